Background: an optimization exercise with open tools, aiming at small area, a short achievable clock period and few clock cycles per item. Do not read the settings as production practice.
RTL that was checked went through simulation tests only; none was proved equivalent to the original.
Runs are listed by start time; runs that overlapped did not see each other's results, and the first one shown may already differ from the original design.
Not every run is shown, and edits may drop behaviour that the tests do not exercise.
Only the layout flow was run in runs 5, 6, 8, 10 to 21, 23 to 26, 28, 29, 35, 36, 39 and 41; the RTL was not checked for function there.
Power is estimated from default activity; no workload was simulated.

===== design.v =====
`timescale 1ns / 1ps
module COMP_Control(
    input clock,
    input rst,
    input start_trigger,
    input reset_act,
    input reset_data,
    input signed [15:0] K0,
    input signed [15:0] K1,
    input signed [15:0] K2,
    input signed [17:0] setPoint,
    input signed [17:0] data,
    output reg busy,
    output wire signed [15:0] COMP_output
    );
    reg [2:0] state;
    wire signed [16:0] K0_sign;
    wire signed [16:0] K1_sign;
    wire signed [16:0] K2_sign;
    assign K0_sign[16:0] = {1'b0,K0[15:0]};
    assign K1_sign[16:0] = {1'b0,K1[15:0]};
    assign K2_sign[16:0] = {1'b0,K2[15:0]};
    reg signed [20:0] difference;
    reg signed [20:0] difference_buf;
    reg signed [20:0] difference_buf2;
    reg signed [47:0] COMP_output_buf;
    assign COMP_output[15:0] = {COMP_output_buf[47],COMP_output_buf[29:15]};
    parameter STANDBY=0,
               CAL1=1,
               CAL2=2,
               RST=3,
               END_OF_CYCLE=4;
    always@ (posedge clock) begin
        if(rst==1'b1)begin
            state <= STANDBY;
            busy <= 1'b0;
            difference<=0;
            difference_buf<=0;
            difference_buf2<=0;
            COMP_output_buf<=0;
        end
        else if(reset_act==1'b1)begin
            if(reset_data==1'b1)begin
                difference<=0;
                difference_buf<=0;
                difference_buf2<=0;
                COMP_output_buf<=0;
            end
            else begin
                difference<=0;
                COMP_output_buf<=COMP_output_buf;
            end
            busy <= 1'b0;
        end
        else begin
            case(state)
                STANDBY: begin
                    if (start_trigger == 1'b1) begin
                        state <= CAL1;
                        busy <= 1'b1;
                    end
                    else begin
                        busy <= 1'b0;
                    end
                end
                CAL1: begin
                    state <= CAL2;
                    difference <= setPoint-data;
                    difference_buf <=difference;
                    difference_buf2 <= difference_buf;
                end
                CAL2: begin
                    state <= END_OF_CYCLE;
                    COMP_output_buf <= COMP_output_buf + difference * K0_sign- difference_buf * K1_sign+ difference_buf2 * K2_sign;
                end
                END_OF_CYCLE: begin
                    state <= STANDBY;
                end
                default:
                    state <= STANDBY;
            endcase
        end
    end
endmodule

===== config.mk =====
export PLATFORM = sky130hd
export DESIGN_NAME = COMP_Control
export DESIGN_NICKNAME = COMP_Control
export VERILOG_FILES = /design/flow/design.v
export SDC_FILE = /design/flow/constraint.sdc
export NUM_CORES = 4
export LEC_CHECK = 0
export CAP_MARGIN = 20
export CORE_MARGIN = 2
export CORE_UTILIZATION = 40
export SLEW_MARGIN = 20

===== constraint.sdc =====
create_clock -name core_clock -period 12.0 [get_ports {clock}]
set_input_delay 2.4000 -clock core_clock [delete_from_list [all_inputs] [get_ports {clock}]]
set_output_delay 2.4000 -clock core_clock [all_outputs]
set_load 0.01 [all_outputs]

===== run.sh =====
#!/bin/bash
# synth_recipe.tcl (not shown) runs the flow's synth.tcl, then flattens the netlist and writes it again
# the make line also repeats each setting of config.mk as NAME=value (left out here)
make -C /OpenROAD-flow-scripts/flow DESIGN_CONFIG=/design/flow/config.mk WORK_HOME=/design/flow/orfs CLKGATE_MAP_FILE= SYNTH_SCRIPT=/design/flow/synth_recipe.tcl finish

==> results of run 1 <==
## routing by layer
metal	GRT usage, %	vias up	routed length [um]
met5	0	-	7
met2	38.2	736	60300
met4	8.27	2	4810
li1	-	13299	-
met1	26.1	15615	43000
met3	2.55	194	5040
## report_power, final
group / internal (uW) / switching, uW
clock: 145 / 198
sequential: 383 / 29.1
combinational: 3460 / 5390
## flip-flops by register name, indices dropped and copies added, names as in the netlist
register / cells
COMP_output_buf: 48
difference_buf: 19
state: 3
difference_buf2: 19
busy: 1
difference: 19
## cell usage after synthesis, types with 6 or more instances
library cell / count
a211oi_1: 10
o211ai_1: 12
ha_1: 269
dfxtp_1: 109
o21ai_0: 53
a21oi_1: 73
inv_1: 1366
a22oi_1: 64
xor2_1: 21
fa_1: 1219
nand2_1: 535
buf_4: 16
and3_1: 10
nor3_1: 9
nor2_1: 94
o21a_1: 12
a21o_1: 23
and2_1: 461
nor2b_1: 8
o21bai_1: 7
nand4_1: 7
clkbuf_1: 168
a31oi_1: 11
buf_1: 10
nand3_1: 14
xnor2_1: 47
or3_1: 6
nand2b_1: 9
## metrics by stage
| step | hold slack (ns) | cells | setup slack [ns] | instance area, um^2 |
|---|---|---|---|---|
| after floorplan | 0.425 | 4696 | 1.83 | 44200 |
| after global placement | 0.438 | 6134 | 0.701 | 46700 |
| after detailed placement | 0.449 | 6134 | 0.665 | 46700 |
| after CTS | 0.469 | 6149 | 1.07 | 47000 |
| after global routing | 0.486 | 6151 | 0.486 | 47100 |
| final | 0.465 | 6151 | 0.951 | 47100 |
## cell type report
cell class              instances  area, um^2
diodes                          1        2.50
fillers                     10803       62200
clock buffers                   9         225
repair buffers                157        1460
flip-flops and latches        109        2180
multi-input cells            3027       36200
well taps                    1476        1850
inverters                    1366        5130
clock inverters                 6        61.3
## tightest hold or removal path, cell delays in order (launching register included)
cell     delay [ns]
dfxtp_1        0.33
nand2_1        0.05
o21ai_0        0.06
## logic make-up (layout without fill, tap and decap cells)
| kind of cell | count (synthesis) | after routing | share of synthesized area, % |
|---|---|---|---|
| buffers and inverters | 1560 | 1538 | 13.4 |
| flip-flops | 109 | 109 | 4.94 |
| AO/OA/AOI/OAI | 293 | 293 | 4.38 |
| other | 0 | 1 | 0 |
| adder cells (fa/ha/maj) | 1488 | 1488 | 62.8 |
| multiplexers | 4 | 4 | 0.0906 |
| AND/OR/NAND/NOR | 1174 | 1174 | 13.1 |
| XOR/XNOR | 68 | 68 | 1.35 |
## how the worst max path moves through the flow
stage,cells past startpoint,start,to
4_1_cts,26,K1[5],COMP_output_buf[47]
2_1_floorplan,32,K0[0],COMP_output_buf[44]
6_report,27,K1[5],COMP_output_buf[45]
3_5_place_dp,26,K1[5],COMP_output_buf[39]
5_1_grt,26,K1[5],COMP_output_buf[39]
3_3_place_gp,26,K1[5],COMP_output_buf[39]
==> notes.md, run 1 <==
Lkg Pwr=0.0221 uW; number of global-route vias before repair=32566; Critical R2R Launch=difference_buf[19]; Worst setup SP type=input port; via count=29846; gr usage total=21.3%; die height=336 um; Slew @ Worst Pin=1.02 ns; min Tclk post-route=11.05 ns; Sink Count=109; register area share after synthesis=4.94%; Num CTS Buffers=9; Top-Level Pins=106; clk buf depth=2; Top delay family on crit path=adder cells; num rows=121; initial antenna violation count=3; final WL=113000 um; hold buffers post-CTS=0; critical path type=in2reg; ratio of cells with drive above 1 in the final layout=1.97%; total gr overflow=0; Synth Area per Inst=9.41 um^2; Max Clk Rate=0.0905 GHz; final core utilization=43.1%; pin count of the biggest net entering global routing=43; Nets=6247; max-slew violation count=0; post-DP HPWL=98100 um; Remaining DRCs=0; reg2reg end=COMP_output_buf[45]; most frequent cells in the layout=1366 x inv_1, 1219 x fa_1, 534 x nand2_1; number of I/O port buffers=105; Setup Skew=0.0372 ns; Worst Hold Launch=COMP_output_buf[33]; Post-synth EDFFs=0; Core Box Area=109000 um^2; # Max-Cap Violations=0; register bit total from synthesis=109; CP most frequent cell=fa_1; Max-slew headroom=31.6%; DRT Pass-1 Iters=5; total chip power=9600 uW; crit path max fanout=19; commonest non-fill, non-tap cell in the layout=inv_1; Post-Route Setup TNS=0 ns; share of synthesized registers carrying an async set or reset=0%; antenna viol nets, final=0; CTS tree=done; PwrDens=204 nW/um^2; Vias/cell=4.85; post-synth top area share=55.2%; Worst Setup End Kind=flop; Hold Path Sink=COMP_output_buf[33]; Synth cell types=56; CP required=12.32 ns; placer congestion estimate=0.910; CTS HTree Levels=3; WP data arrival=11.37 ns; Crit-path slowest cell=clkdlybuf4s50_1; worst-skew pair later-pin latency=0.44 ns; Worst R2R Setup Slack=2.99 ns; post-synth top area cell=fa_1; largest cells by area after synthesis=fa_1 55%, inv_1 12%, ha_1 7.6%, and2_1 6.5%, dfxtp_1 4.9%; Worst Path Buf+Inv=7; endpoints failing hold=0; HP Class=reg2reg; Cells after Synth=4696; DR iter-0 viols=1543; Worst Hold Depth=2; root buffer cell=clkbuf_16; effective utilization at floorplan=40.4%; Syn Std Cell Area=44200 um^2; CP max stage delay=0.84 ns; first-pass GRT wire length=183000 um; ys flop type=dfxtp_1; Setup Buffers After CTS=0; drt wl/cell=18.4 um; ratio of final minimum period to clock period=92.1%; CTS clock-pin slew for the worst setup and hold paths=0.09 ns; post-cts sizing count=0; area grow syn2layout=6.46%; Peak VDD IR=0.527 mV; outcome=no timing/DRC/antenna violations; unrepaired setup endpoints after global routing=false; die width=336 um; die area=113000 um^2; Synthesis Warnings=1; count of final setup violators=0; cells on worst reg2reg path=26
Testbench counts, summed over its fixed seeds: cycles 120,000, items 24,000.
## Run 2: large edit since run 1, in outline
design.v: 84 -> 1932 lines; modules unchanged: 0
  COMP_Control: edited, 83 -> 1928 lines, shown in part
  FA: new, 4 lines
  code outside the modules changed too, not shown
==> module COMP_Control, changes in run 2, first 42 of 1981 lines <==
@@ -13,70 +13,1915 @@
     output wire signed [15:0] COMP_output
     );
-    reg [2:0] state;
-    wire signed [16:0] K0_sign;
-    wire signed [16:0] K1_sign;
-    wire signed [16:0] K2_sign;
-    assign K0_sign[16:0] = {1'b0,K0[15:0]};
-    assign K1_sign[16:0] = {1'b0,K1[15:0]};
-    assign K2_sign[16:0] = {1'b0,K2[15:0]};
-    reg signed [20:0] difference;
-    reg signed [20:0] difference_buf;
-    reg signed [20:0] difference_buf2;
-    reg signed [47:0] COMP_output_buf;
-    assign COMP_output[15:0] = {COMP_output_buf[47],COMP_output_buf[29:15]};
-    parameter STANDBY=0,
-               CAL1=1,
-               CAL2=2,
-               RST=3,
-               END_OF_CYCLE=4;
-    always@ (posedge clock) begin
-        if(rst==1'b1)begin
-            state <= STANDBY;
-            busy <= 1'b0;
-            difference<=0;
-            difference_buf<=0;
-            difference_buf2<=0;
-            COMP_output_buf<=0;
-        end
-        else if(reset_act==1'b1)begin
-            if(reset_data==1'b1)begin
-                difference<=0;
-                difference_buf<=0;
-                difference_buf2<=0;
-                COMP_output_buf<=0;
-            end
-            else begin
-                difference<=0;
-                COMP_output_buf<=COMP_output_buf;
+    reg [18:0] e0, e1, e2;
+    reg [47:0] S, C;
+    reg [15:0] K0r, K1r, K2r;
==> module FA as of run 2 <==
module FA(input a, input b, input c, output s, output co);
    assign s = a ^ b ^ c;
    assign co = (a & b) | (a & c) | (b & c);
endmodule
--- a/config.mk
+++ b/config.mk
@@ -10,2 +10,4 @@
 export CORE_UTILIZATION = 40
 export SLEW_MARGIN = 20
+export SYNTH_HIERARCHICAL = 1
+export SYNTH_MINIMUM_KEEP_SIZE = 0
==> run 2 against run 1 <==
Against the previous run:
- still clean on timing, DRC and antenna
- worst setup slack better by 4.2 ns
- sequential share of layout area is 7.6 points higher
- clock power increased by 140%
- wire length fell by 0.27%
- flip-flop and latch count is 93 higher
- clock-buffer cell count up 26
- synthesized cell count shrank 37%
- combinational power decreased by 76%
- die area decreased by 32%
- critical path depth decreased by 17
- largest cell class unchanged
- highest routed layer is now met4
==> notes.md, run 2 <==
outcome=no timing/DRC/antenna violations; pin count of the biggest net entering global routing=96 (+120%); critical path type=reg2out; fillers=7006 (-35%); crit path max fanout=5 (-14); Sink Count=202 (+85%); CTS HTree Levels=1 (-2); ys flop type=dfxtp_1; post-synth top area share=38.6% (-17 points); Vias/cell=5.97 (+23%); Placed Area=32100 um^2 (-31%); final WL=113000 um (-0.27%); number of global-route vias before repair=24452 (-25%); Syn Std Cell Area=30100 um^2 (-32%); share of synthesized registers carrying an async set or reset=0% (unchanged); ant diodes=0 (-1); number of I/O port buffers=105 (unchanged); clk buf depth=3 (+1); CTS clock-pin slew for the worst setup and hold paths=0.06 ns (-0.03 ns); CP most frequent cell=o21ai_0; Crit-path slowest cell=o21ai_0; Largest regs=C: 48 flops, S: 48 flops; via count=23283 (-22%); antenna viol nets, final=0 (unchanged); unrepaired setup endpoints after global routing=false; worst-skew pair later-pin latency=0.63 ns (+0.19 ns); register area share after synthesis=13.4% (+8.5 points); endpoints failing hold=0 (unchanged); commonest non-fill, non-tap cell in the layout=fa_1; Critical R2R Launch=e1[1]; total gr overflow=0 (unchanged); PwrDens=116 nW/um^2 (-43%); Post-synth EDFFs=0 (unchanged); Worst Hold Launch=e2[18]; Final WS setup=5.16 ns (+4.21 ns); Num CTS Buffers=27 (+18); crit-path cells=ha_1, and3_1, nand4_1, nor2_1, a221oi_4, o21ai_0, a21oi_1, o21ai_0, xnor2_1, clkdlybuf4s50_1; hold buffers post-CTS=0 (unchanged); min Tclk post-route=6.84 ns (-4.21 ns); Setup Skew=0.0460 ns (+0.00884 ns); placer congestion estimate=0.980 (+7.7%); most frequent cells in the layout=581 x fa_1, 484 x xnor2_1, 362 x a22oi_1; register bit total from synthesis=202 (+85%); Top delay family on crit path=compound AO/OA/AOI/OAI gates; effective utilization at floorplan=40.5% (about the same); Max Clk Rate=0.146 GHz (+62%); Worst R2R Setup Slack=5.69 ns (+2.70 ns); DP Worst Slack=5.76 ns (+5.10 ns); cell area after layout=33000 um^2 (-30%); initial antenna violation count=0 (-3); max-slew violation count=0 (unchanged); Synth Area per Inst=10.2 um^2 (+8.1%); CP max stage delay=0.88 ns (+0.04 ns); Peak VDD IR=0.121 mV (-77%); CP required=9.60 ns (-2.72 ns); Worst Hold Depth=2 (unchanged); count of final setup violators=0 (unchanged); Post-Route Setup TNS=0 ns (unchanged); post-cts sizing count=0 (unchanged); Worst setup SP type=flop; DRT Pass-1 Iters=6 (+1); post-synth top area cell=fa_1; ratio of final minimum period to clock period=57.0% (-35 points); Worst Setup End Kind=primary output; die width=278 um (-17%); Finished Layout Cells=3903 (-37%); Setup Buffers After CTS=0 (unchanged); # Max-Cap Violations=0 (unchanged); num rows=100 (-17%); drt wl/cell=28.9 um (+57%); Lkg Pwr=0.0135 uW (-39%); die area=77500 um^2 (-32%); most common cell in the netlist=fa_1; Slew @ Worst Pin=1.09 ns (+0.0674 ns); Hold Path Sink=e2[18]; cells on worst reg2reg path=13 (-50%); gr usage total=29.4% (+8.1 points); Cells after Synth=2959 (-37%); die height=278 um (-17%); Synth top cells by count=581 x fa_1, 484 x xnor2_1, 362 x a22oi_1; Core Box Area=74400 um^2 (-32%); Synthesis Warnings=7 (+6); Worst Path Buf+Inv=1 (-6); area grow syn2layout=9.42%; CTS tree=done; HP Class=reg2reg; Placed Cells=3855 (-37%); largest cells by area after synthesis=fa_1 39%, xnor2_1 14%, dfxtp_1 13%, a22oi_1 9.0%, ha_1 4.2%; post-DP HPWL=88600 um (-9.7%); Max-slew headroom=26.4% (-5.2 points); ratio of cells with drive above 1 in the final layout=6.03% (+4.1 points); WP data arrival=4.44 ns (-6.93 ns); DR iter-0 viols=2859 (+85%); Top-Level Pins=106 (unchanged); Synth cell types=59 (+5.4%); Remaining DRCs=0 (unchanged); reg2reg end=C[19]; root buffer cell=clkbuf_16; first-pass GRT wire length=167000 um (-8.8%); Nets=3687 (-41%)
-- run 2: kinds of logic (layout without fill, tap and decap cells) --
kind of cell,Yosys count,count (layout),share of synthesized area (%)
xor+xnor,526,526,15.3
compound gates,631,631,14.7
simple gates,549,549,9.05
other cells,1,12,0.0125
buf+inv,364,328,4.59
mux,3,3,0.0997
fa+ha+maj,683,683,42.9
flops,202,202,13.4
-- run 2: how the worst max path moves through the flow --
stage | start | slack [ns] | depth (start not counted) | endpoint
finish | S[14] | 5.16 | 10 | COMP_output[15]
global route | S[14] | 5.10 | 10 | COMP_output[15]
CTS | C[1] | 5.19 | 10 | COMP_output[15]
detailed placement | e1[1] | 5.76 | 13 | C[19]
global placement | C[1] | 5.84 | 10 | COMP_output[15]
floorplan | e1[13] | 6.38 | 15 | C[18]
-- run 2: layout make-up --
cell class                      count  area [um^2]  area share [%]
Tap cell                          969         1210            3.68
Inverter                           97          364            1.10
Multi-Input combinational cell   2404        24800            75.3
Clock inverter                     13          146           0.444
Timing Repair Buffer              183         1640            4.97
Clock buffer                       35          726            2.20
Sequential cell                   202         4040            12.3
-- run 2: routing by layer --
metal | GRT usage (%) | vias to the layer above | share of wire [%]
met2 | 46.9 | 1270 | 47
met1 | 36.5 | 11924 | 37
li1 | - | 9773 | -
met4 | 20.3 | 0 | 8.5
met5 | 0 | - | 0
met3 | 4.91 | 316 | 8.3
-- run 2: power by group --
part | switching (uW) | internal [uW] | leakage (uW)
Combinational | 1160 | 988 | 0.0115
Clock | 354 | 471 | 0.000425
Sequential | 86.7 | 769 | 0.00165
-- run 2: stage by stage --
stage	hold WS, ns	util (%)	power, uW
3_5_place_dp	0.455	43.1	3010
2_1_floorplan	0.440	-	2280
5_1_grt	0.487	44.3	4140
4_1_cts	0.463	44.3	3860
3_3_place_gp	0.452	43.1	2980
6_report	0.457	44.3	3820
-- run 2: worst reg2reg max path, stage by stage (launching register included) --
cell and delay, ns:
dfxtp_1 1.03, inv_1 0.22, ha_1 0.72, a22oi_1 0.22
xnor2_1 0.18, fa_1 0.46, fa_1 0.54, fa_1 0.47
fa_1 0.46, fa_1 0.42, fa_1 0.40, fa_1 0.52
fa_1 0.41, and2_1 0.14
-- run 2: per-module statistics from Yosys, one instance, submodules excluded --
| module | area [um^2] | copies in the design |
|---|---|---|
| FA | 20.0 | 580 |
| COMP_Control | 18500 | 1 |
Testbench counts for the RTL of run 2, summed over its fixed seeds: cycles 48,000, items 24,000.
--- run 3: outline of the changes from run 2 ---
design.v: 1932 -> 831 lines; modules unchanged: 1
  COMP_Control: edited, 1928 -> 827 lines, shown in part
==> module COMP_Control as of run 3, first 40 of 827 lines <==
module COMP_Control(
    input clock,
    input rst,
    input start_trigger,
    input reset_act,
    input reset_data,
    input signed [15:0] K0,
    input signed [15:0] K1,
    input signed [15:0] K2,
    input signed [17:0] setPoint,
    input signed [17:0] data,
    output reg busy,
    output wire signed [15:0] COMP_output
    );
    reg [18:0] e0, e1, e2;
    reg [47:0] S, C;
    reg [15:0] Kr;
    reg sB, sC, sD;    
    wire load = start_trigger & ~busy & ~reset_act & ~rst;
    wire clr_all = rst | (reset_act & reset_data);
    wire [18:0] diff = {setPoint[17], setPoint} - {data[17], data};
    wire [47:0] acc = S + C;
    assign COMP_output = {acc[47], acc[29:15]};
    wire d0_one = e2[0] ^ 1'b0;
    wire d0_two = (e2[1] & ~e2[0] & ~1'b0) | (~e2[1] & e2[0] & 1'b0);
    wire d0_neg = (e2[1] & ~(e2[0] & 1'b0)) ^ sC;
    wire d0_pp0 = ((d0_one & Kr[0])) ^ d0_neg;
    wire d0_pp1 = ((d0_one & Kr[1]) | (d0_two & Kr[0])) ^ d0_neg;
    wire d0_pp2 = ((d0_one & Kr[2]) | (d0_two & Kr[1])) ^ d0_neg;
    wire d0_pp3 = ((d0_one & Kr[3]) | (d0_two & Kr[2])) ^ d0_neg;
    wire d0_pp4 = ((d0_one & Kr[4]) | (d0_two & Kr[3])) ^ d0_neg;
    wire d0_pp5 = ((d0_one & Kr[5]) | (d0_two & Kr[4])) ^ d0_neg;
    wire d0_pp6 = ((d0_one & Kr[6]) | (d0_two & Kr[5])) ^ d0_neg;
    wire d0_pp7 = ((d0_one & Kr[7]) | (d0_two & Kr[6])) ^ d0_neg;
    wire d0_pp8 = ((d0_one & Kr[8]) | (d0_two & Kr[7])) ^ d0_neg;
    wire d0_pp9 = ((d0_one & Kr[9]) | (d0_two & Kr[8])) ^ d0_neg;
    wire d0_pp10 = ((d0_one & Kr[10]) | (d0_two & Kr[9])) ^ d0_neg;
    wire d0_pp11 = ((d0_one & Kr[11]) | (d0_two & Kr[10])) ^ d0_neg;
    wire d0_pp12 = ((d0_one & Kr[12]) | (d0_two & Kr[11])) ^ d0_neg;
    wire d0_pp13 = ((d0_one & Kr[13]) | (d0_two & Kr[12])) ^ d0_neg;
==> run 3 against run 2 <==
Against the previous run:
- still clean on timing, DRC and antenna
- sequential power fell by 16%
- wire length fell by 63%
- total power is 41% lower
- sequential share of layout area rose by 6.7 points
==> notes.md, run 3 <==
count of final setup violators=0 (unchanged); most common cell in the netlist=fa_1; die area=41900 um^2 (-46%); CTS tree=done; area grow syn2layout=12.9%; pin count of the biggest net entering global routing=95 (-1.0%); final WL=41700 um (-63%); Worst Hold Depth=2 (unchanged); Worst setup SP type=flop; total chip power=2270 uW (-41%); DR iter-0 viols=867 (-70%); share of synthesized registers carrying an async set or reset=0% (unchanged); root buffer cell=clkbuf_16; Synth cell types=70 (+19%); Lkg Pwr=0.00745 uW (-45%); Peak VDD IR=0.0587 mV (-51%); outcome=no timing/DRC/antenna violations; number of global-route vias before repair=12282 (-50%); Top-Level Pins=106 (unchanged); HP Class=reg2reg; ys flop type=dfxtp_1; largest cells by area after synthesis=fa_1 26%, dfxtp_1 21%, xnor2_1 10%, ha_1 7.3%, a22oi_1 6.3%; CTS clock-pin slew for the worst setup and hold paths=0.08 ns (+0.02 ns); Post-synth EDFFs=0 (unchanged); die width=205 um (-26%); Cells after Synth=1665 (-44%); total gr overflow=0 (unchanged); CP startpoint=C[2]; Worst Hold Launch=e1[12]; Max-slew headroom=29.7% (+3.3 points); reg2reg end=C[21]; Worst Setup End Kind=primary output; fillers=3806 (-46%); worst-skew pair later-pin latency=0.45 ns (-0.18 ns); placer congestion estimate=0.868 (-11%); post-DP HPWL=30900 um (-65%); Slew @ Worst Pin=1.05 ns (-0.0430 ns); CTS HTree Levels=4 (+3); ant diodes=0 (unchanged); CP required=9.60 ns (about the same); ratio of cells with drive above 1 in the final layout=4.81% (-1.2 points); hold buffers post-CTS=0 (unchanged); crit path max fanout=3 (-2); crit-path cells=ha_1, a21oi_1, a21oi_1, o21ai_0, nand3_1, a41oi_1, o21ai_0, xnor2_1, clkdlybuf4s50_1; Critical R2R Launch=e2[3]; Sink Count=172 (-15%); Core Box Area=39700 um^2 (-47%); Post-Synth Simple-Gate Area=12.8% (+3.7 points); Synth Area per Inst=9.68 um^2 (-4.9%); post-cts sizing count=0 (unchanged); initial antenna violation count=0 (unchanged); Largest regs=C: 48 flops, S: 48 flops; max-slew violation count=0 (unchanged); Setup Skew=0.0160 ns (-0.0300 ns); number of I/O port buffers=105 (unchanged); post-synth top area cell=fa_1; CP max stage delay=0.63 ns (-0.25 ns); antenna viol nets, final=0 (unchanged); register bit total from synthesis=172 (-15%); Worst R2R Setup Slack=6.93 ns (+1.24 ns); Nets=2107 (-43%); gr usage total=20.4% (-9.0 points); clk buf depth=2 (-1); most frequent cells in the layout=211 x fa_1, 185 x xnor2_1, 171 x dfxtp_1; Max Clk Rate=0.165 GHz (+13%); critical path type=reg2out; drt wl/cell=18.5 um (-36%); Num CTS Buffers=17 (-37%); register area share after synthesis=21.4% (+7.9 points); via count=12144 (-48%); proportion of synthesized area in mux cells=0.443% (+0.34 points); unrepaired setup endpoints after global routing=false; largest family of logic cells by synthesized area=adder cells; Worst Path Buf+Inv=1 (unchanged); num rows=73 (-27%); Remaining DRCs=0 (unchanged); Syn Std Cell Area=16100 um^2 (-47%); Setup Buffers After CTS=0 (unchanged); Crit-path slowest cell=a41oi_1; ratio of final minimum period to clock period=50.4% (-6.6 points); Hold Path Sink=e2[12]; Top delay family on crit path=compound AO/OA/AOI/OAI gates; commonest non-fill, non-tap cell in the layout=fa_1; Vias/cell=5.39 (-9.6%); first-pass GRT wire length=67400 um (-60%); PwrDens=125 nW/um^2 (+7.5%); cells on worst reg2reg path=12 (-1); Post-Synth Adder-Cell Area=33.5% (-9.3 points); Synthesis Warnings=7 (unchanged); Synth Area in Compound Gates=15.7% (+1.1 points); post-synth top area share=26.2% (-12 points); DRT Pass-1 Iters=6 (unchanged); min Tclk post-route=6.05 ns (-0.790 ns); effective utilization at floorplan=40.5% (+0.096 points); WP data arrival=3.65 ns (-0.79 ns); die height=205 um (-26%); WP depth=9 (-1); XOR/XNOR Fraction of Synth Area=12.0% (-3.3 points); # Max-Cap Violations=0 (unchanged); Post-Route Setup TNS=0 ns (unchanged); Synth top cells by count=211 x fa_1, 185 x xnor2_1, 172 x dfxtp_1; endpoints failing hold=0 (unchanged)
==> run 3: changes by cell type in the layout (fill, tap and decap cells not counted), sizes merged, moves of 30 or more <==
cell | previous run | this run
inv | 98 | 49
xnor2 | 484 | 186
a22oi | 362 | 136
nand2 | 213 | 161
buf | 78 | 21
and3 | 60 | 6
fa | 581 | 211
dfxtp | 202 | 172
==> run 3: per-stage QoR <==
stage | cells | setup WS [ns] | util [%] | area [um^2] | hold slack [ns]
6_report | 2251 | 5.95 | 45.8 | 18200 | 0.445
5_1_grt | 2251 | 5.71 | 45.8 | 18200 | 0.461
4_1_cts | 2251 | 5.88 | 45.8 | 18200 | 0.453
3_5_place_dp | 2219 | 6.17 | 44.2 | 17600 | 0.444
3_3_place_gp | 2219 | 6.18 | 44.2 | 17600 | 0.439
2_1_floorplan | 1686 | 7.62 | - | 16200 | 0.427
==> run 3: Yosys stat by module (local to each module, per instance) <==
module / cells / flip-flops and latches
COMP_Control: 1455 / 172
FA: 1 / 0
==> run 3: logic make-up after synthesis <==
family,count (synthesis)
adder cells (fa/ha/maj),305
AO/OA/AOI/OAI,393
multiplexers,7
flip-flops,172
buffers and inverters,161
other,1
XOR/XNOR,219
AND/OR/NAND/NOR,407
==> run 3: how the worst max path moves through the flow <==
stage | end | slack, ns
after CTS | COMP_output[15] | 5.88
final | COMP_output[15] | 5.95
after global placement | e1[0] | 6.18
after detailed placement | e1[13] | 6.17
after global routing | COMP_output[15] | 5.71
after floorplan | COMP_output[15] | 7.62
==> run 3: final cells by class <==
type / instances / area, um^2 / area share, %
inverter: 43 / 161 / 0.887
timing repair buffer: 126 / 1210 / 6.64
tap: 525 / 657 / 3.61
clock inverter: 14 / 198 / 1.09
multi-input combinational: 1353 / 12100 / 66.4
clock buffer: 18 / 439 / 2.41
sequential: 172 / 3440 / 18.9
==> run 3: metal layers <==
| layer | wire [um] | GRT usage [%] | part of all wire, % |
|---|---|---|---|
| met3 | 2530 | 2.62 | 6.1 |
| met1 | 18800 | 28.8 | 45 |
| met5 | 0 | 0 | 0 |
| met4 | 933 | 6.63 | 2.2 |
| met2 | 19500 | 32.3 | 47 |
==> run 3: tightest hold or removal path, delay by kind of cell, from the launching register on <==
| family | cells | cell delay, ns |
|---|---|---|
| simple gates | 1 | 0.05 |
| compound gates | 1 | 0.05 |
| flops | 1 | 0.31 |
==> run 3: power breakdown <==
group          switching, uW  internal (uW)  total [uW]  leakage [uW]
Clock                    277            325         603      0.000308
Combinational            482            469         950       0.00574
Sequential              70.8            645         716       0.00140
Total                    830           1440        2270       0.00745
Testbench counts for the RTL of run 3, summed over its fixed seeds: cycles 96,000, items 24,000.
==> run 4, diff against run 3 <==
==> flow/run.sh (new file) <==
#!/bin/bash
# The standard layout (standard.sh: the standard flow's synthesis, floorplan, placement,
# CTS, routing) at the design's clock period and constraints, with two
# changes to how hard the resizer works:
#  - repair_timing aims for a setup slack of SETUP_MARGIN ns instead of 0,
#    so the critical paths get sized and buffered although the 12 ns clock
#    would already be met;
#  - the port buffers are buf_4 cells rather than the resizer's pick.
set -euo pipefail
cd "$(dirname "$0")/.."
SETUP_MARGIN=$(cat flow/setup_margin.txt)
bash standard.sh "SETUP_SLACK_MARGIN=$SETUP_MARGIN" \
  "BUFFER_PORTS_ARGS=-buffer_cell sky130_fd_sc_hd__buf_4" finish > standard_make.log 2>&1
==> flow/setup_margin.txt (new file) <==
7.5
==> standard.sh (new file) <==
#!/bin/bash
# synth_recipe.tcl (not shown) runs the flow's synth.tcl, then flattens the netlist and writes it again
# the make line also repeats each setting of config.mk as NAME=value (left out here)
make -C /OpenROAD-flow-scripts/flow DESIGN_CONFIG=/design/flow/config.mk WORK_HOME=/design/flow/orfs CLKGATE_MAP_FILE= SYNTH_SCRIPT=/design/flow/synth_recipe.tcl "${@:-finish}"
removed: run.sh
==> run 4 against run 3 <==
Against the previous run:
- critical endpoint is now COMP_output[7]
- clock-buffer cell count fell by 1
- via count rose by 1.1%
- synthesized area did not move
- worst setup slack improved by 1.2 ns
- clock skew rose by 0.0015 ns
- combinational power rose by 6%
- highest routed layer unchanged
- still clean on timing, DRC and antenna
- largest cell class unchanged
==> notes.md, run 4 <==
outcome=no timing/DRC/antenna violations; Crit-path slowest cell=dfxtp_2; crit path max fanout=5 (+2); Sink Count=172 (unchanged); CP required=9.60 ns (about the same); final WL=42200 um (+1.2%); number of global-route vias before repair=12283 (+0.0081%); Max Clk Rate=0.207 GHz (+25%); drt wl/cell=18.5 um (about the same); crit-path cells=ha_4, a21oi_2, o21ai_2, nor3b_2, a31oi_2, buf_6, a21o_4, a21oi_2, xnor2_1, buf_4; hold buffers post-CTS=0 (unchanged); Post-synth EDFFs=0 (unchanged); proportion of synthesized area in mux cells=0.443% (unchanged); Synth Area in Compound Gates=15.7% (unchanged); Placed Cells=2217 (-0.090%); total gr overflow=0 (unchanged); Num CTS Buffers=17 (unchanged); Vias/cell=5.39 (about the same); largest family of logic cells by synthesized area=adder cells; DR iter-0 viols=809 (-6.7%); Slew @ Worst Pin=0.961 ns (-0.0879 ns); Finished Layout Cells=2278 (+1.2%); Worst setup SP type=flop; root buffer cell=clkbuf_16; ratio of final minimum period to clock period=40.3% (-10 points); Synth cell types=70 (unchanged); ant diodes=0 (unchanged); Top-Level Pins=106 (unchanged); Cells after Synth=1665 (unchanged); PwrDens=123 nW/um^2 (-1.6%); first-pass GRT wire length=67400 um (+0.11%); Core Box Area=39700 um^2 (unchanged); largest cells by area after synthesis=fa_1 26%, dfxtp_1 21%, xnor2_1 10%, ha_1 7.3%, a22oi_1 6.3%; register area=3510 um^2 (+1.9%); CP max stage delay=0.35 ns (-0.28 ns); Remaining DRCs=0 (unchanged); area grow syn2layout=17.2%; Post-Synth Simple-Gate Area=12.8% (unchanged); pin count of the biggest net entering global routing=95 (unchanged); CP most frequent cell=a21oi_2; cells on worst reg2reg path=10 (-2); max-slew violation count=0 (unchanged); CTS HTree Levels=4 (unchanged); num rows=73 (unchanged); die height=205 um (unchanged); most frequent cells in the layout=211 x fa_1, 175 x xnor2_1, 157 x nand2_1; worst-skew pair later-pin latency=0.46 ns (about the same); Nets=2134 (+1.3%); via count=12281 (+1.1%); clk buf depth=2 (unchanged); Synth top cells by count=211 x fa_1, 185 x xnor2_1, 172 x dfxtp_1; fillers=3709 (-2.5%); endpoints failing hold=0 (unchanged); ys flop type=dfxtp_1; CTS clock-pin slew for the worst setup and hold paths=0.07 ns (about the same); number of I/O port buffers=105 (unchanged); gr usage total=20.4% (about the same); antenna viol nets, final=0 (unchanged); initial antenna violation count=0 (unchanged); count of final setup violators=0 (unchanged); DRT Pass-1 Iters=5 (-1); post-DP HPWL=31000 um (+0.20%); Peak VDD IR=0.0841 mV (+43%); Setup Skew=0.0175 ns (+0.00147 ns); CTS tree=done; WP data arrival=2.44 ns (-1.21 ns); share of synthesized registers carrying an async set or reset=0% (unchanged); Syn Std Cell Area=16100 um^2 (unchanged); XOR/XNOR Fraction of Synth Area=12.0% (unchanged); post-synth top area share=26.2% (unchanged); Synth Area per Inst=9.68 um^2 (unchanged); critical path type=reg2out; Worst Setup End Kind=primary output; register area share after synthesis=21.4% (unchanged); area of the multi-input gates=12700 um^2 (+5.4%); # Max-Cap Violations=0 (unchanged); Post-Synth Adder-Cell Area=33.5% (unchanged); die width=205 um (unchanged); HP Class=reg2reg; Largest regs=C: 48 flops, S: 48 flops; post-synth top area cell=fa_1; Max-slew headroom=35.6% (+5.9 points); die area=41900 um^2 (unchanged); unrepaired setup endpoints after global routing=true; Lkg Pwr=0.00773 uW (+3.7%); Worst Hold Depth=2 (unchanged); effective utilization at floorplan=40.5% (unchanged); Synthesis Warnings=7 (unchanged); placer congestion estimate=0.862 (-0.70%); Post-Route Setup TNS=0 ns (unchanged); ratio of cells with drive above 1 in the final layout=19.7% (+15 points); most common cell in the netlist=fa_1; min Tclk post-route=4.84 ns (-1.21 ns); commonest non-fill, non-tap cell in the layout=fa_1; register bit total from synthesis=172 (unchanged)
==> run 4: cell counts after synthesis <==
No cell type changed its count.
==> run 4: per-layer routing <==
metal	vias up	part of all wire (%)	track usage (%)
met2	381	47	32.5
li1	5781	-	-
met1	6068	45	28.7
met3	51	5.7	2.77
met5	-	0	0
met4	0	2.2	6.50
==> run 4: logic make-up after synthesis <==
logic type / after synthesis
muxes: 7
AOI/OAI and AO/OA: 393
DFF: 172
adders and majority gates: 305
xor gates and xnor gates: 219
buffers and inverters: 161
and+or+nand+nor: 407
other: 1
==> run 4: per-module statistics from Yosys (local to each module, per instance) <==
module        cell area [um^2]  cells inside
COMP_Control             11900          1455
FA                        20.0             1
==> run 4: final timing paths <==
| kind | from | end | slack [ns] |
|---|---|---|---|
| hold / removal | e1[11] | e2[11] | 0.45 |
| hold reg to reg | e1[11] | e2[11] | 0.45 |
| setup / recovery | C[13] | COMP_output[7] | 7.16 |
| setup reg to reg | e2[14] | C[21] | 7.70 |
==> run 4: worst max-delay path: cells and delay by family (launching register included) <==
family | cells | cell delay, ns
fa+ha+maj | 1 | 0.27
xor+xnor | 1 | 0.13
simple gates | 1 | 0.20
buf+inv | 2 | 0.30
flops | 1 | 0.35
compound gates | 5 | 0.74
==> run 4: cell type report <==
class | instances | area share, %
Clock inverter | 15 | 1.04
Multi-Input combinational cell | 1353 | 67.4
Tap cell | 525 | 3.48
Sequential cell | 172 | 18.6
Inverter | 43 | 1.00
Timing Repair Buffer | 153 | 6.20
Clock buffer | 17 | 2.25
==> run 4: repair_timing <==
item,CTS,global route
setup buffers,11,18
resized for setup,133,56
setup endpoints to repair,75,58
pin swaps,42,29
endpoints found under the hold margin,0,0
==> run 4: power by group <==
part,switching (uW),internal [uW]
Sequential,80.9,650
Clock,289,285
Combinational,514,499
Total,884,1430
==> run 4: per-stage QoR <==
stage / utilization, % / hold WS [ns] / total power [uW] / setup WS (ns) / cell area, um^2
global placement: 43.5 / 0.435 / 1650 / 6.72 / 17300
global route: 47.5 / 0.470 / 2530 / 6.98 / 18900
detailed placement: 43.5 / 0.442 / 1670 / 6.79 / 17300
CTS: 46.7 / 0.453 / 2330 / 7.11 / 18600
floorplan: - / 0.427 / 1390 / 7.62 / 16200
finish: 47.5 / 0.452 / 2320 / 7.16 / 18900
--- run 5: outline of the changes from run 4 ---
design.v: 831 -> 865 lines; modules unchanged: 1
  COMP_Control: edited, 827 -> 861 lines, not shown
--- a/flow/run.sh
+++ b/flow/run.sh
@@ -6,8 +6,8 @@
 #    so the critical paths get sized and buffered although the 12 ns clock
 #    would already be met;
-#  - the port buffers are buf_4 cells rather than the resizer's pick.
+#  - the port buffers are buf_2 cells rather than the resizer's pick.
 set -euo pipefail
 cd "$(dirname "$0")/.."
 SETUP_MARGIN=$(cat flow/setup_margin.txt)
 bash standard.sh "SETUP_SLACK_MARGIN=$SETUP_MARGIN" \
-  "BUFFER_PORTS_ARGS=-buffer_cell sky130_fd_sc_hd__buf_4" finish > standard_make.log 2>&1
+  "BUFFER_PORTS_ARGS=-buffer_cell sky130_fd_sc_hd__buf_2" finish > standard_make.log 2>&1
==> run 5 against run 4 <==
Against the previous run:
- register-to-register slack lost 0.10 ns
- maximum frequency shrank 9.3%
- clock power shrank 0.9%
- die area shrank 0.50%
- core utilization shrank 1.8 points
- critical endpoint unchanged
==> notes.md, run 5 <==
outcome=no timing/DRC/antenna violations; Synthesis Warnings=7 (unchanged); WP data arrival=2.94 ns (+0.50 ns); Vias/cell=5.41 (+0.31%); number of I/O port buffers=105 (unchanged); Synth Area per Inst=9.61 um^2 (-0.69%); ratio of cells with drive above 1 in the final layout=14.9% (-4.7 points); cell area after layout=18100 um^2 (-4.1%); post-synth top area cell=fa_1; Slew @ Worst Pin=0.968 ns (+0.00672 ns); ys flop type=dfxtp_1; combinational share of power=43.1% (-0.6 points); Setup Skew=0.0143 ns (-0.00314 ns); Crit-path slowest cell=dfxtp_2; Core Box Area=39600 um^2 (-0.23%); Top-Level Pins=106 (unchanged); Finished Layout Cells=2252 (-1.1%); gr usage total=21.2% (+0.83 points); DRT Pass-1 Iters=6 (+1); clk buf depth=2 (unchanged); commonest non-fill, non-tap cell in the layout=fa_1; CP max stage delay=0.33 ns (-0.02 ns); total chip power=2310 uW (-0.48%); cells on worst reg2reg path=9 (-1); Lkg Pwr=0.00743 uW (-3.9%); Post-Synth Adder-Cell Area=33.4% (-0.14 points); pin count of the biggest net entering global routing=96 (+1.1%); Worst setup SP type=flop; number of global-route vias before repair=12837 (+4.5%); Post-Route Setup TNS=0 ns (unchanged); Synth top cells by count=211 x fa_1, 185 x xnor2_1, 172 x dfxtp_1; die area=41700 um^2 (-0.50%); count of final setup violators=0 (unchanged); register area=3460 um^2 (-1.4%); DR iter-0 viols=987 (+22%); fillers=3747 (+1.0%); Final WS setup=6.66 ns (-0.499 ns); Reg power frac=32.3% (+0.8 points); first-pass GRT wire length=69600 um (+3.2%); Post-synth EDFFs=0 (unchanged); Worst R2R Setup Slack=7.60 ns (-0.10 ns); cell internal pwr=1400 uW (-2.5%); max-slew violation count=0 (unchanged); via count=12179 (-0.83%); die width=204 um (-0.25%); register bit total from synthesis=172 (unchanged); ant diodes=0 (unchanged); root buffer cell=clkbuf_16; XOR/XNOR Fraction of Synth Area=12.2% (+0.28 points); endpoints failing hold=0 (unchanged); crit path max fanout=3 (-2); initial antenna violation count=0 (unchanged); Syn Std Cell Area=16000 um^2 (-0.51%); placer congestion estimate=0.850 (-1.3%); Hold Path Sink=e1[12]; area of the multi-input gates=12400 um^2 (-3.0%); DP Worst Slack=6.54 ns (-0.250 ns); Synth Area in Compound Gates=15.9% (+0.17 points); Max Clk Rate=0.187 GHz (-9.3%); Placed Area=16900 um^2 (-1.9%); unrepaired setup endpoints after global routing=true; drt wl/cell=18.6 um (+0.34%); Sw Share=39.4% (+1.2 points); die height=204 um (-0.25%); largest family of logic cells by synthesized area=adder cells; CTS tree=done; num rows=73 (unchanged); crit-path cells=ha_4, a211oi_4, o21ai_2, a31o_1, a211o_1, a221oi_4, buf_6, nor3_2, a221oi_2, o31a_1, buf_2; hold buffers post-CTS=0 (unchanged); largest cells by area after synthesis=fa_1 26%, dfxtp_1 21%, xnor2_1 10%, ha_1 7.0%, a22oi_1 6.4%; most common cell in the netlist=fa_1; Max-slew headroom=35.4% (-0.26 points); post-synth top area share=26.4% (+0.14 points); CTS clock-pin slew for the worst setup and hold paths=0.08 ns (about the same); Worst Hold Launch=e0[12]; proportion of synthesized area in mux cells=0.312% (-0.13 points); ratio of final minimum period to clock period=44.5% (+4.2 points); # Max-Cap Violations=0 (unchanged); register area share after synthesis=21.5% (+0.11 points); Cells after Synth=1668 (+0.18%); antenna viol nets, final=0 (unchanged); Remaining DRCs=0 (unchanged); Post-Synth Simple-Gate Area=12.3% (-0.41 points); Synth cell types=64 (-8.6%); final WL=41800 um (-0.81%); critical path type=reg2out; post-DP HPWL=31100 um (+0.52%); Clk pwr share=24.6% (about the same); PwrDens=127 nW/um^2 (+3.7%); worst-skew pair later-pin latency=0.45 ns (about the same); reg2reg end=C[19]; CP required=9.60 ns (about the same); Sink Count=172 (unchanged); Worst Hold Depth=2 (unchanged); Nets=2104 (-1.4%); most frequent cells in the layout=211 x fa_1, 176 x xnor2_1, 161 x dfxtp_1; Switch Pwr=908 uW (+2.7%); Worst Setup End Kind=primary output; Peak VDD IR=0.0952 mV (+13%); area grow syn2layout=13.0%; Largest regs=C: 48 flops, S: 48 flops; min Tclk post-route=5.34 ns (+0.499 ns); total gr overflow=0 (unchanged); Critical R2R Launch=sC; Num CTS Buffers=17 (unchanged); HP Class=reg2reg; share of synthesized registers carrying an async set or reset=0% (unchanged); CTS HTree Levels=4 (unchanged); effective utilization at floorplan=40.4% (-0.11 points); Placed Cells=2208 (-0.41%)
run 5: changes by cell type after synthesis, sizes merged, moves of 5 or more:
cell | before | now
inv | 43 | 57
nor2 | 47 | 60
clkbuf | 83 | 93
nor3 | 15 | 5
a21o | 21 | 12
buf | 35 | 26
nand2 | 161 | 155
a211oi | 9 | 14
and3 | 6 | 1
run 5: cell type report:
class	instances	share of cell area, %
multi-input combinational	1325	68.2
inverter	58	1.30
tap	525	3.63
clock inverter	15	0.946
sequential	172	19.1
clock buffer	17	2.35
timing repair buffer	140	4.48
run 5: worst max path at each step:
stage | to | start | depth (start not counted)
finish | COMP_output[7] | S[1] | 11
CTS | COMP_output[15] | C[24] | 10
global route | COMP_output[15] | C[16] | 10
floorplan | COMP_output[7] | S[1] | 9
detailed placement | COMP_output[15] | C[15] | 9
global placement | COMP_output[15] | C[15] | 9
run 5: what timing repair did:
action	4_1_cts	5_1_grt
resized for setup	46	46
setup buffers	4	8
endpoints found under the setup margin	83	66
pin swaps	17	24
run 5: cells by family (layout without fill, tap and decap cells):
kind of cell	after synthesis	in the layout
simple gates	398	398
compound gates	391	391
fa+ha+maj	301	301
xor+xnor	223	223
buf+inv	177	230
flops	172	172
mux	5	5
other cells	1	7
run 5: critical path: cells and delay by family (launching register included):
kind	cells	cell delay, ns
fa+ha+maj	1	0.24
buf+inv	2	0.30
flops	1	0.33
compound gates	7	1.56
simple gates	1	0.05
run 5: power by group through the flow:
stage	clock network, uW	logic (uW)	registers (uW)
global placement	0	949	753
CTS	581	988	745
detailed placement	0	963	757
finish	568	994	745
global route	606	1150	762
floorplan	0	705	727
run 5: routing by layer:
layer  global-route usage [%]  share of wire [%]  up-vias
met4                     7.43                2.7        0
met3                     3.28                5.5       85
met5                        0                  0        -
li1                         -                  -     5703
met2                     34.6                 47      396
met1                     28.7                 45     5995
run 5: Yosys stat by module, one instance, submodules excluded:
| module | cells | cell area [um^2] | flops+latches | times used |
|---|---|---|---|---|
| COMP_Control | 1458 | 11800 | 172 | 1 |
| FA | 1 | 20.0 | 0 | 210 |
run 5: stage by stage:
| stage | hold WS (ns) | utilization, % |
|---|---|---|
| floorplan | 0.427 | - |
| global placement | 0.433 | 42.7 |
| detailed placement | 0.437 | 42.7 |
| CTS | 0.450 | 45.0 |
| global route | 0.463 | 45.7 |
| finish | 0.451 | 45.7 |
--- run 6: outline of the changes from run 5 ---
design.v: 865 -> 861 lines; modules unchanged: 1
  COMP_Control: edited, 861 -> 857 lines, not shown
==> flow/setup_margin.txt (replaced) <==
7.0
==> run 6 against run 5 <==
Against the previous run:
- clock power grew 2%
- flip-flop and latch count shrank 20
- non-clock buffer count increased by 82
- via count shrank 0.47%
- global-route usage is 2.1 points higher
- clock skew is 0.0088 ns higher
- wire length grew 6.8%
- first-iteration DRC count shrank 24%
- register-to-register slack worse by 0.82 ns
- sequential share of layout area fell by 3.3 points
- final area increased by 6.9%
- critical path depth rose by 5
==> notes.md, run 6 <==
number of I/O port buffers=105 (unchanged); ant diodes=0 (unchanged); Slew @ Worst Pin=0.982 ns (+0.0134 ns); Synth top cells by count=211 x fa_1, 209 x xnor2_1, 152 x dfxtp_1; crit path max fanout=6 (+3); Post-Route Setup TNS=0 ns (unchanged); combinational share of power=52.2% (+9.1 points); most common cell in the netlist=fa_1; Nets=2099 (-0.24%); Vias/cell=5.43 (+0.38%); outcome=no timing/DRC/antenna violations; effective utilization at floorplan=40.5% (+0.10 points); Post-Synth Adder-Cell Area=35.1% (+1.7 points); Finished Layout Cells=2233 (-0.84%); clk buf depth=2 (unchanged); placer congestion estimate=0.892 (+4.8%); PwrDens=137 nW/um^2 (+7.9%); max-slew violation count=0 (unchanged); CTS clock-pin slew for the worst setup and hold paths=0.07 ns (about the same); first-pass GRT wire length=70700 um (+1.5%); HP Class=reg2reg; ratio of final minimum period to clock period=49.8% (+5.3 points); endpoints failing hold=0 (unchanged); XOR/XNOR Fraction of Synth Area=12.7% (+0.47 points); Syn Std Cell Area=15200 um^2 (-5.0%); Num CTS Buffers=17 (unchanged); Setup Skew=0.0231 ns (+0.00876 ns); area grow syn2layout=27.1%; antenna viol nets, final=0 (unchanged); largest cells by area after synthesis=fa_1 28%, dfxtp_1 20%, xnor2_1 12%, ha_1 7.4%, a22oi_1 6.7%; die width=199 um (-2.5%); commonest non-fill, non-tap cell in the layout=xnor2_1; min Tclk post-route=5.97 ns (+0.630 ns); proportion of synthesized area in mux cells=0.131% (-0.18 points); Placed Area=16500 um^2 (-2.6%); via count=12122 (-0.47%); unrepaired setup endpoints after global routing=true; num rows=71 (-2.7%); cell internal pwr=1620 uW (+16%); Top-Level Pins=106 (unchanged); CP required=12.34 ns (+2.74 ns); Placed Cells=2099 (-4.9%); Cells after Synth=1555 (-6.8%); Core Box Area=37600 um^2 (-5.2%); cell area after layout=19400 um^2 (+6.9%); Lkg Pwr=0.00788 uW (+6.0%); Synth cell types=59 (-7.8%); die height=199 um (-2.5%); Worst setup SP type=input port; largest family of logic cells by synthesized area=adder cells; Sink Count=152 (-12%); critical path type=in2reg; Post-Synth Simple-Gate Area=11.0% (-1.3 points); register bit total from synthesis=152 (-12%); # Max-Cap Violations=0 (unchanged); ratio of cells with drive above 1 in the final layout=31.9% (+17 points); ys flop type=dfxtp_1; hold buffers post-CTS=0 (unchanged); Reg power frac=26.0% (-6.3 points); total gr overflow=0 (unchanged); share of synthesized registers carrying an async set or reset=0% (unchanged); Sw Share=39.1% (-0.24 points); number of global-route vias before repair=12500 (-2.6%); initial antenna violation count=0 (unchanged); Largest regs=C: 48 flops, S: 48 flops; Peak VDD IR=0.104 mV (+9.3%); final WL=44700 um (+6.8%); worst-skew pair later-pin latency=0.46 ns (about the same); Remaining DRCs=0 (unchanged); post-DP HPWL=32600 um (+4.8%); most frequent cells in the layout=170 x xnor2_1, 144 x dfxtp_1, 128 x nand2_1; Post-synth EDFFs=0 (unchanged); DRT Pass-1 Iters=5 (-1); drt wl/cell=20.0 um (+7.7%); Synth Area per Inst=9.80 um^2 (+1.9%); Worst Setup End Kind=flop; die area=39700 um^2 (-4.9%); Synth Area in Compound Gates=17.1% (+1.2 points); Clk pwr share=21.7% (-2.9 points); post-synth top area share=27.7% (+1.4 points); root buffer cell=clkbuf_16; count of final setup violators=0 (unchanged); DR iter-0 viols=754 (-24%); Max-slew headroom=34.5% (-0.90 points); register area share after synthesis=20.0% (-1.5 points); CTS tree=done; Switch Pwr=1040 uW (+15%); CTS HTree Levels=4 (unchanged); gr usage total=23.3% (+2.1 points); Max Clk Rate=0.167 GHz (-11%); WP data arrival=6.31 ns (+3.37 ns); pin count of the biggest net entering global routing=96 (unchanged); Synthesis Warnings=7 (unchanged); post-synth top area cell=fa_1
==> run 6: changes by cell type in the layout (fill, tap and decap cells not counted), moves of 12 or more <==
cell / previous run / this run
a22oi_1: 136 / 87
fa_1: 211 / 101
xor2_1: 35 / 11
a21o_1: 12 / 24
nand2_1: 154 / 128
xnor2_2: 6 / 38
buf_4: 31 / 72
dfxtp_1: 161 / 144
fa_2: 0 / 110
a21oi_1: 116 / 74
buf_6: 4 / 32
nor3b_1: 19 / 2
a22oi_2: 0 / 50
a21o_4: 0 / 16
==> run 6: critical path, stage by stage <==
cell and delay, ns:
buf_8 0.10, or2_4 0.26, nor3_4 0.12, buf_6 0.15, buf_6 0.12, buf_16 0.12
a21o_4 0.18, buf_12 0.12, a22oi_2 0.07, xnor2_1 0.18, fa_1 0.57, fa_2 0.46
fa_2 0.35, fa_2 0.54, fa_2 0.42, and2_4 0.14
==> run 6: repair_timing <==
action                                 CTS  global route
setup buffers                           81            14
pin swaps                              150           102
gates resized for setup                200            75
cloned                                   7             0
setup endpoints to repair               85            73
endpoints found under the hold margin    0             0
==> run 6: path summary, 6_finish.rpt <==
kind	depth (start not counted)	slack [ns]	startpoint	endpoint
worst min register to register	2	0.45	e0[5]	e1[5]
worst max-delay path	16	6.03	rst	C[20]
worst max register to register	10	6.78	sB	C[19]
worst min-delay path	2	0.45	e0[5]	e1[5]
==> run 6: cell families after synthesis <==
family          Yosys count
other cells               1
mux                       2
buf+inv                 148
compound gates          388
simple gates            342
fa+ha+maj               301
flops                   152
xor+xnor                221
==> run 6: modules after synthesis, one instance, submodules excluded <==
module,cells,flip-flops and latches
COMP_Control,1345,152
FA,1,0
==> run 6: metal layers <==
layer	up-vias	share of wire [%]	global-route usage (%)
li1	5611	-	-
met1	6046	45	31.9
met2	392	47	37.3
met3	73	5.1	3.46
met4	0	3.1	8.90
met5	-	0	0
==> run 6: stage by stage <==
step | hold WS [ns] | setup slack (ns) | utilization [%] | power [uW]
4_1_cts | 0.452 | 6.10 | 50.2 | 2660
3_3_place_gp | 0.429 | 4.60 | 43.9 | 1920
6_report | 0.451 | 6.03 | 51.5 | 2660
2_1_floorplan | 0.427 | 5.78 | - | 1600
3_5_place_dp | 0.442 | 4.50 | 43.9 | 1960
5_1_grt | 0.465 | 5.93 | 51.5 | 2910
==> run 6: power by group through the flow <==
| stage | sequential [uW] | clock [uW] | combinational (uW) |
|---|---|---|---|
| after floorplan | 675 | 0 | 928 |
| after global placement | 697 | 0 | 1230 |
| after detailed placement | 699 | 0 | 1270 |
| after CTS | 693 | 590 | 1370 |
| after global routing | 709 | 609 | 1590 |
| final | 693 | 578 | 1390 |
==> run 6: layout make-up <==
cell class | instances | area (um^2)
Fill cell | 3338 | 18200
Multi-Input combinational cell | 1263 | 13100
Timing Repair Buffer | 222 | 1780
Tap cell | 511 | 639
Sequential cell | 152 | 3060
Clock buffer | 19 | 443
Clock inverter | 13 | 180
Inverter | 53 | 203
==> run 7, diff against run 6 <==
--- a/design.v
+++ b/design.v
@@ -20,5 +20,6 @@
     wire clr_all = rst | (reset_act & reset_data);
     wire [18:0] diff = {setPoint[17], setPoint} - {data[17], data};
-    wire [15:0] Km = Kr | (K2 & {16{load}});
+    wire [15:0] Km = busy ? Kr : K2;
+    wire acc_en = load | busy;
     wire [47:0] acc = S + C;
     assign COMP_output = {acc[47], acc[29:15]};
@@ -819,10 +820,5 @@
     assign C_n[47] = f249_s;
     always @(posedge clock) begin
-        if (load)
-            Kr <= K1;
-        else if (sB & ~rst)
-            Kr <= K0;
-        else
-            Kr <= 16'd0;
+        Kr <= sB ? K0 : K1;
         if (rst) begin
             busy <= 1'b0;
@@ -841,6 +837,8 @@
             e2 <= 19'd0;
         end else begin
-            S <= S_n;
-            C <= C_n;
+            if (acc_en) begin
+                S <= S_n;
+                C <= C_n;
+            end
             if (reset_act) begin
                 e0 <= 19'd0;
==> flow/setup_margin.txt (replaced) <==
7.5
==> run 7 against run 6 <==
Against the previous run:
- still clean
- register-to-register slack improved by 0.18 ns
- sequential power fell by 12%
- critical endpoint is now C[15]
- wire length rose by 2.5%
- sequential share of layout area rose by 0.28 points
- clock power fell by 3%
- worst setup slack improved by 0.53 ns
- total power fell by 14%
- via count rose by 8.5%
- final area fell by 0.37%
- highest routed layer unchanged
- core utilization fell by 3.0 points
- critical path depth fell by 4
- first-iteration DRC count rose by 29%
==> notes.md, run 7 <==
outcome=no timing/DRC/antenna violations; commonest non-fill, non-tap cell in the layout=nand2_1; ys flop type=dfxtp_1; post-DP HPWL=32700 um (+0.18%); hold buffers post-CTS=0 (unchanged); area of the multi-input gates=13500 um^2 (+3.4%); Core Box Area=39700 um^2 (+5.7%); Finished Layout Cells=2393 (+7.2%); CTS HTree Levels=4 (unchanged); post-synth top area cell=fa_1; CP required=12.31 ns (-0.03 ns); Worst Setup End Kind=flop; register area share after synthesis=18.9% (-1.0 points); Synthesis Warnings=7 (unchanged); total gr overflow=0 (unchanged); combinational share of power=48.9% (-3.3 points); fillers=3692 (+11%); num rows=73 (+2.8%); Nets=2244 (+6.9%); number of I/O port buffers=105 (unchanged); initial antenna violation count=1 (+1); most common cell in the netlist=nand2_1; Max-slew headroom=27.4% (-7.1 points); ratio of final minimum period to clock period=45.3% (-4.4 points); die width=204 um (+2.7%); Sink Count=152 (unchanged); Slew @ Worst Pin=1.09 ns (+0.106 ns); Switch Pwr=912 uW (-12%); HP Class=reg2reg; Lkg Pwr=0.00751 uW (-4.7%); Post-synth EDFFs=0 (unchanged); root buffer cell=clkbuf_16; Clk pwr share=24.5% (+2.8 points); most frequent cells in the layout=305 x nand2_1, 173 x xnor2_1, 173 x a21oi_1; Worst setup SP type=input port; critical path type=in2reg; DRT Pass-1 Iters=5 (unchanged); die area=41800 um^2 (+5.4%); final WL=45800 um (+2.5%); Syn Std Cell Area=16100 um^2 (+5.5%); Vias/cell=5.50 (+1.3%); register bit total from synthesis=152 (unchanged); crit path max fanout=6 (unchanged); worst-skew pair later-pin latency=0.47 ns (about the same); CTS tree=done; Placed Cells=2303 (+9.7%); Synth top cells by count=307 x nand2_1, 211 x fa_1, 189 x xnor2_1; Sw Share=39.9% (+0.72 points); Top-Level Pins=106 (unchanged); endpoints failing hold=0 (unchanged); DR iter-0 viols=975 (+29%); clk buf depth=2 (unchanged); largest cells by area after synthesis=fa_1 26%, dfxtp_1 19%, xnor2_1 10%, nand2_1 7.2%, ha_1 7.0%; Num CTS Buffers=17 (unchanged); effective utilization at floorplan=40.5% (-0.082 points); share of synthesized registers carrying an async set or reset=0% (unchanged); Max Clk Rate=0.184 GHz (+9.7%); Reg power frac=26.6% (+0.6 points); ratio of cells with drive above 1 in the final layout=26.2% (-5.6 points); max-slew violation count=0 (unchanged); # Max-Cap Violations=0 (unchanged); area grow syn2layout=20.0%; Largest regs=C: 48 flops, S: 48 flops; pin count of the biggest net entering global routing=99 (+3.1%); via count=13155 (+8.5%); Post-Route Setup TNS=0 ns (unchanged); Synth Area per Inst=9.12 um^2 (-6.9%); PwrDens=119 nW/um^2 (-14%); Peak VDD IR=0.0755 mV (-27%); cell internal pwr=1380 uW (-15%); drt wl/cell=19.1 um (-4.4%); min Tclk post-route=5.44 ns (-0.528 ns); number of global-route vias before repair=13527 (+8.2%); count of final setup violators=0 (unchanged); Remaining DRCs=0 (unchanged); die height=204 um (+2.7%); Synth cell types=61 (+3.4%); register area=3100 um^2 (+1.4%); post-synth top area share=26.3% (-1.5 points); gr usage total=22.8% (-0.50 points); WP data arrival=5.76 ns (-0.55 ns); Setup Skew=0.00973 ns (-0.0134 ns); placer congestion estimate=0.873 (-2.1%); antenna viol nets, final=0 (unchanged); first-pass GRT wire length=74800 um (+5.9%); Cells after Synth=1763 (+13%); unrepaired setup endpoints after global routing=true; CTS clock-pin slew for the worst setup and hold paths=0.07 ns (about the same); total chip power=2290 uW (-14%); Worst R2R Setup Slack=6.96 ns (+0.18 ns)
[run 7: changes by cell type after synthesis, moves of 19 or more]
cell	change
nand2_1	+178
and2_1	-94
a21oi_1	+91
mux2_2	+32
a21o_1	-28
xnor2_1	-20
xor2_1	+20
clkbuf_1	+19
[run 7: per-layer routing]
layer,track usage [%],wire [um]
met1,29.8,19600
met4,9.52,1690
met2,37.9,22100
met3,3.22,2380
met5,0,0
[run 7: worst max-delay path, stage by stage]
cell and delay [ns]:
buf_6 0.09, mux2_4 0.32, xor2_1 0.16, a2bb2oi_2 0.20, xnor2_2 0.11, fa_1 0.55
fa_2 0.44, fa_2 0.36, fa_2 0.54, fa_2 0.43, nand2_1 0.08, a21oi_1 0.06
[run 7: final timing paths]
path                from      to  cells after the start
setup / recovery  K2[14]   C[15]                     12
hold / removal    e0[17]  e1[17]                      2
hold reg to reg   e0[17]  e1[17]                      2
setup reg to reg   e1[1]   C[19]                     13
[run 7: cell families after synthesis]
logic type	Yosys count	share of synthesized area, %
compound gates	444	17.6
simple gates	430	11.2
fa+ha+maj	301	33.3
xor+xnor	222	12.1
buf+inv	175	4.27
flops	152	18.9
mux	38	2.62
other cells	1	0.0233
[run 7: timing repair]
item                       in CTS  in global routing
buffers inserted               42                 12
pin swaps                      63                 43
resized for setup             162                 67
gates cloned                    3                  0
setup endpoints to repair      88                 93
[run 7: layout make-up]
class | count | share of cell area, %
clock buffer | 18 | 2.28
antenna | 1 | 0.0130
clock inverter | 14 | 0.817
multi-input combinational | 1445 | 70.0
timing repair buffer | 176 | 6.21
tap | 525 | 3.40
sequential | 152 | 16.1
inverter | 62 | 1.21
[run 7: per-module statistics from Yosys (local to each module, per instance)]
module / flip-flops and latches / cell area (um^2)
COMP_Control: 152 / 11900
FA: 0 / 20.0
[run 7: power groups by stage]
stage / logic [uW] / registers [uW] / clock network [uW]
finish: 1120 / 609 / 560
floorplan: 785 / 599 / 0
detailed placement: 1040 / 613 / 0
global route: 1280 / 617 / 588
global placement: 1020 / 612 / 0
CTS: 1100 / 609 / 570
[run 7: metrics by stage]
stage | instance area (um^2) | utilization, % | hold slack [ns] | setup WS (ns)
2_1_floorplan | 16500 | - | 0.427 | 6.34
3_3_place_gp | 17300 | 43.4 | 0.438 | 6.02
3_5_place_dp | 17300 | 43.4 | 0.445 | 5.94
4_1_cts | 18900 | 47.6 | 0.456 | 6.59
5_1_grt | 19300 | 48.6 | 0.467 | 6.49
6_report | 19300 | 48.6 | 0.458 | 6.56
Testbench counts for the RTL of run 7, summed over its fixed seeds: cycles 72,000, items 24,000.
==> run 8: too many edits to list; what changed since run 7 <==
design.v: 859 -> 869 lines; modules unchanged: 1
  COMP_Control: edited, 855 -> 855 lines, not shown
  FAX: new, 4 lines
  XOR3: new, 3 lines
  MAJ3: new, 3 lines
==> module FAX as of run 8 <==
module FAX(input a, input b, input c, output s, output co);
    XOR3 ux (.a(a), .b(b), .c(c), .y(s));
    MAJ3 um (.a(a), .b(b), .c(c), .y(co));
endmodule
==> module XOR3 as of run 8 <==
module XOR3(input a, input b, input c, output y);
    assign y = a ^ b ^ c;
endmodule
==> module MAJ3 as of run 8 <==
module MAJ3(input a, input b, input c, output y);
    assign y = (a & b) | (a & c) | (b & c);
endmodule
==> run 8 against run 7 <==
Against the previous run:
- wire length grew 11%
- synthesized area grew 4.6%
- final area grew 9.7%
- clock power shrank 3%
- clock-buffer cell count is the same
- non-clock buffer count grew 70
- die area grew 4.6%
- flip-flop and latch count is the same
- global-route usage grew 0.51 points
- synthesized cell count grew 0.79%
- highest routed layer unchanged
==> notes.md, run 8 <==
PwrDens=126 nW/um^2 (+6.1%); Largest regs=C: 48 flops, S: 48 flops; num rows=75 (+2.7%); CTS clock-pin slew for the worst setup and hold paths=0.07 ns (about the same); antenna viol nets, final=0 (unchanged); Synthesis Warnings=7 (unchanged); Worst Hold Launch=e0[5]; most frequent cells in the layout=275 x nand2_1, 145 x xnor2_1, 145 x a21oi_1; Synth cell types=62 (+1.6%); Synth Area in Compound Gates=15.5% (-2.0 points); max-slew violation count=0 (unchanged); Final WS setup=6.54 ns (-0.0173 ns); gr usage total=23.3% (+0.51 points); die width=209 um (+2.3%); Worst setup SP type=flop; unrepaired setup endpoints after global routing=true; register area share after synthesis=18.1% (-0.84 points); Hold Path Sink=e1[5]; root buffer cell=clkbuf_16; Post-synth EDFFs=0 (unchanged); number of global-route vias before repair=13988 (+3.4%); ratio of final minimum period to clock period=45.5% (+0.14 points); Worst R2R Setup Slack=7.29 ns (+0.33 ns); Core Box Area=41800 um^2 (+5.1%); CTS HTree Levels=4 (unchanged); ys flop type=dfxtp_1; combinational share of power=56.9% (+8.0 points); Switch Pwr=969 uW (+6.2%); Post-Synth Simple-Gate Area=10.5% (-0.66 points); DR iter-0 viols=1090 (+12%); HP Class=reg2reg; count of final setup violators=0 (unchanged); initial antenna violation count=0 (-1); endpoints failing hold=0 (unchanged); Top-Level Pins=106 (unchanged); reg2reg end=C[21]; pin count of the biggest net entering global routing=98 (-1.0%); Setup Skew=0.0110 ns (+0.00131 ns); most common cell in the netlist=nand2_1; Worst Hold Depth=2 (unchanged); outcome=no timing/DRC/antenna violations; Post-Route Setup TNS=0 ns (unchanged); register bit total from synthesis=152 (unchanged); total gr overflow=0 (unchanged); largest family of logic cells by synthesized area=adder cells; ratio of cells with drive above 1 in the final layout=34.3% (+8.0 points); die height=209 um (+2.3%); largest cells by area after synthesis=dfxtp_1 18%, fa_1 17%, xnor2_1 9.7%, xor3_1 9.2%, ha_1 6.7%; cell internal pwr=1690 uW (+23%); worst-skew pair later-pin latency=0.46 ns (about the same); cells on worst reg2reg path=11 (-2); Cells after Synth=1777 (+0.79%); final WL=50900 um (+11%); Worst Setup End Kind=primary output; Nets=2270 (+1.2%); Synth Area per Inst=9.47 um^2 (+3.8%); Max Clk Rate=0.183 GHz (-0.32%); Lkg Pwr=0.00870 uW (+16%); post-synth top area cell=dfxtp_1; clk buf depth=2 (unchanged); CP required=9.60 ns (-2.71 ns); via count=14149 (+7.6%); die area=43700 um^2 (+4.6%); post-synth top area share=18.1% (-8.2 points); XOR/XNOR Fraction of Synth Area=20.6% (+8.5 points); critical path type=reg2out; Vias/cell=5.67 (+3.2%); effective utilization at floorplan=40.3% (-0.17 points); post-DP HPWL=32900 um (+0.60%); proportion of synthesized area in mux cells=2.98% (+0.36 points); share of synthesized registers carrying an async set or reset=0% (unchanged); Peak VDD IR=0.124 mV (+64%); drt wl/cell=20.4 um (+6.7%); first-pass GRT wire length=79600 um (+6.4%); Sw Share=36.4% (-3.5 points); # Max-Cap Violations=0 (unchanged); placer congestion estimate=0.851 (-2.5%); Remaining DRCs=0 (unchanged); CTS tree=done; Reg power frac=22.8% (-3.8 points); hold buffers post-CTS=0 (unchanged); Slew @ Worst Pin=1.12 ns (+0.0326 ns); area grow syn2layout=25.8%; commonest non-fill, non-tap cell in the layout=nand2_1; min Tclk post-route=5.46 ns (+0.0173 ns); Synth top cells by count=290 x nand2_1, 187 x xnor2_1, 165 x a21oi_1; Post-Synth Adder-Cell Area=28.4% (-4.9 points); Num CTS Buffers=17 (unchanged); Max-slew headroom=25.3% (-2.0 points); ant diodes=0 (-1); DP Worst Slack=6.36 ns (+0.417 ns); number of I/O port buffers=105 (unchanged); crit path max fanout=5 (-1); Sink Count=152 (unchanged); DRT Pass-1 Iters=5 (unchanged); Clk pwr share=20.4% (-4.1 points); Critical R2R Launch=sB; Syn Std Cell Area=16800 um^2 (+4.6%); WP data arrival=3.06 ns (-2.70 ns)
==> run 8: worst max-delay path by stage <==
stage                 from              end  slack (ns)
detailed placement  K2[14]            S[20]        6.36
global placement    K2[13]            C[14]        6.36
global route          S[1]  COMP_output[13]        6.47
floorplan           K2[10]            C[22]        6.70
CTS                   S[1]  COMP_output[13]        6.51
finish                S[1]  COMP_output[15]        6.54
==> run 8: layer usage <==
layer	global-route usage, %	vias to the layer above	share of wire, %
met2	37.0	544	45
met1	31.8	6995	44
met3	4.16	141	7.0
met4	9.09	0	3.8
li1	-	6469	-
met5	0	-	0
==> run 8: critical path, stage by stage, from the launching register on <==
cell      delay [ns]
dfxtp_2         0.34
ha_4            0.25
a211oi_4        0.23
o21ai_2         0.10
a221oi_4        0.39
buf_4           0.19
o21ai_4         0.08
a21oi_4         0.23
o31ai_4         0.11
or4_1           0.42
nand4_1         0.11
buf_2           0.15
==> run 8: through the flow <==
stage                     hold slack [ns]  util, %  instances  area [um^2]  power (uW)
after CTS                           0.453     48.6       2455        20300        2620
after global routing                0.476     50.7       2494        21200        2830
after global placement              0.434     43.5       2335        18200        1940
after detailed placement            0.446     43.5       2335        18200        1960
final                               0.452     50.7       2494        21200        2660
after floorplan                     0.427        -       1783        17400        1700
==> run 8: timing repair <==
item / CTS / global route
pin swaps: 181 / 114
buffers inserted: 84 / 38
gates resized for setup: 177 / 109
setup endpoints to repair: 70 / 78
gates cloned: 7 / 0
==> run 8: logic make-up (layout without fill, tap and decap cells) <==
group / count (synthesis) / in the layout
AO/OA/AOI/OAI: 407 / 407
other: 1 / 7
adder cells (fa/ha/maj): 301 / 301
multiplexers: 46 / 53
buffers and inverters: 166 / 331
XOR/XNOR: 284 / 284
flip-flops: 152 / 152
AND/OR/NAND/NOR: 420 / 420
==> run 8: power by group through the flow <==
stage | clock network, uW | logic (uW) | registers [uW]
after floorplan | 0 | 1100 | 599
after global placement | 0 | 1330 | 613
after detailed placement | 0 | 1340 | 615
after CTS | 555 | 1460 | 607
after global routing | 573 | 1650 | 615
final | 542 | 1510 | 607
==> run 8: layout make-up <==
type | count | area [um^2]
Clock buffer | 18 | 439
Clock inverter | 11 | 126
Fill cell | 3680 | 20600
Inverter | 56 | 210
Multi-Input combinational cell | 1472 | 14700
Sequential cell | 152 | 3060
Tap cell | 539 | 674
Timing Repair Buffer | 246 | 1970
==> run 8: modules after synthesis (local to each module, per instance), excerpt <==
module / times used / area (um^2) / flops+latches
COMP_Control: 1 / 11600 / 152
FA: 145 / 20.0 / 0
MAJ3: 65 / 11.3 / 0
XOR3: 65 / 23.8 / 0
==> run 9, diff against run 8 <==
==> design.v: back to that of run 7 <==
==> flow/setup_margin.txt (replaced) <==
7.0
==> run 9 against run 8 <==
Against the previous run:
- via count fell by 6.3%
- synthesized cell count decreased by 0.79%
- register-to-register slack got worse by 0.43 ns
- clock skew is 0.0037 ns lower
- maximum frequency is essentially flat
- combinational power down 25%
- first-iteration DRC count decreased by 17%
- global-route usage is 0.31 points lower
- final cell count decreased by 4.0%
- clock-buffer cell count did not move
- worst hold slack got worse by 0.0010 ns
- critical path type is now in2reg
- highest routed layer unchanged
==> notes.md, run 9 <==
final WL=45900 um (-10%); ratio of cells with drive above 1 in the final layout=25.7% (-8.6 points); antenna viol nets, final=0 (unchanged); register bit total from synthesis=152 (unchanged); XOR/XNOR Fraction of Synth Area=12.1% (-8.5 points); commonest non-fill, non-tap cell in the layout=nand2_1; most frequent cells in the layout=304 x nand2_1, 173 x a21oi_1, 171 x xnor2_1; crit path max fanout=5 (unchanged); Synth top cells by count=307 x nand2_1, 211 x fa_1, 189 x xnor2_1; CP max stage delay=0.55 ns (+0.13 ns); die width=204 um (-2.2%); Top-Level Pins=106 (unchanged); Synth cell types=61 (-1.6%); num rows=73 (-2.7%); DR iter-0 viols=902 (-17%); # Max-Cap Violations=0 (unchanged); fillers=3667 (-0.35%); ratio of final minimum period to clock period=45.5% (about the same); Worst Setup End Kind=flop; Post-Synth Simple-Gate Area=11.2% (+0.66 points); clk buf depth=2 (unchanged); WP data arrival=5.78 ns (+2.72 ns); Synthesis Warnings=7 (unchanged); max-slew violation count=0 (unchanged); Lkg Pwr=0.00751 uW (-14%); unrepaired setup endpoints after global routing=true; DRT Pass-1 Iters=5 (unchanged); Max-slew headroom=26.4% (+1.1 points); Nets=2245 (-1.1%); register area share after synthesis=18.9% (+0.84 points); drt wl/cell=19.2 um (-6.2%); die area=41800 um^2 (-4.4%); total gr overflow=0 (unchanged); Num CTS Buffers=17 (unchanged); Synth Area in Compound Gates=17.6% (+2.0 points); die height=204 um (-2.2%); Largest regs=C: 48 flops, S: 48 flops; gr usage total=23.0% (-0.31 points); Post-Synth Adder-Cell Area=33.3% (+4.9 points); ys flop type=dfxtp_1; Worst setup SP type=input port; CTS clock-pin slew for the worst setup and hold paths=0.07 ns (about the same); root buffer cell=clkbuf_16; Max Clk Rate=0.183 GHz (about the same); CTS HTree Levels=4 (unchanged); initial antenna violation count=1 (+1); proportion of synthesized area in mux cells=2.62% (-0.36 points); number of I/O port buffers=105 (unchanged); pin count of the biggest net entering global routing=97 (-1.0%); largest cells by area after synthesis=fa_1 26%, dfxtp_1 19%, xnor2_1 10%, nand2_1 7.2%, ha_1 7.0%; CP required=12.32 ns (+2.72 ns); post-synth top area share=26.3% (+8.2 points); HP Class=reg2reg; share of synthesized registers carrying an async set or reset=0% (unchanged); Remaining DRCs=0 (unchanged); Post-Route Setup TNS=0 ns (unchanged); Peak VDD IR=0.0831 mV (-33%); critical path type=in2reg; CP most frequent cell=fa_2; Slew @ Worst Pin=1.10 ns (-0.0158 ns); GRT met1 Usage=30.4% (-1.4 points); post-synth top area cell=fa_1; Top delay family on crit path=adder cells; grt met3 use=3.06% (-1.1 points); Synth Area per Inst=9.12 um^2 (-3.7%); endpoints failing hold=0 (unchanged); Crit-path slowest cell=fa_2; CTS tree=done; Vias/cell=5.54 (-2.4%); Core Box Area=39700 um^2 (-4.9%); Worst Path Buf+Inv=1 (-1); number of global-route vias before repair=13678 (-2.2%); Cells after Synth=1763 (-0.79%); largest family of logic cells by synthesized area=adder cells; via count=13262 (-6.3%); most common cell in the netlist=nand2_1; worst-skew pair later-pin latency=0.46 ns (about the same); first-pass GRT wire length=75200 um (-5.5%); area grow syn2layout=19.7%; min Tclk post-route=5.46 ns (-0.000590 ns); Setup Skew=0.00732 ns (-0.00372 ns); Placed Area=17200 um^2 (-5.2%); effective utilization at floorplan=40.5% (+0.17 points); gr busiest metal=met2; Post-synth EDFFs=0 (unchanged); post-DP HPWL=32400 um (-1.3%); outcome=no timing/DRC/antenna violations; cell area after layout=19200 um^2 (-9.1%); Sink Count=152 (unchanged); placer congestion estimate=0.917 (+7.7%); PwrDens=119 nW/um^2 (-5.5%); met2 global-route usage=38.0% (+1.1 points); Syn Std Cell Area=16100 um^2 (-4.4%); count of final setup violators=0 (unchanged); crit-path cells=buf_8, mux2_4, xor2_2, a2bb2oi_2, xnor2_2, fa_1, fa_1, fa_2, fa_2, fa_2, nand2_1, a21oi_1
==> run 9: modules after synthesis (local to each module, per instance) <==
module	times used	flops+latches	cell area, um^2
FA	210	0	20.0
COMP_Control	1	152	11900
==> run 9: worst paths after layout <==
kind	slack [ns]	cells after the start	to	startpoint
setup / recovery	6.54	12	C[15]	K2[14]
hold / removal	0.45	2	e1[5]	e0[5]
setup reg to reg	6.86	13	C[19]	e1[1]
hold reg to reg	0.45	2	e1[5]	e0[5]
==> run 9: metrics by stage <==
step	utilization (%)	cells	hold slack, ns	worst slack, ns	total power (uW)
floorplan	-	1769	0.427	6.34	1380
global placement	43.4	2303	0.438	6.04	1630
detailed placement	43.4	2303	0.441	5.96	1650
CTS	47.5	2383	0.449	6.59	2280
global route	48.4	2394	0.461	6.47	2490
finish	48.4	2394	0.451	6.54	2290
==> run 9: cells by family after synthesis <==
kind of cell | count (synthesis)
AOI/OAI and AO/OA | 444
and+or+nand+nor | 430
adders and majority gates | 301
xor gates and xnor gates | 222
buffers and inverters | 175
DFF | 152
muxes | 38
other | 1
==> run 9: what timing repair did <==
item,CTS,global route
hold buffers,0,0
pin swaps,49,44
buffers inserted,44,10
gates cloned,4,0
setup endpoints to repair,45,57
gates resized for setup,149,59
==> run 9: layout make-up <==
class | instances | area, um^2 | share of cell area, %
Antenna cell | 1 | 2.50 | 0.0130
Inverter | 62 | 233 | 1.21
Multi-Input combinational cell | 1446 | 13500 | 70.3
Clock inverter | 14 | 154 | 0.800
Tap cell | 525 | 657 | 3.42
Sequential cell | 152 | 3090 | 16.1
Timing Repair Buffer | 176 | 1140 | 5.91
Clock buffer | 18 | 439 | 2.28
==> run 9: where the power goes <==
part           internal (uW)  switching (uW)  total [uW]
Combinational            522             605        1130
Sequential               554            52.8         607
Clock                    300             254         553
==> run 9: per-layer routing <==
metal | routed length [um] | share of wire, %
met3 | 2270 | 4.9
met2 | 22100 | 48
met4 | 1850 | 4.0
met1 | 19600 | 43
met5 | 0 | 0
==> run 9: worst reg2reg max path: cells and delay by family, from the launching register on <==
kind / cells / cell delay, ns
buffers and inverters: 2 / 0.84
AND/OR/NAND/NOR: 2 / 0.10
adder cells (fa/ha/maj): 6 / 2.65
flip-flops: 1 / 0.31
AO/OA/AOI/OAI: 1 / 0.16
XOR/XNOR: 2 / 1.00
Testbench counts for the RTL of run 9, summed over its fixed seeds: cycles 72,000, items 24,000.
--- run 10: outline of the changes from run 9 ---
design.v: 859 -> 1219 lines; modules unchanged: 1
  COMP_Control: edited, 855 -> 1187 lines, not shown
  FAX: new, 4 lines, not shown
  XOR3: new, 3 lines
  MAJ3: new, 3 lines
  AOI21: new, 3 lines
  OAI21: new, 3 lines
  NAND2: new, 3 lines
  NOR2: new, 3 lines
  XOR2: new, 3 lines
  XNOR2: new, 3 lines
==> module XOR3 as of run 10 <==
module XOR3(input a, input b, input c, output y);
    assign y = a ^ b ^ c;
endmodule
==> module MAJ3 as of run 10 <==
module MAJ3(input a, input b, input c, output y);
    assign y = (a & b) | (a & c) | (b & c);
endmodule
==> module AOI21 as of run 10 <==
module AOI21(input a, input b, input c, output y);    
    assign y = ~(a | (b & c));
endmodule
==> module OAI21 as of run 10 <==
module OAI21(input a, input b, input c, output y);    
    assign y = ~(a & (b | c));
endmodule
==> module NAND2 as of run 10 <==
module NAND2(input a, input b, output y);
    assign y = ~(a & b);
endmodule
==> module NOR2 as of run 10 <==
module NOR2(input a, input b, output y);
    assign y = ~(a | b);
endmodule
==> module XOR2 as of run 10 <==
module XOR2(input a, input b, output y);
    assign y = a ^ b;
endmodule
==> module XNOR2 as of run 10 <==
module XNOR2(input a, input b, output y);
    assign y = ~(a ^ b);
endmodule
==> run 10 against run 9 <==
Against the previous run:
- still clean on timing, DRC and antenna
- total power shrank 1.4%
- die area increased by 3.0%
- worst hold slack got worse by 0.0013 ns
- final area fell by 0.48%
- clock skew rose by 0.0039 ns
- sequential share of layout area down 0.11 points
- wire length up 7.8%
- core utilization shrank 1.5 points
- clock-buffer cell count is 2 higher
- final cell count is 5.6% higher
==> notes.md, run 10 <==
Worst R2R Setup Slack=6.57 ns (-0.29 ns); Remaining DRCs=0 (unchanged); CTS HTree Levels=4 (unchanged); CTS tree=done; unrepaired setup endpoints after global routing=true; via count=13953 (+5.2%); effective utilization at floorplan=40.6% (+0.12 points); most frequent cells in the layout=375 x nand2_1, 189 x xnor2_1, 141 x a21oi_1; Synth Area per Inst=8.67 um^2 (-4.9%); Top-Level Pins=106 (unchanged); pin count of the biggest net entering global routing=99 (+2.1%); largest cells by area after synthesis=fa_1 25%, dfxtp_1 18%, xnor2_1 11%, nand2_1 8.5%, a22oi_1 5.4%; antenna viol nets, final=0 (unchanged); ratio of cells with drive above 1 in the final layout=24.4% (-1.3 points); min Tclk post-route=5.44 ns (-0.0204 ns); Setup Skew=0.0112 ns (+0.00392 ns); Synth Area in Compound Gates=18.7% (+1.1 points); DR iter-0 viols=1255 (+39%); area of the multi-input gates=13600 um^2 (+0.49%); Nets=2336 (+4.1%); Top delay family on crit path=adder cells; final core utilization=46.9% (-1.5 points); area grow syn2layout=15.5%; die area=43100 um^2 (+3.0%); crit path max fanout=6 (+1); DRT Pass-1 Iters=5 (unchanged); most common cell in the netlist=nand2_1; HP Class=reg2reg; Post-Synth Adder-Cell Area=29.3% (-3.9 points); hold buffers post-CTS=0 (unchanged); crit-path cells=buf_6, mux2_4, a22oi_2, xnor2_2, fa_1, fa_1, fa_2, fa_2, fa_2, nand2_1, a21oi_1; total gr overflow=0 (unchanged); Placed Cells=2456 (+6.6%); Largest regs=C: 48 flops, S: 48 flops; ratio of final minimum period to clock period=45.3% (-0.17 points); ant diodes=0 (-1); Sink Count=152 (unchanged); register area=3060 um^2 (-1.1%); root buffer cell=clkbuf_16; worst-skew pair later-pin latency=0.45 ns (about the same); Placed Area=17700 um^2 (+2.6%); Syn Std Cell Area=16600 um^2 (+3.1%); Max Clk Rate=0.184 GHz (+0.38%); die width=208 um (+1.5%); post-synth top area share=25.5% (-0.79 points); final WL=49400 um (+7.8%); Slew @ Worst Pin=1.15 ns (+0.0433 ns); Worst Path Buf+Inv=1 (unchanged); Post-synth EDFFs=0 (unchanged); number of I/O port buffers=105 (unchanged); # Max-Cap Violations=0 (unchanged); CTS clock-pin slew for the worst setup and hold paths=0.07 ns (about the same); Post-Synth Simple-Gate Area=14.0% (+2.8 points); register area share after synthesis=18.4% (-0.57 points); post-synth top area cell=fa_1; critical path type=in2reg; number of global-route vias before repair=14079 (+2.9%); Synthesis Warnings=7 (unchanged); WP data arrival=5.74 ns (-0.04 ns); Peak VDD IR=0.0926 mV (+11%); num rows=74 (+1.4%); endpoints failing hold=0 (unchanged); CP required=12.30 ns (-0.02 ns); Post-Route Setup TNS=0 ns (unchanged); drt wl/cell=19.5 um (+2.0%); commonest non-fill, non-tap cell in the layout=nand2_1; outcome=no timing/DRC/antenna violations; initial antenna violation count=0 (-1); Finished Layout Cells=2529 (+5.6%); Lkg Pwr=0.00694 uW (-7.6%); placer congestion estimate=0.994 (+8.4%); cell area after layout=19100 um^2 (-0.48%); Worst setup SP type=input port; ys flop type=dfxtp_1; PwrDens=118 nW/um^2 (-0.90%); largest family of logic cells by synthesized area=adder cells; share of synthesized registers carrying an async set or reset=0% (unchanged); Vias/cell=5.52 (-0.41%); Crit-path slowest cell=fa_1; register bit total from synthesis=152 (unchanged); Cells after Synth=1911 (+8.4%); fillers=3895 (+6.2%); proportion of synthesized area in mux cells=2.73% (+0.12 points); first-pass GRT wire length=79400 um (+5.5%); CP max stage delay=0.61 ns (+0.06 ns); gr usage total=23.4% (+0.36 points); post-DP HPWL=35200 um (+8.4%); die height=208 um (+1.5%); CP most frequent cell=fa_2; final hold slack=0.450 ns (-0.00127 ns); count of final setup violators=0 (unchanged); Core Box Area=40800 um^2 (+2.8%); clk buf depth=2 (unchanged); max-slew violation count=0 (unchanged); Max-slew headroom=23.0% (-3.4 points); Synth top cells by count=375 x nand2_1, 211 x fa_1, 203 x xnor2_1; Num CTS Buffers=17 (unchanged); Synth cell types=61 (unchanged); Worst Setup End Kind=flop; XOR/XNOR Fraction of Synth Area=12.5% (+0.38 points)
## run 10: cell types whose count changed in the layout (fill, tap and decap cells not counted), moves of 16 or more
cell / before / now
a21oi_1: 173 / 141
a21oi_2: 5 / 56
buf_4: 63 / 39
dfxtp_1: 123 / 139
ha_1: 70 / 51
ha_4: 17 / 0
nand2_1: 304 / 375
nor2_1: 39 / 124
nor2_2: 1 / 17
o21ai_0: 35 / 18
o21ai_1: 10 / 79
xnor2_1: 171 / 189
## run 10: final timing paths
check	start	to	depth (start not counted)
worst max-delay path	K2[15]	C[20]	11
worst min register to register	e0[13]	e1[13]	2
worst min-delay path	e0[13]	e1[13]	2
worst max register to register	sB	C[20]	11
## run 10: worst register-to-register path, stage by stage (launching register included)
cell and delay (ns):
dfxtp_2 0.47, buf_4 0.36, xnor2_1 0.97, inv_2 0.60, xnor2_1 0.39, fa_1 0.50, fa_1 0.48, fa_2 0.40
fa_2 0.55, fa_2 0.42, nand2_1 0.07, a21oi_1 0.06
## run 10: cells by family after synthesis
kind of cell,after synthesis
simple gates,574
compound gates,477
xor+xnor,236
fa+ha+maj,262
buf+inv,171
flops,152
mux,38
other cells,1
## run 10: cell type report
cell class / instances / share of cell area (%)
multi-input cells: 1599 / 71.0
flip-flops and latches: 152 / 16.0
repair buffers: 155 / 5.25
well taps: 532 / 3.48
clock buffers: 20 / 2.44
inverters: 60 / 1.18
clock inverters: 11 / 0.713
## run 10: repair_timing
item,CTS,global route
gates resized for setup,91,47
pin swaps,65,25
buffers inserted,35,1
gates cloned,5,0
endpoints found under the hold margin,0,0
endpoints found under the setup margin,33,57
## run 10: Yosys stat by module (local to each module, per instance)
module	cell area, um^2	copies in the design
OAI21	5.00	79
COMP_Control	10700	1
NAND2	3.75	92
NOR2	3.75	107
FA	20.0	210
AOI21	8.76	55
## run 10: power breakdown
group          internal [uW]  switching (uW)  total, uW  leakage (uW)
registers                554            81.7        636       0.00124
clock network            326             244        569      0.000284
logic                    482             569       1050       0.00542
total                   1360             895       2260       0.00694
## run 10: routing by layer
layer  routed length [um]  global-route usage, %  part of all wire, %
met1                21600                   31.8                   44
met2                22700                   36.8                   46
met3                 3160                   4.24                  6.4
met4                 1980                   9.63                  4.0
met5                    0                      0                    0
## run 10: stage by stage
step                worst slack [ns]  power [uW]
finish                          6.56        2260
global route                    6.53        2450
CTS                             6.58        2250
detailed placement              6.03        1620
global placement                6.00        1610
floorplan                       6.37        1370
==> run 11, diff against run 10 <==
--- a/design.v
+++ b/design.v
@@ -15,10 +15,9 @@
     reg [18:0] e0, e1, e2;
     reg [47:0] S, C;
-    reg [15:0] Kr;
     reg sB, sC;    
     wire load = start_trigger & ~busy & ~reset_act & ~rst;
     wire clr_all = rst | (reset_act & reset_data);
     wire [18:0] diff = {setPoint[17], setPoint} - {data[17], data};
-    wire [15:0] Km = busy ? Kr : K2;
+    wire [15:0] Km = (K2 & {16{~busy}}) | (K1 & {16{sB}}) | (K0 & {16{sC}});
     wire acc_en = load | busy;
     wire d0_one = e1[0] ^ 1'b0;
@@ -319,5 +318,5 @@
     FA uf48 (.a(d5_pp4), .b(d6_pp2), .c(d7_pp0), .s(f48_s), .co(f48_c));
     wire f49_s, f49_c;
-    FA uf49 (.a(d7_neg), .b(h4_s), .c(f3_s), .s(f49_s), .co(f49_c));
+    FAX uf49 (.a(d7_neg), .b(h4_s), .c(f3_s), .s(f49_s), .co(f49_c));
     wire f50_s, f50_c;
     FA uf50 (.a(d3_pp9), .b(d4_pp7), .c(d5_pp5), .s(f50_s), .co(f50_c));
@@ -325,5 +324,5 @@
     FA uf51 (.a(d6_pp3), .b(d7_pp1), .c(h4_c), .s(f51_s), .co(f51_c));
     wire f52_s, f52_c;
-    FA uf52 (.a(h6_s), .b(f3_c), .c(f5_s), .s(f52_s), .co(f52_c));
+    FAX uf52 (.a(h6_s), .b(f3_c), .c(f5_s), .s(f52_s), .co(f52_c));
     wire f53_s, f53_c;
     FA uf53 (.a(d6_pp4), .b(d7_pp2), .c(d8_pp0), .s(f53_s), .co(f53_c));
@@ -331,5 +330,5 @@
     FA uf54 (.a(d8_neg), .b(h6_c), .c(h9_s), .s(f54_s), .co(f54_c));
     wire f55_s, f55_c;
-    FA uf55 (.a(f5_c), .b(f7_s), .c(f8_s), .s(f55_s), .co(f55_c));
+    FAX uf55 (.a(f5_c), .b(f7_s), .c(f8_s), .s(f55_s), .co(f55_c));
     wire f56_s, f56_c;
     FA uf56 (.a(f10_s), .b(d6_pp5), .c(d7_pp3), .s(f56_s), .co(f56_c));
@@ -337,5 +336,5 @@
     FA uf57 (.a(d8_pp1), .b(h9_c), .c(f7_c), .s(f57_s), .co(f57_c));
     wire f58_s, f58_c;
-    FA uf58 (.a(f8_c), .b(f11_s), .c(f12_s), .s(f58_s), .co(f58_c));
+    FAX uf58 (.a(f8_c), .b(f11_s), .c(f12_s), .s(f58_s), .co(f58_c));
     wire f59_s, f59_c;
     FA uf59 (.a(f10_c), .b(f13_s), .c(d9_pp0), .s(f59_s), .co(f59_c));
@@ -343,11 +342,11 @@
     FA uf60 (.a(d9_neg), .b(h16_s), .c(f11_c), .s(f60_s), .co(f60_c));
     wire f61_s, f61_c;
-    FA uf61 (.a(f12_c), .b(f14_s), .c(f15_s), .s(f61_s), .co(f61_c));
+    FAX uf61 (.a(f12_c), .b(f14_s), .c(f15_s), .s(f61_s), .co(f61_c));
     wire f62_s, f62_c;
     FA uf62 (.a(f13_c), .b(d8_pp3), .c(d9_pp1), .s(f62_s), .co(f62_c));
     wire f63_s, f63_c;
-    FA uf63 (.a(h16_c), .b(f14_c), .c(f15_c), .s(f63_s), .co(f63_c));
+    FAX uf63 (.a(h16_c), .b(f14_c), .c(f15_c), .s(f63_s), .co(f63_c));
     wire f64_s, f64_c;
-    FA uf64 (.a(f17_s), .b(f18_s), .c(f19_s), .s(f64_s), .co(f64_c));
+    FAX uf64 (.a(f17_s), .b(f18_s), .c(f19_s), .s(f64_s), .co(f64_c));
     wire f65_s, f65_c;
     FA uf65 (.a(f20_s), .b(d7_pp6), .c(d8_pp4), .s(f65_s), .co(f65_c));
@@ -355,5 +354,5 @@
     FA uf66 (.a(d9_pp2), .b(h22_s), .c(f17_c), .s(f66_s), .co(f66_c));
     wire f67_s, f67_c;
-    FA uf67 (.a(f18_c), .b(f19_c), .c(f21_s), .s(f67_s), .co(f67_c));
+    FAX uf67 (.a(f18_c), .b(f19_c), .c(f21_s), .s(f67_s), .co(f67_c));
     wire f68_s, f68_c;
     FA uf68 (.a(f20_c), .b(d6_pp9), .c(d7_pp7), .s(f68_s), .co(f68_c));
@@ -361,5 +360,5 @@
     FA uf69 (.a(d8_pp5), .b(d9_pp3), .c(h22_c), .s(f69_s), .co(f69_c));
     wire f70_s, f70_c;
-    FA uf70 (.a(f21_c), .b(f23_s), .c(f24_s), .s(f70_s), .co(f70_c));
+    FAX uf70 (.a(f21_c), .b(f23_s), .c(f24_s), .s(f70_s), .co(f70_c));
     wire f71_s, f71_c;
     FA uf71 (.a(f25_s), .b(d5_pp12), .c(d6_pp10), .s(f71_s), .co(f71_c));
@@ -373,5 +372,5 @@
     FA uf75 (.a(d6_pp11), .b(d7_pp9), .c(d8_pp7), .s(f75_s), .co(f75_c));
     wire f76_s, f76_c;
-    FA uf76 (.a(d9_pp5), .b(h26_c), .c(f27_s), .s(f76_s), .co(f76_c));
+    FAX uf76 (.a(d9_pp5), .b(h26_c), .c(f27_s), .s(f76_s), .co(f76_c));
     wire f77_s, f77_c;
     FA uf77 (.a(C[24]), .b(h28_s), .c(d4_pp16), .s(f77_s), .co(f77_c));
@@ -451,41 +450,41 @@
     FA uf114 (.a(f44_c), .b(f45_c), .c(f46_c), .s(f114_s), .co(f114_c));
     wire f115_s, f115_c;
-    FA uf115 (.a(f47_s), .b(f48_s), .c(f49_s), .s(f115_s), .co(f115_c));
+    FAX uf115 (.a(f47_s), .b(f48_s), .c(f49_s), .s(f115_s), .co(f115_c));
     wire f116_s, f116_c;
     FA uf116 (.a(f47_c), .b(f48_c), .c(f50_s), .s(f116_s), .co(f116_c));
     wire f117_s, f117_c;
-    FA uf117 (.a(f51_s), .b(f49_c), .c(f52_s), .s(f117_s), .co(f117_c));
+    FAX uf117 (.a(f51_s), .b(f52_s), .c(f49_c), .s(f117_s), .co(f117_c));
     wire f118_s, f118_c;
     FA uf118 (.a(f50_c), .b(f53_s), .c(f51_c), .s(f118_s), .co(f118_c));
     wire f119_s, f119_c;
-    FA uf119 (.a(f54_s), .b(f52_c), .c(f55_s), .s(f119_s), .co(f119_c));
+    FAX uf119 (.a(f54_s), .b(f52_c), .c(f55_s), .s(f119_s), .co(f119_c));
     wire f120_s, f120_c;
     FA uf120 (.a(f53_c), .b(f56_s), .c(f54_c), .s(f120_s), .co(f120_c));
     wire f121_s, f121_c;
-    FA uf121 (.a(f57_s), .b(f55_c), .c(f58_s), .s(f121_s), .co(f121_c));
+    FAX uf121 (.a(f57_s), .b(f55_c), .c(f58_s), .s(f121_s), .co(f121_c));
     wire f122_s, f122_c;
     FA uf122 (.a(f56_c), .b(f59_s), .c(f57_c), .s(f122_s), .co(f122_c));
     wire f123_s, f123_c;
-    FA uf123 (.a(f60_s), .b(f58_c), .c(f61_s), .s(f123_s), .co(f123_c));
+    FAX uf123 (.a(f58_c), .b(f61_s), .c(f60_s), .s(f123_s), .co(f123_c));
     wire f124_s, f124_c;
-    FA uf124 (.a(f59_c), .b(f62_s), .c(f60_c), .s(f124_s), .co(f124_c));
+    FAX uf124 (.a(f59_c), .b(f62_s), .c(f60_c), .s(f124_s), .co(f124_c));
     wire f125_s, f125_c;
-    FA uf125 (.a(f61_c), .b(f63_s), .c(f64_s), .s(f125_s), .co(f125_c));
+    FAX uf125 (.a(f63_s), .b(f61_c), .c(f64_s), .s(f125_s), .co(f125_c));
     wire f126_s, f126_c;
-    FA uf126 (.a(f62_c), .b(f65_s), .c(f66_s), .s(f126_s), .co(f126_c));
+    FAX uf126 (.a(f62_c), .b(f65_s), .c(f66_s), .s(f126_s), .co(f126_c));
     wire f127_s, f127_c;
-    FA uf127 (.a(f63_c), .b(f64_c), .c(f67_s), .s(f127_s), .co(f127_c));
+    FAX uf127 (.a(f63_c), .b(f67_s), .c(f64_c), .s(f127_s), .co(f127_c));
     wire f128_s, f128_c;
     FA uf128 (.a(f65_c), .b(f68_s), .c(f69_s), .s(f128_s), .co(f128_c));
     wire f129_s, f129_c;
-    FA uf129 (.a(f66_c), .b(f67_c), .c(f70_s), .s(f129_s), .co(f129_c));
+    FAX uf129 (.a(f66_c), .b(f70_s), .c(f67_c), .s(f129_s), .co(f129_c));
     wire f130_s, f130_c;
     FA uf130 (.a(f68_c), .b(f71_s), .c(f72_s), .s(f130_s), .co(f130_c));
     wire f131_s, f131_c;
-    FA uf131 (.a(f69_c), .b(f70_c), .c(f73_s), .s(f131_s), .co(f131_c));
+    FAX uf131 (.a(f69_c), .b(f70_c), .c(f73_s), .s(f131_s), .co(f131_c));
     wire f132_s, f132_c;
     FA uf132 (.a(f71_c), .b(f72_c), .c(f74_s), .s(f132_s), .co(f132_c));
     wire f133_s, f133_c;
-    FA uf133 (.a(f75_s), .b(f73_c), .c(f76_s), .s(f133_s), .co(f133_c));
+    FAX uf133 (.a(f75_s), .b(f76_s), .c(f73_c), .s(f133_s), .co(f133_c));
     wire f134_s, f134_c;
     FA uf134 (.a(f74_c), .b(f75_c), .c(f77_s), .s(f134_s), .co(f134_c));
@@ -559,25 +558,25 @@
     FA uf168 (.a(f112_c), .b(f113_c), .c(f114_s), .s(f168_s), .co(f168_c));
     wire f169_s, f169_c;
-    FA uf169 (.a(f114_c), .b(f116_s), .c(f115_c), .s(f169_s), .co(f169_c));
+    FAX uf169 (.a(f114_c), .b(f116_s), .c(f115_c), .s(f169_s), .co(f169_c));
     wire f170_s, f170_c;
-    FA uf170 (.a(f116_c), .b(f118_s), .c(f117_c), .s(f170_s), .co(f170_c));
+    FAX uf170 (.a(f116_c), .b(f118_s), .c(f117_c), .s(f170_s), .co(f170_c));
     wire f171_s, f171_c;
-    FA uf171 (.a(f118_c), .b(f120_s), .c(f119_c), .s(f171_s), .co(f171_c));
+    FAX uf171 (.a(f118_c), .b(f120_s), .c(f119_c), .s(f171_s), .co(f171_c));
     wire f172_s, f172_c;
-    FA uf172 (.a(f120_c), .b(f122_s), .c(f121_c), .s(f172_s), .co(f172_c));
+    FAX uf172 (.a(f120_c), .b(f122_s), .c(f121_c), .s(f172_s), .co(f172_c));
     wire f173_s, f173_c;
-    FA uf173 (.a(f122_c), .b(f124_s), .c(f123_c), .s(f173_s), .co(f173_c));
+    FAX uf173 (.a(f124_s), .b(f122_c), .c(f123_c), .s(f173_s), .co(f173_c));
     wire f174_s, f174_c;
-    FA uf174 (.a(f124_c), .b(f126_s), .c(f125_c), .s(f174_s), .co(f174_c));
+    FAX uf174 (.a(f126_s), .b(f124_c), .c(f125_c), .s(f174_s), .co(f174_c));
     wire f175_s, f175_c;
-    FA uf175 (.a(f128_s), .b(f126_c), .c(f127_c), .s(f175_s), .co(f175_c));
+    FAX uf175 (.a(f128_s), .b(f126_c), .c(f127_c), .s(f175_s), .co(f175_c));
     wire f176_s, f176_c;
-    FA uf176 (.a(f130_s), .b(f128_c), .c(f129_c), .s(f176_s), .co(f176_c));
+    FAX uf176 (.a(f130_s), .b(f128_c), .c(f129_c), .s(f176_s), .co(f176_c));
     wire f177_s, f177_c;
-    FA uf177 (.a(f130_c), .b(f132_s), .c(f131_c), .s(f177_s), .co(f177_c));
+    FAX uf177 (.a(f130_c), .b(f132_s), .c(f131_c), .s(f177_s), .co(f177_c));
     wire f178_s, f178_c;
-    FA uf178 (.a(f132_c), .b(f134_s), .c(f133_c), .s(f178_s), .co(f178_c));
+    FAX uf178 (.a(f132_c), .b(f134_s), .c(f133_c), .s(f178_s), .co(f178_c));
     wire f179_s, f179_c;
-    FA uf179 (.a(f134_c), .b(f136_s), .c(f137_s), .s(f179_s), .co(f179_c));
+    FAX uf179 (.a(f134_c), .b(f136_s), .c(f137_s), .s(f179_s), .co(f179_c));
     wire f180_s, f180_c;
     FA uf180 (.a(f138_s), .b(f136_c), .c(f139_s), .s(f180_s), .co(f180_c));
@@ -653,29 +652,29 @@
     FA uf215 (.a(f113_s), .b(f166_c), .c(f167_s), .s(f215_s), .co(f215_c));
     wire f216_s, f216_c;
-    FA uf216 (.a(f167_c), .b(f115_s), .c(f168_s), .s(f216_s), .co(f216_c));
+    FA uf216 (.a(f115_s), .b(f167_c), .c(f168_s), .s(f216_s), .co(f216_c));
     wire f217_s, f217_c;
-    FA uf217 (.a(f168_c), .b(f117_s), .c(f169_s), .s(f217_s), .co(f217_c));
+    FAX uf217 (.a(f117_s), .b(f168_c), .c(f169_s), .s(f217_s), .co(f217_c));
     wire f218_s, f218_c;
-    FA uf218 (.a(f119_s), .b(f169_c), .c(f170_s), .s(f218_s), .co(f218_c));
+    FAX uf218 (.a(f119_s), .b(f169_c), .c(f170_s), .s(f218_s), .co(f218_c));
     wire f219_s, f219_c;
-    FA uf219 (.a(f121_s), .b(f170_c), .c(f171_s), .s(f219_s), .co(f219_c));
+    FAX uf219 (.a(f121_s), .b(f171_s), .c(f170_c), .s(f219_s), .co(f219_c));
     wire f220_s, f220_c;
-    FA uf220 (.a(f123_s), .b(f171_c), .c(f172_s), .s(f220_s), .co(f220_c));
+    FAX uf220 (.a(f123_s), .b(f171_c), .c(f172_s), .s(f220_s), .co(f220_c));
     wire f221_s, f221_c;
-    FA uf221 (.a(f125_s), .b(f172_c), .c(f173_s), .s(f221_s), .co(f221_c));
+    FAX uf221 (.a(f125_s), .b(f173_s), .c(f172_c), .s(f221_s), .co(f221_c));
     wire f222_s, f222_c;
-    FA uf222 (.a(f127_s), .b(f173_c), .c(f174_s), .s(f222_s), .co(f222_c));
+    FAX uf222 (.a(f127_s), .b(f174_s), .c(f173_c), .s(f222_s), .co(f222_c));
     wire f223_s, f223_c;
-    FA uf223 (.a(f129_s), .b(f174_c), .c(f175_s), .s(f223_s), .co(f223_c));
+    FAX uf223 (.a(f129_s), .b(f175_s), .c(f174_c), .s(f223_s), .co(f223_c));
     wire f224_s, f224_c;
-    FA uf224 (.a(f131_s), .b(f175_c), .c(f176_s), .s(f224_s), .co(f224_c));
+    FAX uf224 (.a(f131_s), .b(f176_s), .c(f175_c), .s(f224_s), .co(f224_c));
     wire f225_s, f225_c;
-    FA uf225 (.a(f133_s), .b(f176_c), .c(f177_s), .s(f225_s), .co(f225_c));
+    FAX uf225 (.a(f133_s), .b(f177_s), .c(f176_c), .s(f225_s), .co(f225_c));
     wire f226_s, f226_c;
-    FA uf226 (.a(f135_s), .b(f177_c), .c(f178_s), .s(f226_s), .co(f226_c));
+    FAX uf226 (.a(f135_s), .b(f178_s), .c(f177_c), .s(f226_s), .co(f226_c));
     wire f227_s, f227_c;
-    FA uf227 (.a(f135_c), .b(f178_c), .c(f179_s), .s(f227_s), .co(f227_c));
+    FAX uf227 (.a(f135_c), .b(f179_s), .c(f178_c), .s(f227_s), .co(f227_c));
     wire f228_s, f228_c;
-    FA uf228 (.a(f137_c), .b(f180_s), .c(f179_c), .s(f228_s), .co(f228_c));
+    FAX uf228 (.a(f137_c), .b(f180_s), .c(f179_c), .s(f228_s), .co(f228_c));
     wire f229_s, f229_c;
     FA uf229 (.a(f141_s), .b(f180_c), .c(f181_s), .s(f229_s), .co(f229_c));
@@ -1085,6 +1084,6 @@
     assign S_n[14] = f215_c;
     assign C_n[14] = f216_s;
-    assign S_n[15] = f216_c;
-    assign C_n[15] = f217_s;
+    assign S_n[15] = f217_s;
+    assign C_n[15] = f216_c;
     assign S_n[16] = f217_c;
     assign C_n[16] = f218_s;
@@ -1093,18 +1092,18 @@
     assign S_n[18] = f219_c;
     assign C_n[18] = f220_s;
-    assign S_n[19] = f220_c;
-    assign C_n[19] = f221_s;
-    assign S_n[20] = f221_c;
-    assign C_n[20] = f222_s;
-    assign S_n[21] = f222_c;
-    assign C_n[21] = f223_s;
-    assign S_n[22] = f223_c;
-    assign C_n[22] = f224_s;
-    assign S_n[23] = f224_c;
-    assign C_n[23] = f225_s;
-    assign S_n[24] = f225_c;
-    assign C_n[24] = f226_s;
-    assign S_n[25] = f226_c;
-    assign C_n[25] = f227_s;
+    assign S_n[19] = f221_s;
+    assign C_n[19] = f220_c;
+    assign S_n[20] = f222_s;
+    assign C_n[20] = f221_c;
+    assign S_n[21] = f223_s;
+    assign C_n[21] = f222_c;
+    assign S_n[22] = f224_s;
+    assign C_n[22] = f223_c;
+    assign S_n[23] = f225_s;
+    assign C_n[23] = f224_c;
+    assign S_n[24] = f226_s;
+    assign C_n[24] = f225_c;
+    assign S_n[25] = f227_s;
+    assign C_n[25] = f226_c;
     assign S_n[26] = f228_s;
     assign C_n[26] = f227_c;
@@ -1152,5 +1151,4 @@
     assign C_n[47] = f249_s;
     always @(posedge clock) begin
-        Kr <= sB ? K0 : K1;
         if (rst) begin
             busy <= 1'b0;
==> run 11 against run 10 <==
Against the previous run:
- clock skew rose by 0.012 ns
- clock power fell by 5.1%
- register-to-register slack improved by 0.93 ns
- flip-flop and latch count fell by 15
- first-iteration DRC count fell by 3.7%
- core utilization rose by 0.98 points
- total power rose by 12%
- worst setup slack improved by 0.23 ns
- sequential share of layout area fell by 2.1 points
==> notes.md, run 11 <==
outcome=no timing/DRC/antenna violations; die area=43900 um^2 (+2.0%); Core Box Area=41900 um^2 (+2.5%); ant diodes=0 (unchanged); clk buf depth=2 (unchanged); max-slew violation count=0 (unchanged); endpoints failing hold=0 (unchanged); Max Clk Rate=0.192 GHz (+4.4%); Syn Std Cell Area=16900 um^2 (+2.0%); HP Class=reg2reg; min Tclk post-route=5.21 ns (-0.230 ns); die height=210 um (+0.98%); Post-Route Setup TNS=0 ns (unchanged); Synth cell types=61 (unchanged); post-synth top area share=19.7% (-5.8 points); DP Worst Slack=6.05 ns (+0.0271 ns); Worst Setup End Kind=flop; Setup Skew=0.0232 ns (+0.0119 ns); # Max-Cap Violations=0 (unchanged); commonest non-fill, non-tap cell in the layout=nand2_1; Synth Area per Inst=8.51 um^2 (-1.9%); routed length on met3=2820 um (-11%); Top-Level Pins=106 (unchanged); crit path max fanout=11 (+5); register area share after synthesis=16.2% (-2.1 points); antenna viol nets, final=0 (unchanged); total gr overflow=0 (unchanged); Largest regs=C: 48 flops, S: 48 flops; number of I/O port buffers=105 (unchanged); Max-slew headroom=22.1% (-0.83 points); Num CTS Buffers=17 (unchanged); highest routed layer=met4; Metal-1 WL=21700 um (+0.33%); WP data arrival=5.51 ns (-0.23 ns); final WL=52900 um (+7.0%); CTS clock-pin slew for the worst setup and hold paths=0.07 ns (about the same); Placed Cells=2538 (+3.3%); root buffer cell=clkbuf_16; Synth top cells by count=415 x nand2_1, 213 x xnor2_1, 166 x fa_1; gr usage total=24.4% (+0.99 points); PwrDens=126 nW/um^2 (+6.7%); Nets=2394 (+2.5%); Remaining DRCs=0 (unchanged); effective utilization at floorplan=40.4% (-0.20 points); initial antenna violation count=0 (unchanged); CTS HTree Levels=4 (unchanged); first-pass GRT wire length=83600 um (+5.3%); number of global-route vias before repair=15066 (+7.0%); unrepaired setup endpoints after global routing=true; via count=14753 (+5.7%); Cells after Synth=1986 (+3.9%); metal2 WL=25800 um (+14%); num rows=75 (+1.4%); Finished Layout Cells=2640 (+4.4%); largest cells by area after synthesis=fa_1 20%, dfxtp_1 16%, xnor2_1 11%, nand2_1 9.2%, xor3_1 6.3%; ratio of final minimum period to clock period=43.4% (-1.9 points); most common cell in the netlist=nand2_1; critical path type=in2reg; Sink Count=137 (-9.9%); Synthesis Warnings=7 (unchanged); Worst setup SP type=input port; count of final setup violators=0 (unchanged); Peak VDD IR=0.0953 mV (+2.9%); Final WS setup=6.79 ns (+0.230 ns); ratio of cells with drive above 1 in the final layout=26.7% (+2.3 points); register bit total from synthesis=137 (-9.9%); Lkg Pwr=0.00752 uW (+8.3%); die width=210 um (+0.98%); placer congestion estimate=0.913 (-8.2%); Slew @ Worst Pin=1.17 ns (+0.0206 ns); ys flop type=dfxtp_1; pin count of the biggest net entering global routing=98 (-1.0%); DR iter-0 viols=1208 (-3.7%); Post-synth EDFFs=0 (unchanged); post-DP HPWL=37700 um (+7.1%); worst-skew pair later-pin latency=0.46 ns (about the same); DRT Pass-1 Iters=6 (+1); most frequent cells in the layout=379 x nand2_1, 204 x xnor2_1, 149 x a21oi_1; area grow syn2layout=18.5%; drt wl/cell=20.0 um (+2.5%); CP required=12.30 ns (about the same); CTS tree=done; share of synthesized registers carrying an async set or reset=0% (unchanged); Vias/cell=5.59 (+1.3%); post-synth top area cell=fa_1
-- run 11: cell count changes after synthesis, sizes merged, moves of 15 or more --
cell and change:
fa -45, dfxtp -15, xor3 +45, mux2 -32
maj3 +45, nand2 +40
-- run 11: logic make-up (layout without fill, tap and decap cells) --
| family | count (synthesis) | in the layout | share of synthesized area (%) |
|---|---|---|---|
| AOI/OAI and AO/OA | 502 | 502 | 18.9 |
| xor gates and xnor gates | 282 | 282 | 18.7 |
| adders and majority gates | 262 | 262 | 26.4 |
| muxes | 6 | 6 | 0.370 |
| other | 1 | 7 | 0.0222 |
| and+or+nand+nor | 624 | 627 | 15.1 |
| buffers and inverters | 172 | 278 | 4.28 |
| DFF | 137 | 137 | 16.2 |
-- run 11: layout make-up --
class / instances / area (um^2)
fill: 4026 / 21800
multi-input combinational: 1686 / 14400
sequential: 137 / 2770
timing repair buffer: 185 / 1350
tap: 539 / 674
clock buffer: 17 / 425
inverter: 61 / 234
clock inverter: 15 / 170
-- run 11: layer usage --
layer | vias to the layer above | global-route usage, %
met5 | - | 0
met4 | 0 | 11.1
met3 | 135 | 3.20
met2 | 512 | 42.4
met1 | 7178 | 30.2
li1 | 6928 | -
-- run 11: path summary, 6_finish.rpt --
path | cells after the start | slack, ns | start | to
max | 12 | 6.79 | K2[15] | S[23]
min | 2 | 0.45 | e0[13] | e1[13]
max reg2reg | 11 | 7.50 | sB | C[18]
min reg2reg | 2 | 0.45 | e0[13] | e1[13]
-- run 11: Yosys stat by module, one instance, submodules excluded, a selection --
| module | area [um^2] | cells inside |
|---|---|---|
| AOI21 | 8.76 | 1 |
| COMP_Control | 10400 | 1398 |
| FA | 20.0 | 1 |
| MAJ3 | 11.3 | 1 |
| NAND2 | 3.75 | 1 |
| NOR2 | 3.75 | 1 |
| OAI21 | 5.00 | 1 |
| XOR3 | 23.8 | 1 |
-- run 11: what timing repair did --
action,CTS,global route
hold buffers,0,0
setup endpoints to repair,45,58
setup buffers,55,11
gates cloned,2,1
resized for setup,50,107
pin swaps,67,35
-- run 11: where the power goes --
part	switching [uW]	internal, uW	total, uW
Sequential	76.8	500	577
Clock	243	297	540
Combinational	646	758	1400
Total	966	1550	2520
-- run 11: worst max-delay path, cell delays in order --
cell	delay (ns)
buf_2	0.11
inv_6	0.03
o21ai_4	0.28
buf_4	0.27
a22oi_1	0.11
xnor2_1	0.29
fa_2	0.49
fa_1	0.55
xor3_1	0.45
xor3_1	0.38
nand2_1	0.07
a21oi_1	0.06
-- run 11: metrics by stage --
| stage | util, % | hold WS, ns | power, uW | instance area [um^2] |
|---|---|---|---|---|
| 5_1_grt | 47.9 | 0.465 | 2680 | 20000 |
| 3_5_place_dp | 43.5 | 0.441 | 1900 | 18200 |
| 4_1_cts | 46.7 | 0.451 | 2500 | 19500 |
| 2_1_floorplan | - | 0.427 | 1610 | 17500 |
| 3_3_place_gp | 43.5 | 0.432 | 1880 | 18200 |
| 6_report | 47.9 | 0.454 | 2520 | 20000 |
==> run 12, diff against run 11 <==
--- a/design.v
+++ b/design.v
@@ -318,5 +318,5 @@
     FA uf48 (.a(d5_pp4), .b(d6_pp2), .c(d7_pp0), .s(f48_s), .co(f48_c));
     wire f49_s, f49_c;
-    FAX uf49 (.a(d7_neg), .b(h4_s), .c(f3_s), .s(f49_s), .co(f49_c));
+    FA uf49 (.a(d7_neg), .b(h4_s), .c(f3_s), .s(f49_s), .co(f49_c));
     wire f50_s, f50_c;
     FA uf50 (.a(d3_pp9), .b(d4_pp7), .c(d5_pp5), .s(f50_s), .co(f50_c));
@@ -324,5 +324,5 @@
     FA uf51 (.a(d6_pp3), .b(d7_pp1), .c(h4_c), .s(f51_s), .co(f51_c));
     wire f52_s, f52_c;
-    FAX uf52 (.a(h6_s), .b(f3_c), .c(f5_s), .s(f52_s), .co(f52_c));
+    FA uf52 (.a(h6_s), .b(f3_c), .c(f5_s), .s(f52_s), .co(f52_c));
     wire f53_s, f53_c;
     FA uf53 (.a(d6_pp4), .b(d7_pp2), .c(d8_pp0), .s(f53_s), .co(f53_c));
@@ -330,5 +330,5 @@
     FA uf54 (.a(d8_neg), .b(h6_c), .c(h9_s), .s(f54_s), .co(f54_c));
     wire f55_s, f55_c;
-    FAX uf55 (.a(f5_c), .b(f7_s), .c(f8_s), .s(f55_s), .co(f55_c));
+    FA uf55 (.a(f5_c), .b(f7_s), .c(f8_s), .s(f55_s), .co(f55_c));
     wire f56_s, f56_c;
     FA uf56 (.a(f10_s), .b(d6_pp5), .c(d7_pp3), .s(f56_s), .co(f56_c));
@@ -336,5 +336,5 @@
     FA uf57 (.a(d8_pp1), .b(h9_c), .c(f7_c), .s(f57_s), .co(f57_c));
     wire f58_s, f58_c;
-    FAX uf58 (.a(f8_c), .b(f11_s), .c(f12_s), .s(f58_s), .co(f58_c));
+    FA uf58 (.a(f8_c), .b(f11_s), .c(f12_s), .s(f58_s), .co(f58_c));
     wire f59_s, f59_c;
     FA uf59 (.a(f10_c), .b(f13_s), .c(d9_pp0), .s(f59_s), .co(f59_c));
@@ -342,11 +342,11 @@
     FA uf60 (.a(d9_neg), .b(h16_s), .c(f11_c), .s(f60_s), .co(f60_c));
     wire f61_s, f61_c;
-    FAX uf61 (.a(f12_c), .b(f14_s), .c(f15_s), .s(f61_s), .co(f61_c));
+    FA uf61 (.a(f12_c), .b(f14_s), .c(f15_s), .s(f61_s), .co(f61_c));
     wire f62_s, f62_c;
     FA uf62 (.a(f13_c), .b(d8_pp3), .c(d9_pp1), .s(f62_s), .co(f62_c));
     wire f63_s, f63_c;
-    FAX uf63 (.a(h16_c), .b(f14_c), .c(f15_c), .s(f63_s), .co(f63_c));
+    FA uf63 (.a(h16_c), .b(f14_c), .c(f15_c), .s(f63_s), .co(f63_c));
     wire f64_s, f64_c;
-    FAX uf64 (.a(f17_s), .b(f18_s), .c(f19_s), .s(f64_s), .co(f64_c));
+    FA uf64 (.a(f17_s), .b(f18_s), .c(f19_s), .s(f64_s), .co(f64_c));
     wire f65_s, f65_c;
     FA uf65 (.a(f20_s), .b(d7_pp6), .c(d8_pp4), .s(f65_s), .co(f65_c));
@@ -354,5 +354,5 @@
     FA uf66 (.a(d9_pp2), .b(h22_s), .c(f17_c), .s(f66_s), .co(f66_c));
     wire f67_s, f67_c;
-    FAX uf67 (.a(f18_c), .b(f19_c), .c(f21_s), .s(f67_s), .co(f67_c));
+    FA uf67 (.a(f18_c), .b(f19_c), .c(f21_s), .s(f67_s), .co(f67_c));
     wire f68_s, f68_c;
     FA uf68 (.a(f20_c), .b(d6_pp9), .c(d7_pp7), .s(f68_s), .co(f68_c));
@@ -360,5 +360,5 @@
     FA uf69 (.a(d8_pp5), .b(d9_pp3), .c(h22_c), .s(f69_s), .co(f69_c));
     wire f70_s, f70_c;
-    FAX uf70 (.a(f21_c), .b(f23_s), .c(f24_s), .s(f70_s), .co(f70_c));
+    FA uf70 (.a(f21_c), .b(f23_s), .c(f24_s), .s(f70_s), .co(f70_c));
     wire f71_s, f71_c;
     FA uf71 (.a(f25_s), .b(d5_pp12), .c(d6_pp10), .s(f71_s), .co(f71_c));
@@ -372,5 +372,5 @@
     FA uf75 (.a(d6_pp11), .b(d7_pp9), .c(d8_pp7), .s(f75_s), .co(f75_c));
     wire f76_s, f76_c;
-    FAX uf76 (.a(d9_pp5), .b(h26_c), .c(f27_s), .s(f76_s), .co(f76_c));
+    FA uf76 (.a(d9_pp5), .b(h26_c), .c(f27_s), .s(f76_s), .co(f76_c));
     wire f77_s, f77_c;
     FA uf77 (.a(C[24]), .b(h28_s), .c(d4_pp16), .s(f77_s), .co(f77_c));
@@ -450,41 +450,41 @@
     FA uf114 (.a(f44_c), .b(f45_c), .c(f46_c), .s(f114_s), .co(f114_c));
     wire f115_s, f115_c;
-    FAX uf115 (.a(f47_s), .b(f48_s), .c(f49_s), .s(f115_s), .co(f115_c));
+    FA uf115 (.a(f47_s), .b(f48_s), .c(f49_s), .s(f115_s), .co(f115_c));
     wire f116_s, f116_c;
     FA uf116 (.a(f47_c), .b(f48_c), .c(f50_s), .s(f116_s), .co(f116_c));
     wire f117_s, f117_c;
-    FAX uf117 (.a(f51_s), .b(f52_s), .c(f49_c), .s(f117_s), .co(f117_c));
+    FA uf117 (.a(f51_s), .b(f49_c), .c(f52_s), .s(f117_s), .co(f117_c));
     wire f118_s, f118_c;
     FA uf118 (.a(f50_c), .b(f53_s), .c(f51_c), .s(f118_s), .co(f118_c));
     wire f119_s, f119_c;
-    FAX uf119 (.a(f54_s), .b(f52_c), .c(f55_s), .s(f119_s), .co(f119_c));
+    FA uf119 (.a(f54_s), .b(f52_c), .c(f55_s), .s(f119_s), .co(f119_c));
     wire f120_s, f120_c;
     FA uf120 (.a(f53_c), .b(f56_s), .c(f54_c), .s(f120_s), .co(f120_c));
     wire f121_s, f121_c;
-    FAX uf121 (.a(f57_s), .b(f55_c), .c(f58_s), .s(f121_s), .co(f121_c));
+    FA uf121 (.a(f57_s), .b(f55_c), .c(f58_s), .s(f121_s), .co(f121_c));
     wire f122_s, f122_c;
     FA uf122 (.a(f56_c), .b(f59_s), .c(f57_c), .s(f122_s), .co(f122_c));
     wire f123_s, f123_c;
-    FAX uf123 (.a(f58_c), .b(f61_s), .c(f60_s), .s(f123_s), .co(f123_c));
+    FA uf123 (.a(f60_s), .b(f58_c), .c(f61_s), .s(f123_s), .co(f123_c));
     wire f124_s, f124_c;
-    FAX uf124 (.a(f59_c), .b(f62_s), .c(f60_c), .s(f124_s), .co(f124_c));
+    FA uf124 (.a(f59_c), .b(f62_s), .c(f60_c), .s(f124_s), .co(f124_c));
     wire f125_s, f125_c;
-    FAX uf125 (.a(f63_s), .b(f61_c), .c(f64_s), .s(f125_s), .co(f125_c));
+    FA uf125 (.a(f61_c), .b(f63_s), .c(f64_s), .s(f125_s), .co(f125_c));
     wire f126_s, f126_c;
-    FAX uf126 (.a(f62_c), .b(f65_s), .c(f66_s), .s(f126_s), .co(f126_c));
+    FA uf126 (.a(f62_c), .b(f65_s), .c(f66_s), .s(f126_s), .co(f126_c));
     wire f127_s, f127_c;
-    FAX uf127 (.a(f63_c), .b(f67_s), .c(f64_c), .s(f127_s), .co(f127_c));
+    FA uf127 (.a(f63_c), .b(f64_c), .c(f67_s), .s(f127_s), .co(f127_c));
     wire f128_s, f128_c;
     FA uf128 (.a(f65_c), .b(f68_s), .c(f69_s), .s(f128_s), .co(f128_c));
     wire f129_s, f129_c;
-    FAX uf129 (.a(f66_c), .b(f70_s), .c(f67_c), .s(f129_s), .co(f129_c));
+    FA uf129 (.a(f66_c), .b(f67_c), .c(f70_s), .s(f129_s), .co(f129_c));
     wire f130_s, f130_c;
     FA uf130 (.a(f68_c), .b(f71_s), .c(f72_s), .s(f130_s), .co(f130_c));
     wire f131_s, f131_c;
-    FAX uf131 (.a(f69_c), .b(f70_c), .c(f73_s), .s(f131_s), .co(f131_c));
+    FA uf131 (.a(f69_c), .b(f70_c), .c(f73_s), .s(f131_s), .co(f131_c));
     wire f132_s, f132_c;
     FA uf132 (.a(f71_c), .b(f72_c), .c(f74_s), .s(f132_s), .co(f132_c));
     wire f133_s, f133_c;
-    FAX uf133 (.a(f75_s), .b(f76_s), .c(f73_c), .s(f133_s), .co(f133_c));
+    FA uf133 (.a(f75_s), .b(f73_c), .c(f76_s), .s(f133_s), .co(f133_c));
     wire f134_s, f134_c;
     FA uf134 (.a(f74_c), .b(f75_c), .c(f77_s), .s(f134_s), .co(f134_c));
@@ -558,25 +558,25 @@
     FA uf168 (.a(f112_c), .b(f113_c), .c(f114_s), .s(f168_s), .co(f168_c));
     wire f169_s, f169_c;
-    FAX uf169 (.a(f114_c), .b(f116_s), .c(f115_c), .s(f169_s), .co(f169_c));
+    FA uf169 (.a(f114_c), .b(f116_s), .c(f115_c), .s(f169_s), .co(f169_c));
     wire f170_s, f170_c;
-    FAX uf170 (.a(f116_c), .b(f118_s), .c(f117_c), .s(f170_s), .co(f170_c));
+    FA uf170 (.a(f116_c), .b(f118_s), .c(f117_c), .s(f170_s), .co(f170_c));
     wire f171_s, f171_c;
-    FAX uf171 (.a(f118_c), .b(f120_s), .c(f119_c), .s(f171_s), .co(f171_c));
+    FA uf171 (.a(f118_c), .b(f120_s), .c(f119_c), .s(f171_s), .co(f171_c));
     wire f172_s, f172_c;
-    FAX uf172 (.a(f120_c), .b(f122_s), .c(f121_c), .s(f172_s), .co(f172_c));
+    FA uf172 (.a(f120_c), .b(f122_s), .c(f121_c), .s(f172_s), .co(f172_c));
     wire f173_s, f173_c;
-    FAX uf173 (.a(f124_s), .b(f122_c), .c(f123_c), .s(f173_s), .co(f173_c));
+    FA uf173 (.a(f122_c), .b(f124_s), .c(f123_c), .s(f173_s), .co(f173_c));
     wire f174_s, f174_c;
-    FAX uf174 (.a(f126_s), .b(f124_c), .c(f125_c), .s(f174_s), .co(f174_c));
+    FA uf174 (.a(f124_c), .b(f126_s), .c(f125_c), .s(f174_s), .co(f174_c));
     wire f175_s, f175_c;
-    FAX uf175 (.a(f128_s), .b(f126_c), .c(f127_c), .s(f175_s), .co(f175_c));
+    FA uf175 (.a(f128_s), .b(f126_c), .c(f127_c), .s(f175_s), .co(f175_c));
     wire f176_s, f176_c;
-    FAX uf176 (.a(f130_s), .b(f128_c), .c(f129_c), .s(f176_s), .co(f176_c));
+    FA uf176 (.a(f130_s), .b(f128_c), .c(f129_c), .s(f176_s), .co(f176_c));
     wire f177_s, f177_c;
-    FAX uf177 (.a(f130_c), .b(f132_s), .c(f131_c), .s(f177_s), .co(f177_c));
+    FA uf177 (.a(f130_c), .b(f132_s), .c(f131_c), .s(f177_s), .co(f177_c));
     wire f178_s, f178_c;
-    FAX uf178 (.a(f132_c), .b(f134_s), .c(f133_c), .s(f178_s), .co(f178_c));
+    FA uf178 (.a(f132_c), .b(f134_s), .c(f133_c), .s(f178_s), .co(f178_c));
     wire f179_s, f179_c;
-    FAX uf179 (.a(f134_c), .b(f136_s), .c(f137_s), .s(f179_s), .co(f179_c));
+    FA uf179 (.a(f134_c), .b(f136_s), .c(f137_s), .s(f179_s), .co(f179_c));
     wire f180_s, f180_c;
     FA uf180 (.a(f138_s), .b(f136_c), .c(f139_s), .s(f180_s), .co(f180_c));
@@ -652,29 +652,29 @@
     FA uf215 (.a(f113_s), .b(f166_c), .c(f167_s), .s(f215_s), .co(f215_c));
     wire f216_s, f216_c;
-    FA uf216 (.a(f115_s), .b(f167_c), .c(f168_s), .s(f216_s), .co(f216_c));
+    FA uf216 (.a(f167_c), .b(f115_s), .c(f168_s), .s(f216_s), .co(f216_c));
     wire f217_s, f217_c;
-    FAX uf217 (.a(f117_s), .b(f168_c), .c(f169_s), .s(f217_s), .co(f217_c));
+    FA uf217 (.a(f168_c), .b(f117_s), .c(f169_s), .s(f217_s), .co(f217_c));
     wire f218_s, f218_c;
-    FAX uf218 (.a(f119_s), .b(f169_c), .c(f170_s), .s(f218_s), .co(f218_c));
+    FA uf218 (.a(f119_s), .b(f169_c), .c(f170_s), .s(f218_s), .co(f218_c));
     wire f219_s, f219_c;
-    FAX uf219 (.a(f121_s), .b(f171_s), .c(f170_c), .s(f219_s), .co(f219_c));
+    FA uf219 (.a(f121_s), .b(f170_c), .c(f171_s), .s(f219_s), .co(f219_c));
     wire f220_s, f220_c;
-    FAX uf220 (.a(f123_s), .b(f171_c), .c(f172_s), .s(f220_s), .co(f220_c));
+    FA uf220 (.a(f123_s), .b(f171_c), .c(f172_s), .s(f220_s), .co(f220_c));
     wire f221_s, f221_c;
-    FAX uf221 (.a(f125_s), .b(f173_s), .c(f172_c), .s(f221_s), .co(f221_c));
+    FA uf221 (.a(f125_s), .b(f172_c), .c(f173_s), .s(f221_s), .co(f221_c));
     wire f222_s, f222_c;
-    FAX uf222 (.a(f127_s), .b(f174_s), .c(f173_c), .s(f222_s), .co(f222_c));
+    FA uf222 (.a(f127_s), .b(f173_c), .c(f174_s), .s(f222_s), .co(f222_c));
     wire f223_s, f223_c;
-    FAX uf223 (.a(f129_s), .b(f175_s), .c(f174_c), .s(f223_s), .co(f223_c));
+    FA uf223 (.a(f129_s), .b(f174_c), .c(f175_s), .s(f223_s), .co(f223_c));
     wire f224_s, f224_c;
-    FAX uf224 (.a(f131_s), .b(f176_s), .c(f175_c), .s(f224_s), .co(f224_c));
+    FA uf224 (.a(f131_s), .b(f175_c), .c(f176_s), .s(f224_s), .co(f224_c));
     wire f225_s, f225_c;
-    FAX uf225 (.a(f133_s), .b(f177_s), .c(f176_c), .s(f225_s), .co(f225_c));
+    FA uf225 (.a(f133_s), .b(f176_c), .c(f177_s), .s(f225_s), .co(f225_c));
     wire f226_s, f226_c;
-    FAX uf226 (.a(f135_s), .b(f178_s), .c(f177_c), .s(f226_s), .co(f226_c));
+    FA uf226 (.a(f135_s), .b(f177_c), .c(f178_s), .s(f226_s), .co(f226_c));
     wire f227_s, f227_c;
-    FAX uf227 (.a(f135_c), .b(f179_s), .c(f178_c), .s(f227_s), .co(f227_c));
+    FA uf227 (.a(f135_c), .b(f178_c), .c(f179_s), .s(f227_s), .co(f227_c));
     wire f228_s, f228_c;
-    FAX uf228 (.a(f137_c), .b(f180_s), .c(f179_c), .s(f228_s), .co(f228_c));
+    FA uf228 (.a(f137_c), .b(f180_s), .c(f179_c), .s(f228_s), .co(f228_c));
     wire f229_s, f229_c;
     FA uf229 (.a(f141_s), .b(f180_c), .c(f181_s), .s(f229_s), .co(f229_c));
@@ -1084,6 +1084,6 @@
     assign S_n[14] = f215_c;
     assign C_n[14] = f216_s;
-    assign S_n[15] = f217_s;
-    assign C_n[15] = f216_c;
+    assign S_n[15] = f216_c;
+    assign C_n[15] = f217_s;
     assign S_n[16] = f217_c;
     assign C_n[16] = f218_s;
@@ -1092,18 +1092,18 @@
     assign S_n[18] = f219_c;
     assign C_n[18] = f220_s;
-    assign S_n[19] = f221_s;
-    assign C_n[19] = f220_c;
-    assign S_n[20] = f222_s;
-    assign C_n[20] = f221_c;
-    assign S_n[21] = f223_s;
-    assign C_n[21] = f222_c;
-    assign S_n[22] = f224_s;
-    assign C_n[22] = f223_c;
-    assign S_n[23] = f225_s;
-    assign C_n[23] = f224_c;
-    assign S_n[24] = f226_s;
-    assign C_n[24] = f225_c;
-    assign S_n[25] = f227_s;
-    assign C_n[25] = f226_c;
+    assign S_n[19] = f220_c;
+    assign C_n[19] = f221_s;
+    assign S_n[20] = f221_c;
+    assign C_n[20] = f222_s;
+    assign S_n[21] = f222_c;
+    assign C_n[21] = f223_s;
+    assign S_n[22] = f223_c;
+    assign C_n[22] = f224_s;
+    assign S_n[23] = f224_c;
+    assign C_n[23] = f225_s;
+    assign S_n[24] = f225_c;
+    assign C_n[24] = f226_s;
+    assign S_n[25] = f226_c;
+    assign C_n[25] = f227_s;
     assign S_n[26] = f228_s;
     assign C_n[26] = f227_c;
==> run 12 against run 11 <==
Against the previous run:
- still clean on timing, DRC and antenna
- core utilization shrank 0.64 points
- final cell count decreased by 3.1%
- register-to-register slack worse by 0.41 ns
- largest cell class unchanged
==> notes.md, run 12 <==
GRT met1 Usage=31.6% (+1.3 points); Clk pwr share=26.4% (+5.0 points); WP data arrival=5.85 ns (+0.34 ns); Post-Route Setup TNS=0 ns (unchanged); PwrDens=117 nW/um^2 (-7.3%); Top-Level Pins=106 (unchanged); Worst setup SP type=input port; first-pass GRT wire length=80800 um (-3.3%); Worst Setup End Kind=flop; outcome=no timing/DRC/antenna violations; endpoints failing hold=0 (unchanged); Post-synth EDFFs=0 (unchanged); Placed Cells=2478 (-2.4%); cell internal pwr=1290 uW (-17%); Lkg Pwr=0.00686 uW (-8.8%); post-synth top area share=26.0% (+6.3 points); final WL=50700 um (-4.1%); register bit total from synthesis=137 (unchanged); CP required=12.29 ns (about the same); Sink Count=137 (unchanged); clk buf depth=2 (unchanged); ys flop type=dfxtp_1; die height=206 um (-1.9%); effective utilization at floorplan=40.7% (+0.35 points); post-DP HPWL=36500 um (-3.0%); most frequent cells in the layout=388 x nand2_1, 204 x xnor2_1, 153 x a21oi_1; CP max stage delay=0.57 ns (+0.02 ns); Switch Pwr=910 uW (-5.7%); Finished Layout Cells=2557 (-3.1%); pin count of the biggest net entering global routing=96 (-2.0%); critical path type=in2reg; crit path max fanout=10 (-1); count of final setup violators=0 (unchanged); die area=42300 um^2 (-3.7%); gr busiest metal=met2; unrepaired setup endpoints after global routing=true; Worst Path Buf+Inv=2 (-1); Synth top cells by count=414 x nand2_1, 215 x xnor2_1, 211 x fa_1; register area share after synthesis=16.9% (+0.64 points); Largest regs=C: 48 flops, S: 48 flops; Synthesis Warnings=7 (unchanged); die width=206 um (-1.9%); hold buffers post-CTS=0 (unchanged); DP Worst Slack=5.82 ns (-0.235 ns); CTS tree=done; Max Clk Rate=0.180 GHz (-6.2%); Peak VDD IR=0.118 mV (+24%); ratio of cells with drive above 1 in the final layout=22.1% (-4.6 points); worst-skew pair later-pin latency=0.47 ns (about the same); gr usage total=24.9% (+0.52 points); DR iter-0 viols=1197 (-0.91%); # Max-Cap Violations=0 (unchanged); Remaining DRCs=0 (unchanged); ant diodes=0 (unchanged); commonest non-fill, non-tap cell in the layout=nand2_1; post-synth top area cell=fa_1; max-slew violation count=0 (unchanged); Vias/cell=5.57 (-0.25%); crit-path cells=buf_2, a22oi_2, o21ai_4, buf_12, a22oi_2, xnor2_2, fa_1, fa_2, fa_2, fa_2, fa_2, nand2_1, a21oi_1; via count=14254 (-3.4%); largest cells by area after synthesis=fa_1 26%, dfxtp_1 17%, xnor2_1 12%, nand2_1 9.6%, a22oi_1 5.7%; Cells after Synth=1941 (-2.3%); Worst R2R Setup Slack=7.09 ns (-0.41 ns); min Tclk post-route=5.55 ns (+0.345 ns); share of synthesized registers carrying an async set or reset=0% (unchanged); CTS HTree Levels=4 (unchanged); Final WS setup=6.45 ns (-0.345 ns); area grow syn2layout=15.9%; Top delay family on crit path=adder cells; num rows=73 (-2.7%); CTS clock-pin slew for the worst setup and hold paths=0.08 ns (about the same); Max-slew headroom=21.2% (-0.95 points); CP most frequent cell=fa_2; Reg power frac=25.9% (+3.0 points); Synth Area per Inst=8.38 um^2 (-1.6%); antenna viol nets, final=0 (unchanged); Sw Share=41.4% (+3.1 points); cell area after layout=18800 um^2 (-5.9%); total chip power=2200 uW (-13%); placer congestion estimate=0.876 (-4.0%); Synth cell types=58 (-4.9%); Core Box Area=39900 um^2 (-4.6%); most common cell in the netlist=nand2_1; total gr overflow=0 (unchanged); DRT Pass-1 Iters=8 (+2); number of global-route vias before repair=14790 (-1.8%); number of I/O port buffers=105 (unchanged); combinational share of power=47.6% (-8.1 points); Syn Std Cell Area=16300 um^2 (-3.8%); Crit-path slowest cell=fa_1; grt met3 use=5.31% (+2.1 points); Setup Skew=0.0157 ns (-0.00750 ns); Slew @ Worst Pin=1.18 ns (+0.0143 ns); initial antenna violation count=0 (unchanged); Placed Area=17400 um^2 (-4.4%); met2 global-route usage=40.2% (-2.2 points); root buffer cell=clkbuf_16; Num CTS Buffers=17 (unchanged); HP Class=reg2reg; Nets=2370 (-1.0%); drt wl/cell=19.8 um (-0.97%); ratio of final minimum period to clock period=46.3% (+2.9 points)
-- run 12: changes by cell type in the layout (fill, tap and decap cells not counted), sizes merged, moves of 3 or more --
cell    before  now
buf        185  164
fa         166  211
nor2b       27   30
o21a         4    1
a21o         9    6
xor3        45    0
maj3        45    0
nor3b        0    4
o211ai       2    5
-- run 12: stage by stage --
stage | util (%) | hold slack, ns
2_1_floorplan | - | 0.427
3_5_place_dp | 43.6 | 0.445
5_1_grt | 47.2 | 0.470
3_3_place_gp | 43.6 | 0.432
6_report | 47.2 | 0.452
4_1_cts | 46.6 | 0.450
-- run 12: modules after synthesis (local to each module, per instance) --
module	times used	area (um^2)	flip-flops and latches	cells inside
OAI21	79	5.00	0	1
NAND2	92	3.75	0	1
NOR2	107	3.75	0	1
FA	210	20.0	0	1
AOI21	55	8.76	0	1
COMP_Control	1	10400	137	1398
-- run 12: worst paths after layout --
check	startpoint	end	cells after the start
worst max register to register	busy	C[22]	14
worst max-delay path	K1[12]	C[22]	13
worst min register to register	e0[6]	e1[6]	2
worst min-delay path	e0[6]	e1[6]	2
-- run 12: tightest hold or removal path: cells and delay by family (launching register included) --
family | cells | cell delay, ns
AO/OA/AOI/OAI | 1 | 0.05
flip-flops | 1 | 0.31
AND/OR/NAND/NOR | 1 | 0.06
-- run 12: repair_timing --
item                                    in CTS  in global routing
cloned                                       1                  0
buffers inserted                            36                 10
pin swaps                                   57                 30
resized for setup                           66                 41
endpoints found under the setup margin      44                 63
-- run 12: cell type report --
cell class	count	area, um^2
multi-input combinational	1639	13500
clock inverter	14	175
fill	3803	21100
sequential	137	2750
inverter	60	225
timing repair buffer	164	1060
tap	525	657
clock buffer	18	439
-- run 12: logic make-up after synthesis --
kind of cell / Yosys count / synth area share [%]
flip-flops: 137 / 16.9
AND/OR/NAND/NOR: 629 / 16.0
buffers and inverters: 172 / 4.63
XOR/XNOR: 237 / 12.8
multiplexers: 4 / 0.246
other: 1 / 0.0231
adder cells (fa/ha/maj): 262 / 29.9
AO/OA/AOI/OAI: 499 / 19.5
-- run 12: power groups by stage --
stage / registers, uW / clock network, uW / logic, uW
floorplan: 555 / 0 / 737
global route: 579 / 605 / 1190
finish: 570 / 581 / 1050
detailed placement: 581 / 0 / 982
CTS: 571 / 591 / 1040
global placement: 579 / 0 / 961
-- run 12: per-layer routing --
| metal | wire, um | part of all wire (%) |
|---|---|---|
| met1 | 21400 | 42 |
| met2 | 23400 | 46 |
| met3 | 3420 | 6.7 |
| met4 | 2420 | 4.8 |
| met5 | 0 | 0 |
==> run 13, diff against run 12 <==
--- a/design.v
+++ b/design.v
@@ -15,9 +15,10 @@
     reg [18:0] e0, e1, e2;
     reg [47:0] S, C;
+    reg [15:0] Kr;
     reg sB, sC;    
     wire load = start_trigger & ~busy & ~reset_act & ~rst;
     wire clr_all = rst | (reset_act & reset_data);
     wire [18:0] diff = {setPoint[17], setPoint} - {data[17], data};
-    wire [15:0] Km = (K2 & {16{~busy}}) | (K1 & {16{sB}}) | (K0 & {16{sC}});
+    wire [15:0] Km = busy ? Kr : K2;
     wire acc_en = load | busy;
     wire d0_one = e1[0] ^ 1'b0;
@@ -1151,4 +1152,5 @@
     assign C_n[47] = f249_s;
     always @(posedge clock) begin
+        Kr <= sB ? K0 : K1;
         if (rst) begin
             busy <= 1'b0;
==> flow/setup_margin.txt (replaced) <==
6.6
==> run 13 against run 12 <==
Against the previous run:
- total power shrank 0.54%
- sequential power grew 11%
- global-route usage shrank 2.5 points
- worst setup slack gained 0.050 ns
- still clean
- non-clock buffer count shrank 10
- worst hold slack lost 0.010 ns
- highest routed layer unchanged
- wire length shrank 6.1%
- final area shrank 1.2%
- largest power group unchanged
- register-to-register slack lost 0.24 ns
- synthesized cell count shrank 1.5%
- maximum frequency grew 0.92%
==> notes.md, run 13 <==
outcome=no timing/DRC/antenna violations; ratio of cells with drive above 1 in the final layout=19.0% (-3.2 points); proportion of synthesized area in mux cells=2.73% (+2.5 points); largest family of logic cells by synthesized area=adder cells; register area share after synthesis=18.4% (+1.5 points); Top-Level Pins=106 (unchanged); Largest regs=C: 48 flops, S: 48 flops; Post-Synth Simple-Gate Area=14.0% (-2.0 points); fillers=3916 (+3.0%); die area=43100 um^2 (+1.9%); most frequent cells in the layout=375 x nand2_1, 200 x xnor2_1, 173 x fa_1; CP required=12.30 ns (about the same); gr usage total=22.5% (-2.5 points); Synth cell types=61 (+5.2%); count of final setup violators=0 (unchanged); DR iter-0 viols=1255 (+4.8%); ratio of final minimum period to clock period=45.9% (-0.42 points); largest cells by area after synthesis=fa_1 25%, dfxtp_1 18%, xnor2_1 11%, nand2_1 8.5%, a22oi_1 5.4%; critical path type=in2reg; Synth Area in Compound Gates=18.7% (-0.85 points); root buffer cell=clkbuf_16; # Max-Cap Violations=0 (unchanged); commonest non-fill, non-tap cell in the layout=nand2_1; XOR/XNOR Fraction of Synth Area=12.5% (-0.29 points); crit path max fanout=7 (-3); Post-synth EDFFs=0 (unchanged); Post-Synth Adder-Cell Area=29.3% (-0.56 points); gr busiest metal=met2; final core utilization=45.6% (-1.6 points); Remaining DRCs=0 (unchanged); num rows=74 (+1.4%); placer congestion estimate=0.969 (+11%); Sink Count=152 (+11%); Crit-path slowest cell=fa_2; die width=208 um (+0.93%); effective utilization at floorplan=40.6% (-0.15 points); CTS clock-pin slew for the worst setup and hold paths=0.07 ns (about the same); Core Box Area=40800 um^2 (+2.3%); drt wl/cell=18.8 um (-5.0%); number of global-route vias before repair=14049 (-5.0%); Vias/cell=5.47 (-1.9%); post-synth top area cell=fa_1; GRT met1 Usage=30.8% (-0.76 points); CP most frequent cell=fa_2; Setup Skew=0.0191 ns (+0.00347 ns); antenna viol nets, final=0 (unchanged); DRT Pass-1 Iters=7 (-1); Synth top cells by count=375 x nand2_1, 211 x fa_1, 203 x xnor2_1; number of I/O port buffers=105 (unchanged); Peak VDD IR=0.0670 mV (-43%); Max-slew headroom=27.4% (+6.2 points); Top delay family on crit path=adder cells; via count=13808 (-3.1%); pin count of the biggest net entering global routing=99 (+3.1%); post-synth top area share=25.5% (-0.49 points); Worst setup SP type=input port; Max Clk Rate=0.182 GHz (+0.92%); HP Class=reg2reg; crit-path cells=buf_6, mux2_4, buf_12, a22oi_2, xnor2_2, fa_2, fa_2, fa_2, fa_2, fa_1, nand2_1, a21oi_1; Synth Area per Inst=8.67 um^2 (+3.5%); met2 global-route usage=35.6% (-4.6 points); most common cell in the netlist=nand2_1; Slew @ Worst Pin=1.09 ns (-0.0931 ns); total gr overflow=0 (unchanged); initial antenna violation count=1 (+1); Num CTS Buffers=17 (unchanged); Cells after Synth=1911 (-1.5%); min Tclk post-route=5.50 ns (-0.0504 ns); ys flop type=dfxtp_1; final hold slack=0.441 ns (-0.0104 ns); die height=208 um (+0.93%); worst-skew pair later-pin latency=0.46 ns (about the same); CTS tree=done; first-pass GRT wire length=76900 um (-4.8%); Synthesis Warnings=7 (unchanged); max-slew violation count=0 (unchanged); hold buffers post-CTS=0 (unchanged); Lkg Pwr=0.00685 uW (-0.17%); Nets=2331 (-1.6%); area grow syn2layout=12.4%; Worst Setup End Kind=flop; Syn Std Cell Area=16600 um^2 (+1.9%); CTS HTree Levels=4 (unchanged); final WL=47600 um (-6.1%); Worst Path Buf+Inv=2 (unchanged); PwrDens=117 nW/um^2 (+0.62%); grt met3 use=4.07% (-1.2 points); Post-Route Setup TNS=0 ns (unchanged); endpoints failing hold=0 (unchanged); DP Worst Slack=5.98 ns (+0.163 ns); WP data arrival=5.80 ns (-0.05 ns); Final WS setup=6.50 ns (+0.0504 ns); share of synthesized registers carrying an async set or reset=0% (unchanged); clk buf depth=2 (unchanged); unrepaired setup endpoints after global routing=true; CP max stage delay=0.55 ns (-0.02 ns); register bit total from synthesis=152 (+11%); post-DP HPWL=34700 um (-4.9%)
[run 13: path summary, 6_finish.rpt]
check / startpoint / to / slack [ns] / cells past startpoint
max: K2[14] / C[22] / 6.50 / 12
min: e0[9] / e1[9] / 0.44 / 2
max reg2reg: sB / C[22] / 6.85 / 11
min reg2reg: e0[9] / e1[9] / 0.44 / 2
[run 13: area by class of cell]
type	instances	area, um^2	area share (%)
clock buffer	20	467	2.51
sequential	152	3050	16.3
clock inverter	12	116	0.625
tap	532	666	3.57
timing repair buffer	154	932	5.00
inverter	60	225	1.21
multi-input combinational	1595	13200	70.7
antenna	1	2.50	0.0134
[run 13: stage by stage]
stage	std cells	power [uW]	instance area [um^2]
6_report	2526	2190	18600
2_1_floorplan	1917	1360	16800
5_1_grt	2525	2380	18600
3_3_place_gp	2460	1600	17600
4_1_cts	2515	2180	18400
3_5_place_dp	2460	1610	17600
[run 13: kinds of logic after synthesis]
kind of cell | after synthesis
xor gates and xnor gates | 236
and+or+nand+nor | 574
buffers and inverters | 171
adders and majority gates | 262
muxes | 38
AOI/OAI and AO/OA | 477
other | 1
DFF | 152
[run 13: per-layer routing]
metal,routed length (um),up-vias
met5,0,-
met3,2990,80
li1,-,6523
met1,21500,6700
met4,1330,0
met2,21800,505
[run 13: Yosys stat by module (local to each module, per instance)]
| module | times used | flops+latches | cells inside |
|---|---|---|---|
| FA | 210 | 0 | 1 |
| COMP_Control | 1 | 152 | 1368 |
| NAND2 | 92 | 0 | 1 |
| AOI21 | 55 | 0 | 1 |
| OAI21 | 79 | 0 | 1 |
| NOR2 | 107 | 0 | 1 |
[run 13: power by group]
| part | internal (uW) | total, uW | switching, uW |
|---|---|---|---|
| combinational | 461 | 1020 | 557 |
| sequential | 552 | 630 | 77.4 |
| clock | 304 | 540 | 235 |
| total | 1320 | 2190 | 869 |
[run 13: worst reg2reg max path: cells and delay by family, from the launching register on]
kind	cells	cell delay, ns
and+or+nand+nor	1	0.07
buffers and inverters	2	0.89
xor gates and xnor gates	2	1.27
DFF	1	0.31
adders and majority gates	5	2.40
AOI/OAI and AO/OA	1	0.06
[run 13: repair_timing]
item	4_1_cts	5_1_grt
pin swaps	2	31
cloned	0	1
setup buffers	23	8
setup endpoints to repair	10	22
gates resized for setup	8	37
==> run 14, diff against run 13 <==
==> flow/setup_margin.txt (replaced) <==
6.2
==> run 14 against run 13 <==
Against the previous run:
- still clean
- sequential share of layout area up 0.56 points
- register-to-register slack better by 0.03 ns
- core utilization down 1.5 points
- critical path depth down 1
- die area unchanged
- via count down 1.9%
- worst hold slack better by 0.0074 ns
- synthesized area unchanged
- wire length down 2.6%
- first-iteration DRC count down 20%
- clock-buffer cell count down 3
- largest cell class unchanged
==> notes.md, run 14 <==
Synth Area per Inst=8.67 um^2 (unchanged); Setup Skew=0.0142 ns (-0.00491 ns); initial antenna violation count=1 (unchanged); Crit-path slowest cell=fa_1; via count=13542 (-1.9%); CTS clock-pin slew for the worst setup and hold paths=0.07 ns (about the same); metal2 WL=21400 um (-1.9%); Nets=2298 (-1.4%); # Max-Cap Violations=0 (unchanged); post-synth top area cell=fa_1; ratio of cells with drive above 1 in the final layout=13.8% (-5.2 points); Finished Layout Cells=2493 (-1.3%); total gr overflow=0 (unchanged); pin count of the biggest net entering global routing=99 (unchanged); post-synth top area share=25.5% (unchanged); share of synthesized registers carrying an async set or reset=0% (unchanged); drt wl/cell=18.6 um (-1.3%); Synth top cells by count=375 x nand2_1, 211 x fa_1, 203 x xnor2_1; register area share after synthesis=18.4% (unchanged); area grow syn2layout=8.71%; crit-path cells=buf_2, mux2_2, a22oi_1, xnor2_1, fa_1, fa_1, fa_1, fa_1, fa_1, nand2_1, a21oi_1; post-DP HPWL=34600 um (-0.25%); Remaining DRCs=0 (unchanged); count of final setup violators=0 (unchanged); CP max stage delay=0.51 ns (-0.04 ns); Worst setup SP type=input port; highest routed layer=met4; Sink Count=152 (unchanged); register area=3050 um^2 (unchanged); max-slew violation count=0 (unchanged); Vias/cell=5.43 (-0.63%); Worst Hold Launch=e0[12]; fillers=4009 (+2.4%); Top-Level Pins=106 (unchanged); Post-synth EDFFs=0 (unchanged); unrepaired setup endpoints after global routing=false; antenna viol nets, final=0 (unchanged); ratio of final minimum period to clock period=47.0% (+1.1 points); area of the multi-input gates=12800 um^2 (-2.6%); die area=43100 um^2 (unchanged); HP Class=reg2reg; WP data arrival=6.01 ns (+0.21 ns); clk buf depth=2 (unchanged); Cells after Synth=1911 (unchanged); Synth cell types=61 (unchanged); PwrDens=119 nW/um^2 (+1.1%); reg2reg end=C[20]; CP required=12.38 ns (+0.08 ns); Worst R2R Setup Slack=6.88 ns (+0.03 ns); commonest non-fill, non-tap cell in the layout=nand2_1; die height=208 um (unchanged); outcome=no timing/DRC/antenna violations; total chip power=2140 uW (-2.2%); Syn Std Cell Area=16600 um^2 (unchanged); Placed Cells=2460 (unchanged); effective utilization at floorplan=40.6% (unchanged); num rows=74 (unchanged); CP startpoint=K2[10]; CTS HTree Levels=4 (unchanged); min Tclk post-route=5.64 ns (+0.134 ns); Worst Hold Depth=2 (unchanged); CP most frequent cell=fa_1; routed length on met3=2830 um (-5.4%); Lkg Pwr=0.00667 uW (-2.5%); CTS tree=done; Synthesis Warnings=7 (unchanged); Metal-1 WL=20700 um (-3.7%); Post-Route Setup TNS=0 ns (unchanged); critical path type=in2reg; gr usage total=22.1% (-0.35 points); crit path max fanout=19 (+12); Core Box Area=40800 um^2 (unchanged); register bit total from synthesis=152 (unchanged); endpoints failing hold=0 (unchanged); Largest regs=C: 48 flops, S: 48 flops; cells on worst reg2reg path=12 (+1); most frequent cells in the layout=375 x nand2_1, 211 x fa_1, 203 x xnor2_1; Peak VDD IR=0.121 mV (+81%); final WL=46400 um (-2.6%); number of global-route vias before repair=14008 (-0.29%); Hold Path Sink=e1[12]; worst-skew pair later-pin latency=0.45 ns (about the same); Slew @ Worst Pin=1.09 ns (-0.00105 ns); Setup Buffers After CTS=0 (-100%); hold buffers post-CTS=0 (unchanged); first-pass GRT wire length=76000 um (-1.2%); Critical R2R Launch=e1[5]; ys flop type=dfxtp_1; Max-slew headroom=27.5% (+0.070 points); Num CTS Buffers=17 (unchanged); Worst Setup End Kind=flop; post-cts sizing count=0 (-8); number of I/O port buffers=105 (unchanged); root buffer cell=clkbuf_16; DRT Pass-1 Iters=6 (-1); largest cells by area after synthesis=fa_1 25%, dfxtp_1 18%, xnor2_1 11%, nand2_1 8.5%, a22oi_1 5.4%; die width=208 um (unchanged); most common cell in the netlist=nand2_1; DR iter-0 viols=1000 (-20%); placer congestion estimate=0.990 (+2.2%); Max Clk Rate=0.177 GHz (-2.4%)
[run 14: how the worst max path moves through the flow]
stage / endpoint / cells past startpoint
global route: C[15] / 12
global placement: C[15] / 12
finish: C[20] / 11
detailed placement: C[15] / 12
floorplan: C[18] / 11
CTS: C[15] / 12
[run 14: through the flow]
stage          utilization [%]  area (um^2)  hold WS, ns  setup slack, ns
2_1_floorplan                -        16600        0.427             6.25
3_3_place_gp              42.7        17400        0.434             5.91
3_5_place_dp              42.7        17400        0.439             5.91
4_1_cts                   44.1        18000        0.450             6.38
5_1_grt                   44.1        18000        0.472             6.23
6_report                  44.1        18000        0.449             6.36
[run 14: logic make-up after synthesis]
family	count (synthesis)	synth area share (%)
buf+inv	171	4.39
simple gates	574	14.0
fa+ha+maj	262	29.3
mux	38	2.73
other cells	1	0.0226
xor+xnor	236	12.5
flops	152	18.4
compound gates	477	18.7
[run 14: Yosys stat by module, one instance, submodules excluded]
module	times used	area [um^2]	cells inside	flip-flops and latches
COMP_Control	1	10700	1368	152
FA	210	20.0	1	0
AOI21	55	8.76	1	0
OAI21	79	5.00	1	0
NAND2	92	3.75	1	0
NOR2	107	3.75	1	0
[run 14: critical path, delay by kind of cell]
| family | cells | cell delay, ns |
|---|---|---|
| AND/OR/NAND/NOR | 1 | 0.05 |
| AO/OA/AOI/OAI | 2 | 0.45 |
| XOR/XNOR | 1 | 0.13 |
| buffers and inverters | 1 | 0.09 |
| adder cells (fa/ha/maj) | 5 | 2.43 |
| multiplexers | 1 | 0.45 |
[run 14: final cells by class]
cell class	instances	area share [%]
multi-input cells	1594	71.3
well taps	532	3.70
diodes	1	0.0139
clock buffers	17	2.36
repair buffers	122	3.65
inverters	60	1.25
clock inverters	15	0.861
flip-flops and latches	152	16.9
[run 14: metal layers]
layer / global-route usage, % / vias up
li1: - / 6463
met2: 35.4 / 422
met4: 9.01 / 0
met3: 4.08 / 86
met1: 29.5 / 6571
met5: 0 / -
[run 14: where the power goes]
group          leakage [uW]  switching (uW)  internal [uW]
registers           0.00124            76.8            552
clock network      0.000285             251            294
logic               0.00515             538            426
total               0.00667             866           1270
--- run 15: outline of the changes from run 14 ---
design.v: 1219 -> 1173 lines; modules unchanged: 10
  COMP_Control: edited, 1187 -> 1141 lines, not shown
==> flow/setup_margin.txt (replaced) <==
6.6
==> run 15 against run 14 <==
Against the previous run:
- flip-flop and latch count decreased by 15
- first-iteration DRC count is 13% lower
- clock-buffer cell count unchanged
- die area rose by 0.38%
- worst setup slack got worse by 0.031 ns
- sequential power down 4.1%
- synthesized cell count decreased by 4.1%
- largest cell class unchanged
==> notes.md, run 15 <==
effective utilization at floorplan=40.6% (+0.064 points); Largest regs=C: 48 flops, S: 48 flops; register area share after synthesis=16.5% (-1.9 points); Lkg Pwr=0.00705 uW (+5.6%); number of global-route vias before repair=13964 (-0.31%); unrepaired setup endpoints after global routing=true; final core utilization=46.8% (+2.7 points); die area=43200 um^2 (+0.38%); Crit-path slowest cell=fa_1; num rows=74 (unchanged); CTS tree=done; pin count of the biggest net entering global routing=70 (-29%); Worst Setup End Kind=flop; Max-slew headroom=23.2% (-4.3 points); Worst Hold Launch=C[0]; Hold Path Sink=C[0]; Nets=2278 (-0.87%); Peak VDD IR=0.115 mV (-5.0%); Post-Route Setup TNS=0 ns (unchanged); fillers=3902 (-2.7%); DP Worst Slack=5.44 ns (-0.474 ns); total gr overflow=0 (unchanged); Synthesis Warnings=7 (unchanged); ratio of final minimum period to clock period=47.2% (+0.26 points); area grow syn2layout=15.2%; CP required=12.38 ns (about the same); critical path type=in2reg; worst-skew pair later-pin latency=0.46 ns (about the same); drt wl/cell=20.2 um (+8.8%); outcome=no timing/DRC/antenna violations; Vias/cell=5.59 (+2.9%); most common cell in the netlist=nand2_1; count of final setup violators=0 (unchanged); ratio of cells with drive above 1 in the final layout=27.3% (+14 points); Worst Path Buf+Inv=3 (+2); WP depth=14 (+3); HP Class=reg2reg; post-synth top area share=27.3% (+1.8 points); Max Clk Rate=0.176 GHz (-0.54%); register bit total from synthesis=137 (-9.9%); DRT Pass-1 Iters=7 (+1); Critical R2R Launch=e1[3]; WP data arrival=6.05 ns (+0.04 ns); largest cells by area after synthesis=fa_1 27%, dfxtp_1 16%, xnor2_1 12%, nand2_1 7.2%, a22oi_2 6.4%; final WL=49700 um (+7.2%); Worst R2R Setup Slack=7.31 ns (+0.43 ns); CTS clock-pin slew for the worst setup and hold paths=0.07 ns (about the same); ys flop type=dfxtp_1; max-slew violation count=0 (unchanged); Post-synth EDFFs=0 (unchanged); post-DP HPWL=34400 um (-0.77%); Synth top cells by count=318 x nand2_1, 227 x fa_1, 225 x xnor2_1; post-synth top area cell=fa_1; Setup Skew=0.0167 ns (+0.00250 ns); CTS HTree Levels=4 (unchanged); die height=208 um (+0.19%); Worst setup SP type=input port; reg2reg end=C[17]; share of synthesized registers carrying an async set or reset=0% (unchanged); first-pass GRT wire length=78800 um (+3.7%); placer congestion estimate=0.873 (-12%); Top-Level Pins=106 (unchanged); Top delay family on crit path=adder cells; via count=13731 (+1.4%); # Max-Cap Violations=0 (unchanged); Sink Count=137 (-9.9%); clk buf depth=2 (unchanged); Syn Std Cell Area=16600 um^2 (+0.39%); Cells after Synth=1832 (-4.1%); Num CTS Buffers=17 (unchanged); Final WS setup=6.33 ns (-0.0308 ns); Synth cell types=59 (-3.3%); crit path max fanout=6 (-13); Slew @ Worst Pin=1.15 ns (+0.0640 ns); Remaining DRCs=0 (unchanged); crit-path cells=buf_6, and2_4, a221o_2, buf_12, buf_6, a22oi_2, xnor2_1, ha_1, fa_1, fa_1, fa_2, fa_2, nand2_1, a21oi_1; Synth Area per Inst=9.08 um^2 (+4.7%); initial antenna violation count=0 (-1); cells on worst reg2reg path=11 (-1); number of I/O port buffers=105 (unchanged); CP max stage delay=0.53 ns (+0.02 ns); die width=208 um (+0.19%); endpoints failing hold=0 (unchanged); ant diodes=0 (-1); PwrDens=141 nW/um^2 (+19%); antenna viol nets, final=0 (unchanged); Worst Hold Depth=2 (unchanged); most frequent cells in the layout=316 x nand2_1, 198 x xnor2_1, 156 x fa_1; min Tclk post-route=5.67 ns (+0.0308 ns); root buffer cell=clkbuf_16; Core Box Area=40900 um^2 (+0.23%); gr usage total=23.1% (+1.0 points); commonest non-fill, non-tap cell in the layout=nand2_1; DR iter-0 viols=869 (-13%)
==> run 15: cell types whose count changed in the layout (fill, tap and decap cells not counted), sizes merged, moves of 19 or more <==
cell	previous run	this run
a21oi	199	153
a221o	0	19
buf	122	180
mux2	34	0
nand2	375	318
o21ai	108	76
o22ai	2	24
xnor2	204	225
xor2	32	8
==> run 15: layout make-up <==
type / count / area, um^2 / area share [%]
Multi-Input combinational cell: 1508 / 13600 / 70.9
Inverter: 65 / 244 / 1.27
Clock buffer: 17 / 425 / 2.22
Sequential cell: 137 / 2750 / 14.3
Timing Repair Buffer: 182 / 1350 / 7.06
Clock inverter: 15 / 136 / 0.712
Tap cell: 532 / 666 / 3.47
==> run 15: worst max path at each step <==
stage                 from  endpoint  slack, ns
floorplan            K1[4]     C[20]       6.15
global placement    K1[11]     C[17]       5.46
detailed placement  K1[13]     C[16]       5.44
CTS                  K1[8]     C[17]       6.41
global route         K1[9]     C[19]       6.29
finish               K1[9]     C[20]       6.33
==> run 15: cell families after synthesis <==
logic type | count (synthesis) | share of synthesized area (%)
flops | 137 | 16.5
buf+inv | 196 | 6.03
compound gates | 449 | 20.7
simple gates | 537 | 13.3
mux | 1 | 0.0602
other cells | 1 | 0.0225
xor+xnor | 233 | 12.3
fa+ha+maj | 278 | 31.2
==> run 15: report_power, final <==
part	internal, uW	switching (uW)	total [uW]
logic	732	840	1570
clock network	272	251	523
registers	512	90.7	603
==> run 15: what timing repair did <==
action                     4_1_cts  5_1_grt
pin swaps                       44       51
hold endpoints to repair         0        0
setup buffers                   37       16
hold buffers                     0        0
setup endpoints to repair       40       47
resized for setup               74       78
cloned                           2        3
==> run 15: stage by stage <==
stage / area [um^2] / instances / power [uW] / hold WS (ns)
after floorplan: 16900 / 1838 / 1720 / 0.449
after global placement: 17400 / 2365 / 2070 / 0.465
after detailed placement: 17400 / 2366 / 2080 / 0.474
after CTS: 18600 / 2437 / 2670 / 0.484
after global routing: 19200 / 2456 / 2960 / 0.508
final: 19200 / 2456 / 2700 / 0.484
==> run 15: modules after synthesis (local to each module, per instance) <==
module / copies in the design / cells inside / flops+latches / cell area (um^2)
COMP_Control: 1 / 1367 / 137 / 11000
FA: 226 / 1 / 0 / 20.0
AOI21: 31 / 1 / 0 / 8.76
OAI21: 54 / 1 / 0 / 5.00
NAND2: 72 / 1 / 0 / 3.75
NOR2: 82 / 1 / 0 / 3.75
==> run 15: layer usage <==
layer	share of wire (%)	GRT usage (%)
met1	41	29.8
met2	48	38.0
met3	7.2	4.95
met4	3.8	8.71
met5	0	0
==> run 15: worst register-to-register path, stage by stage, from the launching register on <==
cell     delay [ns]
dfxtp_1        0.55
nand2_1        0.11
o21ai_2        0.89
a22oi_1        0.28
xnor2_1        0.23
fa_2           0.59
fa_2           0.45
fa_2           0.35
fa_2           0.54
fa_2           0.42
nand2_1        0.07
a21oi_1        0.06
==> run 16, diff against run 15 <==
==> design.v: back to that of run 10 <==
==> flow/setup_margin.txt (replaced) <==
5.4
==> run 16 against run 15 <==
Against the previous run:
- register-to-register slack got worse by 0.43 ns
- sequential power increased by 4.3%
- first-iteration DRC count increased by 15%
- final cell count increased by 1.5%
- wire length decreased by 6.7%
- non-clock buffer count decreased by 60
- synthesized area decreased by 0.38%
- worst setup slack improved by 0.031 ns
- critical endpoint is now C[20]
==> notes.md, run 16 <==
crit path max fanout=19 (+13); Cells after Synth=1911 (+4.3%); Sink Count=152 (+11%); Max-slew headroom=27.5% (+4.3 points); HP Class=reg2reg; Finished Layout Cells=2493 (+1.5%); ys flop type=dfxtp_1; most common cell in the netlist=nand2_1; Worst setup SP type=input port; pin count of the biggest net entering global routing=99 (+41%); number of global-route vias before repair=14008 (+0.32%); Setup Buffers After CTS=0 (-100%); DR iter-0 viols=1000 (+15%); CP required=12.38 ns (about the same); unrepaired setup endpoints after global routing=false; ratio of cells with drive above 1 in the final layout=13.8% (-14 points); PwrDens=119 nW/um^2 (-16%); final WL=46400 um (-6.7%); register bit total from synthesis=152 (+11%); Num CTS Buffers=17 (unchanged); Top-Level Pins=106 (unchanged); Nets=2298 (+0.88%); post-DP HPWL=34600 um (+0.78%); Post-synth EDFFs=0 (unchanged); final core utilization=44.1% (-2.7 points); num rows=74 (unchanged); min Tclk post-route=5.64 ns (-0.0308 ns); critical path type=in2reg; count of final setup violators=0 (unchanged); Placed Cells=2460 (+4.0%); area grow syn2layout=8.71%; root buffer cell=clkbuf_16; Slew @ Worst Pin=1.09 ns (-0.0640 ns); die width=208 um (-0.19%); hold buffers post-CTS=0 (unchanged); gr usage total=22.1% (-1.0 points); share of synthesized registers carrying an async set or reset=0% (unchanged); post-cts sizing count=0 (-100%); CTS HTree Levels=4 (unchanged); Largest regs=C: 48 flops, S: 48 flops; via count=13542 (-1.4%); worst-skew pair later-pin latency=0.45 ns (about the same); Lkg Pwr=0.00667 uW (-5.3%); Synth Area per Inst=8.67 um^2 (-4.5%); antenna viol nets, final=0 (unchanged); Vias/cell=5.43 (-2.8%); clk buf depth=2 (unchanged); Remaining DRCs=0 (unchanged); Synth cell types=61 (+3.4%); Core Box Area=40800 um^2 (-0.23%); Setup Skew=0.0142 ns (-0.00250 ns); Syn Std Cell Area=16600 um^2 (-0.38%); register area share after synthesis=18.4% (+1.9 points); fillers=4009 (+2.7%); CTS tree=done; Post-Route Setup TNS=0 ns (unchanged); effective utilization at floorplan=40.6% (-0.064 points); largest cells by area after synthesis=fa_1 25%, dfxtp_1 18%, xnor2_1 11%, nand2_1 8.5%, a22oi_1 5.4%; post-synth top area cell=fa_1; Synth top cells by count=375 x nand2_1, 211 x fa_1, 203 x xnor2_1; drt wl/cell=18.6 um (-8.1%); Peak VDD IR=0.121 mV (+5.3%); outcome=no timing/DRC/antenna violations; total gr overflow=0 (unchanged); die height=208 um (-0.19%); placer congestion estimate=0.990 (+13%); most frequent cells in the layout=375 x nand2_1, 211 x fa_1, 203 x xnor2_1; first-pass GRT wire length=76000 um (-3.6%); ratio of final minimum period to clock period=47.0% (-0.26 points); commonest non-fill, non-tap cell in the layout=nand2_1; initial antenna violation count=1 (+1); number of I/O port buffers=105 (unchanged); Synthesis Warnings=7 (unchanged); Worst Setup End Kind=flop; die area=43100 um^2 (-0.37%); CTS clock-pin slew for the worst setup and hold paths=0.07 ns (about the same); # Max-Cap Violations=0 (unchanged); max-slew violation count=0 (unchanged); WP data arrival=6.01 ns (-0.04 ns); Max Clk Rate=0.177 GHz (+0.55%); DRT Pass-1 Iters=6 (-1); endpoints failing hold=0 (unchanged); post-synth top area share=25.5% (-1.8 points)
[run 16: cell count changes in the layout (fill, tap and decap cells not counted), sizes merged, moves of 21 or more]
cell	before	now
buf	180	122
xor2	8	32
xnor2	225	204
a21oi	153	199
o22ai	24	2
mux2	0	34
nand2	318	375
o21ai	76	108
[run 16: path summary, 6_finish.rpt]
kind         slack, ns  cells after the start  startpoint      to
max               6.36                     11      K2[10]   C[20]
min               0.45                      2      e0[12]  e1[12]
max reg2reg       6.88                     12       e1[5]   C[20]
min reg2reg       0.45                      2      e0[12]  e1[12]
[run 16: power by group]
group	leakage (uW)	internal, uW	switching [uW]
clock network	0.000285	294	251
registers	0.00124	552	76.8
logic	0.00515	426	538
[run 16: routing by layer]
| layer | GRT usage, % | part of all wire [%] | wire length, um | vias up |
|---|---|---|---|---|
| li1 | - | - | - | 6463 |
| met1 | 29.5 | 45 | 20700 | 6571 |
| met2 | 35.4 | 46 | 21400 | 422 |
| met3 | 4.08 | 6.1 | 2830 | 86 |
| met4 | 9.01 | 3.2 | 1480 | 0 |
| met5 | 0 | 0 | 0 | - |
[run 16: layout make-up]
class                           count  area [um^2]  share of cell area [%]
Sequential cell                   152         3050                    16.9
Antenna cell                        1         2.50                  0.0139
Inverter                           60          225                    1.25
Tap cell                          532          666                    3.70
Multi-Input combinational cell   1594        12800                    71.3
Timing Repair Buffer              122          657                    3.65
Clock inverter                     15          155                   0.861
Clock buffer                       17          425                    2.36
[run 16: logic make-up (layout without fill, tap and decap cells)]
logic type	count (synthesis)	count (layout)	share of synthesized area, %
AO/OA/AOI/OAI	477	477	18.7
XOR/XNOR	236	236	12.5
adder cells (fa/ha/maj)	262	262	29.3
buffers and inverters	171	214	4.39
flip-flops	152	152	18.4
multiplexers	38	38	2.73
other	1	8	0.0226
AND/OR/NAND/NOR	574	574	14.0
[run 16: through the flow]
step / hold WS (ns) / worst slack (ns) / total power, uW / area (um^2)
after floorplan: 0.427 / 6.25 / 1340 / 16600
after global placement: 0.434 / 5.91 / 1580 / 17400
after detailed placement: 0.439 / 5.91 / 1590 / 17400
after CTS: 0.450 / 6.38 / 2160 / 18000
after global routing: 0.472 / 6.23 / 2330 / 18000
final: 0.449 / 6.36 / 2140 / 18000
[run 16: critical path: stages]
cell and delay (ns):
buf_2 0.09, mux2_2 0.45, a22oi_1 0.30, xnor2_1 0.13, fa_1 0.48, fa_1 0.51
fa_1 0.49, fa_1 0.46, fa_1 0.49, nand2_1 0.05, a21oi_1 0.15
[run 16: per-module statistics from Yosys, one instance, submodules excluded]
module | flops+latches | cells inside | times used | area, um^2
NAND2 | 0 | 1 | 92 | 3.75
NOR2 | 0 | 1 | 107 | 3.75
OAI21 | 0 | 1 | 79 | 5.00
FA | 0 | 1 | 210 | 20.0
COMP_Control | 152 | 1368 | 1 | 10700
AOI21 | 0 | 1 | 55 | 8.76
==> run 17, diff against run 16 <==
==> flow/setup_margin.txt (replaced) <==
5.8
==> run 17 against run 16 <==
Against the previous run:
- non-clock buffer count unchanged
- sequential power is essentially flat
- critical path depth stayed put
- clock power about the same
- worst setup slack stayed put
- total power stayed put
- combinational power is essentially flat
- clock skew unchanged
- critical endpoint unchanged
- final cell count did not move
- global-route usage stayed put
- worst hold slack stayed put
==> notes.md, run 17 <==
outcome=no timing/DRC/antenna violations; antenna viol nets, final=0 (unchanged); post-synth top area share=25.5% (unchanged); die height=208 um (unchanged); first-pass GRT wire length=76000 um (unchanged); CTS HTree Levels=4 (unchanged); crit path max fanout=19 (unchanged); max-slew violation count=0 (unchanged); number of global-route vias before repair=14008 (unchanged); Post-synth EDFFs=0 (unchanged); DRT Pass-1 Iters=6 (unchanged); area grow syn2layout=8.71% (unchanged); Synth cell types=61 (unchanged); most frequent cells in the layout=375 x nand2_1, 211 x fa_1, 203 x xnor2_1; Synth Area in Compound Gates=18.7% (unchanged); die area=43100 um^2 (unchanged); ratio of final minimum period to clock period=47.0% (unchanged); via count=13542 (unchanged); Synth top cells by count=375 x nand2_1, 211 x fa_1, 203 x xnor2_1; XOR/XNOR Fraction of Synth Area=12.5% (unchanged); unrepaired setup endpoints after global routing=false; register area=3050 um^2 (unchanged); Largest regs=C: 48 flops, S: 48 flops; total gr overflow=0 (unchanged); worst-skew pair later-pin latency=0.45 ns (about the same); Max-slew headroom=27.5% (unchanged); post-DP HPWL=34600 um (unchanged); drt wl/cell=18.6 um (unchanged); largest family of logic cells by synthesized area=adder cells; CTS tree=done; num rows=74 (unchanged); Max Clk Rate=0.177 GHz (unchanged); Post-Synth Simple-Gate Area=14.0% (unchanged); share of synthesized registers carrying an async set or reset=0% (unchanged); ys flop type=dfxtp_1; critical path type=in2reg; Post-Synth Adder-Cell Area=29.3% (unchanged); register bit total from synthesis=152 (unchanged); most common cell in the netlist=nand2_1; Vias/cell=5.43 (unchanged); WP data arrival=6.01 ns (about the same); pin count of the biggest net entering global routing=99 (unchanged); final WL=46400 um (unchanged); endpoints failing hold=0 (unchanged); gr usage total=22.1% (unchanged); Remaining DRCs=0 (unchanged); initial antenna violation count=1 (unchanged); number of I/O port buffers=105 (unchanged); Peak VDD IR=0.121 mV (unchanged); proportion of synthesized area in mux cells=2.73% (unchanged); Finished Layout Cells=2493 (unchanged); DR iter-0 viols=1000 (unchanged); Synthesis Warnings=7 (unchanged); Setup Buffers After CTS=0 (unchanged); die width=208 um (unchanged); Placed Area=17400 um^2 (unchanged); effective utilization at floorplan=40.6% (unchanged); HP Class=reg2reg; Nets=2298 (unchanged); commonest non-fill, non-tap cell in the layout=nand2_1; fillers=4009 (unchanged); Cells after Synth=1911 (unchanged); CTS clock-pin slew for the worst setup and hold paths=0.07 ns (about the same); min Tclk post-route=5.64 ns (unchanged); Lkg Pwr=0.00667 uW (unchanged); area of the multi-input gates=12800 um^2 (unchanged); Worst Setup End Kind=flop; Syn Std Cell Area=16600 um^2 (unchanged); CP required=12.38 ns (about the same); Setup Skew=0.0142 ns (unchanged); PwrDens=119 nW/um^2 (unchanged); register area share after synthesis=18.4% (unchanged); Slew @ Worst Pin=1.09 ns (unchanged); placer congestion estimate=0.990 (unchanged); Placed Cells=2460 (unchanged); Worst R2R Setup Slack=6.88 ns (about the same); count of final setup violators=0 (unchanged); Post-Route Setup TNS=0 ns (unchanged); clk buf depth=2 (unchanged); cell area after layout=18000 um^2 (unchanged); Top-Level Pins=106 (unchanged); Synth Area per Inst=8.67 um^2 (unchanged); largest cells by area after synthesis=fa_1 25%, dfxtp_1 18%, xnor2_1 11%, nand2_1 8.5%, a22oi_1 5.4%; post-synth top area cell=fa_1; root buffer cell=clkbuf_16; post-cts sizing count=0 (unchanged); Sink Count=152 (unchanged); Core Box Area=40800 um^2 (unchanged); Worst setup SP type=input port; ratio of cells with drive above 1 in the final layout=13.8% (unchanged); Num CTS Buffers=17 (unchanged); hold buffers post-CTS=0 (unchanged); # Max-Cap Violations=0 (unchanged); final hold slack=0.449 ns (unchanged)
[run 17: modules after synthesis (local to each module, per instance)]
module,flip-flops and latches,copies in the design,cells inside
COMP_Control,152,1,1368
FA,0,210,1
AOI21,0,55,1
OAI21,0,79,1
NAND2,0,92,1
NOR2,0,107,1
[run 17: layout make-up]
class / instances / area share [%]
multi-input combinational: 1594 / 71.3
inverter: 60 / 1.25
clock buffer: 17 / 2.36
sequential: 152 / 16.9
antenna: 1 / 0.0139
timing repair buffer: 122 / 3.65
tap: 532 / 3.70
clock inverter: 15 / 0.861
[run 17: layer usage]
layer | track usage, % | vias up | wire [um]
met5 | 0 | - | 0
met4 | 9.01 | 0 | 1480
met3 | 4.08 | 86 | 2830
met2 | 35.4 | 422 | 21400
met1 | 29.5 | 6571 | 20700
li1 | - | 6463 | -
[run 17: per-stage QoR]
stage / util [%] / power, uW / worst slack [ns]
2_1_floorplan: - / 1340 / 6.25
3_3_place_gp: 42.7 / 1580 / 5.91
3_5_place_dp: 42.7 / 1590 / 5.91
4_1_cts: 44.1 / 2160 / 6.38
5_1_grt: 44.1 / 2330 / 6.23
6_report: 44.1 / 2140 / 6.36
[run 17: worst max-delay path: stages]
cell and delay, ns:
buf_2 0.09, mux2_2 0.45, a22oi_1 0.30, xnor2_1 0.13
fa_1 0.48, fa_1 0.51, fa_1 0.49, fa_1 0.46
fa_1 0.49, nand2_1 0.05, a21oi_1 0.15
[run 17: kinds of logic (layout without fill, tap and decap cells)]
family	Yosys count	in the layout
buffers and inverters	171	214
muxes	38	38
xor gates and xnor gates	236	236
adders and majority gates	262	262
DFF	152	152
AOI/OAI and AO/OA	477	477
and+or+nand+nor	574	574
other	1	8
[run 17: worst paths after layout]
kind | from | to | depth (start not counted)
max | K2[10] | C[20] | 11
min | e0[12] | e1[12] | 2
max reg2reg | e1[5] | C[20] | 12
min reg2reg | e0[12] | e1[12] | 2
[run 17: where the power goes]
group          leakage, uW  internal [uW]  switching [uW]
clock             0.000285            294             251
combinational      0.00515            426             538
sequential         0.00124            552            76.8
--- run 18: outline of the changes from run 17 ---
design.v: 1219 -> 1227 lines; modules unchanged: 10
  COMP_Control: edited, 1187 -> 1189 lines, not shown
  BOOTH: new, 3 lines
  KMUX: new, 3 lines
==> module BOOTH as of run 18 <==
module BOOTH(input one, input two, input neg, input k1, input k0, output y);
    assign y = ((one & k1) | (two & k0)) ^ neg;
endmodule
==> module KMUX as of run 18 <==
module KMUX(input busy, input [15:0] kr, input [15:0] k2, output [15:0] y);
    assign y = busy ? kr : k2;
endmodule
==> flow/setup_margin.txt (replaced) <==
6.8
==> run 18 against run 17 <==
Against the previous run:
- still clean
- final cell count rose by 1.5%
- wire length grew 6.7%
- flip-flop and latch count stayed put
- die area grew 3.5%
- total power is 14% higher
- clock-buffer cell count is the same
- clock power up 2%
- largest power group unchanged
- highest routed layer unchanged
==> notes.md, run 18 <==
Sw Share=42.6% (+2.2 points); fillers=4018 (+0.22%); Post-Synth Adder-Cell Area=28.3% (-1.0 points); worst-skew pair later-pin latency=0.47 ns (+0.02 ns); number of I/O port buffers=105 (unchanged); min Tclk post-route=5.41 ns (-0.226 ns); critical path type=in2reg; first-pass GRT wire length=79800 um (+5.0%); commonest non-fill, non-tap cell in the layout=nand2_1; Nets=2330 (+1.4%); DRT Pass-1 Iters=5 (-1); number of global-route vias before repair=14630 (+4.4%); HP Class=reg2reg; ant diodes=0 (-1); placer congestion estimate=0.907 (-8.5%); outcome=no timing/DRC/antenna violations; Sink Count=152 (unchanged); num rows=75 (+1.4%); Synthesis Warnings=7 (unchanged); cell internal pwr=1390 uW (+9.5%); Reg power frac=26.8% (-2.6 points); CTS tree=done; Peak VDD IR=0.0798 mV (-34%); Worst R2R Setup Slack=7.01 ns (+0.13 ns); post-synth top area cell=fa_1; most common cell in the netlist=nand2_1; CP required=12.32 ns (-0.06 ns); ratio of cells with drive above 1 in the final layout=26.4% (+13 points); Largest regs=C: 48 flops, S: 48 flops; CTS clock-pin slew for the worst setup and hold paths=0.09 ns (+0.02 ns); count of final setup violators=0 (unchanged); ys flop type=dfxtp_1; CTS HTree Levels=4 (unchanged); Syn Std Cell Area=17200 um^2 (+3.6%); die width=211 um (+1.7%); Synth Area per Inst=9.34 um^2 (+7.8%); drt wl/cell=19.5 um (+5.1%); final hold slack=0.449 ns (+0.000600 ns); register bit total from synthesis=152 (unchanged); proportion of synthesized area in mux cells=3.94% (+1.2 points); Lkg Pwr=0.00700 uW (+4.9%); Top-Level Pins=106 (unchanged); Post-synth EDFFs=0 (unchanged); endpoints failing hold=0 (unchanged); clk buf depth=2 (unchanged); pin count of the biggest net entering global routing=98 (-1.0%); Post-Route Setup TNS=0 ns (unchanged); Synth Area in Compound Gates=22.7% (+4.1 points); Max-slew headroom=22.8% (-4.6 points); Placed Cells=2468 (+0.33%); XOR/XNOR Fraction of Synth Area=11.5% (-0.99 points); die area=44600 um^2 (+3.5%); initial antenna violation count=0 (-1); combinational share of power=50.3% (+5.2 points); hold buffers post-CTS=0 (unchanged); final WL=49500 um (+6.7%); PwrDens=125 nW/um^2 (+5.1%); Synth top cells by count=369 x nand2_1, 211 x fa_1, 209 x xnor2_1; Finished Layout Cells=2531 (+1.5%); root buffer cell=clkbuf_16; most frequent cells in the layout=365 x nand2_1, 197 x xnor2_1, 177 x fa_1; Vias/cell=5.52 (+1.6%); max-slew violation count=0 (unchanged); Remaining DRCs=0 (unchanged); Worst Setup End Kind=flop; Slew @ Worst Pin=1.16 ns (+0.0693 ns); unrepaired setup endpoints after global routing=true; area grow syn2layout=13.5%; Synth cell types=55 (-9.8%); ratio of final minimum period to clock period=45.1% (-1.9 points); effective utilization at floorplan=40.7% (+0.16 points); Worst setup SP type=input port; antenna viol nets, final=0 (unchanged); Clk pwr share=22.9% (-2.6 points); via count=13966 (+3.1%); register area share after synthesis=17.7% (-0.64 points); Setup Skew=0.0318 ns (+0.0176 ns); Core Box Area=42100 um^2 (+3.2%); Num CTS Buffers=17 (unchanged); total gr overflow=0 (unchanged); post-DP HPWL=37100 um (+7.0%); share of synthesized registers carrying an async set or reset=0% (unchanged); die height=211 um (+1.7%); largest family of logic cells by synthesized area=adder cells; gr usage total=23.0% (+0.86 points); post-synth top area share=24.6% (-0.88 points); crit path max fanout=5 (-14); Cells after Synth=1837 (-3.9%); Switch Pwr=1040 uW (+20%); # Max-Cap Violations=0 (unchanged); Max Clk Rate=0.185 GHz (+4.2%); WP data arrival=5.73 ns (-0.28 ns); largest cells by area after synthesis=fa_1 25%, dfxtp_1 18%, a22oi_2 11%, xnor2_1 11%, nand2_1 8.1%; Post-Synth Simple-Gate Area=12.4% (-1.6 points); DR iter-0 viols=828 (-17%)
run 18: stage by stage:
step | worst slack, ns | total power (uW) | area (um^2) | utilization (%)
2_1_floorplan | 6.44 | 1490 | 17300 | -
3_3_place_gp | 6.15 | 1800 | 18300 | 43.5
3_5_place_dp | 6.11 | 1830 | 18300 | 43.5
4_1_cts | 6.67 | 2420 | 19300 | 45.7
5_1_grt | 6.52 | 2630 | 19500 | 46.2
6_report | 6.59 | 2430 | 19500 | 46.2
run 18: timing repair:
| action | in CTS | in global routing |
|---|---|---|
| endpoints found under the setup margin | 19 | 33 |
| pin swaps | 18 | 10 |
| buffers inserted | 22 | 5 |
| hold endpoints to repair | 0 | 0 |
| gates resized for setup | 23 | 37 |
| cloned | 3 | 0 |
run 18: cell type report:
cell class              instances  area [um^2]  area share, %
multi-input cells            1593        13900           71.5
flip-flops and latches        152         3050           15.7
repair buffers                154          976           5.01
well taps                     539          674           3.46
clock buffers                  17          425           2.18
inverters                      61          236           1.21
clock inverters                15          181          0.931
run 18: per-module statistics from Yosys (local to each module, per instance):
module,copies in the design,flops+latches,cells inside
OAI21,79,0,1
KMUX,2,0,18
FA,210,0,1
AOI21,55,0,1
BOOTH,150,0,2
COMP_Control,1,152,958
NAND2,92,0,1
NOR2,107,0,1
run 18: power by group through the flow:
stage	registers (uW)	clock network [uW]	logic, uW
floorplan	627	0	867
global placement	657	0	1150
detailed placement	660	0	1170
CTS	649	569	1200
global route	664	588	1380
finish	651	555	1220
run 18: routing by layer:
| layer | vias to the layer above | part of all wire (%) | track usage (%) |
|---|---|---|---|
| met5 | - | 0 | 0 |
| li1 | 6511 | - | - |
| met3 | 91 | 4.5 | 2.63 |
| met4 | 0 | 3.3 | 8.84 |
| met2 | 395 | 48 | 39.0 |
| met1 | 6969 | 44 | 30.0 |
run 18: logic make-up (layout without fill, tap and decap cells):
| kind of cell | count (synthesis) | after routing |
|---|---|---|
| other | 2 | 22 |
| AND/OR/NAND/NOR | 538 | 538 |
| XOR/XNOR | 226 | 226 |
| flip-flops | 152 | 152 |
| multiplexers | 54 | 57 |
| AO/OA/AOI/OAI | 488 | 488 |
| buffers and inverters | 115 | 247 |
| adder cells (fa/ha/maj) | 262 | 262 |
run 18: path summary, 6_finish.rpt:
check,from,end,cells past startpoint
setup / recovery,K2[10],C[20],12
hold / removal,e0[2],e1[2],2
hold reg to reg,e0[2],e1[2],2
setup reg to reg,e1[11],C[19],12
run 18: critical path: stages:
cell and delay (ns):
buf_2 0.11, mux2_4 0.31, buf_6 0.13, a22oi_2 0.17, xnor2_2 0.10, fa_2 0.57, fa_2 0.46, fa_2 0.36
fa_2 0.54, fa_2 0.42, nand2_1 0.08, a21oi_1 0.09
==> run 19, diff against run 18 <==
==> flow/setup_margin.txt (replaced) <==
6.0
==> run 19 against run 18 <==
Against the previous run:
- still clean
- combinational power down 6%
- sequential power down 0.9%
- synthesized cell count unchanged
- critical path depth down 1
- critical path type is now reg2reg
==> notes.md, run 19 <==
area of the multi-input gates=13700 um^2 (-1.9%); Worst Setup End Kind=flop; CTS tree=done; hold buffers post-CTS=0 (unchanged); worst-skew pair later-pin latency=0.45 ns (-0.02 ns); ratio of final minimum period to clock period=45.9% (+0.85 points); CP most frequent cell=fa_1; crit path max fanout=21 (+16); register bit total from synthesis=152 (unchanged); CTS HTree Levels=4 (unchanged); Crit-path slowest cell=xnor2_1; PwrDens=124 nW/um^2 (-0.74%); most common cell in the netlist=nand2_1; unrepaired setup endpoints after global routing=false; cell internal pwr=1390 uW (-0.34%); fillers=4070 (+1.3%); number of I/O port buffers=105 (unchanged); Largest regs=C: 48 flops, S: 48 flops; min Tclk post-route=5.51 ns (+0.102 ns); Vias/cell=5.41 (-2.0%); commonest non-fill, non-tap cell in the layout=nand2_1; DRT Pass-1 Iters=5 (unchanged); WP depth=11 (-1); Slew @ Worst Pin=1.09 ns (-0.0711 ns); critical path type=reg2reg; die area=44600 um^2 (unchanged); Clk pwr share=23.4% (+0.5 points); Switch Pwr=953 uW (-8.0%); cell area after layout=18900 um^2 (-2.9%); register area share after synthesis=17.7% (unchanged); antenna viol nets, final=0 (unchanged); Synth Area per Inst=9.34 um^2 (unchanged); Synth cell types=55 (unchanged); Cells after Synth=1837 (unchanged); die height=211 um (unchanged); Sw Share=40.7% (-1.9 points); Placed Area=18300 um^2 (-0.32%); CTS clock-pin slew for the worst setup and hold paths=0.06 ns (-0.03 ns); placer congestion estimate=0.930 (+2.5%); first-pass GRT wire length=77200 um (-3.2%); Max Clk Rate=0.181 GHz (-1.8%); outcome=no timing/DRC/antenna violations; Top-Level Pins=106 (unchanged); via count=13515 (-3.2%); DR iter-0 viols=752 (-9.2%); Num CTS Buffers=17 (unchanged); ant diodes=0 (unchanged); final WL=47900 um (-3.2%); most frequent cells in the layout=368 x nand2_1, 211 x fa_1, 209 x xnor2_1; share of synthesized registers carrying an async set or reset=0% (unchanged); Max-slew headroom=27.5% (+4.7 points); Peak VDD IR=0.102 mV (+28%); # Max-Cap Violations=0 (unchanged); WP data arrival=5.88 ns (+0.15 ns); post-cts sizing count=0 (-100%); area grow syn2layout=10.3%; Setup Skew=0.0146 ns (-0.0172 ns); drt wl/cell=19.2 um (-2.0%); Worst Hold Depth=2 (unchanged); endpoints failing hold=0 (unchanged); gr usage total=22.3% (-0.63 points); root buffer cell=clkbuf_16; initial antenna violation count=0 (unchanged); post-synth top area cell=fa_1; Syn Std Cell Area=17200 um^2 (unchanged); Worst setup SP type=flop; effective utilization at floorplan=40.7% (unchanged); CP max stage delay=0.83 ns (+0.26 ns); register area=3040 um^2 (-0.29%); Synthesis Warnings=7 (unchanged); Remaining DRCs=0 (unchanged); CP required=12.37 ns (+0.05 ns); cells on worst reg2reg path=11 (-1); Sink Count=152 (unchanged); pin count of the biggest net entering global routing=101 (+3.1%); Reg power frac=27.5% (+0.7 points); Worst Path Buf+Inv=2 (unchanged); total gr overflow=0 (unchanged); clk buf depth=2 (unchanged); Nets=2300 (-1.3%); Synth top cells by count=369 x nand2_1, 211 x fa_1, 209 x xnor2_1; ys flop type=dfxtp_1; Lkg Pwr=0.00677 uW (-3.3%); largest cells by area after synthesis=fa_1 25%, dfxtp_1 18%, a22oi_2 11%, xnor2_1 11%, nand2_1 8.1%; Setup Buffers After CTS=0 (-100%); Post-synth EDFFs=0 (unchanged); count of final setup violators=0 (unchanged); num rows=75 (unchanged); combinational share of power=49.1% (-1.2 points); number of global-route vias before repair=14046 (-4.0%); max-slew violation count=0 (unchanged); HP Class=reg2reg; Post-Route Setup TNS=0 ns (unchanged); post-synth top area share=24.6% (unchanged); Top delay family on crit path=adder cells; crit-path cells=buf_4, xnor2_1, inv_1, xnor2_1, fa_1, fa_1, fa_1, fa_1, fa_1, nand2_1, a21oi_1; die width=211 um (unchanged); Core Box Area=42100 um^2 (unchanged); ratio of cells with drive above 1 in the final layout=22.0% (-4.4 points); post-DP HPWL=36800 um (-0.86%)
## run 19: cells by family after synthesis
group / share of synthesized area (%)
buffers and inverters: 3.32
XOR/XNOR: 11.5
multiplexers: 3.94
AND/OR/NAND/NOR: 12.4
other: 0.0438
AO/OA/AOI/OAI: 22.7
flip-flops: 17.7
adder cells (fa/ha/maj): 28.3
## run 19: layer usage
layer / up-vias / share of wire [%] / GRT usage [%]
li1: 6441 / - / -
met1: 6657 / 44 / 29.0
met2: 354 / 48 / 38.2
met3: 63 / 4.6 / 3.17
met4: 0 / 2.7 / 7.29
met5: - / 0 / 0
## run 19: worst paths after layout
check | slack [ns] | endpoint | start
worst min-delay path | 0.45 | e1[6] | e0[6]
worst max register to register | 6.49 | C[19] | sB
worst max-delay path | 6.49 | C[19] | sB
worst min register to register | 0.45 | e1[6] | e0[6]
## run 19: metrics by stage
stage | utilization [%] | worst slack (ns) | power, uW | hold slack, ns | cells
2_1_floorplan | - | 6.40 | 1480 | 0.427 | 1857
3_5_place_dp | 43.4 | 6.06 | 1800 | 0.438 | 2467
5_1_grt | 44.9 | 6.41 | 2550 | 0.466 | 2499
3_3_place_gp | 43.4 | 6.10 | 1780 | 0.432 | 2467
6_report | 44.9 | 6.49 | 2340 | 0.450 | 2499
4_1_cts | 44.8 | 6.51 | 2360 | 0.450 | 2497
## run 19: Yosys stat by module, one instance, submodules excluded
module | cell area, um^2 | flops+latches
OAI21 | 5.00 | 0
FA | 20.0 | 0
NOR2 | 3.75 | 0
KMUX | 249 | 0
BOOTH | 21.3 | 0
COMP_Control | 7650 | 152
AOI21 | 8.76 | 0
NAND2 | 3.75 | 0
## run 19: cell type report
class                      count  area share [%]
clock inverter                 8           0.509
inverter                      61            1.21
tap                          539            3.56
clock buffer                  22            2.56
multi-input combinational   1590            72.2
timing repair buffer         127            3.84
sequential                   152            16.1
## run 19: worst register-to-register path, cell delays in order (launching register included)
cell and delay, ns:
dfxtp_1 0.47, buf_4 0.32, xnor2_1 0.83, inv_1 0.80, xnor2_1 0.45, fa_1 0.48
fa_1 0.50, fa_1 0.42, fa_1 0.48, fa_1 0.49, nand2_1 0.05, a21oi_1 0.15
## run 19: power groups by stage
stage	combinational, uW	clock (uW)	sequential (uW)
2_1_floorplan	854	0	627
3_3_place_gp	1130	0	655
3_5_place_dp	1150	0	657
4_1_cts	1160	561	646
5_1_grt	1310	580	655
6_report	1150	548	645
--- run 20: outline of the changes from run 19 ---
design.v: 1227 -> 1276 lines; modules unchanged: 12
  COMP_Control: edited, 1189 -> 1238 lines, not shown
==> run 20 against run 19 <==
Against the previous run:
- critical path depth is 1 lower
- largest power group unchanged
- worst hold slack improved by 0.031 ns
- wire length up 8.3%
- highest routed layer unchanged
- critical path type is now reg2out
- final cell count up 4.6%
- non-clock buffer count is 8 higher
- synthesized area grew 3.4%
- total power is 23% higher
- global-route usage up 0.95 points
- maximum frequency fell by 0.72%
- flip-flop and latch count grew 1
==> notes.md, run 20 <==
outcome=no timing/DRC/antenna violations; number of I/O port buffers=105 (unchanged); pin count of the biggest net entering global routing=97 (-4.0%); largest cells by area after synthesis=fa_1 26%, dfxtp_1 17%, xnor2_1 11%, a22oi_2 11%, nand2_1 7.1%; HP Class=reg2reg; num rows=77 (+2.7%); Num CTS Buffers=17 (unchanged); Top delay family on crit path=compound AO/OA/AOI/OAI gates; Worst setup SP type=flop; root buffer cell=clkbuf_16; area grow syn2layout=11.0%; ys flop type=dfxtp_1; CP max stage delay=0.55 ns (-0.28 ns); Lkg Pwr=0.00702 uW (+3.7%); count of final setup violators=0 (unchanged); Core Box Area=44000 um^2 (+4.5%); commonest non-fill, non-tap cell in the layout=nand2_1; drt wl/cell=19.8 um (+3.5%); total chip power=2890 uW (+23%); DRT Pass-1 Iters=5 (unchanged); Sink Count=153 (+0.66%); CP required=9.60 ns (-2.77 ns); DP Worst Slack=6.08 ns (+0.0203 ns); Post-synth EDFFs=0 (unchanged); die width=215 um (+1.6%); unrepaired setup endpoints after global routing=false; most frequent cells in the layout=334 x nand2_1, 227 x fa_1, 223 x xnor2_1; crit-path cells=nor2_1, o21ai_1, a21oi_2, o21ai_1, a21oi_2, inv_1, a21oi_2, xor2_1, xnor2_1, buf_2; cell area after layout=19700 um^2 (+4.0%); min Tclk post-route=5.55 ns (+0.0400 ns); grt met3 use=3.28% (+0.11 points); ratio of final minimum period to clock period=46.3% (+0.33 points); Worst R2R Setup Slack=7.48 ns (+0.99 ns); register bit total from synthesis=153 (+0.66%); Crit-path slowest cell=nor2_1; post-cts sizing count=0 (unchanged); Setup Buffers After CTS=0 (unchanged); GRT met1 Usage=31.5% (+2.5 points); Cells after Synth=1899 (+3.4%); Final WS setup=6.45 ns (-0.0400 ns); placer congestion estimate=0.936 (+0.68%); Switch Pwr=1260 uW (+32%); ratio of cells with drive above 1 in the final layout=22.0% (about the same); met2 global-route usage=37.8% (-0.40 points); register area share after synthesis=17.3% (-0.46 points); Slew @ Worst Pin=1.02 ns (-0.0697 ns); DR iter-0 viols=994 (+32%); post-synth top area cell=fa_1; die height=215 um (+1.6%); Vias/cell=5.42 (+0.30%); total gr overflow=0 (unchanged); Synth top cells by count=334 x nand2_1, 227 x fa_1, 223 x xnor2_1; hold buffers post-CTS=0 (unchanged); CTS tree=done; Peak VDD IR=0.102 mV (-0.56%); worst-skew pair later-pin latency=0.47 ns (+0.02 ns); max-slew violation count=0 (unchanged); Synth cell types=51 (-7.3%); post-synth top area share=25.6% (+1.0 points); ant diodes=0 (unchanged); final WL=51900 um (+8.3%); initial antenna violation count=0 (unchanged); combinational share of power=56.7% (+7.6 points); Reg power frac=23.8% (-3.7 points); Placed Cells=2584 (+4.7%); cell internal pwr=1630 uW (+17%); most common cell in the netlist=nand2_1; first-pass GRT wire length=83300 um (+8.0%); WP data arrival=3.15 ns (-2.73 ns); crit path max fanout=4 (-81%); Max-slew headroom=32.2% (+4.7 points); effective utilization at floorplan=40.3% (-0.44 points); Top-Level Pins=106 (unchanged); post-DP HPWL=40600 um (+11%); gr busiest metal=met2; die area=46000 um^2 (+3.3%); Synthesis Warnings=7 (unchanged); Syn Std Cell Area=17700 um^2 (+3.4%); share of synthesized registers carrying an async set or reset=0% (unchanged); Worst Path Buf+Inv=2 (unchanged); clk buf depth=2 (unchanged); CP most frequent cell=a21oi_2; Clk pwr share=19.5% (-3.9 points); CTS clock-pin slew for the worst setup and hold paths=0.07 ns (about the same); Max Clk Rate=0.180 GHz (-0.72%); Sw Share=43.5% (+2.8 points); # Max-Cap Violations=0 (unchanged); Finished Layout Cells=2615 (+4.6%); Remaining DRCs=0 (unchanged); Nets=2379 (+3.4%); endpoints failing hold=0 (unchanged); Largest regs=C: 48 flops, S: 48 flops; CTS HTree Levels=4 (unchanged); gr usage total=23.3% (+0.95 points); number of global-route vias before repair=14569 (+3.7%); Setup Skew=0.0234 ns (+0.00882 ns); PwrDens=147 nW/um^2 (+18%); Synth Area per Inst=9.34 um^2 (about the same); antenna viol nets, final=0 (unchanged); Post-Route Setup TNS=0 ns (unchanged); Worst Setup End Kind=primary output; via count=14185 (+5.0%); critical path type=reg2out; Placed Area=19100 um^2 (+4.3%)
## run 20: worst register-to-register path: stages, from the launching register on
cell and delay (ns):
dfxtp_2 0.38, buf_4 0.52, mux2_2 0.58, a22oi_2 0.27, xnor2_1 0.13, fa_1 0.56
fa_1 0.44, fa_1 0.41, fa_1 0.47, fa_1 0.49, nand2_1 0.05, a21oi_1 0.16
## run 20: area by class of cell
| cell class | instances | area, um^2 |
|---|---|---|
| timing repair buffer | 135 | 771 |
| clock buffer | 19 | 453 |
| tap | 592 | 741 |
| fill | 4276 | 24300 |
| sequential | 153 | 3070 |
| multi-input combinational | 1645 | 14300 |
| clock inverter | 11 | 136 |
| inverter | 60 | 225 |
## run 20: path summary, 6_finish.rpt
check                           start              end  cells after the start
worst min-delay path             S[0]             S[0]                      2
worst max register to register   busy            C[22]                     11
worst max-delay path             C[8]  COMP_output[15]                     10
worst min register to register   S[0]             S[0]                      2
## run 20: Yosys stat by module, one instance, submodules excluded
module        area (um^2)  flops+latches  copies in the design  cells inside
COMP_Control         7900            153                     1          1004
NAND2                3.75              0                    92             1
BOOTH                21.3              0                   150             2
AOI21                8.76              0                    55             1
NOR2                 3.75              0                   107             1
OAI21                5.00              0                    79             1
FA                   20.0              0                   226             1
KMUX                  249              0                     2            18
## run 20: power by group through the flow
stage	Clock [uW]	Combinational [uW]	Sequential, uW
floorplan	0	1240	660
global placement	0	1630	697
detailed placement	0	1660	701
CTS	576	1670	690
global route	596	1890	704
finish	562	1640	688
## run 20: kinds of logic after synthesis
| logic type | share of synthesized area (%) |
|---|---|
| AND/OR/NAND/NOR | 12.5 |
| AO/OA/AOI/OAI | 23.0 |
| adder cells (fa/ha/maj) | 29.2 |
| XOR/XNOR | 11.5 |
| flip-flops | 17.3 |
| buffers and inverters | 3.03 |
| multiplexers | 3.47 |
| other | 0.0423 |
## run 20: metal layers
| metal | vias to the layer above | part of all wire [%] |
|---|---|---|
| met5 | - | 0 |
| met4 | 0 | 3.5 |
| met3 | 66 | 4.6 |
| met2 | 404 | 47 |
| met1 | 7019 | 45 |
| li1 | 6696 | - |
## run 20: per-stage QoR
step                hold WS, ns  util, %
finish                    0.481     44.7
global route              0.507     44.7
CTS                       0.481     44.6
detailed placement        0.471     43.3
global placement          0.463     43.3
floorplan                 0.449        -
## Run 21: large edit since run 20, in outline
design.v: 1276 -> 1183 lines; modules unchanged: 12
  COMP_Control: edited, 1238 -> 1145 lines, not shown
==> run 21 against run 20 <==
Against the previous run:
- register-to-register slack lost 0.16 ns
- critical path depth is 1 higher
- combinational power about the same
- critical path type is now in2reg
- largest power group unchanged
- non-clock buffer count down 6
- clock power decreased by 2%
- clock skew fell by 0.011 ns
- first-iteration DRC count fell by 20%
- worst setup slack improved by 0.021 ns
- via count shrank 6.6%
- synthesized cell count shrank 6.1%
==> notes.md, run 21 <==
outcome=no timing/DRC/antenna violations; PwrDens=151 nW/um^2 (+2.7%); total gr overflow=0 (unchanged); drt wl/cell=18.9 um (-4.5%); post-synth top area cell=fa_1; effective utilization at floorplan=40.7% (+0.42 points); DR iter-0 viols=795 (-20%); crit-path cells=buf_2, mux2_2, a22oi_2, xnor2_1, fa_1, fa_1, fa_1, fa_1, fa_1, nand2_1, a21oi_1; endpoints failing hold=0 (unchanged); final core utilization=45.0% (+0.34 points); min Tclk post-route=5.53 ns (-0.0210 ns); ys flop type=dfxtp_1; max-slew violation count=0 (unchanged); Synth Area in Compound Gates=21.6% (-1.3 points); Worst Setup End Kind=flop; CP max stage delay=0.50 ns (-0.05 ns); Synth cell types=52 (+2.0%); register bit total from synthesis=153 (unchanged); cell area after layout=19000 um^2 (-3.6%); number of global-route vias before repair=13577 (-6.8%); Slew @ Worst Pin=1.13 ns (+0.111 ns); num rows=75 (-2.6%); pin count of the biggest net entering global routing=102 (+5.2%); post-DP HPWL=35000 um (-14%); register area share after synthesis=17.9% (+0.59 points); root buffer cell=clkbuf_16; Vias/cell=5.42 (about the same); ant diodes=0 (unchanged); hold buffers post-CTS=0 (unchanged); Peak VDD IR=0.129 mV (+27%); count of final setup violators=0 (unchanged); proportion of synthesized area in mux cells=3.59% (+0.12 points); CTS clock-pin slew for the worst setup and hold paths=0.06 ns (about the same); most frequent cells in the layout=304 x nand2_1, 227 x fa_1, 221 x xnor2_1; CP required=12.38 ns (+2.78 ns); Nets=2258 (-5.1%); HP Class=reg2reg; antenna viol nets, final=0 (unchanged); post-cts sizing count=0 (unchanged); WP data arrival=5.91 ns (+2.76 ns); critical path type=in2reg; Placed Cells=2410 (-6.7%); Cells after Synth=1784 (-6.1%); DRT Pass-1 Iters=5 (unchanged); Synth top cells by count=304 x nand2_1, 227 x fa_1, 221 x xnor2_1; XOR/XNOR Fraction of Synth Area=11.9% (+0.45 points); clk buf depth=2 (unchanged); Max Clk Rate=0.181 GHz (+0.38%); # Max-Cap Violations=0 (unchanged); Setup Skew=0.0126 ns (-0.0108 ns); die area=44600 um^2 (-3.3%); Max-slew headroom=24.8% (-7.4 points); Core Box Area=42100 um^2 (-4.3%); unrepaired setup endpoints after global routing=false; die height=211 um (-1.6%); most common cell in the netlist=nand2_1; initial antenna violation count=1 (+1); CTS HTree Levels=4 (unchanged); Top delay family on crit path=adder cells; share of synthesized registers carrying an async set or reset=0% (unchanged); ratio of final minimum period to clock period=46.1% (-0.18 points); Finished Layout Cells=2443 (-6.6%); final WL=46300 um (-11%); Worst setup SP type=input port; area grow syn2layout=10.7%; Remaining DRCs=0 (unchanged); Post-synth EDFFs=0 (unchanged); ratio of cells with drive above 1 in the final layout=22.0% (-0.043 points); Syn Std Cell Area=17200 um^2 (-3.3%); worst-skew pair later-pin latency=0.47 ns (about the same); Post-Route Setup TNS=0 ns (unchanged); Crit-path slowest cell=fa_1; largest family of logic cells by synthesized area=adder cells; Num CTS Buffers=17 (unchanged); Synthesis Warnings=7 (unchanged); Post-Synth Adder-Cell Area=30.2% (+1.0 points); Setup Buffers After CTS=0 (unchanged); commonest non-fill, non-tap cell in the layout=nand2_1; Top-Level Pins=106 (unchanged); die width=211 um (-1.6%); via count=13245 (-6.6%); crit path max fanout=10 (+6); Lkg Pwr=0.00690 uW (-1.7%); number of I/O port buffers=105 (unchanged); largest cells by area after synthesis=fa_1 26%, dfxtp_1 18%, xnor2_1 11%, a22oi_2 11%, nand2_1 6.7%; Sink Count=153 (unchanged); CTS tree=done; Post-Synth Simple-Gate Area=11.5% (-1.0 points); Placed Area=18400 um^2 (-3.7%); post-synth top area share=26.5% (+0.88 points); placer congestion estimate=0.856 (-8.6%); first-pass GRT wire length=75300 um (-9.6%); gr usage total=21.7% (-1.6 points); Largest regs=C: 48 flops, S: 48 flops; Synth Area per Inst=9.61 um^2 (+2.9%); Worst Path Buf+Inv=1 (-1); CP most frequent cell=fa_1
run 21: per-layer routing:
layer  up-vias  track usage, %  share of wire [%]
li1       6268               -                  -
met1      6502            28.5                 44
met5         -               0              0.026
met2       385            36.1                 48
met4         2            8.04                3.0
met3        88            3.58                5.3
run 21: final timing paths:
kind / start / to / slack (ns) / cells past startpoint
setup / recovery: K2[13] / C[17] / 6.47 / 11
hold reg to reg: C[0] / C[0] / 0.48 / 2
setup reg to reg: e1[1] / C[17] / 7.32 / 11
hold / removal: C[0] / C[0] / 0.48 / 2
run 21: metrics by stage:
| step | power, uW | setup WS, ns | hold WS [ns] |
|---|---|---|---|
| final | 2860 | 6.47 | 0.481 |
| after detailed placement | 2320 | 6.01 | 0.474 |
| after global placement | 2280 | 6.08 | 0.464 |
| after global routing | 3140 | 6.37 | 0.510 |
| after floorplan | 1880 | 6.36 | 0.449 |
| after CTS | 2890 | 6.50 | 0.482 |
run 21: logic make-up (layout without fill, tap and decap cells):
| family | Yosys count | count (layout) |
|---|---|---|
| xor+xnor | 234 | 234 |
| simple gates | 497 | 497 |
| fa+ha+maj | 278 | 278 |
| other cells | 2 | 22 |
| flops | 153 | 153 |
| mux | 48 | 48 |
| buf+inv | 126 | 226 |
| compound gates | 446 | 446 |
run 21: area by class of cell:
class	count	area [um^2]
Timing Repair Buffer	129	713
Clock buffer	19	433
Clock inverter	13	146
Multi-Input combinational cell	1525	13700
Sequential cell	153	3060
Tap cell	539	674
Fill cell	3965	23200
Inverter	65	244
run 21: per-module statistics from Yosys, one instance, submodules excluded, excerpt:
module | area, um^2 | cells | flops+latches
COMP_Control | 7820 | 983 | 153
FA | 20.0 | 1 | 0
OAI21 | 5.00 | 1 | 0
KMUX | 249 | 18 | 0
NOR2 | 3.75 | 1 | 0
BOOTH | 21.3 | 2 | 0
run 21: tightest hold or removal path: cells and delay by family, from the launching register on:
family / cells / cell delay [ns]
flops: 1 / 0.32
simple gates: 1 / 0.06
compound gates: 1 / 0.05
run 21: where the power goes:
part	leakage, uW	internal, uW	switching [uW]
registers	0.00125	574	112
logic	0.00539	739	883
clock network	0.000266	307	245
total	0.00690	1620	1240
==> run 22: too many edits to list; what changed since run 21 <==
design.v: 1183 -> 1124 lines; modules unchanged: 10
  COMP_Control: edited, 1145 -> 1092 lines, shown in part
  removed: BOOTH, KMUX
==> module COMP_Control as of run 22, first 37 of 1092 lines <==
module COMP_Control(
    input clock,
    input rst,
    input start_trigger,
    input reset_act,
    input reset_data,
    input signed [15:0] K0,
    input signed [15:0] K1,
    input signed [15:0] K2,
    input signed [17:0] setPoint,
    input signed [17:0] data,
    output reg busy,
    output wire signed [15:0] COMP_output
    );
    reg [18:0] e0, e1;
    reg [47:0] S, C;
    reg [15:0] Kr;
    reg sB, sC;    
    wire load = start_trigger & ~busy & ~reset_act & ~rst;
    wire clr_all = rst | (reset_act & reset_data);
    wire [18:0] diff = {setPoint[17], setPoint} - {data[17], data};
    wire [15:0] Km = busy ? Kr : K2;
    wire acc_en = load | busy;
    wire d0_one = e1[0] ^ 1'b0;
    wire d0_two = (e1[1] & ~e1[0] & ~1'b0) | (~e1[1] & e1[0] & 1'b0);
    wire d0_neg = (e1[1] & ~(e1[0] & 1'b0)) ^ sB;
    wire d0_pp0 = ((d0_one & Km[0])) ^ d0_neg;
    wire d0_pp1 = ((d0_one & Km[1]) | (d0_two & Km[0])) ^ d0_neg;
    wire d0_pp2 = ((d0_one & Km[2]) | (d0_two & Km[1])) ^ d0_neg;
    wire d0_pp3 = ((d0_one & Km[3]) | (d0_two & Km[2])) ^ d0_neg;
    wire d0_pp4 = ((d0_one & Km[4]) | (d0_two & Km[3])) ^ d0_neg;
    wire d0_pp5 = ((d0_one & Km[5]) | (d0_two & Km[4])) ^ d0_neg;
    wire d0_pp6 = ((d0_one & Km[6]) | (d0_two & Km[5])) ^ d0_neg;
    wire d0_pp7 = ((d0_one & Km[7]) | (d0_two & Km[6])) ^ d0_neg;
    wire d0_pp8 = ((d0_one & Km[8]) | (d0_two & Km[7])) ^ d0_neg;
    wire d0_pp9 = ((d0_one & Km[9]) | (d0_two & Km[8])) ^ d0_neg;
    wire d0_pp10 = ((d0_one & Km[10]) | (d0_two & Km[9])) ^ d0_neg;
--- a/config.mk
+++ b/config.mk
@@ -9,4 +9,5 @@
 export CORE_MARGIN = 2
 export CORE_UTILIZATION = 40
+export CTS_BUF_LIST = sky130_fd_sc_hd__clkbuf_8
 export SLEW_MARGIN = 20
 export SYNTH_HIERARCHICAL = 1
==> run 22 against run 21 <==
Against the previous run:
- clock-buffer cell count shrank 1
- largest power group unchanged
- still clean
- sequential power shrank 9.2%
- maximum frequency shrank 2.0%
- global-route usage grew 0.093 points
- critical path type unchanged
- critical endpoint is now C[15]
- total power shrank 31%
==> notes.md, run 22 <==
die height=204 um (-3.1%); Synthesis Warnings=7 (unchanged); Worst R2R Setup Slack=7.13 ns (-0.19 ns); Core Box Area=39700 um^2 (-5.7%); total gr overflow=0 (unchanged); most common cell in the netlist=nand2_1; Post-Route Setup TNS=0 ns (unchanged); crit path max fanout=19 (+9); drt wl/cell=18.2 um (-4.1%); Setup Buffers After CTS=0 (unchanged); effective utilization at floorplan=40.4% (-0.26 points); placer congestion estimate=0.892 (+4.2%); Setup Skew=0.0139 ns (+0.00126 ns); antenna viol nets, final=0 (unchanged); Largest regs=C: 48 flops, S: 48 flops; CTS clock-pin slew for the worst setup and hold paths=0.10 ns (+0.04 ns); PwrDens=114 nW/um^2 (-24%); Nets=2205 (-2.3%); Worst setup SP type=input port; Cells after Synth=1819 (+2.0%); Slew @ Worst Pin=1.09 ns (-0.0335 ns); register bit total from synthesis=152 (-0.65%); WP data arrival=6.08 ns (+0.17 ns); Vias/cell=5.34 (-1.5%); root buffer cell=clkbuf_8; num rows=73 (-2.7%); most frequent cells in the layout=355 x nand2_1, 211 x fa_1, 205 x xnor2_1; ratio of cells with drive above 1 in the final layout=13.1% (-8.8 points); clk buf depth=2 (unchanged); endpoints failing hold=0 (unchanged); via count=12785 (-3.5%); Post-synth EDFFs=0 (unchanged); Sink Count=152 (-0.65%); outcome=no timing/DRC/antenna violations; post-synth top area cell=fa_1; initial antenna violation count=1 (unchanged); CTS tree=done; Worst Setup End Kind=flop; final core utilization=43.6% (-1.5 points); CTS HTree Levels=4 (unchanged); # Max-Cap Violations=0 (unchanged); worst-skew pair later-pin latency=0.51 ns (+0.04 ns); max-slew violation count=0 (unchanged); fillers=3912 (-1.3%); Max-slew headroom=27.0% (+2.2 points); Remaining DRCs=0 (unchanged); hold buffers post-CTS=0 (unchanged); HP Class=reg2reg; share of synthesized registers carrying an async set or reset=0% (unchanged); count of final setup violators=0 (unchanged); area grow syn2layout=7.75%; Synth Area per Inst=8.83 um^2 (-8.1%); Top-Level Pins=106 (unchanged); Peak VDD IR=0.0617 mV (-52%); Num CTS Buffers=17 (unchanged); first-pass GRT wire length=71400 um (-5.2%); number of global-route vias before repair=13061 (-3.8%); Synth cell types=61 (+17%); die area=41800 um^2 (-6.2%); unrepaired setup endpoints after global routing=false; Syn Std Cell Area=16100 um^2 (-6.3%); gr usage total=21.8% (+0.093 points); number of I/O port buffers=105 (unchanged); CP required=12.44 ns (+0.06 ns); critical path type=in2reg; pin count of the biggest net entering global routing=98 (-3.9%); Lkg Pwr=0.00649 uW (-5.9%); post-synth top area share=26.3% (-0.21 points); Synth top cells by count=355 x nand2_1, 211 x fa_1, 205 x xnor2_1; final WL=43500 um (-6.1%); min Tclk post-route=5.65 ns (+0.115 ns); die width=204 um (-3.1%); Max Clk Rate=0.177 GHz (-2.0%); post-DP HPWL=32200 um (-8.0%); DRT Pass-1 Iters=5 (unchanged); largest cells by area after synthesis=fa_1 26%, dfxtp_1 19%, xnor2_1 11%, nand2_1 8.3%, a22oi_1 5.6%; ratio of final minimum period to clock period=47.0% (+0.96 points); DR iter-0 viols=831 (+4.5%); commonest non-fill, non-tap cell in the layout=nand2_1; register area share after synthesis=18.9% (+1.1 points); post-cts sizing count=0 (unchanged); ys flop type=dfxtp_1
-- run 22: changes by cell type in the layout (fill, tap and decap cells not counted), moves of 16 or more --
| cell | delta |
|---|---|
| xnor2_1 | -16 |
| a221oi_1 | -16 |
| and2_1 | -18 |
| a21oi_1 | +26 |
| clkbuf_8 | +18 |
| clkbuf_16 | -17 |
| a211oi_1 | -16 |
| a22oi_1 | +118 |
| nand2_1 | +51 |
| nor2_1 | -35 |
| xor2_1 | +17 |
| a22oi_2 | -150 |
| nor2b_1 | +20 |
| fa_1 | -16 |
-- run 22: worst max-delay path: stages --
cell       delay (ns)
buf_2            0.10
mux2_2           0.44
xor2_1           0.21
a2bb2oi_1        0.20
xnor2_1          0.22
fa_1             0.50
fa_1             0.46
fa_1             0.39
fa_1             0.46
fa_1             0.49
nand2_1          0.05
a21oi_1          0.17
-- run 22: logic make-up after synthesis --
group / after synthesis / synth area share [%]
XOR/XNOR: 236 / 12.9
AO/OA/AOI/OAI: 428 / 17.2
multiplexers: 38 / 2.82
adder cells (fa/ha/maj): 262 / 30.3
flip-flops: 152 / 18.9
other: 1 / 0.0233
AND/OR/NAND/NOR: 529 / 13.3
buffers and inverters: 173 / 4.56
-- run 22: power breakdown --
part / switching, uW / internal (uW)
sequential: 71.2 / 552
clock: 237 / 178
combinational: 517 / 420
-- run 22: layout make-up --
class | count | area (um^2) | area share [%]
inverter | 62 | 233 | 1.34
clock buffer | 18 | 248 | 1.43
multi-input combinational | 1500 | 12300 | 71.2
tap | 525 | 657 | 3.79
antenna | 1 | 2.50 | 0.0145
timing repair buffer | 121 | 646 | 3.73
sequential | 152 | 3050 | 17.6
clock inverter | 14 | 153 | 0.882
-- run 22: modules after synthesis (local to each module, per instance) --
module / times used / cells inside / flops+latches
AOI21: 31 / 1 / 0
COMP_Control: 1 / 1370 / 152
FA: 210 / 1 / 0
NAND2: 72 / 1 / 0
NOR2: 82 / 1 / 0
OAI21: 54 / 1 / 0
-- run 22: per-layer routing --
layer / wire length (um) / track usage, % / vias to the layer above
li1: - / - / 6125
met1: 19500 / 29.9 / 6212
met2: 20200 / 34.6 / 390
met3: 2640 / 3.94 / 58
met4: 1100 / 7.58 / 0
met5: 0 / 0 / -
-- run 22: path summary, 6_finish.rpt --
kind                             start      to  depth (start not counted)
worst max-delay path            K2[14]   C[15]                         12
worst min-delay path            e0[12]  e1[12]                          2
worst max register to register   e1[5]   C[20]                         12
worst min register to register  e0[12]  e1[12]                          2
-- run 22: through the flow --
step | hold WS [ns] | setup slack, ns | area (um^2) | power (uW) | cells
after floorplan | 0.427 | 6.25 | 16100 | 1330 | 1825
after global placement | 0.436 | 5.90 | 16900 | 1560 | 2360
after detailed placement | 0.443 | 5.87 | 16900 | 1580 | 2360
after CTS | 0.443 | 6.41 | 17300 | 2000 | 2392
after global routing | 0.469 | 6.21 | 17300 | 2170 | 2393
final | 0.438 | 6.35 | 17300 | 1970 | 2393
Testbench counts for the RTL of run 22, summed over its fixed seeds: cycles 72,000, items 24,000.
## Run 23: large edit since run 22, in outline
design.v: 1124 -> 1096 lines; modules unchanged: 10
  COMP_Control: edited, 1092 -> 1061 lines, not shown
  KMUX: new, 3 lines
==> module KMUX as of run 23 <==
module KMUX(input busy, input [15:0] kr, input [15:0] k2, output [15:0] y);
    assign y = busy ? kr : k2;
endmodule
==> run 23 against run 22 <==
Against the previous run:
- worst hold slack improved by 0.0063 ns
- synthesized area rose by 2.4%
- first-iteration DRC count grew 16%
- via count grew 3.5%
- largest cell class unchanged
- largest power group unchanged
==> notes.md, run 23 <==
Setup Buffers After CTS=0 (unchanged); area grow syn2layout=7.60%; die area=42800 um^2 (+2.4%); WP data arrival=5.98 ns (-0.10 ns); CTS clock-pin slew for the worst setup and hold paths=0.11 ns (about the same); largest cells by area after synthesis=fa_1 26%, dfxtp_1 18%, xnor2_1 11%, nand2_1 7.8%, a22oi_1 5.5%; post-synth top area share=25.7% (-0.62 points); most common cell in the netlist=nand2_1; final hold slack=0.444 ns (+0.00628 ns); crit path max fanout=17 (-2); effective utilization at floorplan=40.4% (-0.045 points); commonest non-fill, non-tap cell in the layout=nand2_1; unrepaired setup endpoints after global routing=false; Synthesis Warnings=7 (unchanged); Sink Count=152 (unchanged); HP Class=reg2reg; num rows=74 (+1.4%); Worst Hold Depth=2 (unchanged); first-pass GRT wire length=74000 um (+3.7%); DR iter-0 viols=960 (+16%); ys flop type=dfxtp_1; placer congestion estimate=0.892 (about the same); Largest regs=C: 48 flops, S: 48 flops; CP required=12.43 ns (about the same); ratio of cells with drive above 1 in the final layout=14.0% (+0.92 points); number of global-route vias before repair=13620 (+4.3%); share of synthesized registers carrying an async set or reset=0% (unchanged); via count=13235 (+3.5%); Cells after Synth=1861 (+2.3%); Post-Route Setup TNS=0 ns (unchanged); Peak VDD IR=0.0633 mV (+2.5%); total gr overflow=0 (unchanged); endpoints failing hold=0 (unchanged); Vias/cell=5.44 (+1.8%); CTS tree=done; PwrDens=127 nW/um^2 (+11%); initial antenna violation count=0 (-1); Max Clk Rate=0.180 GHz (+1.6%); post-cts sizing count=0 (unchanged); worst-skew pair later-pin latency=0.51 ns (about the same); Remaining DRCs=0 (unchanged); Post-synth EDFFs=0 (unchanged); # Max-Cap Violations=0 (unchanged); Critical R2R Launch=e1[15]; ratio of final minimum period to clock period=46.3% (-0.76 points); die height=207 um (+1.2%); DRT Pass-1 Iters=6 (+1); Worst Setup End Kind=flop; Synth Area per Inst=8.84 um^2 (+0.11%); Placed Area=17300 um^2 (+2.1%); min Tclk post-route=5.56 ns (-0.0908 ns); root buffer cell=clkbuf_8; register bit total from synthesis=152 (unchanged); ant diodes=0 (-1); Syn Std Cell Area=16500 um^2 (+2.4%); final core utilization=43.5% (-0.11 points); drt wl/cell=18.6 um (+2.4%); clk buf depth=2 (unchanged); cells on worst reg2reg path=13 (+1); post-DP HPWL=33800 um (+5.0%); gr usage total=22.3% (+0.46 points); cell area after layout=17700 um^2 (+2.3%); Core Box Area=40700 um^2 (+2.5%); most frequent cells in the layout=344 x nand2_1, 211 x fa_1, 203 x xnor2_1; count of final setup violators=0 (unchanged); pin count of the biggest net entering global routing=96 (-2.0%); Worst Hold Launch=e0[8]; antenna viol nets, final=0 (unchanged); Num CTS Buffers=17 (unchanged); register area share after synthesis=18.5% (-0.45 points); Nets=2237 (+1.5%); CTS HTree Levels=4 (unchanged); outcome=no timing/DRC/antenna violations; Setup Skew=0.0208 ns (+0.00698 ns); number of I/O port buffers=105 (unchanged); Lkg Pwr=0.00666 uW (+2.5%); critical path type=reg2reg; CP startpoint=e1[15]; total chip power=2250 uW (+14%); Synth top cells by count=344 x nand2_1, 211 x fa_1, 203 x xnor2_1; hold buffers post-CTS=0 (unchanged); die width=207 um (+1.2%); Top-Level Pins=106 (unchanged); max-slew violation count=0 (unchanged); Max-slew headroom=25.1% (-1.9 points); Synth cell types=69 (+13%); Slew @ Worst Pin=1.12 ns (+0.0288 ns); post-synth top area cell=fa_1; Worst setup SP type=flop; final WL=45200 um (+4.1%)
[run 23: cell types whose count changed after synthesis, moves of 11 or more]
cell	before	now
mux2_4	8	20
nand2_1	355	344
a2bb2oi_1	14	0
inv_1	54	38
a21oi_1	143	156
clkbuf_1	60	73
buf_1	6	21
nor3b_1	0	15
[run 23: worst paths after layout]
check	slack, ns	end
hold reg to reg	0.44	e1[8]
setup / recovery	6.44	C[19]
setup reg to reg	6.44	C[19]
hold / removal	0.44	e1[8]
[run 23: layout make-up]
class | count | area (um^2)
Timing Repair Buffer | 122 | 653
Clock inverter | 15 | 204
Tap cell | 532 | 666
Fill cell | 4070 | 23000
Inverter | 47 | 176
Multi-Input combinational cell | 1549 | 12700
Clock buffer | 17 | 234
Sequential cell | 152 | 3050
[run 23: logic make-up after synthesis]
group | count (synthesis) | synth area share [%]
compound gates | 444 | 17.2
xor+xnor | 234 | 12.5
fa+ha+maj | 259 | 29.3
buf+inv | 181 | 4.80
flops | 152 | 18.5
mux | 52 | 3.98
other cells | 1 | 0.0228
simple gates | 538 | 13.7
[run 23: metrics by stage]
stage,worst slack (ns),std cells
2_1_floorplan,6.27,1882
3_3_place_gp,6.12,2402
3_5_place_dp,6.06,2402
4_1_cts,6.45,2434
5_1_grt,6.14,2434
6_report,6.44,2434
[run 23: worst max-delay path: stages (launching register included)]
cell	delay, ns
dfxtp_1	0.47
ha_1	0.19
nor2_1	0.04
xnor2_1	0.64
inv_2	0.45
fa_1	0.52
fa_1	0.55
fa_1	0.55
fa_1	0.46
fa_1	0.49
fa_1	0.40
fa_1	0.51
nand2_1	0.05
a21oi_1	0.16
[run 23: where the power goes]
part / switching (uW) / internal, uW / total [uW]
registers: 66.8 / 552 / 619
clock network: 242 / 215 / 457
logic: 649 / 521 / 1170
total: 958 / 1290 / 2250
[run 23: per-module statistics from Yosys, one instance, submodules excluded]
module | cells inside | flops+latches
COMP_Control | 1376 | 152
NAND2 | 1 | 0
AOI21 | 1 | 0
NOR2 | 1 | 0
OAI21 | 1 | 0
FA | 1 | 0
KMUX | 18 | 0
[run 23: layer usage]
metal	part of all wire [%]	GRT usage (%)	wire, um	vias to the layer above
li1	-	-	-	6255
met1	41	28.0	18700	6562
met2	51	39.4	23200	359
met3	4.8	3.20	2180	59
met4	2.6	7.07	1160	0
met5	0	0	0	-
==> run 24, diff against run 23 <==
--- a/design.v
+++ b/design.v
@@ -20,9 +20,9 @@
     wire clr_all = rst | (reset_act & reset_data);
     wire [18:0] diff = {setPoint[17], setPoint} - {data[17], data};
+    wire go = start_trigger & ~reset_act;
     wire [15:0] Km;
-    KMUX umA (.busy(busy), .kr(Kr), .k2(K2), .y(Km));
-    wire acc_en = load | busy;
+    KMUX umA (.busy(busy), .go(go), .kr(Kr), .k2(K2), .y(Km));
     wire [15:0] KmB;    
-    KMUX umB (.busy(busy), .kr(Kr), .k2(K2), .y(KmB));
+    KMUX umB (.busy(busy), .go(go), .kr(Kr), .k2(K2), .y(KmB));
     wire d0_one = e1[0] ^ 1'b0;
     wire d0_two = (e1[1] & ~e1[0] & ~1'b0) | (~e1[1] & e1[0] & 1'b0);
@@ -1044,8 +1044,6 @@
             e1 <= 19'd0;
         end else begin
-            if (acc_en) begin
-                S <= S_n;
-                C <= C_n;
-            end
+            S <= S_n;
+            C <= C_n;
             if (reset_act) begin
                 e0 <= 19'd0;
@@ -1074,6 +1072,6 @@
     assign y = (a & b) | (a & c) | (b & c);
 endmodule
-module KMUX(input busy, input [15:0] kr, input [15:0] k2, output [15:0] y);
-    assign y = busy ? kr : k2;
+module KMUX(input busy, input go, input [15:0] kr, input [15:0] k2, output [15:0] y);
+    assign y = busy ? kr : (k2 & {16{go}});
 endmodule
 module AOI21(input a, input b, input c, output y);    
==> run 24 against run 23 <==
Against the previous run:
- still clean
- clock power down 5.3%
- sequential power rose by 13%
- final cell count decreased by 7.8%
- largest power group unchanged
==> notes.md, run 24 <==
outcome=no timing/DRC/antenna violations; die height=201 um (-2.6%); commonest non-fill, non-tap cell in the layout=xnor2_1; via count=11900 (-10%); worst-skew pair later-pin latency=0.51 ns (about the same); Peak VDD IR=0.0986 mV (+56%); min Tclk post-route=5.85 ns (+0.291 ns); ys flop type=dfxtp_1; pin count of the biggest net entering global routing=93 (-3.1%); critical path type=in2reg; Num CTS Buffers=17 (unchanged); DP Worst Slack=5.12 ns (-0.942 ns); HP Class=reg2reg; area grow syn2layout=10.2%; cell area after layout=17200 um^2 (-2.9%); hold buffers post-CTS=0 (unchanged); Cells after Synth=1656 (-11%); Worst Setup End Kind=flop; ratio of cells with drive above 1 in the final layout=17.1% (+3.1 points); die width=201 um (-2.6%); Sink Count=152 (unchanged); gr usage total=22.0% (-0.32 points); placer congestion estimate=0.918 (+2.8%); Post-Route Setup TNS=0 ns (unchanged); unrepaired setup endpoints after global routing=false; Slew @ Worst Pin=1.07 ns (-0.0505 ns); Synth cell types=60 (-13%); Worst R2R Setup Slack=6.63 ns (+0.19 ns); first-pass GRT wire length=69200 um (-6.5%); post-DP HPWL=32900 um (-2.8%); post-synth top area cell=fa_1; CTS tree=done; Synth top cells by count=211 x fa_1, 210 x xnor2_1, 170 x nand2_1; Finished Layout Cells=2244 (-7.8%); Syn Std Cell Area=15600 um^2 (-5.3%); Nets=2060 (-7.9%); Synth Area per Inst=9.42 um^2 (+6.5%); reg2reg end=C[23]; Largest regs=C: 48 flops, S: 48 flops; crit path max fanout=19 (+2); drt wl/cell=19.1 um (+3.0%); Remaining DRCs=0 (unchanged); num rows=72 (-2.7%); Vias/cell=5.30 (-2.5%); post-synth top area share=27.1% (+1.4 points); cells on worst reg2reg path=13 (unchanged); PwrDens=149 nW/um^2 (+17%); Setup Skew=0.0193 ns (-0.00154 ns); CTS clock-pin slew for the worst setup and hold paths=0.09 ns (-0.02 ns); Critical R2R Launch=sB; count of final setup violators=0 (unchanged); final WL=42900 um (-5.1%); ratio of final minimum period to clock period=48.7% (+2.4 points); most common cell in the netlist=fa_1; endpoints failing hold=0 (unchanged); WP data arrival=6.26 ns (+0.28 ns); Critical Path End=C[19]; Placed Area=16600 um^2 (-3.7%); Core Box Area=38600 um^2 (-5.4%); Lkg Pwr=0.00670 uW (+0.67%); clk buf depth=2 (unchanged); DR iter-0 viols=941 (-2.0%); number of I/O port buffers=105 (unchanged); register area share after synthesis=19.5% (+1.0 points); total gr overflow=0 (unchanged); Max-slew headroom=28.0% (+2.9 points); die area=40600 um^2 (-5.2%); root buffer cell=clkbuf_8; max-slew violation count=0 (unchanged); number of global-route vias before repair=12361 (-9.2%); register bit total from synthesis=152 (unchanged); Post-synth EDFFs=0 (unchanged); share of synthesized registers carrying an async set or reset=0% (unchanged); DRT Pass-1 Iters=5 (-1); Synthesis Warnings=7 (unchanged); Top-Level Pins=106 (unchanged); CP startpoint=start_trigger; CP required=12.41 ns (-0.02 ns); CTS HTree Levels=4 (unchanged); most frequent cells in the layout=210 x xnor2_1, 192 x fa_1, 170 x nand2_1; Worst setup SP type=input port; Final WS setup=6.15 ns (-0.291 ns); # Max-Cap Violations=0 (unchanged); initial antenna violation count=2 (+2); Max Clk Rate=0.171 GHz (-5.0%); total chip power=2560 uW (+14%); effective utilization at floorplan=40.4% (+0.044 points); antenna viol nets, final=0 (unchanged); Placed Cells=2203 (-8.3%); largest cells by area after synthesis=fa_1 27%, dfxtp_1 20%, xnor2_1 12%, a22oi_1 5.8%, nand2_1 4.1%
==> run 24: critical path, cell delays in order <==
cell and delay (ns):
buf_6 0.18, inv_4 0.11, nor2_4 0.16, nor2b_4 0.29
buf_4 0.16, a22o_4 0.20, a22oi_1 0.12, xnor2_1 0.20
fa_1 0.48, fa_1 0.43, fa_1 0.42, fa_1 0.55
fa_1 0.42, and2_1 0.14
==> run 24: metrics by stage <==
step,util [%],hold slack [ns]
after floorplan,-,0.427
after global placement,43.1,0.436
after detailed placement,43.1,0.440
after CTS,44.3,0.452
after global routing,44.6,0.466
final,44.6,0.456
==> run 24: area by class of cell <==
type                       count  area [um^2]
antenna                        1         2.50
clock buffer                  19          262
clock inverter                13          166
fill                        3776        21400
inverter                      50          190
multi-input combinational   1361        12100
sequential                   152         3050
tap                          518          648
timing repair buffer         130          732
==> run 24: metal layers <==
layer | track usage (%) | part of all wire, % | vias to the layer above
met5 | 0 | 0.030 | -
met4 | 7.96 | 2.7 | 2
met3 | 4.73 | 7.1 | 66
met2 | 35.0 | 46 | 403
met1 | 29.4 | 44 | 5812
li1 | - | - | 5617
==> run 24: repair_timing <==
item,4_1_cts,5_1_grt
setup endpoints to repair,21,19
endpoints found under the hold margin,0,0
buffers inserted,1,7
pin swaps,0,1
resized for setup,2,11
==> run 24: worst min-delay path by stage <==
stage	start	cells after the start	endpoint	slack (ns)
floorplan	e0[16]	2	e1[16]	0.43
global route	e0[8]	2	e1[8]	0.47
finish	e0[7]	2	e1[7]	0.46
global placement	e0[12]	2	e1[12]	0.44
detailed placement	e0[7]	2	e1[7]	0.44
CTS	e0[7]	2	e1[7]	0.45
==> run 24: kinds of logic after synthesis <==
logic type | Yosys count | synth area share [%]
AND/OR/NAND/NOR | 454 | 14.0
AO/OA/AOI/OAI | 369 | 16.3
adder cells (fa/ha/maj) | 259 | 30.9
XOR/XNOR | 236 | 13.3
buffers and inverters | 164 | 4.49
flip-flops | 152 | 19.5
multiplexers | 21 | 1.48
other | 1 | 0.0240
==> run 24: power by group <==
| group | total, uW | internal (uW) | switching [uW] |
|---|---|---|---|
| Sequential | 700 | 598 | 102 |
| Clock | 433 | 218 | 215 |
| Combinational | 1430 | 677 | 751 |
| Total | 2560 | 1490 | 1070 |
==> run 24: per-module statistics from Yosys (local to each module, per instance) <==
module | flip-flops and latches | times used | area, um^2
OAI21 | 0 | 54 | 5.00
NAND2 | 0 | 72 | 3.75
NOR2 | 0 | 82 | 3.75
COMP_Control | 152 | 1 | 9870
FA | 0 | 210 | 20.0
KMUX | 0 | 2 | 201
AOI21 | 0 | 31 | 8.76
==> run 25: too many edits to list; what changed since run 24 <==
design.v: 1094 -> 1128 lines; modules unchanged: 11
  COMP_Control: edited, 1059 -> 1093 lines, not shown
==> run 25 against run 24 <==
Against the previous run:
- still clean on timing, DRC and antenna
- non-clock buffer count down 4
- synthesized cell count down 0.60%
- clock-buffer cell count down 2
- critical endpoint unchanged
- largest cell class unchanged
==> notes.md, run 25 <==
outcome=no timing/DRC/antenna violations; clk buf depth=2 (unchanged); Num CTS Buffers=17 (unchanged); Sink Count=152 (unchanged); Lkg Pwr=0.00666 uW (-0.70%); number of I/O port buffers=105 (unchanged); hold buffers post-CTS=0 (unchanged); Syn Std Cell Area=15600 um^2 (unchanged); Placed Area=16400 um^2 (-1.2%); CTS HTree Levels=4 (unchanged); Top-Level Pins=106 (unchanged); final core utilization=44.1% (-0.54 points); register area share after synthesis=19.5% (unchanged); register bit total from synthesis=152 (unchanged); Synth top cells by count=211 x fa_1, 207 x xnor2_1, 163 x nand2_1; CTS clock-pin slew for the worst setup and hold paths=0.10 ns (about the same); Worst Hold Launch=e0[8]; total gr overflow=0 (unchanged); final WL=41200 um (-4.1%); unrepaired setup endpoints after global routing=false; ratio of cells with drive above 1 in the final layout=15.2% (-1.9 points); count of final setup violators=0 (unchanged); placer congestion estimate=0.862 (-6.0%); Largest regs=C: 48 flops, S: 48 flops; number of global-route vias before repair=12091 (-2.2%); register area=3050 um^2 (unchanged); antenna viol nets, final=0 (unchanged); gr usage total=20.9% (-1.0 points); Worst setup SP type=input port; fillers=3805 (+0.77%); share of synthesized registers carrying an async set or reset=0% (unchanged); CP startpoint=reset_act; Switch Pwr=975 uW (-8.7%); area of the multi-input gates=12000 um^2 (-1.5%); min Tclk post-route=5.92 ns (+0.0709 ns); Setup Skew=0.0212 ns (+0.00187 ns); # Max-Cap Violations=0 (unchanged); cell internal pwr=1350 uW (-9.6%); worst-skew pair later-pin latency=0.50 ns (about the same); CTS tree=done; die area=40600 um^2 (unchanged); post-synth top area cell=fa_1; Peak VDD IR=0.0676 mV (-31%); ys flop type=dfxtp_1; Synth cell types=58 (-3.3%); effective utilization at floorplan=40.4% (unchanged); Final WS setup=6.08 ns (-0.0709 ns); pin count of the biggest net entering global routing=64 (-31%); DP Worst Slack=5.34 ns (+0.220 ns); Core Box Area=38600 um^2 (unchanged); Cells after Synth=1646 (-0.60%); Worst Setup End Kind=flop; ratio of final minimum period to clock period=49.3% (+0.59 points); first-pass GRT wire length=66400 um (-4.0%); post-DP HPWL=32200 um (-2.0%); Remaining DRCs=0 (unchanged); die width=201 um (unchanged); drt wl/cell=18.6 um (-3.0%); initial antenna violation count=0 (-2); Reg power frac=31.2% (+3.9 points); largest cells by area after synthesis=fa_1 27%, dfxtp_1 20%, xnor2_1 12%, a22oi_1 5.8%, ha_1 4.1%; Synth Area per Inst=9.47 um^2 (+0.61%); DR iter-0 viols=686 (-27%); Clk pwr share=17.8% (+0.9 points); CP required=12.39 ns (-0.02 ns); Critical R2R Launch=sB; max-slew violation count=0 (unchanged); die height=201 um (unchanged); HP Class=reg2reg; ant diodes=0 (-1); critical path type=in2reg; combinational share of power=50.9% (-4.9 points); Post-synth EDFFs=0 (unchanged); WP data arrival=6.31 ns (+0.05 ns); via count=11676 (-1.9%); area grow syn2layout=8.92%; num rows=72 (unchanged); post-synth top area share=27.1% (unchanged); most frequent cells in the layout=211 x fa_1, 207 x xnor2_1, 163 x nand2_1; most common cell in the netlist=fa_1; Sw Share=41.9% (+0.24 points); Worst R2R Setup Slack=7.01 ns (+0.38 ns); Post-Route Setup TNS=0 ns (unchanged); Synthesis Warnings=7 (unchanged); Slew @ Worst Pin=0.921 ns (-0.152 ns); root buffer cell=clkbuf_8; commonest non-fill, non-tap cell in the layout=fa_1; cell area after layout=17000 um^2 (-1.2%); DRT Pass-1 Iters=7 (+2); PwrDens=137 nW/um^2 (-8.1%); Vias/cell=5.26 (-0.73%); crit path max fanout=14 (-5); endpoints failing hold=0 (unchanged); Max-slew headroom=38.1% (+10 points); Max Clk Rate=0.169 GHz (-1.2%); Nets=2038 (-1.1%)
run 25: cell count changes after synthesis, moves of 3 or more:
cell      change
mux2_2        +7
xor2_1        +5
ha_1          +3
nand3_1       +7
nor2_1       -15
xnor2_1       -3
o22ai_1       -3
inv_1        +12
o221ai_1      +4
and4_1        -4
nand2_1       -7
a31oi_1       -5
run 25: worst paths after layout:
path | end | cells after the start
worst max-delay path | C[19] | 13
worst min-delay path | e1[8] | 2
worst max register to register | C[20] | 10
worst min register to register | e1[8] | 2
run 25: cells by family after synthesis:
logic type	Yosys count	synth area share (%)
xor+xnor	238	13.4
mux	27	1.92
flops	152	19.5
fa+ha+maj	262	31.2
other cells	1	0.0240
simple gates	440	13.6
compound gates	356	15.8
buf+inv	170	4.60
run 25: repair_timing:
item,in CTS,in global routing
gates resized for setup,1,12
setup endpoints to repair,10,22
buffers inserted,0,7
run 25: final cells by class:
type	count	share of cell area, %
Sequential cell	152	17.9
Clock inverter	15	0.972
Tap cell	518	3.82
Timing Repair Buffer	126	4.17
Multi-Input combinational cell	1330	70.4
Clock buffer	17	1.38
Inverter	60	1.33
run 25: critical path, stage by stage:
cell and delay, ns:
buf_2 0.17, nor2b_4 0.20, nor2b_4 0.20, buf_12 0.15, a22o_1 0.45, a22oi_1 0.19
xnor2_1 0.17, ha_1 0.36, fa_1 0.50, fa_1 0.46, fa_1 0.51, fa_1 0.40
and2_1 0.14
run 25: per-stage QoR:
step           hold slack (ns)  cells  total power, uW
6_report                 0.446   2218             2330
5_1_grt                  0.465   2218             2580
4_1_cts                  0.449   2211             2360
3_5_place_dp             0.443   2179             1940
3_3_place_gp             0.432   2179             1900
2_1_floorplan            0.429   1652             1600
run 25: per-module statistics from Yosys (local to each module, per instance):
module / cells / area [um^2]
KMUX: 24 / 201
COMP_Control: 1149 / 9870
OAI21: 1 / 5.00
NOR2: 1 / 3.75
FA: 1 / 20.0
AOI21: 1 / 8.76
NAND2: 1 / 3.75
run 25: metal layers:
layer	GRT usage [%]	up-vias	part of all wire, %
met5	0.357	-	0
met4	6.51	0	2.2
met3	4.24	43	5.5
met2	35.1	308	48
met1	27.2	5767	44
li1	-	5558	-
run 25: power by group through the flow:
| stage | Sequential, uW | Combinational (uW) | Clock (uW) |
|---|---|---|---|
| finish | 726 | 1180 | 415 |
| global route | 748 | 1380 | 444 |
| CTS | 728 | 1210 | 427 |
| detailed placement | 740 | 1200 | 0 |
| global placement | 736 | 1160 | 0 |
| floorplan | 709 | 890 | 0 |
==> run 26, diff against run 25 <==
--- a/design.v
+++ b/design.v
@@ -23,6 +23,4 @@
     wire [15:0] Km;
     KMUX umA (.busy(busy), .go(go), .kr(Kr), .k2(K2), .y(Km));
-    wire [15:0] KmB;    
-    KMUX umB (.busy(busy), .go(go), .kr(Kr), .k2(K2), .y(KmB));
     wire d0_one = e1[0] ^ 1'b0;
     wire d0_two = (e1[1] & ~e1[0] & ~1'b0) | (~e1[1] & e1[0] & 1'b0);
@@ -128,101 +126,101 @@
     wire d5_two = (e1[11] & ~e1[10] & ~e1[9]) | (~e1[11] & e1[10] & e1[9]);
     wire d5_neg = (e1[11] & ~(e1[10] & e1[9])) ^ sB;
-    wire d5_pp0 = ((d5_one & KmB[0])) ^ d5_neg;
-    wire d5_pp1 = ((d5_one & KmB[1]) | (d5_two & KmB[0])) ^ d5_neg;
-    wire d5_pp2 = ((d5_one & KmB[2]) | (d5_two & KmB[1])) ^ d5_neg;
-    wire d5_pp3 = ((d5_one & KmB[3]) | (d5_two & KmB[2])) ^ d5_neg;
-    wire d5_pp4 = ((d5_one & KmB[4]) | (d5_two & KmB[3])) ^ d5_neg;
-    wire d5_pp5 = ((d5_one & KmB[5]) | (d5_two & KmB[4])) ^ d5_neg;
-    wire d5_pp6 = ((d5_one & KmB[6]) | (d5_two & KmB[5])) ^ d5_neg;
-    wire d5_pp7 = ((d5_one & KmB[7]) | (d5_two & KmB[6])) ^ d5_neg;
-    wire d5_pp8 = ((d5_one & KmB[8]) | (d5_two & KmB[7])) ^ d5_neg;
-    wire d5_pp9 = ((d5_one & KmB[9]) | (d5_two & KmB[8])) ^ d5_neg;
-    wire d5_pp10 = ((d5_one & KmB[10]) | (d5_two & KmB[9])) ^ d5_neg;
-    wire d5_pp11 = ((d5_one & KmB[11]) | (d5_two & KmB[10])) ^ d5_neg;
-    wire d5_pp12 = ((d5_one & KmB[12]) | (d5_two & KmB[11])) ^ d5_neg;
-    wire d5_pp13 = ((d5_one & KmB[13]) | (d5_two & KmB[12])) ^ d5_neg;
-    wire d5_pp14 = ((d5_one & KmB[14]) | (d5_two & KmB[13])) ^ d5_neg;
-    wire d5_pp15 = ((d5_one & KmB[15]) | (d5_two & KmB[14])) ^ d5_neg;
-    wire d5_pp16 = ((d5_two & KmB[15])) ^ d5_neg;
+    wire d5_pp0 = ((d5_one & Km[0])) ^ d5_neg;
+    wire d5_pp1 = ((d5_one & Km[1]) | (d5_two & Km[0])) ^ d5_neg;
+    wire d5_pp2 = ((d5_one & Km[2]) | (d5_two & Km[1])) ^ d5_neg;
+    wire d5_pp3 = ((d5_one & Km[3]) | (d5_two & Km[2])) ^ d5_neg;
+    wire d5_pp4 = ((d5_one & Km[4]) | (d5_two & Km[3])) ^ d5_neg;
+    wire d5_pp5 = ((d5_one & Km[5]) | (d5_two & Km[4])) ^ d5_neg;
+    wire d5_pp6 = ((d5_one & Km[6]) | (d5_two & Km[5])) ^ d5_neg;
+    wire d5_pp7 = ((d5_one & Km[7]) | (d5_two & Km[6])) ^ d5_neg;
+    wire d5_pp8 = ((d5_one & Km[8]) | (d5_two & Km[7])) ^ d5_neg;
+    wire d5_pp9 = ((d5_one & Km[9]) | (d5_two & Km[8])) ^ d5_neg;
+    wire d5_pp10 = ((d5_one & Km[10]) | (d5_two & Km[9])) ^ d5_neg;
+    wire d5_pp11 = ((d5_one & Km[11]) | (d5_two & Km[10])) ^ d5_neg;
+    wire d5_pp12 = ((d5_one & Km[12]) | (d5_two & Km[11])) ^ d5_neg;
+    wire d5_pp13 = ((d5_one & Km[13]) | (d5_two & Km[12])) ^ d5_neg;
+    wire d5_pp14 = ((d5_one & Km[14]) | (d5_two & Km[13])) ^ d5_neg;
+    wire d5_pp15 = ((d5_one & Km[15]) | (d5_two & Km[14])) ^ d5_neg;
+    wire d5_pp16 = ((d5_two & Km[15])) ^ d5_neg;
     wire d6_one = e1[12] ^ e1[11];
     wire d6_two = (e1[13] & ~e1[12] & ~e1[11]) | (~e1[13] & e1[12] & e1[11]);
     wire d6_neg = (e1[13] & ~(e1[12] & e1[11])) ^ sB;
-    wire d6_pp0 = ((d6_one & KmB[0])) ^ d6_neg;
-    wire d6_pp1 = ((d6_one & KmB[1]) | (d6_two & KmB[0])) ^ d6_neg;
-    wire d6_pp2 = ((d6_one & KmB[2]) | (d6_two & KmB[1])) ^ d6_neg;
-    wire d6_pp3 = ((d6_one & KmB[3]) | (d6_two & KmB[2])) ^ d6_neg;
-    wire d6_pp4 = ((d6_one & KmB[4]) | (d6_two & KmB[3])) ^ d6_neg;
-    wire d6_pp5 = ((d6_one & KmB[5]) | (d6_two & KmB[4])) ^ d6_neg;
-    wire d6_pp6 = ((d6_one & KmB[6]) | (d6_two & KmB[5])) ^ d6_neg;
-    wire d6_pp7 = ((d6_one & KmB[7]) | (d6_two & KmB[6])) ^ d6_neg;
-    wire d6_pp8 = ((d6_one & KmB[8]) | (d6_two & KmB[7])) ^ d6_neg;
-    wire d6_pp9 = ((d6_one & KmB[9]) | (d6_two & KmB[8])) ^ d6_neg;
-    wire d6_pp10 = ((d6_one & KmB[10]) | (d6_two & KmB[9])) ^ d6_neg;
-    wire d6_pp11 = ((d6_one & KmB[11]) | (d6_two & KmB[10])) ^ d6_neg;
-    wire d6_pp12 = ((d6_one & KmB[12]) | (d6_two & KmB[11])) ^ d6_neg;
-    wire d6_pp13 = ((d6_one & KmB[13]) | (d6_two & KmB[12])) ^ d6_neg;
-    wire d6_pp14 = ((d6_one & KmB[14]) | (d6_two & KmB[13])) ^ d6_neg;
-    wire d6_pp15 = ((d6_one & KmB[15]) | (d6_two & KmB[14])) ^ d6_neg;
-    wire d6_pp16 = ((d6_two & KmB[15])) ^ d6_neg;
+    wire d6_pp0 = ((d6_one & Km[0])) ^ d6_neg;
+    wire d6_pp1 = ((d6_one & Km[1]) | (d6_two & Km[0])) ^ d6_neg;
+    wire d6_pp2 = ((d6_one & Km[2]) | (d6_two & Km[1])) ^ d6_neg;
+    wire d6_pp3 = ((d6_one & Km[3]) | (d6_two & Km[2])) ^ d6_neg;
+    wire d6_pp4 = ((d6_one & Km[4]) | (d6_two & Km[3])) ^ d6_neg;
+    wire d6_pp5 = ((d6_one & Km[5]) | (d6_two & Km[4])) ^ d6_neg;
+    wire d6_pp6 = ((d6_one & Km[6]) | (d6_two & Km[5])) ^ d6_neg;
+    wire d6_pp7 = ((d6_one & Km[7]) | (d6_two & Km[6])) ^ d6_neg;
+    wire d6_pp8 = ((d6_one & Km[8]) | (d6_two & Km[7])) ^ d6_neg;
+    wire d6_pp9 = ((d6_one & Km[9]) | (d6_two & Km[8])) ^ d6_neg;
+    wire d6_pp10 = ((d6_one & Km[10]) | (d6_two & Km[9])) ^ d6_neg;
+    wire d6_pp11 = ((d6_one & Km[11]) | (d6_two & Km[10])) ^ d6_neg;
+    wire d6_pp12 = ((d6_one & Km[12]) | (d6_two & Km[11])) ^ d6_neg;
+    wire d6_pp13 = ((d6_one & Km[13]) | (d6_two & Km[12])) ^ d6_neg;
+    wire d6_pp14 = ((d6_one & Km[14]) | (d6_two & Km[13])) ^ d6_neg;
+    wire d6_pp15 = ((d6_one & Km[15]) | (d6_two & Km[14])) ^ d6_neg;
+    wire d6_pp16 = ((d6_two & Km[15])) ^ d6_neg;
     wire d7_one = e1[14] ^ e1[13];
     wire d7_two = (e1[15] & ~e1[14] & ~e1[13]) | (~e1[15] & e1[14] & e1[13]);
     wire d7_neg = (e1[15] & ~(e1[14] & e1[13])) ^ sB;
-    wire d7_pp0 = ((d7_one & KmB[0])) ^ d7_neg;
-    wire d7_pp1 = ((d7_one & KmB[1]) | (d7_two & KmB[0])) ^ d7_neg;
-    wire d7_pp2 = ((d7_one & KmB[2]) | (d7_two & KmB[1])) ^ d7_neg;
-    wire d7_pp3 = ((d7_one & KmB[3]) | (d7_two & KmB[2])) ^ d7_neg;
-    wire d7_pp4 = ((d7_one & KmB[4]) | (d7_two & KmB[3])) ^ d7_neg;
-    wire d7_pp5 = ((d7_one & KmB[5]) | (d7_two & KmB[4])) ^ d7_neg;
-    wire d7_pp6 = ((d7_one & KmB[6]) | (d7_two & KmB[5])) ^ d7_neg;
-    wire d7_pp7 = ((d7_one & KmB[7]) | (d7_two & KmB[6])) ^ d7_neg;
-    wire d7_pp8 = ((d7_one & KmB[8]) | (d7_two & KmB[7])) ^ d7_neg;
-    wire d7_pp9 = ((d7_one & KmB[9]) | (d7_two & KmB[8])) ^ d7_neg;
-    wire d7_pp10 = ((d7_one & KmB[10]) | (d7_two & KmB[9])) ^ d7_neg;
-    wire d7_pp11 = ((d7_one & KmB[11]) | (d7_two & KmB[10])) ^ d7_neg;
-    wire d7_pp12 = ((d7_one & KmB[12]) | (d7_two & KmB[11])) ^ d7_neg;
-    wire d7_pp13 = ((d7_one & KmB[13]) | (d7_two & KmB[12])) ^ d7_neg;
-    wire d7_pp14 = ((d7_one & KmB[14]) | (d7_two & KmB[13])) ^ d7_neg;
-    wire d7_pp15 = ((d7_one & KmB[15]) | (d7_two & KmB[14])) ^ d7_neg;
-    wire d7_pp16 = ((d7_two & KmB[15])) ^ d7_neg;
+    wire d7_pp0 = ((d7_one & Km[0])) ^ d7_neg;
+    wire d7_pp1 = ((d7_one & Km[1]) | (d7_two & Km[0])) ^ d7_neg;
+    wire d7_pp2 = ((d7_one & Km[2]) | (d7_two & Km[1])) ^ d7_neg;
+    wire d7_pp3 = ((d7_one & Km[3]) | (d7_two & Km[2])) ^ d7_neg;
+    wire d7_pp4 = ((d7_one & Km[4]) | (d7_two & Km[3])) ^ d7_neg;
+    wire d7_pp5 = ((d7_one & Km[5]) | (d7_two & Km[4])) ^ d7_neg;
+    wire d7_pp6 = ((d7_one & Km[6]) | (d7_two & Km[5])) ^ d7_neg;
+    wire d7_pp7 = ((d7_one & Km[7]) | (d7_two & Km[6])) ^ d7_neg;
+    wire d7_pp8 = ((d7_one & Km[8]) | (d7_two & Km[7])) ^ d7_neg;
+    wire d7_pp9 = ((d7_one & Km[9]) | (d7_two & Km[8])) ^ d7_neg;
+    wire d7_pp10 = ((d7_one & Km[10]) | (d7_two & Km[9])) ^ d7_neg;
+    wire d7_pp11 = ((d7_one & Km[11]) | (d7_two & Km[10])) ^ d7_neg;
+    wire d7_pp12 = ((d7_one & Km[12]) | (d7_two & Km[11])) ^ d7_neg;
+    wire d7_pp13 = ((d7_one & Km[13]) | (d7_two & Km[12])) ^ d7_neg;
+    wire d7_pp14 = ((d7_one & Km[14]) | (d7_two & Km[13])) ^ d7_neg;
+    wire d7_pp15 = ((d7_one & Km[15]) | (d7_two & Km[14])) ^ d7_neg;
+    wire d7_pp16 = ((d7_two & Km[15])) ^ d7_neg;
     wire d8_one = e1[16] ^ e1[15];
     wire d8_two = (e1[17] & ~e1[16] & ~e1[15]) | (~e1[17] & e1[16] & e1[15]);
     wire d8_neg = (e1[17] & ~(e1[16] & e1[15])) ^ sB;
-    wire d8_pp0 = ((d8_one & KmB[0])) ^ d8_neg;
-    wire d8_pp1 = ((d8_one & KmB[1]) | (d8_two & KmB[0])) ^ d8_neg;
-    wire d8_pp2 = ((d8_one & KmB[2]) | (d8_two & KmB[1])) ^ d8_neg;
-    wire d8_pp3 = ((d8_one & KmB[3]) | (d8_two & KmB[2])) ^ d8_neg;
-    wire d8_pp4 = ((d8_one & KmB[4]) | (d8_two & KmB[3])) ^ d8_neg;
-    wire d8_pp5 = ((d8_one & KmB[5]) | (d8_two & KmB[4])) ^ d8_neg;
-    wire d8_pp6 = ((d8_one & KmB[6]) | (d8_two & KmB[5])) ^ d8_neg;
-    wire d8_pp7 = ((d8_one & KmB[7]) | (d8_two & KmB[6])) ^ d8_neg;
-    wire d8_pp8 = ((d8_one & KmB[8]) | (d8_two & KmB[7])) ^ d8_neg;
-    wire d8_pp9 = ((d8_one & KmB[9]) | (d8_two & KmB[8])) ^ d8_neg;
-    wire d8_pp10 = ((d8_one & KmB[10]) | (d8_two & KmB[9])) ^ d8_neg;
-    wire d8_pp11 = ((d8_one & KmB[11]) | (d8_two & KmB[10])) ^ d8_neg;
-    wire d8_pp12 = ((d8_one & KmB[12]) | (d8_two & KmB[11])) ^ d8_neg;
-    wire d8_pp13 = ((d8_one & KmB[13]) | (d8_two & KmB[12])) ^ d8_neg;
-    wire d8_pp14 = ((d8_one & KmB[14]) | (d8_two & KmB[13])) ^ d8_neg;
-    wire d8_pp15 = ((d8_one & KmB[15]) | (d8_two & KmB[14])) ^ d8_neg;
-    wire d8_pp16 = ((d8_two & KmB[15])) ^ d8_neg;
+    wire d8_pp0 = ((d8_one & Km[0])) ^ d8_neg;
+    wire d8_pp1 = ((d8_one & Km[1]) | (d8_two & Km[0])) ^ d8_neg;
+    wire d8_pp2 = ((d8_one & Km[2]) | (d8_two & Km[1])) ^ d8_neg;
+    wire d8_pp3 = ((d8_one & Km[3]) | (d8_two & Km[2])) ^ d8_neg;
+    wire d8_pp4 = ((d8_one & Km[4]) | (d8_two & Km[3])) ^ d8_neg;
+    wire d8_pp5 = ((d8_one & Km[5]) | (d8_two & Km[4])) ^ d8_neg;
+    wire d8_pp6 = ((d8_one & Km[6]) | (d8_two & Km[5])) ^ d8_neg;
+    wire d8_pp7 = ((d8_one & Km[7]) | (d8_two & Km[6])) ^ d8_neg;
+    wire d8_pp8 = ((d8_one & Km[8]) | (d8_two & Km[7])) ^ d8_neg;
+    wire d8_pp9 = ((d8_one & Km[9]) | (d8_two & Km[8])) ^ d8_neg;
+    wire d8_pp10 = ((d8_one & Km[10]) | (d8_two & Km[9])) ^ d8_neg;
+    wire d8_pp11 = ((d8_one & Km[11]) | (d8_two & Km[10])) ^ d8_neg;
+    wire d8_pp12 = ((d8_one & Km[12]) | (d8_two & Km[11])) ^ d8_neg;
+    wire d8_pp13 = ((d8_one & Km[13]) | (d8_two & Km[12])) ^ d8_neg;
+    wire d8_pp14 = ((d8_one & Km[14]) | (d8_two & Km[13])) ^ d8_neg;
+    wire d8_pp15 = ((d8_one & Km[15]) | (d8_two & Km[14])) ^ d8_neg;
+    wire d8_pp16 = ((d8_two & Km[15])) ^ d8_neg;
     wire d9_one = e1[18] ^ e1[17];
     wire d9_two = (e1[18] & ~e1[18] & ~e1[17]) | (~e1[18] & e1[18] & e1[17]);
     wire d9_neg = (e1[18] & ~(e1[18] & e1[17])) ^ sB;
-    wire d9_pp0 = ((d9_one & KmB[0])) ^ d9_neg;
-    wire d9_pp1 = ((d9_one & KmB[1]) | (d9_two & KmB[0])) ^ d9_neg;
-    wire d9_pp2 = ((d9_one & KmB[2]) | (d9_two & KmB[1])) ^ d9_neg;
-    wire d9_pp3 = ((d9_one & KmB[3]) | (d9_two & KmB[2])) ^ d9_neg;
-    wire d9_pp4 = ((d9_one & KmB[4]) | (d9_two & KmB[3])) ^ d9_neg;
-    wire d9_pp5 = ((d9_one & KmB[5]) | (d9_two & KmB[4])) ^ d9_neg;
-    wire d9_pp6 = ((d9_one & KmB[6]) | (d9_two & KmB[5])) ^ d9_neg;
-    wire d9_pp7 = ((d9_one & KmB[7]) | (d9_two & KmB[6])) ^ d9_neg;
-    wire d9_pp8 = ((d9_one & KmB[8]) | (d9_two & KmB[7])) ^ d9_neg;
-    wire d9_pp9 = ((d9_one & KmB[9]) | (d9_two & KmB[8])) ^ d9_neg;
-    wire d9_pp10 = ((d9_one & KmB[10]) | (d9_two & KmB[9])) ^ d9_neg;
-    wire d9_pp11 = ((d9_one & KmB[11]) | (d9_two & KmB[10])) ^ d9_neg;
-    wire d9_pp12 = ((d9_one & KmB[12]) | (d9_two & KmB[11])) ^ d9_neg;
-    wire d9_pp13 = ((d9_one & KmB[13]) | (d9_two & KmB[12])) ^ d9_neg;
-    wire d9_pp14 = ((d9_one & KmB[14]) | (d9_two & KmB[13])) ^ d9_neg;
-    wire d9_pp15 = ((d9_one & KmB[15]) | (d9_two & KmB[14])) ^ d9_neg;
-    wire d9_pp16 = ((d9_two & KmB[15])) ^ d9_neg;
+    wire d9_pp0 = ((d9_one & Km[0])) ^ d9_neg;
+    wire d9_pp1 = ((d9_one & Km[1]) | (d9_two & Km[0])) ^ d9_neg;
+    wire d9_pp2 = ((d9_one & Km[2]) | (d9_two & Km[1])) ^ d9_neg;
+    wire d9_pp3 = ((d9_one & Km[3]) | (d9_two & Km[2])) ^ d9_neg;
+    wire d9_pp4 = ((d9_one & Km[4]) | (d9_two & Km[3])) ^ d9_neg;
+    wire d9_pp5 = ((d9_one & Km[5]) | (d9_two & Km[4])) ^ d9_neg;
+    wire d9_pp6 = ((d9_one & Km[6]) | (d9_two & Km[5])) ^ d9_neg;
+    wire d9_pp7 = ((d9_one & Km[7]) | (d9_two & Km[6])) ^ d9_neg;
+    wire d9_pp8 = ((d9_one & Km[8]) | (d9_two & Km[7])) ^ d9_neg;
+    wire d9_pp9 = ((d9_one & Km[9]) | (d9_two & Km[8])) ^ d9_neg;
+    wire d9_pp10 = ((d9_one & Km[10]) | (d9_two & Km[9])) ^ d9_neg;
+    wire d9_pp11 = ((d9_one & Km[11]) | (d9_two & Km[10])) ^ d9_neg;
+    wire d9_pp12 = ((d9_one & Km[12]) | (d9_two & Km[11])) ^ d9_neg;
+    wire d9_pp13 = ((d9_one & Km[13]) | (d9_two & Km[12])) ^ d9_neg;
+    wire d9_pp14 = ((d9_one & Km[14]) | (d9_two & Km[13])) ^ d9_neg;
+    wire d9_pp15 = ((d9_one & Km[15]) | (d9_two & Km[14])) ^ d9_neg;
+    wire d9_pp16 = ((d9_two & Km[15])) ^ d9_neg;
     wire h1_s = S[12] ^ C[12];
     wire h1_c = S[12] & C[12];
==> run 26 against run 25 <==
Against the previous run:
- still clean on timing, DRC and antenna
- first-iteration DRC count increased by 12%
- core utilization grew 1.2 points
- global-route usage decreased by 0.71 points
- die area down 0.92%
- combinational power is essentially flat
- synthesized area down 0.94%
- wire length decreased by 3.4%
- final cell count grew 0.14%
- sequential power increased by 1%
- critical path depth grew 1
- final area up 0.80%
- critical endpoint unchanged
- highest routed layer unchanged
==> notes.md, run 26 <==
CTS HTree Levels=4 (unchanged); ratio of cells with drive above 1 in the final layout=17.4% (+2.2 points); share of synthesized registers carrying an async set or reset=0% (unchanged); final core utilization=45.2% (+1.2 points); Nets=2048 (+0.49%); Worst Setup End Kind=flop; die height=201 um (-0.46%); largest cells by area after synthesis=fa_1 27%, dfxtp_1 20%, xnor2_1 12%, a22oi_1 5.8%, ha_1 4.1%; Switch Pwr=963 uW (-1.2%); clk buf depth=2 (unchanged); Synthesis Warnings=7 (unchanged); Sink Count=152 (unchanged); Peak VDD IR=0.0658 mV (-2.6%); PwrDens=138 nW/um^2 (+0.81%); first-pass GRT wire length=64400 um (-3.1%); combinational share of power=51.0% (about the same); Synth cell types=52 (-10%); Core Box Area=37800 um^2 (-1.8%); num rows=71 (-1.4%); commonest non-fill, non-tap cell in the layout=xnor2_1; WP data arrival=6.26 ns (-0.05 ns); unrepaired setup endpoints after global routing=false; Clk pwr share=17.8% (about the same); crit path max fanout=14 (unchanged); Largest regs=C: 48 flops, S: 48 flops; Synth Area per Inst=9.42 um^2 (-0.58%); Lkg Pwr=0.00668 uW (+0.34%); die width=201 um (-0.46%); Synth top cells by count=211 x fa_1, 209 x xnor2_1, 164 x nand2_1; CP required=12.37 ns (-0.02 ns); number of global-route vias before repair=11674 (-3.4%); CP startpoint=reset_act; placer congestion estimate=0.856 (-0.79%); outcome=no timing/DRC/antenna violations; cell internal pwr=1400 uW (+3.7%); # Max-Cap Violations=0 (unchanged); Cells after Synth=1640 (-0.36%); HP Class=reg2reg; CTS tree=done; drt wl/cell=17.9 um (-3.6%); Num CTS Buffers=17 (unchanged); number of I/O port buffers=105 (unchanged); endpoints failing hold=0 (unchanged); Worst setup SP type=input port; critical path type=in2reg; worst-skew pair later-pin latency=0.47 ns (-0.03 ns); Worst Hold Launch=e0[14]; DR iter-0 viols=771 (+12%); most common cell in the netlist=fa_1; Slew @ Worst Pin=1.03 ns (+0.105 ns); effective utilization at floorplan=40.8% (+0.38 points); min Tclk post-route=5.89 ns (-0.0303 ns); Critical R2R Launch=e1[1]; Remaining DRCs=0 (unchanged); Post-Route Setup TNS=0 ns (unchanged); max-slew violation count=0 (unchanged); Top-Level Pins=106 (unchanged); via count=11525 (-1.3%); Sw Share=40.7% (-1.2 points); Syn Std Cell Area=15400 um^2 (-0.94%); root buffer cell=clkbuf_8; Vias/cell=5.19 (-1.4%); initial antenna violation count=0 (unchanged); post-synth top area cell=fa_1; final WL=39700 um (-3.4%); Reg power frac=31.1% (about the same); DRT Pass-1 Iters=5 (-2); count of final setup violators=0 (unchanged); gr usage total=20.2% (-0.71 points); area grow syn2layout=10.8%; Post-synth EDFFs=0 (unchanged); most frequent cells in the layout=209 x xnor2_1, 190 x fa_1, 164 x nand2_1; CTS clock-pin slew for the worst setup and hold paths=0.09 ns (about the same); hold buffers post-CTS=0 (unchanged); post-DP HPWL=29900 um (-7.3%); ys flop type=dfxtp_1; pin count of the biggest net entering global routing=96 (+50%); ratio of final minimum period to clock period=49.1% (-0.25 points); Max Clk Rate=0.170 GHz (+0.51%); register area share after synthesis=19.7% (+0.18 points); total gr overflow=0 (unchanged); Max-slew headroom=31.6% (-6.6 points); Setup Skew=0.0162 ns (-0.00501 ns); post-synth top area share=27.3% (+0.26 points); register bit total from synthesis=152 (unchanged); die area=40200 um^2 (-0.92%); antenna viol nets, final=0 (unchanged)
==> run 26: cell count changes after synthesis, sizes merged, moves of 4 or more <==
cell,before,now
mux2,23,17
nor2,104,115
a211oi,3,10
a22o,28,14
nand3,12,7
nor3,5,11
o221ai,4,0
mux2i,4,10
inv,60,65
==> run 26: what timing repair did <==
action / in CTS / in global routing
setup buffers: 4 / 19
endpoints found under the setup margin: 36 / 14
gates resized for setup: 14 / 6
pin swaps: 1 / 6
==> run 26: path summary, 6_finish.rpt <==
kind / end / slack [ns] / cells past startpoint
worst min-delay path: e1[14] / 0.45 / 2
worst min register to register: e1[14] / 0.45 / 2
worst max-delay path: C[19] / 6.11 / 14
worst max register to register: C[19] / 6.98 / 12
==> run 26: cell families (layout without fill, tap and decap cells) <==
family | count (synthesis) | after routing | synth area share (%)
other | 1 | 8 | 0.0243
AND/OR/NAND/NOR | 446 | 446 | 13.8
flip-flops | 152 | 152 | 19.7
adder cells (fa/ha/maj) | 262 | 262 | 31.5
multiplexers | 27 | 27 | 1.89
XOR/XNOR | 237 | 237 | 13.5
AO/OA/AOI/OAI | 342 | 342 | 14.8
buffers and inverters | 173 | 236 | 4.82
==> run 26: per-module statistics from Yosys, one instance, submodules excluded, a selection <==
module | cells | area (um^2) | copies in the design
NAND2 | 1 | 3.75 | 72
NOR2 | 1 | 3.75 | 82
KMUX | 24 | 201 | 1
FA | 1 | 20.0 | 210
COMP_Control | 1167 | 9920 | 1
AOI21 | 1 | 8.76 | 31
==> run 26: cell type report <==
class	count	area, um^2
flip-flops and latches	152	3050
inverters	65	244
clock inverters	12	150
multi-input cells	1321	12000
diodes	1	2.50
well taps	511	639
clock buffers	19	262
repair buffers	140	816
fillers	3657	20700
==> run 26: stage by stage <==
stage          setup WS, ns  power (uW)  area (um^2)  cells  hold slack, ns
2_1_floorplan          5.70        1640        15800   1646           0.427
3_3_place_gp           4.90        1920        16400   2166           0.432
3_5_place_dp           4.81        1950        16400   2166           0.440
4_1_cts                6.03        2400        16900   2201           0.449
5_1_grt                6.01        2630        17100   2220           0.465
6_report               6.11        2360        17100   2221           0.447
==> run 26: metal layers <==
| layer | wire (um) | global-route usage, % | part of all wire (%) | vias up |
|---|---|---|---|---|
| li1 | - | - | - | 5526 |
| met1 | 18400 | 28.1 | 46 | 5647 |
| met2 | 18600 | 32.5 | 47 | 309 |
| met3 | 1900 | 2.97 | 4.8 | 43 |
| met4 | 836 | 6.51 | 2.1 | 0 |
| met5 | 0 | 0 | 0 | - |
==> run 26: critical path, stage by stage <==
cell and delay (ns):
buf_2 0.23, nor2b_4 0.08, nor2b_4 0.14, buf_12 0.17
buf_4 0.13, a22o_4 0.30, a22oi_1 0.24, xnor2_1 0.13
fa_1 0.56, fa_2 0.46, fa_2 0.37, fa_1 0.50
fa_1 0.40, and2_1 0.14
==> run 26: power groups by stage <==
| stage | logic [uW] | clock network, uW | registers (uW) |
|---|---|---|---|
| after floorplan | 927 | 0 | 711 |
| after CTS | 1220 | 436 | 737 |
| after global placement | 1170 | 0 | 745 |
| after global routing | 1420 | 456 | 757 |
| final | 1210 | 422 | 736 |
| after detailed placement | 1200 | 0 | 748 |
==> run 27, diff against run 26 <==
--- a/design.v
+++ b/design.v
@@ -20,7 +20,6 @@
     wire clr_all = rst | (reset_act & reset_data);
     wire [18:0] diff = {setPoint[17], setPoint} - {data[17], data};
-    wire go = start_trigger & ~reset_act;
-    wire [15:0] Km;
-    KMUX umA (.busy(busy), .go(go), .kr(Kr), .k2(K2), .y(Km));
+    wire [15:0] Km = busy ? Kr : K2;
+    wire acc_en = load | busy;
     wire d0_one = e1[0] ^ 1'b0;
     wire d0_two = (e1[1] & ~e1[0] & ~1'b0) | (~e1[1] & e1[0] & 1'b0);
@@ -1076,6 +1075,8 @@
             e1 <= 19'd0;
         end else begin
-            S <= S_n;
-            C <= C_n;
+            if (acc_en) begin
+                S <= S_n;
+                C <= C_n;
+            end
             if (reset_act) begin
                 e0 <= 19'd0;
@@ -1104,7 +1105,4 @@
     assign y = (a & b) | (a & c) | (b & c);
 endmodule
-module KMUX(input busy, input go, input [15:0] kr, input [15:0] k2, output [15:0] y);
-    assign y = busy ? kr : (k2 & {16{go}});
-endmodule
 module AOI21(input a, input b, input c, output y);    
     assign y = ~(a | (b & c));
--- a/flow/run.sh
+++ b/flow/run.sh
@@ -6,8 +6,8 @@
 #    so the critical paths get sized and buffered although the 12 ns clock
 #    would already be met;
-#  - the port buffers are buf_2 cells rather than the resizer's pick.
+#  - the port buffers are buf_1 cells rather than the resizer's pick.
 set -euo pipefail
 cd "$(dirname "$0")/.."
 SETUP_MARGIN=$(cat flow/setup_margin.txt)
 bash standard.sh "SETUP_SLACK_MARGIN=$SETUP_MARGIN" \
-  "BUFFER_PORTS_ARGS=-buffer_cell sky130_fd_sc_hd__buf_2" finish > standard_make.log 2>&1
+  "BUFFER_PORTS_ARGS=-buffer_cell sky130_fd_sc_hd__buf_1" finish > standard_make.log 2>&1
==> run 27 against run 26 <==
Against the previous run:
- core utilization fell by 1.9 points
- total power fell by 17%
- maximum frequency rose by 4.5%
- critical endpoint is now C[16]
- register-to-register slack improved by 0.05 ns
- non-clock buffer count fell by 17
- critical path depth fell by 2
- sequential power fell by 15%
- largest power group unchanged
==> notes.md, run 27 <==
Placed Cells=2361 (+9.0%); post-cts sizing count=0 (-14); gr busiest metal=met2; CP most frequent cell=fa_1; CP required=12.44 ns (+0.07 ns); Reg power frac=31.6% (+0.5 points); initial antenna violation count=1 (+1); Top-Level Pins=106 (unchanged); number of global-route vias before repair=13215 (+13%); first-pass GRT wire length=71900 um (+12%); via count=12923 (+12%); ys flop type=dfxtp_1; max-slew violation count=0 (unchanged); Post-synth EDFFs=0 (unchanged); crit path max fanout=19 (+5); Worst Hold Launch=e0[7]; drt wl/cell=18.3 um (+2.1%); hold buffers post-CTS=0 (unchanged); Hold Path Sink=e1[7]; post-DP HPWL=32300 um (+8.3%); worst-skew pair later-pin latency=0.52 ns (+0.05 ns); reg2reg end=C[20]; root buffer cell=clkbuf_8; Max-slew headroom=26.6% (-5.0 points); Max Clk Rate=0.178 GHz (+4.5%); DP Worst Slack=5.82 ns (+1.01 ns); Worst Hold Depth=2 (unchanged); # Max-Cap Violations=0 (unchanged); die height=204 um (+2.0%); post-synth top area share=26.3% (-1.1 points); register bit total from synthesis=152 (unchanged); final WL=43800 um (+10%); HP Class=reg2reg; Nets=2207 (+7.8%); area grow syn2layout=7.23%; Final WS setup=6.37 ns (+0.254 ns); cell area after layout=17200 um^2 (+0.65%); final core utilization=43.4% (-1.9 points); Finished Layout Cells=2395 (+7.8%); Synth cell types=61 (+17%); gr usage total=22.0% (+1.7 points); Peak VDD IR=0.0645 mV (-2.0%); effective utilization at floorplan=40.4% (-0.37 points); Placed Area=16800 um^2 (+2.3%); WP data arrival=6.08 ns (-0.18 ns); placer congestion estimate=0.881 (+3.0%); DR iter-0 viols=940 (+22%); Synth Area per Inst=8.83 um^2 (-6.2%); min Tclk post-route=5.63 ns (-0.254 ns); crit-path cells=buf_1, mux2_2, xor2_1, a2bb2oi_1, xnor2_1, fa_1, fa_1, fa_1, fa_1, fa_1, nand2_1, a21oi_1; Worst setup SP type=input port; combinational share of power=47.5% (-3.5 points); DRT Pass-1 Iters=8 (+3); Sw Share=43.0% (+2.2 points); Slew @ Worst Pin=1.10 ns (+0.0748 ns); post-synth top area cell=fa_1; antenna viol nets, final=0 (unchanged); share of synthesized registers carrying an async set or reset=0% (unchanged); largest cells by area after synthesis=fa_1 26%, dfxtp_1 19%, xnor2_1 11%, nand2_1 8.3%, a22oi_1 5.6%; Cells after Synth=1819 (+11%); pin count of the biggest net entering global routing=98 (+2.1%); clk buf depth=2 (unchanged); CTS tree=done; register area share after synthesis=18.9% (-0.76 points); endpoints failing hold=0 (unchanged); Num CTS Buffers=17 (unchanged); Setup Skew=0.0237 ns (+0.00751 ns); Clk pwr share=20.9% (+3.1 points); CTS HTree Levels=4 (unchanged); Lkg Pwr=0.00620 uW (-7.1%); critical path type=in2reg; Crit-path slowest cell=fa_1; outcome=no timing/DRC/antenna violations; Setup Buffers After CTS=0 (-4); Remaining DRCs=0 (unchanged); Worst Setup End Kind=flop; Worst R2R Setup Slack=7.03 ns (+0.05 ns); Synthesis Warnings=7 (unchanged); Critical R2R Launch=e1[1]; count of final setup violators=0 (unchanged); die width=204 um (+2.0%); GRT met1 Usage=29.8% (+1.6 points); cell internal pwr=1120 uW (-20%); CP max stage delay=0.51 ns (-0.05 ns); Syn Std Cell Area=16100 um^2 (+4.0%); unrepaired setup endpoints after global routing=false; Sink Count=152 (unchanged); Post-Route Setup TNS=0 ns (unchanged); Vias/cell=5.40 (+4.0%); PwrDens=114 nW/um^2 (-17%); Core Box Area=39700 um^2 (+5.0%); Switch Pwr=846 uW (-12%); number of I/O port buffers=105 (unchanged); ratio of cells with drive above 1 in the final layout=7.60% (-9.8 points); total gr overflow=0 (unchanged); CTS clock-pin slew for the worst setup and hold paths=0.11 ns (+0.02 ns); grt met3 use=4.07% (+1.1 points); commonest non-fill, non-tap cell in the layout=nand2_1; most common cell in the netlist=nand2_1; die area=41800 um^2 (+3.9%); Largest regs=C: 48 flops, S: 48 flops; Synth top cells by count=355 x nand2_1, 211 x fa_1, 205 x xnor2_1; most frequent cells in the layout=355 x nand2_1, 211 x fa_1, 205 x xnor2_1; met2 global-route usage=34.6% (+2.1 points); ratio of final minimum period to clock period=46.9% (-2.1 points); num rows=73 (+2.8%); cells on worst reg2reg path=13 (+1)
## run 27: metal layers
layer	share of wire, %	vias to the layer above	wire length (um)
li1	-	6128	-
met1	45	6316	19700
met2	46	405	20100
met3	5.9	74	2590
met4	3.2	0	1390
met5	0	-	0
## run 27: critical path, delay by kind of cell
family	cells	cell delay (ns)
adder cells (fa/ha/maj)	5	2.32
buffers and inverters	1	0.07
AO/OA/AOI/OAI	2	0.36
AND/OR/NAND/NOR	1	0.05
XOR/XNOR	2	0.43
multiplexers	1	0.44
## run 27: through the flow
step                hold slack [ns]  power, uW
CTS                           0.460       1990
global placement              0.434       1550
floorplan                     0.427       1330
detailed placement            0.441       1580
finish                        0.456       1970
global route                  0.480       2170
## run 27: power by group through the flow
| stage | Sequential, uW | Combinational, uW | Clock (uW) |
|---|---|---|---|
| after floorplan | 613 | 721 | 0 |
| after global placement | 632 | 922 | 0 |
| after detailed placement | 635 | 942 | 0 |
| after CTS | 624 | 946 | 423 |
| after global routing | 634 | 1090 | 441 |
| final | 622 | 936 | 411 |
## run 27: how the worst max path moves through the flow
stage | slack (ns) | to | startpoint | cells after the start
floorplan | 6.25 | C[18] | K2[8] | 11
detailed placement | 5.82 | C[16] | K2[14] | 12
CTS | 6.38 | C[16] | K2[14] | 12
global route | 6.18 | COMP_output[14] | C[4] | 11
finish | 6.37 | C[16] | K2[14] | 12
global placement | 5.91 | C[15] | K2[14] | 12
## run 27: cell families after synthesis
group / Yosys count / share of synthesized area [%]
AOI/OAI and AO/OA: 428 / 17.2
xor gates and xnor gates: 236 / 12.9
adders and majority gates: 262 / 30.3
buffers and inverters: 173 / 4.56
DFF: 152 / 18.9
muxes: 38 / 2.82
other: 1 / 0.0233
and+or+nand+nor: 529 / 13.3
## run 27: cell type report
class	instances	area, um^2
antenna	1	2.50
clock buffer	17	234
clock inverter	15	180
fill	3919	22500
inverter	62	233
multi-input combinational	1500	12300
sequential	152	3050
tap	525	657
timing repair buffer	123	549
## run 27: Yosys stat by module (local to each module, per instance)
module        cell area (um^2)  flip-flops and latches
NAND2                     3.75                       0
NOR2                      3.75                       0
COMP_Control             10700                     152
AOI21                     8.76                       0
OAI21                     5.00                       0
FA                        20.0                       0
Testbench counts for the RTL of run 27, summed over its fixed seeds: cycles 72,000, items 24,000.
==> run 28, diff against run 27 <==
--- a/design.v
+++ b/design.v
@@ -19,7 +19,89 @@
     wire load = start_trigger & ~busy & ~reset_act & ~rst;
     wire clr_all = rst | (reset_act & reset_data);
-    wire [18:0] diff = {setPoint[17], setPoint} - {data[17], data};
-    wire [15:0] Km = busy ? Kr : K2;
+    wire [18:0] diff;    
+    wire [15:0] Km;
+    KMUX umA (.busy(busy), .kr(Kr), .k2(K2), .y(Km));
     wire acc_en = load | busy;
+    wire [15:0] KmB;    
+    KMUX umB (.busy(busy), .kr(Kr), .k2(K2), .y(KmB));
+    wire sb_1; AOI21 usb_1 (.a((setPoint[1] & ~data[1])), .b((setPoint[1] | ~data[1])), .c((setPoint[0] | ~data[0])), .y(sb_1));
+    wire sb_2; NAND2 usb_2 (.a((setPoint[1] | ~data[1])), .b((setPoint[0] | ~data[0])), .y(sb_2));
+    wire sb_3; AOI21 usb_3 (.a((setPoint[3] & ~data[3])), .b((setPoint[3] | ~data[3])), .c((setPoint[2] & ~data[2])), .y(sb_3));
+    wire sb_4; NAND2 usb_4 (.a((setPoint[3] | ~data[3])), .b((setPoint[2] | ~data[2])), .y(sb_4));
+    wire sb_5; AOI21 usb_5 (.a((setPoint[5] & ~data[5])), .b((setPoint[5] | ~data[5])), .c((setPoint[4] & ~data[4])), .y(sb_5));
+    wire sb_6; NAND2 usb_6 (.a((setPoint[5] | ~data[5])), .b((setPoint[4] | ~data[4])), .y(sb_6));
+    wire sb_7; AOI21 usb_7 (.a((setPoint[7] & ~data[7])), .b((setPoint[7] | ~data[7])), .c((setPoint[6] & ~data[6])), .y(sb_7));
+    wire sb_8; NAND2 usb_8 (.a((setPoint[7] | ~data[7])), .b((setPoint[6] | ~data[6])), .y(sb_8));
+    wire sb_9; AOI21 usb_9 (.a((setPoint[9] & ~data[9])), .b((setPoint[9] | ~data[9])), .c((setPoint[8] & ~data[8])), .y(sb_9));
+    wire sb_10; NAND2 usb_10 (.a((setPoint[9] | ~data[9])), .b((setPoint[8] | ~data[8])), .y(sb_10));
+    wire sb_11; AOI21 usb_11 (.a((setPoint[11] & ~data[11])), .b((setPoint[11] | ~data[11])), .c((setPoint[10] & ~data[10])), .y(sb_11));
+    wire sb_12; NAND2 usb_12 (.a((setPoint[11] | ~data[11])), .b((setPoint[10] | ~data[10])), .y(sb_12));
+    wire sb_13; AOI21 usb_13 (.a((setPoint[13] & ~data[13])), .b((setPoint[13] | ~data[13])), .c((setPoint[12] & ~data[12])), .y(sb_13));
+    wire sb_14; NAND2 usb_14 (.a((setPoint[13] | ~data[13])), .b((setPoint[12] | ~data[12])), .y(sb_14));
+    wire sb_15; AOI21 usb_15 (.a((setPoint[15] & ~data[15])), .b((setPoint[15] | ~data[15])), .c((setPoint[14] & ~data[14])), .y(sb_15));
+    wire sb_16; NAND2 usb_16 (.a((setPoint[15] | ~data[15])), .b((setPoint[14] | ~data[14])), .y(sb_16));
+    wire sb_17; AOI21 usb_17 (.a((setPoint[17] & ~data[17])), .b((setPoint[17] | ~data[17])), .c((setPoint[16] & ~data[16])), .y(sb_17));
+    wire sb_18; NAND2 usb_18 (.a((setPoint[17] | ~data[17])), .b((setPoint[16] | ~data[16])), .y(sb_18));
+    wire sb_19; OAI21 usb_19 (.a(sb_3), .b(sb_4), .c(sb_1), .y(sb_19));
+    wire sb_20; NOR2 usb_20 (.a(sb_4), .b(sb_2), .y(sb_20));
+    wire sb_21; OAI21 usb_21 (.a(sb_7), .b(sb_8), .c(sb_5), .y(sb_21));
+    wire sb_22; NOR2 usb_22 (.a(sb_8), .b(sb_6), .y(sb_22));
+    wire sb_23; OAI21 usb_23 (.a(sb_11), .b(sb_12), .c(sb_9), .y(sb_23));
+    wire sb_24; NOR2 usb_24 (.a(sb_12), .b(sb_10), .y(sb_24));
+    wire sb_25; OAI21 usb_25 (.a(sb_15), .b(sb_16), .c(sb_13), .y(sb_25));
+    wire sb_26; NOR2 usb_26 (.a(sb_16), .b(sb_14), .y(sb_26));
+    wire sb_27; AOI21 usb_27 (.a(sb_21), .b(sb_22), .c(sb_19), .y(sb_27));
+    wire sb_28; NAND2 usb_28 (.a(sb_22), .b(sb_20), .y(sb_28));
+    wire sb_29; AOI21 usb_29 (.a(sb_25), .b(sb_26), .c(sb_23), .y(sb_29));
+    wire sb_30; NAND2 usb_30 (.a(sb_26), .b(sb_24), .y(sb_30));
+    wire sb_31; OAI21 usb_31 (.a(sb_29), .b(sb_30), .c(sb_27), .y(sb_31));
+    wire sb_32; NOR2 usb_32 (.a(sb_30), .b(sb_28), .y(sb_32));
+    wire sb_33; AOI21 usb_33 (.a(sb_23), .b(sb_24), .c(~sb_27), .y(sb_33));
+    wire sb_34; NAND2 usb_34 (.a(sb_24), .b(~sb_28), .y(sb_34));
+    wire sb_35; OAI21 usb_35 (.a(sb_5), .b(sb_6), .c(~sb_19), .y(sb_35));
+    wire sb_36; NOR2 usb_36 (.a(sb_6), .b(~sb_20), .y(sb_36));
+    wire sb_37; OAI21 usb_37 (.a(sb_9), .b(sb_10), .c(sb_27), .y(sb_37));
+    wire sb_38; NOR2 usb_38 (.a(sb_10), .b(sb_28), .y(sb_38));
+    wire sb_39; OAI21 usb_39 (.a(sb_13), .b(sb_14), .c(sb_33), .y(sb_39));
+    wire sb_40; NOR2 usb_40 (.a(sb_14), .b(sb_34), .y(sb_40));
+    wire sb_41; OAI21 usb_41 (.a(sb_17), .b(sb_18), .c(~sb_31), .y(sb_41));
+    wire sb_42; NOR2 usb_42 (.a(sb_18), .b(~sb_32), .y(sb_42));
+    wire sb_43; AOI21 usb_43 (.a((setPoint[2] & ~data[2])), .b((setPoint[2] | ~data[2])), .c(~sb_1), .y(sb_43));
+    wire sb_44; NAND2 usb_44 (.a((setPoint[2] | ~data[2])), .b(~sb_2), .y(sb_44));
+    wire sb_45; AOI21 usb_45 (.a((setPoint[4] & ~data[4])), .b((setPoint[4] | ~data[4])), .c(sb_19), .y(sb_45));
+    wire sb_46; NAND2 usb_46 (.a((setPoint[4] | ~data[4])), .b(sb_20), .y(sb_46));
+    wire sb_47; AOI21 usb_47 (.a((setPoint[6] & ~data[6])), .b((setPoint[6] | ~data[6])), .c(sb_35), .y(sb_47));
+    wire sb_48; NAND2 usb_48 (.a((setPoint[6] | ~data[6])), .b(sb_36), .y(sb_48));
+    wire sb_49; AOI21 usb_49 (.a((setPoint[8] & ~data[8])), .b((setPoint[8] | ~data[8])), .c(~sb_27), .y(sb_49));
+    wire sb_50; NAND2 usb_50 (.a((setPoint[8] | ~data[8])), .b(~sb_28), .y(sb_50));
+    wire sb_51; AOI21 usb_51 (.a((setPoint[10] & ~data[10])), .b((setPoint[10] | ~data[10])), .c(sb_37), .y(sb_51));
+    wire sb_52; NAND2 usb_52 (.a((setPoint[10] | ~data[10])), .b(sb_38), .y(sb_52));
+    wire sb_53; AOI21 usb_53 (.a((setPoint[12] & ~data[12])), .b((setPoint[12] | ~data[12])), .c(~sb_33), .y(sb_53));
+    wire sb_54; NAND2 usb_54 (.a((setPoint[12] | ~data[12])), .b(~sb_34), .y(sb_54));
+    wire sb_55; AOI21 usb_55 (.a((setPoint[14] & ~data[14])), .b((setPoint[14] | ~data[14])), .c(sb_39), .y(sb_55));
+    wire sb_56; NAND2 usb_56 (.a((setPoint[14] | ~data[14])), .b(sb_40), .y(sb_56));
+    wire sb_57; AOI21 usb_57 (.a((setPoint[16] & ~data[16])), .b((setPoint[16] | ~data[16])), .c(sb_31), .y(sb_57));
+    wire sb_58; NAND2 usb_58 (.a((setPoint[16] | ~data[16])), .b(sb_32), .y(sb_58));
+    wire sb_59; AOI21 usb_59 (.a((setPoint[17] & ~data[17])), .b((setPoint[17] | ~data[17])), .c(sb_41), .y(sb_59));
+    wire sb_60; NAND2 usb_60 (.a((setPoint[17] | ~data[17])), .b(sb_42), .y(sb_60));
+    assign diff[0] = ~(setPoint[0] ^ ~data[0]);
+    assign diff[1] = (setPoint[1] ^ ~data[1]) ^ (setPoint[0] | ~data[0]);
+    assign diff[2] = (setPoint[2] ^ ~data[2]) ^ ~sb_1;
+    assign diff[3] = (setPoint[3] ^ ~data[3]) ^ ~sb_43;
+    assign diff[4] = (setPoint[4] ^ ~data[4]) ^ sb_19;
+    assign diff[5] = (setPoint[5] ^ ~data[5]) ^ ~sb_45;
+    assign diff[6] = (setPoint[6] ^ ~data[6]) ^ sb_35;
+    assign diff[7] = (setPoint[7] ^ ~data[7]) ^ ~sb_47;
+    assign diff[8] = (setPoint[8] ^ ~data[8]) ^ ~sb_27;
+    assign diff[9] = (setPoint[9] ^ ~data[9]) ^ ~sb_49;
+    assign diff[10] = (setPoint[10] ^ ~data[10]) ^ sb_37;
+    assign diff[11] = (setPoint[11] ^ ~data[11]) ^ ~sb_51;
+    assign diff[12] = (setPoint[12] ^ ~data[12]) ^ ~sb_33;
+    assign diff[13] = (setPoint[13] ^ ~data[13]) ^ ~sb_53;
+    assign diff[14] = (setPoint[14] ^ ~data[14]) ^ sb_39;
+    assign diff[15] = (setPoint[15] ^ ~data[15]) ^ ~sb_55;
+    assign diff[16] = (setPoint[16] ^ ~data[16]) ^ sb_31;
+    assign diff[17] = (setPoint[17] ^ ~data[17]) ^ ~sb_57;
+    assign diff[18] = (setPoint[17] ^ ~data[17]) ^ sb_41;
     wire d0_one = e1[0] ^ 1'b0;
     wire d0_two = (e1[1] & ~e1[0] & ~1'b0) | (~e1[1] & e1[0] & 1'b0);
@@ -125,101 +207,101 @@
     wire d5_two = (e1[11] & ~e1[10] & ~e1[9]) | (~e1[11] & e1[10] & e1[9]);
     wire d5_neg = (e1[11] & ~(e1[10] & e1[9])) ^ sB;
-    wire d5_pp0 = ((d5_one & Km[0])) ^ d5_neg;
-    wire d5_pp1 = ((d5_one & Km[1]) | (d5_two & Km[0])) ^ d5_neg;
-    wire d5_pp2 = ((d5_one & Km[2]) | (d5_two & Km[1])) ^ d5_neg;
-    wire d5_pp3 = ((d5_one & Km[3]) | (d5_two & Km[2])) ^ d5_neg;
-    wire d5_pp4 = ((d5_one & Km[4]) | (d5_two & Km[3])) ^ d5_neg;
-    wire d5_pp5 = ((d5_one & Km[5]) | (d5_two & Km[4])) ^ d5_neg;
-    wire d5_pp6 = ((d5_one & Km[6]) | (d5_two & Km[5])) ^ d5_neg;
-    wire d5_pp7 = ((d5_one & Km[7]) | (d5_two & Km[6])) ^ d5_neg;
-    wire d5_pp8 = ((d5_one & Km[8]) | (d5_two & Km[7])) ^ d5_neg;
-    wire d5_pp9 = ((d5_one & Km[9]) | (d5_two & Km[8])) ^ d5_neg;
-    wire d5_pp10 = ((d5_one & Km[10]) | (d5_two & Km[9])) ^ d5_neg;
-    wire d5_pp11 = ((d5_one & Km[11]) | (d5_two & Km[10])) ^ d5_neg;
-    wire d5_pp12 = ((d5_one & Km[12]) | (d5_two & Km[11])) ^ d5_neg;
-    wire d5_pp13 = ((d5_one & Km[13]) | (d5_two & Km[12])) ^ d5_neg;
-    wire d5_pp14 = ((d5_one & Km[14]) | (d5_two & Km[13])) ^ d5_neg;
-    wire d5_pp15 = ((d5_one & Km[15]) | (d5_two & Km[14])) ^ d5_neg;
-    wire d5_pp16 = ((d5_two & Km[15])) ^ d5_neg;
+    wire d5_pp0 = ((d5_one & KmB[0])) ^ d5_neg;
+    wire d5_pp1 = ((d5_one & KmB[1]) | (d5_two & KmB[0])) ^ d5_neg;
+    wire d5_pp2 = ((d5_one & KmB[2]) | (d5_two & KmB[1])) ^ d5_neg;
+    wire d5_pp3 = ((d5_one & KmB[3]) | (d5_two & KmB[2])) ^ d5_neg;
+    wire d5_pp4 = ((d5_one & KmB[4]) | (d5_two & KmB[3])) ^ d5_neg;
+    wire d5_pp5 = ((d5_one & KmB[5]) | (d5_two & KmB[4])) ^ d5_neg;
+    wire d5_pp6 = ((d5_one & KmB[6]) | (d5_two & KmB[5])) ^ d5_neg;
+    wire d5_pp7 = ((d5_one & KmB[7]) | (d5_two & KmB[6])) ^ d5_neg;
+    wire d5_pp8 = ((d5_one & KmB[8]) | (d5_two & KmB[7])) ^ d5_neg;
+    wire d5_pp9 = ((d5_one & KmB[9]) | (d5_two & KmB[8])) ^ d5_neg;
+    wire d5_pp10 = ((d5_one & KmB[10]) | (d5_two & KmB[9])) ^ d5_neg;
+    wire d5_pp11 = ((d5_one & KmB[11]) | (d5_two & KmB[10])) ^ d5_neg;
+    wire d5_pp12 = ((d5_one & KmB[12]) | (d5_two & KmB[11])) ^ d5_neg;
+    wire d5_pp13 = ((d5_one & KmB[13]) | (d5_two & KmB[12])) ^ d5_neg;
+    wire d5_pp14 = ((d5_one & KmB[14]) | (d5_two & KmB[13])) ^ d5_neg;
+    wire d5_pp15 = ((d5_one & KmB[15]) | (d5_two & KmB[14])) ^ d5_neg;
+    wire d5_pp16 = ((d5_two & KmB[15])) ^ d5_neg;
     wire d6_one = e1[12] ^ e1[11];
     wire d6_two = (e1[13] & ~e1[12] & ~e1[11]) | (~e1[13] & e1[12] & e1[11]);
     wire d6_neg = (e1[13] & ~(e1[12] & e1[11])) ^ sB;
-    wire d6_pp0 = ((d6_one & Km[0])) ^ d6_neg;
-    wire d6_pp1 = ((d6_one & Km[1]) | (d6_two & Km[0])) ^ d6_neg;
-    wire d6_pp2 = ((d6_one & Km[2]) | (d6_two & Km[1])) ^ d6_neg;
-    wire d6_pp3 = ((d6_one & Km[3]) | (d6_two & Km[2])) ^ d6_neg;
-    wire d6_pp4 = ((d6_one & Km[4]) | (d6_two & Km[3])) ^ d6_neg;
-    wire d6_pp5 = ((d6_one & Km[5]) | (d6_two & Km[4])) ^ d6_neg;
-    wire d6_pp6 = ((d6_one & Km[6]) | (d6_two & Km[5])) ^ d6_neg;
-    wire d6_pp7 = ((d6_one & Km[7]) | (d6_two & Km[6])) ^ d6_neg;
-    wire d6_pp8 = ((d6_one & Km[8]) | (d6_two & Km[7])) ^ d6_neg;
-    wire d6_pp9 = ((d6_one & Km[9]) | (d6_two & Km[8])) ^ d6_neg;
-    wire d6_pp10 = ((d6_one & Km[10]) | (d6_two & Km[9])) ^ d6_neg;
-    wire d6_pp11 = ((d6_one & Km[11]) | (d6_two & Km[10])) ^ d6_neg;
-    wire d6_pp12 = ((d6_one & Km[12]) | (d6_two & Km[11])) ^ d6_neg;
-    wire d6_pp13 = ((d6_one & Km[13]) | (d6_two & Km[12])) ^ d6_neg;
-    wire d6_pp14 = ((d6_one & Km[14]) | (d6_two & Km[13])) ^ d6_neg;
-    wire d6_pp15 = ((d6_one & Km[15]) | (d6_two & Km[14])) ^ d6_neg;
-    wire d6_pp16 = ((d6_two & Km[15])) ^ d6_neg;
+    wire d6_pp0 = ((d6_one & KmB[0])) ^ d6_neg;
+    wire d6_pp1 = ((d6_one & KmB[1]) | (d6_two & KmB[0])) ^ d6_neg;
+    wire d6_pp2 = ((d6_one & KmB[2]) | (d6_two & KmB[1])) ^ d6_neg;
+    wire d6_pp3 = ((d6_one & KmB[3]) | (d6_two & KmB[2])) ^ d6_neg;
+    wire d6_pp4 = ((d6_one & KmB[4]) | (d6_two & KmB[3])) ^ d6_neg;
+    wire d6_pp5 = ((d6_one & KmB[5]) | (d6_two & KmB[4])) ^ d6_neg;
+    wire d6_pp6 = ((d6_one & KmB[6]) | (d6_two & KmB[5])) ^ d6_neg;
+    wire d6_pp7 = ((d6_one & KmB[7]) | (d6_two & KmB[6])) ^ d6_neg;
+    wire d6_pp8 = ((d6_one & KmB[8]) | (d6_two & KmB[7])) ^ d6_neg;
+    wire d6_pp9 = ((d6_one & KmB[9]) | (d6_two & KmB[8])) ^ d6_neg;
+    wire d6_pp10 = ((d6_one & KmB[10]) | (d6_two & KmB[9])) ^ d6_neg;
+    wire d6_pp11 = ((d6_one & KmB[11]) | (d6_two & KmB[10])) ^ d6_neg;
+    wire d6_pp12 = ((d6_one & KmB[12]) | (d6_two & KmB[11])) ^ d6_neg;
+    wire d6_pp13 = ((d6_one & KmB[13]) | (d6_two & KmB[12])) ^ d6_neg;
+    wire d6_pp14 = ((d6_one & KmB[14]) | (d6_two & KmB[13])) ^ d6_neg;
+    wire d6_pp15 = ((d6_one & KmB[15]) | (d6_two & KmB[14])) ^ d6_neg;
+    wire d6_pp16 = ((d6_two & KmB[15])) ^ d6_neg;
     wire d7_one = e1[14] ^ e1[13];
     wire d7_two = (e1[15] & ~e1[14] & ~e1[13]) | (~e1[15] & e1[14] & e1[13]);
     wire d7_neg = (e1[15] & ~(e1[14] & e1[13])) ^ sB;
-    wire d7_pp0 = ((d7_one & Km[0])) ^ d7_neg;
-    wire d7_pp1 = ((d7_one & Km[1]) | (d7_two & Km[0])) ^ d7_neg;
-    wire d7_pp2 = ((d7_one & Km[2]) | (d7_two & Km[1])) ^ d7_neg;
-    wire d7_pp3 = ((d7_one & Km[3]) | (d7_two & Km[2])) ^ d7_neg;
-    wire d7_pp4 = ((d7_one & Km[4]) | (d7_two & Km[3])) ^ d7_neg;
-    wire d7_pp5 = ((d7_one & Km[5]) | (d7_two & Km[4])) ^ d7_neg;
-    wire d7_pp6 = ((d7_one & Km[6]) | (d7_two & Km[5])) ^ d7_neg;
-    wire d7_pp7 = ((d7_one & Km[7]) | (d7_two & Km[6])) ^ d7_neg;
-    wire d7_pp8 = ((d7_one & Km[8]) | (d7_two & Km[7])) ^ d7_neg;
-    wire d7_pp9 = ((d7_one & Km[9]) | (d7_two & Km[8])) ^ d7_neg;
-    wire d7_pp10 = ((d7_one & Km[10]) | (d7_two & Km[9])) ^ d7_neg;
-    wire d7_pp11 = ((d7_one & Km[11]) | (d7_two & Km[10])) ^ d7_neg;
-    wire d7_pp12 = ((d7_one & Km[12]) | (d7_two & Km[11])) ^ d7_neg;
-    wire d7_pp13 = ((d7_one & Km[13]) | (d7_two & Km[12])) ^ d7_neg;
-    wire d7_pp14 = ((d7_one & Km[14]) | (d7_two & Km[13])) ^ d7_neg;
-    wire d7_pp15 = ((d7_one & Km[15]) | (d7_two & Km[14])) ^ d7_neg;
-    wire d7_pp16 = ((d7_two & Km[15])) ^ d7_neg;
+    wire d7_pp0 = ((d7_one & KmB[0])) ^ d7_neg;
+    wire d7_pp1 = ((d7_one & KmB[1]) | (d7_two & KmB[0])) ^ d7_neg;
+    wire d7_pp2 = ((d7_one & KmB[2]) | (d7_two & KmB[1])) ^ d7_neg;
+    wire d7_pp3 = ((d7_one & KmB[3]) | (d7_two & KmB[2])) ^ d7_neg;
+    wire d7_pp4 = ((d7_one & KmB[4]) | (d7_two & KmB[3])) ^ d7_neg;
+    wire d7_pp5 = ((d7_one & KmB[5]) | (d7_two & KmB[4])) ^ d7_neg;
+    wire d7_pp6 = ((d7_one & KmB[6]) | (d7_two & KmB[5])) ^ d7_neg;
+    wire d7_pp7 = ((d7_one & KmB[7]) | (d7_two & KmB[6])) ^ d7_neg;
+    wire d7_pp8 = ((d7_one & KmB[8]) | (d7_two & KmB[7])) ^ d7_neg;
+    wire d7_pp9 = ((d7_one & KmB[9]) | (d7_two & KmB[8])) ^ d7_neg;
+    wire d7_pp10 = ((d7_one & KmB[10]) | (d7_two & KmB[9])) ^ d7_neg;
+    wire d7_pp11 = ((d7_one & KmB[11]) | (d7_two & KmB[10])) ^ d7_neg;
+    wire d7_pp12 = ((d7_one & KmB[12]) | (d7_two & KmB[11])) ^ d7_neg;
+    wire d7_pp13 = ((d7_one & KmB[13]) | (d7_two & KmB[12])) ^ d7_neg;
+    wire d7_pp14 = ((d7_one & KmB[14]) | (d7_two & KmB[13])) ^ d7_neg;
+    wire d7_pp15 = ((d7_one & KmB[15]) | (d7_two & KmB[14])) ^ d7_neg;
+    wire d7_pp16 = ((d7_two & KmB[15])) ^ d7_neg;
     wire d8_one = e1[16] ^ e1[15];
     wire d8_two = (e1[17] & ~e1[16] & ~e1[15]) | (~e1[17] & e1[16] & e1[15]);
     wire d8_neg = (e1[17] & ~(e1[16] & e1[15])) ^ sB;
-    wire d8_pp0 = ((d8_one & Km[0])) ^ d8_neg;
-    wire d8_pp1 = ((d8_one & Km[1]) | (d8_two & Km[0])) ^ d8_neg;
-    wire d8_pp2 = ((d8_one & Km[2]) | (d8_two & Km[1])) ^ d8_neg;
-    wire d8_pp3 = ((d8_one & Km[3]) | (d8_two & Km[2])) ^ d8_neg;
-    wire d8_pp4 = ((d8_one & Km[4]) | (d8_two & Km[3])) ^ d8_neg;
-    wire d8_pp5 = ((d8_one & Km[5]) | (d8_two & Km[4])) ^ d8_neg;
-    wire d8_pp6 = ((d8_one & Km[6]) | (d8_two & Km[5])) ^ d8_neg;
-    wire d8_pp7 = ((d8_one & Km[7]) | (d8_two & Km[6])) ^ d8_neg;
-    wire d8_pp8 = ((d8_one & Km[8]) | (d8_two & Km[7])) ^ d8_neg;
-    wire d8_pp9 = ((d8_one & Km[9]) | (d8_two & Km[8])) ^ d8_neg;
-    wire d8_pp10 = ((d8_one & Km[10]) | (d8_two & Km[9])) ^ d8_neg;
-    wire d8_pp11 = ((d8_one & Km[11]) | (d8_two & Km[10])) ^ d8_neg;
-    wire d8_pp12 = ((d8_one & Km[12]) | (d8_two & Km[11])) ^ d8_neg;
-    wire d8_pp13 = ((d8_one & Km[13]) | (d8_two & Km[12])) ^ d8_neg;
-    wire d8_pp14 = ((d8_one & Km[14]) | (d8_two & Km[13])) ^ d8_neg;
-    wire d8_pp15 = ((d8_one & Km[15]) | (d8_two & Km[14])) ^ d8_neg;
-    wire d8_pp16 = ((d8_two & Km[15])) ^ d8_neg;
+    wire d8_pp0 = ((d8_one & KmB[0])) ^ d8_neg;
+    wire d8_pp1 = ((d8_one & KmB[1]) | (d8_two & KmB[0])) ^ d8_neg;
+    wire d8_pp2 = ((d8_one & KmB[2]) | (d8_two & KmB[1])) ^ d8_neg;
+    wire d8_pp3 = ((d8_one & KmB[3]) | (d8_two & KmB[2])) ^ d8_neg;
+    wire d8_pp4 = ((d8_one & KmB[4]) | (d8_two & KmB[3])) ^ d8_neg;
+    wire d8_pp5 = ((d8_one & KmB[5]) | (d8_two & KmB[4])) ^ d8_neg;
+    wire d8_pp6 = ((d8_one & KmB[6]) | (d8_two & KmB[5])) ^ d8_neg;
+    wire d8_pp7 = ((d8_one & KmB[7]) | (d8_two & KmB[6])) ^ d8_neg;
+    wire d8_pp8 = ((d8_one & KmB[8]) | (d8_two & KmB[7])) ^ d8_neg;
+    wire d8_pp9 = ((d8_one & KmB[9]) | (d8_two & KmB[8])) ^ d8_neg;
+    wire d8_pp10 = ((d8_one & KmB[10]) | (d8_two & KmB[9])) ^ d8_neg;
+    wire d8_pp11 = ((d8_one & KmB[11]) | (d8_two & KmB[10])) ^ d8_neg;
+    wire d8_pp12 = ((d8_one & KmB[12]) | (d8_two & KmB[11])) ^ d8_neg;
+    wire d8_pp13 = ((d8_one & KmB[13]) | (d8_two & KmB[12])) ^ d8_neg;
+    wire d8_pp14 = ((d8_one & KmB[14]) | (d8_two & KmB[13])) ^ d8_neg;
+    wire d8_pp15 = ((d8_one & KmB[15]) | (d8_two & KmB[14])) ^ d8_neg;
+    wire d8_pp16 = ((d8_two & KmB[15])) ^ d8_neg;
     wire d9_one = e1[18] ^ e1[17];
     wire d9_two = (e1[18] & ~e1[18] & ~e1[17]) | (~e1[18] & e1[18] & e1[17]);
     wire d9_neg = (e1[18] & ~(e1[18] & e1[17])) ^ sB;
-    wire d9_pp0 = ((d9_one & Km[0])) ^ d9_neg;
-    wire d9_pp1 = ((d9_one & Km[1]) | (d9_two & Km[0])) ^ d9_neg;
-    wire d9_pp2 = ((d9_one & Km[2]) | (d9_two & Km[1])) ^ d9_neg;
-    wire d9_pp3 = ((d9_one & Km[3]) | (d9_two & Km[2])) ^ d9_neg;
-    wire d9_pp4 = ((d9_one & Km[4]) | (d9_two & Km[3])) ^ d9_neg;
-    wire d9_pp5 = ((d9_one & Km[5]) | (d9_two & Km[4])) ^ d9_neg;
-    wire d9_pp6 = ((d9_one & Km[6]) | (d9_two & Km[5])) ^ d9_neg;
-    wire d9_pp7 = ((d9_one & Km[7]) | (d9_two & Km[6])) ^ d9_neg;
-    wire d9_pp8 = ((d9_one & Km[8]) | (d9_two & Km[7])) ^ d9_neg;
-    wire d9_pp9 = ((d9_one & Km[9]) | (d9_two & Km[8])) ^ d9_neg;
-    wire d9_pp10 = ((d9_one & Km[10]) | (d9_two & Km[9])) ^ d9_neg;
-    wire d9_pp11 = ((d9_one & Km[11]) | (d9_two & Km[10])) ^ d9_neg;
-    wire d9_pp12 = ((d9_one & Km[12]) | (d9_two & Km[11])) ^ d9_neg;
-    wire d9_pp13 = ((d9_one & Km[13]) | (d9_two & Km[12])) ^ d9_neg;
-    wire d9_pp14 = ((d9_one & Km[14]) | (d9_two & Km[13])) ^ d9_neg;
-    wire d9_pp15 = ((d9_one & Km[15]) | (d9_two & Km[14])) ^ d9_neg;
-    wire d9_pp16 = ((d9_two & Km[15])) ^ d9_neg;
+    wire d9_pp0 = ((d9_one & KmB[0])) ^ d9_neg;
+    wire d9_pp1 = ((d9_one & KmB[1]) | (d9_two & KmB[0])) ^ d9_neg;
+    wire d9_pp2 = ((d9_one & KmB[2]) | (d9_two & KmB[1])) ^ d9_neg;
+    wire d9_pp3 = ((d9_one & KmB[3]) | (d9_two & KmB[2])) ^ d9_neg;
+    wire d9_pp4 = ((d9_one & KmB[4]) | (d9_two & KmB[3])) ^ d9_neg;
+    wire d9_pp5 = ((d9_one & KmB[5]) | (d9_two & KmB[4])) ^ d9_neg;
+    wire d9_pp6 = ((d9_one & KmB[6]) | (d9_two & KmB[5])) ^ d9_neg;
+    wire d9_pp7 = ((d9_one & KmB[7]) | (d9_two & KmB[6])) ^ d9_neg;
+    wire d9_pp8 = ((d9_one & KmB[8]) | (d9_two & KmB[7])) ^ d9_neg;
+    wire d9_pp9 = ((d9_one & KmB[9]) | (d9_two & KmB[8])) ^ d9_neg;
+    wire d9_pp10 = ((d9_one & KmB[10]) | (d9_two & KmB[9])) ^ d9_neg;
+    wire d9_pp11 = ((d9_one & KmB[11]) | (d9_two & KmB[10])) ^ d9_neg;
+    wire d9_pp12 = ((d9_one & KmB[12]) | (d9_two & KmB[11])) ^ d9_neg;
+    wire d9_pp13 = ((d9_one & KmB[13]) | (d9_two & KmB[12])) ^ d9_neg;
+    wire d9_pp14 = ((d9_one & KmB[14]) | (d9_two & KmB[13])) ^ d9_neg;
+    wire d9_pp15 = ((d9_one & KmB[15]) | (d9_two & KmB[14])) ^ d9_neg;
+    wire d9_pp16 = ((d9_two & KmB[15])) ^ d9_neg;
     wire h1_s = S[12] ^ C[12];
     wire h1_c = S[12] & C[12];
@@ -1105,4 +1187,7 @@
     assign y = (a & b) | (a & c) | (b & c);
 endmodule
+module KMUX(input busy, input [15:0] kr, input [15:0] k2, output [15:0] y);
+    assign y = busy ? kr : k2;
+endmodule
 module AOI21(input a, input b, input c, output y);    
     assign y = ~(a | (b & c));
==> run 28 against run 27 <==
Against the previous run:
- combinational power increased by 8%
- register-to-register slack improved by 0.13 ns
- synthesized cell count increased by 1.4%
- core utilization decreased by 0.84 points
- non-clock buffer count decreased by 10
- flip-flop and latch count unchanged
- global-route usage decreased by 1.1 points
- critical path depth decreased by 1
- first-iteration DRC count increased by 5.3%
- sequential share of layout area decreased by 0.56 points
- worst setup slack improved by 0.014 ns
- highest routed layer unchanged
==> notes.md, run 28 <==
outcome=no timing/DRC/antenna violations; share of synthesized registers carrying an async set or reset=0% (unchanged); max-slew violation count=0 (unchanged); post-synth top area cell=fa_1; ratio of final minimum period to clock period=46.8% (-0.11 points); Reg power frac=29.5% (-2.1 points); antenna viol nets, final=0 (unchanged); Synth cell types=41 (-33%); combinational share of power=47.8% (+0.3 points); Worst setup SP type=flop; cell internal pwr=1230 uW (+9.9%); most frequent cells in the layout=296 x nand2_1, 210 x xnor2_1, 210 x fa_1; die area=44000 um^2 (+5.3%); die height=210 um (+2.6%); Lkg Pwr=0.00666 uW (+7.4%); count of final setup violators=0 (unchanged); Peak VDD IR=0.0919 mV (+42%); HP Class=reg2reg; root buffer cell=clkbuf_8; largest cells by area after synthesis=fa_1 25%, dfxtp_1 18%, xnor2_1 11%, nand2_1 6.6%, ha_1 5.0%; WP data arrival=3.22 ns (-2.86 ns); PwrDens=119 nW/um^2 (+3.9%); pin count of the biggest net entering global routing=98 (unchanged); first-pass GRT wire length=72300 um (+0.56%); Switch Pwr=879 uW (+3.9%); # Max-Cap Violations=0 (unchanged); Sw Share=41.6% (-1.4 points); gr usage total=20.9% (-1.1 points); placer congestion estimate=0.894 (+1.4%); register area share after synthesis=18.0% (-0.98 points); Max-slew headroom=27.8% (+1.2 points); final WL=44200 um (+0.86%); crit path max fanout=4 (-15); register bit total from synthesis=152 (unchanged); Num CTS Buffers=17 (unchanged); most common cell in the netlist=nand2_1; Max Clk Rate=0.178 GHz (+0.24%); area grow syn2layout=5.05%; endpoints failing hold=0 (unchanged); Cells after Synth=1844 (+1.4%); Vias/cell=5.33 (-1.3%); drt wl/cell=18.4 um (+0.40%); Synth Area per Inst=9.19 um^2 (+4.0%); Sink Count=152 (unchanged); hold buffers post-CTS=0 (unchanged); num rows=75 (+2.7%); via count=12817 (-0.82%); Remaining DRCs=0 (unchanged); min Tclk post-route=5.62 ns (-0.0137 ns); Syn Std Cell Area=16900 um^2 (+5.4%); post-synth top area share=24.8% (-1.5 points); CP required=9.60 ns (-2.84 ns); post-cts sizing count=0 (unchanged); effective utilization at floorplan=40.5% (about the same); fillers=4160 (+6.1%); DP Worst Slack=5.98 ns (+0.163 ns); ys flop type=dfxtp_1; Post-Route Setup TNS=0 ns (unchanged); Placed Cells=2373 (+0.51%); ant diodes=0 (-1); CP startpoint=C[9]; post-DP HPWL=33300 um (+2.8%); Largest regs=C: 48 flops, S: 48 flops; commonest non-fill, non-tap cell in the layout=nand2_1; Nets=2221 (+0.63%); Setup Skew=0.0129 ns (-0.0108 ns); ratio of cells with drive above 1 in the final layout=9.64% (+2.0 points); DRT Pass-1 Iters=7 (-1); Final WS setup=6.38 ns (+0.0137 ns); number of global-route vias before repair=13444 (+1.7%); Top-Level Pins=106 (unchanged); Post-synth EDFFs=0 (unchanged); Synth top cells by count=296 x nand2_1, 210 x fa_1, 210 x xnor2_1; worst-skew pair later-pin latency=0.50 ns (-0.02 ns); unrepaired setup endpoints after global routing=false; CTS clock-pin slew for the worst setup and hold paths=0.09 ns (-0.02 ns); Finished Layout Cells=2406 (+0.46%); Worst Hold Launch=C[0]; critical path type=reg2out; Slew @ Worst Pin=1.08 ns (-0.0181 ns); Critical R2R Launch=busy; die width=210 um (+2.6%); DR iter-0 viols=990 (+5.3%); initial antenna violation count=0 (-1); Core Box Area=41900 um^2 (+5.3%); Setup Buffers After CTS=0 (unchanged); Synthesis Warnings=7 (unchanged); CTS tree=done; CTS HTree Levels=4 (unchanged); clk buf depth=2 (unchanged); total gr overflow=0 (unchanged); number of I/O port buffers=105 (unchanged); Worst Setup End Kind=primary output; Clk pwr share=22.7% (+1.8 points)
## run 28: cell types whose count changed in the layout (fill, tap and decap cells not counted), moves of 10 or more
| cell | previous run | this run |
|---|---|---|
| nor3b_1 | 0 | 15 |
| ha_1 | 51 | 68 |
| mux2_4 | 8 | 20 |
| buf_4 | 17 | 7 |
| a2bb2oi_1 | 14 | 0 |
| a21oi_1 | 143 | 129 |
| mux2i_1 | 4 | 31 |
| nand2_1 | 355 | 296 |
| inv_1 | 54 | 88 |
| a21oi_2 | 31 | 51 |
## run 28: per-module statistics from Yosys (local to each module, per instance)
module        cells  times used  flops+latches  area, um^2
AOI21             1          51              0        8.76
COMP_Control   1318           1            152       10900
FA                1         210              0        20.0
KMUX             18           2              0         249
NAND2             1          81              0        3.75
NOR2              1          85              0        3.75
OAI21             1          63              0        5.00
## run 28: final cells by class
| class | instances | area [um^2] | share of cell area, % |
|---|---|---|---|
| clock inverter | 15 | 229 | 1.29 |
| inverter | 96 | 365 | 2.05 |
| multi-input combinational | 1474 | 12800 | 71.8 |
| timing repair buffer | 113 | 475 | 2.67 |
| sequential | 152 | 3050 | 17.1 |
| clock buffer | 17 | 234 | 1.31 |
| tap | 539 | 674 | 3.79 |
## run 28: through the flow
stage / power [uW] / utilization [%] / cell area (um^2) / hold WS, ns
finish: 2110 / 42.5 / 17800 / 0.491
global route: 2300 / 42.5 / 17800 / 0.516
CTS: 2140 / 42.5 / 17800 / 0.492
detailed placement: 1650 / 41.4 / 17300 / 0.478
global placement: 1620 / 41.4 / 17300 / 0.459
floorplan: 1380 / - / 17000 / 0.449
## run 28: critical path: stages, from the launching register on
cell     delay, ns
dfxtp_1       0.42
nor2_1        0.09
nor2_1        0.41
nand2_1       0.19
o21ai_1       0.30
a21oi_2       0.06
o21ai_1       0.42
inv_1         0.08
o21ai_1       0.19
xnor2_1       0.10
xnor2_1       0.29
buf_1         0.19
## run 28: power groups by stage
stage / sequential, uW / clock [uW] / combinational [uW]
after floorplan: 614 / 0 / 761
after global placement: 634 / 0 / 989
after detailed placement: 637 / 0 / 1010
after CTS: 625 / 493 / 1020
after global routing: 635 / 512 / 1150
final: 623 / 481 / 1010
## run 28: worst paths after layout
path                          end  slack [ns]  cells after the start
setup / recovery  COMP_output[14]        6.38                     11
hold / removal               C[0]        0.49                      2
setup reg to reg            C[15]        7.16                     12
hold reg to reg              C[0]        0.49                      2
## run 28: routing by layer
metal,global-route usage [%],wire (um),vias up
li1,-,-,6053
met1,26.4,18700,6334
met2,36.1,21900,362
met3,3.65,2180,68
met4,7.24,1410,0
met5,0,0,-
## run 28: cells by family (layout without fill, tap and decap cells)
family / Yosys count / in the layout / share of synthesized area [%]
flops: 152 / 152 / 18.0
compound gates: 396 / 396 / 15.2
other cells: 1 / 7 / 0.0221
fa+ha+maj: 278 / 278 / 29.8
xor+xnor: 244 / 244 / 13.2
simple gates: 470 / 470 / 11.5
mux: 79 / 79 / 5.46
buf+inv: 224 / 241 / 6.87
==> run 29, diff against run 28 <==
--- a/design.v
+++ b/design.v
@@ -15,5 +15,4 @@
     reg [18:0] e0, e1;
     reg [47:0] S, C;
-    reg [15:0] Kr;
     reg sB, sC;    
     wire load = start_trigger & ~busy & ~reset_act & ~rst;
@@ -21,8 +20,8 @@
     wire [18:0] diff;    
     wire [15:0] Km;
-    KMUX umA (.busy(busy), .kr(Kr), .k2(K2), .y(Km));
+    KMUX umA (.sA(~busy), .sB(sB), .sC(sC), .k2(K2), .k1(K1), .k0(K0), .y(Km));
     wire acc_en = load | busy;
     wire [15:0] KmB;    
-    KMUX umB (.busy(busy), .kr(Kr), .k2(K2), .y(KmB));
+    KMUX umB (.sA(~busy), .sB(sB), .sC(sC), .k2(K2), .k1(K1), .k0(K0), .y(KmB));
     wire sb_1; AOI21 usb_1 (.a((setPoint[1] & ~data[1])), .b((setPoint[1] | ~data[1])), .c((setPoint[0] | ~data[0])), .y(sb_1));
     wire sb_2; NAND2 usb_2 (.a((setPoint[1] | ~data[1])), .b((setPoint[0] | ~data[0])), .y(sb_2));
@@ -1141,5 +1140,4 @@
     assign C_n[47] = f249_s;
     always @(posedge clock) begin
-        Kr <= sB ? K0 : K1;
         if (rst) begin
             busy <= 1'b0;
@@ -1187,6 +1185,6 @@
     assign y = (a & b) | (a & c) | (b & c);
 endmodule
-module KMUX(input busy, input [15:0] kr, input [15:0] k2, output [15:0] y);
-    assign y = busy ? kr : k2;
+module KMUX(input sA, input sB, input sC, input [15:0] k2, input [15:0] k1, input [15:0] k0, output [15:0] y);
+    assign y = (k2 & {16{sA}}) | (k1 & {16{sB}}) | (k0 & {16{sC}});
 endmodule
 module AOI21(input a, input b, input c, output y);    
==> run 29 against run 28 <==
Against the previous run:
- critical endpoint is now C[17]
- flip-flop and latch count fell by 15
- clock power shrank 16%
- worst hold slack worse by 0.036 ns
- first-iteration DRC count up 3.9%
- sequential share of layout area fell by 1.2 points
- clock skew about the same
==> notes.md, run 29 <==
fillers=4014 (-3.5%); die area=42600 um^2 (-3.3%); cell internal pwr=1150 uW (-6.7%); Max-slew headroom=27.0% (-0.77 points); share of synthesized registers carrying an async set or reset=0% (unchanged); Sw Share=41.9% (+0.30 points); largest cells by area after synthesis=fa_1 26%, dfxtp_1 17%, xnor2_1 11%, nand2_1 7.6%, a22oi_1 5.2%; ratio of final minimum period to clock period=49.2% (+2.4 points); number of I/O port buffers=105 (unchanged); Switch Pwr=830 uW (-5.6%); Peak VDD IR=0.0797 mV (-13%); Worst Hold Launch=e0[3]; Synth cell types=41 (unchanged); Critical Path End=C[17]; crit-path cells=buf_1, a222oi_1, inv_1, a22oi_1, xnor2_1, ha_1, fa_1, fa_1, fa_1, fa_1, nand2_1, a21oi_1; min Tclk post-route=5.90 ns (+0.285 ns); Num CTS Buffers=17 (unchanged); HP Class=reg2reg; number of global-route vias before repair=13387 (-0.42%); Worst setup SP type=input port; Critical R2R Launch=sB; Sink Count=137 (-9.9%); # Max-Cap Violations=0 (unchanged); total gr overflow=0 (unchanged); CTS clock-pin slew for the worst setup and hold paths=0.08 ns (about the same); Worst Setup End Kind=flop; die width=206 um (-1.6%); post-synth top area cell=fa_1; ratio of cells with drive above 1 in the final layout=7.61% (-2.0 points); Slew @ Worst Pin=1.09 ns (+0.0115 ns); antenna viol nets, final=0 (unchanged); via count=13078 (+2.0%); outcome=no timing/DRC/antenna violations; register bit total from synthesis=137 (-9.9%); final WL=44800 um (+1.5%); CP startpoint=K2[7]; unrepaired setup endpoints after global routing=true; Worst Hold Depth=2 (unchanged); placer congestion estimate=0.870 (-2.7%); Setup Skew=0.0132 ns (+0.000254 ns); reg2reg end=C[19]; CP max stage delay=0.59 ns (+0.17 ns); CP required=12.41 ns (+2.81 ns); post-DP HPWL=33800 um (+1.6%); Placed Area=16800 um^2 (-3.0%); Largest regs=C: 48 flops, S: 48 flops; most common cell in the netlist=nand2_1; Nets=2250 (+1.3%); max-slew violation count=0 (unchanged); critical path type=in2reg; Core Box Area=40600 um^2 (-2.9%); Worst R2R Setup Slack=7.08 ns (-0.08 ns); cell area after layout=17300 um^2 (-3.0%); Post-synth EDFFs=0 (unchanged); ys flop type=dfxtp_1; drt wl/cell=18.5 um (+0.69%); CTS HTree Levels=4 (unchanged); die height=206 um (-1.6%); initial antenna violation count=0 (unchanged); Clk pwr share=20.5% (-2.2 points); Reg power frac=28.7% (-0.8 points); CTS tree=done; first-pass GRT wire length=72400 um (about the same); register area share after synthesis=16.7% (-1.2 points); WP data arrival=6.32 ns (+3.10 ns); endpoints failing hold=0 (unchanged); CP most frequent cell=fa_1; Crit-path slowest cell=a222oi_1; Synthesis Warnings=7 (unchanged); clk buf depth=2 (unchanged); Cells after Synth=1864 (+1.1%); Post-Route Setup TNS=0 ns (unchanged); cells on worst reg2reg path=11 (-1); pin count of the biggest net entering global routing=98 (unchanged); num rows=74 (-1.3%); Max Clk Rate=0.169 GHz (-4.8%); combinational share of power=50.8% (+3.0 points); area grow syn2layout=5.39%; crit path max fanout=10 (+6); DRT Pass-1 Iters=6 (-1); Top-Level Pins=106 (unchanged); effective utilization at floorplan=40.3% (-0.19 points); commonest non-fill, non-tap cell in the layout=nand2_1; final hold slack=0.455 ns (-0.0357 ns); Lkg Pwr=0.00637 uW (-4.3%); PwrDens=115 nW/um^2 (-3.3%); Vias/cell=5.39 (+1.2%); root buffer cell=clkbuf_8; DR iter-0 viols=1029 (+3.9%); count of final setup violators=0 (unchanged); most frequent cells in the layout=333 x nand2_1, 210 x xnor2_1, 210 x fa_1; Syn Std Cell Area=16400 um^2 (-3.3%); worst-skew pair later-pin latency=0.48 ns (-0.02 ns); Synth top cells by count=333 x nand2_1, 210 x fa_1, 210 x xnor2_1; Synth Area per Inst=8.79 um^2 (-4.4%); post-synth top area share=25.7% (+0.85 points); Remaining DRCs=0 (unchanged); gr usage total=22.0% (+1.1 points)
[run 29: logic make-up (layout without fill, tap and decap cells)]
family                   Yosys count  in the layout  synth area share [%]
adder cells (fa/ha/maj)          278            278                  30.9
AND/OR/NAND/NOR                  487            487                  12.3
multiplexers                      12             12                 0.733
other                              1              8                0.0229
XOR/XNOR                         244            244                  13.5
buffers and inverters            257            280                  7.58
flip-flops                       137            137                  16.7
AO/OA/AOI/OAI                    448            448                  18.3
[run 29: worst min path at each step]
stage          endpoint  slack [ns]
2_1_floorplan    e1[12]        0.43
3_3_place_gp      e1[6]        0.44
3_5_place_dp     e1[15]        0.45
4_1_cts          e1[15]        0.46
5_1_grt           e1[8]        0.47
6_report          e1[3]        0.46
[run 29: Yosys stat by module, one instance, submodules excluded]
module        cell area [um^2]  flip-flops and latches  times used
AOI21                     8.76                       0          51
COMP_Control             10300                     137           1
FA                        20.0                       0         210
KMUX                       248                       0           2
NAND2                     3.75                       0          81
NOR2                      3.75                       0          85
OAI21                     5.00                       0          63
[run 29: layout make-up]
| type | instances | area, um^2 | share of cell area [%] |
|---|---|---|---|
| antenna | 1 | 2.50 | 0.0145 |
| clock buffer | 20 | 275 | 1.59 |
| clock inverter | 9 | 126 | 0.732 |
| inverter | 128 | 480 | 2.78 |
| multi-input combinational | 1476 | 12400 | 72.1 |
| sequential | 137 | 2740 | 15.9 |
| tap | 532 | 666 | 3.86 |
| timing repair buffer | 121 | 515 | 2.99 |
| timing repair inverter | 2 | 10.0 | 0.0580 |
[run 29: power by group through the flow]
| stage | logic [uW] | registers [uW] | clock network [uW] |
|---|---|---|---|
| 6_report | 1010 | 570 | 406 |
| 5_1_grt | 1170 | 580 | 439 |
| 4_1_cts | 1020 | 570 | 419 |
| 3_5_place_dp | 1010 | 581 | 0 |
| 3_3_place_gp | 992 | 577 | 0 |
| 2_1_floorplan | 762 | 561 | 0 |
[run 29: through the flow]
stage                     cells  setup WS [ns]  total power (uW)  utilization [%]
after floorplan            1870           6.11              1320                -
after global placement     2387           5.54              1570             41.3
after detailed placement   2387           5.56              1590             41.3
after CTS                  2416           6.08              2010             42.3
after global routing       2425           6.00              2180             42.5
final                      2426           6.10              1980             42.5
[run 29: worst max-delay path: cells and delay by family]
kind	cells	cell delay (ns)
AO/OA/AOI/OAI	3	1.05
adder cells (fa/ha/maj)	5	2.15
AND/OR/NAND/NOR	1	0.05
buffers and inverters	2	0.49
XOR/XNOR	1	0.18
[run 29: repair_timing]
action,in CTS,in global routing
setup buffers,0,7
hold endpoints to repair,0,0
hold buffers,0,0
setup endpoints to repair,0,14
resized for setup,0,7
[run 29: layer usage]
metal | track usage, % | wire, um
met5 | 0 | 0
met1 | 29.1 | 19900
met3 | 3.19 | 2290
met2 | 37.0 | 21700
met4 | 6.61 | 973
==> run 30, diff against run 29 <==
--- a/design.v
+++ b/design.v
@@ -15,92 +15,14 @@
     reg [18:0] e0, e1;
     reg [47:0] S, C;
+    reg [15:0] Kr;
     reg sB, sC;    
     wire load = start_trigger & ~busy & ~reset_act & ~rst;
     wire clr_all = rst | (reset_act & reset_data);
-    wire [18:0] diff;    
+    wire [18:0] diff = {setPoint[17], setPoint} - {data[17], data};
     wire [15:0] Km;
-    KMUX umA (.sA(~busy), .sB(sB), .sC(sC), .k2(K2), .k1(K1), .k0(K0), .y(Km));
+    KMUX umA (.busy(busy), .kr(Kr), .k2(K2), .y(Km));
     wire acc_en = load | busy;
     wire [15:0] KmB;    
-    KMUX umB (.sA(~busy), .sB(sB), .sC(sC), .k2(K2), .k1(K1), .k0(K0), .y(KmB));
-    wire sb_1; AOI21 usb_1 (.a((setPoint[1] & ~data[1])), .b((setPoint[1] | ~data[1])), .c((setPoint[0] | ~data[0])), .y(sb_1));
-    wire sb_2; NAND2 usb_2 (.a((setPoint[1] | ~data[1])), .b((setPoint[0] | ~data[0])), .y(sb_2));
-    wire sb_3; AOI21 usb_3 (.a((setPoint[3] & ~data[3])), .b((setPoint[3] | ~data[3])), .c((setPoint[2] & ~data[2])), .y(sb_3));
-    wire sb_4; NAND2 usb_4 (.a((setPoint[3] | ~data[3])), .b((setPoint[2] | ~data[2])), .y(sb_4));
-    wire sb_5; AOI21 usb_5 (.a((setPoint[5] & ~data[5])), .b((setPoint[5] | ~data[5])), .c((setPoint[4] & ~data[4])), .y(sb_5));
-    wire sb_6; NAND2 usb_6 (.a((setPoint[5] | ~data[5])), .b((setPoint[4] | ~data[4])), .y(sb_6));
-    wire sb_7; AOI21 usb_7 (.a((setPoint[7] & ~data[7])), .b((setPoint[7] | ~data[7])), .c((setPoint[6] & ~data[6])), .y(sb_7));
-    wire sb_8; NAND2 usb_8 (.a((setPoint[7] | ~data[7])), .b((setPoint[6] | ~data[6])), .y(sb_8));
-    wire sb_9; AOI21 usb_9 (.a((setPoint[9] & ~data[9])), .b((setPoint[9] | ~data[9])), .c((setPoint[8] & ~data[8])), .y(sb_9));
-    wire sb_10; NAND2 usb_10 (.a((setPoint[9] | ~data[9])), .b((setPoint[8] | ~data[8])), .y(sb_10));
-    wire sb_11; AOI21 usb_11 (.a((setPoint[11] & ~data[11])), .b((setPoint[11] | ~data[11])), .c((setPoint[10] & ~data[10])), .y(sb_11));
-    wire sb_12; NAND2 usb_12 (.a((setPoint[11] | ~data[11])), .b((setPoint[10] | ~data[10])), .y(sb_12));
-    wire sb_13; AOI21 usb_13 (.a((setPoint[13] & ~data[13])), .b((setPoint[13] | ~data[13])), .c((setPoint[12] & ~data[12])), .y(sb_13));
-    wire sb_14; NAND2 usb_14 (.a((setPoint[13] | ~data[13])), .b((setPoint[12] | ~data[12])), .y(sb_14));
-    wire sb_15; AOI21 usb_15 (.a((setPoint[15] & ~data[15])), .b((setPoint[15] | ~data[15])), .c((setPoint[14] & ~data[14])), .y(sb_15));
-    wire sb_16; NAND2 usb_16 (.a((setPoint[15] | ~data[15])), .b((setPoint[14] | ~data[14])), .y(sb_16));
-    wire sb_17; AOI21 usb_17 (.a((setPoint[17] & ~data[17])), .b((setPoint[17] | ~data[17])), .c((setPoint[16] & ~data[16])), .y(sb_17));
-    wire sb_18; NAND2 usb_18 (.a((setPoint[17] | ~data[17])), .b((setPoint[16] | ~data[16])), .y(sb_18));
-    wire sb_19; OAI21 usb_19 (.a(sb_3), .b(sb_4), .c(sb_1), .y(sb_19));
-    wire sb_20; NOR2 usb_20 (.a(sb_4), .b(sb_2), .y(sb_20));
-    wire sb_21; OAI21 usb_21 (.a(sb_7), .b(sb_8), .c(sb_5), .y(sb_21));
-    wire sb_22; NOR2 usb_22 (.a(sb_8), .b(sb_6), .y(sb_22));
-    wire sb_23; OAI21 usb_23 (.a(sb_11), .b(sb_12), .c(sb_9), .y(sb_23));
-    wire sb_24; NOR2 usb_24 (.a(sb_12), .b(sb_10), .y(sb_24));
-    wire sb_25; OAI21 usb_25 (.a(sb_15), .b(sb_16), .c(sb_13), .y(sb_25));
-    wire sb_26; NOR2 usb_26 (.a(sb_16), .b(sb_14), .y(sb_26));
-    wire sb_27; AOI21 usb_27 (.a(sb_21), .b(sb_22), .c(sb_19), .y(sb_27));
-    wire sb_28; NAND2 usb_28 (.a(sb_22), .b(sb_20), .y(sb_28));
-    wire sb_29; AOI21 usb_29 (.a(sb_25), .b(sb_26), .c(sb_23), .y(sb_29));
-    wire sb_30; NAND2 usb_30 (.a(sb_26), .b(sb_24), .y(sb_30));
-    wire sb_31; OAI21 usb_31 (.a(sb_29), .b(sb_30), .c(sb_27), .y(sb_31));
-    wire sb_32; NOR2 usb_32 (.a(sb_30), .b(sb_28), .y(sb_32));
-    wire sb_33; AOI21 usb_33 (.a(sb_23), .b(sb_24), .c(~sb_27), .y(sb_33));
-    wire sb_34; NAND2 usb_34 (.a(sb_24), .b(~sb_28), .y(sb_34));
-    wire sb_35; OAI21 usb_35 (.a(sb_5), .b(sb_6), .c(~sb_19), .y(sb_35));
-    wire sb_36; NOR2 usb_36 (.a(sb_6), .b(~sb_20), .y(sb_36));
-    wire sb_37; OAI21 usb_37 (.a(sb_9), .b(sb_10), .c(sb_27), .y(sb_37));
-    wire sb_38; NOR2 usb_38 (.a(sb_10), .b(sb_28), .y(sb_38));
-    wire sb_39; OAI21 usb_39 (.a(sb_13), .b(sb_14), .c(sb_33), .y(sb_39));
-    wire sb_40; NOR2 usb_40 (.a(sb_14), .b(sb_34), .y(sb_40));
-    wire sb_41; OAI21 usb_41 (.a(sb_17), .b(sb_18), .c(~sb_31), .y(sb_41));
-    wire sb_42; NOR2 usb_42 (.a(sb_18), .b(~sb_32), .y(sb_42));
-    wire sb_43; AOI21 usb_43 (.a((setPoint[2] & ~data[2])), .b((setPoint[2] | ~data[2])), .c(~sb_1), .y(sb_43));
-    wire sb_44; NAND2 usb_44 (.a((setPoint[2] | ~data[2])), .b(~sb_2), .y(sb_44));
-    wire sb_45; AOI21 usb_45 (.a((setPoint[4] & ~data[4])), .b((setPoint[4] | ~data[4])), .c(sb_19), .y(sb_45));
-    wire sb_46; NAND2 usb_46 (.a((setPoint[4] | ~data[4])), .b(sb_20), .y(sb_46));
-    wire sb_47; AOI21 usb_47 (.a((setPoint[6] & ~data[6])), .b((setPoint[6] | ~data[6])), .c(sb_35), .y(sb_47));
-    wire sb_48; NAND2 usb_48 (.a((setPoint[6] | ~data[6])), .b(sb_36), .y(sb_48));
-    wire sb_49; AOI21 usb_49 (.a((setPoint[8] & ~data[8])), .b((setPoint[8] | ~data[8])), .c(~sb_27), .y(sb_49));
-    wire sb_50; NAND2 usb_50 (.a((setPoint[8] | ~data[8])), .b(~sb_28), .y(sb_50));
-    wire sb_51; AOI21 usb_51 (.a((setPoint[10] & ~data[10])), .b((setPoint[10] | ~data[10])), .c(sb_37), .y(sb_51));
-    wire sb_52; NAND2 usb_52 (.a((setPoint[10] | ~data[10])), .b(sb_38), .y(sb_52));
-    wire sb_53; AOI21 usb_53 (.a((setPoint[12] & ~data[12])), .b((setPoint[12] | ~data[12])), .c(~sb_33), .y(sb_53));
-    wire sb_54; NAND2 usb_54 (.a((setPoint[12] | ~data[12])), .b(~sb_34), .y(sb_54));
-    wire sb_55; AOI21 usb_55 (.a((setPoint[14] & ~data[14])), .b((setPoint[14] | ~data[14])), .c(sb_39), .y(sb_55));
-    wire sb_56; NAND2 usb_56 (.a((setPoint[14] | ~data[14])), .b(sb_40), .y(sb_56));
-    wire sb_57; AOI21 usb_57 (.a((setPoint[16] & ~data[16])), .b((setPoint[16] | ~data[16])), .c(sb_31), .y(sb_57));
-    wire sb_58; NAND2 usb_58 (.a((setPoint[16] | ~data[16])), .b(sb_32), .y(sb_58));
-    wire sb_59; AOI21 usb_59 (.a((setPoint[17] & ~data[17])), .b((setPoint[17] | ~data[17])), .c(sb_41), .y(sb_59));
-    wire sb_60; NAND2 usb_60 (.a((setPoint[17] | ~data[17])), .b(sb_42), .y(sb_60));
-    assign diff[0] = ~(setPoint[0] ^ ~data[0]);
-    assign diff[1] = (setPoint[1] ^ ~data[1]) ^ (setPoint[0] | ~data[0]);
-    assign diff[2] = (setPoint[2] ^ ~data[2]) ^ ~sb_1;
-    assign diff[3] = (setPoint[3] ^ ~data[3]) ^ ~sb_43;
-    assign diff[4] = (setPoint[4] ^ ~data[4]) ^ sb_19;
-    assign diff[5] = (setPoint[5] ^ ~data[5]) ^ ~sb_45;
-    assign diff[6] = (setPoint[6] ^ ~data[6]) ^ sb_35;
-    assign diff[7] = (setPoint[7] ^ ~data[7]) ^ ~sb_47;
-    assign diff[8] = (setPoint[8] ^ ~data[8]) ^ ~sb_27;
-    assign diff[9] = (setPoint[9] ^ ~data[9]) ^ ~sb_49;
-    assign diff[10] = (setPoint[10] ^ ~data[10]) ^ sb_37;
-    assign diff[11] = (setPoint[11] ^ ~data[11]) ^ ~sb_51;
-    assign diff[12] = (setPoint[12] ^ ~data[12]) ^ ~sb_33;
-    assign diff[13] = (setPoint[13] ^ ~data[13]) ^ ~sb_53;
-    assign diff[14] = (setPoint[14] ^ ~data[14]) ^ sb_39;
-    assign diff[15] = (setPoint[15] ^ ~data[15]) ^ ~sb_55;
-    assign diff[16] = (setPoint[16] ^ ~data[16]) ^ sb_31;
-    assign diff[17] = (setPoint[17] ^ ~data[17]) ^ ~sb_57;
-    assign diff[18] = (setPoint[17] ^ ~data[17]) ^ sb_41;
+    KMUX umB (.busy(busy), .kr(Kr), .k2(K2), .y(KmB));
     wire d0_one = e1[0] ^ 1'b0;
     wire d0_two = (e1[1] & ~e1[0] & ~1'b0) | (~e1[1] & e1[0] & 1'b0);
@@ -1140,4 +1062,5 @@
     assign C_n[47] = f249_s;
     always @(posedge clock) begin
+        Kr <= sB ? K0 : K1;
         if (rst) begin
             busy <= 1'b0;
@@ -1185,6 +1108,6 @@
     assign y = (a & b) | (a & c) | (b & c);
 endmodule
-module KMUX(input sA, input sB, input sC, input [15:0] k2, input [15:0] k1, input [15:0] k0, output [15:0] y);
-    assign y = (k2 & {16{sA}}) | (k1 & {16{sB}}) | (k0 & {16{sC}});
+module KMUX(input busy, input [15:0] kr, input [15:0] k2, output [15:0] y);
+    assign y = busy ? kr : k2;
 endmodule
 module AOI21(input a, input b, input c, output y);    
--- a/flow/run.sh
+++ b/flow/run.sh
@@ -6,8 +6,8 @@
 #    so the critical paths get sized and buffered although the 12 ns clock
 #    would already be met;
-#  - the port buffers are buf_1 cells rather than the resizer's pick.
+#  - the port buffers are buf_2 cells rather than the resizer's pick.
 set -euo pipefail
 cd "$(dirname "$0")/.."
 SETUP_MARGIN=$(cat flow/setup_margin.txt)
 bash standard.sh "SETUP_SLACK_MARGIN=$SETUP_MARGIN" \
-  "BUFFER_PORTS_ARGS=-buffer_cell sky130_fd_sc_hd__buf_1" finish > standard_make.log 2>&1
+  "BUFFER_PORTS_ARGS=-buffer_cell sky130_fd_sc_hd__buf_2" finish > standard_make.log 2>&1
==> run 30 against run 29 <==
Against the previous run:
- clock power grew 2%
- clock-buffer cell count shrank 3
- final cell count shrank 0.87%
- flip-flop and latch count grew 15
- core utilization grew 1.5 points
- register-to-register slack lost 0.18 ns
- global-route usage shrank 0.27 points
- maximum frequency grew 7.3%
- sequential power grew 8.9%
- clock skew grew 0.0065 ns
- combinational power shrank 4%
- still clean
==> notes.md, run 30 <==
post-synth top area share=25.9% (+0.28 points); min Tclk post-route=5.50 ns (-0.401 ns); ant diodes=0 (-1); area grow syn2layout=7.69%; CP most frequent cell=o21ai_1; ratio of final minimum period to clock period=45.9% (-3.3 points); first-pass GRT wire length=71400 um (-1.4%); DRT Pass-1 Iters=5 (-1); Setup Skew=0.0196 ns (+0.00647 ns); Syn Std Cell Area=16300 um^2 (-0.60%); hold buffers post-CTS=0 (unchanged); initial antenna violation count=0 (unchanged); CTS clock-pin slew for the worst setup and hold paths=0.11 ns (+0.03 ns); Post-synth EDFFs=0 (unchanged); count of final setup violators=0 (unchanged); # Max-Cap Violations=0 (unchanged); critical path type=reg2out; Crit-path slowest cell=dfxtp_1; Peak VDD IR=0.0643 mV (-19%); Post-Route Setup TNS=0 ns (unchanged); CTS tree=done; cells on worst reg2reg path=13 (+2); die width=206 um (-0.30%); worst-skew pair later-pin latency=0.51 ns (+0.03 ns); Top delay family on crit path=compound AO/OA/AOI/OAI gates; HP Class=reg2reg; effective utilization at floorplan=40.8% (+0.49 points); Synth cell types=54 (+32%); Max Clk Rate=0.182 GHz (+7.3%); root buffer cell=clkbuf_8; Slew @ Worst Pin=0.831 ns (-0.263 ns); CTS HTree Levels=4 (unchanged); most frequent cells in the layout=344 x nand2_1, 211 x fa_1, 207 x xnor2_1; Synth Area per Inst=8.81 um^2 (+0.20%); Setup Buffers After CTS=0 (unchanged); Sink Count=152 (+11%); share of synthesized registers carrying an async set or reset=0% (unchanged); max-slew violation count=0 (unchanged); largest cells by area after synthesis=fa_1 26%, dfxtp_1 19%, xnor2_1 11%, nand2_1 8.0%, a22oi_1 5.5%; register bit total from synthesis=152 (+11%); CP required=9.60 ns (-2.81 ns); Core Box Area=39900 um^2 (-1.8%); met2 global-route usage=36.9% (-0.14 points); register area=3050 um^2 (+11%); post-synth top area cell=fa_1; fillers=3947 (-1.7%); endpoints failing hold=0 (unchanged); die height=206 um (-0.30%); post-cts sizing count=0 (unchanged); Nets=2218 (-1.4%); num rows=73 (-1.4%); GRT met1 Usage=28.7% (-0.43 points); Largest regs=C: 48 flops, S: 48 flops; most common cell in the netlist=nand2_1; Worst Path Buf+Inv=2 (unchanged); Synth top cells by count=345 x nand2_1, 211 x fa_1, 207 x xnor2_1; via count=12951 (-0.97%); WP data arrival=3.10 ns (-3.22 ns); Lkg Pwr=0.00659 uW (+3.4%); Synthesis Warnings=7 (unchanged); unrepaired setup endpoints after global routing=false; Remaining DRCs=0 (unchanged); Vias/cell=5.39 (-0.11%); final core utilization=43.9% (+1.5 points); area of the multi-input gates=12500 um^2 (+0.48%); WP depth=11 (-1); drt wl/cell=18.4 um (-0.54%); Worst setup SP type=flop; final WL=44200 um (-1.4%); gr busiest metal=met2; Cells after Synth=1849 (-0.80%); Top-Level Pins=106 (unchanged); crit path max fanout=4 (-6); DR iter-0 viols=1040 (+1.1%); crit-path cells=nor2_1, nor2_1, nand2_1, o21ai_1, a21oi_2, o21ai_1, inv_1, o21ai_1, xnor2_1, xnor2_1, buf_2; Worst Setup End Kind=primary output; Worst Hold Depth=2 (unchanged); ys flop type=dfxtp_1; number of I/O port buffers=105 (unchanged); register area share after synthesis=18.7% (+1.9 points); commonest non-fill, non-tap cell in the layout=nand2_1; post-DP HPWL=33000 um (-2.2%); grt met3 use=2.72% (-0.46 points); pin count of the biggest net entering global routing=97 (-1.0%); CP max stage delay=0.43 ns (-0.16 ns); Num CTS Buffers=17 (unchanged); outcome=no timing/DRC/antenna violations; Max-slew headroom=44.2% (+17 points); gr usage total=21.7% (-0.27 points); placer congestion estimate=0.872 (+0.24%); number of global-route vias before repair=12979 (-3.0%); PwrDens=114 nW/um^2 (-0.28%); die area=42300 um^2 (-0.59%); total gr overflow=0 (unchanged); ratio of cells with drive above 1 in the final layout=13.5% (+5.9 points); antenna viol nets, final=0 (unchanged); clk buf depth=2 (unchanged)
[run 30: modules after synthesis (local to each module, per instance)]
module,times used,area [um^2],cells inside,flip-flops and latches
AOI21,31,8.76,1,0
COMP_Control,1,10500,1364,152
FA,210,20.0,1,0
KMUX,2,249,18,0
NAND2,72,3.75,1,0
NOR2,82,3.75,1,0
OAI21,54,5.00,1,0
[run 30: stage by stage]
step | worst slack [ns] | total power [uW] | hold slack, ns | std cells | instance area [um^2]
after floorplan | 6.24 | 1350 | 0.427 | 1855 | 16300
after global placement | 6.04 | 1590 | 0.429 | 2372 | 17100
after global routing | 6.18 | 2190 | 0.477 | 2405 | 17500
after CTS | 6.36 | 2030 | 0.460 | 2404 | 17500
after detailed placement | 6.04 | 1610 | 0.444 | 2372 | 17100
final | 6.50 | 2010 | 0.458 | 2405 | 17500
[run 30: final cells by class]
| type | count | share of cell area [%] |
|---|---|---|
| repair buffers | 123 | 3.88 |
| clock buffers | 17 | 1.33 |
| well taps | 525 | 3.75 |
| multi-input cells | 1510 | 71.3 |
| inverters | 63 | 1.35 |
| flip-flops and latches | 152 | 17.4 |
| clock inverters | 15 | 1.01 |
[run 30: cells by family after synthesis]
kind of cell / after synthesis / synth area share [%]
buf+inv: 193 / 4.83
xor+xnor: 241 / 13.0
simple gates: 519 / 13.0
other cells: 1 / 0.0230
mux: 56 / 4.27
fa+ha+maj: 262 / 29.9
compound gates: 425 / 16.3
flops: 152 / 18.7
[run 30: final timing paths]
check                            start               to  slack [ns]
worst min-delay path            e0[17]           e1[17]        0.46
worst max register to register   e1[1]            C[20]        6.90
worst min register to register  e0[17]           e1[17]        0.46
worst max-delay path              C[9]  COMP_output[14]        6.50
[run 30: worst reg2reg max path, delay by kind of cell, from the launching register on]
kind	cells	cell delay, ns
and+or+nand+nor	2	0.10
AOI/OAI and AO/OA	1	0.15
buffers and inverters	2	0.89
xor gates and xnor gates	2	1.00
adders and majority gates	6	2.56
DFF	1	0.32
[run 30: power breakdown]
group | switching, uW | leakage, uW | internal [uW]
clock | 256 | 0.000208 | 160
combinational | 537 | 0.00515 | 433
sequential | 69.0 | 0.00124 | 552
total | 862 | 0.00659 | 1150
[run 30: metal layers]
layer  vias to the layer above  part of all wire (%)
met5                         -                     0
met4                         0                   2.5
met3                        60                   4.3
met2                       352                    49
met1                      6392                    44
li1                       6147                     -
Testbench counts for the RTL of run 30, summed over its fixed seeds: cycles 72,000, items 24,000.
==> run 31, diff against run 30 <==
==> flow/setup_margin.txt (replaced) <==
6.6
==> run 31 against run 30 <==
Against the previous run:
- die area unchanged
- critical path depth increased by 1
- clock power about the same
- final cell count increased by 0.21%
- core utilization increased by 0.67 points
- critical endpoint is now C[15]
- largest power group unchanged
==> notes.md, run 31 <==
outcome=no timing/DRC/antenna violations; Peak VDD IR=0.0727 mV (+13%); crit path max fanout=5 (+1); HP Class=reg2reg; cells on worst reg2reg path=13 (unchanged); Synth top cells by count=345 x nand2_1, 211 x fa_1, 207 x xnor2_1; Worst Setup End Kind=flop; # Max-Cap Violations=0 (unchanged); Post-Synth Adder-Cell Area=29.9% (unchanged); register area=3070 um^2 (+0.66%); Clk pwr share=20.3% (-0.4 points); CTS HTree Levels=4 (unchanged); critical path type=in2reg; Worst Hold Launch=e0[0]; total chip power=2060 uW (+2.6%); Synthesis Warnings=7 (unchanged); XOR/XNOR Fraction of Synth Area=13.0% (unchanged); initial antenna violation count=0 (unchanged); DR iter-0 viols=958 (-7.9%); min Tclk post-route=5.40 ns (-0.106 ns); Hold Path Sink=e1[0]; largest cells by area after synthesis=fa_1 26%, dfxtp_1 19%, xnor2_1 11%, nand2_1 8.0%, a22oi_1 5.5%; ratio of cells with drive above 1 in the final layout=17.3% (+3.8 points); Largest regs=C: 48 flops, S: 48 flops; Post-synth EDFFs=0 (unchanged); placer congestion estimate=0.891 (+2.1%); clk buf depth=2 (unchanged); effective utilization at floorplan=40.8% (unchanged); Post-Route Setup TNS=0 ns (unchanged); max-slew violation count=0 (unchanged); Post-Synth Simple-Gate Area=13.0% (unchanged); area grow syn2layout=9.34%; Lkg Pwr=0.00664 uW (+0.70%); Placed Area=17100 um^2 (+0.30%); area of the multi-input gates=12800 um^2 (+2.0%); Synth cell types=54 (unchanged); number of I/O port buffers=105 (unchanged); ant diodes=0 (unchanged); Max-slew headroom=41.6% (-2.6 points); DRT Pass-1 Iters=5 (unchanged); register bit total from synthesis=152 (unchanged); Switch Pwr=863 uW (+0.11%); cell area after layout=17800 um^2 (+1.5%); post-DP HPWL=33500 um (+1.4%); Cells after Synth=1849 (unchanged); fillers=3893 (-1.4%); total gr overflow=0 (unchanged); Synth Area per Inst=8.81 um^2 (unchanged); cell internal pwr=1200 uW (+4.4%); die height=206 um (unchanged); Top-Level Pins=106 (unchanged); Num CTS Buffers=17 (unchanged); root buffer cell=clkbuf_8; Crit-path slowest cell=fa_2; crit-path cells=buf_2, mux2_4, xor2_1, a21oi_2, xnor2_2, fa_1, fa_2, fa_2, fa_2, fa_1, nand2_1, a21oi_2; Slew @ Worst Pin=0.869 ns (+0.0380 ns); Remaining DRCs=0 (unchanged); endpoints failing hold=0 (unchanged); Worst setup SP type=input port; reg2reg end=C[19]; CP most frequent cell=fa_2; Worst R2R Setup Slack=6.82 ns (-0.08 ns); Sw Share=41.9% (-1.0 points); die area=42300 um^2 (unchanged); die width=206 um (unchanged); post-synth top area cell=fa_1; CP required=12.34 ns (+2.74 ns); proportion of synthesized area in mux cells=4.27% (unchanged); worst-skew pair later-pin latency=0.50 ns (about the same); ys flop type=dfxtp_1; Sink Count=152 (unchanged); pin count of the biggest net entering global routing=99 (+2.1%); Synth Area in Compound Gates=16.3% (unchanged); antenna viol nets, final=0 (unchanged); Max Clk Rate=0.185 GHz (+2.0%); commonest non-fill, non-tap cell in the layout=nand2_1; largest family of logic cells by synthesized area=adder cells; final WL=45400 um (+2.8%); gr usage total=22.2% (+0.47 points); drt wl/cell=18.9 um (+2.6%); count of final setup violators=0 (unchanged); Reg power frac=30.5% (-0.4 points); Worst Hold Depth=2 (unchanged); unrepaired setup endpoints after global routing=true; via count=13094 (+1.1%); Nets=2223 (+0.23%); CTS clock-pin slew for the worst setup and hold paths=0.09 ns (-0.02 ns); ratio of final minimum period to clock period=45.0% (-0.89 points); Setup Skew=0.0209 ns (+0.00127 ns); num rows=73 (unchanged); CTS tree=done; PwrDens=116 nW/um^2 (+1.0%); most common cell in the netlist=nand2_1; Core Box Area=39900 um^2 (unchanged); combinational share of power=49.2% (+0.9 points); final core utilization=44.6% (+0.67 points); CP max stage delay=0.53 ns (+0.10 ns); first-pass GRT wire length=72900 um (+2.1%); WP data arrival=5.74 ns (+2.64 ns); number of global-route vias before repair=13396 (+3.2%); register area share after synthesis=18.7% (unchanged); hold buffers post-CTS=0 (unchanged); Critical R2R Launch=e1[1]; post-synth top area share=25.9% (unchanged); final hold slack=0.459 ns (+0.0000950 ns); Syn Std Cell Area=16300 um^2 (unchanged); Vias/cell=5.43 (+0.89%); share of synthesized registers carrying an async set or reset=0% (unchanged); most frequent cells in the layout=344 x nand2_1, 203 x xnor2_1, 194 x fa_1
==> run 31: how the worst max path moves through the flow <==
stage	start	endpoint	slack, ns	depth (start not counted)
5_1_grt	K2[14]	C[17]	6.53	12
3_5_place_dp	K2[15]	C[22]	6.02	11
2_1_floorplan	K2[14]	C[15]	6.32	12
6_report	K2[14]	C[15]	6.60	12
4_1_cts	C[6]	COMP_output[14]	6.60	11
3_3_place_gp	K2[15]	C[22]	6.04	11
==> run 31: layout make-up <==
cell class	instances	share of cell area (%)
timing repair buffer	126	3.86
inverter	63	1.33
clock inverter	15	0.914
sequential	152	17.2
clock buffer	17	1.31
tap	525	3.69
multi-input combinational	1512	71.7
==> run 31: power by group through the flow <==
stage               combinational, uW  sequential, uW  clock [uW]
finish                           1010             628         418
floorplan                         743             614           0
detailed placement                993             636           0
CTS                              1000             624         431
global route                     1140             639         449
global placement                  984             633           0
==> run 31: stage by stage <==
stage | setup WS (ns) | cells
5_1_grt | 6.53 | 2410
4_1_cts | 6.60 | 2405
2_1_floorplan | 6.32 | 1855
6_report | 6.60 | 2410
3_5_place_dp | 6.02 | 2373
3_3_place_gp | 6.04 | 2373
==> run 31: kinds of logic (layout without fill, tap and decap cells) <==
family	Yosys count	count (layout)
AO/OA/AOI/OAI	425	425
XOR/XNOR	241	241
adder cells (fa/ha/maj)	262	262
buffers and inverters	193	221
flip-flops	152	152
multiplexers	56	58
other	1	7
AND/OR/NAND/NOR	519	519
==> run 31: critical path: cells and delay by family <==
| kind | cells | cell delay (ns) |
|---|---|---|
| AO/OA/AOI/OAI | 2 | 0.27 |
| XOR/XNOR | 2 | 0.26 |
| adder cells (fa/ha/maj) | 5 | 2.24 |
| buffers and inverters | 1 | 0.13 |
| multiplexers | 1 | 0.33 |
| AND/OR/NAND/NOR | 1 | 0.08 |
==> run 31: timing repair <==
item,4_1_cts,5_1_grt
setup endpoints to repair,6,22
gates resized for setup,6,53
pin swaps,0,6
gates cloned,0,2
buffers inserted,0,3
==> run 31: modules after synthesis, one instance, submodules excluded <==
module        cells  flops+latches  area, um^2  copies in the design
AOI21             1              0        8.76                    31
COMP_Control   1364            152       10500                     1
FA                1              0        20.0                   210
KMUX             18              0         249                     2
NAND2             1              0        3.75                    72
NOR2              1              0        3.75                    82
OAI21             1              0        5.00                    54
==> run 31: metal layers <==
layer	vias to the layer above	wire length, um	GRT usage, %	part of all wire (%)
li1	6171	-	-	-
met1	6441	19500	28.7	43
met2	404	21800	36.9	48
met3	78	2610	3.94	5.7
met4	0	1480	8.27	3.3
met5	-	0	0	0
==> run 32, diff against run 31 <==
==> flow/setup_margin.txt (replaced) <==
6.8
==> run 32 against run 31 <==
Against the previous run:
- still clean
- sequential share of layout area down 0.20 points
- wire length rose by 1.1%
- worst hold slack got worse by 0.014 ns
- flip-flop and latch count is the same
- largest cell class unchanged
- highest routed layer unchanged
==> notes.md, run 32 <==
Max Clk Rate=0.185 GHz (-0.36%); Post-Route Setup TNS=0 ns (unchanged); Vias/cell=5.43 (about the same); final WL=45900 um (+1.1%); Post-synth EDFFs=0 (unchanged); Placed Cells=2373 (unchanged); Worst setup SP type=input port; unrepaired setup endpoints after global routing=true; die width=206 um (unchanged); crit path max fanout=8 (+3); Setup Skew=0.0103 ns (-0.0106 ns); number of global-route vias before repair=13501 (+0.78%); total gr overflow=0 (unchanged); cells on worst reg2reg path=13 (unchanged); area of the multi-input gates=13000 um^2 (+2.0%); Worst Hold Depth=2 (unchanged); area grow syn2layout=11.6%; Top-Level Pins=106 (unchanged); min Tclk post-route=5.42 ns (+0.0197 ns); antenna viol nets, final=0 (unchanged); count of final setup violators=0 (unchanged); largest cells by area after synthesis=fa_1 26%, dfxtp_1 19%, xnor2_1 11%, nand2_1 8.0%, a22oi_1 5.5%; Slew @ Worst Pin=1.09 ns (+0.220 ns); gr usage total=22.6% (+0.43 points); Synth cell types=54 (unchanged); endpoints failing hold=0 (unchanged); Synthesis Warnings=7 (unchanged); Nets=2236 (+0.58%); Synth Area per Inst=8.81 um^2 (unchanged); drt wl/cell=19.0 um (+0.59%); ratio of cells with drive above 1 in the final layout=22.7% (+5.3 points); die height=206 um (unchanged); critical path type=in2reg; worst-skew pair later-pin latency=0.50 ns (about the same); via count=13152 (+0.44%); pin count of the biggest net entering global routing=99 (unchanged); register area=3090 um^2 (+0.94%); max-slew violation count=0 (unchanged); ys flop type=dfxtp_1; Finished Layout Cells=2423 (+0.54%); number of I/O port buffers=105 (unchanged); most common cell in the netlist=nand2_1; post-synth top area cell=fa_1; post-synth top area share=25.9% (unchanged); Lkg Pwr=0.00673 uW (+1.4%); most frequent cells in the layout=342 x nand2_1, 201 x xnor2_1, 173 x fa_1; effective utilization at floorplan=40.8% (unchanged); Synth top cells by count=345 x nand2_1, 211 x fa_1, 207 x xnor2_1; Sink Count=152 (unchanged); num rows=73 (unchanged); DR iter-0 viols=1049 (+9.5%); root buffer cell=clkbuf_8; register area share after synthesis=18.7% (unchanged); first-pass GRT wire length=73800 um (+1.3%); CP max stage delay=0.61 ns (+0.08 ns); CP most frequent cell=fa_2; Cells after Synth=1849 (unchanged); crit-path cells=buf_6, mux2_4, a22oi_2, xnor2_2, fa_2, fa_2, fa_2, fa_2, fa_2, nand2_1, a21oi_1; share of synthesized registers carrying an async set or reset=0% (unchanged); Worst Setup End Kind=flop; CTS tree=done; die area=42300 um^2 (unchanged); CP required=12.42 ns (+0.08 ns); Syn Std Cell Area=16300 um^2 (unchanged); ant diodes=0 (unchanged); Num CTS Buffers=17 (unchanged); HP Class=reg2reg; register bit total from synthesis=152 (unchanged); WP data arrival=5.84 ns (+0.10 ns); CTS clock-pin slew for the worst setup and hold paths=0.10 ns (about the same); ratio of final minimum period to clock period=45.1% (+0.16 points); placer congestion estimate=0.876 (-1.6%); CTS HTree Levels=4 (unchanged); Remaining DRCs=0 (unchanged); commonest non-fill, non-tap cell in the layout=nand2_1; clk buf depth=2 (unchanged); DRT Pass-1 Iters=5 (unchanged); Crit-path slowest cell=fa_2; PwrDens=114 nW/um^2 (-1.4%); post-DP HPWL=33400 um (-0.38%); # Max-Cap Violations=0 (unchanged); fillers=3827 (-1.7%); Peak VDD IR=0.0719 mV (-1.2%); Max-slew headroom=27.4% (-14 points); Core Box Area=39900 um^2 (unchanged); Largest regs=C: 48 flops, S: 48 flops; outcome=no timing/DRC/antenna violations; initial antenna violation count=0 (unchanged)
[run 32: cell counts after synthesis]
No cell type changed its count.
[run 32: final timing paths]
check        startpoint  endpoint  slack (ns)
max              K2[15]     C[20]        6.58
min              e0[13]    e1[13]        0.44
min reg2reg      e0[13]    e1[13]        0.44
max reg2reg       e1[1]     C[18]        6.84
[run 32: final cells by class]
cell class              count  area share, %
multi-input cells        1512           71.6
well taps                 525           3.61
repair buffers            139           4.40
clock buffers              17           1.29
inverters                  63           1.30
clock inverters            15          0.778
flip-flops and latches    152           17.0
[run 32: power breakdown]
group / switching (uW) / internal [uW] / total, uW
sequential: 70.3 / 558 / 628
clock: 235 / 168 / 403
combinational: 575 / 466 / 1040
total: 879 / 1190 / 2070
[run 32: per-layer routing]
layer  vias to the layer above  part of all wire [%]  track usage [%]
li1                       6186                     -                -
met1                      6453                    43             28.8
met2                       433                    48             37.9
met3                        80                   5.9             4.50
met4                         0                   3.1             8.17
met5                         -                     0                0
[run 32: cell families (layout without fill, tap and decap cells)]
family	after synthesis	count (layout)	synth area share, %
muxes	56	58	4.27
other	1	7	0.0230
and+or+nand+nor	519	519	13.0
AOI/OAI and AO/OA	425	425	16.3
adders and majority gates	262	262	29.9
DFF	152	152	18.7
xor gates and xnor gates	241	241	13.0
buffers and inverters	193	234	4.83
[run 32: Yosys stat by module (local to each module, per instance)]
module,copies in the design,cells,flops+latches
AOI21,31,1,0
COMP_Control,1,1364,152
FA,210,1,0
OAI21,54,1,0
KMUX,2,18,0
NAND2,72,1,0
NOR2,82,1,0
[run 32: metrics by stage]
step	instance area, um^2	worst slack [ns]	total power [uW]	utilization [%]	hold WS, ns
final	18200	6.58	2070	45.5	0.445
after global routing	18200	6.52	2270	45.5	0.468
after CTS	17900	6.65	2070	44.8	0.454
after detailed placement	17200	6.03	1640	43.2	0.442
after global placement	17200	6.06	1620	43.2	0.432
after floorplan	16600	6.32	1370	-	0.427
[run 32: timing repair]
item,in CTS,in global routing
gates resized for setup,47,85
pin swaps,17,18
setup endpoints to repair,28,38
setup buffers,11,5
hold buffers,0,0
cloned,1,1
[run 32: critical path: cells and delay by family]
| kind | cells | cell delay, ns |
|---|---|---|
| AOI/OAI and AO/OA | 2 | 0.39 |
| xor gates and xnor gates | 1 | 0.12 |
| adders and majority gates | 5 | 2.44 |
| buffers and inverters | 1 | 0.10 |
| muxes | 1 | 0.33 |
| and+or+nand+nor | 1 | 0.05 |
==> run 33, diff against run 32 <==
==> flow/setup_margin.txt (replaced) <==
6.0
--- a/config.mk
+++ b/config.mk
@@ -8,5 +8,5 @@
 export CAP_MARGIN = 20
 export CORE_MARGIN = 2
-export CORE_UTILIZATION = 40
+export CORE_UTILIZATION = 55
 export CTS_BUF_LIST = sky130_fd_sc_hd__clkbuf_8
 export SLEW_MARGIN = 20
==> run 33 against run 32 <==
Against the previous run:
- worst hold slack better by 0.0074 ns
- synthesized area unchanged
- die area down 27%
- flip-flop and latch count unchanged
- core utilization up 14 points
- critical path depth unchanged
- clock skew up 0.0090 ns
- register-to-register slack worse by 0.05 ns
- largest cell class unchanged
- still clean on timing, DRC and antenna
- clock-buffer cell count up 1
- synthesized cell count unchanged
- clock power up 9.7%
==> notes.md, run 33 <==
outcome=no timing/DRC/antenna violations; register bit total from synthesis=152 (unchanged); Cells after Synth=1849 (unchanged); ys flop type=dfxtp_1; DR iter-0 viols=1082 (+3.1%); gr usage total=30.2% (+7.6 points); final core utilization=60.0% (+14 points); initial antenna violation count=0 (unchanged); cell area after layout=17300 um^2 (-4.6%); Post-Synth Adder-Cell Area=29.9% (unchanged); Crit-path slowest cell=o21ai_1; ratio of final minimum period to clock period=46.4% (+1.3 points); Nets=2218 (-0.81%); Post-Route Setup TNS=0 ns (unchanged); total chip power=2030 uW (-2.0%); die height=176 um (-14%); worst-skew pair later-pin latency=0.52 ns (+0.02 ns); # Max-Cap Violations=0 (unchanged); XOR/XNOR Fraction of Synth Area=13.0% (unchanged); Sink Count=152 (unchanged); most common cell in the netlist=nand2_1; Sw Share=40.1% (-2.4 points); root buffer cell=clkbuf_8; pin count of the biggest net entering global routing=72 (-27%); WP data arrival=3.17 ns (-2.67 ns); min Tclk post-route=5.57 ns (+0.151 ns); cell internal pwr=1220 uW (+2.0%); Synth Area in Compound Gates=16.3% (unchanged); effective utilization at floorplan=56.3% (+15 points); Reg power frac=30.5% (+0.2 points); CP most frequent cell=o21ai_1; combinational share of power=47.7% (-2.5 points); clk buf depth=2 (unchanged); Setup Buffers After CTS=0 (-11); first-pass GRT wire length=72500 um (-1.8%); die width=176 um (-14%); critical path type=reg2out; die area=31000 um^2 (-27%); Critical R2R Launch=sB; antenna viol nets, final=0 (unchanged); Setup Skew=0.0193 ns (+0.00896 ns); num rows=62 (-15%); Worst Hold Launch=e0[10]; Syn Std Cell Area=16300 um^2 (unchanged); CP required=9.60 ns (-2.82 ns); largest family of logic cells by synthesized area=adder cells; max-slew violation count=0 (unchanged); Switch Pwr=813 uW (-7.5%); Slew @ Worst Pin=0.996 ns (-0.0928 ns); commonest non-fill, non-tap cell in the layout=nand2_1; Largest regs=C: 48 flops, S: 48 flops; most frequent cells in the layout=344 x nand2_1, 211 x fa_1, 207 x xnor2_1; Synthesis Warnings=7 (unchanged); post-cts sizing count=0 (-100%); HP Class=reg2reg; CTS HTree Levels=4 (unchanged); ratio of cells with drive above 1 in the final layout=13.4% (-9.3 points); Num CTS Buffers=17 (unchanged); Post-synth EDFFs=0 (unchanged); Worst Setup End Kind=primary output; CP max stage delay=0.48 ns (-0.13 ns); proportion of synthesized area in mux cells=4.27% (unchanged); hold buffers post-CTS=0 (unchanged); Clk pwr share=21.8% (+2.4 points); CTS clock-pin slew for the worst setup and hold paths=0.09 ns (about the same); crit path max fanout=4 (-4); CTS tree=done; Placed Area=16900 um^2 (-1.8%); post-DP HPWL=32800 um (-1.6%); share of synthesized registers carrying an async set or reset=0% (unchanged); DRT Pass-1 Iters=6 (+1); post-synth top area cell=fa_1; area grow syn2layout=6.55%; number of I/O port buffers=105 (unchanged); CP startpoint=C[9]; endpoints failing hold=0 (unchanged); final WL=43800 um (-4.7%); PwrDens=117 nW/um^2 (+2.6%); Max-slew headroom=33.4% (+6.1 points); register area share after synthesis=18.7% (unchanged); ant diodes=0 (unchanged); total gr overflow=0 (unchanged); Max Clk Rate=0.180 GHz (-2.7%); Core Box Area=28900 um^2 (-28%); count of final setup violators=0 (unchanged); crit-path cells=nor2_1, nor2_1, nand2_1, o21ai_1, a21oi_2, o21ai_1, inv_1, o21ai_1, xnor2_1, xnor2_1, buf_2; Peak VDD IR=0.0952 mV (+32%); Synth cell types=54 (unchanged); Synth top cells by count=345 x nand2_1, 211 x fa_1, 207 x xnor2_1; Post-Synth Simple-Gate Area=13.0% (unchanged); placer congestion estimate=0.891 (+1.7%); Top-Level Pins=106 (unchanged); Synth Area per Inst=8.81 um^2 (unchanged); Worst setup SP type=flop; largest cells by area after synthesis=fa_1 26%, dfxtp_1 19%, xnor2_1 11%, nand2_1 8.0%, a22oi_1 5.5%; Lkg Pwr=0.00659 uW (-2.0%); number of global-route vias before repair=13170 (-2.5%); Remaining DRCs=0 (unchanged); unrepaired setup endpoints after global routing=false; drt wl/cell=19.3 um (+2.0%); Vias/cell=5.69 (+4.8%); post-synth top area share=25.9% (unchanged); via count=12869 (-2.2%)
-- run 33: cell counts after synthesis --
No cell type changed its count.
-- run 33: power groups by stage --
stage | sequential, uW | combinational [uW] | clock, uW
CTS | 621 | 975 | 455
detailed placement | 633 | 969 | 0
finish | 620 | 967 | 442
global route | 631 | 1120 | 475
floorplan | 614 | 732 | 0
global placement | 630 | 950 | 0
-- run 33: cells by family (layout without fill, tap and decap cells) --
family          Yosys count  count (layout)
mux                      56              56
xor+xnor                241             241
simple gates            519             519
flops                   152             152
compound gates          425             425
fa+ha+maj               262             262
buf+inv                 193             217
other cells               1               7
-- run 33: final timing paths --
kind	end	slack [ns]	depth (start not counted)
min	e1[10]	0.45	2
min reg2reg	e1[10]	0.45	2
max reg2reg	C[20]	6.79	11
max	COMP_output[14]	6.43	11
-- run 33: final cells by class --
type,instances,area [um^2]
Sequential cell,152,3050
Fill cell,2593,11600
Clock buffer,18,248
Multi-Input combinational cell,1510,12500
Tap cell,384,480
Inverter,63,236
Timing Repair Buffer,123,661
Clock inverter,13,178
-- run 33: metrics by stage --
step                      cells  hold WS (ns)  setup slack, ns
after detailed placement   2232         0.437             6.04
final                      2263         0.452             6.43
after global placement     2232         0.432             6.11
after global routing       2263         0.482             6.23
after CTS                  2263         0.450             6.42
after floorplan            1855         0.427             6.24
-- run 33: modules after synthesis (local to each module, per instance) --
| module | area, um^2 | cells inside | flip-flops and latches | times used |
|---|---|---|---|---|
| COMP_Control | 10500 | 1364 | 152 | 1 |
| KMUX | 249 | 18 | 0 | 2 |
| FA | 20.0 | 1 | 0 | 210 |
| AOI21 | 8.76 | 1 | 0 | 31 |
| OAI21 | 5.00 | 1 | 0 | 54 |
| NAND2 | 3.75 | 1 | 0 | 72 |
| NOR2 | 3.75 | 1 | 0 | 82 |
-- run 33: worst max-delay path: cells and delay by family, from the launching register on --
kind / cells / cell delay [ns]
AO/OA/AOI/OAI: 4 / 1.02
XOR/XNOR: 2 / 0.28
buffers and inverters: 2 / 0.23
AND/OR/NAND/NOR: 3 / 0.70
flip-flops: 1 / 0.42
-- run 33: per-layer routing --
metal / GRT usage [%] / part of all wire (%) / vias to the layer above
li1: - / - / 6157
met1: 40.2 / 43 / 6244
met2: 49.9 / 47 / 406
met3: 5.84 / 6.6 / 62
met4: 9.50 / 2.8 / 0
met5: 0 / 0 / -
==> run 34, diff against run 33 <==
--- a/config.mk
+++ b/config.mk
@@ -8,5 +8,5 @@
 export CAP_MARGIN = 20
 export CORE_MARGIN = 2
-export CORE_UTILIZATION = 55
+export CORE_UTILIZATION = 70
 export CTS_BUF_LIST = sky130_fd_sc_hd__clkbuf_8
 export SLEW_MARGIN = 20
==> run 34 against run 33 <==
Against the previous run:
- still clean
- critical path depth is the same
- via count grew 4.0%
- flip-flop and latch count is the same
- sequential share of layout area grew 0.19 points
- core utilization grew 16 points
- register-to-register slack is essentially flat
- critical endpoint is now COMP_output[12]
- largest cell class unchanged
==> notes.md, run 34 <==
Top delay family on crit path=compound AO/OA/AOI/OAI gates; worst-skew pair later-pin latency=0.48 ns (-0.04 ns); placer congestion estimate=0.963 (+8.0%); post-DP HPWL=31800 um (-3.3%); Worst Hold Depth=2 (unchanged); register area share after synthesis=18.7% (unchanged); DR iter-0 viols=1297 (+20%); unrepaired setup endpoints after global routing=false; cell internal pwr=1150 uW (-5.6%); CP startpoint=S[8]; antenna viol nets, final=0 (unchanged); initial antenna violation count=0 (unchanged); most frequent cells in the layout=344 x nand2_1, 211 x fa_1, 207 x xnor2_1; min Tclk post-route=5.66 ns (+0.0887 ns); Worst Path Buf+Inv=2 (unchanged); die height=157 um (-11%); critical path type=reg2out; die area=24500 um^2 (-21%); Post-synth EDFFs=0 (unchanged); HP Class=reg2reg; total gr overflow=0 (unchanged); Synthesis Warnings=7 (unchanged); ratio of cells with drive above 1 in the final layout=13.4% (+0.053 points); Synth top cells by count=345 x nand2_1, 211 x fa_1, 207 x xnor2_1; Crit-path slowest cell=nor2_1; num rows=55 (-11%); first-pass GRT wire length=69600 um (-4.0%); outcome=no timing/DRC/antenna violations; Top-Level Pins=106 (unchanged); CTS clock-pin slew for the worst setup and hold paths=0.10 ns (about the same); WP depth=11 (unchanged); max-slew violation count=0 (unchanged); # Max-Cap Violations=0 (unchanged); Hold Path Sink=e1[13]; total chip power=1990 uW (-2.0%); cells on worst reg2reg path=13 (+2); register bit total from synthesis=152 (unchanged); Synth cell types=54 (unchanged); pin count of the biggest net entering global routing=98 (+36%); CTS HTree Levels=4 (unchanged); combinational share of power=48.8% (+1.1 points); root buffer cell=clkbuf_8; Max-slew headroom=24.9% (-8.5 points); Largest regs=C: 48 flops, S: 48 flops; cell area after layout=17200 um^2 (-1.1%); die width=157 um (-11%); Worst setup SP type=flop; Setup Buffers After CTS=0 (unchanged); number of global-route vias before repair=13418 (+1.9%); DRT Pass-1 Iters=6 (unchanged); CTS tree=done; Nets=2217 (-0.045%); Worst Setup End Kind=primary output; CP required=9.60 ns (about the same); Sink Count=152 (unchanged); share of synthesized registers carrying an async set or reset=0% (unchanged); post-synth top area share=25.9% (unchanged); number of I/O port buffers=105 (unchanged); clk buf depth=2 (unchanged); ant diodes=0 (unchanged); CP most frequent cell=o21ai_1; final WL=42700 um (-2.5%); Vias/cell=6.18 (+8.8%); PwrDens=116 nW/um^2 (-0.96%); Clk pwr share=19.9% (-1.9 points); Worst R2R Setup Slack=6.79 ns (about the same); via count=13383 (+4.0%); Final WS setup=6.34 ns (-0.0887 ns); reg2reg end=C[20]; crit path max fanout=4 (unchanged); Cells after Synth=1849 (unchanged); hold buffers post-CTS=0 (unchanged); post-synth top area cell=fa_1; effective utilization at floorplan=71.7% (+15 points); count of final setup violators=0 (unchanged); Max Clk Rate=0.177 GHz (-1.6%); Num CTS Buffers=17 (unchanged); Syn Std Cell Area=16300 um^2 (unchanged); Sw Share=42.3% (+2.2 points); Peak VDD IR=0.0637 mV (-33%); Slew @ Worst Pin=1.13 ns (+0.130 ns); endpoints failing hold=0 (unchanged); ys flop type=dfxtp_1; Lkg Pwr=0.00656 uW (-0.54%); Placed Area=16800 um^2 (-0.78%); Post-Route Setup TNS=0 ns (unchanged); most common cell in the netlist=nand2_1; gr usage total=36.4% (+6.2 points); Critical R2R Launch=e1[1]; Setup Skew=0.0156 ns (-0.00367 ns); area grow syn2layout=5.43%; ratio of final minimum period to clock period=47.1% (+0.74 points); crit-path cells=nor2_1, nor2_1, nand2_1, o21ai_1, a21oi_2, o21ai_1, inv_1, o21ai_1, xnor2_1, xnor2_1, buf_2; DP Worst Slack=5.99 ns (-0.0474 ns); Remaining DRCs=0 (unchanged); drt wl/cell=19.7 um (+2.0%); CP max stage delay=0.51 ns (+0.03 ns); WP data arrival=3.26 ns (+0.09 ns); Synth Area per Inst=8.81 um^2 (unchanged); Reg power frac=31.2% (+0.7 points); Worst Hold Launch=e0[13]; Core Box Area=22700 um^2 (-22%); post-cts sizing count=0 (unchanged); largest cells by area after synthesis=fa_1 26%, dfxtp_1 19%, xnor2_1 11%, nand2_1 8.0%, a22oi_1 5.5%; commonest non-fill, non-tap cell in the layout=nand2_1; Switch Pwr=840 uW (+3.3%)
-- run 34: per-stage QoR --
step                utilization [%]  cells  hold WS, ns
floorplan                         -   1855        0.427
global placement               73.9   2131        0.435
detailed placement             73.9   2132        0.441
CTS                            75.6   2164        0.446
global route                   75.6   2164        0.467
finish                         75.6   2164        0.446
-- run 34: Yosys stat by module (local to each module, per instance), excerpt --
| module | area (um^2) | times used | cells | flops+latches |
|---|---|---|---|---|
| COMP_Control | 10500 | 1 | 1364 | 152 |
| NAND2 | 3.75 | 72 | 1 | 0 |
| NOR2 | 3.75 | 82 | 1 | 0 |
| FA | 20.0 | 210 | 1 | 0 |
| KMUX | 249 | 2 | 18 | 0 |
| AOI21 | 8.76 | 31 | 1 | 0 |
-- run 34: layout make-up --
cell class / instances / area [um^2]
timing repair buffer: 122 / 653
fill: 1751 / 5540
tap: 285 / 357
clock buffer: 19 / 262
sequential: 152 / 3050
multi-input combinational: 1510 / 12500
clock inverter: 13 / 111
inverter: 63 / 236
-- run 34: worst max path at each step --
| stage | end | slack [ns] |
|---|---|---|
| after detailed placement | C[20] | 5.99 |
| after CTS | C[20] | 6.49 |
| after floorplan | C[15] | 6.24 |
| after global placement | C[20] | 6.10 |
| after global routing | COMP_output[14] | 6.25 |
| final | COMP_output[12] | 6.34 |
-- run 34: metal layers --
metal	GRT usage (%)	up-vias	part of all wire, %
li1	-	6149	-
met1	46.2	6482	39
met2	61.2	620	48
met3	7.01	132	8.1
met4	15.6	0	4.5
met5	0	-	0
-- run 34: kinds of logic after synthesis --
logic type               after synthesis  synth area share, %
flip-flops                           152                 18.7
other                                  1               0.0230
buffers and inverters                193                 4.83
adder cells (fa/ha/maj)              262                 29.9
multiplexers                          56                 4.27
XOR/XNOR                             241                 13.0
AND/OR/NAND/NOR                      519                 13.0
AO/OA/AOI/OAI                        425                 16.3
-- run 34: worst reg2reg max path: cells and delay by family, from the launching register on --
family	cells	cell delay, ns
compound gates	1	0.16
fa+ha+maj	6	2.61
buf+inv	2	0.89
flops	1	0.32
simple gates	2	0.10
xor+xnor	2	1.07
-- run 34: power groups by stage --
stage,logic [uW],clock network (uW),registers (uW)
3_5_place_dp,967,0,633
3_3_place_gp,929,0,629
4_1_cts,974,402,621
5_1_grt,1110,420,631
6_report,971,396,621
2_1_floorplan,732,0,614
--- run 35: outline of the changes from run 34 ---
design.v: 1130 -> 1226 lines; modules unchanged: 11
  COMP_Control: edited, 1095 -> 1188 lines, not shown
  BOOTH: new, 3 lines
==> module BOOTH as of run 35 <==
module BOOTH(input one, input two, input neg, input k1, input k0, output y);
    assign y = ((one & k1) | (two & k0)) ^ neg;
endmodule
--- a/config.mk
+++ b/config.mk
@@ -8,5 +8,5 @@
 export CAP_MARGIN = 20
 export CORE_MARGIN = 2
-export CORE_UTILIZATION = 70
+export CORE_UTILIZATION = 40
 export CTS_BUF_LIST = sky130_fd_sc_hd__clkbuf_8
 export SLEW_MARGIN = 20
==> run 35 against run 34 <==
Against the previous run:
- clock-buffer cell count shrank 1
- maximum frequency grew 3.8%
- non-clock buffer count is 6 higher
- critical endpoint is now C[22]
- largest power group unchanged
==> notes.md, run 35 <==
outcome=no timing/DRC/antenna violations; most frequent cells in the layout=368 x nand2_1, 211 x fa_1, 209 x xnor2_1; die height=211 um (+35%); total gr overflow=0 (unchanged); final WL=47300 um (+11%); Setup Skew=0.0258 ns (+0.0102 ns); Peak VDD IR=0.0797 mV (+25%); count of final setup violators=0 (unchanged); crit-path cells=buf_2, mux2_2, a22oi_2, xnor2_1, fa_1, fa_1, fa_1, fa_1, fa_1, nand2_1, a21oi_1; first-pass GRT wire length=77500 um (+11%); reg2reg end=C[20]; Worst Setup End Kind=flop; Critical R2R Launch=sB; Post-Synth Simple-Gate Area=12.4% (-0.62 points); post-synth top area share=24.6% (-1.3 points); Synth Area per Inst=9.34 um^2 (+6.1%); Final WS setup=6.55 ns (+0.208 ns); Synth Area in Compound Gates=22.7% (+6.4 points); critical path type=in2reg; Cells after Synth=1837 (-0.65%); area grow syn2layout=9.00%; Synthesis Warnings=7 (unchanged); Top-Level Pins=106 (unchanged); pin count of the biggest net entering global routing=98 (unchanged); CP required=12.44 ns (+2.84 ns); Syn Std Cell Area=17200 um^2 (+5.4%); gr usage total=22.3% (-14 points); share of synthesized registers carrying an async set or reset=0% (unchanged); number of I/O port buffers=105 (unchanged); die area=44600 um^2 (+82%); commonest non-fill, non-tap cell in the layout=nand2_1; Core Box Area=42100 um^2 (+86%); register area share after synthesis=17.7% (-0.96 points); drt wl/cell=18.9 um (-4.2%); max-slew violation count=0 (unchanged); largest family of logic cells by synthesized area=adder cells; register bit total from synthesis=152 (unchanged); clk buf depth=2 (unchanged); Max Clk Rate=0.184 GHz (+3.8%); HP Class=reg2reg; Setup Buffers After CTS=0 (unchanged); most common cell in the netlist=nand2_1; CTS clock-pin slew for the worst setup and hold paths=0.11 ns (about the same); hold buffers post-CTS=0 (unchanged); cells on worst reg2reg path=11 (-2); Remaining DRCs=0 (unchanged); DP Worst Slack=6.07 ns (+0.0763 ns); proportion of synthesized area in mux cells=3.94% (-0.34 points); WP data arrival=5.88 ns (+2.62 ns); Synth top cells by count=369 x nand2_1, 211 x fa_1, 209 x xnor2_1; Post-Route Setup TNS=0 ns (unchanged); CTS tree=done; ant diodes=0 (unchanged); XOR/XNOR Fraction of Synth Area=11.5% (-1.5 points); fillers=4073 (+130%); effective utilization at floorplan=40.7% (-31 points); Worst setup SP type=input port; die width=211 um (+35%); Worst R2R Setup Slack=6.56 ns (-0.23 ns); Slew @ Worst Pin=1.10 ns (-0.0303 ns); ratio of final minimum period to clock period=45.4% (-1.7 points); Crit-path slowest cell=fa_1; Sink Count=152 (unchanged); via count=13602 (+1.6%); worst-skew pair later-pin latency=0.50 ns (+0.02 ns); post-cts sizing count=0 (unchanged); Lkg Pwr=0.00669 uW (+1.9%); largest cells by area after synthesis=fa_1 25%, dfxtp_1 18%, a22oi_2 11%, xnor2_1 11%, nand2_1 8.1%; Synth cell types=55 (+1.9%); DR iter-0 viols=783 (-40%); unrepaired setup endpoints after global routing=false; PwrDens=118 nW/um^2 (+2.2%); Worst Hold Launch=e0[14]; CTS HTree Levels=4 (unchanged); placer congestion estimate=0.944 (-2.0%); Post-synth EDFFs=0 (unchanged); Worst Hold Depth=2 (unchanged); ratio of cells with drive above 1 in the final layout=22.1% (+8.6 points); root buffer cell=clkbuf_8; number of global-route vias before repair=14295 (+6.5%); # Max-Cap Violations=0 (unchanged); DRT Pass-1 Iters=5 (-1); antenna viol nets, final=0 (unchanged); Hold Path Sink=e1[14]; Post-Synth Adder-Cell Area=28.3% (-1.5 points); min Tclk post-route=5.45 ns (-0.208 ns); post-synth top area cell=fa_1; Vias/cell=5.44 (-12%); Max-slew headroom=26.9% (+1.9 points); Nets=2301 (+3.8%); num rows=75 (+36%); endpoints failing hold=0 (unchanged); initial antenna violation count=0 (unchanged); crit path max fanout=10 (+6); post-DP HPWL=37000 um (+17%); CP most frequent cell=fa_1; Largest regs=C: 48 flops, S: 48 flops; CP max stage delay=0.59 ns (+0.08 ns); ys flop type=dfxtp_1; Num CTS Buffers=17 (unchanged)
-- run 35: changes by cell type after synthesis, sizes merged, moves of 17 or more --
| cell | delta |
|---|---|
| clkbuf | -69 |
| a22oi | +30 |
| o21ai | +28 |
| nand2 | +24 |
| nor2 | +23 |
| nor2b | -17 |
-- run 35: power by group --
group / internal (uW) / switching, uW / leakage (uW) / total (uW)
clock: 192 / 224 / 0.000211 / 416
combinational: 507 / 647 / 0.00524 / 1150
sequential: 557 / 87.7 / 0.00124 / 645
total: 1260 / 959 / 0.00669 / 2220
-- run 35: worst max-delay path by stage --
| stage | from | to | cells past startpoint |
|---|---|---|---|
| after global placement | K2[13] | C[20] | 11 |
| final | K2[15] | C[22] | 11 |
| after detailed placement | K2[15] | C[22] | 11 |
| after floorplan | K2[13] | C[20] | 10 |
| after global routing | sB | C[19] | 11 |
| after CTS | sB | C[20] | 11 |
-- run 35: layout make-up --
class,instances,area [um^2],area share (%)
flip-flops and latches,152,3040,16.3
well taps,539,674,3.60
clock inverters,14,148,0.789
repair buffers,128,698,3.73
multi-input cells,1590,13700,73.1
clock buffers,18,248,1.32
inverters,61,229,1.22
-- run 35: cells by family (layout without fill, tap and decap cells) --
family / Yosys count / in the layout
DFF: 152 / 152
buffers and inverters: 115 / 221
other: 2 / 22
and+or+nand+nor: 538 / 538
xor gates and xnor gates: 226 / 226
muxes: 54 / 54
adders and majority gates: 262 / 262
AOI/OAI and AO/OA: 488 / 488
-- run 35: critical path: cells and delay by family --
kind | cells | cell delay, ns
compound gates | 2 | 0.39
xor+xnor | 1 | 0.12
fa+ha+maj | 5 | 2.42
buf+inv | 1 | 0.11
mux | 1 | 0.38
simple gates | 1 | 0.05
-- run 35: routing by layer --
layer  track usage, %  vias to the layer above  share of wire, %
li1                 -                     6436                 -
met1             28.7                     6717                44
met2             37.1                      366                48
met3             4.62                       83               5.5
met4             8.04                        0               3.0
met5                0                        -                 0
-- run 35: through the flow --
stage	area (um^2)	power [uW]	hold slack [ns]	utilization, %	std cells
floorplan	17200	1480	0.427	-	1857
detailed placement	18300	1810	0.442	43.4	2470
global route	18700	2420	0.476	44.4	2502
CTS	18700	2230	0.451	44.4	2502
global placement	18300	1790	0.429	43.4	2470
finish	18700	2220	0.452	44.4	2502
-- run 35: modules after synthesis, one instance, submodules excluded --
module / area [um^2] / flops+latches / copies in the design / cells inside
NOR2: 3.75 / 0 / 107 / 1
BOOTH: 21.3 / 0 / 150 / 2
NAND2: 3.75 / 0 / 92 / 1
AOI21: 8.76 / 0 / 55 / 1
FA: 20.0 / 0 / 210 / 1
COMP_Control: 7650 / 152 / 1 / 958
KMUX: 249 / 0 / 2 / 18
OAI21: 5.00 / 0 / 79 / 1
==> run 36: too many edits to list; what changed since run 35 <==
design.v: 1226 -> 1130 lines; modules unchanged: 11
  COMP_Control: edited, 1188 -> 1095 lines, shown in part
  removed: BOOTH
==> module COMP_Control as of run 36, first 41 of 1095 lines <==
module COMP_Control(
    input clock,
    input rst,
    input start_trigger,
    input reset_act,
    input reset_data,
    input signed [15:0] K0,
    input signed [15:0] K1,
    input signed [15:0] K2,
    input signed [17:0] setPoint,
    input signed [17:0] data,
    output reg busy,
    output wire signed [15:0] COMP_output
    );
    reg [18:0] e0, e1;
    reg [47:0] S, C;
    reg [15:0] Kr;
    reg sB, sC;    
    wire load = start_trigger & ~busy & ~reset_act & ~rst;
    wire clr_all = rst | (reset_act & reset_data);
    wire [18:0] diff = {setPoint[17], setPoint} - {data[17], data};
    wire [15:0] Km;
    KMUX umA (.busy(busy), .kr(Kr), .k2(K2), .y(Km));
    wire acc_en = load | busy;
    wire [15:0] KmB;    
    KMUX umB (.busy(busy), .kr(Kr), .k2(K2), .y(KmB));
    wire d0_one = e1[0] ^ 1'b0;
    wire d0_two = (e1[1] & ~e1[0] & ~1'b0) | (~e1[1] & e1[0] & 1'b0);
    wire d0_neg = (e1[1] & ~(e1[0] & 1'b0)) ^ sB;
    wire d0_pp0 = ((d0_one & Km[0])) ^ d0_neg;
    wire d0_pp1 = ((d0_one & Km[1]) | (d0_two & Km[0])) ^ d0_neg;
    wire d0_pp2 = ((d0_one & Km[2]) | (d0_two & Km[1])) ^ d0_neg;
    wire d0_pp3 = ((d0_one & Km[3]) | (d0_two & Km[2])) ^ d0_neg;
    wire d0_pp4 = ((d0_one & Km[4]) | (d0_two & Km[3])) ^ d0_neg;
    wire d0_pp5 = ((d0_one & Km[5]) | (d0_two & Km[4])) ^ d0_neg;
    wire d0_pp6 = ((d0_one & Km[6]) | (d0_two & Km[5])) ^ d0_neg;
    wire d0_pp7 = ((d0_one & Km[7]) | (d0_two & Km[6])) ^ d0_neg;
    wire d0_pp8 = ((d0_one & Km[8]) | (d0_two & Km[7])) ^ d0_neg;
    wire d0_pp9 = ((d0_one & Km[9]) | (d0_two & Km[8])) ^ d0_neg;
    wire d0_pp10 = ((d0_one & Km[10]) | (d0_two & Km[9])) ^ d0_neg;
    wire d0_pp11 = ((d0_one & Km[11]) | (d0_two & Km[10])) ^ d0_neg;
==> run 36 against run 35 <==
Against the previous run:
- combinational power up 6%
- non-clock buffer count fell by 4
- synthesized area decreased by 3.0%
- first-iteration DRC count grew 47%
- largest power group unchanged
- die area shrank 3.0%
- worst setup slack got worse by 0.094 ns
- highest routed layer unchanged
- register-to-register slack better by 0.63 ns
- clock-buffer cell count up 1
- core utilization fell by 0.58 points
- total power increased by 3.5%
==> notes.md, run 36 <==
GRT met1 Usage=30.4% (+1.7 points); die height=208 um (-1.5%); crit path max fanout=4 (-6); via count=13217 (-2.8%); register area share after synthesis=18.3% (+0.55 points); fillers=4079 (+0.15%); final WL=45300 um (-4.2%); Clk pwr share=19.3% (+0.5 points); effective utilization at floorplan=40.7% (-0.068 points); pin count of the biggest net entering global routing=98 (unchanged); combinational share of power=53.4% (+1.3 points); gr usage total=21.6% (-0.72 points); Vias/cell=5.43 (-0.20%); cell internal pwr=1440 uW (+15%); die area=43300 um^2 (-3.0%); cell area after layout=17900 um^2 (-4.1%); critical path type=reg2out; total chip power=2290 uW (+3.5%); Num CTS Buffers=17 (unchanged); number of I/O port buffers=105 (unchanged); drt wl/cell=18.6 um (-1.6%); die width=208 um (-1.5%); HP Class=reg2reg; # Max-Cap Violations=0 (unchanged); Placed Area=17500 um^2 (-4.6%); area grow syn2layout=7.76%; max-slew violation count=0 (unchanged); Worst Path Buf+Inv=2 (+1); worst-skew pair later-pin latency=0.52 ns (+0.02 ns); Worst R2R Setup Slack=7.19 ns (+0.63 ns); CTS HTree Levels=4 (unchanged); Post-synth EDFFs=0 (unchanged); ant diodes=0 (unchanged); commonest non-fill, non-tap cell in the layout=nand2_1; Peak VDD IR=0.0789 mV (-1.1%); Hold Path Sink=e1[18]; Setup Skew=0.0126 ns (-0.0132 ns); Nets=2219 (-3.6%); Max-slew headroom=24.3% (-2.6 points); WP data arrival=3.14 ns (-2.74 ns); root buffer cell=clkbuf_8; grt met3 use=3.22% (-1.4 points); Synth Area per Inst=8.89 um^2 (-4.9%); DR iter-0 viols=1148 (+47%); share of synthesized registers carrying an async set or reset=0% (unchanged); Worst Hold Launch=e0[18]; min Tclk post-route=5.54 ns (+0.0940 ns); placer congestion estimate=0.904 (-4.2%); Synth top cells by count=345 x nand2_1, 207 x xnor2_1, 187 x fa_1; Max Clk Rate=0.180 GHz (-1.7%); post-cts sizing count=0 (unchanged); Remaining DRCs=0 (unchanged); PwrDens=128 nW/um^2 (+8.0%); Synth cell types=56 (+1.8%); Top-Level Pins=106 (unchanged); num rows=74 (-1.3%); Sink Count=152 (unchanged); Top delay family on crit path=compound AO/OA/AOI/OAI gates; number of global-route vias before repair=13272 (-7.2%); Cells after Synth=1873 (+2.0%); CP required=9.60 ns (-2.84 ns); endpoints failing hold=0 (unchanged); Lkg Pwr=0.00679 uW (+1.5%); Crit-path slowest cell=o21ai_1; antenna viol nets, final=0 (unchanged); initial antenna violation count=0 (unchanged); Setup Buffers After CTS=0 (unchanged); Core Box Area=40900 um^2 (-2.9%); Largest regs=C: 48 flops, S: 48 flops; Slew @ Worst Pin=1.14 ns (+0.0397 ns); reg2reg end=S[21]; cells on worst reg2reg path=11 (unchanged); ratio of cells with drive above 1 in the final layout=14.5% (-7.5 points); gr busiest metal=met2; Sw Share=37.1% (-6.1 points); final hold slack=0.454 ns (+0.00256 ns); Worst Hold Depth=2 (unchanged); count of final setup violators=0 (unchanged); largest cells by area after synthesis=fa_1 22%, dfxtp_1 18%, xnor2_1 11%, nand2_1 7.8%, a22oi_1 5.4%; post-synth top area cell=fa_1; met2 global-route usage=34.0% (-3.1 points); crit-path cells=nor2_1, nor2_1, nand2_1, o21ai_1, a21oi_2, o21ai_1, inv_1, o21ai_1, xnor2_1, xnor2_1, buf_2; CP max stage delay=0.46 ns (-0.13 ns); CP most frequent cell=o21ai_1; Synthesis Warnings=7 (unchanged); DRT Pass-1 Iters=5 (unchanged); CTS clock-pin slew for the worst setup and hold paths=0.09 ns (-0.02 ns); total gr overflow=0 (unchanged); Post-Route Setup TNS=0 ns (unchanged); Worst Setup End Kind=primary output; unrepaired setup endpoints after global routing=false; Critical R2R Launch=sB; DP Worst Slack=6.21 ns (+0.136 ns); first-pass GRT wire length=73900 um (-4.6%); hold buffers post-CTS=0 (unchanged); register bit total from synthesis=152 (unchanged); Reg power frac=27.3% (-1.8 points); Worst setup SP type=flop; ratio of final minimum period to clock period=46.2% (+0.78 points); Syn Std Cell Area=16600 um^2 (-3.0%); post-synth top area share=22.5% (-2.1 points); post-DP HPWL=34200 um (-7.5%); Switch Pwr=852 uW (-11%); ys flop type=dfxtp_1; Final WS setup=6.46 ns (-0.0940 ns); outcome=no timing/DRC/antenna violations; most common cell in the netlist=nand2_1; clk buf depth=2 (unchanged); CTS tree=done; most frequent cells in the layout=344 x nand2_1, 207 x xnor2_1, 187 x fa_1
-- run 36: changes by cell type in the layout (fill, tap and decap cells not counted), moves of 24 or more --
cell     previous run  this run
a22oi_2           150         0
a22oi_1             0       120
a21oi_2            56        31
o21ai_1            87        62
fa_1              211       187
maj3_2              0        24
nand2_1           368       344
xor3_1              0        24
-- run 36: cells by family after synthesis --
group	share of synthesized area [%]
DFF	18.3
muxes	4.18
and+or+nand+nor	12.7
adders and majority gates	28.0
buffers and inverters	4.73
other	0.0225
AOI/OAI and AO/OA	15.9
xor gates and xnor gates	16.2
-- run 36: through the flow --
step | cells | util, %
3_5_place_dp | 2404 | 42.7
3_3_place_gp | 2404 | 42.7
6_report | 2436 | 43.8
4_1_cts | 2435 | 43.8
5_1_grt | 2436 | 43.8
2_1_floorplan | 1879 | -
-- run 36: worst min-delay path, delay by kind of cell, from the launching register on --
kind / cells / cell delay (ns)
compound gates: 1 / 0.05
flops: 1 / 0.31
simple gates: 1 / 0.05
-- run 36: power by group through the flow --
stage | Clock, uW | Combinational (uW) | Sequential (uW)
3_5_place_dp | 0 | 1220 | 639
3_3_place_gp | 0 | 1210 | 635
6_report | 442 | 1220 | 626
4_1_cts | 456 | 1230 | 627
2_1_floorplan | 0 | 978 | 615
5_1_grt | 475 | 1360 | 638
-- run 36: modules after synthesis (local to each module, per instance), excerpt --
module | cells | copies in the design | area [um^2] | flip-flops and latches
FA | 1 | 186 | 20.0 | 0
NAND2 | 1 | 72 | 3.75 | 0
MAJ3 | 1 | 24 | 11.3 | 0
XOR3 | 1 | 24 | 23.8 | 0
NOR2 | 1 | 82 | 3.75 | 0
COMP_Control | 1364 | 1 | 10500 | 152
KMUX | 18 | 2 | 249 | 0
AOI21 | 1 | 31 | 8.76 | 0
-- run 36: worst max-delay path by stage --
stage,start,to,slack [ns],cells after the start
3_3_place_gp,K2[15],S[19],6.27,11
3_5_place_dp,K2[15],S[19],6.21,11
6_report,C[8],COMP_output[14],6.46,11
5_1_grt,S[9],COMP_output[14],6.26,11
4_1_cts,S[9],COMP_output[14],6.41,11
2_1_floorplan,K2[15],S[19],6.51,11
-- run 36: cell type report --
class                           instances  area (um^2)  area share, %
Multi-Input combinational cell       1534        12900           71.7
Timing Repair Buffer                  124          688           3.84
Sequential cell                       152         3050           17.0
Inverter                               63          236           1.32
Clock buffer                           19          262           1.46
Tap cell                              532          666           3.71
Clock inverter                         12          175          0.977
-- run 36: layer usage --
layer / wire [um] / vias up
met5: 0 / -
met4: 1160 / 0
met3: 2620 / 64
met2: 20600 / 396
met1: 20900 / 6492
li1: - / 6265
==> run 37, diff against run 36 <==
==> design.v: back to that of run 30 <==
--- a/config.mk
+++ b/config.mk
@@ -10,4 +10,6 @@
 export CORE_UTILIZATION = 40
 export CTS_BUF_LIST = sky130_fd_sc_hd__clkbuf_8
+export CTS_CLUSTER_DIAMETER = 80
+export CTS_CLUSTER_SIZE = 40
 export SLEW_MARGIN = 20
 export SYNTH_HIERARCHICAL = 1
==> run 37 against run 36 <==
Against the previous run:
- still clean on timing, DRC and antenna
- final cell count down 1.3%
- register-to-register slack worse by 0.29 ns
- via count down 2.0%
- largest cell class unchanged
- largest power group unchanged
- highest routed layer unchanged
==> notes.md, run 37 <==
largest family of logic cells by synthesized area=adder cells; post-DP HPWL=33000 um (-3.5%); crit-path cells=nor2_1, nor2_1, nand2_1, o21ai_1, a21oi_2, o21ai_1, inv_1, o21ai_1, xnor2_1, xnor2_1, buf_2; num rows=73 (-1.4%); Post-synth EDFFs=0 (unchanged); die area=42300 um^2 (-2.1%); DR iter-0 viols=1040 (-9.4%); # Max-Cap Violations=0 (unchanged); Nets=2218 (-0.045%); antenna viol nets, final=0 (unchanged); placer congestion estimate=0.872 (-3.5%); largest cells by area after synthesis=fa_1 26%, dfxtp_1 19%, xnor2_1 11%, nand2_1 8.0%, a22oi_1 5.5%; number of I/O port buffers=105 (unchanged); die width=206 um (-1.1%); CTS tree=done; Worst Path Buf+Inv=2 (unchanged); Num CTS Buffers=17 (unchanged); Post-Route Setup TNS=0 ns (unchanged); crit path max fanout=4 (unchanged); gr usage total=21.7% (+0.098 points); most frequent cells in the layout=344 x nand2_1, 211 x fa_1, 207 x xnor2_1; Synth Area per Inst=8.81 um^2 (-0.90%); WP data arrival=3.10 ns (-0.04 ns); via count=12951 (-2.0%); Peak VDD IR=0.0643 mV (-18%); Cells after Synth=1849 (-1.3%); Max Clk Rate=0.182 GHz (+0.71%); Largest regs=C: 48 flops, S: 48 flops; CP max stage delay=0.43 ns (-0.03 ns); unrepaired setup endpoints after global routing=false; final hold slack=0.458 ns (+0.00400 ns); Post-Synth Adder-Cell Area=29.9% (+1.9 points); commonest non-fill, non-tap cell in the layout=nand2_1; critical path type=reg2out; ys flop type=dfxtp_1; drt wl/cell=18.4 um (-1.2%); initial antenna violation count=0 (unchanged); highest routed layer=met4; hold buffers post-CTS=0 (unchanged); Top delay family on crit path=compound AO/OA/AOI/OAI gates; Syn Std Cell Area=16300 um^2 (-2.2%); final WL=44200 um (-2.4%); XOR/XNOR Fraction of Synth Area=13.0% (-3.1 points); Max-slew headroom=44.2% (+20 points); min Tclk post-route=5.50 ns (-0.0393 ns); endpoints failing hold=0 (unchanged); Vias/cell=5.39 (-0.75%); die height=206 um (-1.1%); ant diodes=0 (unchanged); root buffer cell=clkbuf_8; post-synth top area cell=fa_1; post-synth top area share=25.9% (+3.4 points); most common cell in the netlist=nand2_1; post-cts sizing count=0 (unchanged); total chip power=2010 uW (-12%); Synthesis Warnings=7 (unchanged); metal2 WL=21700 um (+5.3%); Slew @ Worst Pin=0.831 ns (-0.304 ns); count of final setup violators=0 (unchanged); worst-skew pair later-pin latency=0.51 ns (about the same); register area=3050 um^2 (unchanged); routed length on met3=1890 um (-28%); Metal-1 WL=19500 um (-6.8%); Setup Buffers After CTS=0 (unchanged); Remaining DRCs=0 (unchanged); Synth top cells by count=345 x nand2_1, 211 x fa_1, 207 x xnor2_1; ratio of final minimum period to clock period=45.9% (-0.33 points); CTS HTree Levels=4 (unchanged); register bit total from synthesis=152 (unchanged); Setup Skew=0.0196 ns (+0.00700 ns); Crit-path slowest cell=dfxtp_1; CP required=9.60 ns (about the same); effective utilization at floorplan=40.8% (+0.13 points); area grow syn2layout=7.69% (about the same); CTS clock-pin slew for the worst setup and hold paths=0.11 ns (+0.02 ns); fillers=3947 (-3.2%); Top-Level Pins=106 (unchanged); Post-Synth Simple-Gate Area=13.0% (+0.28 points); outcome=no timing/DRC/antenna violations; Synth Area in Compound Gates=16.3% (+0.35 points); first-pass GRT wire length=71400 um (-3.4%); proportion of synthesized area in mux cells=4.27% (+0.093 points); max-slew violation count=0 (unchanged); PwrDens=114 nW/um^2 (-10%); number of global-route vias before repair=12979 (-2.2%); ratio of cells with drive above 1 in the final layout=13.5% (-1.0 points); register area share after synthesis=18.7% (+0.40 points); HP Class=reg2reg; Sink Count=152 (unchanged); pin count of the biggest net entering global routing=97 (-1.0%); area of the multi-input gates=12500 um^2 (-2.8%); Core Box Area=39900 um^2 (-2.5%); DRT Pass-1 Iters=5 (unchanged); clk buf depth=2 (unchanged); Synth cell types=54 (-3.6%); Worst setup SP type=flop; Lkg Pwr=0.00659 uW (-2.8%); share of synthesized registers carrying an async set or reset=0% (unchanged); Worst Setup End Kind=primary output; Placed Area=17100 um^2 (-2.1%); CP most frequent cell=o21ai_1; total gr overflow=0 (unchanged); cell area after layout=17500 um^2 (-2.2%)
run 37: cell count changes after synthesis, sizes merged:
cell / previous run / this run
buf: 35 / 33
clkbuf: 95 / 97
fa: 187 / 211
maj3: 24 / 0
xor3: 24 / 0
run 37: metal layers:
layer  up-vias  GRT usage (%)
li1       6147              -
met4         0           6.71
met2       352           36.9
met1      6392           28.7
met3        60           2.72
met5         -              0
run 37: Yosys stat by module (local to each module, per instance):
| module | area [um^2] | flip-flops and latches | copies in the design | cells |
|---|---|---|---|---|
| NOR2 | 3.75 | 0 | 82 | 1 |
| COMP_Control | 10500 | 152 | 1 | 1364 |
| FA | 20.0 | 0 | 210 | 1 |
| KMUX | 249 | 0 | 2 | 18 |
| NAND2 | 3.75 | 0 | 72 | 1 |
| OAI21 | 5.00 | 0 | 54 | 1 |
| AOI21 | 8.76 | 0 | 31 | 1 |
run 37: report_power, final:
| part | internal, uW | total (uW) | switching (uW) |
|---|---|---|---|
| registers | 552 | 621 | 69.0 |
| logic | 433 | 970 | 537 |
| clock network | 160 | 416 | 256 |
| total | 1150 | 2010 | 862 |
run 37: path summary, 6_finish.rpt:
kind	from	to	slack, ns	cells after the start
max reg2reg	e1[1]	C[20]	6.90	13
max	C[9]	COMP_output[14]	6.50	11
min reg2reg	e0[17]	e1[17]	0.46	2
min	e0[17]	e1[17]	0.46	2
run 37: cells by family (layout without fill, tap and decap cells):
| logic type | after synthesis | after routing |
|---|---|---|
| buffers and inverters | 193 | 218 |
| xor gates and xnor gates | 241 | 241 |
| DFF | 152 | 152 |
| AOI/OAI and AO/OA | 425 | 425 |
| and+or+nand+nor | 519 | 519 |
| other | 1 | 7 |
| adders and majority gates | 262 | 262 |
| muxes | 56 | 56 |
run 37: tightest hold or removal path, cell delays in order (launching register included):
cell	delay (ns)
dfxtp_1	0.32
nand2_1	0.05
a21oi_1	0.05
run 37: final cells by class:
class	instances	share of cell area, %
clock buffers	17	1.33
clock inverters	15	1.01
inverters	63	1.35
multi-input cells	1510	71.3
flip-flops and latches	152	17.4
well taps	525	3.75
repair buffers	123	3.88
run 37: stage by stage:
step / std cells / setup WS [ns] / utilization (%)
after floorplan: 1855 / 6.24 / -
after global placement: 2372 / 6.04 / 42.8
after detailed placement: 2372 / 6.04 / 42.8
after CTS: 2404 / 6.36 / 43.9
after global routing: 2405 / 6.18 / 43.9
final: 2405 / 6.50 / 43.9
Testbench counts for the RTL of run 37, summed over its fixed seeds: cycles 72,000, items 24,000.
==> run 38, diff against run 37 <==
--- a/config.mk
+++ b/config.mk
@@ -6,10 +6,9 @@
 export NUM_CORES = 4
 export LEC_CHECK = 0
+export ABC_AREA = 1
 export CAP_MARGIN = 20
 export CORE_MARGIN = 2
 export CORE_UTILIZATION = 40
 export CTS_BUF_LIST = sky130_fd_sc_hd__clkbuf_8
-export CTS_CLUSTER_DIAMETER = 80
-export CTS_CLUSTER_SIZE = 40
 export SLEW_MARGIN = 20
 export SYNTH_HIERARCHICAL = 1
==> run 38 against run 37 <==
Against the previous run:
- sequential power increased by 5.8%
- critical path type is now reg2reg
- critical path depth up 1
- wire length rose by 1.3%
- sequential share of layout area rose by 0.068 points
- synthesized area decreased by 0.43%
- clock skew is 0.0059 ns lower
- total power up 29%
- clock-buffer cell count up 1
- critical endpoint is now C[19]
- clock power decreased by 4%
- flip-flop and latch count is the same
- largest cell class unchanged
- first-iteration DRC count rose by 26%
==> notes.md, run 38 <==
Num CTS Buffers=17 (unchanged); Peak VDD IR=0.0777 mV (+21%); cell area after layout=17500 um^2 (-0.47%); worst-skew pair later-pin latency=0.51 ns (about the same); Final WS setup=6.40 ns (-0.0978 ns); root buffer cell=clkbuf_8; number of global-route vias before repair=13730 (+5.8%); DP Worst Slack=5.98 ns (-0.0586 ns); Remaining DRCs=0 (unchanged); total gr overflow=0 (unchanged); most common cell in the netlist=nand2_1; WP data arrival=6.02 ns (+2.92 ns); Nets=2432 (+9.6%); post-DP HPWL=34900 um (+5.7%); Synth Area per Inst=8.02 um^2 (-8.9%); fillers=3996 (+1.2%); first-pass GRT wire length=73100 um (+2.4%); Lkg Pwr=0.00794 uW (+20%); Worst setup SP type=flop; Synth cell types=38 (-30%); register bit total from synthesis=152 (unchanged); Setup Skew=0.0137 ns (-0.00593 ns); critical path type=reg2reg; Sink Count=152 (unchanged); clk buf depth=2 (unchanged); DR iter-0 viols=1312 (+26%); reg2reg end=C[19]; Worst R2R Setup Slack=6.40 ns (-0.50 ns); post-synth top area cell=fa_1; endpoints failing hold=0 (unchanged); Crit-path slowest cell=dfxtp_1; outcome=no timing/DRC/antenna violations; XOR/XNOR Fraction of Synth Area=11.2% (-1.8 points); area grow syn2layout=7.65% (about the same); share of synthesized registers carrying an async set or reset=0% (unchanged); ratio of cells with drive above 1 in the final layout=10.8% (-2.7 points); Setup Buffers After CTS=0 (unchanged); min Tclk post-route=5.60 ns (+0.0978 ns); Synthesis Warnings=7 (unchanged); commonest non-fill, non-tap cell in the layout=nand2_1; final WL=44800 um (+1.3%); Worst Setup End Kind=flop; Top-Level Pins=106 (unchanged); effective utilization at floorplan=40.6% (-0.18 points); placer congestion estimate=0.999 (+15%); PwrDens=149 nW/um^2 (+30%); Max Clk Rate=0.179 GHz (-1.7%); Post-Route Setup TNS=0 ns (unchanged); cells on worst reg2reg path=12 (-1); die width=205 um (-0.21%); die area=42200 um^2 (-0.42%); hold buffers post-CTS=0 (unchanged); Vias/cell=5.25 (-2.5%); ys flop type=dfxtp_1; Synth top cells by count=513 x nand2_1, 211 x fa_1, 167 x nor2_1; CP required=12.42 ns (+2.82 ns); crit-path cells=inv_1, o21ai_0, nand2_1, inv_2, xor2_1, fa_1, fa_1, fa_1, fa_1, fa_1, nand2_1, a21oi_1; ratio of final minimum period to clock period=46.7% (+0.82 points); CP max stage delay=1.02 ns (+0.59 ns); Synth Area in Compound Gates=15.6% (-0.74 points); number of I/O port buffers=105 (unchanged); final core utilization=43.7% (-0.21 points); Critical R2R Launch=sB; max-slew violation count=0 (unchanged); CTS HTree Levels=4 (unchanged); via count=13759 (+6.2%); Worst Hold Depth=2 (unchanged); most frequent cells in the layout=512 x nand2_1, 211 x fa_1, 167 x nor2_1; Worst Hold Launch=e0[12]; pin count of the biggest net entering global routing=86 (-11%); largest cells by area after synthesis=fa_1 26%, dfxtp_1 19%, nand2_1 12%, xor2_1 8.8%, o22ai_1 5.3%; die height=205 um (-0.21%); gr usage total=22.1% (+0.45 points); CP most frequent cell=fa_1; crit path max fanout=28 (+24); antenna viol nets, final=0 (unchanged); count of final setup violators=0 (unchanged); unrepaired setup endpoints after global routing=false; CTS tree=done; Syn Std Cell Area=16200 um^2 (-0.43%); Post-Synth Simple-Gate Area=18.0% (+5.0 points); Placed Area=17100 um^2 (-0.19%); largest family of logic cells by synthesized area=adder cells; register area share after synthesis=18.8% (+0.081 points); Cells after Synth=2022 (+9.4%); drt wl/cell=17.1 um (-7.0%); initial antenna violation count=1 (+1); DRT Pass-1 Iters=7 (+2); Core Box Area=39900 um^2 (unchanged); post-cts sizing count=0 (unchanged); Post-synth EDFFs=0 (unchanged); Max-slew headroom=30.0% (-14 points); CTS clock-pin slew for the worst setup and hold paths=0.10 ns (about the same); total chip power=2600 uW (+29%); Largest regs=C: 48 flops, S: 48 flops; num rows=73 (unchanged); Slew @ Worst Pin=1.05 ns (+0.217 ns); HP Class=reg2reg; # Max-Cap Violations=0 (unchanged); Post-Synth Adder-Cell Area=30.0% (+0.13 points); post-synth top area share=26.1% (+0.11 points); Hold Path Sink=e1[12]; proportion of synthesized area in mux cells=0% (-4.3 points)
==> run 38: cell types whose count changed after synthesis, moves of 22 or more <==
| cell | before | now |
|---|---|---|
| clkinv_1 | 0 | 31 |
| nand2_1 | 345 | 513 |
| nand3_1 | 5 | 31 |
| clkbuf_1 | 97 | 35 |
| xnor2_1 | 207 | 44 |
| mux2_2 | 28 | 0 |
| o22ai_1 | 3 | 137 |
| inv_1 | 55 | 111 |
| nor2_1 | 110 | 167 |
| a21oi_1 | 160 | 108 |
| xor2_1 | 33 | 163 |
| nor2b_1 | 27 | 0 |
| a22oi_1 | 120 | 0 |
| o21ai_0 | 18 | 40 |
==> run 38: worst max-delay path by stage <==
stage / start / end / slack [ns] / cells past startpoint
after detailed placement: K2[15] / C[22] / 5.98 / 13
after global placement: K2[15] / C[22] / 6.01 / 13
after floorplan: K2[15] / C[18] / 6.44 / 12
after global routing: sB / C[19] / 6.06 / 12
after CTS: sB / C[22] / 6.41 / 12
final: sB / C[19] / 6.40 / 12
==> run 38: cells by family (layout without fill, tap and decap cells) <==
family,count (synthesis),after routing
AO/OA/AOI/OAI,418,418
XOR/XNOR,207,207
adder cells (fa/ha/maj),262,262
buffers and inverters,243,309
flip-flops,152,152
other,1,8
AND/OR/NAND/NOR,739,739
==> run 38: cell type report <==
| class | instances | area, um^2 | share of cell area (%) |
|---|---|---|---|
| Inverter | 160 | 611 | 3.50 |
| Clock inverter | 14 | 126 | 0.724 |
| Sequential cell | 152 | 3040 | 17.4 |
| Multi-Input combinational cell | 1633 | 12100 | 69.6 |
| Clock buffer | 18 | 248 | 1.42 |
| Antenna cell | 1 | 2.50 | 0.0143 |
| Timing Repair Buffer | 117 | 616 | 3.53 |
| Tap cell | 525 | 657 | 3.76 |
==> run 38: per-module statistics from Yosys, one instance, submodules excluded <==
module	cell area, um^2	flip-flops and latches	copies in the design
OAI21	5.00	0	54
AOI21	8.76	0	31
KMUX	244	0	2
NAND2	3.75	0	72
FA	20.0	0	210
NOR2	3.75	0	82
COMP_Control	10400	152	1
==> run 38: metal layers <==
| layer | share of wire, % | global-route usage (%) | routed length (um) |
|---|---|---|---|
| met1 | 45 | 29.8 | 20000 |
| met2 | 47 | 36.2 | 20800 |
| met4 | 3.3 | 7.86 | 1490 |
| met3 | 5.4 | 3.37 | 2410 |
| met5 | 0 | 0 | 0 |
==> run 38: power by group <==
part	internal, uW	total, uW	switching [uW]
registers	566	657	90.7
clock network	158	398	241
logic	683	1540	859
==> run 38: through the flow <==
stage | cells | hold WS [ns]
detailed placement | 2586 | 0.451
finish | 2620 | 0.471
global route | 2620 | 0.493
global placement | 2586 | 0.447
floorplan | 2028 | 0.439
CTS | 2618 | 0.469
==> run 38: critical path: cells and delay by family, from the launching register on <==
kind	cells	cell delay, ns
buf+inv	2	1.16
xor+xnor	1	0.17
flops	1	1.02
fa+ha+maj	5	2.43
compound gates	2	0.39
simple gates	2	0.33
==> run 39, diff against run 38 <==
--- a/design.v
+++ b/design.v
@@ -21,8 +21,7 @@
     wire [18:0] diff = {setPoint[17], setPoint} - {data[17], data};
     wire [15:0] Km;
-    KMUX umA (.busy(busy), .kr(Kr), .k2(K2), .y(Km));
-    wire acc_en = load | busy;
+    KMUX umA (.busy(busy), .start(start_trigger), .ract(reset_act), .kr(Kr), .k2(K2), .y(Km));
     wire [15:0] KmB;    
-    KMUX umB (.busy(busy), .kr(Kr), .k2(K2), .y(KmB));
+    KMUX umB (.busy(busy), .start(start_trigger), .ract(reset_act), .kr(Kr), .k2(K2), .y(KmB));
     wire d0_one = e1[0] ^ 1'b0;
     wire d0_two = (e1[1] & ~e1[0] & ~1'b0) | (~e1[1] & e1[0] & 1'b0);
@@ -1078,8 +1077,6 @@
             e1 <= 19'd0;
         end else begin
-            if (acc_en) begin
-                S <= S_n;
-                C <= C_n;
-            end
+            S <= S_n;
+            C <= C_n;
             if (reset_act) begin
                 e0 <= 19'd0;
@@ -1108,6 +1105,7 @@
     assign y = (a & b) | (a & c) | (b & c);
 endmodule
-module KMUX(input busy, input [15:0] kr, input [15:0] k2, output [15:0] y);
-    assign y = busy ? kr : k2;
+module KMUX(input busy, input start, input ract, input [15:0] kr, input [15:0] k2, output [15:0] y);
+    wire go = start & ~ract;
+    assign y = busy ? kr : (k2 & {16{go}});
 endmodule
 module AOI21(input a, input b, input c, output y);    
--- a/config.mk
+++ b/config.mk
@@ -6,5 +6,4 @@
 export NUM_CORES = 4
 export LEC_CHECK = 0
-export ABC_AREA = 1
 export CAP_MARGIN = 20
 export CORE_MARGIN = 2
==> run 39 against run 38 <==
Against the previous run:
- worst setup slack lost 0.31 ns
- critical path depth decreased by 1
- critical path type is now in2reg
- global-route usage down 1.2 points
- synthesized area decreased by 2.8%
- via count decreased by 13%
- combinational power down 19%
- register-to-register slack better by 0.67 ns
==> notes.md, run 39 <==
outcome=no timing/DRC/antenna violations; effective utilization at floorplan=40.7% (+0.046 points); first-pass GRT wire length=67000 um (-8.3%); num rows=72 (-1.4%); fillers=3793 (-5.1%); Sw Share=42.1% (-3.7 points); initial antenna violation count=0 (-1); area grow syn2layout=9.90%; Lkg Pwr=0.00674 uW (-15%); Synth Area per Inst=9.28 um^2 (+16%); die height=202 um (-1.4%); most common cell in the netlist=fa_1; combinational share of power=52.1% (-7.3 points); CTS tree=done; min Tclk post-route=5.91 ns (+0.310 ns); Syn Std Cell Area=15800 um^2 (-2.8%); number of global-route vias before repair=12366 (-9.9%); reg2reg end=C[22]; unrepaired setup endpoints after global routing=false; Sink Count=152 (unchanged); clk buf depth=2 (unchanged); final core utilization=44.7% (+0.96 points); WP data arrival=6.30 ns (+0.28 ns); largest cells by area after synthesis=fa_1 27%, dfxtp_1 19%, xnor2_1 12%, a22oi_1 5.7%, nand2_1 4.4%; Slew @ Worst Pin=0.938 ns (-0.111 ns); gr usage total=21.0% (-1.2 points); Nets=2097 (-14%); total gr overflow=0 (unchanged); Largest regs=C: 48 flops, S: 48 flops; DR iter-0 viols=761 (-42%); Worst Setup End Kind=flop; Critical R2R Launch=sB; Peak VDD IR=0.0598 mV (-23%); share of synthesized registers carrying an async set or reset=0% (unchanged); Setup Skew=0.0158 ns (+0.00205 ns); die area=41000 um^2 (-2.8%); HP Class=reg2reg; CTS clock-pin slew for the worst setup and hold paths=0.09 ns (about the same); endpoints failing hold=0 (unchanged); register bit total from synthesis=152 (unchanged); CTS HTree Levels=4 (unchanged); Num CTS Buffers=17 (unchanged); post-DP HPWL=32200 um (-7.8%); Placed Cells=2237 (-13%); critical path type=in2reg; Synthesis Warnings=7 (unchanged); register area share after synthesis=19.3% (+0.55 points); via count=11959 (-13%); DRT Pass-1 Iters=5 (-2); cells on worst reg2reg path=10 (-2); Max-slew headroom=37.0% (+7.1 points); cell internal pwr=1380 uW (-1.8%); CP startpoint=start_trigger; Worst R2R Setup Slack=7.07 ns (+0.67 ns); CP required=12.39 ns (-0.03 ns); Max Clk Rate=0.169 GHz (-5.3%); ratio of final minimum period to clock period=49.3% (+2.6 points); Clk pwr share=17.3% (+2.0 points); count of final setup violators=0 (unchanged); Post-Route Setup TNS=0 ns (unchanged); Switch Pwr=1010 uW (-15%); Synth cell types=60 (+58%); Synth top cells by count=211 x fa_1, 210 x xnor2_1, 185 x nand2_1; Worst Hold Depth=2 (unchanged); final hold slack=0.449 ns (-0.0219 ns); Core Box Area=38700 um^2 (-2.9%); number of I/O port buffers=105 (unchanged); commonest non-fill, non-tap cell in the layout=fa_1; area of the multi-input gates=12200 um^2 (+0.56%); ant diodes=0 (-1); ys flop type=dfxtp_1; total chip power=2390 uW (-8.0%); die width=202 um (-1.4%); Worst setup SP type=input port; ratio of cells with drive above 1 in the final layout=15.1% (+4.3 points); drt wl/cell=18.1 um (+6.1%); final WL=41300 um (-7.8%); most frequent cells in the layout=211 x fa_1, 210 x xnor2_1, 185 x nand2_1; Worst Hold Launch=e0[12]; pin count of the biggest net entering global routing=96 (+12%); # Max-Cap Violations=0 (unchanged); placer congestion estimate=0.888 (-11%); worst-skew pair later-pin latency=0.50 ns (about the same); Top-Level Pins=106 (unchanged); Vias/cell=5.25 (about the same); Remaining DRCs=0 (unchanged); crit path max fanout=26 (-7.1%); Reg power frac=30.6% (+5.3 points); post-synth top area cell=fa_1; Cells after Synth=1698 (-16%); max-slew violation count=0 (unchanged); Critical Path End=C[17]; post-synth top area share=26.8% (+0.76 points); Post-synth EDFFs=0 (unchanged); root buffer cell=clkbuf_8; PwrDens=138 nW/um^2 (-7.3%); register area=3050 um^2 (about the same); antenna viol nets, final=0 (unchanged); Finished Layout Cells=2277 (-13%)
-- run 39: through the flow --
step                setup slack [ns]  instance area [um^2]
floorplan                       6.05                 15800
detailed placement              4.96                 16600
global route                    6.02                 17300
global placement                4.78                 16600
finish                          6.09                 17300
CTS                             6.04                 17100
-- run 39: kinds of logic (layout without fill, tap and decap cells) --
| family | count (synthesis) | after routing | synth area share (%) |
|---|---|---|---|
| simple gates | 492 | 492 | 15.0 |
| compound gates | 354 | 354 | 15.1 |
| fa+ha+maj | 262 | 262 | 30.9 |
| xor+xnor | 241 | 241 | 13.4 |
| buf+inv | 171 | 226 | 4.53 |
| flops | 152 | 152 | 19.3 |
| mux | 25 | 25 | 1.72 |
| other cells | 1 | 7 | 0.0238 |
-- run 39: worst min-delay path by stage --
stage	slack, ns	to
final	0.45	e1[12]
after global routing	0.48	e1[10]
after CTS	0.45	e1[14]
after detailed placement	0.44	e1[12]
after global placement	0.43	e1[13]
after floorplan	0.43	e1[10]
-- run 39: modules after synthesis, one instance, submodules excluded --
module / times used / flops+latches
KMUX: 2 / 0
AOI21: 31 / 0
OAI21: 54 / 0
COMP_Control: 1 / 152
NAND2: 72 / 0
NOR2: 82 / 0
FA: 210 / 0
-- run 39: power by group through the flow --
stage | clock, uW | combinational (uW) | sequential [uW]
finish | 413 | 1240 | 731
global route | 448 | 1460 | 753
CTS | 426 | 1260 | 734
detailed placement | 0 | 1250 | 745
global placement | 0 | 1200 | 741
floorplan | 0 | 928 | 715
-- run 39: critical path: stages --
cell	delay (ns)
buf_4	0.32
nand2b_4	0.27
o21ai_2	0.59
a22oi_1	0.17
xnor2_1	0.24
ha_1	0.29
fa_1	0.48
fa_1	0.46
fa_1	0.51
fa_1	0.40
and2_1	0.14
-- run 39: layout make-up --
class | count | area share, %
Timing Repair Buffer | 132 | 4.44
Clock inverter | 15 | 0.954
Multi-Input combinational cell | 1381 | 70.6
Inverter | 62 | 1.34
Sequential cell | 152 | 17.6
Clock buffer | 17 | 1.35
Tap cell | 518 | 3.74
-- run 39: per-layer routing --
metal	part of all wire, %	GRT usage, %	vias to the layer above
met5	0	0	-
met4	2.6	7.25	0
met3	5.6	3.32	56
met2	47	34.6	384
met1	45	27.9	5841
li1	-	-	5678
-- run 39: timing repair --
action | in CTS | in global routing
hold buffers | 0 | 0
endpoints found under the setup margin | 28 | 23
setup buffers | 0 | 8
resized for setup | 20 | 15
pin swaps | 0 | 7
endpoints found under the hold margin | 0 | 0
==> run 40, diff against run 39 <==
--- a/design.v
+++ b/design.v
@@ -21,7 +21,8 @@
     wire [18:0] diff = {setPoint[17], setPoint} - {data[17], data};
     wire [15:0] Km;
-    KMUX umA (.busy(busy), .start(start_trigger), .ract(reset_act), .kr(Kr), .k2(K2), .y(Km));
+    KMUX umA (.busy(busy), .kr(Kr), .k2(K2), .y(Km));
+    wire acc_en = load | busy;
     wire [15:0] KmB;    
-    KMUX umB (.busy(busy), .start(start_trigger), .ract(reset_act), .kr(Kr), .k2(K2), .y(KmB));
+    KMUX umB (.busy(busy), .kr(Kr), .k2(K2), .y(KmB));
     wire d0_one = e1[0] ^ 1'b0;
     wire d0_two = (e1[1] & ~e1[0] & ~1'b0) | (~e1[1] & e1[0] & 1'b0);
@@ -1077,6 +1078,8 @@
             e1 <= 19'd0;
         end else begin
-            S <= S_n;
-            C <= C_n;
+            if (acc_en) begin
+                S <= S_n;
+                C <= C_n;
+            end
             if (reset_act) begin
                 e0 <= 19'd0;
@@ -1105,7 +1108,6 @@
     assign y = (a & b) | (a & c) | (b & c);
 endmodule
-module KMUX(input busy, input start, input ract, input [15:0] kr, input [15:0] k2, output [15:0] y);
-    wire go = start & ~ract;
-    assign y = busy ? kr : (k2 & {16{go}});
+module KMUX(input busy, input [15:0] kr, input [15:0] k2, output [15:0] y);
+    assign y = busy ? kr : k2;
 endmodule
 module AOI21(input a, input b, input c, output y);    
==> flow/setup_margin.txt (replaced) <==
6.4
==> run 40 against run 39 <==
Against the previous run:
- clock power about the same
- worst setup slack better by 0.45 ns
- die area grew 3.3%
- first-iteration DRC count grew 16%
- final cell count increased by 5.7%
- combinational power shrank 22%
- critical path type unchanged
- sequential share of layout area shrank 0.22 points
- largest cell class unchanged
- maximum frequency increased by 8.3%
- global-route usage up 0.99 points
- wire length up 7.2%
- via count rose by 8.3%
- non-clock buffer count down 8
==> notes.md, run 40 <==
outcome=no timing/DRC/antenna violations; min Tclk post-route=5.46 ns (-0.451 ns); critical path type=in2reg; Sink Count=152 (unchanged); WP data arrival=5.89 ns (-0.41 ns); most common cell in the netlist=nand2_1; Synth top cells by count=345 x nand2_1, 211 x fa_1, 207 x xnor2_1; number of global-route vias before repair=13298 (+7.5%); via count=12951 (+8.3%); reg2reg end=C[20]; Worst Path Buf+Inv=1 (unchanged); commonest non-fill, non-tap cell in the layout=nand2_1; Nets=2219 (+5.8%); # Max-Cap Violations=0 (unchanged); worst-skew pair later-pin latency=0.52 ns (+0.02 ns); number of I/O port buffers=105 (unchanged); final core utilization=43.9% (-0.76 points); grt met3 use=3.67% (+0.35 points); Max-slew headroom=38.6% (+1.6 points); Syn Std Cell Area=16300 um^2 (+3.4%); CTS tree=done; gr usage total=21.9% (+0.99 points); Worst Hold Launch=e0[10]; post-DP HPWL=33300 um (+3.5%); Num CTS Buffers=17 (unchanged); Post-synth EDFFs=0 (unchanged); Synth Area per Inst=8.81 um^2 (-5.1%); share of synthesized registers carrying an async set or reset=0% (unchanged); post-synth top area share=25.9% (-0.87 points); ratio of final minimum period to clock period=45.5% (-3.8 points); GRT met1 Usage=28.0% (about the same); ys flop type=dfxtp_1; fillers=3933 (+3.7%); met2 global-route usage=37.4% (+2.7 points); antenna viol nets, final=0 (unchanged); die width=206 um (+1.6%); Final WS setup=6.54 ns (+0.451 ns); final WL=44300 um (+7.2%); Slew @ Worst Pin=0.921 ns (-0.0174 ns); Synth cell types=54 (-10%); Finished Layout Cells=2406 (+5.7%); Remaining DRCs=0 (unchanged); CP startpoint=K2[15]; register area=3050 um^2 (unchanged); Worst Setup End Kind=flop; hold buffers post-CTS=0 (unchanged); Setup Buffers After CTS=0 (unchanged); register bit total from synthesis=152 (unchanged); Top-Level Pins=106 (unchanged); Synthesis Warnings=7 (unchanged); root buffer cell=clkbuf_8; Top delay family on crit path=adder cells; Setup Skew=0.0182 ns (+0.00240 ns); Placed Cells=2374 (+6.1%); clk buf depth=2 (unchanged); PwrDens=114 nW/um^2 (-17%); Post-Route Setup TNS=0 ns (unchanged); effective utilization at floorplan=40.8% (+0.13 points); CTS clock-pin slew for the worst setup and hold paths=0.09 ns (about the same); Worst Hold Depth=2 (unchanged); die height=206 um (+1.6%); ratio of cells with drive above 1 in the final layout=14.0% (-1.1 points); Vias/cell=5.38 (+2.5%); post-synth top area cell=fa_1; count of final setup violators=0 (unchanged); pin count of the biggest net entering global routing=81 (-16%); DP Worst Slack=6.06 ns (+1.10 ns); area grow syn2layout=7.69%; CP max stage delay=0.64 ns (+0.05 ns); area of the multi-input gates=12500 um^2 (+2.6%); crit-path cells=buf_2, mux2_2, a22oi_1, xnor2_1, fa_1, fa_1, fa_1, fa_1, fa_1, nand2_1, a21oi_1; DR iter-0 viols=881 (+16%); DRT Pass-1 Iters=6 (+1); Max Clk Rate=0.183 GHz (+8.3%); die area=42300 um^2 (+3.3%); Critical R2R Launch=e1[1]; register area share after synthesis=18.7% (-0.63 points); CP required=12.43 ns (+0.04 ns); gr busiest metal=met2; Hold Path Sink=e1[10]; Core Box Area=39900 um^2 (+3.0%); Lkg Pwr=0.00658 uW (-2.4%); Worst R2R Setup Slack=6.88 ns (-0.19 ns); Peak VDD IR=0.0638 mV (+6.6%); ant diodes=0 (unchanged); Largest regs=C: 48 flops, S: 48 flops; total gr overflow=0 (unchanged); first-pass GRT wire length=72000 um (+7.5%); initial antenna violation count=0 (unchanged); CP most frequent cell=fa_1; endpoints failing hold=0 (unchanged); Worst setup SP type=input port; Cells after Synth=1849 (+8.9%); num rows=73 (+1.4%); max-slew violation count=0 (unchanged); drt wl/cell=18.4 um (+1.5%); most frequent cells in the layout=344 x nand2_1, 208 x fa_1, 207 x xnor2_1; final hold slack=0.453 ns (+0.00404 ns); Crit-path slowest cell=fa_1; CTS HTree Levels=4 (unchanged); crit path max fanout=10 (-62%); cells on worst reg2reg path=13 (+3); HP Class=reg2reg; unrepaired setup endpoints after global routing=true; placer congestion estimate=0.900 (+1.3%); largest cells by area after synthesis=fa_1 26%, dfxtp_1 19%, xnor2_1 11%, nand2_1 8.0%, a22oi_1 5.5%
## run 40: changes by cell type after synthesis, sizes merged, moves of 25 or more
cell | before | now
a21oi | 93 | 191
mux2 | 17 | 48
nand2b | 34 | 2
clkbuf | 72 | 97
nand2 | 186 | 345
and2 | 97 | 1
o21ai | 107 | 81
## run 40: what timing repair did
item,CTS,global route
setup endpoints to repair,0,4
endpoints found under the hold margin,0,0
resized for setup,0,4
## run 40: worst register-to-register path: cells and delay by family, from the launching register on
family | cells | cell delay [ns]
fa+ha+maj | 6 | 2.58
xor+xnor | 2 | 1.01
buf+inv | 2 | 0.87
flops | 1 | 0.33
compound gates | 1 | 0.15
simple gates | 2 | 0.11
## run 40: cell type report
type	count	share of cell area, %
Multi-Input combinational cell	1510	71.5
Sequential cell	152	17.4
Timing Repair Buffer	124	3.81
Tap cell	525	3.75
Inverter	63	1.35
Clock buffer	17	1.33
Clock inverter	15	0.899
## run 40: routing by layer
layer / wire length [um] / share of wire, %
met1: 18800 / 43
met2: 21500 / 49
met3: 2540 / 5.7
met4: 1340 / 3.0
met5: 0 / 0
## run 40: cells by family (layout without fill, tap and decap cells)
group | count (synthesis) | in the layout | share of synthesized area (%)
simple gates | 519 | 519 | 13.0
compound gates | 425 | 425 | 16.3
fa+ha+maj | 262 | 262 | 29.9
xor+xnor | 241 | 241 | 13.0
buf+inv | 193 | 219 | 4.83
flops | 152 | 152 | 18.7
mux | 56 | 56 | 4.27
other cells | 1 | 7 | 0.0230
## run 40: where the power goes
part           switching [uW]  internal, uW
Clock                     239           172
Combinational             537           433
Sequential               68.1           552
Total                     843          1160
## run 40: worst max-delay path by stage
stage	cells after the start	slack, ns	endpoint
detailed placement	11	6.06	C[22]
CTS	11	6.43	COMP_output[14]
finish	11	6.54	C[22]
global route	11	6.40	C[20]
global placement	12	6.07	C[17]
floorplan	12	6.32	C[15]
## run 40: per-stage QoR
stage | instance area [um^2] | power (uW)
after detailed placement | 17100 | 1610
final | 17500 | 2000
after global placement | 17100 | 1600
after global routing | 17500 | 2190
after floorplan | 16400 | 1350
after CTS | 17500 | 2030
## run 40: Yosys stat by module, one instance, submodules excluded
| module | flops+latches | times used |
|---|---|---|
| KMUX | 0 | 2 |
| AOI21 | 0 | 31 |
| NOR2 | 0 | 82 |
| FA | 0 | 210 |
| COMP_Control | 152 | 1 |
| NAND2 | 0 | 72 |
| OAI21 | 0 | 54 |
Testbench counts for the RTL of run 40, summed over its fixed seeds: cycles 72,000, items 24,000.
==> run 41: too many edits to list; what changed since run 40 <==
design.v: 1130 -> 1223 lines; modules unchanged: 11
  COMP_Control: edited, 1095 -> 1188 lines, not shown
==> flow/setup_margin.txt (replaced) <==
6.6
==> run 41 against run 40 <==
Against the previous run:
- die area rose by 3.0%
- sequential power up 1%
- final cell count up 4.7%
- critical path depth stayed put
- worst setup slack improved by 0.013 ns
- synthesized area up 3.1%
- worst hold slack lost 0.00076 ns
- highest routed layer unchanged
- total power increased by 2.3%
- largest power group unchanged
- clock skew decreased by 0.0016 ns
- clock-buffer cell count unchanged
- still clean
- first-iteration DRC count fell by 2.5%
- register-to-register slack improved by 0.03 ns
==> notes.md, run 41 <==
outcome=no timing/DRC/antenna violations; Worst R2R Setup Slack=6.91 ns (+0.03 ns); Final WS setup=6.55 ns (+0.0126 ns); pin count of the biggest net entering global routing=101 (+25%); Post-synth EDFFs=0 (unchanged); Cells after Synth=1941 (+5.0%); root buffer cell=clkbuf_8; register area share after synthesis=18.1% (-0.55 points); Setup Skew=0.0165 ns (-0.00163 ns); Remaining DRCs=0 (unchanged); Syn Std Cell Area=16800 um^2 (+3.1%); DR iter-0 viols=859 (-2.5%); Synth Area per Inst=8.64 um^2 (-1.8%); die width=209 um (+1.5%); commonest non-fill, non-tap cell in the layout=nand2_1; min Tclk post-route=5.45 ns (-0.0126 ns); hold buffers post-CTS=0 (unchanged); drt wl/cell=18.8 um (+2.0%); Num CTS Buffers=17 (unchanged); # Max-Cap Violations=0 (unchanged); endpoints failing hold=0 (unchanged); PwrDens=112 nW/um^2 (-1.8%); die area=43600 um^2 (+3.0%); ratio of cells with drive above 1 in the final layout=16.3% (+2.2 points); unrepaired setup endpoints after global routing=true; initial antenna violation count=0 (unchanged); Critical R2R Launch=sB; Largest regs=C: 48 flops, S: 48 flops; Worst setup SP type=input port; reg2reg end=C[19]; antenna viol nets, final=0 (unchanged); Hold Path Sink=e1[15]; CP required=12.33 ns (-0.10 ns); Sink Count=152 (unchanged); WP data arrival=5.78 ns (-0.11 ns); Synth cell types=54 (unchanged); post-DP HPWL=36100 um (+8.3%); Worst Setup End Kind=flop; die height=209 um (+1.5%); number of I/O port buffers=105 (unchanged); most frequent cells in the layout=364 x nand2_1, 203 x xnor2_1, 195 x fa_1; Post-Route Setup TNS=0 ns (unchanged); post-synth top area share=25.2% (-0.77 points); critical path type=in2reg; total gr overflow=0 (unchanged); clk buf depth=2 (unchanged); ant diodes=0 (unchanged); num rows=75 (+2.7%); Finished Layout Cells=2519 (+4.7%); crit path max fanout=9 (-1); Top-Level Pins=106 (unchanged); placer congestion estimate=0.896 (-0.47%); Worst Hold Launch=e0[15]; register bit total from synthesis=152 (unchanged); cells on worst reg2reg path=11 (-2); gr usage total=22.3% (+0.36 points); Synth top cells by count=365 x nand2_1, 211 x fa_1, 205 x xnor2_1; Worst Hold Depth=2 (unchanged); most common cell in the netlist=nand2_1; ratio of final minimum period to clock period=45.4% (-0.10 points); CTS clock-pin slew for the worst setup and hold paths=0.09 ns (about the same); Vias/cell=5.41 (+0.43%); Peak VDD IR=0.0697 mV (+9.2%); Lkg Pwr=0.00671 uW (+2.0%); effective utilization at floorplan=40.3% (-0.52 points); Max Clk Rate=0.184 GHz (+0.23%); largest cells by area after synthesis=fa_1 25%, dfxtp_1 18%, xnor2_1 11%, nand2_1 8.2%, a22oi_1 5.4%; worst-skew pair later-pin latency=0.49 ns (-0.03 ns); final WL=47300 um (+6.8%); Synthesis Warnings=7 (unchanged); CTS HTree Levels=4 (unchanged); share of synthesized registers carrying an async set or reset=0% (unchanged); ys flop type=dfxtp_1; Placed Cells=2481 (+4.5%); first-pass GRT wire length=76800 um (+6.6%); max-slew violation count=0 (unchanged); number of global-route vias before repair=14007 (+5.3%); Max-slew headroom=27.2% (-11 points); via count=13618 (+5.2%); DRT Pass-1 Iters=7 (+1); Core Box Area=41700 um^2 (+4.4%); area grow syn2layout=8.81%; count of final setup violators=0 (unchanged); post-synth top area cell=fa_1; HP Class=reg2reg; DP Worst Slack=6.01 ns (-0.0500 ns); Nets=2318 (+4.5%); CTS tree=done; Slew @ Worst Pin=1.09 ns (+0.171 ns)
run 41: how the worst max path moves through the flow:
stage | start | end | slack (ns) | cells after the start
after floorplan | K2[14] | C[15] | 6.32 | 12
after global placement | K2[15] | C[22] | 6.03 | 11
after detailed placement | K2[15] | C[22] | 6.01 | 11
after CTS | K2[14] | C[16] | 6.59 | 12
after global routing | K2[8] | C[19] | 6.54 | 11
final | K2[8] | C[19] | 6.55 | 11
run 41: area by class of cell:
type / instances / area, um^2
clock inverter: 15 / 151
clock buffer: 17 / 234
sequential: 152 / 3050
fill: 4155 / 23400
inverter: 61 / 229
tap: 539 / 674
timing repair buffer: 129 / 726
multi-input combinational: 1606 / 13200
run 41: what timing repair did:
| item | CTS | global route |
|---|---|---|
| cloned | 0 | 2 |
| pin swaps | 0 | 7 |
| setup buffers | 0 | 4 |
| endpoints found under the hold margin | 0 | 0 |
| resized for setup | 2 | 28 |
| endpoints found under the setup margin | 5 | 13 |
run 41: Yosys stat by module, one instance, submodules excluded:
module        cell area [um^2]  copies in the design  flip-flops and latches  cells inside
NOR2                      3.75                   107                       0             1
NAND2                     3.75                    92                       0             1
KMUX                       249                     2                       0            18
OAI21                     5.00                    79                       0             1
FA                        20.0                   210                       0             1
AOI21                     8.76                    55                       0             1
COMP_Control             10500                     1                     152          1362
run 41: cell families (layout without fill, tap and decap cells):
kind of cell	count (synthesis)	count (layout)	synth area share, %
buffers and inverters	191	222	4.65
adders and majority gates	262	262	29.0
AOI/OAI and AO/OA	474	474	17.8
other	1	7	0.0223
muxes	56	58	4.15
xor gates and xnor gates	241	241	12.6
and+or+nand+nor	564	564	13.6
DFF	152	152	18.1
run 41: metrics by stage:
stage                     total power, uW  utilization [%]  hold WS [ns]  cell area, um^2
after detailed placement             1650             42.4         0.442            17700
after floorplan                      1370                -         0.427            16900
after CTS                            2060             43.4         0.455            18100
after global placement               1630             42.4         0.436            17700
after global routing                 2230             43.8         0.479            18300
final                                2050             43.8         0.453            18300
run 41: power by group:
group / internal [uW] / switching [uW]
Sequential: 552 / 77.0
Clock: 184 / 216
Combinational: 449 / 567
Total: 1190 / 860
run 41: critical path, stage by stage:
cell	delay, ns
buf_2	0.11
mux2_4	0.34
a22oi_1	0.27
xnor2_1	0.14
fa_1	0.56
fa_2	0.46
fa_1	0.41
fa_2	0.54
fa_1	0.40
nand2_1	0.07
a21oi_1	0.08
run 41: per-layer routing:
layer	part of all wire, %	wire (um)	global-route usage (%)
met1	43	20500	28.8
met2	48	22800	37.6
met3	5.2	2450	3.50
met4	3.3	1570	8.72
met5	0	0	0

## re-timing with driven ports
In the flow no input, the clock included, has a driving cell. The finished layouts below were timed again as built, in two steps.
Step 1, drivers: a clkbuf_16 drives clock and a buf_2 each remaining input, both assumed.
Step 2, shift: input delay + t, output delay - t, t = (earliest + latest rising clock arrival at the registers) / 2. This alone moves slack from input paths to output paths.
a / b / c = no drivers / after step 1 / after step 2; a / b = the first two.
| run | t, ns | setup WS [ns] | hold slack, ns | worst setup path at the end | worst data-port slew with drivers (ns) |
|---|---|---|---|---|---|
| run 1 | 0.491 | 0.951 / 0.988 / 0.496 | 0.465 / 0.465 / 0.465 | input to register | 0.10 |
| run 2 | 0.665 | 5.158 / 5.097 / 5.695 | 0.457 / 0.457 / 0.457 | register to register | 0.04 |
| run 3 | 0.491 | 5.948 / 5.899 / 6.162 | 0.445 / 0.445 / 0.445 | input to register | 0.05 |
| run 4 | 0.495 | 7.159 / 7.111 / 7.340 | 0.452 / 0.452 / 0.452 | input to register | 0.06 |
| run 5 | 0.504 | 6.660 / 6.603 / 7.106 | 0.451 / 0.451 / 0.451 | register to output | 0.04 |
| run 6 | 0.502 | 6.030 / 6.034 / 5.533 | 0.451 / 0.451 / 0.451 | input to register | 0.07 |
| run 7 | 0.514 | 6.558 / 6.577 / 6.063 | 0.458 / 0.458 / 0.458 | input to register | 0.08 |
| run 8 | 0.512 | 6.541 / 6.483 / 6.323 | 0.452 / 0.452 / 0.452 | input to register | 0.07 |
| run 9 | 0.514 | 6.542 / 6.547 / 6.033 | 0.451 / 0.451 / 0.451 | input to register | 0.08 |
| run 10 | 0.496 | 6.562 / 6.547 / 6.051 | 0.450 / 0.450 / 0.450 | input to register | 0.08 |
| run 11 | 0.497 | 6.792 / 6.822 / 6.325 | 0.454 / 0.454 / 0.454 | input to register | 0.07 |
| run 12 | 0.512 | 6.447 / 6.481 / 5.970 | 0.452 / 0.452 / 0.452 | input to register | 0.04 |
| run 13 | 0.502 | 6.498 / 6.521 / 6.019 | 0.441 / 0.441 / 0.441 | input to register | 0.06 |
| run 14 | 0.503 | 6.364 / 6.384 / 5.881 | 0.449 / 0.449 / 0.449 | input to register | 0.06 |
| run 15 | 0.510 | 6.333 / 6.353 / 5.843 | 0.484 / 0.484 / 0.484 | input to register | 0.04 |
| run 16 | 0.503 | 6.364 / 6.384 / 5.881 | 0.449 / 0.449 / 0.449 | input to register | 0.06 |
| run 17 | 0.503 | 6.364 / 6.384 / 5.881 | 0.449 / 0.449 / 0.449 | input to register | 0.06 |
| run 18 | 0.505 | 6.590 / 6.610 / 6.105 | 0.449 / 0.449 / 0.449 | input to register | 0.06 |
| run 19 | 0.494 | 6.488 / 6.488 / 6.041 | 0.450 / 0.450 / 0.450 | input to register | 0.05 |
| run 20 | 0.514 | 6.448 / 6.390 / 6.053 | 0.481 / 0.481 / 0.481 | input to register | 0.04 |
| run 21 | 0.513 | 6.469 / 6.501 / 5.988 | 0.481 / 0.481 / 0.481 | input to register | 0.05 |
| run 22 | 0.556 | 6.354 / 6.384 / 5.828 | 0.438 / 0.438 / 0.438 | input to register | 0.08 |
| run 23 | 0.546 | 6.445 / 6.445 / 6.031 | 0.444 / 0.444 / 0.444 | input to register | 0.04 |
| run 24 | 0.556 | 6.154 / 6.165 / 5.609 | 0.456 / 0.456 / 0.456 | input to register | 0.06 |
| run 25 | 0.536 | 6.083 / 6.096 / 5.560 | 0.446 / 0.446 / 0.446 | input to register | 0.05 |
| run 26 | 0.519 | 6.114 / 6.134 / 5.615 | 0.447 / 0.447 / 0.447 | input to register | 0.06 |
| run 27 | 0.556 | 6.367 / 6.396 / 5.840 | 0.456 / 0.456 / 0.456 | input to register | 0.09 |
| run 28 | 0.543 | 6.381 / 6.333 / 5.935 | 0.491 / 0.491 / 0.491 | input to register | 0.03 |
| run 29 | 0.527 | 6.097 / 6.129 / 5.602 | 0.455 / 0.455 / 0.455 | input to register | 0.06 |
| run 30 | 0.546 | 6.497 / 6.452 / 5.999 | 0.458 / 0.458 / 0.458 | input to register | 0.05 |
| run 31 | 0.540 | 6.604 / 6.631 / 6.091 | 0.459 / 0.459 / 0.459 | input to register | 0.05 |
| run 32 | 0.542 | 6.584 / 6.599 / 6.057 | 0.445 / 0.445 / 0.445 | input to register | 0.04 |
| run 33 | 0.561 | 6.433 / 6.380 / 5.997 | 0.452 / 0.452 / 0.452 | input to register | 0.05 |
| run 34 | 0.524 | 6.344 / 6.296 / 5.954 | 0.446 / 0.446 / 0.446 | input to register | 0.05 |
| run 35 | 0.536 | 6.552 / 6.563 / 6.033 | 0.452 / 0.452 / 0.452 | input to register | 0.05 |
| run 36 | 0.568 | 6.458 / 6.408 / 6.231 | 0.454 / 0.454 / 0.454 | input to register | 0.05 |
| run 37 | 0.546 | 6.497 / 6.452 / 5.999 | 0.458 / 0.458 / 0.458 | input to register | 0.05 |
| run 38 | 0.550 | 6.400 / 6.400 / 5.904 | 0.471 / 0.471 / 0.471 | input to register | 0.08 |
| run 39 | 0.547 | 6.089 / 6.091 / 5.544 | 0.449 / 0.449 / 0.449 | input to register | 0.05 |
| run 40 | 0.558 | 6.540 / 6.566 / 6.007 | 0.453 / 0.453 / 0.453 | input to register | 0.04 |
| run 41 | 0.532 | 6.553 / 6.583 / 6.051 | 0.453 / 0.453 / 0.453 | input to register | 0.07 |
After both steps setup and hold are still met in every run listed.
